Context: an optimization exercise on an open-source flow, tuned for small area and a short achievable clock period. The choices shown serve that exercise and are no tape-out recipe. At most, simulation tests tie the RTL to the original design; equivalence was not proved. The runs stand in the order in which they began. Some may have run side by side, so a run need not build on the results above it, and the first need not be the original design. Some runs may be left out. An edit can pass the tests and still lose a function that they never use. The RTL of runs 7, 8, 15 and 17 was laid out without a check of its function. Power figures rest on the tool's default switching activity, not on a simulated workload.

$ cat flow/config.mk
export PLATFORM = sky130hd
export DESIGN_NAME = IMU_synth
export DESIGN_NICKNAME = IMU_synth
export VERILOG_FILES = /design/flow/design.v
export SDC_FILE = /design/flow/constraint.sdc
export NUM_CORES = 4
export LEC_CHECK = 0
export CAP_MARGIN = 20
export CORE_MARGIN = 2
export CORE_UTILIZATION = 40
export SLEW_MARGIN = 20
$ cat flow/constraint.sdc
create_clock -name core_clock -period 8.0 [get_ports {clk}]
set_input_delay 1.6000 -clock core_clock [delete_from_list [all_inputs] [get_ports {clk}]]
set_output_delay 1.6000 -clock core_clock [all_outputs]
set_load 0.01 [all_outputs]
$ cat flow/design.v
`timescale 1ns/10ps
module IMU_synth
                                (data,  
                                value, row, clk, rst);
    output [31:0] data;
    input [31:0] value;
    input [31:0] row;
    input clk;
    input rst;
    wire [31:0] value_w;
    wire [31:0] row_w;
    wire [31:0] data_w;
    D_FF_32 DF1(row_w, row, clk, rst);
    D_FF_32 DF2(value_w, value, clk, rst);
    IMU_FP FP1(data_w, value_w, row_w);
    D_FF_32 DF3(data, data_w, clk, rst);
endmodule
module IMU_FP   
                                (out_data,  
                                value, row_data);  
    output [31:0] out_data;  
    input [31:0] value;
    input [31:0] row_data;
    wire check_zero;
    wire [31:0]mult_out;
    assign check_zero = (row_data == 32'b0); 
    float32_multiplier fpmult(value, row_data, mult_out);
    assign out_data = mult_out & {32{~check_zero}};
endmodule
module float32_multiplier (
    a, b, out
);
    input [31:0] a;    
    input [31:0] b;    
    output [31:0] out;  
    wire sign_a = a[31];
    wire [7:0] exponent_a = a[30:23];
    wire [22:0] mantissa_a = a[22:0];
    wire sign_b = b[31];
    wire [7:0] exponent_b = b[30:23];
    wire [22:0] mantissa_b = b[22:0];
    wire out_sign = sign_a ^ sign_b;
    wire [8:0] exponent_sum = {1'b0, exponent_a} + {1'b0, exponent_b} - 8'd127;
    wire [23:0] normalized_mantissa_a = {1'b1, mantissa_a};
    wire [23:0] normalized_mantissa_b = {1'b1, mantissa_b};
    wire [47:0] mantissa_product = normalized_mantissa_a * normalized_mantissa_b;
    wire [7:0] out_exponent;
    wire [22:0] out_mantissa;
    assign out_exponent = (mantissa_product[47]) ? exponent_sum[7:0] + 1 : exponent_sum[7:0];
    assign out_mantissa = (mantissa_product[47]) ? mantissa_product[46:24] : mantissa_product[45:23];
    assign out = {out_sign, out_exponent, out_mantissa};
endmodule
module D_FF_32(q, in, clk, reset);  
  	output [31:0] q;
  	input [31:0] in;
  	input clk, reset;
  	reg [31:0] q;
    	always @ (posedge clk)
  	  begin
      	   if(!reset)
             q <= 2'b0;
            else
             q <= in;
      end
endmodule
$ cat flow/run.sh
#!/bin/bash
# synth_recipe.tcl (not shown) runs the flow's synth.tcl, then flattens the netlist and writes it again
# the make line also repeats each setting of config.mk as NAME=value (left out here)
make -C /OpenROAD-flow-scripts/flow DESIGN_CONFIG=/design/flow/config.mk WORK_HOME=/design/flow/orfs CLKGATE_MAP_FILE= SYNTH_SCRIPT=/design/flow/synth_recipe.tcl finish
==> results.json, run 1 <==
{
  "critPathSlowestCell": "sky130_fd_sc_hd__dfxtp_1",
  "final_max_slew_viol_count": 0,
  "top_level_ports": 98,
  "first_global_vias": 18000,
  "outcome": "timing/DRC/antenna clean",
  "synthToLayoutAreaGrowth_pct": 11.8,
  "post_synth_instance_area_mm2": 0.0216,
  "first_pass_iters": 7,
  "combPwrFrac": 0.768,
  "switchingPower_uw": 2540,
  "detail_route.vias_per_cell": 4.96,
  "synth.net_count": 3121,
  "placed_cells_incl_taps": 3178,
  "share_of_post_route_cells_with_drive_strength_above_1": 0.0649,
  "die_x_um": 237,
  "yosysWarningCount": 1,
  "instances_no_fill": 3196,
  "critical_path_peak_fanout": 14,
  "critPathCapture": "DF3.q[20]",
  "timing.critical_path.from": "DF2.q[3]",
  "multi_input_area_mm2": 0.0171,
  "grt_start_max_net_pins": 66,
  "finalWirelength_um": 60600,
  "synth.yosys.seq_area_share": 0.0888,
  "layout_commonest_cell": "sky130_fd_sc_hd__inv_1",
  "clkSlewWorstSetupHoldPaths_ps": 110,
  "ir_drop_mv": 0.203,
  "tritoncts_clock_tree": "done",
  "grt.total_usage": 0.229,
  "power.share.switching": 0.515,
  "pwr-share-clk": 0.105,
  "post_synth_inst_count": 2390,
  "power_density_mw_per_mm2": 204,
  "number_of_i_o_port_buffers": 97,
  "synth_enable_flop_cells": 0,
  "hold_path.class": "reg2reg",
  "finalCriticalPeriod_ps": 7570,
  "synth-seq-cells": 96,
  "postCtsHoldBufs": 0,
  "clk_path_buf_depth": 2,
  "clock-sinks": 96,
  "fin_util": 0.451,
  "cts_root_buffer_type": "sky130_fd_sc_hd__clkbuf_16",
  "fillerInstances": 5189,
  "route.detailed.wl_per_inst_um": 19.0,
  "critPathArrivalTime_ps": 7840,
  "place_congestion": 0.890,
  "critical_path.cell_chain": "buf_4 -> and2_1 -> fa_1 -> inv_1 -> fa_1 -> fa_1 -> fa_1 -> inv_1 -> fa_1 -> fa_1 -> inv_1 -> fa_1 -> inv_1 -> ha_1 -> a21oi_1 -> o21ai_0 -> a31oi_1 -> o221a_2 -> a31o_4 -> o31ai_4 -> xnor2_4 -> buf_4 -> nor2_1 -> a2111oi_1",
  "antenna_found_initial": 3,
  "die_y_um": 237,
  "synth_area_per_cell_um2": 9.06,
  "rsz0062_at_grt": "false",
  "crit_type": "reg2reg",
  "most-common-layout-cells": "604 x sky130_fd_sc_hd__inv_1, 482 x sky130_fd_sc_hd__fa_1, 301 x sky130_fd_sc_hd__and2_1",
  "cpLargestDelayFamily": "adder cells",
  "critPathRequiredTime_ps": 8270,
  "cp_num_cells": 24,
  "cts.htree.levels": 3,
  "timing.clock.skew_ps": 26.7,
  "coreArea_mm2": 0.0537,
  "power.sequential.fraction": 0.127,
  "worst_path_most_repeated_cell": "sky130_fd_sc_hd__fa_1",
  "drtIter0Drc": 888,
  "rr_endpoint": "DF3.q[20]",
  "design.die.area_mm2": 0.0560,
  "p_leak_uw": 0.0122,
  "ys.flop_type": "sky130_fd_sc_hd__dfxtp_1",
  "std_cell_rows": 85,
  "synthDistinctLibCells": 57,
  "worst_setup_path_end_kind": "flop",
  "worstReg2RegStart": "DF2.q[3]",
  "globalRoute.totalOverflow": 0,
  "internal-power_uw": 2390,
  "drcViolationCount": 0,
  "hpwlAfterDp_um": 50800,
  "element_type_at_the_critical_path_start": "flop",
  "maxCapViolCount": 0,
  "starting_density": 0.403,
  "drt.antenna.violating_nets": 0,
  "setup_violations": 0,
  "numCtsBuffers": 9,
  "clock_insertion_delay_at_the_later_pin_of_the_skew_report_ps": 410,
  "grt_pass1_wl_um": 97900,
  "fin_setup_tns_ps": 0,
  "reg2regPathDepth": 24,
  "route.vias.total": 15900,
  "finalCritPeriodShare": 0.946,
  "final-hold-violation-count": 0,
  "critical_path_buf_inv_count": 6,
  "maxClockFrequency_mhz": 132,
  "worst_pin_slew_ps": 809,
  "synthArstFlopShare": 0,
  "worst-r2r-setup-slack_ps": 430,
  "nNetsFinal": 3224,
  "post_cts.repair.setup_buffers": 0,
  "critPathMaxStageDelay_ps": 860,
  "maxSlewHeadroom": 0.460,
  "sequential_standard_cell_area_mm2": 0.00196
}
layer usage:
| metal | vias up | share of wire | global-route usage |
|---|---|---|---|
| met5 | - | 0.00021 | 0 |
| met2 | 408 | 0.50 | 0.398 |
| li1 | 7166 | - | - |
| met1 | 8194 | 0.41 | 0.286 |
| met3 | 97 | 0.048 | 0.0403 |
| met4 | 2 | 0.037 | 0.0844 |
cell families (layout without fill, tap and decap cells):
logic type,count (synthesis),after routing,share of synthesized area
simple gates,733,733,0.171
buf+inv,713,821,0.124
fa+ha+maj,665,665,0.552
compound gates,126,126,0.0390
flops,96,96,0.0888
xor+xnor,34,34,0.0141
mux,23,23,0.0109
other cells,0,2,0
state kept, by name (all words and copies together) (netlist names):
register,count
DF3.q,32
DF1.q,32
DF2.q,32
layout make-up:
type | count | area share
diodes | 2 | 0.000207
clock buffers | 9 | 0.00930
clock inverters | 7 | 0.00367
inverters | 606 | 0.0940
multi-input cells | 1581 | 0.704
flip-flops and latches | 96 | 0.0808
well taps | 696 | 0.0360
repair buffers | 199 | 0.0716
worst reg2reg max path, stage by stage, from the launching register on:
cell and delay [ps]:
sky130_fd_sc_hd__dfxtp_1 860, sky130_fd_sc_hd__buf_4 360, sky130_fd_sc_hd__and2_1 190, sky130_fd_sc_hd__fa_1 160, sky130_fd_sc_hd__inv_1 50, sky130_fd_sc_hd__fa_1 470
sky130_fd_sc_hd__fa_1 450, sky130_fd_sc_hd__fa_1 490, sky130_fd_sc_hd__inv_1 50, sky130_fd_sc_hd__fa_1 440, sky130_fd_sc_hd__fa_1 520, sky130_fd_sc_hd__inv_1 60
sky130_fd_sc_hd__fa_1 500, sky130_fd_sc_hd__inv_1 50, sky130_fd_sc_hd__ha_1 310, sky130_fd_sc_hd__a21oi_1 410, sky130_fd_sc_hd__o21ai_0 170, sky130_fd_sc_hd__a31oi_1 290
sky130_fd_sc_hd__o221a_2 300, sky130_fd_sc_hd__a31o_4 190, sky130_fd_sc_hd__o31ai_4 90, sky130_fd_sc_hd__xnor2_4 420, sky130_fd_sc_hd__buf_4 210, sky130_fd_sc_hd__nor2_1 40
sky130_fd_sc_hd__a2111oi_1 350
power groups by stage:
stage	sequential [uW]	combinational, uW	clock (uW)
floorplan	621	2510	0
global placement	641	3750	0
detailed placement	638	3790	0
CTS	629	3830	534
global route	638	4280	547
finish	629	3790	517
Yosys cell counts (all sizes together) (8+ instances only):
| cell type | n | area share |
|---|---|---|
| ha | 183 | 0.11 |
| a21oi | 40 | 0.0092 |
| or3 | 9 | 0.0026 |
| o21ai | 21 | 0.0049 |
| mux2i | 19 | 0.0088 |
| and3 | 8 | 0.0023 |
| nor4 | 12 | 0.0038 |
| buf | 10 | 0.0025 |
| xor2 | 12 | 0.0049 |
| a21o | 24 | 0.0083 |
| fa | 482 | 0.45 |
| nand4 | 12 | 0.0038 |
| xnor2 | 22 | 0.0092 |
| clkbuf | 97 | 0.017 |
| nor2 | 68 | 0.012 |
| nand3 | 9 | 0.0021 |
| dfxtp | 96 | 0.089 |
| and2 | 301 | 0.087 |
| nand2 | 286 | 0.050 |
| inv | 604 | 0.10 |
worst min-delay path by stage:
stage / startpoint / to / depth (start not counted)
4_1_cts: DF2.q[31] / DF3.q[31] / 2
5_1_grt: DF2.q[31] / DF3.q[31] / 2
2_1_floorplan: DF2.q[31] / DF3.q[31] / 2
3_5_place_dp: DF2.q[31] / DF3.q[31] / 2
6_report: DF2.q[31] / DF3.q[31] / 2
3_3_place_gp: DF2.q[31] / DF3.q[31] / 2
metrics by stage:
| stage | hold WS [ps] | setup WS, ps | area [um2] | total power [uW] |
|---|---|---|---|---|
| floorplan | 454 | 1060 | 21600 | 3130 |
| global placement | 467 | 337 | 23800 | 4390 |
| detailed placement | 488 | 251 | 23800 | 4420 |
| CTS | 509 | 181 | 24200 | 4990 |
| global route | 557 | 12.4 | 24200 | 5470 |
| finish | 500 | 428 | 24200 | 4930 |
repair_timing:
action | 4_1_cts | 5_1_grt
endpoints found under the hold margin | 0 | 0
setup endpoints to repair | 0 | 28
resized for setup | 0 | 29
==> inputs of run 2 (changes only) <==
==> flow/design.v (replaced) <==
`timescale 1ns/10ps
module IMU_synth (data, value, row, clk, rst);
  output [31:0] data;
  input [31:0] value;
  input [31:0] row;
  input clk;
  input rst;
  wire [24:0] bx = {2'b01, row[22:0]};    
  wire [11:0] neg_d, one_d, two_d;
  genvar g;
  generate for (g = 0; g < 12; g = g + 1) begin : enc
    wire b2 = bx[2*g+1];
    wire b1 = bx[2*g];
    wire b0 = (g == 0) ? 1'b0 : bx[2*g-1];
    assign neg_d[g] = b2;
    assign one_d[g] = b1 ^ b0;
    assign two_d[g] = (b2 & ~b1 & ~b0) | (~b2 & b1 & b0);
  end endgenerate
  wire [7:0] e_d = value[30:23] + row[30:23] + 8'd129;   
  wire v_d = rst & (|row);
  reg [22:0] a_r;
  reg [11:0] one_r, two_r;
  reg [10:0] neg_r;
  reg [7:0] e_r;
  reg s_r, v_r;
  always @(posedge clk) begin
    a_r <= value[22:0];
    one_r <= one_d[11:0];
    two_r <= two_d[11:0];
    neg_r <= neg_d[10:0];
    e_r <= e_d;
    s_r <= value[31] ^ row[31];
    v_r <= v_d;
  end
  wire pp1;
  assign pp1 = ((one_r[0] & a_r[0])) ^ neg_r[0];
  wire pp2;
  assign pp2 = ((one_r[0] & a_r[1]) | (two_r[0] & a_r[0])) ^ neg_r[0];
  wire pp3;
  assign pp3 = ((one_r[0] & a_r[2]) | (two_r[0] & a_r[1])) ^ neg_r[0];
  wire pp4;
  assign pp4 = ((one_r[0] & a_r[3]) | (two_r[0] & a_r[2])) ^ neg_r[0];
  wire pp5;
  assign pp5 = ((one_r[0] & a_r[4]) | (two_r[0] & a_r[3])) ^ neg_r[0];
  wire pp6;
  assign pp6 = ((one_r[0] & a_r[5]) | (two_r[0] & a_r[4])) ^ neg_r[0];
  wire pp7;
  assign pp7 = ((one_r[0] & a_r[6]) | (two_r[0] & a_r[5])) ^ neg_r[0];
  wire pp8;
  assign pp8 = ((one_r[0] & a_r[7]) | (two_r[0] & a_r[6])) ^ neg_r[0];
  wire pp9;
  assign pp9 = ((one_r[0] & a_r[8]) | (two_r[0] & a_r[7])) ^ neg_r[0];
  wire pp10;
  assign pp10 = ((one_r[0] & a_r[9]) | (two_r[0] & a_r[8])) ^ neg_r[0];
  wire pp11;
  assign pp11 = ((one_r[0] & a_r[10]) | (two_r[0] & a_r[9])) ^ neg_r[0];
  wire pp12;
  assign pp12 = ((one_r[0] & a_r[11]) | (two_r[0] & a_r[10])) ^ neg_r[0];
  wire pp13;
  assign pp13 = ((one_r[0] & a_r[12]) | (two_r[0] & a_r[11])) ^ neg_r[0];
  wire pp14;
  assign pp14 = ((one_r[0] & a_r[13]) | (two_r[0] & a_r[12])) ^ neg_r[0];
  wire pp15;
  assign pp15 = ((one_r[0] & a_r[14]) | (two_r[0] & a_r[13])) ^ neg_r[0];
  wire pp16;
  assign pp16 = ((one_r[0] & a_r[15]) | (two_r[0] & a_r[14])) ^ neg_r[0];
  wire pp17;
  assign pp17 = ((one_r[0] & a_r[16]) | (two_r[0] & a_r[15])) ^ neg_r[0];
  wire pp18;
  assign pp18 = ((one_r[0] & a_r[17]) | (two_r[0] & a_r[16])) ^ neg_r[0];
  wire pp19;
  assign pp19 = ((one_r[0] & a_r[18]) | (two_r[0] & a_r[17])) ^ neg_r[0];
  wire pp20;
  assign pp20 = ((one_r[0] & a_r[19]) | (two_r[0] & a_r[18])) ^ neg_r[0];
  wire pp21;
  assign pp21 = ((one_r[0] & a_r[20]) | (two_r[0] & a_r[19])) ^ neg_r[0];
  wire pp22;
  assign pp22 = ((one_r[0] & a_r[21]) | (two_r[0] & a_r[20])) ^ neg_r[0];
  wire pp23;
  assign pp23 = ((one_r[0] & a_r[22]) | (two_r[0] & a_r[21])) ^ neg_r[0];
  wire pp24;
  assign pp24 = (one_r[0] | (two_r[0] & a_r[22])) ^ neg_r[0];
  wire pp25;
  assign pp25 = (two_r[0]) ^ neg_r[0];
  wire ns26;
  assign ns26 = ~neg_r[0];
  wire pp27;
  assign pp27 = ((one_r[1] & a_r[0])) ^ neg_r[1];
  wire pp28;
  assign pp28 = ((one_r[1] & a_r[1]) | (two_r[1] & a_r[0])) ^ neg_r[1];
  wire pp29;
  assign pp29 = ((one_r[1] & a_r[2]) | (two_r[1] & a_r[1])) ^ neg_r[1];
  wire pp30;
  assign pp30 = ((one_r[1] & a_r[3]) | (two_r[1] & a_r[2])) ^ neg_r[1];
  wire pp31;
  assign pp31 = ((one_r[1] & a_r[4]) | (two_r[1] & a_r[3])) ^ neg_r[1];
  wire pp32;
  assign pp32 = ((one_r[1] & a_r[5]) | (two_r[1] & a_r[4])) ^ neg_r[1];
  wire pp33;
  assign pp33 = ((one_r[1] & a_r[6]) | (two_r[1] & a_r[5])) ^ neg_r[1];
  wire pp34;
  assign pp34 = ((one_r[1] & a_r[7]) | (two_r[1] & a_r[6])) ^ neg_r[1];
  wire pp35;
  assign pp35 = ((one_r[1] & a_r[8]) | (two_r[1] & a_r[7])) ^ neg_r[1];
  wire pp36;
  assign pp36 = ((one_r[1] & a_r[9]) | (two_r[1] & a_r[8])) ^ neg_r[1];
  wire pp37;
  assign pp37 = ((one_r[1] & a_r[10]) | (two_r[1] & a_r[9])) ^ neg_r[1];
  wire pp38;
  assign pp38 = ((one_r[1] & a_r[11]) | (two_r[1] & a_r[10])) ^ neg_r[1];
  wire pp39;
  assign pp39 = ((one_r[1] & a_r[12]) | (two_r[1] & a_r[11])) ^ neg_r[1];
  wire pp40;
  assign pp40 = ((one_r[1] & a_r[13]) | (two_r[1] & a_r[12])) ^ neg_r[1];
  wire pp41;
  assign pp41 = ((one_r[1] & a_r[14]) | (two_r[1] & a_r[13])) ^ neg_r[1];
  wire pp42;
  assign pp42 = ((one_r[1] & a_r[15]) | (two_r[1] & a_r[14])) ^ neg_r[1];
  wire pp43;
  assign pp43 = ((one_r[1] & a_r[16]) | (two_r[1] & a_r[15])) ^ neg_r[1];
  wire pp44;
  assign pp44 = ((one_r[1] & a_r[17]) | (two_r[1] & a_r[16])) ^ neg_r[1];
  wire pp45;
  assign pp45 = ((one_r[1] & a_r[18]) | (two_r[1] & a_r[17])) ^ neg_r[1];
  wire pp46;
  assign pp46 = ((one_r[1] & a_r[19]) | (two_r[1] & a_r[18])) ^ neg_r[1];
  wire pp47;
  assign pp47 = ((one_r[1] & a_r[20]) | (two_r[1] & a_r[19])) ^ neg_r[1];
  wire pp48;
  assign pp48 = ((one_r[1] & a_r[21]) | (two_r[1] & a_r[20])) ^ neg_r[1];
  wire pp49;
  assign pp49 = ((one_r[1] & a_r[22]) | (two_r[1] & a_r[21])) ^ neg_r[1];
  wire pp50;
  assign pp50 = (one_r[1] | (two_r[1] & a_r[22])) ^ neg_r[1];
  wire pp51;
  assign pp51 = (two_r[1]) ^ neg_r[1];
  wire ns52;
  assign ns52 = ~neg_r[1];
  wire pp53;
  assign pp53 = ((one_r[2] & a_r[0])) ^ neg_r[2];
  wire pp54;
  assign pp54 = ((one_r[2] & a_r[1]) | (two_r[2] & a_r[0])) ^ neg_r[2];
  wire pp55;
  assign pp55 = ((one_r[2] & a_r[2]) | (two_r[2] & a_r[1])) ^ neg_r[2];
  wire pp56;
  assign pp56 = ((one_r[2] & a_r[3]) | (two_r[2] & a_r[2])) ^ neg_r[2];
  wire pp57;
  assign pp57 = ((one_r[2] & a_r[4]) | (two_r[2] & a_r[3])) ^ neg_r[2];
  wire pp58;
  assign pp58 = ((one_r[2] & a_r[5]) | (two_r[2] & a_r[4])) ^ neg_r[2];
  wire pp59;
  assign pp59 = ((one_r[2] & a_r[6]) | (two_r[2] & a_r[5])) ^ neg_r[2];
  wire pp60;
  assign pp60 = ((one_r[2] & a_r[7]) | (two_r[2] & a_r[6])) ^ neg_r[2];
  wire pp61;
  assign pp61 = ((one_r[2] & a_r[8]) | (two_r[2] & a_r[7])) ^ neg_r[2];
  wire pp62;
  assign pp62 = ((one_r[2] & a_r[9]) | (two_r[2] & a_r[8])) ^ neg_r[2];
  wire pp63;
  assign pp63 = ((one_r[2] & a_r[10]) | (two_r[2] & a_r[9])) ^ neg_r[2];
  wire pp64;
  assign pp64 = ((one_r[2] & a_r[11]) | (two_r[2] & a_r[10])) ^ neg_r[2];
  wire pp65;
  assign pp65 = ((one_r[2] & a_r[12]) | (two_r[2] & a_r[11])) ^ neg_r[2];
  wire pp66;
  assign pp66 = ((one_r[2] & a_r[13]) | (two_r[2] & a_r[12])) ^ neg_r[2];
  wire pp67;
  assign pp67 = ((one_r[2] & a_r[14]) | (two_r[2] & a_r[13])) ^ neg_r[2];
  wire pp68;
  assign pp68 = ((one_r[2] & a_r[15]) | (two_r[2] & a_r[14])) ^ neg_r[2];
  wire pp69;
  assign pp69 = ((one_r[2] & a_r[16]) | (two_r[2] & a_r[15])) ^ neg_r[2];
  wire pp70;
  assign pp70 = ((one_r[2] & a_r[17]) | (two_r[2] & a_r[16])) ^ neg_r[2];
  wire pp71;
  assign pp71 = ((one_r[2] & a_r[18]) | (two_r[2] & a_r[17])) ^ neg_r[2];
  wire pp72;
  assign pp72 = ((one_r[2] & a_r[19]) | (two_r[2] & a_r[18])) ^ neg_r[2];
  wire pp73;
  assign pp73 = ((one_r[2] & a_r[20]) | (two_r[2] & a_r[19])) ^ neg_r[2];
  wire pp74;
  assign pp74 = ((one_r[2] & a_r[21]) | (two_r[2] & a_r[20])) ^ neg_r[2];
  wire pp75;
  assign pp75 = ((one_r[2] & a_r[22]) | (two_r[2] & a_r[21])) ^ neg_r[2];
  wire pp76;
  assign pp76 = (one_r[2] | (two_r[2] & a_r[22])) ^ neg_r[2];
  wire pp77;
  assign pp77 = (two_r[2]) ^ neg_r[2];
  wire ns78;
  assign ns78 = ~neg_r[2];
  wire pp79;
  assign pp79 = ((one_r[3] & a_r[0])) ^ neg_r[3];
  wire pp80;
  assign pp80 = ((one_r[3] & a_r[1]) | (two_r[3] & a_r[0])) ^ neg_r[3];
  wire pp81;
  assign pp81 = ((one_r[3] & a_r[2]) | (two_r[3] & a_r[1])) ^ neg_r[3];
  wire pp82;
  assign pp82 = ((one_r[3] & a_r[3]) | (two_r[3] & a_r[2])) ^ neg_r[3];
  wire pp83;
  assign pp83 = ((one_r[3] & a_r[4]) | (two_r[3] & a_r[3])) ^ neg_r[3];
  wire pp84;
  assign pp84 = ((one_r[3] & a_r[5]) | (two_r[3] & a_r[4])) ^ neg_r[3];
  wire pp85;
  assign pp85 = ((one_r[3] & a_r[6]) | (two_r[3] & a_r[5])) ^ neg_r[3];
  wire pp86;
  assign pp86 = ((one_r[3] & a_r[7]) | (two_r[3] & a_r[6])) ^ neg_r[3];
  wire pp87;
  assign pp87 = ((one_r[3] & a_r[8]) | (two_r[3] & a_r[7])) ^ neg_r[3];
  wire pp88;
  assign pp88 = ((one_r[3] & a_r[9]) | (two_r[3] & a_r[8])) ^ neg_r[3];
  wire pp89;
  assign pp89 = ((one_r[3] & a_r[10]) | (two_r[3] & a_r[9])) ^ neg_r[3];
  wire pp90;
  assign pp90 = ((one_r[3] & a_r[11]) | (two_r[3] & a_r[10])) ^ neg_r[3];
  wire pp91;
  assign pp91 = ((one_r[3] & a_r[12]) | (two_r[3] & a_r[11])) ^ neg_r[3];
  wire pp92;
  assign pp92 = ((one_r[3] & a_r[13]) | (two_r[3] & a_r[12])) ^ neg_r[3];
  wire pp93;
  assign pp93 = ((one_r[3] & a_r[14]) | (two_r[3] & a_r[13])) ^ neg_r[3];
  wire pp94;
  assign pp94 = ((one_r[3] & a_r[15]) | (two_r[3] & a_r[14])) ^ neg_r[3];
  wire pp95;
  assign pp95 = ((one_r[3] & a_r[16]) | (two_r[3] & a_r[15])) ^ neg_r[3];
  wire pp96;
  assign pp96 = ((one_r[3] & a_r[17]) | (two_r[3] & a_r[16])) ^ neg_r[3];
  wire pp97;
  assign pp97 = ((one_r[3] & a_r[18]) | (two_r[3] & a_r[17])) ^ neg_r[3];
  wire pp98;
  assign pp98 = ((one_r[3] & a_r[19]) | (two_r[3] & a_r[18])) ^ neg_r[3];
  wire pp99;
  assign pp99 = ((one_r[3] & a_r[20]) | (two_r[3] & a_r[19])) ^ neg_r[3];
  wire pp100;
  assign pp100 = ((one_r[3] & a_r[21]) | (two_r[3] & a_r[20])) ^ neg_r[3];
  wire pp101;
  assign pp101 = ((one_r[3] & a_r[22]) | (two_r[3] & a_r[21])) ^ neg_r[3];
  wire pp102;
  assign pp102 = (one_r[3] | (two_r[3] & a_r[22])) ^ neg_r[3];
  wire pp103;
  assign pp103 = (two_r[3]) ^ neg_r[3];
  wire ns104;
  assign ns104 = ~neg_r[3];
  wire pp105;
  assign pp105 = ((one_r[4] & a_r[0])) ^ neg_r[4];
  wire pp106;
  assign pp106 = ((one_r[4] & a_r[1]) | (two_r[4] & a_r[0])) ^ neg_r[4];
  wire pp107;
  assign pp107 = ((one_r[4] & a_r[2]) | (two_r[4] & a_r[1])) ^ neg_r[4];
  wire pp108;
  assign pp108 = ((one_r[4] & a_r[3]) | (two_r[4] & a_r[2])) ^ neg_r[4];
  wire pp109;
  assign pp109 = ((one_r[4] & a_r[4]) | (two_r[4] & a_r[3])) ^ neg_r[4];
  wire pp110;
  assign pp110 = ((one_r[4] & a_r[5]) | (two_r[4] & a_r[4])) ^ neg_r[4];
  wire pp111;
  assign pp111 = ((one_r[4] & a_r[6]) | (two_r[4] & a_r[5])) ^ neg_r[4];
  wire pp112;
  assign pp112 = ((one_r[4] & a_r[7]) | (two_r[4] & a_r[6])) ^ neg_r[4];
  wire pp113;
  assign pp113 = ((one_r[4] & a_r[8]) | (two_r[4] & a_r[7])) ^ neg_r[4];
  wire pp114;
  assign pp114 = ((one_r[4] & a_r[9]) | (two_r[4] & a_r[8])) ^ neg_r[4];
  wire pp115;
  assign pp115 = ((one_r[4] & a_r[10]) | (two_r[4] & a_r[9])) ^ neg_r[4];
  wire pp116;
  assign pp116 = ((one_r[4] & a_r[11]) | (two_r[4] & a_r[10])) ^ neg_r[4];
  wire pp117;
  assign pp117 = ((one_r[4] & a_r[12]) | (two_r[4] & a_r[11])) ^ neg_r[4];
  wire pp118;
  assign pp118 = ((one_r[4] & a_r[13]) | (two_r[4] & a_r[12])) ^ neg_r[4];
  wire pp119;
  assign pp119 = ((one_r[4] & a_r[14]) | (two_r[4] & a_r[13])) ^ neg_r[4];
  wire pp120;
  assign pp120 = ((one_r[4] & a_r[15]) | (two_r[4] & a_r[14])) ^ neg_r[4];
  wire pp121;
  assign pp121 = ((one_r[4] & a_r[16]) | (two_r[4] & a_r[15])) ^ neg_r[4];
  wire pp122;
  assign pp122 = ((one_r[4] & a_r[17]) | (two_r[4] & a_r[16])) ^ neg_r[4];
  wire pp123;
  assign pp123 = ((one_r[4] & a_r[18]) | (two_r[4] & a_r[17])) ^ neg_r[4];
  wire pp124;
  assign pp124 = ((one_r[4] & a_r[19]) | (two_r[4] & a_r[18])) ^ neg_r[4];
  wire pp125;
  assign pp125 = ((one_r[4] & a_r[20]) | (two_r[4] & a_r[19])) ^ neg_r[4];
  wire pp126;
  assign pp126 = ((one_r[4] & a_r[21]) | (two_r[4] & a_r[20])) ^ neg_r[4];
  wire pp127;
  assign pp127 = ((one_r[4] & a_r[22]) | (two_r[4] & a_r[21])) ^ neg_r[4];
  wire pp128;
  assign pp128 = (one_r[4] | (two_r[4] & a_r[22])) ^ neg_r[4];
  wire pp129;
  assign pp129 = (two_r[4]) ^ neg_r[4];
  wire ns130;
  assign ns130 = ~neg_r[4];
  wire pp131;
  assign pp131 = ((one_r[5] & a_r[0])) ^ neg_r[5];
  wire pp132;
  assign pp132 = ((one_r[5] & a_r[1]) | (two_r[5] & a_r[0])) ^ neg_r[5];
  wire pp133;
  assign pp133 = ((one_r[5] & a_r[2]) | (two_r[5] & a_r[1])) ^ neg_r[5];
  wire pp134;
  assign pp134 = ((one_r[5] & a_r[3]) | (two_r[5] & a_r[2])) ^ neg_r[5];
  wire pp135;
  assign pp135 = ((one_r[5] & a_r[4]) | (two_r[5] & a_r[3])) ^ neg_r[5];
  wire pp136;
  assign pp136 = ((one_r[5] & a_r[5]) | (two_r[5] & a_r[4])) ^ neg_r[5];
  wire pp137;
  assign pp137 = ((one_r[5] & a_r[6]) | (two_r[5] & a_r[5])) ^ neg_r[5];
  wire pp138;
  assign pp138 = ((one_r[5] & a_r[7]) | (two_r[5] & a_r[6])) ^ neg_r[5];
  wire pp139;
  assign pp139 = ((one_r[5] & a_r[8]) | (two_r[5] & a_r[7])) ^ neg_r[5];
  wire pp140;
  assign pp140 = ((one_r[5] & a_r[9]) | (two_r[5] & a_r[8])) ^ neg_r[5];
  wire pp141;
  assign pp141 = ((one_r[5] & a_r[10]) | (two_r[5] & a_r[9])) ^ neg_r[5];
  wire pp142;
  assign pp142 = ((one_r[5] & a_r[11]) | (two_r[5] & a_r[10])) ^ neg_r[5];
  wire pp143;
  assign pp143 = ((one_r[5] & a_r[12]) | (two_r[5] & a_r[11])) ^ neg_r[5];
  wire pp144;
  assign pp144 = ((one_r[5] & a_r[13]) | (two_r[5] & a_r[12])) ^ neg_r[5];
  wire pp145;
  assign pp145 = ((one_r[5] & a_r[14]) | (two_r[5] & a_r[13])) ^ neg_r[5];
  wire pp146;
  assign pp146 = ((one_r[5] & a_r[15]) | (two_r[5] & a_r[14])) ^ neg_r[5];
  wire pp147;
  assign pp147 = ((one_r[5] & a_r[16]) | (two_r[5] & a_r[15])) ^ neg_r[5];
  wire pp148;
  assign pp148 = ((one_r[5] & a_r[17]) | (two_r[5] & a_r[16])) ^ neg_r[5];
  wire pp149;
  assign pp149 = ((one_r[5] & a_r[18]) | (two_r[5] & a_r[17])) ^ neg_r[5];
  wire pp150;
  assign pp150 = ((one_r[5] & a_r[19]) | (two_r[5] & a_r[18])) ^ neg_r[5];
  wire pp151;
  assign pp151 = ((one_r[5] & a_r[20]) | (two_r[5] & a_r[19])) ^ neg_r[5];
  wire pp152;
  assign pp152 = ((one_r[5] & a_r[21]) | (two_r[5] & a_r[20])) ^ neg_r[5];
  wire pp153;
  assign pp153 = ((one_r[5] & a_r[22]) | (two_r[5] & a_r[21])) ^ neg_r[5];
  wire pp154;
  assign pp154 = (one_r[5] | (two_r[5] & a_r[22])) ^ neg_r[5];
  wire pp155;
  assign pp155 = (two_r[5]) ^ neg_r[5];
  wire ns156;
  assign ns156 = ~neg_r[5];
  wire pp157;
  assign pp157 = ((one_r[6] & a_r[0])) ^ neg_r[6];
  wire pp158;
  assign pp158 = ((one_r[6] & a_r[1]) | (two_r[6] & a_r[0])) ^ neg_r[6];
  wire pp159;
  assign pp159 = ((one_r[6] & a_r[2]) | (two_r[6] & a_r[1])) ^ neg_r[6];
  wire pp160;
  assign pp160 = ((one_r[6] & a_r[3]) | (two_r[6] & a_r[2])) ^ neg_r[6];
  wire pp161;
  assign pp161 = ((one_r[6] & a_r[4]) | (two_r[6] & a_r[3])) ^ neg_r[6];
  wire pp162;
  assign pp162 = ((one_r[6] & a_r[5]) | (two_r[6] & a_r[4])) ^ neg_r[6];
  wire pp163;
  assign pp163 = ((one_r[6] & a_r[6]) | (two_r[6] & a_r[5])) ^ neg_r[6];
  wire pp164;
  assign pp164 = ((one_r[6] & a_r[7]) | (two_r[6] & a_r[6])) ^ neg_r[6];
  wire pp165;
  assign pp165 = ((one_r[6] & a_r[8]) | (two_r[6] & a_r[7])) ^ neg_r[6];
  wire pp166;
  assign pp166 = ((one_r[6] & a_r[9]) | (two_r[6] & a_r[8])) ^ neg_r[6];
  wire pp167;
  assign pp167 = ((one_r[6] & a_r[10]) | (two_r[6] & a_r[9])) ^ neg_r[6];
  wire pp168;
  assign pp168 = ((one_r[6] & a_r[11]) | (two_r[6] & a_r[10])) ^ neg_r[6];
  wire pp169;
  assign pp169 = ((one_r[6] & a_r[12]) | (two_r[6] & a_r[11])) ^ neg_r[6];
  wire pp170;
  assign pp170 = ((one_r[6] & a_r[13]) | (two_r[6] & a_r[12])) ^ neg_r[6];
  wire pp171;
  assign pp171 = ((one_r[6] & a_r[14]) | (two_r[6] & a_r[13])) ^ neg_r[6];
  wire pp172;
  assign pp172 = ((one_r[6] & a_r[15]) | (two_r[6] & a_r[14])) ^ neg_r[6];
  wire pp173;
  assign pp173 = ((one_r[6] & a_r[16]) | (two_r[6] & a_r[15])) ^ neg_r[6];
  wire pp174;
  assign pp174 = ((one_r[6] & a_r[17]) | (two_r[6] & a_r[16])) ^ neg_r[6];
  wire pp175;
  assign pp175 = ((one_r[6] & a_r[18]) | (two_r[6] & a_r[17])) ^ neg_r[6];
  wire pp176;
  assign pp176 = ((one_r[6] & a_r[19]) | (two_r[6] & a_r[18])) ^ neg_r[6];
  wire pp177;
  assign pp177 = ((one_r[6] & a_r[20]) | (two_r[6] & a_r[19])) ^ neg_r[6];
  wire pp178;
  assign pp178 = ((one_r[6] & a_r[21]) | (two_r[6] & a_r[20])) ^ neg_r[6];
  wire pp179;
  assign pp179 = ((one_r[6] & a_r[22]) | (two_r[6] & a_r[21])) ^ neg_r[6];
  wire pp180;
  assign pp180 = (one_r[6] | (two_r[6] & a_r[22])) ^ neg_r[6];
  wire pp181;
  assign pp181 = (two_r[6]) ^ neg_r[6];
  wire ns182;
  assign ns182 = ~neg_r[6];
  wire pp183;
  assign pp183 = ((one_r[7] & a_r[0])) ^ neg_r[7];
  wire pp184;
  assign pp184 = ((one_r[7] & a_r[1]) | (two_r[7] & a_r[0])) ^ neg_r[7];
  wire pp185;
  assign pp185 = ((one_r[7] & a_r[2]) | (two_r[7] & a_r[1])) ^ neg_r[7];
  wire pp186;
  assign pp186 = ((one_r[7] & a_r[3]) | (two_r[7] & a_r[2])) ^ neg_r[7];
  wire pp187;
  assign pp187 = ((one_r[7] & a_r[4]) | (two_r[7] & a_r[3])) ^ neg_r[7];
  wire pp188;
  assign pp188 = ((one_r[7] & a_r[5]) | (two_r[7] & a_r[4])) ^ neg_r[7];
  wire pp189;
  assign pp189 = ((one_r[7] & a_r[6]) | (two_r[7] & a_r[5])) ^ neg_r[7];
  wire pp190;
  assign pp190 = ((one_r[7] & a_r[7]) | (two_r[7] & a_r[6])) ^ neg_r[7];
  wire pp191;
  assign pp191 = ((one_r[7] & a_r[8]) | (two_r[7] & a_r[7])) ^ neg_r[7];
  wire pp192;
  assign pp192 = ((one_r[7] & a_r[9]) | (two_r[7] & a_r[8])) ^ neg_r[7];
  wire pp193;
  assign pp193 = ((one_r[7] & a_r[10]) | (two_r[7] & a_r[9])) ^ neg_r[7];
  wire pp194;
  assign pp194 = ((one_r[7] & a_r[11]) | (two_r[7] & a_r[10])) ^ neg_r[7];
  wire pp195;
  assign pp195 = ((one_r[7] & a_r[12]) | (two_r[7] & a_r[11])) ^ neg_r[7];
  wire pp196;
  assign pp196 = ((one_r[7] & a_r[13]) | (two_r[7] & a_r[12])) ^ neg_r[7];
  wire pp197;
  assign pp197 = ((one_r[7] & a_r[14]) | (two_r[7] & a_r[13])) ^ neg_r[7];
  wire pp198;
  assign pp198 = ((one_r[7] & a_r[15]) | (two_r[7] & a_r[14])) ^ neg_r[7];
  wire pp199;
  assign pp199 = ((one_r[7] & a_r[16]) | (two_r[7] & a_r[15])) ^ neg_r[7];
  wire pp200;
  assign pp200 = ((one_r[7] & a_r[17]) | (two_r[7] & a_r[16])) ^ neg_r[7];
  wire pp201;
  assign pp201 = ((one_r[7] & a_r[18]) | (two_r[7] & a_r[17])) ^ neg_r[7];
  wire pp202;
  assign pp202 = ((one_r[7] & a_r[19]) | (two_r[7] & a_r[18])) ^ neg_r[7];
  wire pp203;
  assign pp203 = ((one_r[7] & a_r[20]) | (two_r[7] & a_r[19])) ^ neg_r[7];
  wire pp204;
  assign pp204 = ((one_r[7] & a_r[21]) | (two_r[7] & a_r[20])) ^ neg_r[7];
  wire pp205;
  assign pp205 = ((one_r[7] & a_r[22]) | (two_r[7] & a_r[21])) ^ neg_r[7];
  wire pp206;
  assign pp206 = (one_r[7] | (two_r[7] & a_r[22])) ^ neg_r[7];
  wire pp207;
  assign pp207 = (two_r[7]) ^ neg_r[7];
  wire ns208;
  assign ns208 = ~neg_r[7];
  wire pp209;
  assign pp209 = ((one_r[8] & a_r[0])) ^ neg_r[8];
  wire pp210;
  assign pp210 = ((one_r[8] & a_r[1]) | (two_r[8] & a_r[0])) ^ neg_r[8];
  wire pp211;
  assign pp211 = ((one_r[8] & a_r[2]) | (two_r[8] & a_r[1])) ^ neg_r[8];
  wire pp212;
  assign pp212 = ((one_r[8] & a_r[3]) | (two_r[8] & a_r[2])) ^ neg_r[8];
  wire pp213;
  assign pp213 = ((one_r[8] & a_r[4]) | (two_r[8] & a_r[3])) ^ neg_r[8];
  wire pp214;
  assign pp214 = ((one_r[8] & a_r[5]) | (two_r[8] & a_r[4])) ^ neg_r[8];
  wire pp215;
  assign pp215 = ((one_r[8] & a_r[6]) | (two_r[8] & a_r[5])) ^ neg_r[8];
  wire pp216;
  assign pp216 = ((one_r[8] & a_r[7]) | (two_r[8] & a_r[6])) ^ neg_r[8];
  wire pp217;
  assign pp217 = ((one_r[8] & a_r[8]) | (two_r[8] & a_r[7])) ^ neg_r[8];
  wire pp218;
  assign pp218 = ((one_r[8] & a_r[9]) | (two_r[8] & a_r[8])) ^ neg_r[8];
  wire pp219;
  assign pp219 = ((one_r[8] & a_r[10]) | (two_r[8] & a_r[9])) ^ neg_r[8];
  wire pp220;
  assign pp220 = ((one_r[8] & a_r[11]) | (two_r[8] & a_r[10])) ^ neg_r[8];
  wire pp221;
  assign pp221 = ((one_r[8] & a_r[12]) | (two_r[8] & a_r[11])) ^ neg_r[8];
  wire pp222;
  assign pp222 = ((one_r[8] & a_r[13]) | (two_r[8] & a_r[12])) ^ neg_r[8];
  wire pp223;
  assign pp223 = ((one_r[8] & a_r[14]) | (two_r[8] & a_r[13])) ^ neg_r[8];
  wire pp224;
  assign pp224 = ((one_r[8] & a_r[15]) | (two_r[8] & a_r[14])) ^ neg_r[8];
  wire pp225;
  assign pp225 = ((one_r[8] & a_r[16]) | (two_r[8] & a_r[15])) ^ neg_r[8];
  wire pp226;
  assign pp226 = ((one_r[8] & a_r[17]) | (two_r[8] & a_r[16])) ^ neg_r[8];
  wire pp227;
  assign pp227 = ((one_r[8] & a_r[18]) | (two_r[8] & a_r[17])) ^ neg_r[8];
  wire pp228;
  assign pp228 = ((one_r[8] & a_r[19]) | (two_r[8] & a_r[18])) ^ neg_r[8];
  wire pp229;
  assign pp229 = ((one_r[8] & a_r[20]) | (two_r[8] & a_r[19])) ^ neg_r[8];
  wire pp230;
  assign pp230 = ((one_r[8] & a_r[21]) | (two_r[8] & a_r[20])) ^ neg_r[8];
  wire pp231;
  assign pp231 = ((one_r[8] & a_r[22]) | (two_r[8] & a_r[21])) ^ neg_r[8];
  wire pp232;
  assign pp232 = (one_r[8] | (two_r[8] & a_r[22])) ^ neg_r[8];
  wire pp233;
  assign pp233 = (two_r[8]) ^ neg_r[8];
  wire ns234;
  assign ns234 = ~neg_r[8];
  wire pp235;
  assign pp235 = ((one_r[9] & a_r[0])) ^ neg_r[9];
  wire pp236;
  assign pp236 = ((one_r[9] & a_r[1]) | (two_r[9] & a_r[0])) ^ neg_r[9];
  wire pp237;
  assign pp237 = ((one_r[9] & a_r[2]) | (two_r[9] & a_r[1])) ^ neg_r[9];
  wire pp238;
  assign pp238 = ((one_r[9] & a_r[3]) | (two_r[9] & a_r[2])) ^ neg_r[9];
  wire pp239;
  assign pp239 = ((one_r[9] & a_r[4]) | (two_r[9] & a_r[3])) ^ neg_r[9];
  wire pp240;
  assign pp240 = ((one_r[9] & a_r[5]) | (two_r[9] & a_r[4])) ^ neg_r[9];
  wire pp241;
  assign pp241 = ((one_r[9] & a_r[6]) | (two_r[9] & a_r[5])) ^ neg_r[9];
  wire pp242;
  assign pp242 = ((one_r[9] & a_r[7]) | (two_r[9] & a_r[6])) ^ neg_r[9];
  wire pp243;
  assign pp243 = ((one_r[9] & a_r[8]) | (two_r[9] & a_r[7])) ^ neg_r[9];
  wire pp244;
  assign pp244 = ((one_r[9] & a_r[9]) | (two_r[9] & a_r[8])) ^ neg_r[9];
  wire pp245;
  assign pp245 = ((one_r[9] & a_r[10]) | (two_r[9] & a_r[9])) ^ neg_r[9];
  wire pp246;
  assign pp246 = ((one_r[9] & a_r[11]) | (two_r[9] & a_r[10])) ^ neg_r[9];
  wire pp247;
  assign pp247 = ((one_r[9] & a_r[12]) | (two_r[9] & a_r[11])) ^ neg_r[9];
  wire pp248;
  assign pp248 = ((one_r[9] & a_r[13]) | (two_r[9] & a_r[12])) ^ neg_r[9];
  wire pp249;
  assign pp249 = ((one_r[9] & a_r[14]) | (two_r[9] & a_r[13])) ^ neg_r[9];
  wire pp250;
  assign pp250 = ((one_r[9] & a_r[15]) | (two_r[9] & a_r[14])) ^ neg_r[9];
  wire pp251;
  assign pp251 = ((one_r[9] & a_r[16]) | (two_r[9] & a_r[15])) ^ neg_r[9];
  wire pp252;
  assign pp252 = ((one_r[9] & a_r[17]) | (two_r[9] & a_r[16])) ^ neg_r[9];
  wire pp253;
  assign pp253 = ((one_r[9] & a_r[18]) | (two_r[9] & a_r[17])) ^ neg_r[9];
  wire pp254;
  assign pp254 = ((one_r[9] & a_r[19]) | (two_r[9] & a_r[18])) ^ neg_r[9];
  wire pp255;
  assign pp255 = ((one_r[9] & a_r[20]) | (two_r[9] & a_r[19])) ^ neg_r[9];
  wire pp256;
  assign pp256 = ((one_r[9] & a_r[21]) | (two_r[9] & a_r[20])) ^ neg_r[9];
  wire pp257;
  assign pp257 = ((one_r[9] & a_r[22]) | (two_r[9] & a_r[21])) ^ neg_r[9];
  wire pp258;
  assign pp258 = (one_r[9] | (two_r[9] & a_r[22])) ^ neg_r[9];
  wire pp259;
  assign pp259 = (two_r[9]) ^ neg_r[9];
  wire ns260;
  assign ns260 = ~neg_r[9];
  wire pp261;
  assign pp261 = ((one_r[10] & a_r[0])) ^ neg_r[10];
  wire pp262;
  assign pp262 = ((one_r[10] & a_r[1]) | (two_r[10] & a_r[0])) ^ neg_r[10];
  wire pp263;
  assign pp263 = ((one_r[10] & a_r[2]) | (two_r[10] & a_r[1])) ^ neg_r[10];
  wire pp264;
  assign pp264 = ((one_r[10] & a_r[3]) | (two_r[10] & a_r[2])) ^ neg_r[10];
  wire pp265;
  assign pp265 = ((one_r[10] & a_r[4]) | (two_r[10] & a_r[3])) ^ neg_r[10];
  wire pp266;
  assign pp266 = ((one_r[10] & a_r[5]) | (two_r[10] & a_r[4])) ^ neg_r[10];
  wire pp267;
  assign pp267 = ((one_r[10] & a_r[6]) | (two_r[10] & a_r[5])) ^ neg_r[10];
  wire pp268;
  assign pp268 = ((one_r[10] & a_r[7]) | (two_r[10] & a_r[6])) ^ neg_r[10];
  wire pp269;
  assign pp269 = ((one_r[10] & a_r[8]) | (two_r[10] & a_r[7])) ^ neg_r[10];
  wire pp270;
  assign pp270 = ((one_r[10] & a_r[9]) | (two_r[10] & a_r[8])) ^ neg_r[10];
  wire pp271;
  assign pp271 = ((one_r[10] & a_r[10]) | (two_r[10] & a_r[9])) ^ neg_r[10];
  wire pp272;
  assign pp272 = ((one_r[10] & a_r[11]) | (two_r[10] & a_r[10])) ^ neg_r[10];
  wire pp273;
  assign pp273 = ((one_r[10] & a_r[12]) | (two_r[10] & a_r[11])) ^ neg_r[10];
  wire pp274;
  assign pp274 = ((one_r[10] & a_r[13]) | (two_r[10] & a_r[12])) ^ neg_r[10];
  wire pp275;
  assign pp275 = ((one_r[10] & a_r[14]) | (two_r[10] & a_r[13])) ^ neg_r[10];
  wire pp276;
  assign pp276 = ((one_r[10] & a_r[15]) | (two_r[10] & a_r[14])) ^ neg_r[10];
  wire pp277;
  assign pp277 = ((one_r[10] & a_r[16]) | (two_r[10] & a_r[15])) ^ neg_r[10];
  wire pp278;
  assign pp278 = ((one_r[10] & a_r[17]) | (two_r[10] & a_r[16])) ^ neg_r[10];
  wire pp279;
  assign pp279 = ((one_r[10] & a_r[18]) | (two_r[10] & a_r[17])) ^ neg_r[10];
  wire pp280;
  assign pp280 = ((one_r[10] & a_r[19]) | (two_r[10] & a_r[18])) ^ neg_r[10];
  wire pp281;
  assign pp281 = ((one_r[10] & a_r[20]) | (two_r[10] & a_r[19])) ^ neg_r[10];
  wire pp282;
  assign pp282 = ((one_r[10] & a_r[21]) | (two_r[10] & a_r[20])) ^ neg_r[10];
  wire pp283;
  assign pp283 = ((one_r[10] & a_r[22]) | (two_r[10] & a_r[21])) ^ neg_r[10];
  wire pp284;
  assign pp284 = (one_r[10] | (two_r[10] & a_r[22])) ^ neg_r[10];
  wire pp285;
  assign pp285 = (two_r[10]) ^ neg_r[10];
  wire ns286;
  assign ns286 = ~neg_r[10];
  wire pp287;
  assign pp287 = ~((one_r[11] & a_r[0]));
  wire pp288;
  assign pp288 = ~((one_r[11] & a_r[1]) | (two_r[11] & a_r[0]));
  wire pp289;
  assign pp289 = ~((one_r[11] & a_r[2]) | (two_r[11] & a_r[1]));
  wire pp290;
  assign pp290 = ~((one_r[11] & a_r[3]) | (two_r[11] & a_r[2]));
  wire pp291;
  assign pp291 = ~((one_r[11] & a_r[4]) | (two_r[11] & a_r[3]));
  wire pp292;
  assign pp292 = ~((one_r[11] & a_r[5]) | (two_r[11] & a_r[4]));
  wire pp293;
  assign pp293 = ~((one_r[11] & a_r[6]) | (two_r[11] & a_r[5]));
  wire pp294;
  assign pp294 = ~((one_r[11] & a_r[7]) | (two_r[11] & a_r[6]));
  wire pp295;
  assign pp295 = ~((one_r[11] & a_r[8]) | (two_r[11] & a_r[7]));
  wire pp296;
  assign pp296 = ~((one_r[11] & a_r[9]) | (two_r[11] & a_r[8]));
  wire pp297;
  assign pp297 = ~((one_r[11] & a_r[10]) | (two_r[11] & a_r[9]));
  wire pp298;
  assign pp298 = ~((one_r[11] & a_r[11]) | (two_r[11] & a_r[10]));
  wire pp299;
  assign pp299 = ~((one_r[11] & a_r[12]) | (two_r[11] & a_r[11]));
  wire pp300;
  assign pp300 = ~((one_r[11] & a_r[13]) | (two_r[11] & a_r[12]));
  wire pp301;
  assign pp301 = ~((one_r[11] & a_r[14]) | (two_r[11] & a_r[13]));
  wire pp302;
  assign pp302 = ~((one_r[11] & a_r[15]) | (two_r[11] & a_r[14]));
  wire pp303;
  assign pp303 = ~((one_r[11] & a_r[16]) | (two_r[11] & a_r[15]));
  wire pp304;
  assign pp304 = ~((one_r[11] & a_r[17]) | (two_r[11] & a_r[16]));
  wire pp305;
  assign pp305 = ~((one_r[11] & a_r[18]) | (two_r[11] & a_r[17]));
  wire pp306;
  assign pp306 = ~((one_r[11] & a_r[19]) | (two_r[11] & a_r[18]));
  wire pp307;
  assign pp307 = ~((one_r[11] & a_r[20]) | (two_r[11] & a_r[19]));
  wire pp308;
  assign pp308 = ~((one_r[11] & a_r[21]) | (two_r[11] & a_r[20]));
  wire pp309;
  assign pp309 = ~((one_r[11] & a_r[22]) | (two_r[11] & a_r[21]));
  wire pp310;
  assign pp310 = ~(one_r[11] | (two_r[11] & a_r[22]));
  wire pp311;
  assign pp311 = ~(two_r[11]);
  wire s312;
  wire c313;
  assign s312 = neg_r[1] ^ pp3 ^ pp27;
  assign c313 = (neg_r[1] & pp3) | (neg_r[1] & pp27) | (pp3 & pp27);
  wire s314;
  wire c315;
  assign s314 = pp4 ^ pp28;
  assign c315 = pp4 & pp28;
  wire s316;
  wire c317;
  assign s316 = neg_r[2] ^ pp5 ^ pp29;
  assign c317 = (neg_r[2] & pp5) | (neg_r[2] & pp29) | (pp5 & pp29);
  wire s318;
  wire c319;
  assign s318 = pp53 ^ c315;
  assign c319 = pp53 & c315;
  wire s320;
  wire c321;
  assign s320 = pp6 ^ pp30 ^ pp54;
  assign c321 = (pp6 & pp30) | (pp6 & pp54) | (pp30 & pp54);
  wire s322;
  wire c323;
  assign s322 = c317 ^ c319 ^ s320;
  assign c323 = (c317 & c319) | (c317 & s320) | (c319 & s320);
  wire s324;
  wire c325;
  assign s324 = neg_r[3] ^ pp7 ^ pp31;
  assign c325 = (neg_r[3] & pp7) | (neg_r[3] & pp31) | (pp7 & pp31);
  wire s326;
  wire c327;
  assign s326 = pp55 ^ pp79 ^ c321;
  assign c327 = (pp55 & pp79) | (pp55 & c321) | (pp79 & c321);
  wire s328;
  wire c329;
  assign s328 = s324 ^ c323 ^ s326;
  assign c329 = (s324 & c323) | (s324 & s326) | (c323 & s326);
  wire s330;
  wire c331;
  assign s330 = pp8 ^ pp32 ^ pp56;
  assign c331 = (pp8 & pp32) | (pp8 & pp56) | (pp32 & pp56);
  wire s332;
  wire c333;
  assign s332 = pp80 ^ c325 ^ s330;
  assign c333 = (pp80 & c325) | (pp80 & s330) | (c325 & s330);
  wire s334;
  wire c335;
  assign s334 = c327 ^ s332;
  assign c335 = c327 & s332;
  wire s336;
  wire c337;
  assign s336 = neg_r[4] ^ pp9 ^ pp33;
  assign c337 = (neg_r[4] & pp9) | (neg_r[4] & pp33) | (pp9 & pp33);
  wire s338;
  wire c339;
  assign s338 = pp57 ^ pp81 ^ pp105;
  assign c339 = (pp57 & pp81) | (pp57 & pp105) | (pp81 & pp105);
  wire s340;
  wire c341;
  assign s340 = c331 ^ s336 ^ s338;
  assign c341 = (c331 & s336) | (c331 & s338) | (s336 & s338);
  wire s342;
  wire c343;
  assign s342 = c333 ^ s340;
  assign c343 = c333 & s340;
  wire s344;
  wire c345;
  assign s344 = pp10 ^ pp34 ^ pp58;
  assign c345 = (pp10 & pp34) | (pp10 & pp58) | (pp34 & pp58);
  wire s346;
  wire c347;
  assign s346 = pp82 ^ pp106 ^ c337;
  assign c347 = (pp82 & pp106) | (pp82 & c337) | (pp106 & c337);
  wire s348;
  wire c349;
  assign s348 = c339 ^ s344 ^ c341;
  assign c349 = (c339 & s344) | (c339 & c341) | (s344 & c341);
  wire s350;
  wire c351;
  assign s350 = s346 ^ c343 ^ s348;
  assign c351 = (s346 & c343) | (s346 & s348) | (c343 & s348);
  wire s352;
  wire c353;
  assign s352 = neg_r[5] ^ pp11 ^ pp35;
  assign c353 = (neg_r[5] & pp11) | (neg_r[5] & pp35) | (pp11 & pp35);
  wire s354;
  wire c355;
  assign s354 = pp59 ^ pp83 ^ pp107;
  assign c355 = (pp59 & pp83) | (pp59 & pp107) | (pp83 & pp107);
  wire s356;
  wire c357;
  assign s356 = pp131 ^ c345 ^ s352;
  assign c357 = (pp131 & c345) | (pp131 & s352) | (c345 & s352);
  wire s358;
  wire c359;
  assign s358 = s354 ^ c347 ^ s356;
  assign c359 = (s354 & c347) | (s354 & s356) | (c347 & s356);
  wire s360;
  wire c361;
  assign s360 = c349 ^ s358;
  assign c361 = c349 & s358;
  wire s362;
  wire c363;
  assign s362 = pp12 ^ pp36 ^ pp60;
  assign c363 = (pp12 & pp36) | (pp12 & pp60) | (pp36 & pp60);
  wire s364;
  wire c365;
  assign s364 = pp84 ^ pp108 ^ pp132;
  assign c365 = (pp84 & pp108) | (pp84 & pp132) | (pp108 & pp132);
  wire s366;
  wire c367;
  assign s366 = c353 ^ c355 ^ s362;
  assign c367 = (c353 & c355) | (c353 & s362) | (c355 & s362);
  wire s368;
  wire c369;
  assign s368 = s364 ^ c357 ^ s366;
  assign c369 = (s364 & c357) | (s364 & s366) | (c357 & s366);
  wire s370;
  wire c371;
  assign s370 = c359 ^ s368;
  assign c371 = c359 & s368;
  wire s372;
  wire c373;
  assign s372 = neg_r[6] ^ pp13 ^ pp37;
  assign c373 = (neg_r[6] & pp13) | (neg_r[6] & pp37) | (pp13 & pp37);
  wire s374;
  wire c375;
  assign s374 = pp61 ^ pp85 ^ pp109;
  assign c375 = (pp61 & pp85) | (pp61 & pp109) | (pp85 & pp109);
  wire s376;
  wire c377;
  assign s376 = pp133 ^ pp157 ^ c363;
  assign c377 = (pp133 & pp157) | (pp133 & c363) | (pp157 & c363);
  wire s378;
  wire c379;
  assign s378 = c365 ^ s372 ^ s374;
  assign c379 = (c365 & s372) | (c365 & s374) | (s372 & s374);
  wire s380;
  wire c381;
  assign s380 = c367 ^ s376 ^ s378;
  assign c381 = (c367 & s376) | (c367 & s378) | (s376 & s378);
  wire s382;
  wire c383;
  assign s382 = c369 ^ s380;
  assign c383 = c369 & s380;
  wire s384;
  wire c385;
  assign s384 = pp14 ^ pp38 ^ pp62;
  assign c385 = (pp14 & pp38) | (pp14 & pp62) | (pp38 & pp62);
  wire s386;
  wire c387;
  assign s386 = pp86 ^ pp110 ^ pp134;
  assign c387 = (pp86 & pp110) | (pp86 & pp134) | (pp110 & pp134);
  wire s388;
  wire c389;
  assign s388 = pp158 ^ c373 ^ c375;
  assign c389 = (pp158 & c373) | (pp158 & c375) | (c373 & c375);
  wire s390;
  wire c391;
  assign s390 = s384 ^ s386 ^ c377;
  assign c391 = (s384 & s386) | (s384 & c377) | (s386 & c377);
  wire s392;
  wire c393;
  assign s392 = c379 ^ s388 ^ s390;
  assign c393 = (c379 & s388) | (c379 & s390) | (s388 & s390);
  wire s394;
  wire c395;
  assign s394 = c381 ^ c383 ^ s392;
  assign c395 = (c381 & c383) | (c381 & s392) | (c383 & s392);
  wire s396;
  wire c397;
  assign s396 = neg_r[7] ^ pp15 ^ pp39;
  assign c397 = (neg_r[7] & pp15) | (neg_r[7] & pp39) | (pp15 & pp39);
  wire s398;
  wire c399;
  assign s398 = pp63 ^ pp87 ^ pp111;
  assign c399 = (pp63 & pp87) | (pp63 & pp111) | (pp87 & pp111);
  wire s400;
  wire c401;
  assign s400 = pp135 ^ pp159 ^ pp183;
  assign c401 = (pp135 & pp159) | (pp135 & pp183) | (pp159 & pp183);
  wire s402;
  wire c403;
  assign s402 = c385 ^ c387 ^ s396;
  assign c403 = (c385 & c387) | (c385 & s396) | (c387 & s396);
  wire s404;
  wire c405;
  assign s404 = s398 ^ s400 ^ c389;
  assign c405 = (s398 & s400) | (s398 & c389) | (s400 & c389);
  wire s406;
  wire c407;
  assign s406 = s402 ^ c391 ^ s404;
  assign c407 = (s402 & c391) | (s402 & s404) | (c391 & s404);
  wire s408;
  wire c409;
  assign s408 = c393 ^ s406;
  assign c409 = c393 & s406;
  wire s410;
  wire c411;
  assign s410 = pp16 ^ pp40 ^ pp64;
  assign c411 = (pp16 & pp40) | (pp16 & pp64) | (pp40 & pp64);
  wire s412;
  wire c413;
  assign s412 = pp88 ^ pp112 ^ pp136;
  assign c413 = (pp88 & pp112) | (pp88 & pp136) | (pp112 & pp136);
  wire s414;
  wire c415;
  assign s414 = pp160 ^ pp184 ^ c397;
  assign c415 = (pp160 & pp184) | (pp160 & c397) | (pp184 & c397);
  wire s416;
  wire c417;
  assign s416 = c399 ^ c401 ^ s410;
  assign c417 = (c399 & c401) | (c399 & s410) | (c401 & s410);
  wire s418;
  wire c419;
  assign s418 = s412 ^ c403 ^ s414;
  assign c419 = (s412 & c403) | (s412 & s414) | (c403 & s414);
  wire s420;
  wire c421;
  assign s420 = s416 ^ c405 ^ s418;
  assign c421 = (s416 & c405) | (s416 & s418) | (c405 & s418);
  wire s422;
  wire c423;
  assign s422 = c407 ^ s420 ^ c409;
  assign c423 = (c407 & s420) | (c407 & c409) | (s420 & c409);
  wire s424;
  wire c425;
  assign s424 = neg_r[8] ^ pp17 ^ pp41;
  assign c425 = (neg_r[8] & pp17) | (neg_r[8] & pp41) | (pp17 & pp41);
  wire s426;
  wire c427;
  assign s426 = pp65 ^ pp89 ^ pp113;
  assign c427 = (pp65 & pp89) | (pp65 & pp113) | (pp89 & pp113);
  wire s428;
  wire c429;
  assign s428 = pp137 ^ pp161 ^ pp185;
  assign c429 = (pp137 & pp161) | (pp137 & pp185) | (pp161 & pp185);
  wire s430;
  wire c431;
  assign s430 = pp209 ^ c411 ^ c413;
  assign c431 = (pp209 & c411) | (pp209 & c413) | (c411 & c413);
  wire s432;
  wire c433;
  assign s432 = s424 ^ s426 ^ s428;
  assign c433 = (s424 & s426) | (s424 & s428) | (s426 & s428);
  wire s434;
  wire c435;
  assign s434 = c415 ^ c417 ^ s430;
  assign c435 = (c415 & c417) | (c415 & s430) | (c417 & s430);
  wire s436;
  wire c437;
  assign s436 = s432 ^ c419 ^ s434;
  assign c437 = (s432 & c419) | (s432 & s434) | (c419 & s434);
  wire s438;
  wire c439;
  assign s438 = c421 ^ s436;
  assign c439 = c421 & s436;
  wire s440;
  wire c441;
  assign s440 = pp18 ^ pp42 ^ pp66;
  assign c441 = (pp18 & pp42) | (pp18 & pp66) | (pp42 & pp66);
  wire s442;
  wire c443;
  assign s442 = pp90 ^ pp114 ^ pp138;
  assign c443 = (pp90 & pp114) | (pp90 & pp138) | (pp114 & pp138);
  wire s444;
  wire c445;
  assign s444 = pp162 ^ pp186 ^ pp210;
  assign c445 = (pp162 & pp186) | (pp162 & pp210) | (pp186 & pp210);
  wire s446;
  wire c447;
  assign s446 = c425 ^ c427 ^ c429;
  assign c447 = (c425 & c427) | (c425 & c429) | (c427 & c429);
  wire s448;
  wire c449;
  assign s448 = s440 ^ s442 ^ s444;
  assign c449 = (s440 & s442) | (s440 & s444) | (s442 & s444);
  wire s450;
  wire c451;
  assign s450 = c431 ^ c433 ^ s446;
  assign c451 = (c431 & c433) | (c431 & s446) | (c433 & s446);
  wire s452;
  wire c453;
  assign s452 = s448 ^ c435 ^ s450;
  assign c453 = (s448 & c435) | (s448 & s450) | (c435 & s450);
  wire s454;
  wire c455;
  assign s454 = c437 ^ s452;
  assign c455 = c437 & s452;
  wire s456;
  wire c457;
  assign s456 = neg_r[9] ^ pp19 ^ pp43;
  assign c457 = (neg_r[9] & pp19) | (neg_r[9] & pp43) | (pp19 & pp43);
  wire s458;
  wire c459;
  assign s458 = pp67 ^ pp91 ^ pp115;
  assign c459 = (pp67 & pp91) | (pp67 & pp115) | (pp91 & pp115);
  wire s460;
  wire c461;
  assign s460 = pp139 ^ pp163 ^ pp187;
  assign c461 = (pp139 & pp163) | (pp139 & pp187) | (pp163 & pp187);
  wire s462;
  wire c463;
  assign s462 = pp211 ^ pp235 ^ c441;
  assign c463 = (pp211 & pp235) | (pp211 & c441) | (pp235 & c441);
  wire s464;
  wire c465;
  assign s464 = c443 ^ c445 ^ s456;
  assign c465 = (c443 & c445) | (c443 & s456) | (c445 & s456);
  wire s466;
  wire c467;
  assign s466 = s458 ^ s460 ^ c447;
  assign c467 = (s458 & s460) | (s458 & c447) | (s460 & c447);
  wire s468;
  wire c469;
  assign s468 = c449 ^ s462 ^ s464;
  assign c469 = (c449 & s462) | (c449 & s464) | (s462 & s464);
  wire s470;
  wire c471;
  assign s470 = c451 ^ s466 ^ s468;
  assign c471 = (c451 & s466) | (c451 & s468) | (s466 & s468);
  wire s472;
  wire c473;
  assign s472 = c453 ^ s470 ^ c455;
  assign c473 = (c453 & s470) | (c453 & c455) | (s470 & c455);
  wire s474;
  wire c475;
  assign s474 = pp20 ^ pp44 ^ pp68;
  assign c475 = (pp20 & pp44) | (pp20 & pp68) | (pp44 & pp68);
  wire s476;
  wire c477;
  assign s476 = pp92 ^ pp116 ^ pp140;
  assign c477 = (pp92 & pp116) | (pp92 & pp140) | (pp116 & pp140);
  wire s478;
  wire c479;
  assign s478 = pp164 ^ pp188 ^ pp212;
  assign c479 = (pp164 & pp188) | (pp164 & pp212) | (pp188 & pp212);
  wire s480;
  wire c481;
  assign s480 = pp236 ^ c457 ^ c459;
  assign c481 = (pp236 & c457) | (pp236 & c459) | (c457 & c459);
  wire s482;
  wire c483;
  assign s482 = c461 ^ s474 ^ s476;
  assign c483 = (c461 & s474) | (c461 & s476) | (s474 & s476);
  wire s484;
  wire c485;
  assign s484 = s478 ^ c463 ^ c465;
  assign c485 = (s478 & c463) | (s478 & c465) | (c463 & c465);
  wire s486;
  wire c487;
  assign s486 = s480 ^ s482 ^ c467;
  assign c487 = (s480 & s482) | (s480 & c467) | (s482 & c467);
  wire s488;
  wire c489;
  assign s488 = c469 ^ s484 ^ s486;
  assign c489 = (c469 & s484) | (c469 & s486) | (s484 & s486);
  wire s490;
  wire c491;
  assign s490 = c471 ^ s488;
  assign c491 = c471 & s488;
  wire s492;
  wire c493;
  assign s492 = neg_r[10] ^ pp21 ^ pp45;
  assign c493 = (neg_r[10] & pp21) | (neg_r[10] & pp45) | (pp21 & pp45);
  wire s494;
  wire c495;
  assign s494 = pp69 ^ pp93 ^ pp117;
  assign c495 = (pp69 & pp93) | (pp69 & pp117) | (pp93 & pp117);
  wire s496;
  wire c497;
  assign s496 = pp141 ^ pp165 ^ pp189;
  assign c497 = (pp141 & pp165) | (pp141 & pp189) | (pp165 & pp189);
  wire s498;
  wire c499;
  assign s498 = pp213 ^ pp237 ^ pp261;
  assign c499 = (pp213 & pp237) | (pp213 & pp261) | (pp237 & pp261);
  wire s500;
  wire c501;
  assign s500 = c475 ^ c477 ^ c479;
  assign c501 = (c475 & c477) | (c475 & c479) | (c477 & c479);
  wire s502;
  wire c503;
  assign s502 = s492 ^ s494 ^ s496;
  assign c503 = (s492 & s494) | (s492 & s496) | (s494 & s496);
  wire s504;
  wire c505;
  assign s504 = s498 ^ c481 ^ c483;
  assign c505 = (s498 & c481) | (s498 & c483) | (c481 & c483);
  wire s506;
  wire c507;
  assign s506 = s500 ^ s502 ^ c485;
  assign c507 = (s500 & s502) | (s500 & c485) | (s502 & c485);
  wire s508;
  wire c509;
  assign s508 = s504 ^ c487 ^ s506;
  assign c509 = (s504 & c487) | (s504 & s506) | (c487 & s506);
  wire s510;
  wire c511;
  assign s510 = c489 ^ s508 ^ c491;
  assign c511 = (c489 & s508) | (c489 & c491) | (s508 & c491);
  wire s512;
  wire c513;
  assign s512 = pp22 ^ pp46 ^ pp70;
  assign c513 = (pp22 & pp46) | (pp22 & pp70) | (pp46 & pp70);
  wire s514;
  wire c515;
  assign s514 = pp94 ^ pp118 ^ pp142;
  assign c515 = (pp94 & pp118) | (pp94 & pp142) | (pp118 & pp142);
  wire s516;
  wire c517;
  assign s516 = pp166 ^ pp190 ^ pp214;
  assign c517 = (pp166 & pp190) | (pp166 & pp214) | (pp190 & pp214);
  wire s518;
  wire c519;
  assign s518 = pp238 ^ pp262 ^ c493;
  assign c519 = (pp238 & pp262) | (pp238 & c493) | (pp262 & c493);
  wire s520;
  wire c521;
  assign s520 = c495 ^ c497 ^ c499;
  assign c521 = (c495 & c497) | (c495 & c499) | (c497 & c499);
  wire s522;
  wire c523;
  assign s522 = s512 ^ s514 ^ s516;
  assign c523 = (s512 & s514) | (s512 & s516) | (s514 & s516);
  wire s524;
  wire c525;
  assign s524 = c501 ^ c503 ^ s518;
  assign c525 = (c501 & c503) | (c501 & s518) | (c503 & s518);
  wire s526;
  wire c527;
  assign s526 = s520 ^ s522 ^ c505;
  assign c527 = (s520 & s522) | (s520 & c505) | (s522 & c505);
  wire s528;
  wire c529;
  assign s528 = s524 ^ c507 ^ s526;
  assign c529 = (s524 & c507) | (s524 & s526) | (c507 & s526);
  wire s530;
  wire c531;
  assign s530 = c509 ^ s528;
  assign c531 = c509 & s528;
  wire s532;
  wire c533;
  assign s532 = ~(pp23 ^ pp47);
  assign c533 = pp23 | pp47;
  wire s534;
  wire c535;
  assign s534 = pp71 ^ pp95 ^ pp119;
  assign c535 = (pp71 & pp95) | (pp71 & pp119) | (pp95 & pp119);
  wire s536;
  wire c537;
  assign s536 = pp143 ^ pp167 ^ pp191;
  assign c537 = (pp143 & pp167) | (pp143 & pp191) | (pp167 & pp191);
  wire s538;
  wire c539;
  assign s538 = pp215 ^ pp239 ^ pp263;
  assign c539 = (pp215 & pp239) | (pp215 & pp263) | (pp239 & pp263);
  wire s540;
  wire c541;
  assign s540 = pp287 ^ s532 ^ c513;
  assign c541 = (pp287 & s532) | (pp287 & c513) | (s532 & c513);
  wire s542;
  wire c543;
  assign s542 = c515 ^ c517 ^ s534;
  assign c543 = (c515 & c517) | (c515 & s534) | (c517 & s534);
  wire s544;
  wire c545;
  assign s544 = s536 ^ s538 ^ c519;
  assign c545 = (s536 & s538) | (s536 & c519) | (s538 & c519);
  wire s546;
  wire c547;
  assign s546 = c521 ^ c523 ^ s540;
  assign c547 = (c521 & c523) | (c521 & s540) | (c523 & s540);
  wire s548;
  wire c549;
  assign s548 = s542 ^ c525 ^ s544;
  assign c549 = (s542 & c525) | (s542 & s544) | (c525 & s544);
  wire s550;
  wire c551;
  assign s550 = s546 ^ c527 ^ s548;
  assign c551 = (s546 & c527) | (s546 & s548) | (c527 & s548);
  wire s552;
  wire c553;
  assign s552 = c529 ^ s550;
  assign c553 = c529 & s550;
  wire s554;
  wire c555;
  assign s554 = pp24 ^ pp48 ^ pp72;
  assign c555 = (pp24 & pp48) | (pp24 & pp72) | (pp48 & pp72);
  wire s556;
  wire c557;
  assign s556 = pp96 ^ pp120 ^ pp144;
  assign c557 = (pp96 & pp120) | (pp96 & pp144) | (pp120 & pp144);
  wire s558;
  wire c559;
  assign s558 = pp168 ^ pp192 ^ pp216;
  assign c559 = (pp168 & pp192) | (pp168 & pp216) | (pp192 & pp216);
  wire s560;
  wire c561;
  assign s560 = pp240 ^ pp264 ^ pp288;
  assign c561 = (pp240 & pp264) | (pp240 & pp288) | (pp264 & pp288);
  wire s562;
  wire c563;
  assign s562 = c533 ^ c535 ^ c537;
  assign c563 = (c533 & c535) | (c533 & c537) | (c535 & c537);
  wire s564;
  wire c565;
  assign s564 = c539 ^ s554 ^ s556;
  assign c565 = (c539 & s554) | (c539 & s556) | (s554 & s556);
  wire s566;
  wire c567;
  assign s566 = s558 ^ s560 ^ c541;
  assign c567 = (s558 & s560) | (s558 & c541) | (s560 & c541);
  wire s568;
  wire c569;
  assign s568 = c543 ^ s562 ^ s564;
  assign c569 = (c543 & s562) | (c543 & s564) | (s562 & s564);
  wire s570;
  wire c571;
  assign s570 = c545 ^ c547 ^ s566;
  assign c571 = (c545 & c547) | (c545 & s566) | (c547 & s566);
  wire s572;
  wire c573;
  assign s572 = s568 ^ c549 ^ s570;
  assign c573 = (s568 & c549) | (s568 & s570) | (c549 & s570);
  wire s574;
  wire c575;
  assign s574 = c551 ^ s572;
  assign c575 = c551 & s572;
  wire s576;
  wire c577;
  assign s576 = a_r[0] ^ pp25 ^ pp49;
  assign c577 = (a_r[0] & pp25) | (a_r[0] & pp49) | (pp25 & pp49);
  wire s578;
  wire c579;
  assign s578 = pp73 ^ pp97 ^ pp121;
  assign c579 = (pp73 & pp97) | (pp73 & pp121) | (pp97 & pp121);
  wire s580;
  wire c581;
  assign s580 = pp145 ^ pp169 ^ pp193;
  assign c581 = (pp145 & pp169) | (pp145 & pp193) | (pp169 & pp193);
  wire s582;
  wire c583;
  assign s582 = pp217 ^ pp241 ^ pp265;
  assign c583 = (pp217 & pp241) | (pp217 & pp265) | (pp241 & pp265);
  wire s584;
  wire c585;
  assign s584 = pp289 ^ c555 ^ c557;
  assign c585 = (pp289 & c555) | (pp289 & c557) | (c555 & c557);
  wire s586;
  wire c587;
  assign s586 = c559 ^ c561 ^ s576;
  assign c587 = (c559 & c561) | (c559 & s576) | (c561 & s576);
  wire s588;
  wire c589;
  assign s588 = s578 ^ s580 ^ s582;
  assign c589 = (s578 & s580) | (s578 & s582) | (s580 & s582);
  wire s590;
  wire c591;
  assign s590 = c563 ^ c565 ^ s584;
  assign c591 = (c563 & c565) | (c563 & s584) | (c565 & s584);
  wire s592;
  wire c593;
  assign s592 = s586 ^ s588 ^ c567;
  assign c593 = (s586 & s588) | (s586 & c567) | (s588 & c567);
  wire s594;
  wire c595;
  assign s594 = c569 ^ s590 ^ c571;
  assign c595 = (c569 & s590) | (c569 & c571) | (s590 & c571);
  wire s596;
  wire c597;
  assign s596 = s592 ^ c573 ^ s594;
  assign c597 = (s592 & c573) | (s592 & s594) | (c573 & s594);
  wire s598;
  wire c599;
  assign s598 = ~(ns26 ^ a_r[1]);
  assign c599 = ns26 | a_r[1];
  wire s600;
  wire c601;
  assign s600 = pp50 ^ pp74 ^ pp98;
  assign c601 = (pp50 & pp74) | (pp50 & pp98) | (pp74 & pp98);
  wire s602;
  wire c603;
  assign s602 = pp122 ^ pp146 ^ pp170;
  assign c603 = (pp122 & pp146) | (pp122 & pp170) | (pp146 & pp170);
  wire s604;
  wire c605;
  assign s604 = pp194 ^ pp218 ^ pp242;
  assign c605 = (pp194 & pp218) | (pp194 & pp242) | (pp218 & pp242);
  wire s606;
  wire c607;
  assign s606 = pp266 ^ pp290 ^ s598;
  assign c607 = (pp266 & pp290) | (pp266 & s598) | (pp290 & s598);
  wire s608;
  wire c609;
  assign s608 = c577 ^ c579 ^ c581;
  assign c609 = (c577 & c579) | (c577 & c581) | (c579 & c581);
  wire s610;
  wire c611;
  assign s610 = c583 ^ s600 ^ s602;
  assign c611 = (c583 & s600) | (c583 & s602) | (s600 & s602);
  wire s612;
  wire c613;
  assign s612 = s604 ^ s606 ^ c585;
  assign c613 = (s604 & s606) | (s604 & c585) | (s606 & c585);
  wire s614;
  wire c615;
  assign s614 = c587 ^ c589 ^ s608;
  assign c615 = (c587 & c589) | (c587 & s608) | (c589 & s608);
  wire s616;
  wire c617;
  assign s616 = s610 ^ c591 ^ s612;
  assign c617 = (s610 & c591) | (s610 & s612) | (c591 & s612);
  wire s618;
  wire c619;
  assign s618 = s614 ^ c593 ^ s616;
  assign c619 = (s614 & c593) | (s614 & s616) | (c593 & s616);
  wire s620;
  wire c621;
  assign s620 = c595 ^ s618;
  assign c621 = c595 & s618;
  wire s622;
  wire c623;
  assign s622 = ~(a_r[2] ^ c599);
  assign c623 = a_r[2] | c599;
  wire s624;
  wire c625;
  assign s624 = pp51 ^ pp75 ^ pp99;
  assign c625 = (pp51 & pp75) | (pp51 & pp99) | (pp75 & pp99);
  wire s626;
  wire c627;
  assign s626 = pp123 ^ pp147 ^ pp171;
  assign c627 = (pp123 & pp147) | (pp123 & pp171) | (pp147 & pp171);
  wire s628;
  wire c629;
  assign s628 = pp195 ^ pp219 ^ pp243;
  assign c629 = (pp195 & pp219) | (pp195 & pp243) | (pp219 & pp243);
  wire s630;
  wire c631;
  assign s630 = pp267 ^ pp291 ^ s622;
  assign c631 = (pp267 & pp291) | (pp267 & s622) | (pp291 & s622);
  wire s632;
  wire c633;
  assign s632 = c601 ^ c603 ^ c605;
  assign c633 = (c601 & c603) | (c601 & c605) | (c603 & c605);
  wire s634;
  wire c635;
  assign s634 = c607 ^ s624 ^ s626;
  assign c635 = (c607 & s624) | (c607 & s626) | (s624 & s626);
  wire s636;
  wire c637;
  assign s636 = s628 ^ s630 ^ c609;
  assign c637 = (s628 & s630) | (s628 & c609) | (s630 & c609);
  wire s638;
  wire c639;
  assign s638 = c611 ^ s632 ^ s634;
  assign c639 = (c611 & s632) | (c611 & s634) | (s632 & s634);
  wire s640;
  wire c641;
  assign s640 = c613 ^ c615 ^ s636;
  assign c641 = (c613 & c615) | (c613 & s636) | (c615 & s636);
  wire s642;
  wire c643;
  assign s642 = s638 ^ c617 ^ s640;
  assign c643 = (s638 & c617) | (s638 & s640) | (c617 & s640);
  wire s644;
  wire c645;
  assign s644 = c619 ^ s642;
  assign c645 = c619 & s642;
  wire s646;
  wire c647;
  assign s646 = ns52 ^ a_r[3] ^ pp76;
  assign c647 = (ns52 & a_r[3]) | (ns52 & pp76) | (a_r[3] & pp76);
  wire s648;
  wire c649;
  assign s648 = pp100 ^ pp124 ^ pp148;
  assign c649 = (pp100 & pp124) | (pp100 & pp148) | (pp124 & pp148);
  wire s650;
  wire c651;
  assign s650 = pp172 ^ pp196 ^ pp220;
  assign c651 = (pp172 & pp196) | (pp172 & pp220) | (pp196 & pp220);
  wire s652;
  wire c653;
  assign s652 = pp244 ^ pp268 ^ pp292;
  assign c653 = (pp244 & pp268) | (pp244 & pp292) | (pp268 & pp292);
  wire s654;
  wire c655;
  assign s654 = c623 ^ c625 ^ c627;
  assign c655 = (c623 & c625) | (c623 & c627) | (c625 & c627);
  wire s656;
  wire c657;
  assign s656 = c629 ^ s646 ^ s648;
  assign c657 = (c629 & s646) | (c629 & s648) | (s646 & s648);
  wire s658;
  wire c659;
  assign s658 = s650 ^ s652 ^ c631;
  assign c659 = (s650 & s652) | (s650 & c631) | (s652 & c631);
  wire s660;
  wire c661;
  assign s660 = c633 ^ c635 ^ s654;
  assign c661 = (c633 & c635) | (c633 & s654) | (c635 & s654);
  wire s662;
  wire c663;
  assign s662 = s656 ^ s658 ^ c637;
  assign c663 = (s656 & s658) | (s656 & c637) | (s658 & c637);
  wire s664;
  wire c665;
  assign s664 = c639 ^ s660 ^ c641;
  assign c665 = (c639 & s660) | (c639 & c641) | (s660 & c641);
  wire s666;
  wire c667;
  assign s666 = s662 ^ c643 ^ s664;
  assign c667 = (s662 & c643) | (s662 & s664) | (c643 & s664);
  wire s668;
  wire c669;
  assign s668 = ~(a_r[4] ^ pp77);
  assign c669 = a_r[4] | pp77;
  wire s670;
  wire c671;
  assign s670 = pp101 ^ pp125 ^ pp149;
  assign c671 = (pp101 & pp125) | (pp101 & pp149) | (pp125 & pp149);
  wire s672;
  wire c673;
  assign s672 = pp173 ^ pp197 ^ pp221;
  assign c673 = (pp173 & pp197) | (pp173 & pp221) | (pp197 & pp221);
  wire s674;
  wire c675;
  assign s674 = pp245 ^ pp269 ^ pp293;
  assign c675 = (pp245 & pp269) | (pp245 & pp293) | (pp269 & pp293);
  wire s676;
  wire c677;
  assign s676 = s668 ^ c647 ^ c649;
  assign c677 = (s668 & c647) | (s668 & c649) | (c647 & c649);
  wire s678;
  wire c679;
  assign s678 = c651 ^ c653 ^ s670;
  assign c679 = (c651 & c653) | (c651 & s670) | (c653 & s670);
  wire s680;
  wire c681;
  assign s680 = s672 ^ s674 ^ c655;
  assign c681 = (s672 & s674) | (s672 & c655) | (s674 & c655);
  wire s682;
  wire c683;
  assign s682 = c657 ^ s676 ^ s678;
  assign c683 = (c657 & s676) | (c657 & s678) | (s676 & s678);
  wire s684;
  wire c685;
  assign s684 = c659 ^ c661 ^ s680;
  assign c685 = (c659 & c661) | (c659 & s680) | (c661 & s680);
  wire s686;
  wire c687;
  assign s686 = s682 ^ c663 ^ s684;
  assign c687 = (s682 & c663) | (s682 & s684) | (c663 & s684);
  wire s688;
  wire c689;
  assign s688 = c665 ^ s686;
  assign c689 = c665 & s686;
  wire s690;
  wire c691;
  assign s690 = ns78 ^ a_r[5] ^ pp102;
  assign c691 = (ns78 & a_r[5]) | (ns78 & pp102) | (a_r[5] & pp102);
  wire s692;
  wire c693;
  assign s692 = pp126 ^ pp150 ^ pp174;
  assign c693 = (pp126 & pp150) | (pp126 & pp174) | (pp150 & pp174);
  wire s694;
  wire c695;
  assign s694 = pp198 ^ pp222 ^ pp246;
  assign c695 = (pp198 & pp222) | (pp198 & pp246) | (pp222 & pp246);
  wire s696;
  wire c697;
  assign s696 = pp270 ^ pp294 ^ c669;
  assign c697 = (pp270 & pp294) | (pp270 & c669) | (pp294 & c669);
  wire s698;
  wire c699;
  assign s698 = c671 ^ c673 ^ c675;
  assign c699 = (c671 & c673) | (c671 & c675) | (c673 & c675);
  wire s700;
  wire c701;
  assign s700 = s690 ^ s692 ^ s694;
  assign c701 = (s690 & s692) | (s690 & s694) | (s692 & s694);
  wire s702;
  wire c703;
  assign s702 = s696 ^ c677 ^ c679;
  assign c703 = (s696 & c677) | (s696 & c679) | (c677 & c679);
  wire s704;
  wire c705;
  assign s704 = s698 ^ s700 ^ c681;
  assign c705 = (s698 & s700) | (s698 & c681) | (s700 & c681);
  wire s706;
  wire c707;
  assign s706 = c683 ^ s702 ^ c685;
  assign c707 = (c683 & s702) | (c683 & c685) | (s702 & c685);
  wire s708;
  wire c709;
  assign s708 = s704 ^ c687 ^ s706;
  assign c709 = (s704 & c687) | (s704 & s706) | (c687 & s706);
  wire s710;
  wire c711;
  assign s710 = ~(a_r[6] ^ pp103);
  assign c711 = a_r[6] | pp103;
  wire s712;
  wire c713;
  assign s712 = pp127 ^ pp151 ^ pp175;
  assign c713 = (pp127 & pp151) | (pp127 & pp175) | (pp151 & pp175);
  wire s714;
  wire c715;
  assign s714 = pp199 ^ pp223 ^ pp247;
  assign c715 = (pp199 & pp223) | (pp199 & pp247) | (pp223 & pp247);
  wire s716;
  wire c717;
  assign s716 = pp271 ^ pp295 ^ s710;
  assign c717 = (pp271 & pp295) | (pp271 & s710) | (pp295 & s710);
  wire s718;
  wire c719;
  assign s718 = c691 ^ c693 ^ c695;
  assign c719 = (c691 & c693) | (c691 & c695) | (c693 & c695);
  wire s720;
  wire c721;
  assign s720 = s712 ^ s714 ^ c697;
  assign c721 = (s712 & s714) | (s712 & c697) | (s714 & c697);
  wire s722;
  wire c723;
  assign s722 = c699 ^ s716 ^ c701;
  assign c723 = (c699 & s716) | (c699 & c701) | (s716 & c701);
  wire s724;
  wire c725;
  assign s724 = s718 ^ s720 ^ c703;
  assign c725 = (s718 & s720) | (s718 & c703) | (s720 & c703);
  wire s726;
  wire c727;
  assign s726 = s722 ^ c705 ^ s724;
  assign c727 = (s722 & c705) | (s722 & s724) | (c705 & s724);
  wire s728;
  wire c729;
  assign s728 = c707 ^ s726;
  assign c729 = c707 & s726;
  wire s730;
  wire c731;
  assign s730 = ns104 ^ a_r[7] ^ pp128;
  assign c731 = (ns104 & a_r[7]) | (ns104 & pp128) | (a_r[7] & pp128);
  wire s732;
  wire c733;
  assign s732 = pp152 ^ pp176 ^ pp200;
  assign c733 = (pp152 & pp176) | (pp152 & pp200) | (pp176 & pp200);
  wire s734;
  wire c735;
  assign s734 = pp224 ^ pp248 ^ pp272;
  assign c735 = (pp224 & pp248) | (pp224 & pp272) | (pp248 & pp272);
  wire s736;
  wire c737;
  assign s736 = pp296 ^ c711 ^ c713;
  assign c737 = (pp296 & c711) | (pp296 & c713) | (c711 & c713);
  wire s738;
  wire c739;
  assign s738 = c715 ^ s730 ^ s732;
  assign c739 = (c715 & s730) | (c715 & s732) | (s730 & s732);
  wire s740;
  wire c741;
  assign s740 = s734 ^ c717 ^ c719;
  assign c741 = (s734 & c717) | (s734 & c719) | (c717 & c719);
  wire s742;
  wire c743;
  assign s742 = s736 ^ s738 ^ c721;
  assign c743 = (s736 & s738) | (s736 & c721) | (s738 & c721);
  wire s744;
  wire c745;
  assign s744 = c723 ^ s740 ^ s742;
  assign c745 = (c723 & s740) | (c723 & s742) | (s740 & s742);
  wire s746;
  wire c747;
  assign s746 = c725 ^ s744 ^ c727;
  assign c747 = (c725 & s744) | (c725 & c727) | (s744 & c727);
  wire s748;
  wire c749;
  assign s748 = ~(a_r[8] ^ pp129);
  assign c749 = a_r[8] | pp129;
  wire s750;
  wire c751;
  assign s750 = pp153 ^ pp177 ^ pp201;
  assign c751 = (pp153 & pp177) | (pp153 & pp201) | (pp177 & pp201);
  wire s752;
  wire c753;
  assign s752 = pp225 ^ pp249 ^ pp273;
  assign c753 = (pp225 & pp249) | (pp225 & pp273) | (pp249 & pp273);
  wire s754;
  wire c755;
  assign s754 = pp297 ^ s748 ^ c731;
  assign c755 = (pp297 & s748) | (pp297 & c731) | (s748 & c731);
  wire s756;
  wire c757;
  assign s756 = c733 ^ c735 ^ s750;
  assign c757 = (c733 & c735) | (c733 & s750) | (c735 & s750);
  wire s758;
  wire c759;
  assign s758 = s752 ^ c737 ^ c739;
  assign c759 = (s752 & c737) | (s752 & c739) | (c737 & c739);
  wire s760;
  wire c761;
  assign s760 = s754 ^ s756 ^ c741;
  assign c761 = (s754 & s756) | (s754 & c741) | (s756 & c741);
  wire s762;
  wire c763;
  assign s762 = s758 ^ c743 ^ s760;
  assign c763 = (s758 & c743) | (s758 & s760) | (c743 & s760);
  wire s764;
  wire c765;
  assign s764 = c745 ^ s762;
  assign c765 = c745 & s762;
  wire s766;
  wire c767;
  assign s766 = ns130 ^ a_r[9] ^ pp154;
  assign c767 = (ns130 & a_r[9]) | (ns130 & pp154) | (a_r[9] & pp154);
  wire s768;
  wire c769;
  assign s768 = pp178 ^ pp202 ^ pp226;
  assign c769 = (pp178 & pp202) | (pp178 & pp226) | (pp202 & pp226);
  wire s770;
  wire c771;
  assign s770 = pp250 ^ pp274 ^ pp298;
  assign c771 = (pp250 & pp274) | (pp250 & pp298) | (pp274 & pp298);
  wire s772;
  wire c773;
  assign s772 = c749 ^ c751 ^ c753;
  assign c773 = (c749 & c751) | (c749 & c753) | (c751 & c753);
  wire s774;
  wire c775;
  assign s774 = s766 ^ s768 ^ s770;
  assign c775 = (s766 & s768) | (s766 & s770) | (s768 & s770);
  wire s776;
  wire c777;
  assign s776 = c755 ^ c757 ^ s772;
  assign c777 = (c755 & c757) | (c755 & s772) | (c757 & s772);
  wire s778;
  wire c779;
  assign s778 = s774 ^ c759 ^ s776;
  assign c779 = (s774 & c759) | (s774 & s776) | (c759 & s776);
  wire s780;
  wire c781;
  assign s780 = c761 ^ s778 ^ c763;
  assign c781 = (c761 & s778) | (c761 & c763) | (s778 & c763);
  wire s782;
  wire c783;
  assign s782 = ~(a_r[10] ^ pp155);
  assign c783 = a_r[10] | pp155;
  wire s784;
  wire c785;
  assign s784 = pp179 ^ pp203 ^ pp227;
  assign c785 = (pp179 & pp203) | (pp179 & pp227) | (pp203 & pp227);
  wire s786;
  wire c787;
  assign s786 = pp251 ^ pp275 ^ pp299;
  assign c787 = (pp251 & pp275) | (pp251 & pp299) | (pp275 & pp299);
  wire s788;
  wire c789;
  assign s788 = s782 ^ c767 ^ c769;
  assign c789 = (s782 & c767) | (s782 & c769) | (c767 & c769);
  wire s790;
  wire c791;
  assign s790 = c771 ^ s784 ^ s786;
  assign c791 = (c771 & s784) | (c771 & s786) | (s784 & s786);
  wire s792;
  wire c793;
  assign s792 = c773 ^ c775 ^ s788;
  assign c793 = (c773 & c775) | (c773 & s788) | (c775 & s788);
  wire s794;
  wire c795;
  assign s794 = s790 ^ c777 ^ s792;
  assign c795 = (s790 & c777) | (s790 & s792) | (c777 & s792);
  wire s796;
  wire c797;
  assign s796 = c779 ^ s794;
  assign c797 = c779 & s794;
  wire s798;
  wire c799;
  assign s798 = ns156 ^ a_r[11] ^ pp180;
  assign c799 = (ns156 & a_r[11]) | (ns156 & pp180) | (a_r[11] & pp180);
  wire s800;
  wire c801;
  assign s800 = pp204 ^ pp228 ^ pp252;
  assign c801 = (pp204 & pp228) | (pp204 & pp252) | (pp228 & pp252);
  wire s802;
  wire c803;
  assign s802 = pp276 ^ pp300 ^ c783;
  assign c803 = (pp276 & pp300) | (pp276 & c783) | (pp300 & c783);
  wire s804;
  wire c805;
  assign s804 = c785 ^ c787 ^ s798;
  assign c805 = (c785 & c787) | (c785 & s798) | (c787 & s798);
  wire s806;
  wire c807;
  assign s806 = s800 ^ s802 ^ c789;
  assign c807 = (s800 & s802) | (s800 & c789) | (s802 & c789);
  wire s808;
  wire c809;
  assign s808 = c791 ^ s804 ^ c793;
  assign c809 = (c791 & s804) | (c791 & c793) | (s804 & c793);
  wire s810;
  wire c811;
  assign s810 = s806 ^ c795 ^ s808;
  assign c811 = (s806 & c795) | (s806 & s808) | (c795 & s808);
  wire s812;
  wire c813;
  assign s812 = ~(a_r[12] ^ pp181);
  assign c813 = a_r[12] | pp181;
  wire s814;
  wire c815;
  assign s814 = pp205 ^ pp229 ^ pp253;
  assign c815 = (pp205 & pp229) | (pp205 & pp253) | (pp229 & pp253);
  wire s816;
  wire c817;
  assign s816 = pp277 ^ pp301 ^ s812;
  assign c817 = (pp277 & pp301) | (pp277 & s812) | (pp301 & s812);
  wire s818;
  wire c819;
  assign s818 = c799 ^ c801 ^ s814;
  assign c819 = (c799 & c801) | (c799 & s814) | (c801 & s814);
  wire s820;
  wire c821;
  assign s820 = c803 ^ s816 ^ c805;
  assign c821 = (c803 & s816) | (c803 & c805) | (s816 & c805);
  wire s822;
  wire c823;
  assign s822 = s818 ^ c807 ^ s820;
  assign c823 = (s818 & c807) | (s818 & s820) | (c807 & s820);
  wire s824;
  wire c825;
  assign s824 = c809 ^ s822;
  assign c825 = c809 & s822;
  wire s826;
  wire c827;
  assign s826 = ns182 ^ a_r[13] ^ pp206;
  assign c827 = (ns182 & a_r[13]) | (ns182 & pp206) | (a_r[13] & pp206);
  wire s828;
  wire c829;
  assign s828 = pp230 ^ pp254 ^ pp278;
  assign c829 = (pp230 & pp254) | (pp230 & pp278) | (pp254 & pp278);
  wire s830;
  wire c831;
  assign s830 = pp302 ^ c813 ^ c815;
  assign c831 = (pp302 & c813) | (pp302 & c815) | (c813 & c815);
  wire s832;
  wire c833;
  assign s832 = s826 ^ s828 ^ c817;
  assign c833 = (s826 & s828) | (s826 & c817) | (s828 & c817);
  wire s834;
  wire c835;
  assign s834 = c819 ^ s830 ^ s832;
  assign c835 = (c819 & s830) | (c819 & s832) | (s830 & s832);
  wire s836;
  wire c837;
  assign s836 = c821 ^ s834 ^ c823;
  assign c837 = (c821 & s834) | (c821 & c823) | (s834 & c823);
  wire s838;
  wire c839;
  assign s838 = ~(a_r[14] ^ pp207);
  assign c839 = a_r[14] | pp207;
  wire s840;
  wire c841;
  assign s840 = pp231 ^ pp255 ^ pp279;
  assign c841 = (pp231 & pp255) | (pp231 & pp279) | (pp255 & pp279);
  wire s842;
  wire c843;
  assign s842 = pp303 ^ s838 ^ c827;
  assign c843 = (pp303 & s838) | (pp303 & c827) | (s838 & c827);
  wire s844;
  wire c845;
  assign s844 = c829 ^ s840 ^ c831;
  assign c845 = (c829 & s840) | (c829 & c831) | (s840 & c831);
  wire s846;
  wire c847;
  assign s846 = s842 ^ c833 ^ s844;
  assign c847 = (s842 & c833) | (s842 & s844) | (c833 & s844);
  wire s848;
  wire c849;
  assign s848 = c835 ^ s846;
  assign c849 = c835 & s846;
  wire s850;
  wire c851;
  assign s850 = ns208 ^ a_r[15] ^ pp232;
  assign c851 = (ns208 & a_r[15]) | (ns208 & pp232) | (a_r[15] & pp232);
  wire s852;
  wire c853;
  assign s852 = pp256 ^ pp280 ^ pp304;
  assign c853 = (pp256 & pp280) | (pp256 & pp304) | (pp280 & pp304);
  wire s854;
  wire c855;
  assign s854 = c839 ^ c841 ^ s850;
  assign c855 = (c839 & c841) | (c839 & s850) | (c841 & s850);
  wire s856;
  wire c857;
  assign s856 = s852 ^ c843 ^ s854;
  assign c857 = (s852 & c843) | (s852 & s854) | (c843 & s854);
  wire s858;
  wire c859;
  assign s858 = c845 ^ s856 ^ c847;
  assign c859 = (c845 & s856) | (c845 & c847) | (s856 & c847);
  wire s860;
  wire c861;
  assign s860 = ~(a_r[16] ^ pp233);
  assign c861 = a_r[16] | pp233;
  wire s862;
  wire c863;
  assign s862 = pp257 ^ pp281 ^ pp305;
  assign c863 = (pp257 & pp281) | (pp257 & pp305) | (pp281 & pp305);
  wire s864;
  wire c865;
  assign s864 = s860 ^ c851 ^ c853;
  assign c865 = (s860 & c851) | (s860 & c853) | (c851 & c853);
  wire s866;
  wire c867;
  assign s866 = s862 ^ c855 ^ s864;
  assign c867 = (s862 & c855) | (s862 & s864) | (c855 & s864);
  wire s868;
  wire c869;
  assign s868 = c857 ^ s866;
  assign c869 = c857 & s866;
  wire s870;
  wire c871;
  assign s870 = ns234 ^ a_r[17] ^ pp258;
  assign c871 = (ns234 & a_r[17]) | (ns234 & pp258) | (a_r[17] & pp258);
  wire s872;
  wire c873;
  assign s872 = pp282 ^ pp306 ^ c861;
  assign c873 = (pp282 & pp306) | (pp282 & c861) | (pp306 & c861);
  wire s874;
  wire c875;
  assign s874 = c863 ^ s870 ^ s872;
  assign c875 = (c863 & s870) | (c863 & s872) | (s870 & s872);
  wire s876;
  wire c877;
  assign s876 = c865 ^ s874 ^ c867;
  assign c877 = (c865 & s874) | (c865 & c867) | (s874 & c867);
  wire s878;
  wire c879;
  assign s878 = ~(a_r[18] ^ pp259);
  assign c879 = a_r[18] | pp259;
  wire s880;
  wire c881;
  assign s880 = pp283 ^ pp307 ^ s878;
  assign c881 = (pp283 & pp307) | (pp283 & s878) | (pp307 & s878);
  wire s882;
  wire c883;
  assign s882 = c871 ^ c873 ^ s880;
  assign c883 = (c871 & c873) | (c871 & s880) | (c873 & s880);
  wire s884;
  wire c885;
  assign s884 = c875 ^ s882;
  assign c885 = c875 & s882;
  wire s886;
  wire c887;
  assign s886 = ns260 ^ a_r[19] ^ pp284;
  assign c887 = (ns260 & a_r[19]) | (ns260 & pp284) | (a_r[19] & pp284);
  wire s888;
  wire c889;
  assign s888 = pp308 ^ c879 ^ s886;
  assign c889 = (pp308 & c879) | (pp308 & s886) | (c879 & s886);
  wire s890;
  wire c891;
  assign s890 = c881 ^ s888 ^ c883;
  assign c891 = (c881 & s888) | (c881 & c883) | (s888 & c883);
  wire s892;
  wire c893;
  assign s892 = ~(a_r[20] ^ pp285);
  assign c893 = a_r[20] | pp285;
  wire s894;
  wire c895;
  assign s894 = pp309 ^ s892 ^ c887;
  assign c895 = (pp309 & s892) | (pp309 & c887) | (s892 & c887);
  wire s896;
  wire c897;
  assign s896 = c889 ^ s894;
  assign c897 = c889 & s894;
  wire s898;
  wire c899;
  assign s898 = ns286 ^ a_r[21] ^ pp310;
  assign c899 = (ns286 & a_r[21]) | (ns286 & pp310) | (a_r[21] & pp310);
  wire s900;
  wire c901;
  assign s900 = c893 ^ s898 ^ c895;
  assign c901 = (c893 & s898) | (c893 & c895) | (s898 & c895);
  wire s902;
  wire c903;
  assign s902 = ~(a_r[22] ^ pp311);
  assign c903 = a_r[22] | pp311;
  wire s904;
  wire c905;
  assign s904 = s902 ^ c899;
  assign c905 = s902 & c899;
  wire s906;
  wire c907;
  assign s906 = ~(c903 ^ c905);
  assign c907 = c903 | c905;
  wire [47:0] rs = {s906, c901, c897, c891, c885, c877, c869, c859, c849, c837, c825, c811, c797, c781, c765, c747, c729, c709, c689, c667, c645, c621, c597, c575, c553, c531, c511, s510, c473, s472, c439, c423, s422, c395, s394, c371, c361, c351, s350, c335, c329, s328, s322, s316, c313, s312, pp2, pp1};
  wire [47:0] rc = {1'b0, s904, s900, s896, s890, s884, s876, s868, s858, s848, s836, s824, s810, s796, s780, s764, s746, s728, s708, s688, s666, s644, s620, s596, s574, s552, s530, 1'b0, s490, 1'b0, s454, s438, 1'b0, s408, 1'b0, s382, s370, s360, 1'b0, s342, s334, 1'b0, 1'b0, s318, s314, 1'b0, 1'b0, neg_r[0]};
  wire [17:0] lo = {1'b0, rs[16:0]} + {1'b0, rc[16:0]};
  wire [30:0] hg = rs[47:17] & rc[47:17];
  wire [30:0] hp = rs[47:17] ^ rc[47:17];
  reg [30:0] hg_q, hp_q;
  reg ci_q, s_q, v_q;
  reg [7:0] e_q;
  always @(posedge clk) begin
    hg_q <= hg;
    hp_q <= hp;
    ci_q <= lo[17];
    e_q <= e_r;
    s_q <= s_r;
    v_q <= rst & v_r;
  end
  wire gg_0_1 = hg_q[0] | (hp_q[0] & ci_q);
  wire gg_2_3 = hg_q[2] | (hp_q[2] & hg_q[1]);
  wire gp_2_3 = hp_q[2] & hp_q[1];
  wire gg_4_5 = hg_q[4] | (hp_q[4] & hg_q[3]);
  wire gp_4_5 = hp_q[4] & hp_q[3];
  wire gg_6_7 = hg_q[6] | (hp_q[6] & hg_q[5]);
  wire gp_6_7 = hp_q[6] & hp_q[5];
  wire gg_8_9 = hg_q[8] | (hp_q[8] & hg_q[7]);
  wire gp_8_9 = hp_q[8] & hp_q[7];
  wire gg_10_11 = hg_q[10] | (hp_q[10] & hg_q[9]);
  wire gp_10_11 = hp_q[10] & hp_q[9];
  wire gg_12_13 = hg_q[12] | (hp_q[12] & hg_q[11]);
  wire gp_12_13 = hp_q[12] & hp_q[11];
  wire gg_14_15 = hg_q[14] | (hp_q[14] & hg_q[13]);
  wire gp_14_15 = hp_q[14] & hp_q[13];
  wire gg_16_17 = hg_q[16] | (hp_q[16] & hg_q[15]);
  wire gp_16_17 = hp_q[16] & hp_q[15];
  wire gg_18_19 = hg_q[18] | (hp_q[18] & hg_q[17]);
  wire gp_18_19 = hp_q[18] & hp_q[17];
  wire gg_20_21 = hg_q[20] | (hp_q[20] & hg_q[19]);
  wire gp_20_21 = hp_q[20] & hp_q[19];
  wire gg_22_23 = hg_q[22] | (hp_q[22] & hg_q[21]);
  wire gp_22_23 = hp_q[22] & hp_q[21];
  wire gg_24_25 = hg_q[24] | (hp_q[24] & hg_q[23]);
  wire gp_24_25 = hp_q[24] & hp_q[23];
  wire gg_26_27 = hg_q[26] | (hp_q[26] & hg_q[25]);
  wire gp_26_27 = hp_q[26] & hp_q[25];
  wire gg_28_29 = hg_q[28] | (hp_q[28] & hg_q[27]);
  wire gp_28_29 = hp_q[28] & hp_q[27];
  wire gg_30_31 = hg_q[30] | (hp_q[30] & hg_q[29]);
  wire gp_30_31 = hp_q[30] & hp_q[29];
  wire gg_0_2 = hg_q[1] | (hp_q[1] & gg_0_1);
  wire gg_0_3 = gg_2_3 | (gp_2_3 & gg_0_1);
  wire gg_4_6 = hg_q[5] | (hp_q[5] & gg_4_5);
  wire gp_4_6 = hp_q[5] & gp_4_5;
  wire gg_4_7 = gg_6_7 | (gp_6_7 & gg_4_5);
  wire gp_4_7 = gp_6_7 & gp_4_5;
  wire gg_8_10 = hg_q[9] | (hp_q[9] & gg_8_9);
  wire gp_8_10 = hp_q[9] & gp_8_9;
  wire gg_8_11 = gg_10_11 | (gp_10_11 & gg_8_9);
  wire gp_8_11 = gp_10_11 & gp_8_9;
  wire gg_12_14 = hg_q[13] | (hp_q[13] & gg_12_13);
  wire gp_12_14 = hp_q[13] & gp_12_13;
  wire gg_12_15 = gg_14_15 | (gp_14_15 & gg_12_13);
  wire gp_12_15 = gp_14_15 & gp_12_13;
  wire gg_16_18 = hg_q[17] | (hp_q[17] & gg_16_17);
  wire gp_16_18 = hp_q[17] & gp_16_17;
  wire gg_16_19 = gg_18_19 | (gp_18_19 & gg_16_17);
  wire gp_16_19 = gp_18_19 & gp_16_17;
  wire gg_20_22 = hg_q[21] | (hp_q[21] & gg_20_21);
  wire gp_20_22 = hp_q[21] & gp_20_21;
  wire gg_20_23 = gg_22_23 | (gp_22_23 & gg_20_21);
  wire gp_20_23 = gp_22_23 & gp_20_21;
  wire gg_24_26 = hg_q[25] | (hp_q[25] & gg_24_25);
  wire gp_24_26 = hp_q[25] & gp_24_25;
  wire gg_24_27 = gg_26_27 | (gp_26_27 & gg_24_25);
  wire gp_24_27 = gp_26_27 & gp_24_25;
  wire gg_28_30 = hg_q[29] | (hp_q[29] & gg_28_29);
  wire gp_28_30 = hp_q[29] & gp_28_29;
  wire gg_28_31 = gg_30_31 | (gp_30_31 & gg_28_29);
  wire gp_28_31 = gp_30_31 & gp_28_29;
  wire gg_0_4 = hg_q[3] | (hp_q[3] & gg_0_3);
  wire gg_0_5 = gg_4_5 | (gp_4_5 & gg_0_3);
  wire gg_0_6 = gg_4_6 | (gp_4_6 & gg_0_3);
  wire gg_0_7 = gg_4_7 | (gp_4_7 & gg_0_3);
  wire gg_8_12 = hg_q[11] | (hp_q[11] & gg_8_11);
  wire gp_8_12 = hp_q[11] & gp_8_11;
  wire gg_8_13 = gg_12_13 | (gp_12_13 & gg_8_11);
  wire gp_8_13 = gp_12_13 & gp_8_11;
  wire gg_8_14 = gg_12_14 | (gp_12_14 & gg_8_11);
  wire gp_8_14 = gp_12_14 & gp_8_11;
  wire gg_8_15 = gg_12_15 | (gp_12_15 & gg_8_11);
  wire gp_8_15 = gp_12_15 & gp_8_11;
  wire gg_16_20 = hg_q[19] | (hp_q[19] & gg_16_19);
  wire gp_16_20 = hp_q[19] & gp_16_19;
  wire gg_16_21 = gg_20_21 | (gp_20_21 & gg_16_19);
  wire gp_16_21 = gp_20_21 & gp_16_19;
  wire gg_16_22 = gg_20_22 | (gp_20_22 & gg_16_19);
  wire gp_16_22 = gp_20_22 & gp_16_19;
  wire gg_16_23 = gg_20_23 | (gp_20_23 & gg_16_19);
  wire gp_16_23 = gp_20_23 & gp_16_19;
  wire gg_24_28 = hg_q[27] | (hp_q[27] & gg_24_27);
  wire gp_24_28 = hp_q[27] & gp_24_27;
  wire gg_24_29 = gg_28_29 | (gp_28_29 & gg_24_27);
  wire gp_24_29 = gp_28_29 & gp_24_27;
  wire gg_24_30 = gg_28_30 | (gp_28_30 & gg_24_27);
  wire gp_24_30 = gp_28_30 & gp_24_27;
  wire gg_24_31 = gg_28_31 | (gp_28_31 & gg_24_27);
  wire gp_24_31 = gp_28_31 & gp_24_27;
  wire gg_0_8 = hg_q[7] | (hp_q[7] & gg_0_7);
  wire gg_0_9 = gg_8_9 | (gp_8_9 & gg_0_7);
  wire gg_0_10 = gg_8_10 | (gp_8_10 & gg_0_7);
  wire gg_0_11 = gg_8_11 | (gp_8_11 & gg_0_7);
  wire gg_0_12 = gg_8_12 | (gp_8_12 & gg_0_7);
  wire gg_0_13 = gg_8_13 | (gp_8_13 & gg_0_7);
  wire gg_0_14 = gg_8_14 | (gp_8_14 & gg_0_7);
  wire gg_0_15 = gg_8_15 | (gp_8_15 & gg_0_7);
  wire gg_16_24 = hg_q[23] | (hp_q[23] & gg_16_23);
  wire gp_16_24 = hp_q[23] & gp_16_23;
  wire gg_16_25 = gg_24_25 | (gp_24_25 & gg_16_23);
  wire gp_16_25 = gp_24_25 & gp_16_23;
  wire gg_16_26 = gg_24_26 | (gp_24_26 & gg_16_23);
  wire gp_16_26 = gp_24_26 & gp_16_23;
  wire gg_16_27 = gg_24_27 | (gp_24_27 & gg_16_23);
  wire gp_16_27 = gp_24_27 & gp_16_23;
  wire gg_16_28 = gg_24_28 | (gp_24_28 & gg_16_23);
  wire gp_16_28 = gp_24_28 & gp_16_23;
  wire gg_16_29 = gg_24_29 | (gp_24_29 & gg_16_23);
  wire gp_16_29 = gp_24_29 & gp_16_23;
  wire gg_16_30 = gg_24_30 | (gp_24_30 & gg_16_23);
  wire gp_16_30 = gp_24_30 & gp_16_23;
  wire gg_16_31 = gg_24_31 | (gp_24_31 & gg_16_23);
  wire gp_16_31 = gp_24_31 & gp_16_23;
  wire gg_0_16 = hg_q[15] | (hp_q[15] & gg_0_15);
  wire gg_0_17 = gg_16_17 | (gp_16_17 & gg_0_15);
  wire gg_0_18 = gg_16_18 | (gp_16_18 & gg_0_15);
  wire gg_0_19 = gg_16_19 | (gp_16_19 & gg_0_15);
  wire gg_0_20 = gg_16_20 | (gp_16_20 & gg_0_15);
  wire gg_0_21 = gg_16_21 | (gp_16_21 & gg_0_15);
  wire gg_0_22 = gg_16_22 | (gp_16_22 & gg_0_15);
  wire gg_0_23 = gg_16_23 | (gp_16_23 & gg_0_15);
  wire gg_0_24 = gg_16_24 | (gp_16_24 & gg_0_15);
  wire gg_0_25 = gg_16_25 | (gp_16_25 & gg_0_15);
  wire gg_0_26 = gg_16_26 | (gp_16_26 & gg_0_15);
  wire gg_0_27 = gg_16_27 | (gp_16_27 & gg_0_15);
  wire gg_0_28 = gg_16_28 | (gp_16_28 & gg_0_15);
  wire gg_0_29 = gg_16_29 | (gp_16_29 & gg_0_15);
  wire gg_0_30 = gg_16_30 | (gp_16_30 & gg_0_15);
  wire gg_0_31 = gg_16_31 | (gp_16_31 & gg_0_15);
  wire [24:0] p;    
  assign p[0] = hp_q[6] ^ gg_0_6;
  assign p[1] = hp_q[7] ^ gg_0_7;
  assign p[2] = hp_q[8] ^ gg_0_8;
  assign p[3] = hp_q[9] ^ gg_0_9;
  assign p[4] = hp_q[10] ^ gg_0_10;
  assign p[5] = hp_q[11] ^ gg_0_11;
  assign p[6] = hp_q[12] ^ gg_0_12;
  assign p[7] = hp_q[13] ^ gg_0_13;
  assign p[8] = hp_q[14] ^ gg_0_14;
  assign p[9] = hp_q[15] ^ gg_0_15;
  assign p[10] = hp_q[16] ^ gg_0_16;
  assign p[11] = hp_q[17] ^ gg_0_17;
  assign p[12] = hp_q[18] ^ gg_0_18;
  assign p[13] = hp_q[19] ^ gg_0_19;
  assign p[14] = hp_q[20] ^ gg_0_20;
  assign p[15] = hp_q[21] ^ gg_0_21;
  assign p[16] = hp_q[22] ^ gg_0_22;
  assign p[17] = hp_q[23] ^ gg_0_23;
  assign p[18] = hp_q[24] ^ gg_0_24;
  assign p[19] = hp_q[25] ^ gg_0_25;
  assign p[20] = hp_q[26] ^ gg_0_26;
  assign p[21] = hp_q[27] ^ gg_0_27;
  assign p[22] = hp_q[28] ^ gg_0_28;
  assign p[23] = hp_q[29] ^ gg_0_29;
  assign p[24] = hp_q[30] ^ gg_0_30;
  wire sel1 = v_q & p[24];
  wire sel0 = v_q & ~p[24];
  wire [7:0] e1_q = e_q + 8'd1;
  assign data[31] = v_q & s_q;
  assign data[30:23] = ({8{sel1}} & e1_q) | ({8{sel0}} & e_q);
  assign data[22:0] = ({23{sel1}} & p[23:1]) | ({23{sel0}} & p[22:0]);
endmodule
==> flow/flow/run.sh (new file) <==
#!/bin/bash
# Layout flow: the standard ORFS flow (standard.sh) with two make settings added:
#  - SYNTH_ARGS=-noabc: Yosys's synth skips its early generic "abc -fast" pass, so extract_fa
#    maps the RTL's explicit full adders directly, without polarity inverters between them.
#    Registers, their names and their cell types are the same as the standard synthesis.
#  - BUFFER_PORTS_ARGS: the port buffers are buf_2 cells (repair may resize them later).
# Each tool's full output is in orfs/logs/; make's own output goes to standard.log.
set -euo pipefail
bash standard.sh SYNTH_ARGS=-noabc "BUFFER_PORTS_ARGS=-buffer_cell sky130_fd_sc_hd__buf_2" finish > standard.log 2>&1
==> flow/standard.sh (new file) <==
#!/bin/bash
# synth_recipe.tcl (not shown) runs the flow's synth.tcl, then flattens the netlist and writes it again
# the make line also repeats each setting of config.mk as NAME=value (left out here)
make -C /OpenROAD-flow-scripts/flow DESIGN_CONFIG=/design/flow/config.mk WORK_HOME=/design/flow/orfs CLKGATE_MAP_FILE= SYNTH_SCRIPT=/design/flow/synth_recipe.tcl "${@:-finish}"
--- a/flow/config.mk
+++ b/flow/config.mk
@@ -5,7 +5,10 @@
 export SDC_FILE = /design/flow/constraint.sdc
 export NUM_CORES = 4
 export LEC_CHECK = 0
+export ABC_CLOCK_PERIOD_IN_PS = 4000
 export CAP_MARGIN = 20
 export CORE_MARGIN = 2
-export CORE_UTILIZATION = 40
+export CORE_UTILIZATION = 45
+export CTS_BUF_LIST = sky130_fd_sc_hd__clkbuf_4 sky130_fd_sc_hd__clkbuf_8
+export SETUP_SLACK_MARGIN = 2.8
 export SLEW_MARGIN = 20
removed: flow/run.sh
==> run 2 against run 1 <==
Against the previous run: still clean on timing, DRC and antenna; core utilization is 4.3 points higher; sequential share of layout area is 7.2 points higher; design area is 25% lower; synthesized cell count is 31% lower; clock power is 18% higher; flip-flop and latch count is 42 higher; worst setup slack better by 2600 ps; critical endpoint is now data[19]; largest power group unchanged.
==> results.json, run 2 <==
{
  "outcome": "timing/DRC/antenna clean",
  "tritoncts_clock_tree": "done",
  "layout_commonest_cell": "sky130_fd_sc_hd__xnor2_1",
  "sequential_standard_cell_area_mm2": 0.00277,
  "p_leak_uw": 0.00731,
  "synth-seq-cells": 138,
  "hold_path.class": "reg2reg",
  "grt.total_usage": 0.257,
  "antenna_found_initial": 0,
  "post_synth_instance_area_mm2": 0.0168,
  "synth.yosys.seq_area_share": 0.165,
  "timing.clock.skew_ps": 31.8,
  "die_x_um": 197,
  "synth_area_per_cell_um2": 10.2,
  "cts.htree.levels": 4,
  "finalWirelength_um": 49000,
  "final-hold-violation-count": 0,
  "postLayoutSetupSlackWorst_ps": 3050,
  "worst_pin_slew_ps": 1140,
  "hpwlAfterDp_um": 34000,
  "rr_endpoint": "hp_q[4]",
  "first_pass_iters": 5,
  "hold_path_startpoint": "e_r[7]",
  "clock-sinks": 138,
  "fin_setup_tns_ps": 0,
  "most-common-layout-cells": "262 x sky130_fd_sc_hd__xnor2_1, 259 x sky130_fd_sc_hd__fa_1, 249 x sky130_fd_sc_hd__a22oi_1",
  "largest_area_contributor_in_the_synthesized_netlist": "sky130_fd_sc_hd__fa_1",
  "std_cell_rows": 70,
  "top_level_ports": 98,
  "timing.hold.worst_endpoint": "e_q[7]",
  "pre_cts_slack_ps": 2990,
  "n_antenna_cell": 0,
  "design.die.area_mm2": 0.0389,
  "multi_input_area_mm2": 0.0131,
  "largest_reg_flops": 31,
  "postCtsHoldBufs": 0,
  "power_density_mw_per_mm2": 424,
  "worstReg2RegStart": "a_r[15]",
  "worstHoldPathCells": 0,
  "synth.net_count": 2074,
  "ir_drop_mv": 0.252,
  "reg2regPathDepth": 10,
  "fillerInstances": 3351,
  "maxClockFrequency_mhz": 202,
  "setup_violations": 0,
  "starting_density": 0.457,
  "ys.flop_type": "sky130_fd_sc_hd__dfxtp_1",
  "number_of_i_o_port_buffers": 97,
  "crit_type": "reg2out",
  "synth.area.top_cells": "sky130_fd_sc_hd__fa_1 31%, sky130_fd_sc_hd__dfxtp_1 16%, sky130_fd_sc_hd__xnor2_1 14%",
  "route.detailed.wl_per_inst_um": 22.9,
  "synth_top_area_share": 0.309,
  "critPathArrivalTime_ps": 3350,
  "yosys-top-cells-count": "262 x sky130_fd_sc_hd__xnor2_1, 259 x sky130_fd_sc_hd__fa_1, 249 x sky130_fd_sc_hd__a22oi_1",
  "globalRoute.totalOverflow": 0,
  "element_type_at_the_critical_path_start": "flop",
  "place_congestion": 0.882,
  "register_with_the_highest_flop_count": "hp_q",
  "critPathSlowestCell": "sky130_fd_sc_hd__o31a_2",
  "clkSlewWorstSetupHoldPaths_ps": 100,
  "share_of_post_route_cells_with_drive_strength_above_1": 0.125,
  "synthDistinctLibCells": 66,
  "clock_insertion_delay_at_the_later_pin_of_the_skew_report_ps": 490,
  "drtIter0Drc": 1182,
  "drt.antenna.violating_nets": 0,
  "worst_setup_path_end_kind": "primary output",
  "synthToLayoutAreaGrowth_pct": 8.02,
  "first_global_vias": 13300,
  "rsz0062_at_grt": "false",
  "post_synth_inst_count": 1653,
  "cts_root_buffer_type": "sky130_fd_sc_hd__clkbuf_8",
  "grt_start_max_net_pins": 28,
  "yosysWarningCount": 1,
  "route.vias.total": 12900,
  "worst-r2r-setup-slack_ps": 3070,
  "critPathRequiredTime_ps": 6400,
  "grt_pass1_wl_um": 76500,
  "numCtsBuffers": 17,
  "nNetsFinal": 2083,
  "coreArea_mm2": 0.0367,
  "yosysMostFrequentCell": "sky130_fd_sc_hd__xnor2_1",
  "finalCriticalPeriod_ps": 4950,
  "critical_path_peak_fanout": 16,
  "drcViolationCount": 0,
  "reg.largest.list": "hp_q (31), hg_q (28), a_r (23)",
  "critPathMaxStageDelay_ps": 440,
  "power.total_uw": 7690,
  "synthArstFlopShare": 0,
  "finalCritPeriodShare": 0.619,
  "detail_route.vias_per_cell": 6.02,
  "synth_enable_flop_cells": 0,
  "maxCapViolCount": 0,
  "clk_path_buf_depth": 2,
  "die_y_um": 197,
  "final_max_slew_viol_count": 0,
  "maxSlewHeadroom": 0.239,
  "critical_path.cell_chain": "a211oi_2 -> nor3_4 -> and4_4 -> o21ai_4 -> o31a_2 -> o211ai_4 -> o21ai_1 -> o22ai_1 -> buf_2"
}
-- run 2: cell count changes in the layout (fill, tap and decap cells not counted), sizes merged, moves of 29 or more --
cell and change:
nor2 -45, nand2 -243, ha -87, clkdlybuf4s50 -96
fa -223, xor2 +29, a22oi +249, inv -500
and2 -297, xnor2 +240, dfxtp +42, buf +48
-- run 2: worst max path at each step --
stage / start / end / slack (ps) / depth (start not counted)
2_1_floorplan: neg_r[2] / hp_q[4] / 3380 / 11
3_3_place_gp: ci_q / data[19] / 2950 / 9
3_5_place_dp: a_r[16] / hp_q[4] / 2990 / 10
4_1_cts: hg_q[23] / data[6] / 2810 / 9
5_1_grt: hp_q[17] / data[13] / 2860 / 12
6_report: ci_q / data[19] / 3050 / 9
-- run 2: kinds of logic (layout without fill, tap and decap cells) --
| family | after synthesis | count (layout) | synth area share |
|---|---|---|---|
| xor+xnor | 303 | 303 | 0.158 |
| compound gates | 416 | 418 | 0.178 |
| mux | 6 | 6 | 0.00358 |
| simple gates | 170 | 170 | 0.0547 |
| buf+inv | 265 | 285 | 0.0599 |
| fa+ha+maj | 355 | 355 | 0.381 |
| flops | 138 | 138 | 0.165 |
-- run 2: layout make-up --
cell class / instances / share of cell area
timing repair buffer: 151 / 0.0505
sequential: 138 / 0.153
multi-input combinational: 1252 / 0.722
clock buffer: 20 / 0.0148
tap: 468 / 0.0323
clock inverter: 12 / 0.00711
inverter: 102 / 0.0211
-- run 2: where the power goes --
part	internal [uW]	total (uW)	switching, uW
combinational	2700	5840	3140
clock	276	609	333
sequential	1030	1240	210
total	4010	7690	3690
-- run 2: worst max-delay path: cells and delay by family, from the launching register on --
kind,cells,cell delay (ps)
AOI/OAI and AO/OA,6,1600
and+or+nand+nor,2,630
DFF,1,420
buffers and inverters,1,200
-- run 2: through the flow --
| step | hold slack [ps] | area (um2) | std cells | utilization |
|---|---|---|---|---|
| finish | 333 | 18100 | 2143 | 0.494 |
| global route | 341 | 18100 | 2143 | 0.494 |
| CTS | 336 | 18000 | 2134 | 0.491 |
| detailed placement | 314 | 17600 | 2100 | 0.479 |
| global placement | 311 | 17600 | 2100 | 0.479 |
| floorplan | 310 | 16800 | 1653 | - |
-- run 2: metal layers --
metal	track usage	routed length [um]
met3	0.0570	4730
met2	0.388	21700
met5	0	0
met4	0.0780	912
met1	0.369	21600
-- run 2: repair_timing --
action,CTS,global route
resized for setup,2,4
cloned,2,0
setup buffers,0,9
endpoints found under the setup margin,29,26
pin swaps,3,3
==> inputs of run 3 (changes only) <==
--- a/flow/config.mk
+++ b/flow/config.mk
@@ -10,5 +10,5 @@
 export CORE_MARGIN = 2
 export CORE_UTILIZATION = 45
 export CTS_BUF_LIST = sky130_fd_sc_hd__clkbuf_4 sky130_fd_sc_hd__clkbuf_8
-export SETUP_SLACK_MARGIN = 2.8
+export SETUP_SLACK_MARGIN = 3.3
 export SLEW_MARGIN = 20
==> run 3 against run 2 <==
Against the previous run: still clean on timing, DRC and antenna; critical path depth is 3 higher; fmax is 6.3% higher; cell count is 1.4% higher; synthesized cell count stayed put; clock power hardly changed; combinational power is 4.5% higher; sequential power hardly changed; non-clock buffer count is 29 higher; die area stayed put; flip-flop and latch count stayed put; critical endpoint unchanged.
==> results.json, run 3 <==
{
  "power_density_mw_per_mm2": 428,
  "first_global_vias": 13400,
  "finalCritPeriodShare": 0.582,
  "final-hold-violation-count": 0,
  "cts.htree.levels": 4,
  "coreArea_mm2": 0.0367,
  "die_x_um": 197,
  "hpwlAfterDp_um": 34000,
  "drt.antenna.violating_nets": 0,
  "synthXorXnorAreaFrac": 0.158,
  "placed_area_mm2": 0.0176,
  "finalCriticalPeriod_ps": 4660,
  "post_synth_instance_area_mm2": 0.0168,
  "p_leak_uw": 0.00753,
  "place_congestion": 0.882,
  "std_cell_rows": 70,
  "globalRoute.totalOverflow": 0,
  "setup_violations": 0,
  "drtIter0Drc": 1168,
  "synth_top_family_by_area": "adder cells",
  "n_antenna_cell": 0,
  "synth_area_per_cell_um2": 10.2,
  "reg2regPathDepth": 10,
  "power.sequential.fraction": 0.158,
  "grt_start_max_net_pins": 28,
  "grt_pass1_wl_um": 77000,
  "synth_enable_flop_cells": 0,
  "routedLengthMet1_um": 21800,
  "postCtsHoldBufs": 0,
  "fin_setup_tns_ps": 0,
  "worstReg2RegStart": "a_r[15]",
  "outcome": "timing/DRC/antenna clean",
  "maxCapViolCount": 0,
  "share_of_post_route_cells_with_drive_strength_above_1": 0.169,
  "hold_path_startpoint": "e_r[7]",
  "first_pass_iters": 8,
  "rsz0062_at_grt": "true",
  "met3_wirelength_um": 4830,
  "synth.net_count": 2074,
  "hold_path.class": "reg2reg",
  "crit_type": "reg2out",
  "critPathArrivalTime_ps": 3060,
  "final_max_slew_viol_count": 0,
  "antenna_found_initial": 0,
  "route.vias.total": 13100,
  "ir_drop_mv": 0.256,
  "switchingPower_uw": 3800,
  "synthArstFlopShare": 0,
  "number_of_i_o_port_buffers": 97,
  "worst_pin_slew_ps": 707,
  "clock-sinks": 138,
  "drcViolationCount": 0,
  "detail_route.vias_per_cell": 6.04,
  "synthToLayoutAreaGrowth_pct": 11.0,
  "power.share.switching": 0.477,
  "synthDistinctLibCells": 66,
  "maxSlewHeadroom": 0.528,
  "combPwrFrac": 0.766,
  "worstHoldPathCells": 0,
  "cts_root_buffer_type": "sky130_fd_sc_hd__clkbuf_8",
  "pwr-share-clk": 0.076,
  "critical_path_peak_fanout": 4,
  "critPathRequiredTime_ps": 6400,
  "route.detailed.wl_per_inst_um": 23.0,
  "element_type_at_the_critical_path_start": "flop",
  "synth.yosys.seq_area_share": 0.165,
  "rr_endpoint": "hp_q[4]",
  "fillerInstances": 3340,
  "wl_met2_um": 22400,
  "design.die.area_mm2": 0.0389,
  "top_level_ports": 98,
  "reg.largest.list": "hp_q (31), hg_q (28), a_r (23)",
  "most-common-layout-cells": "262 x sky130_fd_sc_hd__xnor2_1, 259 x sky130_fd_sc_hd__fa_1, 249 x sky130_fd_sc_hd__a22oi_1",
  "maxClockFrequency_mhz": 215,
  "clkSlewWorstSetupHoldPaths_ps": 90,
  "worst-r2r-setup-slack_ps": 3470,
  "die_y_um": 197,
  "synth.area.top_cells": "sky130_fd_sc_hd__fa_1 31%, sky130_fd_sc_hd__dfxtp_1 16%, sky130_fd_sc_hd__xnor2_1 14%",
  "multi_input_area_mm2": 0.0133,
  "synth-seq-cells": 138,
  "sequential_standard_cell_area_mm2": 0.00282,
  "synth-adder-area-share": 0.381,
  "post_synth_inst_count": 1653,
  "tritoncts_clock_tree": "done",
  "finalWirelength_um": 50000,
  "clock_insertion_delay_at_the_later_pin_of_the_skew_report_ps": 490,
  "numCtsBuffers": 17,
  "yosysWarningCount": 1,
  "post_synth_simple_gate_area": 0.0547,
  "timing.hold.worst_endpoint": "e_q[7]",
  "synth_compound_gate_area_share": 0.178,
  "nNetsFinal": 2113,
  "max_used_layer": "met4",
  "yosysMostFrequentCell": "sky130_fd_sc_hd__xnor2_1",
  "timing.clock.skew_ps": 29.2,
  "internal-power_uw": 4170,
  "yosys-top-cells-count": "262 x sky130_fd_sc_hd__xnor2_1, 259 x sky130_fd_sc_hd__fa_1, 249 x sky130_fd_sc_hd__a22oi_1",
  "largest_area_contributor_in_the_synthesized_netlist": "sky130_fd_sc_hd__fa_1",
  "synth_top_area_share": 0.309,
  "grt.total_usage": 0.258,
  "ys.flop_type": "sky130_fd_sc_hd__dfxtp_1",
  "starting_density": 0.457,
  "layout_commonest_cell": "sky130_fd_sc_hd__xnor2_1",
  "worst_setup_path_end_kind": "primary output",
  "muxShareOfSynthArea": 0.00358,
  "design_area_mm2": 0.0186,
  "largest_reg_flops": 31,
  "clk_path_buf_depth": 2,
  "register_with_the_highest_flop_count": "hp_q"
}
==> run 3: cell types whose count changed in the layout (fill, tap and decap cells not counted), sizes merged <==
cell and delta:
buf +28, clkbuf +1, o211a +1
==> run 3: worst max path at each step <==
stage / startpoint / end / slack, ps / cells past startpoint
after detailed placement: a_r[16] / hp_q[4] / 2990 / 10
after floorplan: neg_r[2] / hp_q[4] / 3380 / 11
after global placement: ci_q / data[19] / 2950 / 9
after global routing: hp_q[12] / data[1] / 3220 / 13
final: hp_q[12] / data[19] / 3340 / 12
after CTS: hp_q[17] / data[6] / 3270 / 10
==> run 3: cell families after synthesis <==
| family | Yosys count |
|---|---|
| and+or+nand+nor | 170 |
| muxes | 6 |
| AOI/OAI and AO/OA | 416 |
| adders and majority gates | 355 |
| xor gates and xnor gates | 303 |
| DFF | 138 |
| buffers and inverters | 265 |
==> run 3: repair_timing <==
| item | in CTS | in global routing |
|---|---|---|
| gates cloned | 2 | 3 |
| endpoints found under the setup margin | 43 | 40 |
| setup buffers | 18 | 18 |
| pin swaps | 13 | 33 |
| resized for setup | 31 | 58 |
==> run 3: routing by layer <==
layer  vias to the layer above  GRT usage
li1                       5759          -
met1                      6668      0.371
met2                       638      0.391
met3                        61     0.0563
met4                         0     0.0771
met5                         -          0
==> run 3: final cells by class <==
type                       count  area share
multi-input combinational   1253       0.711
sequential                   138       0.151
timing repair buffer         180      0.0641
tap                          468      0.0314
inverter                     102      0.0206
clock buffer                  20      0.0144
clock inverter                12     0.00692
==> run 3: power groups by stage <==
stage,clock (uW),combinational (uW),sequential (uW)
5_1_grt,650,7020,1280
3_3_place_gp,0,5510,1250
4_1_cts,623,5940,1240
3_5_place_dp,0,5730,1250
2_1_floorplan,0,4050,1170
6_report,608,6100,1260
==> run 3: worst max-delay path, stage by stage (launching register included) <==
cell	delay (ps)
sky130_fd_sc_hd__dfxtp_4	360
sky130_fd_sc_hd__a21oi_4	150
sky130_fd_sc_hd__o21ai_2	100
sky130_fd_sc_hd__a221oi_4	350
sky130_fd_sc_hd__a2bb2oi_4	200
sky130_fd_sc_hd__o311ai_4	120
sky130_fd_sc_hd__buf_12	160
sky130_fd_sc_hd__buf_12	120
sky130_fd_sc_hd__a211oi_4	320
sky130_fd_sc_hd__buf_4	160
sky130_fd_sc_hd__o21ai_1	90
sky130_fd_sc_hd__o22ai_2	260
sky130_fd_sc_hd__buf_2	180
==> run 3: metrics by stage <==
stage	hold WS [ps]	setup slack, ps	instances	utilization	power [uW]
final	333	3340	2173	0.508	7970
after global routing	341	3220	2173	0.508	8960
after detailed placement	314	2990	2100	0.479	6980
after CTS	336	3270	2152	0.498	7800
after floorplan	310	3380	1653	-	5210
after global placement	311	2950	2100	0.479	6760
==> inputs of run 4 (changes only) <==
--- a/flow/design.v
+++ b/flow/design.v
@@ -732,8 +732,8 @@
   assign c349 = (c339 & s344) | (c339 & c341) | (s344 & c341);
   wire s350;
   wire c351;
-  assign s350 = s346 ^ c343 ^ s348;
-  assign c351 = (s346 & c343) | (s346 & s348) | (c343 & s348);
+  assign s350 = s346 ^ c343;
+  assign c351 = s346 & c343;
   wire s352;
   wire c353;
   assign s352 = neg_r[5] ^ pp11 ^ pp35;
@@ -752,8 +752,8 @@
   assign c359 = (s354 & c347) | (s354 & s356) | (c347 & s356);
   wire s360;
   wire c361;
-  assign s360 = c349 ^ s358;
-  assign c361 = c349 & s358;
+  assign s360 = c349 ^ c351 ^ s358;
+  assign c361 = (c349 & c351) | (c349 & s358) | (c351 & s358);
   wire s362;
   wire c363;
   assign s362 = pp12 ^ pp36 ^ pp60;
@@ -820,8 +820,8 @@
   assign c393 = (c379 & s388) | (c379 & s390) | (s388 & s390);
   wire s394;
   wire c395;
-  assign s394 = c381 ^ c383 ^ s392;
-  assign c395 = (c381 & c383) | (c381 & s392) | (c383 & s392);
+  assign s394 = c381 ^ c383;
+  assign c395 = c381 & c383;
   wire s396;
   wire c397;
   assign s396 = neg_r[7] ^ pp15 ^ pp39;
@@ -876,8 +876,8 @@
   assign c421 = (s416 & c405) | (s416 & s418) | (c405 & s418);
   wire s422;
   wire c423;
-  assign s422 = c407 ^ s420 ^ c409;
-  assign c423 = (c407 & s420) | (c407 & c409) | (s420 & c409);
+  assign s422 = c407 ^ s420;
+  assign c423 = c407 & s420;
   wire s424;
   wire c425;
   assign s424 = neg_r[8] ^ pp17 ^ pp41;
@@ -976,8 +976,8 @@
   assign c471 = (c451 & s466) | (c451 & s468) | (s466 & s468);
   wire s472;
   wire c473;
-  assign s472 = c453 ^ s470 ^ c455;
-  assign c473 = (c453 & s470) | (c453 & c455) | (s470 & c455);
+  assign s472 = c453 ^ s470;
+  assign c473 = c453 & s470;
   wire s474;
   wire c475;
   assign s474 = pp20 ^ pp44 ^ pp68;
@@ -1052,8 +1052,8 @@
   assign c509 = (s504 & c487) | (s504 & s506) | (c487 & s506);
   wire s510;
   wire c511;
-  assign s510 = c489 ^ s508 ^ c491;
-  assign c511 = (c489 & s508) | (c489 & c491) | (s508 & c491);
+  assign s510 = c489 ^ s508;
+  assign c511 = c489 & s508;
   wire s512;
   wire c513;
   assign s512 = pp22 ^ pp46 ^ pp70;
@@ -1846,19 +1846,21 @@
   wire c907;
   assign s906 = ~(c903 ^ c905);
   assign c907 = c903 | c905;
-  wire [47:0] rs = {s906, c901, c897, c891, c885, c877, c869, c859, c849, c837, c825, c811, c797, c781, c765, c747, c729, c709, c689, c667, c645, c621, c597, c575, c553, c531, c511, s510, c473, s472, c439, c423, s422, c395, s394, c371, c361, c351, s350, c335, c329, s328, s322, s316, c313, s312, pp2, pp1};
-  wire [47:0] rc = {1'b0, s904, s900, s896, s890, s884, s876, s868, s858, s848, s836, s824, s810, s796, s780, s764, s746, s728, s708, s688, s666, s644, s620, s596, s574, s552, s530, 1'b0, s490, 1'b0, s454, s438, 1'b0, s408, 1'b0, s382, s370, s360, 1'b0, s342, s334, 1'b0, 1'b0, s318, s314, 1'b0, 1'b0, neg_r[0]};
+  wire [47:0] rs = {s906, c901, c897, c891, c885, c877, c869, c859, c849, c837, c825, c811, c797, c781, c765, c747, c729, c709, c689, c667, c645, c621, c597, c575, c553, c531, c511, c491, c473, c455, c439, c423, c409, c395, s392, c371, c361, s360, s348, c335, c329, s328, s322, s316, c313, s312, pp2, pp1};
+  wire [47:0] rc = {1'b0, s904, s900, s896, s890, s884, s876, s868, s858, s848, s836, s824, s810, s796, s780, s764, s746, s728, s708, s688, s666, s644, s620, s596, s574, s552, s530, s510, s490, s472, s454, s438, s422, s408, s394, s382, s370, 1'b0, s350, s342, s334, 1'b0, 1'b0, s318, s314, 1'b0, 1'b0, neg_r[0]};
   wire [17:0] lo = {1'b0, rs[16:0]} + {1'b0, rc[16:0]};
   wire [30:0] hg = rs[47:17] & rc[47:17];
   wire [30:0] hp = rs[47:17] ^ rc[47:17];
   reg [30:0] hg_q, hp_q;
   reg ci_q, s_q, v_q;
   reg [7:0] e_q;
+  reg [7:0] e1_q;
   always @(posedge clk) begin
     hg_q <= hg;
     hp_q <= hp;
     ci_q <= lo[17];
     e_q <= e_r;
+    e1_q <= e_r + 8'd1;
     s_q <= s_r;
     v_q <= rst & v_r;
   end
@@ -2019,7 +2021,6 @@
   assign p[24] = hp_q[30] ^ gg_0_30;
   wire sel1 = v_q & p[24];
   wire sel0 = v_q & ~p[24];
-  wire [7:0] e1_q = e_q + 8'd1;
   assign data[31] = v_q & s_q;
   assign data[30:23] = ({8{sel1}} & e1_q) | ({8{sel0}} & e_q);
   assign data[22:0] = ({23{sel1}} & p[23:1]) | ({23{sel0}} & p[22:0]);
--- a/flow/config.mk
+++ b/flow/config.mk
@@ -10,5 +10,5 @@
 export CORE_MARGIN = 2
 export CORE_UTILIZATION = 45
 export CTS_BUF_LIST = sky130_fd_sc_hd__clkbuf_4 sky130_fd_sc_hd__clkbuf_8
-export SETUP_SLACK_MARGIN = 3.3
+export SETUP_SLACK_MARGIN = 3.8
 export SLEW_MARGIN = 20
==> run 4 against run 3 <==
Against the previous run: die area down 0.22%; largest cell class unchanged; register-to-register slack better by 430 ps; clock skew down 11 ps; highest routed layer is now met5.
==> results.json, run 4 <==
{
  "post_synth_inst_count": 1611,
  "grt.total_usage": 0.258,
  "fin_setup_tns_ps": 0,
  "route.vias.total": 13000,
  "finalWirelength_um": 51200,
  "drcViolationCount": 0,
  "place_congestion": 0.848,
  "cts.htree.levels": 4,
  "n_antenna_cell": 0,
  "placed_area_mm2": 0.0176,
  "tritoncts_clock_tree": "done",
  "critical_path_peak_fanout": 8,
  "worst-r2r-setup-slack_ps": 3900,
  "yosysMostFrequentCell": "sky130_fd_sc_hd__xnor2_1",
  "first_global_vias": 13100,
  "globalRoute.totalOverflow": 0,
  "finalCritPeriodShare": 0.603,
  "maxSlewHeadroom": 0.706,
  "drt.antenna.violating_nets": 0,
  "register_with_the_highest_flop_count": "hp_q",
  "synth_top_area_share": 0.305,
  "top_level_ports": 98,
  "grt_start_max_net_pins": 41,
  "final-hold-violation-count": 0,
  "post_synth_instance_area_mm2": 0.0167,
  "instances_no_fill": 2137,
  "design.die.area_mm2": 0.0388,
  "hold_path.class": "reg2reg",
  "die_x_um": 197,
  "largest_reg_flops": 31,
  "critPathRequiredTime_ps": 6400,
  "power_density_mw_per_mm2": 392,
  "antenna_found_initial": 0,
  "synthArstFlopShare": 0,
  "clkSlewWorstSetupHoldPaths_ps": 90,
  "synthToLayoutAreaGrowth_pct": 14.5,
  "largest_area_contributor_in_the_synthesized_netlist": "sky130_fd_sc_hd__fa_1",
  "yosys-top-cells-count": "266 x sky130_fd_sc_hd__xnor2_1, 255 x sky130_fd_sc_hd__fa_1, 249 x sky130_fd_sc_hd__a22oi_1",
  "final_max_slew_viol_count": 0,
  "yosysWarningCount": 1,
  "placed_cells_incl_taps": 2075,
  "numCtsBuffers": 17,
  "critPathArrivalTime_ps": 3220,
  "element_type_at_the_critical_path_start": "flop",
  "synth_area_per_cell_um2": 10.4,
  "route.detailed.wl_per_inst_um": 24.0,
  "std_cell_rows": 70,
  "hpwlAfterDp_um": 31500,
  "timing.clock.skew_ps": 18.0,
  "die_y_um": 197,
  "synth.net_count": 2036,
  "maxClockFrequency_mhz": 207,
  "rsz0062_at_grt": "true",
  "synth.yosys.seq_area_share": 0.177,
  "maxCapViolCount": 0,
  "setup_violations": 0,
  "first_pass_iters": 6,
  "clock-sinks": 148,
  "nNetsFinal": 2082,
  "synth_enable_flop_cells": 0,
  "grt_pass1_wl_um": 75800,
  "worst_pin_slew_ps": 438,
  "postLayoutSetupSlackWorst_ps": 3180,
  "p_leak_uw": 0.00776,
  "outcome": "timing/DRC/antenna clean",
  "clk_path_buf_depth": 2,
  "starting_density": 0.457,
  "ir_drop_mv": 0.204,
  "detail_route.vias_per_cell": 6.07,
  "layout_commonest_cell": "sky130_fd_sc_hd__xnor2_1",
  "reg.largest.list": "hp_q (31), hg_q (30), a_r (23)",
  "most-common-layout-cells": "263 x sky130_fd_sc_hd__xnor2_1, 246 x sky130_fd_sc_hd__fa_1, 239 x sky130_fd_sc_hd__a22oi_1",
  "finalCriticalPeriod_ps": 4820,
  "crit_type": "reg2out",
  "number_of_i_o_port_buffers": 97,
  "synth.area.top_cells": "sky130_fd_sc_hd__fa_1 30%, sky130_fd_sc_hd__dfxtp_1 18%, sky130_fd_sc_hd__xnor2_1 14%",
  "design_area_mm2": 0.0192,
  "ys.flop_type": "sky130_fd_sc_hd__dfxtp_1",
  "cts_root_buffer_type": "sky130_fd_sc_hd__clkbuf_8",
  "coreArea_mm2": 0.0366,
  "worst_setup_path_end_kind": "primary output",
  "synth-seq-cells": 148,
  "clock_insertion_delay_at_the_later_pin_of_the_skew_report_ps": 490,
  "drtIter0Drc": 1320,
  "synthDistinctLibCells": 59,
  "pre_cts_slack_ps": 3130,
  "share_of_post_route_cells_with_drive_strength_above_1": 0.172,
  "fillerInstances": 3350
}
==> run 4: metrics by stage <==
step,hold WS [ps],total power [uW],utilization
after floorplan,310,5130,-
after global placement,313,6480,0.481
after detailed placement,315,6630,0.481
after CTS,337,7420,0.503
after global routing,351,8530,0.523
final,334,7510,0.523
==> run 4: cells by family after synthesis <==
kind of cell	after synthesis	share of synthesized area
adder cells (fa/ha/maj)	359	0.383
multiplexers	30	0.0179
XOR/XNOR	310	0.162
AND/OR/NAND/NOR	141	0.0418
flip-flops	148	0.177
buffers and inverters	259	0.0594
AO/OA/AOI/OAI	364	0.159
==> run 4: repair_timing <==
item / 4_1_cts / 5_1_grt
hold endpoints to repair: 0 / 0
setup buffers: 8 / 12
gates cloned: 2 / 9
hold buffers: 0 / 0
pin swaps: 9 / 13
resized for setup: 91 / 107
endpoints found under the setup margin: 66 / 48
==> run 4: final cells by class <==
type                            instances  area, um2  share of cell area
Multi-Input combinational cell       1204      13000               0.680
Sequential cell                       148       3020               0.157
Timing Repair Buffer                  182       1790              0.0935
Tap cell                              468        586              0.0306
Inverter                              104        390              0.0204
Clock buffer                           19        249              0.0130
Clock inverter                         12       95.1             0.00496
==> run 4: final timing paths <==
kind	cells after the start	endpoint	start
max	13	data[27]	ci_q
min	0	s_q	s_r
max reg2reg	10	hp_q[12]	a_r[22]
min reg2reg	0	s_q	s_r
==> run 4: where the power goes <==
group | switching [uW] | internal [uW]
clock | 319 | 224
combinational | 2970 | 2720
sequential | 171 | 1100
total | 3460 | 4050
==> run 4: critical path, stage by stage, from the launching register on <==
cell,delay (ps)
sky130_fd_sc_hd__dfxtp_4,390
sky130_fd_sc_hd__a21oi_4,160
sky130_fd_sc_hd__o22ai_4,100
sky130_fd_sc_hd__a41oi_4,210
sky130_fd_sc_hd__a211oi_4,90
sky130_fd_sc_hd__buf_6,140
sky130_fd_sc_hd__o211ai_4,240
sky130_fd_sc_hd__a21oi_4,100
sky130_fd_sc_hd__o31a_2,320
sky130_fd_sc_hd__o211ai_4,190
sky130_fd_sc_hd__buf_12,170
sky130_fd_sc_hd__buf_16,170
sky130_fd_sc_hd__mux2i_2,250
sky130_fd_sc_hd__buf_2,170
==> run 4: metal layers <==
metal / track usage / vias up / routed length [um]
li1: - / 5564 / -
met1: 0.365 / 6493 / 21300
met2: 0.394 / 812 / 23000
met3: 0.0546 / 98 / 5680
met4: 0.0883 / 2 / 1150
met5: 0 / - / 86
==> inputs of run 5 (changes only) <==
--- a/flow/config.mk
+++ b/flow/config.mk
@@ -8,7 +8,7 @@
 export ABC_CLOCK_PERIOD_IN_PS = 4000
 export CAP_MARGIN = 20
 export CORE_MARGIN = 2
-export CORE_UTILIZATION = 45
+export CORE_UTILIZATION = 55
 export CTS_BUF_LIST = sky130_fd_sc_hd__clkbuf_4 sky130_fd_sc_hd__clkbuf_8
-export SETUP_SLACK_MARGIN = 3.8
+export SETUP_SLACK_MARGIN = 3.5
 export SLEW_MARGIN = 20
==> run 5 against run 4 <==
Against the previous run: design area fell by 4.8%; clock skew rose by 2.8 ps; worst setup slack got worse by 19 ps; non-clock buffer count fell by 24; global-route usage rose by 6.4 points; area after synthesis did not move; sequential share of layout area rose by 0.82 points; critical endpoint is now data[22].
==> results.json, run 5 <==
{
  "first_pass_iters": 6,
  "tritoncts_clock_tree": "done",
  "most-common-layout-cells": "266 x sky130_fd_sc_hd__xnor2_1, 255 x sky130_fd_sc_hd__fa_1, 249 x sky130_fd_sc_hd__a22oi_1",
  "worst-r2r-setup-slack_ps": 3600,
  "maxSlewHeadroom": 0.594,
  "design.die.area_mm2": 0.0319,
  "largest_reg_flops": 31,
  "std_cell_rows": 63,
  "setup_violations": 0,
  "place_congestion": 0.881,
  "finalWirelength_um": 48900,
  "synth.area.top_cells": "sky130_fd_sc_hd__fa_1 30%, sky130_fd_sc_hd__dfxtp_1 18%, sky130_fd_sc_hd__xnor2_1 14%",
  "grt.total_usage": 0.322,
  "clkSlewWorstSetupHoldPaths_ps": 90,
  "maxClockFrequency_mhz": 207,
  "synth_top_area_share": 0.305,
  "register_with_the_highest_flop_count": "hp_q",
  "rsz0062_at_grt": "true",
  "maxCapViolCount": 0,
  "layout_commonest_cell": "sky130_fd_sc_hd__xnor2_1",
  "sequential_standard_cell_area_mm2": 0.00302,
  "reg2regPathDepth": 10,
  "cp_num_cells": 12,
  "timing.clock.skew_ps": 20.8,
  "yosysMostFrequentCell": "sky130_fd_sc_hd__xnor2_1",
  "hpwlAfterDp_um": 32000,
  "clk_path_buf_depth": 2,
  "cts_root_buffer_type": "sky130_fd_sc_hd__clkbuf_8",
  "synth.net_count": 2036,
  "critical_path.cell_chain": "nand4_1 -> o22ai_4 -> a41oi_4 -> a211oi_4 -> o211ai_2 -> a21oi_2 -> o31a_2 -> o211ai_4 -> buf_6 -> buf_16 -> o2111a_1 -> buf_2",
  "synth-seq-cells": 148,
  "route.detailed.wl_per_inst_um": 24.0,
  "number_of_i_o_port_buffers": 97,
  "synth_enable_flop_cells": 0,
  "die_x_um": 178,
  "critPathMaxStageDelay_ps": 420,
  "top_level_ports": 98,
  "cpLargestDelayFamily": "compound AO/OA/AOI/OAI gates",
  "numCtsBuffers": 17,
  "ir_drop_mv": 0.280,
  "outcome": "timing/DRC/antenna clean",
  "reg.largest.list": "hp_q (31), hg_q (30), a_r (23)",
  "synthToLayoutAreaGrowth_pct": 8.98,
  "rr_endpoint": "hp_q[10]",
  "synthArstFlopShare": 0,
  "worstReg2RegStart": "a_r[11]",
  "fin_hold_ws_ps": 340,
  "fin_util": 0.612,
  "p_leak_uw": 0.00748,
  "critical_path_peak_fanout": 15,
  "placed_area_mm2": 0.0175,
  "hold_path_startpoint": "s_r",
  "share_of_post_route_cells_with_drive_strength_above_1": 0.144,
  "die_y_um": 178,
  "crit_type": "reg2out",
  "final-hold-violation-count": 0,
  "yosys-top-cells-count": "266 x sky130_fd_sc_hd__xnor2_1, 255 x sky130_fd_sc_hd__fa_1, 249 x sky130_fd_sc_hd__a22oi_1",
  "design_area_mm2": 0.0182,
  "grt_pass1_wl_um": 76500,
  "synthDistinctLibCells": 59,
  "worst_setup_path_end_kind": "primary output",
  "antenna_found_initial": 3,
  "synth.yosys.seq_area_share": 0.177,
  "clock-sinks": 148,
  "timing.hold.worst_endpoint": "s_q",
  "drtIter0Drc": 1325,
  "element_type_at_the_critical_path_start": "flop",
  "worstHoldPathCells": 0,
  "worst_pin_slew_ps": 610,
  "grt_start_max_net_pins": 41,
  "clock_insertion_delay_at_the_later_pin_of_the_skew_report_ps": 490,
  "drt.antenna.violating_nets": 0,
  "power.total_uw": 7580,
  "critPathRequiredTime_ps": 6400,
  "fin_setup_tns_ps": 0,
  "final_max_slew_viol_count": 0,
  "fillerInstances": 2606,
  "multi_input_area_mm2": 0.0129,
  "ys.flop_type": "sky130_fd_sc_hd__dfxtp_1",
  "starting_density": 0.562,
  "critPathArrivalTime_ps": 3240,
  "route.vias.total": 12700,
  "finalCritPeriodShare": 0.605,
  "finalCriticalPeriod_ps": 4840,
  "power_density_mw_per_mm2": 416,
  "yosysWarningCount": 1,
  "nNetsFinal": 2058,
  "hold_path.class": "reg2reg",
  "post_synth_instance_area_mm2": 0.0167,
  "globalRoute.totalOverflow": 0,
  "drcViolationCount": 0,
  "post_synth_inst_count": 1611,
  "synth_area_per_cell_um2": 10.4,
  "first_global_vias": 13300,
  "postCtsHoldBufs": 0,
  "detail_route.vias_per_cell": 6.24,
  "critical_path_buf_inv_count": 3,
  "cts.htree.levels": 4,
  "largest_area_contributor_in_the_synthesized_netlist": "sky130_fd_sc_hd__fa_1",
  "coreArea_mm2": 0.0298,
  "critPathSlowestCell": "sky130_fd_sc_hd__a211oi_4"
}
==> run 5: worst max path at each step <==
stage                     startpoint       end  slack [ps]
after detailed placement    two_r[3]  hp_q[10]        3150
after global placement          ci_q   data[1]        3180
after CTS                       ci_q  data[28]        3150
final                        hp_q[4]  data[22]        3160
after floorplan             neg_r[2]   hp_q[7]        3530
after global routing         hp_q[4]  data[22]        3010
==> run 5: worst reg2reg max path, delay by kind of cell, from the launching register on <==
| family | cells | cell delay [ps] |
|---|---|---|
| AO/OA/AOI/OAI | 1 | 190 |
| XOR/XNOR | 1 | 180 |
| adder cells (fa/ha/maj) | 7 | 3230 |
| buffers and inverters | 1 | 340 |
| flip-flops | 1 | 330 |
==> run 5: cells by family (layout without fill, tap and decap cells) <==
family | after synthesis | after routing | share of synthesized area
compound gates | 364 | 364 | 0.159
xor+xnor | 310 | 310 | 0.162
fa+ha+maj | 359 | 359 | 0.383
buf+inv | 259 | 294 | 0.0594
flops | 148 | 148 | 0.177
mux | 30 | 30 | 0.0179
other cells | 0 | 2 | 0
simple gates | 141 | 141 | 0.0418
==> run 5: through the flow <==
step	setup WS (ps)	std cells
after floorplan	3530	1611
after global placement	3180	1994
after detailed placement	3150	1994
after CTS	3150	2034
after global routing	3010	2036
final	3160	2038
==> run 5: report_power, final <==
part / internal, uW / switching (uW) / total [uW]
logic: 2670 / 2990 / 5660
clock network: 292 / 338 / 631
registers: 1100 / 193 / 1290
total: 4060 / 3520 / 7580
==> run 5: repair_timing <==
item | in CTS | in global routing
cloned | 2 | 0
buffers inserted | 6 | 2
pin swaps | 9 | 5
setup endpoints to repair | 62 | 41
resized for setup | 38 | 32
==> run 5: area by class of cell <==
class / count / share of cell area
antenna: 2 / 0.000274
clock buffer: 17 / 0.0128
clock inverter: 15 / 0.0106
inverter: 104 / 0.0214
multi-input combinational: 1204 / 0.706
sequential: 148 / 0.166
tap: 390 / 0.0267
timing repair buffer: 158 / 0.0570
==> run 5: metal layers <==
metal / GRT usage / vias up / share of wire
li1: - / 5517 / -
met1: 0.434 / 6339 / 0.42
met2: 0.493 / 743 / 0.44
met3: 0.0963 / 123 / 0.11
met4: 0.112 / 2 / 0.031
met5: 0 / - / 0.00016
==> inputs of run 6 (changes only) <==
--- a/flow/config.mk
+++ b/flow/config.mk
@@ -8,7 +8,8 @@
 export ABC_CLOCK_PERIOD_IN_PS = 4000
 export CAP_MARGIN = 20
 export CORE_MARGIN = 2
-export CORE_UTILIZATION = 55
+export CORE_UTILIZATION = 45
 export CTS_BUF_LIST = sky130_fd_sc_hd__clkbuf_4 sky130_fd_sc_hd__clkbuf_8
 export SETUP_SLACK_MARGIN = 3.5
 export SLEW_MARGIN = 20
+export TNS_END_PERCENT = 10
==> run 6 against run 5 <==
Against the previous run: still clean on timing, DRC and antenna; area after synthesis is the same; power shrank 1.1%; combinational power shrank 0.9%; non-clock buffer count grew 5; fmax grew 1.0%; sequential share of layout area shrank 0.32 points; core utilization shrank 11 points; worst setup slack gained 50 ps.
==> results.json, run 6 <==
{
  "design.die.area_mm2": 0.0388,
  "fin_setup_tns_ps": 0,
  "final-hold-violation-count": 0,
  "synthDistinctLibCells": 59,
  "reg.largest.list": "hp_q (31), hg_q (30), a_r (23)",
  "hold_path.class": "reg2reg",
  "power_density_mw_per_mm2": 409,
  "first_pass_iters": 6,
  "yosysWarningCount": 1,
  "synth_top_area_share": 0.305,
  "yosysMostFrequentCell": "sky130_fd_sc_hd__xnor2_1",
  "hold_path_startpoint": "s_r",
  "p_leak_uw": 0.00748,
  "top_level_ports": 98,
  "nNetsFinal": 2063,
  "fillerInstances": 3374,
  "tritoncts_clock_tree": "done",
  "timing.clock.skew_ps": 25.0,
  "reg2regPathDepth": 10,
  "clk_path_buf_depth": 2,
  "power.total_uw": 7500,
  "cts_root_buffer_type": "sky130_fd_sc_hd__clkbuf_8",
  "layout_commonest_cell": "sky130_fd_sc_hd__xnor2_1",
  "finalWirelength_um": 50200,
  "placed_cells_incl_taps": 2076,
  "worstReg2RegStart": "two_r[4]",
  "ir_drop_mv": 0.242,
  "most-common-layout-cells": "266 x sky130_fd_sc_hd__xnor2_1, 255 x sky130_fd_sc_hd__fa_1, 249 x sky130_fd_sc_hd__a22oi_1",
  "maxClockFrequency_mhz": 209,
  "synthToLayoutAreaGrowth_pct": 9.49,
  "synth_enable_flop_cells": 0,
  "fin_hold_ws_ps": 336,
  "timing.hold.worst_endpoint": "s_q",
  "ys.flop_type": "sky130_fd_sc_hd__dfxtp_1",
  "placed_area_mm2": 0.0176,
  "synth.net_count": 2036,
  "critPathRequiredTime_ps": 8360,
  "die_x_um": 197,
  "antenna_found_initial": 1,
  "synth_area_per_cell_um2": 10.4,
  "share_of_post_route_cells_with_drive_strength_above_1": 0.141,
  "std_cell_rows": 70,
  "grt_start_max_net_pins": 41,
  "rr_endpoint": "hp_q[7]",
  "final_max_slew_viol_count": 0,
  "hpwlAfterDp_um": 31700,
  "grt_pass1_wl_um": 77300,
  "cts.htree.levels": 4,
  "maxCapViolCount": 0,
  "post_synth_instance_area_mm2": 0.0167,
  "maxSlewHeadroom": 0.369,
  "place_congestion": 0.875,
  "critical_path_peak_fanout": 13,
  "rsz0062_at_grt": "true",
  "finalCritPeriodShare": 0.599,
  "finalCriticalPeriod_ps": 4790,
  "synth-seq-cells": 148,
  "number_of_i_o_port_buffers": 97,
  "design_area_mm2": 0.0183,
  "worst_pin_slew_ps": 945,
  "numCtsBuffers": 17,
  "detail_route.vias_per_cell": 6.08,
  "largest_reg_flops": 31,
  "register_with_the_highest_flop_count": "hp_q",
  "synthArstFlopShare": 0,
  "critPathArrivalTime_ps": 5150,
  "n_antenna_cell": 0,
  "clkSlewWorstSetupHoldPaths_ps": 110,
  "globalRoute.totalOverflow": 0,
  "drcViolationCount": 0,
  "drtIter0Drc": 1346,
  "yosys-top-cells-count": "266 x sky130_fd_sc_hd__xnor2_1, 255 x sky130_fd_sc_hd__fa_1, 249 x sky130_fd_sc_hd__a22oi_1",
  "post_synth_inst_count": 1611,
  "clock-sinks": 148,
  "first_global_vias": 13400,
  "synth.area.top_cells": "sky130_fd_sc_hd__fa_1 30%, sky130_fd_sc_hd__dfxtp_1 18%, sky130_fd_sc_hd__xnor2_1 14%",
  "setup_violations": 0,
  "route.vias.total": 12900,
  "worst-r2r-setup-slack_ps": 3210,
  "clock_insertion_delay_at_the_later_pin_of_the_skew_report_ps": 480,
  "largest_area_contributor_in_the_synthesized_netlist": "sky130_fd_sc_hd__fa_1",
  "drt.antenna.violating_nets": 0,
  "synth.yosys.seq_area_share": 0.177,
  "worst_setup_path_end_kind": "flop",
  "route.detailed.wl_per_inst_um": 23.7,
  "element_type_at_the_critical_path_start": "flop",
  "worstHoldPathCells": 0,
  "starting_density": 0.457,
  "instances_no_fill": 2119,
  "coreArea_mm2": 0.0366,
  "die_y_um": 197,
  "grt.total_usage": 0.264,
  "outcome": "timing/DRC/antenna clean",
  "postCtsHoldBufs": 0,
  "crit_type": "reg2reg"
}
==> run 6: cell counts after synthesis <==
Identical to the previous run, type by type.
==> run 6: metrics by stage <==
stage	util	setup slack (ps)
2_1_floorplan	-	3530
3_3_place_gp	0.481	3260
3_5_place_dp	0.481	3210
4_1_cts	0.499	3220
5_1_grt	0.501	3140
6_report	0.501	3210
==> run 6: worst max-delay path: stages (launching register included) <==
cell and delay, ps:
sky130_fd_sc_hd__dfxtp_1 870, sky130_fd_sc_hd__buf_4 370, sky130_fd_sc_hd__a22oi_1 130, sky130_fd_sc_hd__xnor2_1 220
sky130_fd_sc_hd__fa_1 480, sky130_fd_sc_hd__fa_1 430, sky130_fd_sc_hd__fa_1 440, sky130_fd_sc_hd__fa_1 480
sky130_fd_sc_hd__fa_1 490, sky130_fd_sc_hd__fa_1 550, sky130_fd_sc_hd__ha_1 220
==> run 6: how the worst max path moves through the flow <==
stage / startpoint / to / slack [ps] / depth (start not counted)
6_report: two_r[4] / hp_q[7] / 3210 / 10
3_5_place_dp: a_r[18] / hp_q[10] / 3210 / 9
4_1_cts: ci_q / data[22] / 3220 / 11
2_1_floorplan: neg_r[2] / hp_q[7] / 3530 / 10
5_1_grt: hp_q[4] / data[7] / 3140 / 12
3_3_place_gp: ci_q / data[29] / 3260 / 11
==> run 6: cells by family after synthesis <==
family / after synthesis / share of synthesized area
buffers and inverters: 259 / 0.0594
and+or+nand+nor: 141 / 0.0418
DFF: 148 / 0.177
AOI/OAI and AO/OA: 364 / 0.159
xor gates and xnor gates: 310 / 0.162
adders and majority gates: 359 / 0.383
muxes: 30 / 0.0179
==> run 6: routing by layer <==
metal / GRT usage / part of all wire
met4: 0.102 / 0.027
met3: 0.0657 / 0.11
met2: 0.396 / 0.44
met1: 0.369 / 0.42
met5: 0 / 0.00022
==> run 6: area by class of cell <==
| cell class | count | area, um2 | area share |
|---|---|---|---|
| multi-input cells | 1204 | 12900 | 0.704 |
| flip-flops and latches | 148 | 2980 | 0.162 |
| repair buffers | 163 | 1070 | 0.0584 |
| well taps | 468 | 586 | 0.0319 |
| inverters | 104 | 390 | 0.0213 |
| clock buffers | 18 | 241 | 0.0132 |
| clock inverters | 14 | 159 | 0.00867 |
==> run 6: power by group <==
group | total (uW) | internal (uW) | switching [uW]
clock | 616 | 240 | 376
sequential | 1270 | 1100 | 173
combinational | 5610 | 2650 | 2960
==> run 6: timing repair <==
| action | 4_1_cts | 5_1_grt |
|---|---|---|
| pin swaps | 12 | 4 |
| gates resized for setup | 26 | 14 |
| endpoints found under the setup margin | 56 | 64 |
| buffers inserted | 6 | 2 |
| gates cloned | 3 | 0 |
==> inputs of run 7 (changes only) <==
--- a/flow/design.v
+++ b/flow/design.v
@@ -1865,133 +1865,231 @@
     v_q <= rst & v_r;
   end
   wire gg_0_1 = hg_q[0] | (hp_q[0] & ci_q);
+  wire gg_1_2 = hg_q[1] | (hp_q[1] & hg_q[0]);
+  wire gp_1_2 = hp_q[1] & hp_q[0];
   wire gg_2_3 = hg_q[2] | (hp_q[2] & hg_q[1]);
   wire gp_2_3 = hp_q[2] & hp_q[1];
+  wire gg_3_4 = hg_q[3] | (hp_q[3] & hg_q[2]);
+  wire gp_3_4 = hp_q[3] & hp_q[2];
   wire gg_4_5 = hg_q[4] | (hp_q[4] & hg_q[3]);
   wire gp_4_5 = hp_q[4] & hp_q[3];
+  wire gg_5_6 = hg_q[5] | (hp_q[5] & hg_q[4]);
+  wire gp_5_6 = hp_q[5] & hp_q[4];
   wire gg_6_7 = hg_q[6] | (hp_q[6] & hg_q[5]);
   wire gp_6_7 = hp_q[6] & hp_q[5];
+  wire gg_7_8 = hg_q[7] | (hp_q[7] & hg_q[6]);
+  wire gp_7_8 = hp_q[7] & hp_q[6];
   wire gg_8_9 = hg_q[8] | (hp_q[8] & hg_q[7]);
   wire gp_8_9 = hp_q[8] & hp_q[7];
+  wire gg_9_10 = hg_q[9] | (hp_q[9] & hg_q[8]);
+  wire gp_9_10 = hp_q[9] & hp_q[8];
   wire gg_10_11 = hg_q[10] | (hp_q[10] & hg_q[9]);
   wire gp_10_11 = hp_q[10] & hp_q[9];
+  wire gg_11_12 = hg_q[11] | (hp_q[11] & hg_q[10]);
+  wire gp_11_12 = hp_q[11] & hp_q[10];
   wire gg_12_13 = hg_q[12] | (hp_q[12] & hg_q[11]);
   wire gp_12_13 = hp_q[12] & hp_q[11];
+  wire gg_13_14 = hg_q[13] | (hp_q[13] & hg_q[12]);
+  wire gp_13_14 = hp_q[13] & hp_q[12];
   wire gg_14_15 = hg_q[14] | (hp_q[14] & hg_q[13]);
   wire gp_14_15 = hp_q[14] & hp_q[13];
+  wire gg_15_16 = hg_q[15] | (hp_q[15] & hg_q[14]);
+  wire gp_15_16 = hp_q[15] & hp_q[14];
   wire gg_16_17 = hg_q[16] | (hp_q[16] & hg_q[15]);
   wire gp_16_17 = hp_q[16] & hp_q[15];
+  wire gg_17_18 = hg_q[17] | (hp_q[17] & hg_q[16]);
+  wire gp_17_18 = hp_q[17] & hp_q[16];
   wire gg_18_19 = hg_q[18] | (hp_q[18] & hg_q[17]);
   wire gp_18_19 = hp_q[18] & hp_q[17];
+  wire gg_19_20 = hg_q[19] | (hp_q[19] & hg_q[18]);
+  wire gp_19_20 = hp_q[19] & hp_q[18];
   wire gg_20_21 = hg_q[20] | (hp_q[20] & hg_q[19]);
   wire gp_20_21 = hp_q[20] & hp_q[19];
+  wire gg_21_22 = hg_q[21] | (hp_q[21] & hg_q[20]);
+  wire gp_21_22 = hp_q[21] & hp_q[20];
   wire gg_22_23 = hg_q[22] | (hp_q[22] & hg_q[21]);
   wire gp_22_23 = hp_q[22] & hp_q[21];
+  wire gg_23_24 = hg_q[23] | (hp_q[23] & hg_q[22]);
+  wire gp_23_24 = hp_q[23] & hp_q[22];
   wire gg_24_25 = hg_q[24] | (hp_q[24] & hg_q[23]);
   wire gp_24_25 = hp_q[24] & hp_q[23];
+  wire gg_25_26 = hg_q[25] | (hp_q[25] & hg_q[24]);
+  wire gp_25_26 = hp_q[25] & hp_q[24];
   wire gg_26_27 = hg_q[26] | (hp_q[26] & hg_q[25]);
   wire gp_26_27 = hp_q[26] & hp_q[25];
+  wire gg_27_28 = hg_q[27] | (hp_q[27] & hg_q[26]);
+  wire gp_27_28 = hp_q[27] & hp_q[26];
   wire gg_28_29 = hg_q[28] | (hp_q[28] & hg_q[27]);
   wire gp_28_29 = hp_q[28] & hp_q[27];
+  wire gg_29_30 = hg_q[29] | (hp_q[29] & hg_q[28]);
+  wire gp_29_30 = hp_q[29] & hp_q[28];
   wire gg_30_31 = hg_q[30] | (hp_q[30] & hg_q[29]);
   wire gp_30_31 = hp_q[30] & hp_q[29];
-  wire gg_0_2 = hg_q[1] | (hp_q[1] & gg_0_1);
+  wire gg_0_2 = gg_1_2 | (gp_1_2 & ci_q);
   wire gg_0_3 = gg_2_3 | (gp_2_3 & gg_0_1);
-  wire gg_4_6 = hg_q[5] | (hp_q[5] & gg_4_5);
-  wire gp_4_6 = hp_q[5] & gp_4_5;
+  wire gg_1_4 = gg_3_4 | (gp_3_4 & gg_1_2);
+  wire gp_1_4 = gp_3_4 & gp_1_2;
+  wire gg_2_5 = gg_4_5 | (gp_4_5 & gg_2_3);
+  wire gp_2_5 = gp_4_5 & gp_2_3;
+  wire gg_3_6 = gg_5_6 | (gp_5_6 & gg_3_4);
+  wire gp_3_6 = gp_5_6 & gp_3_4;
   wire gg_4_7 = gg_6_7 | (gp_6_7 & gg_4_5);
   wire gp_4_7 = gp_6_7 & gp_4_5;
-  wire gg_8_10 = hg_q[9] | (hp_q[9] & gg_8_9);
-  wire gp_8_10 = hp_q[9] & gp_8_9;
+  wire gg_5_8 = gg_7_8 | (gp_7_8 & gg_5_6);
+  wire gp_5_8 = gp_7_8 & gp_5_6;
+  wire gg_6_9 = gg_8_9 | (gp_8_9 & gg_6_7);
+  wire gp_6_9 = gp_8_9 & gp_6_7;
+  wire gg_7_10 = gg_9_10 | (gp_9_10 & gg_7_8);
+  wire gp_7_10 = gp_9_10 & gp_7_8;
   wire gg_8_11 = gg_10_11 | (gp_10_11 & gg_8_9);
   wire gp_8_11 = gp_10_11 & gp_8_9;
-  wire gg_12_14 = hg_q[13] | (hp_q[13] & gg_12_13);
-  wire gp_12_14 = hp_q[13] & gp_12_13;
+  wire gg_9_12 = gg_11_12 | (gp_11_12 & gg_9_10);
+  wire gp_9_12 = gp_11_12 & gp_9_10;
+  wire gg_10_13 = gg_12_13 | (gp_12_13 & gg_10_11);
+  wire gp_10_13 = gp_12_13 & gp_10_11;
+  wire gg_11_14 = gg_13_14 | (gp_13_14 & gg_11_12);
+  wire gp_11_14 = gp_13_14 & gp_11_12;
   wire gg_12_15 = gg_14_15 | (gp_14_15 & gg_12_13);
   wire gp_12_15 = gp_14_15 & gp_12_13;
-  wire gg_16_18 = hg_q[17] | (hp_q[17] & gg_16_17);
-  wire gp_16_18 = hp_q[17] & gp_16_17;
+  wire gg_13_16 = gg_15_16 | (gp_15_16 & gg_13_14);
+  wire gp_13_16 = gp_15_16 & gp_13_14;
+  wire gg_14_17 = gg_16_17 | (gp_16_17 & gg_14_15);
+  wire gp_14_17 = gp_16_17 & gp_14_15;
+  wire gg_15_18 = gg_17_18 | (gp_17_18 & gg_15_16);
+  wire gp_15_18 = gp_17_18 & gp_15_16;
   wire gg_16_19 = gg_18_19 | (gp_18_19 & gg_16_17);
   wire gp_16_19 = gp_18_19 & gp_16_17;
-  wire gg_20_22 = hg_q[21] | (hp_q[21] & gg_20_21);
-  wire gp_20_22 = hp_q[21] & gp_20_21;
+  wire gg_17_20 = gg_19_20 | (gp_19_20 & gg_17_18);
+  wire gp_17_20 = gp_19_20 & gp_17_18;
+  wire gg_18_21 = gg_20_21 | (gp_20_21 & gg_18_19);
+  wire gp_18_21 = gp_20_21 & gp_18_19;
+  wire gg_19_22 = gg_21_22 | (gp_21_22 & gg_19_20);
+  wire gp_19_22 = gp_21_22 & gp_19_20;
   wire gg_20_23 = gg_22_23 | (gp_22_23 & gg_20_21);
   wire gp_20_23 = gp_22_23 & gp_20_21;
-  wire gg_24_26 = hg_q[25] | (hp_q[25] & gg_24_25);
-  wire gp_24_26 = hp_q[25] & gp_24_25;
+  wire gg_21_24 = gg_23_24 | (gp_23_24 & gg_21_22);
+  wire gp_21_24 = gp_23_24 & gp_21_22;
+  wire gg_22_25 = gg_24_25 | (gp_24_25 & gg_22_23);
+  wire gp_22_25 = gp_24_25 & gp_22_23;
+  wire gg_23_26 = gg_25_26 | (gp_25_26 & gg_23_24);
+  wire gp_23_26 = gp_25_26 & gp_23_24;
   wire gg_24_27 = gg_26_27 | (gp_26_27 & gg_24_25);
   wire gp_24_27 = gp_26_27 & gp_24_25;
-  wire gg_28_30 = hg_q[29] | (hp_q[29] & gg_28_29);
-  wire gp_28_30 = hp_q[29] & gp_28_29;
+  wire gg_25_28 = gg_27_28 | (gp_27_28 & gg_25_26);
+  wire gp_25_28 = gp_27_28 & gp_25_26;
+  wire gg_26_29 = gg_28_29 | (gp_28_29 & gg_26_27);
+  wire gp_26_29 = gp_28_29 & gp_26_27;
+  wire gg_27_30 = gg_29_30 | (gp_29_30 & gg_27_28);
+  wire gp_27_30 = gp_29_30 & gp_27_28;
   wire gg_28_31 = gg_30_31 | (gp_30_31 & gg_28_29);
   wire gp_28_31 = gp_30_31 & gp_28_29;
-  wire gg_0_4 = hg_q[3] | (hp_q[3] & gg_0_3);
-  wire gg_0_5 = gg_4_5 | (gp_4_5 & gg_0_3);
-  wire gg_0_6 = gg_4_6 | (gp_4_6 & gg_0_3);
+  wire gg_0_4 = gg_1_4 | (gp_1_4 & ci_q);
+  wire gg_0_5 = gg_2_5 | (gp_2_5 & gg_0_1);
+  wire gg_0_6 = gg_3_6 | (gp_3_6 & gg_0_2);
   wire gg_0_7 = gg_4_7 | (gp_4_7 & gg_0_3);
-  wire gg_8_12 = hg_q[11] | (hp_q[11] & gg_8_11);
-  wire gp_8_12 = hp_q[11] & gp_8_11;
-  wire gg_8_13 = gg_12_13 | (gp_12_13 & gg_8_11);
-  wire gp_8_13 = gp_12_13 & gp_8_11;
-  wire gg_8_14 = gg_12_14 | (gp_12_14 & gg_8_11);
-  wire gp_8_14 = gp_12_14 & gp_8_11;
+  wire gg_1_8 = gg_5_8 | (gp_5_8 & gg_1_4);
+  wire gp_1_8 = gp_5_8 & gp_1_4;
+  wire gg_2_9 = gg_6_9 | (gp_6_9 & gg_2_5);
+  wire gp_2_9 = gp_6_9 & gp_2_5;
+  wire gg_3_10 = gg_7_10 | (gp_7_10 & gg_3_6);
+  wire gp_3_10 = gp_7_10 & gp_3_6;
+  wire gg_4_11 = gg_8_11 | (gp_8_11 & gg_4_7);
+  wire gp_4_11 = gp_8_11 & gp_4_7;
+  wire gg_5_12 = gg_9_12 | (gp_9_12 & gg_5_8);
+  wire gp_5_12 = gp_9_12 & gp_5_8;
+  wire gg_6_13 = gg_10_13 | (gp_10_13 & gg_6_9);
+  wire gp_6_13 = gp_10_13 & gp_6_9;
+  wire gg_7_14 = gg_11_14 | (gp_11_14 & gg_7_10);
+  wire gp_7_14 = gp_11_14 & gp_7_10;
   wire gg_8_15 = gg_12_15 | (gp_12_15 & gg_8_11);
   wire gp_8_15 = gp_12_15 & gp_8_11;
-  wire gg_16_20 = hg_q[19] | (hp_q[19] & gg_16_19);
-  wire gp_16_20 = hp_q[19] & gp_16_19;
-  wire gg_16_21 = gg_20_21 | (gp_20_21 & gg_16_19);
-  wire gp_16_21 = gp_20_21 & gp_16_19;
-  wire gg_16_22 = gg_20_22 | (gp_20_22 & gg_16_19);
-  wire gp_16_22 = gp_20_22 & gp_16_19;
+  wire gg_9_16 = gg_13_16 | (gp_13_16 & gg_9_12);
+  wire gp_9_16 = gp_13_16 & gp_9_12;
+  wire gg_10_17 = gg_14_17 | (gp_14_17 & gg_10_13);
+  wire gp_10_17 = gp_14_17 & gp_10_13;
+  wire gg_11_18 = gg_15_18 | (gp_15_18 & gg_11_14);
+  wire gp_11_18 = gp_15_18 & gp_11_14;
+  wire gg_12_19 = gg_16_19 | (gp_16_19 & gg_12_15);
+  wire gp_12_19 = gp_16_19 & gp_12_15;
+  wire gg_13_20 = gg_17_20 | (gp_17_20 & gg_13_16);
+  wire gp_13_20 = gp_17_20 & gp_13_16;
+  wire gg_14_21 = gg_18_21 | (gp_18_21 & gg_14_17);
+  wire gp_14_21 = gp_18_21 & gp_14_17;
+  wire gg_15_22 = gg_19_22 | (gp_19_22 & gg_15_18);
+  wire gp_15_22 = gp_19_22 & gp_15_18;
   wire gg_16_23 = gg_20_23 | (gp_20_23 & gg_16_19);
   wire gp_16_23 = gp_20_23 & gp_16_19;
-  wire gg_24_28 = hg_q[27] | (hp_q[27] & gg_24_27);
-  wire gp_24_28 = hp_q[27] & gp_24_27;
-  wire gg_24_29 = gg_28_29 | (gp_28_29 & gg_24_27);
-  wire gp_24_29 = gp_28_29 & gp_24_27;
-  wire gg_24_30 = gg_28_30 | (gp_28_30 & gg_24_27);
-  wire gp_24_30 = gp_28_30 & gp_24_27;
+  wire gg_17_24 = gg_21_24 | (gp_21_24 & gg_17_20);
+  wire gp_17_24 = gp_21_24 & gp_17_20;
+  wire gg_18_25 = gg_22_25 | (gp_22_25 & gg_18_21);
+  wire gp_18_25 = gp_22_25 & gp_18_21;
+  wire gg_19_26 = gg_23_26 | (gp_23_26 & gg_19_22);
+  wire gp_19_26 = gp_23_26 & gp_19_22;
+  wire gg_20_27 = gg_24_27 | (gp_24_27 & gg_20_23);
+  wire gp_20_27 = gp_24_27 & gp_20_23;
+  wire gg_21_28 = gg_25_28 | (gp_25_28 & gg_21_24);
+  wire gp_21_28 = gp_25_28 & gp_21_24;
+  wire gg_22_29 = gg_26_29 | (gp_26_29 & gg_22_25);
+  wire gp_22_29 = gp_26_29 & gp_22_25;
+  wire gg_23_30 = gg_27_30 | (gp_27_30 & gg_23_26);
+  wire gp_23_30 = gp_27_30 & gp_23_26;
   wire gg_24_31 = gg_28_31 | (gp_28_31 & gg_24_27);
   wire gp_24_31 = gp_28_31 & gp_24_27;
-  wire gg_0_8 = hg_q[7] | (hp_q[7] & gg_0_7);
-  wire gg_0_9 = gg_8_9 | (gp_8_9 & gg_0_7);
-  wire gg_0_10 = gg_8_10 | (gp_8_10 & gg_0_7);
-  wire gg_0_11 = gg_8_11 | (gp_8_11 & gg_0_7);
-  wire gg_0_12 = gg_8_12 | (gp_8_12 & gg_0_7);
-  wire gg_0_13 = gg_8_13 | (gp_8_13 & gg_0_7);
-  wire gg_0_14 = gg_8_14 | (gp_8_14 & gg_0_7);
+  wire gg_0_8 = gg_1_8 | (gp_1_8 & ci_q);
+  wire gg_0_9 = gg_2_9 | (gp_2_9 & gg_0_1);
+  wire gg_0_10 = gg_3_10 | (gp_3_10 & gg_0_2);
+  wire gg_0_11 = gg_4_11 | (gp_4_11 & gg_0_3);
+  wire gg_0_12 = gg_5_12 | (gp_5_12 & gg_0_4);
+  wire gg_0_13 = gg_6_13 | (gp_6_13 & gg_0_5);
+  wire gg_0_14 = gg_7_14 | (gp_7_14 & gg_0_6);
   wire gg_0_15 = gg_8_15 | (gp_8_15 & gg_0_7);
-  wire gg_16_24 = hg_q[23] | (hp_q[23] & gg_16_23);
-  wire gp_16_24 = hp_q[23] & gp_16_23;
-  wire gg_16_25 = gg_24_25 | (gp_24_25 & gg_16_23);
-  wire gp_16_25 = gp_24_25 & gp_16_23;
-  wire gg_16_26 = gg_24_26 | (gp_24_26 & gg_16_23);
-  wire gp_16_26 = gp_24_26 & gp_16_23;
-  wire gg_16_27 = gg_24_27 | (gp_24_27 & gg_16_23);
-  wire gp_16_27 = gp_24_27 & gp_16_23;
-  wire gg_16_28 = gg_24_28 | (gp_24_28 & gg_16_23);
-  wire gp_16_28 = gp_24_28 & gp_16_23;
-  wire gg_16_29 = gg_24_29 | (gp_24_29 & gg_16_23);
-  wire gp_16_29 = gp_24_29 & gp_16_23;
-  wire gg_16_30 = gg_24_30 | (gp_24_30 & gg_16_23);
-  wire gp_16_30 = gp_24_30 & gp_16_23;
+  wire gg_1_16 = gg_9_16 | (gp_9_16 & gg_1_8);
+  wire gp_1_16 = gp_9_16 & gp_1_8;
+  wire gg_2_17 = gg_10_17 | (gp_10_17 & gg_2_9);
+  wire gp_2_17 = gp_10_17 & gp_2_9;
+  wire gg_3_18 = gg_11_18 | (gp_11_18 & gg_3_10);
+  wire gp_3_18 = gp_11_18 & gp_3_10;
+  wire gg_4_19 = gg_12_19 | (gp_12_19 & gg_4_11);
+  wire gp_4_19 = gp_12_19 & gp_4_11;
+  wire gg_5_20 = gg_13_20 | (gp_13_20 & gg_5_12);
+  wire gp_5_20 = gp_13_20 & gp_5_12;
+  wire gg_6_21 = gg_14_21 | (gp_14_21 & gg_6_13);
+  wire gp_6_21 = gp_14_21 & gp_6_13;
+  wire gg_7_22 = gg_15_22 | (gp_15_22 & gg_7_14);
+  wire gp_7_22 = gp_15_22 & gp_7_14;
+  wire gg_8_23 = gg_16_23 | (gp_16_23 & gg_8_15);
+  wire gp_8_23 = gp_16_23 & gp_8_15;
+  wire gg_9_24 = gg_17_24 | (gp_17_24 & gg_9_16);
+  wire gp_9_24 = gp_17_24 & gp_9_16;
+  wire gg_10_25 = gg_18_25 | (gp_18_25 & gg_10_17);
+  wire gp_10_25 = gp_18_25 & gp_10_17;
+  wire gg_11_26 = gg_19_26 | (gp_19_26 & gg_11_18);
+  wire gp_11_26 = gp_19_26 & gp_11_18;
+  wire gg_12_27 = gg_20_27 | (gp_20_27 & gg_12_19);
+  wire gp_12_27 = gp_20_27 & gp_12_19;
+  wire gg_13_28 = gg_21_28 | (gp_21_28 & gg_13_20);
+  wire gp_13_28 = gp_21_28 & gp_13_20;
+  wire gg_14_29 = gg_22_29 | (gp_22_29 & gg_14_21);
+  wire gp_14_29 = gp_22_29 & gp_14_21;
+  wire gg_15_30 = gg_23_30 | (gp_23_30 & gg_15_22);
+  wire gp_15_30 = gp_23_30 & gp_15_22;
   wire gg_16_31 = gg_24_31 | (gp_24_31 & gg_16_23);
   wire gp_16_31 = gp_24_31 & gp_16_23;
-  wire gg_0_16 = hg_q[15] | (hp_q[15] & gg_0_15);
-  wire gg_0_17 = gg_16_17 | (gp_16_17 & gg_0_15);
-  wire gg_0_18 = gg_16_18 | (gp_16_18 & gg_0_15);
-  wire gg_0_19 = gg_16_19 | (gp_16_19 & gg_0_15);
-  wire gg_0_20 = gg_16_20 | (gp_16_20 & gg_0_15);
-  wire gg_0_21 = gg_16_21 | (gp_16_21 & gg_0_15);
-  wire gg_0_22 = gg_16_22 | (gp_16_22 & gg_0_15);
-  wire gg_0_23 = gg_16_23 | (gp_16_23 & gg_0_15);
-  wire gg_0_24 = gg_16_24 | (gp_16_24 & gg_0_15);
-  wire gg_0_25 = gg_16_25 | (gp_16_25 & gg_0_15);
-  wire gg_0_26 = gg_16_26 | (gp_16_26 & gg_0_15);
-  wire gg_0_27 = gg_16_27 | (gp_16_27 & gg_0_15);
-  wire gg_0_28 = gg_16_28 | (gp_16_28 & gg_0_15);
-  wire gg_0_29 = gg_16_29 | (gp_16_29 & gg_0_15);
-  wire gg_0_30 = gg_16_30 | (gp_16_30 & gg_0_15);
+  wire gg_0_16 = gg_1_16 | (gp_1_16 & ci_q);
+  wire gg_0_17 = gg_2_17 | (gp_2_17 & gg_0_1);
+  wire gg_0_18 = gg_3_18 | (gp_3_18 & gg_0_2);
+  wire gg_0_19 = gg_4_19 | (gp_4_19 & gg_0_3);
+  wire gg_0_20 = gg_5_20 | (gp_5_20 & gg_0_4);
+  wire gg_0_21 = gg_6_21 | (gp_6_21 & gg_0_5);
+  wire gg_0_22 = gg_7_22 | (gp_7_22 & gg_0_6);
+  wire gg_0_23 = gg_8_23 | (gp_8_23 & gg_0_7);
+  wire gg_0_24 = gg_9_24 | (gp_9_24 & gg_0_8);
+  wire gg_0_25 = gg_10_25 | (gp_10_25 & gg_0_9);
+  wire gg_0_26 = gg_11_26 | (gp_11_26 & gg_0_10);
+  wire gg_0_27 = gg_12_27 | (gp_12_27 & gg_0_11);
+  wire gg_0_28 = gg_13_28 | (gp_13_28 & gg_0_12);
+  wire gg_0_29 = gg_14_29 | (gp_14_29 & gg_0_13);
+  wire gg_0_30 = gg_15_30 | (gp_15_30 & gg_0_14);
   wire gg_0_31 = gg_16_31 | (gp_16_31 & gg_0_15);
   wire [24:0] p;    
   assign p[0] = hp_q[6] ^ gg_0_6;
--- a/flow/config.mk
+++ b/flow/config.mk
@@ -12,4 +12,3 @@
 export CTS_BUF_LIST = sky130_fd_sc_hd__clkbuf_4 sky130_fd_sc_hd__clkbuf_8
 export SETUP_SLACK_MARGIN = 3.5
 export SLEW_MARGIN = 20
-export TNS_END_PERCENT = 10
==> run 7 against run 6 <==
Against the previous run: still clean on timing, DRC and antenna; global-route usage increased by 0.49 points; cell count grew 2.9%; sequential power about the same; sequential share of layout area fell by 0.47 points; combinational power is 15% higher; highest routed layer is now met4.
==> results.json, run 7 <==
{
  "outcome": "timing/DRC/antenna clean",
  "maxCapViolCount": 0,
  "synth.net_count": 2072,
  "largest_area_contributor_in_the_synthesized_netlist": "sky130_fd_sc_hd__fa_1",
  "die_x_um": 197,
  "layout_commonest_cell": "sky130_fd_sc_hd__xnor2_1",
  "synth_area_per_cell_um2": 10.2,
  "finalCritPeriodShare": 0.598,
  "cts.htree.levels": 4,
  "clock_insertion_delay_at_the_later_pin_of_the_skew_report_ps": 490,
  "setup_violations": 0,
  "die_y_um": 197,
  "synthArstFlopShare": 0,
  "clock-sinks": 148,
  "post_synth_inst_count": 1649,
  "routedLengthMet1_um": 21700,
  "globalRoute.totalOverflow": 0,
  "critical_path_peak_fanout": 7,
  "critPathArrivalTime_ps": 3180,
  "grt_start_max_net_pins": 28,
  "worst_path_most_repeated_cell": "sky130_fd_sc_hd__buf_12",
  "top_level_ports": 98,
  "place_congestion": 0.859,
  "critPathMaxStageDelay_ps": 360,
  "met3_wirelength_um": 5800,
  "numCtsBuffers": 17,
  "synthDistinctLibCells": 61,
  "final-hold-violation-count": 0,
  "synth_enable_flop_cells": 0,
  "element_type_at_the_critical_path_start": "flop",
  "detail_route.vias_per_cell": 6.00,
  "power_density_mw_per_mm2": 441,
  "register_with_the_highest_flop_count": "hp_q",
  "drtIter0Drc": 1295,
  "ys.flop_type": "sky130_fd_sc_hd__dfxtp_1",
  "critical_path.cell_chain": "a21oi_2 -> o21bai_1 -> a221oi_2 -> a21oi_2 -> o211ai_2 -> a21o_2 -> a31oi_4 -> buf_12 -> xor2_4 -> buf_12 -> buf_12 -> nor2_4 -> a2111oi_4 -> buf_2",
  "synth-seq-cells": 148,
  "placed_cells_incl_taps": 2112,
  "largest_reg_flops": 31,
  "drt.antenna.violating_nets": 0,
  "route.detailed.wl_per_inst_um": 23.8,
  "reg.largest.list": "hp_q (31), hg_q (30), a_r (23)",
  "synth.yosys.seq_area_share": 0.176,
  "yosysWarningCount": 1,
  "finalWirelength_um": 51800,
  "nNetsFinal": 2122,
  "post_synth_instance_area_mm2": 0.0168,
  "crit_type": "reg2out",
  "instances_no_fill": 2180,
  "yosysMostFrequentCell": "sky130_fd_sc_hd__xnor2_1",
  "grt.total_usage": 0.269,
  "ir_drop_mv": 0.244,
  "maxSlewHeadroom": 0.562,
  "rsz0062_at_grt": "true",
  "std_cell_rows": 70,
  "most-common-layout-cells": "267 x sky130_fd_sc_hd__xnor2_1, 255 x sky130_fd_sc_hd__fa_1, 249 x sky130_fd_sc_hd__a22oi_1",
  "cts_root_buffer_type": "sky130_fd_sc_hd__clkbuf_8",
  "drcViolationCount": 0,
  "pre_cts_slack_ps": 3010,
  "worst_setup_path_end_kind": "primary output",
  "timing.clock.skew_ps": 21.0,
  "wl_met2_um": 23000,
  "synthToLayoutAreaGrowth_pct": 12.7,
  "clk_path_buf_depth": 2,
  "worst_pin_slew_ps": 656,
  "synth_top_area_share": 0.303,
  "hold_path.class": "reg2reg",
  "grt_pass1_wl_um": 79400,
  "final_max_slew_viol_count": 0,
  "first_pass_iters": 6,
  "number_of_i_o_port_buffers": 97,
  "p_leak_uw": 0.00770,
  "critPathSlowestCell": "sky130_fd_sc_hd__dfxtp_4",
  "share_of_post_route_cells_with_drive_strength_above_1": 0.184,
  "tritoncts_clock_tree": "done",
  "postLayoutSetupSlackWorst_ps": 3220,
  "design.die.area_mm2": 0.0390,
  "route.vias.total": 13100,
  "yosys-top-cells-count": "267 x sky130_fd_sc_hd__xnor2_1, 255 x sky130_fd_sc_hd__fa_1, 249 x sky130_fd_sc_hd__a22oi_1",
  "maxClockFrequency_mhz": 209,
  "hpwlAfterDp_um": 32100,
  "coreArea_mm2": 0.0367,
  "max_used_layer": "met4",
  "critPathRequiredTime_ps": 6400,
  "clkSlewWorstSetupHoldPaths_ps": 90,
  "synth.area.top_cells": "sky130_fd_sc_hd__fa_1 30%, sky130_fd_sc_hd__dfxtp_1 18%, sky130_fd_sc_hd__xnor2_1 14%",
  "finalCriticalPeriod_ps": 4780,
  "fin_setup_tns_ps": 0,
  "antenna_found_initial": 0,
  "first_global_vias": 13800,
  "starting_density": 0.458,
  "n_antenna_cell": 0
}
-- run 7: cell types whose count changed in the layout (fill, tap and decap cells not counted), sizes merged, moves of 5 or more --
| cell | before | now |
|---|---|---|
| a21oi | 36 | 65 |
| nor2 | 11 | 30 |
| buf | 163 | 186 |
| nand3b | 9 | 4 |
| o311ai | 1 | 6 |
| nand2 | 65 | 73 |
| mux2i | 30 | 3 |
-- run 7: cell families (layout without fill, tap and decap cells) --
family / after synthesis / after routing / share of synthesized area
simple gates: 161 / 161 / 0.0450
mux: 4 / 4 / 0.00245
buf+inv: 259 / 321 / 0.0591
xor+xnor: 313 / 314 / 0.164
flops: 148 / 148 / 0.176
compound gates: 407 / 407 / 0.174
fa+ha+maj: 357 / 357 / 0.379
-- run 7: timing repair --
item	4_1_cts	5_1_grt
pin swaps	35	33
hold buffers	0	0
gates resized for setup	39	79
setup buffers	21	11
setup endpoints to repair	47	33
cloned	1	2
-- run 7: worst max-delay path: cells and delay by family, from the launching register on --
kind / cells / cell delay (ps)
flip-flops: 1 / 360
XOR/XNOR: 1 / 220
AO/OA/AOI/OAI: 8 / 1470
AND/OR/NAND/NOR: 1 / 40
buffers and inverters: 4 / 610
-- run 7: layout make-up --
type	count	area (um2)
repair buffers	188	1350
clock inverters	14	185
fillers	3327	17700
clock buffers	18	248
inverters	101	379
flip-flops and latches	148	2990
multi-input cells	1243	13200
well taps	468	586
-- run 7: per-layer routing --
metal,vias up,GRT usage
li1,5683,-
met1,6550,0.366
met2,741,0.407
met3,109,0.0792
met4,0,0.0983
met5,-,0
-- run 7: stage by stage --
stage	hold WS (ps)	power, uW	cell area [um2]	util
2_1_floorplan	310	5310	16800	-
3_3_place_gp	311	6960	17700	0.482
3_5_place_dp	321	7020	17700	0.482
4_1_cts	343	8080	18500	0.504
5_1_grt	352	9450	19000	0.517
6_report	339	8370	19000	0.517
-- run 7: worst paths after layout --
path	endpoint	start	slack [ps]	cells past startpoint
worst max-delay path	data[8]	hp_q[11]	3220	14
worst min-delay path	s_q	s_r	340	0
worst max register to register	hp_q[10]	one_r[1]	3630	9
worst min register to register	s_q	s_r	340	0
-- run 7: power breakdown --
part	total (uW)	internal, uW	switching (uW)
Sequential	1290	1110	185
Clock	647	303	344
Combinational	6430	3020	3410
Total	8370	4430	3940
==> inputs of run 8 (changes only) <==
--- a/flow/config.mk
+++ b/flow/config.mk
@@ -10,5 +10,5 @@
 export CORE_MARGIN = 2
 export CORE_UTILIZATION = 45
 export CTS_BUF_LIST = sky130_fd_sc_hd__clkbuf_4 sky130_fd_sc_hd__clkbuf_8
-export SETUP_SLACK_MARGIN = 3.5
+export SETUP_SLACK_MARGIN = 3.7
 export SLEW_MARGIN = 20
==> run 8 against run 7 <==
Against the previous run: die area did not move; flip-flop and latch count did not move; non-clock buffer count fell by 5; first-iteration DRC count fell by 2.0%; core utilization rose by 0.68 points; clock skew fell by 2.6 ps; design area rose by 1.3%; worst hold slack got worse by 4.3 ps; worst setup slack improved by 39 ps; critical path depth did not move.
==> results.json, run 8 <==
{
  "share_of_post_route_cells_with_drive_strength_above_1": 0.175,
  "synthDistinctLibCells": 61,
  "p_leak_uw": 0.00777,
  "first_global_vias": 13600,
  "yosys-top-cells-count": "267 x sky130_fd_sc_hd__xnor2_1, 255 x sky130_fd_sc_hd__fa_1, 249 x sky130_fd_sc_hd__a22oi_1",
  "worstReg2RegStart": "two_r[1]",
  "register_with_the_highest_flop_count": "hp_q",
  "clock-sinks": 148,
  "yosysMostFrequentCell": "sky130_fd_sc_hd__xnor2_1",
  "placed_cells_incl_taps": 2111,
  "clk_path_buf_depth": 2,
  "drcViolationCount": 0,
  "finalCriticalPeriod_ps": 4740,
  "ys.flop_type": "sky130_fd_sc_hd__dfxtp_1",
  "first_pass_iters": 6,
  "die_x_um": 197,
  "clkSlewWorstSetupHoldPaths_ps": 80,
  "grt_start_max_net_pins": 28,
  "grt.total_usage": 0.268,
  "most-common-layout-cells": "267 x sky130_fd_sc_hd__xnor2_1, 251 x sky130_fd_sc_hd__fa_1, 248 x sky130_fd_sc_hd__a22oi_1",
  "maxCapViolCount": 0,
  "synth.area.top_cells": "sky130_fd_sc_hd__fa_1 30%, sky130_fd_sc_hd__dfxtp_1 18%, sky130_fd_sc_hd__xnor2_1 14%",
  "power.sequential.fraction": 0.159,
  "std_cell_rows": 70,
  "power_density_mw_per_mm2": 424,
  "route.detailed.wl_per_inst_um": 24.0,
  "ir_drop_mv": 0.258,
  "worst_setup_path_end_kind": "primary output",
  "top_level_ports": 98,
  "die_y_um": 197,
  "outcome": "timing/DRC/antenna clean",
  "rsz0062_at_grt": "true",
  "fin_hold_ws_ps": 334,
  "critPathSlowestCell": "sky130_fd_sc_hd__dfxtp_2",
  "maxSlewHeadroom": 0.509,
  "hpwlAfterDp_um": 32500,
  "synth.net_count": 2072,
  "globalRoute.totalOverflow": 0,
  "hold_path_startpoint": "s_r",
  "rr_endpoint": "hp_q[4]",
  "synthArstFlopShare": 0,
  "critPathArrivalTime_ps": 3140,
  "timing.clock.skew_ps": 18.5,
  "element_type_at_the_critical_path_start": "flop",
  "worst-r2r-setup-slack_ps": 3780,
  "worst_pin_slew_ps": 737,
  "detail_route.vias_per_cell": 6.01,
  "synth_enable_flop_cells": 0,
  "internal-power_uw": 4310,
  "finalCritPeriodShare": 0.593,
  "critical_path_buf_inv_count": 4,
  "postLayoutSetupSlackWorst_ps": 3260,
  "fin_util": 0.523,
  "largest_reg_flops": 31,
  "cts.htree.levels": 4,
  "reg.largest.list": "hp_q (31), hg_q (30), a_r (23)",
  "critical_path.cell_chain": "a21oi_2 -> o21bai_1 -> a221oi_2 -> a21oi_2 -> o211ai_2 -> a21o_2 -> a31oi_4 -> buf_12 -> xor2_4 -> buf_12 -> buf_6 -> mux2i_1 -> a211oi_2 -> buf_2",
  "number_of_i_o_port_buffers": 97,
  "finalWirelength_um": 52200,
  "antenna_found_initial": 1,
  "switchingPower_uw": 3840,
  "power.share.switching": 0.472,
  "synth_top_area_share": 0.303,
  "maxClockFrequency_mhz": 211,
  "starting_density": 0.458,
  "numCtsBuffers": 17,
  "drt.antenna.violating_nets": 0,
  "largest_area_contributor_in_the_synthesized_netlist": "sky130_fd_sc_hd__fa_1",
  "yosysWarningCount": 1,
  "design.die.area_mm2": 0.0390,
  "critPathRequiredTime_ps": 6400,
  "coreArea_mm2": 0.0367,
  "critPathMaxStageDelay_ps": 360,
  "postCtsHoldBufs": 0,
  "tritoncts_clock_tree": "done",
  "pwr-share-clk": 0.065,
  "synth_area_per_cell_um2": 10.2,
  "worstHoldPathCells": 0,
  "fin_setup_tns_ps": 0,
  "cts_root_buffer_type": "sky130_fd_sc_hd__clkbuf_8",
  "clock_insertion_delay_at_the_later_pin_of_the_skew_report_ps": 480,
  "nNetsFinal": 2117,
  "drtIter0Drc": 1269,
  "pre_cts_slack_ps": 3030,
  "synth-seq-cells": 148,
  "final-hold-violation-count": 0,
  "synthToLayoutAreaGrowth_pct": 14.2,
  "critical_path_peak_fanout": 6,
  "crit_type": "reg2out",
  "post_synth_instance_area_mm2": 0.0168,
  "grt_pass1_wl_um": 78800,
  "reg2regPathDepth": 10,
  "layout_commonest_cell": "sky130_fd_sc_hd__xnor2_1",
  "n_antenna_cell": 0,
  "post_synth_inst_count": 1649,
  "setup_violations": 0,
  "cpLargestDelayFamily": "compound AO/OA/AOI/OAI gates",
  "hold_path.class": "reg2reg",
  "combPwrFrac": 0.776,
  "timing.hold.worst_endpoint": "s_q",
  "instances_no_fill": 2174,
  "place_congestion": 0.853,
  "synth.yosys.seq_area_share": 0.176,
  "route.vias.total": 13100,
  "final_max_slew_viol_count": 0
}
-- run 8: cell counts after synthesis --
Identical to the previous run, type by type.
-- run 8: cells by family (layout without fill, tap and decap cells) --
group,Yosys count,after routing,share of synthesized area
AO/OA/AOI/OAI,407,407,0.174
AND/OR/NAND/NOR,161,161,0.0450
XOR/XNOR,313,314,0.164
flip-flops,148,148,0.176
adder cells (fa/ha/maj),357,357,0.379
multiplexers,4,4,0.00245
buffers and inverters,259,315,0.0591
-- run 8: cell type report --
cell class / count / area [um2]
clock buffer: 19 / 255
fill: 3268 / 17500
clock inverter: 12 / 96.3
inverter: 101 / 383
timing repair buffer: 183 / 1760
multi-input combinational: 1243 / 13100
sequential: 148 / 3010
tap: 468 / 586
-- run 8: layer usage --
layer  up-vias  part of all wire  GRT usage  routed length (um)
met5         -           0.00021          0                  11
met4         2             0.022     0.0902                1170
met3       101              0.12     0.0785                6020
met2       746              0.45      0.412               23300
met1      6535              0.41      0.362               21600
li1       5677                 -          -                   -
-- run 8: worst max-delay path by stage --
stage | depth (start not counted) | startpoint | end
after global routing | 11 | ci_q | data[7]
after floorplan | 10 | neg_r[5] | hp_q[4]
after detailed placement | 11 | hp_q[9] | data[18]
final | 14 | hp_q[11] | data[5]
after CTS | 13 | ci_q | data[8]
after global placement | 11 | hp_q[5] | data[18]
-- run 8: per-stage QoR --
| stage | instance area, um2 | total power [uW] |
|---|---|---|
| after global routing | 19200 | 9210 |
| final | 19200 | 8150 |
| after detailed placement | 17700 | 7010 |
| after floorplan | 16800 | 5310 |
| after CTS | 18400 | 7930 |
| after global placement | 17700 | 6930 |
-- run 8: worst reg2reg max path, cell delays in order, from the launching register on --
cell and delay, ps:
sky130_fd_sc_hd__dfxtp_4 500, sky130_fd_sc_hd__buf_6 220, sky130_fd_sc_hd__a22oi_1 120, sky130_fd_sc_hd__xnor2_1 300, sky130_fd_sc_hd__fa_1 510, sky130_fd_sc_hd__fa_1 430
sky130_fd_sc_hd__fa_1 450, sky130_fd_sc_hd__fa_1 480, sky130_fd_sc_hd__fa_1 500, sky130_fd_sc_hd__ha_1 300, sky130_fd_sc_hd__ha_1 290
-- run 8: power by group through the flow --
stage / registers [uW] / logic [uW] / clock network [uW]
floorplan: 1230 / 4080 / 0
global placement: 1270 / 5660 / 0
detailed placement: 1280 / 5740 / 0
CTS: 1270 / 6110 / 544
global route: 1320 / 7310 / 574
finish: 1300 / 6330 / 528
-- run 8: timing repair --
item                                    CTS  global route
endpoints found under the setup margin   60            52
setup buffers                            17             9
gates cloned                              1             5
resized for setup                        47           162
pin swaps                                26            34
==> inputs of run 9 (changes only) <==
==> flow/design.v: back to that of run 4 <==
--- a/flow/config.mk
+++ b/flow/config.mk
@@ -10,5 +10,5 @@
 export CORE_MARGIN = 2
 export CORE_UTILIZATION = 45
 export CTS_BUF_LIST = sky130_fd_sc_hd__clkbuf_4 sky130_fd_sc_hd__clkbuf_8
-export SETUP_SLACK_MARGIN = 3.7
+export SETUP_SLACK_MARGIN = 3.5
 export SLEW_MARGIN = 20
==> run 9 against run 8 <==
Against the previous run: worst hold slack gained 2.1 ps; routed wire length decreased by 3.8%; sequential power hardly changed; cell count down 2.5%; area after synthesis is 0.48% lower; critical path depth fell by 2; global-route usage decreased by 0.37 points; highest routed layer unchanged; clock power grew 17%; core utilization shrank 2.2 points; still clean; non-clock buffer count down 20.
==> results.json, run 9 <==
{
  "number_of_i_o_port_buffers": 97,
  "pre_cts_slack_ps": 3210,
  "detail_route.vias_per_cell": 6.09,
  "post_synth_inst_count": 1611,
  "drt.antenna.violating_nets": 0,
  "fillerInstances": 3372,
  "design.die.area_mm2": 0.0388,
  "yosysMostFrequentCell": "sky130_fd_sc_hd__xnor2_1",
  "synthDistinctLibCells": 59,
  "tritoncts_clock_tree": "done",
  "route.vias.total": 12900,
  "ir_drop_mv": 0.249,
  "final_max_slew_viol_count": 0,
  "post_synth_instance_area_mm2": 0.0167,
  "critPathRequiredTime_ps": 6400,
  "post_synth_simple_gate_area": 0.0418,
  "numCtsBuffers": 17,
  "rsz0062_at_grt": "true",
  "clock-sinks": 148,
  "synth.area.top_cells": "sky130_fd_sc_hd__fa_1 30%, sky130_fd_sc_hd__dfxtp_1 18%, sky130_fd_sc_hd__xnor2_1 14%",
  "synthXorXnorAreaFrac": 0.162,
  "synth_enable_flop_cells": 0,
  "finalCritPeriodShare": 0.589,
  "die_y_um": 197,
  "first_global_vias": 13400,
  "synth_top_family_by_area": "adder cells",
  "p_leak_uw": 0.00748,
  "postLayoutSetupSlackWorst_ps": 3290,
  "cts_root_buffer_type": "sky130_fd_sc_hd__clkbuf_8",
  "synth-adder-area-share": 0.383,
  "clk_path_buf_depth": 2,
  "outcome": "timing/DRC/antenna clean",
  "register_with_the_highest_flop_count": "hp_q",
  "power_density_mw_per_mm2": 409,
  "fin_hold_ws_ps": 337,
  "critical_path.cell_chain": "a21o_1 -> a21o_1 -> a221oi_4 -> o21ai_1 -> clkinv_1 -> a21oi_4 -> o31a_2 -> o211ai_4 -> buf_12 -> buf_12 -> mux2i_1 -> buf_2",
  "critPathSlowestCell": "sky130_fd_sc_hd__dfxtp_1",
  "ys.flop_type": "sky130_fd_sc_hd__dfxtp_1",
  "starting_density": 0.457,
  "placed_area_mm2": 0.0176,
  "largest_reg_flops": 31,
  "power.sequential.fraction": 0.170,
  "synthArstFlopShare": 0,
  "reg.largest.list": "hp_q (31), hg_q (30), a_r (23)",
  "synth_top_area_share": 0.305,
  "yosysWarningCount": 1,
  "drcViolationCount": 0,
  "synthToLayoutAreaGrowth_pct": 9.61,
  "grt_pass1_wl_um": 77300,
  "hold_path.class": "reg2reg",
  "share_of_post_route_cells_with_drive_strength_above_1": 0.141,
  "element_type_at_the_critical_path_start": "flop",
  "critical_path_peak_fanout": 8,
  "final-hold-violation-count": 0,
  "postCtsHoldBufs": 0,
  "setup_violations": 0,
  "critPathMaxStageDelay_ps": 360,
  "cpLargestDelayFamily": "compound AO/OA/AOI/OAI gates",
  "grt.total_usage": 0.264,
  "route.detailed.wl_per_inst_um": 23.7,
  "clkSlewWorstSetupHoldPaths_ps": 110,
  "power.share.switching": 0.468,
  "largest_area_contributor_in_the_synthesized_netlist": "sky130_fd_sc_hd__fa_1",
  "critPathArrivalTime_ps": 3110,
  "crit_type": "reg2out",
  "top_level_ports": 98,
  "synth_area_per_cell_um2": 10.4,
  "fin_setup_tns_ps": 0,
  "synth_compound_gate_area_share": 0.159,
  "finalCriticalPeriod_ps": 4710,
  "layout_commonest_cell": "sky130_fd_sc_hd__xnor2_1",
  "first_pass_iters": 6,
  "maxClockFrequency_mhz": 212,
  "worst_pin_slew_ps": 950,
  "combPwrFrac": 0.748,
  "hpwlAfterDp_um": 31700,
  "yosys-top-cells-count": "266 x sky130_fd_sc_hd__xnor2_1, 255 x sky130_fd_sc_hd__fa_1, 249 x sky130_fd_sc_hd__a22oi_1",
  "n_antenna_cell": 0,
  "cts.htree.levels": 4,
  "timing.clock.skew_ps": 24.0,
  "most-common-layout-cells": "266 x sky130_fd_sc_hd__xnor2_1, 255 x sky130_fd_sc_hd__fa_1, 249 x sky130_fd_sc_hd__a22oi_1",
  "place_congestion": 0.875,
  "globalRoute.totalOverflow": 0,
  "fin_util": 0.501,
  "antenna_found_initial": 1,
  "pwr-share-clk": 0.083,
  "worst_setup_path_end_kind": "primary output",
  "maxSlewHeadroom": 0.366,
  "critical_path_buf_inv_count": 4,
  "drtIter0Drc": 1397,
  "nNetsFinal": 2063,
  "coreArea_mm2": 0.0366,
  "die_x_um": 197,
  "design_area_mm2": 0.0184,
  "finalWirelength_um": 50200,
  "clock_insertion_delay_at_the_later_pin_of_the_skew_report_ps": 490,
  "muxShareOfSynthArea": 0.0179,
  "switchingPower_uw": 3510,
  "maxCapViolCount": 0,
  "synth.net_count": 2036,
  "synth.yosys.seq_area_share": 0.177,
  "grt_start_max_net_pins": 41,
  "synth-seq-cells": 148,
  "internal-power_uw": 3990,
  "std_cell_rows": 70
}
-- run 9: path summary, 6_finish.rpt --
kind,start,end,slack [ps],depth (start not counted)
worst max-delay path,hp_q[20],data[29],3290,12
worst min-delay path,s_r,s_q,340,0
worst max register to register,one_r[10],hp_q[10],3560,9
worst min register to register,s_r,s_q,340,0
-- run 9: kinds of logic after synthesis --
kind of cell,count (synthesis)
DFF,148
AOI/OAI and AO/OA,364
muxes,30
xor gates and xnor gates,310
buffers and inverters,259
and+or+nand+nor,141
adders and majority gates,359
-- run 9: worst reg2reg max path, stage by stage, from the launching register on --
cell and delay [ps]:
sky130_fd_sc_hd__dfxtp_1 780, sky130_fd_sc_hd__a22oi_1 220, sky130_fd_sc_hd__xnor2_1 180, sky130_fd_sc_hd__fa_1 430, sky130_fd_sc_hd__fa_1 450, sky130_fd_sc_hd__fa_1 460, sky130_fd_sc_hd__fa_1 540, sky130_fd_sc_hd__fa_1 500
sky130_fd_sc_hd__fa_1 560, sky130_fd_sc_hd__ha_1 220
-- run 9: what timing repair did --
item	4_1_cts	5_1_grt
buffers inserted	6	2
gates cloned	3	0
gates resized for setup	32	16
setup endpoints to repair	56	41
pin swaps	12	4
-- run 9: power by group through the flow --
stage / Combinational, uW / Sequential [uW] / Clock [uW]
final: 5610 / 1270 / 619
after global routing: 6600 / 1300 / 668
after CTS: 5650 / 1260 / 634
after detailed placement: 5410 / 1270 / 0
after global placement: 5250 / 1270 / 0
after floorplan: 3900 / 1220 / 0
-- run 9: stage by stage --
step                power (uW)  cells
floorplan                 5120   1611
global placement          6510   2076
detailed placement        6680   2076
CTS                       7550   2117
global route              8560   2119
finish                    7500   2119
-- run 9: layer usage --
| layer | GRT usage | wire length, um |
|---|---|---|
| met5 | 0 | 11 |
| met4 | 0.102 | 1590 |
| met3 | 0.0657 | 5150 |
| met2 | 0.396 | 22100 |
| met1 | 0.369 | 21400 |
-- run 9: final cells by class --
type,instances,area (um2),share of cell area
tap,468,586,0.0319
clock inverter,14,159,0.00866
inverter,104,390,0.0213
clock buffer,18,241,0.0132
multi-input combinational,1204,12900,0.703
timing repair buffer,163,1070,0.0585
sequential,148,2990,0.163
==> inputs of run 10 (changes only) <==
--- a/flow/config.mk
+++ b/flow/config.mk
@@ -6,9 +6,9 @@
 export NUM_CORES = 4
 export LEC_CHECK = 0
 export ABC_CLOCK_PERIOD_IN_PS = 4000
-export CAP_MARGIN = 20
+export CAP_MARGIN = 0
 export CORE_MARGIN = 2
 export CORE_UTILIZATION = 45
 export CTS_BUF_LIST = sky130_fd_sc_hd__clkbuf_4 sky130_fd_sc_hd__clkbuf_8
 export SETUP_SLACK_MARGIN = 3.5
-export SLEW_MARGIN = 20
+export SLEW_MARGIN = 0
==> run 10 against run 9 <==
Against the previous run: register-to-register slack about the same; non-clock buffer count unchanged; clock skew unchanged; largest cell class unchanged; clock-buffer cell count unchanged; fmax unchanged; flip-flop and latch count unchanged; routed wire length unchanged; area after synthesis unchanged; highest routed layer unchanged.
==> results.json, run 10 <==
{
  "design.die.area_mm2": 0.0388,
  "wl_met2_um": 22100,
  "globalRoute.totalOverflow": 0,
  "finalCriticalPeriod_ps": 4710,
  "cts.htree.levels": 4,
  "largest_area_contributor_in_the_synthesized_netlist": "sky130_fd_sc_hd__fa_1",
  "most-common-layout-cells": "266 x sky130_fd_sc_hd__xnor2_1, 255 x sky130_fd_sc_hd__fa_1, 249 x sky130_fd_sc_hd__a22oi_1",
  "place_congestion": 0.875,
  "grt.total_usage": 0.264,
  "synth.area.top_cells": "sky130_fd_sc_hd__fa_1 30%, sky130_fd_sc_hd__dfxtp_1 18%, sky130_fd_sc_hd__xnor2_1 14%",
  "ys.flop_type": "sky130_fd_sc_hd__dfxtp_1",
  "setup_violations": 0,
  "yosysMostFrequentCell": "sky130_fd_sc_hd__xnor2_1",
  "cts_root_buffer_type": "sky130_fd_sc_hd__clkbuf_8",
  "layout_commonest_cell": "sky130_fd_sc_hd__xnor2_1",
  "placed_area_mm2": 0.0176,
  "synth.yosys.seq_area_share": 0.177,
  "route.vias.total": 12900,
  "design_area_mm2": 0.0184,
  "yosys-top-cells-count": "266 x sky130_fd_sc_hd__xnor2_1, 255 x sky130_fd_sc_hd__fa_1, 249 x sky130_fd_sc_hd__a22oi_1",
  "synth-seq-cells": 148,
  "top_level_ports": 98,
  "critPathRequiredTime_ps": 6400,
  "ir_drop_mv": 0.249,
  "maxClockFrequency_mhz": 212,
  "critPathArrivalTime_ps": 3110,
  "p_leak_uw": 0.00748,
  "number_of_i_o_port_buffers": 97,
  "maxCapViolCount": 0,
  "yosysWarningCount": 1,
  "first_pass_iters": 6,
  "post_synth_inst_count": 1611,
  "synth_area_per_cell_um2": 10.4,
  "final-hold-violation-count": 0,
  "largest_reg_flops": 31,
  "grt_pass1_wl_um": 77300,
  "element_type_at_the_critical_path_start": "flop",
  "met3_wirelength_um": 5150,
  "critPathSlowestCell": "sky130_fd_sc_hd__dfxtp_1",
  "max_used_layer": "met5",
  "clock-sinks": 148,
  "fin_setup_tns_ps": 0,
  "timing.clock.skew_ps": 24.0,
  "outcome": "timing/DRC/antenna clean",
  "register_with_the_highest_flop_count": "hp_q",
  "grt_start_max_net_pins": 41,
  "starting_density": 0.457,
  "reg.largest.list": "hp_q (31), hg_q (30), a_r (23)",
  "die_x_um": 197,
  "worst_setup_path_end_kind": "primary output",
  "numCtsBuffers": 17,
  "synthToLayoutAreaGrowth_pct": 9.61,
  "power.total_uw": 7500,
  "nNetsFinal": 2063,
  "finalWirelength_um": 50200,
  "std_cell_rows": 70,
  "antenna_found_initial": 1,
  "synth_enable_flop_cells": 0,
  "critical_path.cell_chain": "a21o_1 -> a21o_1 -> a221oi_4 -> o21ai_1 -> clkinv_1 -> a21oi_4 -> o31a_2 -> o211ai_4 -> buf_12 -> buf_12 -> mux2i_1 -> buf_2",
  "final_max_slew_viol_count": 0,
  "finalCritPeriodShare": 0.589,
  "coreArea_mm2": 0.0366,
  "synthDistinctLibCells": 59,
  "share_of_post_route_cells_with_drive_strength_above_1": 0.141,
  "n_antenna_cell": 0,
  "worst_pin_slew_ps": 950,
  "drcViolationCount": 0,
  "route.detailed.wl_per_inst_um": 23.7,
  "routedLengthMet1_um": 21400,
  "pre_cts_slack_ps": 3210,
  "tritoncts_clock_tree": "done",
  "die_y_um": 197,
  "critical_path_peak_fanout": 8,
  "hold_path.class": "reg2reg",
  "drt.antenna.violating_nets": 0,
  "maxSlewHeadroom": 0.366,
  "first_global_vias": 13400,
  "postLayoutSetupSlackWorst_ps": 3290,
  "rsz0062_at_grt": "true",
  "drtIter0Drc": 1397,
  "clk_path_buf_depth": 2,
  "synthArstFlopShare": 0,
  "post_synth_instance_area_mm2": 0.0167,
  "power_density_mw_per_mm2": 409,
  "hpwlAfterDp_um": 31700,
  "critPathMaxStageDelay_ps": 360,
  "clkSlewWorstSetupHoldPaths_ps": 110,
  "crit_type": "reg2out",
  "detail_route.vias_per_cell": 6.09,
  "postCtsHoldBufs": 0,
  "synth.net_count": 2036,
  "synth_top_area_share": 0.305,
  "clock_insertion_delay_at_the_later_pin_of_the_skew_report_ps": 490
}
run 10: report_power, final:
group          total (uW)  internal (uW)  switching [uW]  leakage, uW
clock network         619            240             379     0.000199
registers            1270           1100             173      0.00125
logic                5610           2650            2960      0.00603
total                7500           3990            3510      0.00748
run 10: kinds of logic (layout without fill, tap and decap cells):
logic type / Yosys count / after routing / synth area share
buffers and inverters: 259 / 299 / 0.0594
DFF: 148 / 148 / 0.177
and+or+nand+nor: 141 / 141 / 0.0418
adders and majority gates: 359 / 359 / 0.383
xor gates and xnor gates: 310 / 310 / 0.162
muxes: 30 / 30 / 0.0179
AOI/OAI and AO/OA: 364 / 364 / 0.159
run 10: metrics by stage:
step           std cells  utilization  hold WS [ps]
2_1_floorplan       1611            -           310
3_3_place_gp        2076        0.481           313
3_5_place_dp        2076        0.481           312
4_1_cts             2117        0.499           338
5_1_grt             2119        0.501           351
6_report            2119        0.501           337
run 10: routing by layer:
metal  up-vias  track usage
met2       717        0.396
met4         2        0.102
met1      6507        0.369
met5         -            0
met3       135       0.0657
li1       5537            -
run 10: what timing repair did:
action | 4_1_cts | 5_1_grt
setup endpoints to repair | 56 | 41
gates cloned | 3 | 0
gates resized for setup | 32 | 16
hold endpoints to repair | 0 | 0
pin swaps | 12 | 4
buffers inserted | 6 | 2
run 10: cell type report:
| class | count | area, um2 |
|---|---|---|
| Clock buffer | 18 | 241 |
| Clock inverter | 14 | 159 |
| Fill cell | 3372 | 18300 |
| Inverter | 104 | 390 |
| Multi-Input combinational cell | 1204 | 12900 |
| Sequential cell | 148 | 2990 |
| Tap cell | 468 | 586 |
| Timing Repair Buffer | 163 | 1070 |
run 10: critical path, delay by kind of cell, from the launching register on:
kind,cells,cell delay [ps]
buffers and inverters,4,590
flip-flops,1,360
multiplexers,1,200
AO/OA/AOI/OAI,7,1470
run 10: final timing paths:
path | startpoint | to | slack (ps) | cells past startpoint
setup reg to reg | one_r[10] | hp_q[10] | 3560 | 9
hold reg to reg | s_r | s_q | 340 | 0
setup / recovery | hp_q[20] | data[29] | 3290 | 12
hold / removal | s_r | s_q | 340 | 0
==> inputs of run 11 (changes only) <==
--- a/flow/config.mk
+++ b/flow/config.mk
@@ -6,9 +6,9 @@
 export NUM_CORES = 4
 export LEC_CHECK = 0
 export ABC_CLOCK_PERIOD_IN_PS = 4000
-export CAP_MARGIN = 0
+export CAP_MARGIN = 20
 export CORE_MARGIN = 2
 export CORE_UTILIZATION = 45
 export CTS_BUF_LIST = sky130_fd_sc_hd__clkbuf_4 sky130_fd_sc_hd__clkbuf_8
-export SETUP_SLACK_MARGIN = 3.5
-export SLEW_MARGIN = 0
+export SETUP_SLACK_MARGIN = 3.3
+export SLEW_MARGIN = 20
==> run 11 against run 10 <==
Against the previous run: first-iteration DRC count grew 6.1%; via count is 0.29% lower; routed wire length up 0.22%; die area unchanged; synthesized cell count stayed put; clock power about the same; register-to-register slack got worse by 80 ps; critical endpoint unchanged.
==> results.json, run 11 <==
{
  "layout_commonest_cell": "sky130_fd_sc_hd__xnor2_1",
  "globalRoute.totalOverflow": 0,
  "ir_drop_mv": 0.249,
  "setup_violations": 0,
  "postCtsHoldBufs": 0,
  "outcome": "timing/DRC/antenna clean",
  "yosysMostFrequentCell": "sky130_fd_sc_hd__xnor2_1",
  "crit_type": "reg2out",
  "most-common-layout-cells": "266 x sky130_fd_sc_hd__xnor2_1, 255 x sky130_fd_sc_hd__fa_1, 249 x sky130_fd_sc_hd__a22oi_1",
  "fillerInstances": 3373,
  "clock-sinks": 148,
  "nNetsFinal": 2063,
  "synth_enable_flop_cells": 0,
  "ys.flop_type": "sky130_fd_sc_hd__dfxtp_1",
  "element_type_at_the_critical_path_start": "flop",
  "synth.net_count": 2036,
  "largest_area_contributor_in_the_synthesized_netlist": "sky130_fd_sc_hd__fa_1",
  "design.die.area_mm2": 0.0388,
  "maxSlewHeadroom": 0.360,
  "rsz0062_at_grt": "true",
  "clkSlewWorstSetupHoldPaths_ps": 100,
  "cts_root_buffer_type": "sky130_fd_sc_hd__clkbuf_8",
  "drtIter0Drc": 1482,
  "finalCritPeriodShare": 0.591,
  "first_global_vias": 13400,
  "reg.largest.list": "hp_q (31), hg_q (30), a_r (23)",
  "grt.met3_usage": 0.0657,
  "fin_util": 0.501,
  "antenna_found_initial": 1,
  "number_of_i_o_port_buffers": 97,
  "maxClockFrequency_mhz": 212,
  "busiest_layer": "met2",
  "hold_path.class": "reg2reg",
  "final_max_slew_viol_count": 0,
  "yosysWarningCount": 1,
  "share_of_post_route_cells_with_drive_strength_above_1": 0.141,
  "worst_pin_slew_ps": 959,
  "post_synth_inst_count": 1611,
  "drcViolationCount": 0,
  "register_with_the_highest_flop_count": "hp_q",
  "coreArea_mm2": 0.0366,
  "globalRouteMet2Util": 0.396,
  "critPathArrivalTime_ps": 3130,
  "die_y_um": 197,
  "detail_route.vias_per_cell": 6.07,
  "fin_setup_tns_ps": 0,
  "synthDistinctLibCells": 59,
  "std_cell_rows": 70,
  "place_congestion": 0.875,
  "worstHoldPathCells": 0,
  "grt_start_max_net_pins": 41,
  "finalWirelength_um": 50300,
  "drt.antenna.violating_nets": 0,
  "synthToLayoutAreaGrowth_pct": 9.50,
  "worst_setup_path_end_kind": "primary output",
  "synth-seq-cells": 148,
  "timing.clock.skew_ps": 24.7,
  "synth_top_area_share": 0.305,
  "tritoncts_clock_tree": "done",
  "starting_density": 0.457,
  "postLayoutSetupSlackWorst_ps": 3270,
  "hpwlAfterDp_um": 31700,
  "maxCapViolCount": 0,
  "grt_pass1_wl_um": 77300,
  "cts.htree.levels": 4,
  "first_pass_iters": 6,
  "post_synth_instance_area_mm2": 0.0167,
  "grt.total_usage": 0.264,
  "synthArstFlopShare": 0,
  "synth.area.top_cells": "sky130_fd_sc_hd__fa_1 30%, sky130_fd_sc_hd__dfxtp_1 18%, sky130_fd_sc_hd__xnor2_1 14%",
  "n_antenna_cell": 0,
  "route.vias.total": 12900,
  "die_x_um": 197,
  "finalCriticalPeriod_ps": 4730,
  "critical_path_peak_fanout": 8,
  "power_density_mw_per_mm2": 410,
  "critPathRequiredTime_ps": 6400,
  "largest_reg_flops": 31,
  "route.detailed.wl_per_inst_um": 23.7,
  "synth.yosys.seq_area_share": 0.177,
  "top_level_ports": 98,
  "pre_cts_slack_ps": 3210,
  "fin_hold_ws_ps": 336,
  "p_leak_uw": 0.00748,
  "final-hold-violation-count": 0,
  "reg2regPathDepth": 10,
  "synth_area_per_cell_um2": 10.4,
  "clock_insertion_delay_at_the_later_pin_of_the_skew_report_ps": 500,
  "met1_usage": 0.368,
  "clk_path_buf_depth": 2,
  "numCtsBuffers": 17,
  "yosys-top-cells-count": "266 x sky130_fd_sc_hd__xnor2_1, 255 x sky130_fd_sc_hd__fa_1, 249 x sky130_fd_sc_hd__a22oi_1"
}
[run 11: cell counts after synthesis]
No cell type changed its count.
[run 11: critical path, cell delays in order (launching register included)]
cell and delay (ps):
sky130_fd_sc_hd__dfxtp_2 350, sky130_fd_sc_hd__a21oi_2 180, sky130_fd_sc_hd__o21ai_2 90, sky130_fd_sc_hd__a41oi_4 260, sky130_fd_sc_hd__a211oi_4 140, sky130_fd_sc_hd__o211ai_4 280
sky130_fd_sc_hd__a21oi_4 120, sky130_fd_sc_hd__o31a_2 330, sky130_fd_sc_hd__o211ai_4 210, sky130_fd_sc_hd__buf_12 160, sky130_fd_sc_hd__buf_12 160, sky130_fd_sc_hd__mux2i_1 210
sky130_fd_sc_hd__buf_2 160
[run 11: final cells by class]
| cell class | count | area (um2) | area share |
|---|---|---|---|
| multi-input cells | 1204 | 12900 | 0.704 |
| clock buffers | 18 | 241 | 0.0132 |
| repair buffers | 163 | 1070 | 0.0584 |
| inverters | 104 | 390 | 0.0213 |
| well taps | 468 | 586 | 0.0319 |
| flip-flops and latches | 148 | 2980 | 0.162 |
| clock inverters | 14 | 159 | 0.00867 |
[run 11: power by group]
part           switching (uW)  internal, uW  total [uW]
clock network             379           239         618
registers                 173          1100        1270
logic                    2970          2650        5620
[run 11: metrics by stage]
step / instance area, um2 / std cells / total power, uW
3_3_place_gp: 17600 / 2076 / 6510
2_1_floorplan: 16700 / 1611 / 5120
6_report: 18300 / 2119 / 7510
4_1_cts: 18300 / 2117 / 7550
5_1_grt: 18300 / 2119 / 8560
3_5_place_dp: 17600 / 2076 / 6680
[run 11: cell families (layout without fill, tap and decap cells)]
logic type               count (synthesis)  in the layout  synth area share
AND/OR/NAND/NOR                        141            141            0.0418
adder cells (fa/ha/maj)                359            359             0.383
AO/OA/AOI/OAI                          364            364             0.159
XOR/XNOR                               310            310             0.162
multiplexers                            30             30            0.0179
flip-flops                             148            148             0.177
buffers and inverters                  259            299            0.0594
[run 11: worst paths after layout]
path	start	to	slack [ps]
worst min register to register	s_r	s_q	340
worst min-delay path	s_r	s_q	340
worst max register to register	one_r[4]	hp_q[10]	3480
worst max-delay path	hp_q[8]	data[29]	3270
[run 11: repair_timing]
| item | CTS | global route |
|---|---|---|
| pin swaps | 12 | 4 |
| setup buffers | 6 | 2 |
| hold endpoints to repair | 0 | 0 |
| gates cloned | 3 | 0 |
| resized for setup | 27 | 14 |
| setup endpoints to repair | 36 | 53 |
[run 11: per-layer routing]
| layer | vias to the layer above | part of all wire |
|---|---|---|
| met5 | - | 0.00022 |
| met4 | 2 | 0.030 |
| met3 | 127 | 0.11 |
| met2 | 742 | 0.44 |
| met1 | 6451 | 0.42 |
| li1 | 5538 | - |
==> inputs of run 12 (changes only) <==
--- a/flow/config.mk
+++ b/flow/config.mk
@@ -10,5 +10,6 @@
 export CORE_MARGIN = 2
 export CORE_UTILIZATION = 45
 export CTS_BUF_LIST = sky130_fd_sc_hd__clkbuf_4 sky130_fd_sc_hd__clkbuf_8
-export SETUP_SLACK_MARGIN = 3.3
+export PLACE_DENSITY = 0.75
+export SETUP_SLACK_MARGIN = 3.5
 export SLEW_MARGIN = 20
==> run 12 against run 11 <==
Against the previous run: combinational power decreased by 2%; fmax decreased by 1.9%; area after synthesis did not move; non-clock buffer count shrank 11; sequential share of layout area rose by 0.30 points; clock skew fell by 3.7 ps; power shrank 1.5%.
==> results.json, run 12 <==
{
  "synth_top_area_share": 0.305,
  "cts_root_buffer_type": "sky130_fd_sc_hd__clkbuf_8",
  "critPathRequiredTime_ps": 6400,
  "std_cell_rows": 70,
  "die_y_um": 197,
  "top_level_ports": 98,
  "maxClockFrequency_mhz": 208,
  "nNetsFinal": 2052,
  "share_of_post_route_cells_with_drive_strength_above_1": 0.141,
  "ys.flop_type": "sky130_fd_sc_hd__dfxtp_1",
  "critPathArrivalTime_ps": 3220,
  "rsz0062_at_grt": "true",
  "yosysWarningCount": 1,
  "layout_commonest_cell": "sky130_fd_sc_hd__xnor2_1",
  "setup_violations": 0,
  "drcViolationCount": 0,
  "detail_route.vias_per_cell": 6.21,
  "reg.largest.list": "hp_q (31), hg_q (30), a_r (23)",
  "outcome": "timing/DRC/antenna clean",
  "most-common-layout-cells": "266 x sky130_fd_sc_hd__xnor2_1, 255 x sky130_fd_sc_hd__fa_1, 249 x sky130_fd_sc_hd__a22oi_1",
  "synth_enable_flop_cells": 0,
  "synthDistinctLibCells": 59,
  "synth.yosys.seq_area_share": 0.177,
  "ir_drop_mv": 0.173,
  "hold_path.class": "reg2reg",
  "place_congestion": 0.927,
  "finalCritPeriodShare": 0.602,
  "coreArea_mm2": 0.0366,
  "hpwlAfterDp_um": 31600,
  "numCtsBuffers": 17,
  "starting_density": 0.457,
  "post_synth_inst_count": 1611,
  "synth.net_count": 2036,
  "largest_reg_flops": 31,
  "synthToLayoutAreaGrowth_pct": 9.12,
  "clkSlewWorstSetupHoldPaths_ps": 100,
  "final_max_slew_viol_count": 0,
  "grt_start_max_net_pins": 41,
  "number_of_i_o_port_buffers": 97,
  "antenna_found_initial": 0,
  "element_type_at_the_critical_path_start": "flop",
  "yosysMostFrequentCell": "sky130_fd_sc_hd__xnor2_1",
  "crit_type": "reg2out",
  "finalCriticalPeriod_ps": 4820,
  "tritoncts_clock_tree": "done",
  "maxSlewHeadroom": 0.592,
  "synth.area.top_cells": "sky130_fd_sc_hd__fa_1 30%, sky130_fd_sc_hd__dfxtp_1 18%, sky130_fd_sc_hd__xnor2_1 14%",
  "design.die.area_mm2": 0.0388,
  "postCtsHoldBufs": 0,
  "critical_path_peak_fanout": 7,
  "p_leak_uw": 0.00742,
  "maxCapViolCount": 0,
  "clk_path_buf_depth": 2,
  "route.vias.total": 13100,
  "clock-sinks": 148,
  "die_x_um": 197,
  "clock_insertion_delay_at_the_later_pin_of_the_skew_report_ps": 500,
  "cts.htree.levels": 4,
  "post_synth_instance_area_mm2": 0.0167,
  "power.total_uw": 7390,
  "first_pass_iters": 7,
  "fin_setup_tns_ps": 0,
  "timing.clock.skew_ps": 20.9,
  "synth-seq-cells": 148,
  "worst_setup_path_end_kind": "primary output",
  "drt.antenna.violating_nets": 0,
  "globalRoute.totalOverflow": 0,
  "postLayoutSetupSlackWorst_ps": 3180,
  "route.detailed.wl_per_inst_um": 22.7,
  "first_global_vias": 13600,
  "power_density_mw_per_mm2": 405,
  "synthArstFlopShare": 0,
  "register_with_the_highest_flop_count": "hp_q",
  "finalWirelength_um": 47900,
  "grt_pass1_wl_um": 74800,
  "final-hold-violation-count": 0,
  "largest_area_contributor_in_the_synthesized_netlist": "sky130_fd_sc_hd__fa_1",
  "synth_area_per_cell_um2": 10.4,
  "worst_pin_slew_ps": 612,
  "yosys-top-cells-count": "266 x sky130_fd_sc_hd__xnor2_1, 255 x sky130_fd_sc_hd__fa_1, 249 x sky130_fd_sc_hd__a22oi_1",
  "pre_cts_slack_ps": 3140,
  "drtIter0Drc": 2086,
  "grt.total_usage": 0.250
}
run 12: cell count changes in the layout (fill, tap and decap cells not counted), moves of 3 or more:
cell	before	now
sky130_fd_sc_hd__a21oi_1	30	33
sky130_fd_sc_hd__buf_4	60	49
sky130_fd_sc_hd__dfxtp_1	137	126
sky130_fd_sc_hd__dfxtp_4	1	13
sky130_fd_sc_hd__inv_6	5	0
sky130_fd_sc_hd__inv_8	3	6
sky130_fd_sc_hd__mux2i_1	30	27
sky130_fd_sc_hd__mux2i_2	0	3
sky130_fd_sc_hd__o21ai_1	3	6
sky130_fd_sc_hd__o21ai_2	3	0
run 12: critical path: stages (launching register included):
cell                        delay (ps)
sky130_fd_sc_hd__dfxtp_1           350
sky130_fd_sc_hd__nand4_1           110
sky130_fd_sc_hd__o22ai_2           260
sky130_fd_sc_hd__a41oi_4           180
sky130_fd_sc_hd__a211oi_4          390
sky130_fd_sc_hd__o211ai_2          190
sky130_fd_sc_hd__a21oi_4           240
sky130_fd_sc_hd__o31a_2            190
sky130_fd_sc_hd__o211ai_4          110
sky130_fd_sc_hd__buf_12            160
sky130_fd_sc_hd__clkbuf_16         160
sky130_fd_sc_hd__o2111a_1          250
sky130_fd_sc_hd__buf_2             140
run 12: path summary, 6_finish.rpt:
| check | cells after the start | endpoint | start | slack, ps |
|---|---|---|---|---|
| min reg2reg | 0 | s_q | s_r | 340 |
| max | 12 | data[22] | hp_q[2] | 3180 |
| max reg2reg | 9 | hp_q[10] | neg_r[5] | 3600 |
| min | 0 | s_q | s_r | 340 |
run 12: timing repair:
| item | CTS | global route |
|---|---|---|
| buffers inserted | 4 | 3 |
| gates resized for setup | 35 | 25 |
| pin swaps | 7 | 6 |
| setup endpoints to repair | 64 | 37 |
| gates cloned | 1 | 1 |
run 12: layer usage:
metal	GRT usage	vias to the layer above	wire length (um)
met5	0	-	0
met4	0.114	0	2010
met3	0.0549	210	5770
met2	0.395	989	21500
met1	0.329	6391	18700
li1	-	5501	-
run 12: where the power goes:
group	switching (uW)	leakage, uW	internal [uW]	total (uW)
Combinational	2880	0.00597	2600	5480
Clock	376	0.000205	240	616
Sequential	195	0.00125	1100	1300
run 12: cells by family after synthesis:
family / share of synthesized area
buffers and inverters: 0.0594
AO/OA/AOI/OAI: 0.159
AND/OR/NAND/NOR: 0.0418
adder cells (fa/ha/maj): 0.383
XOR/XNOR: 0.162
flip-flops: 0.177
multiplexers: 0.0179
run 12: stage by stage:
| step | instances | area [um2] | utilization | hold slack, ps |
|---|---|---|---|---|
| 3_5_place_dp | 2067 | 17600 | 0.480 | 313 |
| 6_report | 2109 | 18300 | 0.499 | 341 |
| 5_1_grt | 2108 | 18300 | 0.499 | 342 |
| 2_1_floorplan | 1611 | 16700 | - | 310 |
| 4_1_cts | 2104 | 18100 | 0.495 | 339 |
| 3_3_place_gp | 2067 | 17600 | 0.480 | 313 |
run 12: layout make-up:
class / instances / area (um2)
multi-input combinational: 1204 / 12900
timing repair buffer: 152 / 968
antenna: 1 / 2.50
clock inverter: 15 / 183
sequential: 148 / 3020
tap: 468 / 586
inverter: 104 / 390
clock buffer: 17 / 234
fill: 3234 / 18300
==> inputs of run 13 (changes only) <==
--- a/flow/config.mk
+++ b/flow/config.mk
@@ -8,8 +8,7 @@
 export ABC_CLOCK_PERIOD_IN_PS = 4000
 export CAP_MARGIN = 20
 export CORE_MARGIN = 2
-export CORE_UTILIZATION = 45
+export CORE_UTILIZATION = 35
 export CTS_BUF_LIST = sky130_fd_sc_hd__clkbuf_4 sky130_fd_sc_hd__clkbuf_8
-export PLACE_DENSITY = 0.75
 export SETUP_SLACK_MARGIN = 3.5
 export SLEW_MARGIN = 20
==> run 13 against run 12 <==
Against the previous run: still clean on timing, DRC and antenna; die area rose by 28%; routed wire length rose by 6.6%; area after synthesis did not move; sequential power barely moved; synthesized cell count did not move; core utilization fell by 11 points; clock power fell by 7.3%; cell count rose by 7.5%; largest cell class unchanged.
==> results.json, run 13 <==
{
  "fin_util": 0.391,
  "cts.htree.levels": 4,
  "std_cell_rows": 80,
  "critical_path_peak_fanout": 8,
  "place_congestion": 0.861,
  "worst_pin_slew_ps": 802,
  "yosysWarningCount": 1,
  "antenna_found_initial": 0,
  "power_density_mw_per_mm2": 406,
  "hold_path.class": "reg2reg",
  "rsz0062_at_grt": "true",
  "cts_root_buffer_type": "sky130_fd_sc_hd__clkbuf_8",
  "grt_pass1_wl_um": 78300,
  "synthToLayoutAreaGrowth_pct": 10.8,
  "finalCriticalPeriod_ps": 4760,
  "worst_setup_path_end_kind": "primary output",
  "yosysMostFrequentCell": "sky130_fd_sc_hd__xnor2_1",
  "fin_setup_tns_ps": 0,
  "share_of_post_route_cells_with_drive_strength_above_1": 0.142,
  "globalRoute.totalOverflow": 0,
  "clk_path_buf_depth": 2,
  "largest_area_contributor_in_the_synthesized_netlist": "sky130_fd_sc_hd__fa_1",
  "final-hold-violation-count": 0,
  "critPathRequiredTime_ps": 6400,
  "layout_commonest_cell": "sky130_fd_sc_hd__xnor2_1",
  "clkSlewWorstSetupHoldPaths_ps": 90,
  "number_of_i_o_port_buffers": 97,
  "clock_insertion_delay_at_the_later_pin_of_the_skew_report_ps": 510,
  "fillerInstances": 4671,
  "synthDistinctLibCells": 59,
  "yosys-top-cells-count": "266 x sky130_fd_sc_hd__xnor2_1, 255 x sky130_fd_sc_hd__fa_1, 249 x sky130_fd_sc_hd__a22oi_1",
  "most-common-layout-cells": "266 x sky130_fd_sc_hd__xnor2_1, 255 x sky130_fd_sc_hd__fa_1, 249 x sky130_fd_sc_hd__a22oi_1",
  "n_antenna_cell": 0,
  "ys.flop_type": "sky130_fd_sc_hd__dfxtp_1",
  "detail_route.vias_per_cell": 5.65,
  "synth-seq-cells": 148,
  "grt.total_usage": 0.206,
  "element_type_at_the_critical_path_start": "flop",
  "globalRouteMet2Util": 0.330,
  "die_x_um": 223,
  "met1_usage": 0.269,
  "nNetsFinal": 2065,
  "synthArstFlopShare": 0,
  "tritoncts_clock_tree": "done",
  "starting_density": 0.353,
  "post_synth_inst_count": 1611,
  "synth_top_area_share": 0.305,
  "ir_drop_mv": 0.213,
  "clock-sinks": 148,
  "synth.yosys.seq_area_share": 0.177,
  "route.detailed.wl_per_inst_um": 22.5,
  "outcome": "timing/DRC/antenna clean",
  "reg.largest.list": "hp_q (31), hg_q (30), a_r (23)",
  "maxClockFrequency_mhz": 210,
  "numCtsBuffers": 17,
  "busiest_layer": "met2",
  "crit_type": "reg2out",
  "first_global_vias": 13700,
  "drtIter0Drc": 1047,
  "setup_violations": 0,
  "maxSlewHeadroom": 0.465,
  "synth_area_per_cell_um2": 10.4,
  "grt_start_max_net_pins": 41,
  "synth.area.top_cells": "sky130_fd_sc_hd__fa_1 30%, sky130_fd_sc_hd__dfxtp_1 18%, sky130_fd_sc_hd__xnor2_1 14%",
  "finalCritPeriodShare": 0.595,
  "post_synth_instance_area_mm2": 0.0167,
  "design.die.area_mm2": 0.0496,
  "die_y_um": 223,
  "postCtsHoldBufs": 0,
  "top_level_ports": 98,
  "largest_reg_flops": 31,
  "coreArea_mm2": 0.0474,
  "synth_enable_flop_cells": 0,
  "timing.clock.skew_ps": 30.6,
  "final_max_slew_viol_count": 0,
  "finalWirelength_um": 51100,
  "first_pass_iters": 5,
  "hpwlAfterDp_um": 33200,
  "critPathArrivalTime_ps": 3160,
  "grt.met3_usage": 0.0454,
  "register_with_the_highest_flop_count": "hp_q",
  "drt.antenna.violating_nets": 0,
  "maxCapViolCount": 0,
  "drcViolationCount": 0,
  "p_leak_uw": 0.00749,
  "route.vias.total": 12800,
  "synth.net_count": 2036
}
-- run 13: metal layers --
metal / share of wire / vias up / routed length, um
li1: - / 5528 / -
met1: 0.42 / 6471 / 21300
met2: 0.46 / 678 / 23500
met3: 0.090 / 131 / 4570
met4: 0.034 / 0 / 1740
met5: 0 / - / 0
-- run 13: power by group --
group | switching (uW) | internal, uW | total (uW)
Clock | 334 | 236 | 571
Combinational | 3020 | 2680 | 5700
Sequential | 170 | 1100 | 1270
-- run 13: worst max-delay path, stage by stage (launching register included) --
cell and delay [ps]:
sky130_fd_sc_hd__dfxtp_1 350, sky130_fd_sc_hd__a21o_1 180, sky130_fd_sc_hd__a21o_1 210, sky130_fd_sc_hd__a221oi_4 320, sky130_fd_sc_hd__o21ai_1 140, sky130_fd_sc_hd__clkinv_1 110, sky130_fd_sc_hd__a21oi_4 80, sky130_fd_sc_hd__o31a_4 310
sky130_fd_sc_hd__o211ai_4 240, sky130_fd_sc_hd__buf_12 170, sky130_fd_sc_hd__buf_12 160, sky130_fd_sc_hd__mux2i_2 230, sky130_fd_sc_hd__buf_2 170
-- run 13: final cells by class --
| class | instances | area, um2 | share of cell area |
|---|---|---|---|
| Multi-Input combinational cell | 1204 | 12900 | 0.696 |
| Sequential cell | 148 | 3000 | 0.161 |
| Timing Repair Buffer | 165 | 1100 | 0.0594 |
| Tap cell | 615 | 769 | 0.0415 |
| Inverter | 104 | 390 | 0.0210 |
| Clock buffer | 18 | 248 | 0.0134 |
| Clock inverter | 14 | 141 | 0.00762 |
-- run 13: through the flow --
| stage | std cells | total power [uW] | setup slack [ps] | area (um2) | hold slack [ps] |
|---|---|---|---|---|---|
| 2_1_floorplan | 1611 | 5120 | 3530 | 16700 | 310 |
| 3_3_place_gp | 2225 | 6550 | 3250 | 17800 | 312 |
| 3_5_place_dp | 2225 | 6760 | 3230 | 17800 | 320 |
| 4_1_cts | 2265 | 7580 | 3150 | 18400 | 341 |
| 5_1_grt | 2268 | 8520 | 3080 | 18600 | 343 |
| 6_report | 2268 | 7540 | 3240 | 18600 | 337 |
-- run 13: cells by family after synthesis --
logic type / share of synthesized area
AOI/OAI and AO/OA: 0.159
adders and majority gates: 0.383
xor gates and xnor gates: 0.162
buffers and inverters: 0.0594
DFF: 0.177
and+or+nand+nor: 0.0418
muxes: 0.0179
-- run 13: path summary, 6_finish.rpt --
| check | start | to | slack [ps] | cells past startpoint |
|---|---|---|---|---|
| worst min-delay path | s_r | s_q | 340 | 0 |
| worst max register to register | one_r[10] | hp_q[10] | 3520 | 9 |
| worst max-delay path | hp_q[20] | data[29] | 3240 | 12 |
| worst min register to register | s_r | s_q | 340 | 0 |
-- run 13: timing repair --
| item | in CTS | in global routing |
|---|---|---|
| endpoints found under the setup margin | 56 | 41 |
| setup buffers | 6 | 2 |
| pin swaps | 11 | 5 |
| cloned | 2 | 1 |
| resized for setup | 23 | 26 |
==> inputs of run 14 (changes only) <==
--- a/flow/config.mk
+++ b/flow/config.mk
@@ -5,10 +5,11 @@
 export SDC_FILE = /design/flow/constraint.sdc
 export NUM_CORES = 4
 export LEC_CHECK = 0
+export ABC_AREA = 1
 export ABC_CLOCK_PERIOD_IN_PS = 4000
 export CAP_MARGIN = 20
 export CORE_MARGIN = 2
-export CORE_UTILIZATION = 35
+export CORE_UTILIZATION = 45
 export CTS_BUF_LIST = sky130_fd_sc_hd__clkbuf_4 sky130_fd_sc_hd__clkbuf_8
 export SETUP_SLACK_MARGIN = 3.5
 export SLEW_MARGIN = 20
==> run 14 against run 13 <==
Against the previous run: still clean; worst hold slack gained 7.3 ps; design area grew 0.51%; area after synthesis grew 0.72%; non-clock buffer count shrank 9; clock skew grew 3.3 ps; combinational power shrank 0.9%; clock-buffer cell count shrank 1; power grew 0.25%; first-iteration DRC count grew 54%; cell count grew 3.6%; fmax grew 6.0%.
==> results.json, run 14 <==
{
  "critPathArrivalTime_ps": 4880,
  "clkSlewWorstSetupHoldPaths_ps": 100,
  "timing.hold.worst_endpoint": "s_q",
  "routedLengthMet1_um": 21500,
  "hold_path.class": "reg2reg",
  "first_global_vias": 14100,
  "std_cell_rows": 70,
  "synth-seq-cells": 148,
  "worst_path_most_repeated_cell": "sky130_fd_sc_hd__fa_1",
  "yosysMostFrequentCell": "sky130_fd_sc_hd__xor2_1",
  "synthArstFlopShare": 0,
  "pre_cts_slack_ps": 3220,
  "wl_met2_um": 22800,
  "numCtsBuffers": 17,
  "first_pass_iters": 6,
  "clock_insertion_delay_at_the_later_pin_of_the_skew_report_ps": 520,
  "ys.flop_type": "sky130_fd_sc_hd__dfxtp_1",
  "n_antenna_cell": 0,
  "cp_num_cells": 10,
  "hold_path_startpoint": "s_r",
  "postCtsHoldBufs": 0,
  "reg2regPathDepth": 10,
  "hpwlAfterDp_um": 33800,
  "die_y_um": 198,
  "drt.antenna.violating_nets": 0,
  "power_density_mw_per_mm2": 405,
  "share_of_post_route_cells_with_drive_strength_above_1": 0.162,
  "critical_path_buf_inv_count": 2,
  "maxClockFrequency_mhz": 223,
  "yosys-top-cells-count": "272 x sky130_fd_sc_hd__xor2_1, 264 x sky130_fd_sc_hd__o22ai_1, 255 x sky130_fd_sc_hd__fa_1",
  "element_type_at_the_critical_path_start": "flop",
  "finalWirelength_um": 53300,
  "layout_commonest_cell": "sky130_fd_sc_hd__xor2_1",
  "synthDistinctLibCells": 35,
  "grt_start_max_net_pins": 64,
  "synth_top_area_share": 0.303,
  "tritoncts_clock_tree": "done",
  "route.detailed.wl_per_inst_um": 22.7,
  "synth.yosys.seq_area_share": 0.176,
  "critical_path.cell_chain": "buf_4 -> inv_1 -> xor2_1 -> fa_1 -> fa_1 -> fa_1 -> fa_1 -> fa_1 -> fa_1 -> ha_1",
  "cts_root_buffer_type": "sky130_fd_sc_hd__clkbuf_8",
  "globalRoute.totalOverflow": 0,
  "synth_enable_flop_cells": 0,
  "worstHoldPathCells": 0,
  "grt_pass1_wl_um": 79400,
  "nNetsFinal": 2294,
  "finalCritPeriodShare": 0.561,
  "starting_density": 0.458,
  "cpLargestDelayFamily": "adder cells",
  "worstReg2RegStart": "neg_r[0]",
  "fin_setup_tns_ps": 0,
  "post_synth_instance_area_mm2": 0.0169,
  "detail_route.vias_per_cell": 5.95,
  "grt.total_usage": 0.268,
  "setup_violations": 0,
  "number_of_i_o_port_buffers": 97,
  "critPathMaxStageDelay_ps": 540,
  "synthToLayoutAreaGrowth_pct": 10.6,
  "drcViolationCount": 0,
  "outcome": "timing/DRC/antenna clean",
  "rsz0062_at_grt": "false",
  "synth.area.top_cells": "sky130_fd_sc_hd__fa_1 30%, sky130_fd_sc_hd__dfxtp_1 18%, sky130_fd_sc_hd__xor2_1 14%",
  "drtIter0Drc": 1610,
  "largest_area_contributor_in_the_synthesized_netlist": "sky130_fd_sc_hd__fa_1",
  "postLayoutSetupSlackWorst_ps": 3510,
  "post_synth_inst_count": 1813,
  "met3_wirelength_um": 6350,
  "ir_drop_mv": 0.194,
  "critPathRequiredTime_ps": 8390,
  "top_level_ports": 98,
  "register_with_the_highest_flop_count": "hp_q",
  "coreArea_mm2": 0.0368,
  "final-hold-violation-count": 0,
  "crit_type": "reg2reg",
  "critical_path_peak_fanout": 26,
  "final_max_slew_viol_count": 0,
  "largest_reg_flops": 31,
  "finalCriticalPeriod_ps": 4490,
  "timing.clock.skew_ps": 33.9,
  "reg.largest.list": "hp_q (31), hg_q (30), a_r (23)",
  "most-common-layout-cells": "272 x sky130_fd_sc_hd__xor2_1, 264 x sky130_fd_sc_hd__o22ai_1, 255 x sky130_fd_sc_hd__fa_1",
  "maxSlewHeadroom": 0.291,
  "clk_path_buf_depth": 2,
  "worst-r2r-setup-slack_ps": 3510,
  "p_leak_uw": 0.00841,
  "clock-sinks": 148,
  "rr_endpoint": "hp_q[10]",
  "maxCapViolCount": 0,
  "worst_setup_path_end_kind": "flop",
  "cts.htree.levels": 4,
  "synth.net_count": 2238,
  "worst_pin_slew_ps": 1050,
  "max_used_layer": "met4",
  "synth_area_per_cell_um2": 9.30,
  "place_congestion": 0.901,
  "yosysWarningCount": 1,
  "design.die.area_mm2": 0.0390,
  "antenna_found_initial": 0,
  "route.vias.total": 14000,
  "die_x_um": 198,
  "critPathSlowestCell": "sky130_fd_sc_hd__fa_1"
}
==> run 14: worst max-delay path by stage <==
stage               slack, ps       end  startpoint
floorplan                3570   hp_q[7]    neg_r[1]
global placement         3260  hp_q[10]      a_r[0]
detailed placement       3220  hp_q[10]      a_r[0]
CTS                      3370   hp_q[7]    one_r[3]
global route             3480  hp_q[10]    two_r[9]
finish                   3510  hp_q[10]    neg_r[0]
==> run 14: worst reg2reg max path, stage by stage, from the launching register on <==
cell and delay, ps:
sky130_fd_sc_hd__dfxtp_1 320, sky130_fd_sc_hd__buf_4 390, sky130_fd_sc_hd__inv_1 220, sky130_fd_sc_hd__xor2_1 220, sky130_fd_sc_hd__fa_1 540, sky130_fd_sc_hd__fa_1 490, sky130_fd_sc_hd__fa_1 480, sky130_fd_sc_hd__fa_1 490
sky130_fd_sc_hd__fa_1 460, sky130_fd_sc_hd__fa_1 550, sky130_fd_sc_hd__ha_1 210
==> run 14: layer usage <==
layer | track usage | vias to the layer above
li1 | - | 6090
met1 | 0.356 | 6672
met4 | 0.124 | 0
met5 | 0 | -
met3 | 0.0683 | 201
met2 | 0.409 | 1003
==> run 14: kinds of logic (layout without fill, tap and decap cells) <==
family                   count (synthesis)  count (layout)  share of synthesized area
XOR/XNOR                               301             301                      0.156
multiplexers                             4               4                    0.00267
buffers and inverters                  333             397                     0.0786
adder cells (fa/ha/maj)                359             359                      0.380
AO/OA/AOI/OAI                          323             323                      0.117
flip-flops                             148             148                      0.176
AND/OR/NAND/NOR                        345             349                     0.0902
==> run 14: layout make-up <==
cell class                 count  area [um2]
clock buffer                  17         234
clock inverter                14         190
fill                        3451       18100
inverter                     193         833
multi-input combinational   1336       12700
sequential                   148        3000
tap                          468         586
timing repair buffer         156        1020
timing repair inverter        17         120
==> run 14: stage by stage <==
step | util | hold WS (ps) | instances | instance area [um2] | power, uW
floorplan | - | 310 | 1813 | 16900 | 5200
global placement | 0.475 | 310 | 2258 | 17500 | 6570
detailed placement | 0.475 | 327 | 2258 | 17500 | 6750
CTS | 0.492 | 348 | 2307 | 18100 | 7520
global route | 0.507 | 351 | 2349 | 18600 | 8590
finish | 0.507 | 344 | 2349 | 18600 | 7560
==> run 14: timing repair <==
action,in CTS,in global routing
endpoints found under the setup margin,60,67
pin swaps,0,5
setup buffers,10,29
resized for setup,22,76
gates cloned,8,13
hold endpoints to repair,0,0
==> run 14: where the power goes <==
group	switching (uW)	internal [uW]	total [uW]	leakage, uW
Combinational	3150	2510	5650	0.00695
Sequential	146	1100	1240	0.00125
Clock	345	318	662	0.000211
Total	3640	3920	7560	0.00841
==> inputs of run 15 (changes only) <==
--- a/flow/design.v
+++ b/flow/design.v
@@ -1851,19 +1851,21 @@
   wire [17:0] lo = {1'b0, rs[16:0]} + {1'b0, rc[16:0]};
   wire [30:0] hg = rs[47:17] & rc[47:17];
   wire [30:0] hp = rs[47:17] ^ rc[47:17];
-  reg [30:0] hg_q, hp_q;
+  reg [30:0] hs_q, hc_q;
   reg ci_q, s_q, v_q;
   reg [7:0] e_q;
   reg [7:0] e1_q;
   always @(posedge clk) begin
-    hg_q <= hg;
-    hp_q <= hp;
+    hs_q <= rs[47:17];
+    hc_q <= rc[47:17];
     ci_q <= lo[17];
     e_q <= e_r;
     e1_q <= e_r + 8'd1;
     s_q <= s_r;
     v_q <= rst & v_r;
   end
+  wire [30:0] hg_q = hs_q & hc_q;
+  wire [30:0] hp_q = hs_q ^ hc_q;
   wire gg_0_1 = hg_q[0] | (hp_q[0] & ci_q);
   wire gg_2_3 = hg_q[2] | (hp_q[2] & hg_q[1]);
   wire gp_2_3 = hp_q[2] & hp_q[1];
==> run 15 against run 14 <==
Against the previous run: fmax is 0.33% higher; clock-buffer cell count is 4 higher; power is 5.2% lower; routed wire length is 1.5% lower; still clean; cell count stayed put; first-iteration DRC count is 18% lower; critical path type unchanged; combinational power is 4.2% lower; worst hold slack worse by 9.3 ps; via count hardly changed; largest power group unchanged; highest routed layer unchanged; synthesized cell count is 0.11% higher; sequential power is 6% lower; non-clock buffer count is 4 lower.
==> results.json, run 15 <==
{
  "largest_area_contributor_in_the_synthesized_netlist": "sky130_fd_sc_hd__fa_1",
  "globalRouteMet2Util": 0.398,
  "grt.met3_usage": 0.0511,
  "number_of_i_o_port_buffers": 97,
  "first_global_vias": 13800,
  "synth_top_area_share": 0.305,
  "starting_density": 0.459,
  "postCtsHoldBufs": 0,
  "grt.total_usage": 0.257,
  "critical_path.cell_chain": "clkinvlp_4 -> o22ai_1 -> xor2_1 -> fa_1 -> fa_1 -> fa_1 -> fa_1 -> fa_1 -> fa_1",
  "synth_area_per_cell_um2": 9.30,
  "synth.net_count": 2240,
  "finalWirelength_um": 52500,
  "yosysMostFrequentCell": "sky130_fd_sc_hd__xor2_1",
  "design_area_mm2": 0.0186,
  "synth_top_family_by_area": "adder cells",
  "design.die.area_mm2": 0.0391,
  "synth-seq-cells": 148,
  "drcViolationCount": 0,
  "fin_setup_tns_ps": 0,
  "worst_pin_slew_ps": 1150,
  "reg.largest.list": "hs_q (31), hc_q (30), a_r (23)",
  "grt_start_max_net_pins": 64,
  "timing.clock.skew_ps": 16.9,
  "synthXorXnorAreaFrac": 0.156,
  "critPathSlowestCell": "sky130_fd_sc_hd__clkinvlp_4",
  "hold_path.class": "reg2reg",
  "synthArstFlopShare": 0,
  "die_x_um": 198,
  "clock-sinks": 148,
  "first_pass_iters": 7,
  "n_antenna_cell": 0,
  "die_y_um": 198,
  "antenna_found_initial": 0,
  "final_max_slew_viol_count": 0,
  "met1_usage": 0.355,
  "critPathRequiredTime_ps": 8390,
  "std_cell_rows": 70,
  "synth_compound_gate_area_share": 0.117,
  "crit_type": "reg2reg",
  "post_synth_inst_count": 1815,
  "cts.htree.levels": 4,
  "synthDistinctLibCells": 36,
  "numCtsBuffers": 17,
  "power_density_mw_per_mm2": 385,
  "finalCriticalPeriod_ps": 4470,
  "layout_commonest_cell": "sky130_fd_sc_hd__xor2_1",
  "maxSlewHeadroom": 0.224,
  "detail_route.vias_per_cell": 5.94,
  "synth_enable_flop_cells": 0,
  "synthToLayoutAreaGrowth_pct": 10.2,
  "maxClockFrequency_mhz": 224,
  "share_of_post_route_cells_with_drive_strength_above_1": 0.159,
  "final-hold-violation-count": 0,
  "coreArea_mm2": 0.0368,
  "register_with_the_highest_flop_count": "hs_q",
  "worst_setup_path_end_kind": "flop",
  "clock_insertion_delay_at_the_later_pin_of_the_skew_report_ps": 510,
  "route.detailed.wl_per_inst_um": 22.3,
  "route.vias.total": 14000,
  "critPathArrivalTime_ps": 4870,
  "drtIter0Drc": 1327,
  "post_synth_simple_gate_area": 0.0909,
  "placed_cells_incl_taps": 2259,
  "critPathMaxStageDelay_ps": 550,
  "hpwlAfterDp_um": 34100,
  "fillerInstances": 3408,
  "muxShareOfSynthArea": 0.00267,
  "clkSlewWorstSetupHoldPaths_ps": 90,
  "setup_violations": 0,
  "element_type_at_the_critical_path_start": "flop",
  "critical_path_peak_fanout": 22,
  "yosys-top-cells-count": "273 x sky130_fd_sc_hd__xor2_1, 264 x sky130_fd_sc_hd__o22ai_1, 257 x sky130_fd_sc_hd__fa_1",
  "placed_area_mm2": 0.0175,
  "synth.yosys.seq_area_share": 0.175,
  "busiest_layer": "met2",
  "post_synth_instance_area_mm2": 0.0169,
  "maxCapViolCount": 0,
  "instances_no_fill": 2349,
  "tritoncts_clock_tree": "done",
  "worst_path_most_repeated_cell": "sky130_fd_sc_hd__fa_1",
  "top_level_ports": 98,
  "grt_pass1_wl_um": 77100,
  "ir_drop_mv": 0.187,
  "fin_util": 0.506,
  "cts_root_buffer_type": "sky130_fd_sc_hd__clkbuf_8",
  "rsz0062_at_grt": "true",
  "p_leak_uw": 0.00840,
  "place_congestion": 0.867,
  "yosysWarningCount": 1,
  "finalCritPeriodShare": 0.559,
  "clk_path_buf_depth": 2,
  "synth.area.top_cells": "sky130_fd_sc_hd__fa_1 30%, sky130_fd_sc_hd__dfxtp_1 18%, sky130_fd_sc_hd__xor2_1 14%",
  "nNetsFinal": 2294,
  "synth-adder-area-share": 0.380,
  "drt.antenna.violating_nets": 0,
  "outcome": "timing/DRC/antenna clean",
  "largest_reg_flops": 31,
  "most-common-layout-cells": "272 x sky130_fd_sc_hd__xor2_1, 264 x sky130_fd_sc_hd__o22ai_1, 256 x sky130_fd_sc_hd__fa_1",
  "power.total_uw": 7160,
  "ys.flop_type": "sky130_fd_sc_hd__dfxtp_1",
  "globalRoute.totalOverflow": 0
}
run 15: cell types whose count changed after synthesis, moves of 2 or more:
cell	delta
sky130_fd_sc_hd__nand2_4	+2
sky130_fd_sc_hd__nand2_2	-4
sky130_fd_sc_hd__nand2_1	+6
sky130_fd_sc_hd__nor2_1	+4
sky130_fd_sc_hd__a21oi_1	-2
sky130_fd_sc_hd__ha_1	-2
sky130_fd_sc_hd__xnor2_1	-2
sky130_fd_sc_hd__a21oi_2	+2
sky130_fd_sc_hd__fa_1	+2
run 15: worst paths after layout:
check | slack [ps] | from | cells past startpoint | endpoint
min | 330 | s_r | 0 | s_q
min reg2reg | 330 | s_r | 0 | s_q
max | 3530 | two_r[7] | 9 | hc_q[10]
max reg2reg | 3530 | two_r[7] | 9 | hc_q[10]
run 15: logic make-up (layout without fill, tap and decap cells):
group	after synthesis	after routing
adder cells (fa/ha/maj)	359	359
AND/OR/NAND/NOR	350	356
multiplexers	4	4
AO/OA/AOI/OAI	323	323
XOR/XNOR	300	300
flip-flops	148	148
buffers and inverters	331	391
run 15: power by group:
group	switching (uW)	leakage (uW)	internal [uW]
clock	319	0.000186	269
combinational	3130	0.00697	2280
sequential	105	0.00125	1060
run 15: worst max-delay path: cells and delay by family (launching register included):
family          cells  cell delay (ps)
fa+ha+maj           6             2750
buf+inv             1              550
flops               1              420
compound gates      1              410
xor+xnor            1              220
run 15: what timing repair did:
action | CTS | global route
hold endpoints to repair | 0 | 0
gates cloned | 0 | 23
endpoints found under the setup margin | 39 | 37
buffers inserted | 2 | 34
pin swaps | 2 | 9
resized for setup | 14 | 76
run 15: area by class of cell:
| type | count | area, um2 | share of cell area |
|---|---|---|---|
| well taps | 468 | 586 | 0.0315 |
| clock buffers | 21 | 277 | 0.0149 |
| inverters | 191 | 800 | 0.0430 |
| flip-flops and latches | 148 | 2980 | 0.160 |
| repair buffers | 152 | 898 | 0.0483 |
| repair inverters | 17 | 113 | 0.00605 |
| clock inverters | 10 | 97.6 | 0.00525 |
| multi-input cells | 1342 | 12900 | 0.691 |
run 15: layer usage:
layer / share of wire / wire length (um)
met1: 0.42 / 22200
met4: 0.041 / 2140
met5: 0 / 0
met3: 0.098 / 5170
met2: 0.44 / 23000
run 15: per-stage QoR:
stage                     hold WS, ps  setup WS [ps]
after floorplan                   310           3710
after global placement            310           3330
after detailed placement          316           3280
after CTS                         337           3480
after global routing              344           3420
final                             335           3530
==> inputs of run 16 (changes only) <==
--- a/flow/design.v
+++ b/flow/design.v
@@ -1851,21 +1851,19 @@
   wire [17:0] lo = {1'b0, rs[16:0]} + {1'b0, rc[16:0]};
   wire [30:0] hg = rs[47:17] & rc[47:17];
   wire [30:0] hp = rs[47:17] ^ rc[47:17];
-  reg [30:0] hs_q, hc_q;
+  reg [30:0] hg_q, hp_q;
   reg ci_q, s_q, v_q;
   reg [7:0] e_q;
   reg [7:0] e1_q;
   always @(posedge clk) begin
-    hs_q <= rs[47:17];
-    hc_q <= rc[47:17];
+    hg_q <= hg;
+    hp_q <= hp;
     ci_q <= lo[17];
     e_q <= e_r;
     e1_q <= e_r + 8'd1;
     s_q <= s_r;
     v_q <= rst & v_r;
   end
-  wire [30:0] hg_q = hs_q & hc_q;
-  wire [30:0] hp_q = hs_q ^ hc_q;
   wire gg_0_1 = hg_q[0] | (hp_q[0] & ci_q);
   wire gg_2_3 = hg_q[2] | (hp_q[2] & hg_q[1]);
   wire gp_2_3 = hp_q[2] & hp_q[1];
--- a/flow/config.mk
+++ b/flow/config.mk
@@ -11,5 +11,5 @@
 export CORE_MARGIN = 2
 export CORE_UTILIZATION = 45
 export CTS_BUF_LIST = sky130_fd_sc_hd__clkbuf_4 sky130_fd_sc_hd__clkbuf_8
-export SETUP_SLACK_MARGIN = 3.5
+export SETUP_SLACK_MARGIN = 4.1
 export SLEW_MARGIN = 20
==> run 16 against run 15 <==
Against the previous run: global-route usage increased by 4.5 points; still clean on timing, DRC and antenna; core utilization increased by 7.0 points; critical path type unchanged; clock-buffer cell count decreased by 4; non-clock buffer count grew 88; critical endpoint is now ci_q; first-iteration DRC count up 32%.
==> results.json, run 16 <==
{
  "register_with_the_highest_flop_count": "hp_q",
  "reg2regPathDepth": 17,
  "synth_enable_flop_cells": 0,
  "clock-sinks": 148,
  "power.share.switching": 0.478,
  "switchingPower_uw": 4020,
  "place_congestion": 0.906,
  "synth.yosys.seq_area_share": 0.176,
  "power.sequential.fraction": 0.150,
  "nNetsFinal": 2385,
  "critical_path_peak_fanout": 6,
  "coreArea_mm2": 0.0368,
  "hpwlAfterDp_um": 33800,
  "largest_area_contributor_in_the_synthesized_netlist": "sky130_fd_sc_hd__fa_1",
  "route.vias.total": 14600,
  "placed_cells_incl_taps": 2254,
  "share_of_post_route_cells_with_drive_strength_above_1": 0.342,
  "most-common-layout-cells": "254 x sky130_fd_sc_hd__xor2_1, 207 x sky130_fd_sc_hd__o22ai_1, 166 x sky130_fd_sc_hd__fa_1",
  "power_density_mw_per_mm2": 398,
  "tritoncts_clock_tree": "done",
  "finalCritPeriodShare": 0.524,
  "critPathArrivalTime_ps": 4590,
  "critPathRequiredTime_ps": 8400,
  "globalRouteMet2Util": 0.466,
  "worst-r2r-setup-slack_ps": 3800,
  "worst_pin_slew_ps": 1040,
  "synthDistinctLibCells": 35,
  "setup_violations": 0,
  "p_leak_uw": 0.00916,
  "first_pass_iters": 5,
  "worst_setup_path_end_kind": "flop",
  "design.die.area_mm2": 0.0390,
  "cts.htree.levels": 4,
  "std_cell_rows": 70,
  "timing.clock.skew_ps": 19.0,
  "ir_drop_mv": 0.238,
  "route.detailed.wl_per_inst_um": 23.6,
  "die_x_um": 198,
  "critPathMaxStageDelay_ps": 500,
  "ys.flop_type": "sky130_fd_sc_hd__dfxtp_1",
  "outcome": "timing/DRC/antenna clean",
  "synthToLayoutAreaGrowth_pct": 25.5,
  "worstHoldPathCells": 0,
  "clock_insertion_delay_at_the_later_pin_of_the_skew_report_ps": 500,
  "grt.total_usage": 0.302,
  "yosys-top-cells-count": "272 x sky130_fd_sc_hd__xor2_1, 264 x sky130_fd_sc_hd__o22ai_1, 255 x sky130_fd_sc_hd__fa_1",
  "maxSlewHeadroom": 0.302,
  "drt.antenna.violating_nets": 0,
  "globalRoute.totalOverflow": 0,
  "clk_path_buf_depth": 2,
  "reg.largest.list": "hp_q (31), hg_q (30), a_r (23)",
  "yosysWarningCount": 1,
  "final_max_slew_viol_count": 0,
  "top_level_ports": 98,
  "post_synth_instance_area_mm2": 0.0169,
  "finalCriticalPeriod_ps": 4200,
  "rsz0062_at_grt": "true",
  "grt_pass1_wl_um": 88500,
  "post_synth_inst_count": 1813,
  "n_antenna_cell": 0,
  "layout_commonest_cell": "sky130_fd_sc_hd__xor2_1",
  "synth.net_count": 2238,
  "fin_setup_tns_ps": 0,
  "critical_path.cell_chain": "buf_4 -> clkinvlp_4 -> buf_4 -> o22ai_1 -> xor2_1 -> fa_1 -> fa_1 -> fa_1 -> ha_1 -> ha_1 -> ha_1 -> nand2_1 -> inv_1 -> o21ai_0 -> nand2_1 -> a211oi_2 -> nand2_1",
  "maxClockFrequency_mhz": 238,
  "crit_type": "reg2reg",
  "largest_reg_flops": 31,
  "synth_area_per_cell_um2": 9.30,
  "busiest_layer": "met2",
  "postCtsHoldBufs": 0,
  "maxCapViolCount": 0,
  "yosysMostFrequentCell": "sky130_fd_sc_hd__xor2_1",
  "finalWirelength_um": 57500,
  "hold_path.class": "reg2reg",
  "synthArstFlopShare": 0,
  "synth_top_area_share": 0.303,
  "internal-power_uw": 4400,
  "die_y_um": 198,
  "synth.area.top_cells": "sky130_fd_sc_hd__fa_1 30%, sky130_fd_sc_hd__dfxtp_1 18%, sky130_fd_sc_hd__xor2_1 14%",
  "detail_route.vias_per_cell": 5.99,
  "met1_usage": 0.383,
  "cts_root_buffer_type": "sky130_fd_sc_hd__clkbuf_8",
  "antenna_found_initial": 0,
  "combPwrFrac": 0.772,
  "first_global_vias": 15200,
  "grt.met3_usage": 0.0843,
  "numCtsBuffers": 17,
  "element_type_at_the_critical_path_start": "flop",
  "critPathSlowestCell": "sky130_fd_sc_hd__fa_1",
  "power.total_uw": 8420,
  "drtIter0Drc": 1750,
  "pwr-share-clk": 0.078,
  "drcViolationCount": 0,
  "final-hold-violation-count": 0,
  "instances_no_fill": 2440,
  "clkSlewWorstSetupHoldPaths_ps": 100,
  "number_of_i_o_port_buffers": 97,
  "synth-seq-cells": 148,
  "grt_start_max_net_pins": 64,
  "starting_density": 0.458
}
==> run 16: cell types whose count changed after synthesis, sizes merged <==
cell / delta
nand2: -4
nor2: -3
fa: -2
ha: +2
inv: +2
nor3: +2
xnor2: +2
xor2: -1
==> run 16: area by class of cell <==
type                    count  area [um2]
repair inverters           22         158
clock inverters            14         189
multi-input cells        1338       14100
inverters                 193         947
clock buffers              17         234
well taps                 468         586
flip-flops and latches    148        3070
fillers                  3096       15600
repair buffers            240        1920
==> run 16: critical path: cells and delay by family (launching register included) <==
family / cells / cell delay, ps
adders and majority gates: 6 / 2050
AOI/OAI and AO/OA: 3 / 590
and+or+nand+nor: 3 / 230
buffers and inverters: 4 / 530
xor gates and xnor gates: 1 / 300
DFF: 1 / 390
==> run 16: path summary, 6_finish.rpt <==
kind / from / to
hold reg to reg: s_r / s_q
setup reg to reg: two_r[1] / ci_q
hold / removal: s_r / s_q
setup / recovery: two_r[1] / ci_q
==> run 16: power by group through the flow <==
stage	Clock (uW)	Sequential, uW	Combinational [uW]
2_1_floorplan	0	1210	4060
3_3_place_gp	0	1240	5410
3_5_place_dp	0	1250	5600
4_1_cts	671	1260	6270
5_1_grt	702	1290	7520
6_report	653	1260	6500
==> run 16: stage by stage <==
stage | setup WS (ps) | area (um2) | hold WS, ps | utilization
after global placement | 3270 | 17500 | 312 | 0.477
final | 3800 | 21200 | 337 | 0.575
after CTS | 3910 | 20500 | 340 | 0.558
after detailed placement | 3230 | 17500 | 316 | 0.477
after floorplan | 4090 | 17200 | 310 | -
after global routing | 3720 | 21200 | 346 | 0.575
==> run 16: per-layer routing <==
layer	up-vias	part of all wire
met2	1100	0.44
met1	7009	0.38
met3	249	0.12
met4	0	0.055
li1	6261	-
met5	-	0
==> run 16: what timing repair did <==
action,in CTS,in global routing
buffers inserted,105,19
hold endpoints to repair,0,0
endpoints found under the setup margin,83,72
pin swaps,105,52
cloned,30,0
resized for setup,376,100
==> run 16: cell families after synthesis <==
group / Yosys count / share of synthesized area
DFF: 148 / 0.176
xor gates and xnor gates: 301 / 0.156
adders and majority gates: 359 / 0.380
and+or+nand+nor: 345 / 0.0902
AOI/OAI and AO/OA: 323 / 0.117
muxes: 4 / 0.00267
buffers and inverters: 333 / 0.0786
==> inputs of run 17 (changes only) <==
--- a/flow/design.v
+++ b/flow/design.v
@@ -1851,19 +1851,21 @@
   wire [17:0] lo = {1'b0, rs[16:0]} + {1'b0, rc[16:0]};
   wire [30:0] hg = rs[47:17] & rc[47:17];
   wire [30:0] hp = rs[47:17] ^ rc[47:17];
-  reg [30:0] hg_q, hp_q;
+  reg [30:0] hs_q, hc_q;
   reg ci_q, s_q, v_q;
   reg [7:0] e_q;
   reg [7:0] e1_q;
   always @(posedge clk) begin
-    hg_q <= hg;
-    hp_q <= hp;
+    hs_q <= rs[47:17];
+    hc_q <= rc[47:17];
     ci_q <= lo[17];
     e_q <= e_r;
     e1_q <= e_r + 8'd1;
     s_q <= s_r;
     v_q <= rst & v_r;
   end
+  wire [30:0] hg_q = hs_q & hc_q;
+  wire [30:0] hp_q = hs_q ^ hc_q;
   wire gg_0_1 = hg_q[0] | (hp_q[0] & ci_q);
   wire gg_2_3 = hg_q[2] | (hp_q[2] & hg_q[1]);
   wire gp_2_3 = hp_q[2] & hp_q[1];
--- a/flow/config.mk
+++ b/flow/config.mk
@@ -11,5 +11,5 @@
 export CORE_MARGIN = 2
 export CORE_UTILIZATION = 45
 export CTS_BUF_LIST = sky130_fd_sc_hd__clkbuf_4 sky130_fd_sc_hd__clkbuf_8
-export SETUP_SLACK_MARGIN = 4.1
+export SETUP_SLACK_MARGIN = 3.8
 export SLEW_MARGIN = 20
==> run 17 against run 16 <==
Against the previous run: sequential share of layout area rose by 0.96 points; flip-flop and latch count did not move; worst setup slack got worse by 7.6 ps; worst hold slack improved by 5.9 ps; critical endpoint is now data[9]; non-clock buffer count fell by 64; clock power fell by about 10%; register-to-register slack barely moved; critical path depth fell by 4; critical path type is now reg2out; combinational power fell by 8.5%; clock skew rose by 0.75 ps; design area fell by 7.1%; synthesized cell count rose by 0.11%; highest routed layer unchanged.
==> results.json, run 17 <==
{
  "synthDistinctLibCells": 36,
  "synthToLayoutAreaGrowth_pct": 16.5,
  "die_y_um": 198,
  "antenna_found_initial": 0,
  "design.die.area_mm2": 0.0391,
  "synth.yosys.seq_area_share": 0.175,
  "register_with_the_highest_flop_count": "hs_q",
  "first_global_vias": 14400,
  "share_of_post_route_cells_with_drive_strength_above_1": 0.234,
  "finalCriticalPeriod_ps": 4200,
  "pre_cts_slack_ps": 3250,
  "nNetsFinal": 2318,
  "layout_commonest_cell": "sky130_fd_sc_hd__xor2_1",
  "largest_area_contributor_in_the_synthesized_netlist": "sky130_fd_sc_hd__fa_1",
  "final_max_slew_viol_count": 0,
  "finalWirelength_um": 54200,
  "synth_area_per_cell_um2": 9.30,
  "finalCritPeriodShare": 0.525,
  "clk_path_buf_depth": 2,
  "timing.clock.skew_ps": 19.8,
  "yosysWarningCount": 1,
  "synth_enable_flop_cells": 0,
  "drtIter0Drc": 1539,
  "clkSlewWorstSetupHoldPaths_ps": 100,
  "globalRouteMet2Util": 0.418,
  "switchingPower_uw": 3830,
  "first_pass_iters": 6,
  "yosys-top-cells-count": "273 x sky130_fd_sc_hd__xor2_1, 264 x sky130_fd_sc_hd__o22ai_1, 257 x sky130_fd_sc_hd__fa_1",
  "synth.net_count": 2240,
  "synth_top_area_share": 0.305,
  "numCtsBuffers": 17,
  "synth-seq-cells": 148,
  "postCtsHoldBufs": 0,
  "coreArea_mm2": 0.0368,
  "grt_start_max_net_pins": 64,
  "grt.total_usage": 0.279,
  "instances_no_fill": 2375,
  "starting_density": 0.459,
  "internal-power_uw": 3950,
  "top_level_ports": 98,
  "grt_pass1_wl_um": 82800,
  "combPwrFrac": 0.765,
  "postLayoutSetupSlackWorst_ps": 3800,
  "hold_path.class": "reg2reg",
  "reg.largest.list": "hs_q (31), hc_q (30), a_r (23)",
  "power.share.switching": 0.492,
  "timing.hold.worst_endpoint": "s_q",
  "element_type_at_the_critical_path_start": "flop",
  "cts.htree.levels": 4,
  "busiest_layer": "met2",
  "worst_setup_path_end_kind": "primary output",
  "rsz0062_at_grt": "true",
  "die_x_um": 198,
  "globalRoute.totalOverflow": 0,
  "maxClockFrequency_mhz": 238,
  "p_leak_uw": 0.00863,
  "worst_pin_slew_ps": 1160,
  "reg2regPathDepth": 11,
  "critPathRequiredTime_ps": 6400,
  "detail_route.vias_per_cell": 5.93,
  "std_cell_rows": 70,
  "hpwlAfterDp_um": 34200,
  "cts_root_buffer_type": "sky130_fd_sc_hd__clkbuf_8",
  "critical_path_peak_fanout": 8,
  "post_synth_inst_count": 1815,
  "final-hold-violation-count": 0,
  "number_of_i_o_port_buffers": 97,
  "rr_endpoint": "hc_q[7]",
  "drt.antenna.violating_nets": 0,
  "place_congestion": 0.846,
  "setup_violations": 0,
  "most-common-layout-cells": "271 x sky130_fd_sc_hd__xor2_1, 253 x sky130_fd_sc_hd__o22ai_1, 235 x sky130_fd_sc_hd__fa_1",
  "clock-sinks": 148,
  "ir_drop_mv": 0.220,
  "critPathArrivalTime_ps": 2600,
  "tritoncts_clock_tree": "done",
  "placed_cells_incl_taps": 2261,
  "route.detailed.wl_per_inst_um": 22.8,
  "worst-r2r-setup-slack_ps": 3800,
  "power.sequential.fraction": 0.159,
  "drcViolationCount": 0,
  "power_density_mw_per_mm2": 395,
  "clock_insertion_delay_at_the_later_pin_of_the_skew_report_ps": 510,
  "met1_usage": 0.371,
  "maxSlewHeadroom": 0.223,
  "worstReg2RegStart": "one_r[0]",
  "grt.met3_usage": 0.0824,
  "largest_reg_flops": 31,
  "synthArstFlopShare": 0,
  "fin_setup_tns_ps": 0,
  "synth.area.top_cells": "sky130_fd_sc_hd__fa_1 30%, sky130_fd_sc_hd__dfxtp_1 18%, sky130_fd_sc_hd__xor2_1 14%",
  "yosysMostFrequentCell": "sky130_fd_sc_hd__xor2_1",
  "worstHoldPathCells": 0,
  "ys.flop_type": "sky130_fd_sc_hd__dfxtp_1",
  "route.vias.total": 14100,
  "hold_path_startpoint": "s_r",
  "crit_type": "reg2out",
  "pwr-share-clk": 0.075,
  "post_synth_instance_area_mm2": 0.0169,
  "outcome": "timing/DRC/antenna clean",
  "maxCapViolCount": 0
}
## run 17: cell types whose count changed after synthesis, moves of 2 or more
cell / previous run / this run
sky130_fd_sc_hd__a21oi_1: 46 / 44
sky130_fd_sc_hd__a21oi_2: 1 / 3
sky130_fd_sc_hd__fa_1: 255 / 257
sky130_fd_sc_hd__ha_1: 104 / 102
sky130_fd_sc_hd__nand2_1: 171 / 177
sky130_fd_sc_hd__nand2_2: 14 / 10
sky130_fd_sc_hd__nand2_4: 0 / 2
sky130_fd_sc_hd__nor2_1: 41 / 45
sky130_fd_sc_hd__xnor2_1: 29 / 27
## run 17: metrics by stage
step	power, uW	hold slack, ps	utilization	instance area (um2)
2_1_floorplan	4940	310	-	16900
3_3_place_gp	6250	310	0.476	17500
3_5_place_dp	6400	325	0.476	17500
4_1_cts	7340	346	0.509	18700
5_1_grt	8670	350	0.535	19700
6_report	7770	343	0.535	19700
## run 17: routing by layer
metal  vias to the layer above  wire length, um  part of all wire
li1                       6144                -                 -
met1                      6805            22000              0.41
met2                       947            23800              0.44
met3                       186             5980              0.11
met4                         0             2390             0.044
met5                         -                0                 0
## run 17: worst max-delay path, cell delays in order (launching register included)
cell	delay [ps]
sky130_fd_sc_hd__dfxtp_2	340
sky130_fd_sc_hd__ha_4	260
sky130_fd_sc_hd__nand2_2	70
sky130_fd_sc_hd__nand2_2	60
sky130_fd_sc_hd__nand3_2	80
sky130_fd_sc_hd__nand2_4	70
sky130_fd_sc_hd__nand2_2	70
sky130_fd_sc_hd__nand2_2	60
sky130_fd_sc_hd__nor2_4	250
sky130_fd_sc_hd__nand3_4	280
sky130_fd_sc_hd__nand2_8	190
sky130_fd_sc_hd__nand3_1	80
sky130_fd_sc_hd__nand2_1	120
sky130_fd_sc_hd__buf_2	130
## run 17: power groups by stage
stage	logic, uW	clock network [uW]	registers, uW
3_3_place_gp	5080	0	1170
4_1_cts	5550	602	1190
5_1_grt	6780	633	1260
3_5_place_dp	5230	0	1170
6_report	5950	585	1240
2_1_floorplan	3800	0	1140
## run 17: repair_timing
action | in CTS | in global routing
cloned | 21 | 2
resized for setup | 107 | 160
setup buffers | 27 | 31
endpoints found under the setup margin | 61 | 51
endpoints found under the hold margin | 0 | 0
pin swaps | 22 | 63
## run 17: area by class of cell
cell class	instances	area, um2
well taps	468	586
clock buffers	19	262
inverters	191	841
fillers	3276	17100
flip-flops and latches	148	3040
repair buffers	176	1200
clock inverters	13	119
diodes	1	2.50
repair inverters	17	115
multi-input cells	1342	13500
## run 17: how the worst max path moves through the flow
| stage | from | to | slack [ps] | cells past startpoint |
|---|---|---|---|---|
| detailed placement | a_r[5] | ci_q | 3250 | 15 |
| floorplan | neg_r[0] | ci_q | 3840 | 15 |
| global placement | a_r[5] | ci_q | 3370 | 15 |
| finish | hs_q[24] | data[9] | 3800 | 13 |
| CTS | hs_q[0] | data[8] | 3740 | 13 |
| global route | hs_q[24] | data[9] | 3650 | 13 |
## run 17: cells by family after synthesis
| group | Yosys count | share of synthesized area |
|---|---|---|
| buffers and inverters | 331 | 0.0781 |
| adder cells (fa/ha/maj) | 359 | 0.380 |
| AND/OR/NAND/NOR | 350 | 0.0909 |
| AO/OA/AOI/OAI | 323 | 0.117 |
| flip-flops | 148 | 0.175 |
| XOR/XNOR | 300 | 0.156 |
| multiplexers | 4 | 0.00267 |
==> inputs of run 18 (changes only) <==
--- a/flow/design.v
+++ b/flow/design.v
@@ -1851,21 +1851,19 @@
   wire [17:0] lo = {1'b0, rs[16:0]} + {1'b0, rc[16:0]};
   wire [30:0] hg = rs[47:17] & rc[47:17];
   wire [30:0] hp = rs[47:17] ^ rc[47:17];
-  reg [30:0] hs_q, hc_q;
+  reg [30:0] hg_q, hp_q;
   reg ci_q, s_q, v_q;
   reg [7:0] e_q;
   reg [7:0] e1_q;
   always @(posedge clk) begin
-    hs_q <= rs[47:17];
-    hc_q <= rc[47:17];
+    hg_q <= hg;
+    hp_q <= hp;
     ci_q <= lo[17];
     e_q <= e_r;
     e1_q <= e_r + 8'd1;
     s_q <= s_r;
     v_q <= rst & v_r;
   end
-  wire [30:0] hg_q = hs_q & hc_q;
-  wire [30:0] hp_q = hs_q ^ hc_q;
   wire gg_0_1 = hg_q[0] | (hp_q[0] & ci_q);
   wire gg_2_3 = hg_q[2] | (hp_q[2] & hg_q[1]);
   wire gp_2_3 = hp_q[2] & hp_q[1];
==> run 18 against run 17 <==
Against the previous run: flip-flop and latch count unchanged; global-route usage increased by 0.50 points; area after synthesis decreased by 0.12%; sequential share of layout area increased by 0.058 points; largest power group unchanged; fmax decreased by 0.36%; power increased by 1.7%; cell count increased by 0.42%.
==> results.json, run 18 <==
{
  "grt.total_usage": 0.284,
  "busiest_layer": "met2",
  "met1_usage": 0.368,
  "synth.net_count": 2238,
  "antenna_found_initial": 0,
  "coreArea_mm2": 0.0368,
  "p_leak_uw": 0.00868,
  "reg.largest.list": "hp_q (31), hg_q (30), a_r (23)",
  "hold_path.class": "reg2reg",
  "yosys-top-cells-count": "272 x sky130_fd_sc_hd__xor2_1, 264 x sky130_fd_sc_hd__o22ai_1, 255 x sky130_fd_sc_hd__fa_1",
  "timing.clock.skew_ps": 24.4,
  "route.detailed.wl_per_inst_um": 22.9,
  "drcViolationCount": 0,
  "route.vias.total": 14200,
  "grt_pass1_wl_um": 83800,
  "synth.yosys.seq_area_share": 0.176,
  "final_max_slew_viol_count": 0,
  "post_synth_instance_area_mm2": 0.0169,
  "critPathMaxStageDelay_ps": 530,
  "clock-sinks": 148,
  "clk_path_buf_depth": 2,
  "maxSlewHeadroom": 0.285,
  "clkSlewWorstSetupHoldPaths_ps": 110,
  "clock_insertion_delay_at_the_later_pin_of_the_skew_report_ps": 500,
  "worst_path_most_repeated_cell": "sky130_fd_sc_hd__fa_1",
  "top_level_ports": 98,
  "largest_area_contributor_in_the_synthesized_netlist": "sky130_fd_sc_hd__fa_1",
  "drt.antenna.violating_nets": 0,
  "critPathSlowestCell": "sky130_fd_sc_hd__fa_1",
  "crit_type": "reg2reg",
  "finalCritPeriodShare": 0.527,
  "die_y_um": 198,
  "critical_path_peak_fanout": 5,
  "place_congestion": 0.888,
  "most-common-layout-cells": "268 x sky130_fd_sc_hd__xor2_1, 248 x sky130_fd_sc_hd__o22ai_1, 211 x sky130_fd_sc_hd__fa_1",
  "critPathRequiredTime_ps": 8380,
  "numCtsBuffers": 17,
  "die_x_um": 198,
  "finalWirelength_um": 54600,
  "critical_path.cell_chain": "clkinvlp_4 -> o22ai_2 -> xor2_1 -> fa_1 -> fa_2 -> fa_1 -> fa_1 -> fa_1 -> fa_1 -> ha_1",
  "switchingPower_uw": 3840,
  "post_synth_inst_count": 1813,
  "worst_setup_path_end_kind": "flop",
  "synth_area_per_cell_um2": 9.30,
  "grt_start_max_net_pins": 64,
  "cts_root_buffer_type": "sky130_fd_sc_hd__clkbuf_8",
  "yosysMostFrequentCell": "sky130_fd_sc_hd__xor2_1",
  "synthToLayoutAreaGrowth_pct": 16.0,
  "finalCriticalPeriod_ps": 4220,
  "detail_route.vias_per_cell": 5.94,
  "synthArstFlopShare": 0,
  "maxClockFrequency_mhz": 237,
  "maxCapViolCount": 0,
  "n_antenna_cell": 0,
  "synth_top_area_share": 0.303,
  "grt.met3_usage": 0.0883,
  "final-hold-violation-count": 0,
  "yosysWarningCount": 1,
  "setup_violations": 0,
  "power.sequential.fraction": 0.158,
  "synth-seq-cells": 148,
  "largest_reg_flops": 31,
  "register_with_the_highest_flop_count": "hp_q",
  "drtIter0Drc": 1566,
  "synth_enable_flop_cells": 0,
  "std_cell_rows": 70,
  "first_pass_iters": 6,
  "critPathArrivalTime_ps": 4600,
  "internal-power_uw": 4070,
  "cts.htree.levels": 4,
  "globalRoute.totalOverflow": 0,
  "rsz0062_at_grt": "true",
  "tritoncts_clock_tree": "done",
  "design.die.area_mm2": 0.0390,
  "fin_setup_tns_ps": 0,
  "worst_pin_slew_ps": 1060,
  "pwr-share-clk": 0.077,
  "nNetsFinal": 2329,
  "synthDistinctLibCells": 35,
  "globalRouteMet2Util": 0.423,
  "cpLargestDelayFamily": "adder cells",
  "ys.flop_type": "sky130_fd_sc_hd__dfxtp_1",
  "fin_hold_ws_ps": 333,
  "starting_density": 0.458,
  "power.share.switching": 0.486,
  "first_global_vias": 14500,
  "postCtsHoldBufs": 0,
  "outcome": "timing/DRC/antenna clean",
  "number_of_i_o_port_buffers": 97,
  "share_of_post_route_cells_with_drive_strength_above_1": 0.224,
  "layout_commonest_cell": "sky130_fd_sc_hd__xor2_1",
  "synth.area.top_cells": "sky130_fd_sc_hd__fa_1 30%, sky130_fd_sc_hd__dfxtp_1 18%, sky130_fd_sc_hd__xor2_1 14%",
  "combPwrFrac": 0.765,
  "power_density_mw_per_mm2": 404,
  "hpwlAfterDp_um": 34000,
  "element_type_at_the_critical_path_start": "flop",
  "ir_drop_mv": 0.320,
  "critical_path_buf_inv_count": 1
}
==> run 18: cell count changes in the layout (fill, tap and decap cells not counted), sizes merged, moves of 3 or more <==
cell / change
buf: +12
clkinvlp: +3
nand2: -5
nor2: -3
==> run 18: logic make-up after synthesis <==
kind of cell / synth area share
AOI/OAI and AO/OA: 0.117
and+or+nand+nor: 0.0902
DFF: 0.176
adders and majority gates: 0.380
buffers and inverters: 0.0786
xor gates and xnor gates: 0.156
muxes: 0.00267
==> run 18: power groups by stage <==
stage	logic [uW]	clock network (uW)	registers, uW
finish	6050	611	1250
global route	7090	666	1270
CTS	5850	630	1240
detailed placement	5600	0	1240
global placement	5360	0	1240
floorplan	4000	0	1210
==> run 18: through the flow <==
stage	util	power, uW	setup WS [ps]	cell area [um2]	cells
3_5_place_dp	0.475	6850	3110	17500	2256
5_1_grt	0.532	9030	3730	19600	2385
3_3_place_gp	0.475	6610	3180	17500	2256
2_1_floorplan	-	5200	3800	16900	1813
6_report	0.532	7910	3780	19600	2385
4_1_cts	0.514	7720	3770	18900	2358
==> run 18: what timing repair did <==
item,CTS,global route
cloned,22,2
buffers inserted,48,25
pin swaps,14,26
resized for setup,137,96
setup endpoints to repair,75,60
==> run 18: worst paths after layout <==
check / endpoint / start / slack [ps] / cells past startpoint
worst min register to register: s_q / s_r / 330 / 0
worst max-delay path: hp_q[7] / one_r[0] / 3780 / 10
worst max register to register: hp_q[7] / one_r[0] / 3780 / 10
worst min-delay path: s_q / s_r / 330 / 0
==> run 18: area by class of cell <==
cell class / count / area [um2]
Sequential cell: 148 / 3040
Multi-Input combinational cell: 1337 / 13100
Fill cell: 3350 / 17200
Inverter: 193 / 867
Clock inverter: 13 / 135
Clock buffer: 19 / 255
Timing Repair Buffer: 188 / 1470
Timing Repair inverter: 19 / 140
Tap cell: 468 / 586
==> run 18: routing by layer <==
metal  share of wire  vias up
li1                -     6158
met1            0.39     6810
met2            0.43      989
met3            0.12      211
met4           0.052        0
met5               0        -
==> inputs of run 19 (changes only) <==
--- a/flow/config.mk
+++ b/flow/config.mk
@@ -11,5 +11,5 @@
 export CORE_MARGIN = 2
 export CORE_UTILIZATION = 45
 export CTS_BUF_LIST = sky130_fd_sc_hd__clkbuf_4 sky130_fd_sc_hd__clkbuf_8
-export SETUP_SLACK_MARGIN = 3.8
+export SETUP_SLACK_MARGIN = 3.7
 export SLEW_MARGIN = 20
==> run 19 against run 18 <==
Against the previous run: combinational power is 4.3% lower; clock-buffer cell count stayed put; still clean on timing, DRC and antenna; cell count is 0.46% lower; clock power is 4.9% higher.
==> results.json, run 19 <==
{
  "outcome": "timing/DRC/antenna clean",
  "synth.net_count": 2238,
  "most-common-layout-cells": "268 x sky130_fd_sc_hd__xor2_1, 255 x sky130_fd_sc_hd__o22ai_1, 227 x sky130_fd_sc_hd__fa_1",
  "critPathRequiredTime_ps": 8380,
  "register_with_the_highest_flop_count": "hp_q",
  "nNetsFinal": 2318,
  "crit_type": "reg2reg",
  "placed_area_mm2": 0.0175,
  "timing.clock.skew_ps": 22.0,
  "design_area_mm2": 0.0192,
  "synth-adder-area-share": 0.380,
  "final_max_slew_viol_count": 0,
  "synth_top_area_share": 0.303,
  "number_of_i_o_port_buffers": 97,
  "critPathArrivalTime_ps": 4660,
  "fin_util": 0.521,
  "largest_reg_flops": 31,
  "final-hold-violation-count": 0,
  "yosysWarningCount": 1,
  "synth_compound_gate_area_share": 0.117,
  "drt.antenna.violating_nets": 0,
  "numCtsBuffers": 17,
  "worst_setup_path_end_kind": "flop",
  "clock-sinks": 148,
  "place_congestion": 0.920,
  "route.detailed.wl_per_inst_um": 22.5,
  "synth_enable_flop_cells": 0,
  "placed_cells_incl_taps": 2259,
  "synth_top_family_by_area": "adder cells",
  "worst_path_most_repeated_cell": "sky130_fd_sc_hd__fa_1",
  "globalRoute.totalOverflow": 0,
  "fin_setup_tns_ps": 0,
  "post_synth_simple_gate_area": 0.0902,
  "route.vias.total": 14100,
  "maxSlewHeadroom": 0.312,
  "finalCriticalPeriod_ps": 4280,
  "maxClockFrequency_mhz": 234,
  "setup_violations": 0,
  "share_of_post_route_cells_with_drive_strength_above_1": 0.197,
  "yosysMostFrequentCell": "sky130_fd_sc_hd__xor2_1",
  "starting_density": 0.458,
  "antenna_found_initial": 0,
  "p_leak_uw": 0.00860,
  "critical_path.cell_chain": "inv_1 -> buf_8 -> o22ai_2 -> xor2_1 -> fa_2 -> fa_1 -> fa_2 -> fa_1 -> fa_1 -> fa_1 -> ha_1",
  "std_cell_rows": 70,
  "post_synth_inst_count": 1813,
  "synth-seq-cells": 148,
  "first_global_vias": 14300,
  "synth_area_per_cell_um2": 9.30,
  "design.die.area_mm2": 0.0390,
  "ys.flop_type": "sky130_fd_sc_hd__dfxtp_1",
  "post_synth_instance_area_mm2": 0.0169,
  "power_density_mw_per_mm2": 400,
  "n_antenna_cell": 0,
  "critPathMaxStageDelay_ps": 540,
  "power.total_uw": 7670,
  "synthXorXnorAreaFrac": 0.156,
  "fillerInstances": 3326,
  "cts_root_buffer_type": "sky130_fd_sc_hd__clkbuf_8",
  "cts.htree.levels": 4,
  "synth.yosys.seq_area_share": 0.176,
  "grt_start_max_net_pins": 64,
  "yosys-top-cells-count": "272 x sky130_fd_sc_hd__xor2_1, 264 x sky130_fd_sc_hd__o22ai_1, 255 x sky130_fd_sc_hd__fa_1",
  "first_pass_iters": 8,
  "synthToLayoutAreaGrowth_pct": 13.7,
  "worstHoldPathCells": 0,
  "hold_path.class": "reg2reg",
  "drcViolationCount": 0,
  "critical_path_peak_fanout": 22,
  "top_level_ports": 98,
  "clock_insertion_delay_at_the_later_pin_of_the_skew_report_ps": 500,
  "die_y_um": 198,
  "reg2regPathDepth": 11,
  "finalWirelength_um": 53500,
  "clk_path_buf_depth": 2,
  "rsz0062_at_grt": "true",
  "tritoncts_clock_tree": "done",
  "largest_area_contributor_in_the_synthesized_netlist": "sky130_fd_sc_hd__fa_1",
  "muxShareOfSynthArea": 0.00267,
  "reg.largest.list": "hp_q (31), hg_q (30), a_r (23)",
  "synth.area.top_cells": "sky130_fd_sc_hd__fa_1 30%, sky130_fd_sc_hd__dfxtp_1 18%, sky130_fd_sc_hd__xor2_1 14%",
  "synthDistinctLibCells": 35,
  "grt_pass1_wl_um": 82800,
  "element_type_at_the_critical_path_start": "flop",
  "layout_commonest_cell": "sky130_fd_sc_hd__xor2_1",
  "hpwlAfterDp_um": 34000,
  "drtIter0Drc": 1666,
  "clkSlewWorstSetupHoldPaths_ps": 100,
  "coreArea_mm2": 0.0368,
  "worst_pin_slew_ps": 1020,
  "critPathSlowestCell": "sky130_fd_sc_hd__fa_2",
  "instances_no_fill": 2374,
  "finalCritPeriodShare": 0.535,
  "maxCapViolCount": 0,
  "grt.total_usage": 0.280,
  "detail_route.vias_per_cell": 5.95,
  "ir_drop_mv": 0.214,
  "synthArstFlopShare": 0,
  "die_x_um": 198
}
-- run 19: cell counts after synthesis --
Identical to the previous run, type by type.
-- run 19: path summary, 6_finish.rpt --
| check | startpoint | end | slack, ps |
|---|---|---|---|
| worst max-delay path | two_r[6] | hp_q[12] | 3720 |
| worst min-delay path | s_r | s_q | 350 |
| worst max register to register | two_r[6] | hp_q[12] | 3720 |
| worst min register to register | s_r | s_q | 350 |
-- run 19: power breakdown --
part           internal, uW  total, uW  switching (uW)
combinational          2580       5790            3210
clock                   304        641             336
sequential             1100       1240             143
total                  3980       7670            3690
-- run 19: layout make-up --
| type | count | area, um2 | area share |
|---|---|---|---|
| sequential | 148 | 3030 | 0.158 |
| timing repair inverter | 16 | 113 | 0.00587 |
| multi-input combinational | 1336 | 12900 | 0.673 |
| clock inverter | 13 | 158 | 0.00822 |
| clock buffer | 19 | 262 | 0.0136 |
| inverter | 193 | 846 | 0.0441 |
| timing repair buffer | 181 | 1290 | 0.0671 |
| tap | 468 | 586 | 0.0305 |
-- run 19: stage by stage --
step	hold slack, ps	setup slack (ps)
2_1_floorplan	310	3730
3_3_place_gp	310	3250
3_5_place_dp	328	3210
4_1_cts	350	3690
5_1_grt	358	3620
6_report	345	3720
-- run 19: repair_timing --
item                       4_1_cts  5_1_grt
pin swaps                        5       22
setup buffers                   37       26
resized for setup               93       80
cloned                          18        2
setup endpoints to repair       69       62
hold buffers                     0        0
-- run 19: worst max-delay path: cells and delay by family, from the launching register on --
kind / cells / cell delay [ps]
adders and majority gates: 7 / 2990
DFF: 1 / 390
xor gates and xnor gates: 1 / 280
buffers and inverters: 2 / 270
AOI/OAI and AO/OA: 1 / 180
-- run 19: kinds of logic (layout without fill, tap and decap cells) --
group	count (synthesis)	count (layout)
xor gates and xnor gates	301	301
AOI/OAI and AO/OA	323	323
DFF	148	148
buffers and inverters	333	422
adders and majority gates	359	359
and+or+nand+nor	345	349
muxes	4	4
-- run 19: layer usage --
layer  up-vias  routed length [um]  GRT usage
li1       6134                   -          -
met1      6712               21200      0.366
met2      1011               22600      0.418
met3       269                6610     0.0881
met4         0                3110      0.138
met5         -                   0          0
==> inputs of run 20 (changes only) <==
--- a/flow/config.mk
+++ b/flow/config.mk
@@ -11,5 +11,5 @@
 export CORE_MARGIN = 2
 export CORE_UTILIZATION = 45
 export CTS_BUF_LIST = sky130_fd_sc_hd__clkbuf_4 sky130_fd_sc_hd__clkbuf_8
-export SETUP_SLACK_MARGIN = 3.7
+export SETUP_SLACK_MARGIN = 3.9
 export SLEW_MARGIN = 20
==> run 20 against run 19 <==
Against the previous run: still clean; non-clock buffer count up 53; first-iteration DRC count increased by 10%; sequential power about the same; clock-buffer cell count down 2.
==> results.json, run 20 <==
{
  "cts_root_buffer_type": "sky130_fd_sc_hd__clkbuf_8",
  "layout_commonest_cell": "sky130_fd_sc_hd__xor2_1",
  "antenna_found_initial": 0,
  "synth_enable_flop_cells": 0,
  "hold_path.class": "reg2reg",
  "die_y_um": 198,
  "maxSlewHeadroom": 0.166,
  "tritoncts_clock_tree": "done",
  "fin_setup_tns_ps": 0,
  "nNetsFinal": 2375,
  "critPathMaxStageDelay_ps": 530,
  "met1_usage": 0.372,
  "die_x_um": 198,
  "critPathArrivalTime_ps": 4520,
  "synth_area_per_cell_um2": 9.30,
  "yosysWarningCount": 1,
  "share_of_post_route_cells_with_drive_strength_above_1": 0.308,
  "setup_violations": 0,
  "finalCriticalPeriod_ps": 4130,
  "crit_type": "reg2reg",
  "ir_drop_mv": 0.287,
  "post_synth_instance_area_mm2": 0.0169,
  "starting_density": 0.458,
  "numCtsBuffers": 17,
  "synth.yosys.seq_area_share": 0.176,
  "route.vias.total": 14500,
  "grt_start_max_net_pins": 64,
  "postLayoutSetupSlackWorst_ps": 3870,
  "final-hold-violation-count": 0,
  "timing.clock.skew_ps": 27.1,
  "std_cell_rows": 70,
  "yosys-top-cells-count": "272 x sky130_fd_sc_hd__xor2_1, 264 x sky130_fd_sc_hd__o22ai_1, 255 x sky130_fd_sc_hd__fa_1",
  "element_type_at_the_critical_path_start": "flop",
  "critPathSlowestCell": "sky130_fd_sc_hd__fa_2",
  "top_level_ports": 98,
  "cpLargestDelayFamily": "adder cells",
  "worst_setup_path_end_kind": "flop",
  "register_with_the_highest_flop_count": "hp_q",
  "grt_pass1_wl_um": 83900,
  "detail_route.vias_per_cell": 5.95,
  "drt.antenna.violating_nets": 0,
  "drcViolationCount": 0,
  "grt.total_usage": 0.286,
  "critical_path.cell_chain": "clkinvlp_4 -> buf_6 -> o22ai_4 -> xor2_2 -> fa_1 -> fa_2 -> fa_2 -> fa_2 -> fa_2 -> fa_2 -> ha_1",
  "first_pass_iters": 8,
  "critical_path_buf_inv_count": 2,
  "busiest_layer": "met2",
  "power_density_mw_per_mm2": 408,
  "hpwlAfterDp_um": 34200,
  "clock_insertion_delay_at_the_later_pin_of_the_skew_report_ps": 520,
  "p_leak_uw": 0.00910,
  "route.detailed.wl_per_inst_um": 22.9,
  "drtIter0Drc": 1839,
  "synth_top_area_share": 0.303,
  "cts.htree.levels": 4,
  "finalWirelength_um": 55700,
  "number_of_i_o_port_buffers": 97,
  "synth.area.top_cells": "sky130_fd_sc_hd__fa_1 30%, sky130_fd_sc_hd__dfxtp_1 18%, sky130_fd_sc_hd__xor2_1 14%",
  "clock-sinks": 148,
  "critical_path_peak_fanout": 4,
  "most-common-layout-cells": "258 x sky130_fd_sc_hd__xor2_1, 218 x sky130_fd_sc_hd__o22ai_1, 181 x sky130_fd_sc_hd__fa_1",
  "maxCapViolCount": 0,
  "pre_cts_slack_ps": 3280,
  "globalRouteMet2Util": 0.424,
  "finalCritPeriodShare": 0.516,
  "worst_pin_slew_ps": 1250,
  "fillerInstances": 3143,
  "ys.flop_type": "sky130_fd_sc_hd__dfxtp_1",
  "first_global_vias": 14500,
  "largest_area_contributor_in_the_synthesized_netlist": "sky130_fd_sc_hd__fa_1",
  "n_antenna_cell": 0,
  "grt.met3_usage": 0.0862,
  "coreArea_mm2": 0.0368,
  "clkSlewWorstSetupHoldPaths_ps": 100,
  "yosysMostFrequentCell": "sky130_fd_sc_hd__xor2_1",
  "multi_input_area_mm2": 0.0138,
  "synth.net_count": 2238,
  "globalRoute.totalOverflow": 0,
  "place_congestion": 0.918,
  "reg.largest.list": "hp_q (31), hg_q (30), a_r (23)",
  "rsz0062_at_grt": "true",
  "final_max_slew_viol_count": 0,
  "worst_path_most_repeated_cell": "sky130_fd_sc_hd__fa_2",
  "critPathRequiredTime_ps": 8390,
  "outcome": "timing/DRC/antenna clean",
  "maxClockFrequency_mhz": 242,
  "synthToLayoutAreaGrowth_pct": 23.7,
  "sequential_standard_cell_area_mm2": 0.00307,
  "clk_path_buf_depth": 2,
  "post_synth_inst_count": 1813,
  "synthArstFlopShare": 0,
  "synthDistinctLibCells": 35,
  "synth-seq-cells": 148,
  "design.die.area_mm2": 0.0390,
  "largest_reg_flops": 31
}
run 20: cell count changes in the layout (fill, tap and decap cells not counted), moves of 22 or more:
cell	before	now
sky130_fd_sc_hd__fa_1	227	181
sky130_fd_sc_hd__fa_2	28	74
sky130_fd_sc_hd__o22ai_1	255	218
sky130_fd_sc_hd__o22ai_2	8	38
sky130_fd_sc_hd__buf_4	57	86
sky130_fd_sc_hd__dfxtp_1	127	105
run 20: final cells by class:
| cell class | instances | area share |
|---|---|---|
| Multi-Input combinational cell | 1338 | 0.661 |
| Timing Repair Buffer | 234 | 0.0947 |
| Inverter | 193 | 0.0426 |
| Timing Repair inverter | 18 | 0.00624 |
| Clock buffer | 17 | 0.0112 |
| Clock inverter | 15 | 0.00858 |
| Tap cell | 468 | 0.0281 |
| Sequential cell | 148 | 0.147 |
run 20: stage by stage:
| stage | instances | total power [uW] | hold WS (ps) | cell area (um2) | util |
|---|---|---|---|---|---|
| 2_1_floorplan | 1813 | 5210 | 310 | 16900 | - |
| 3_3_place_gp | 2259 | 6620 | 311 | 17500 | 0.476 |
| 3_5_place_dp | 2259 | 6840 | 316 | 17500 | 0.476 |
| 4_1_cts | 2387 | 7840 | 338 | 19300 | 0.525 |
| 5_1_grt | 2431 | 9580 | 340 | 20900 | 0.567 |
| 6_report | 2431 | 8500 | 334 | 20900 | 0.567 |
run 20: path summary, 6_finish.rpt:
kind	start	end	cells past startpoint	slack (ps)
worst max-delay path	one_r[8]	hp_q[7]	11	3870
worst min register to register	s_r	s_q	0	330
worst min-delay path	s_r	s_q	0	330
worst max register to register	one_r[8]	hp_q[7]	11	3870
run 20: per-layer routing:
layer	up-vias	share of wire	wire [um]
met5	-	0	0
met4	0	0.056	3100
met3	240	0.12	6550
met2	1034	0.44	24400
met1	6928	0.39	21600
li1	6256	-	-
run 20: power by group:
group	total [uW]	internal [uW]	leakage (uW)	switching (uW)
clock network	629	266	0.000208	363
registers	1250	1110	0.00125	146
logic	6620	3020	0.00764	3600
total	8500	4390	0.00910	4110
run 20: logic make-up after synthesis:
kind of cell,after synthesis,synth area share
adder cells (fa/ha/maj),359,0.380
AND/OR/NAND/NOR,345,0.0902
buffers and inverters,333,0.0786
AO/OA/AOI/OAI,323,0.117
XOR/XNOR,301,0.156
flip-flops,148,0.176
multiplexers,4,0.00267
run 20: repair_timing:
| item | CTS | global route |
|---|---|---|
| hold buffers | 0 | 0 |
| pin swaps | 31 | 111 |
| gates cloned | 21 | 3 |
| setup endpoints to repair | 72 | 64 |
| gates resized for setup | 189 | 246 |
| buffers inserted | 75 | 41 |

## separate check: timing with driven ports
How much do the figures lean on ideal ports? The routed layouts below were timed once more, with nothing changed but the port constraints.
Step 1 (the two cells are an assumption about what drives the block):
set clk [get_ports {clk}]
set_driving_cell -lib_cell sky130_fd_sc_hd__clkbuf_16 $clk
set_driving_cell -lib_cell sky130_fd_sc_hd__buf_2 [delete_from_list [all_inputs] $clk]
Step 2 times the ports against the registers' clock, not the clock port: input delays grow and output delays shrink by t, the midpoint of the rising clock arrivals with the driver on.
a / b / c = ideal ports / drivers / drivers and shift; a / b = the first two.
| run | t (ns) | slack for setup (ns) | latest minus earliest clock arrival (ns) |
|---|---|---|---|
| run 1 | 0.454 | 0.428 / 0.428 / 0.428 | 0.028 / 0.028 |
| run 2 | 0.522 | 3.048 / 3.002 / 3.069 | 0.032 / 0.032 |
| run 3 | 0.518 | 3.340 / 3.294 / 3.466 | 0.029 / 0.029 |
| run 4 | 0.531 | 3.178 / 3.127 / 3.658 | 0.018 / 0.018 |
| run 5 | 0.535 | 3.160 / 3.108 / 3.595 | 0.022 / 0.022 |
| run 6 | 0.524 | 3.210 / 3.210 / 3.210 | 0.025 / 0.025 |
| run 7 | 0.528 | 3.219 / 3.171 / 3.625 | 0.021 / 0.021 |
| run 8 | 0.514 | 3.258 / 3.214 / 3.728 | 0.018 / 0.018 |
| run 9 | 0.526 | 3.287 / 3.236 / 3.555 | 0.026 / 0.025 |
| run 10 | 0.526 | 3.287 / 3.236 / 3.555 | 0.026 / 0.025 |
| run 11 | 0.537 | 3.275 / 3.223 / 3.479 | 0.026 / 0.026 |
| run 12 | 0.550 | 3.184 / 3.126 / 3.596 | 0.021 / 0.021 |
| run 13 | 0.542 | 3.240 / 3.190 / 3.519 | 0.030 / 0.031 |
| run 14 | 0.551 | 3.511 / 3.511 / 3.511 | 0.033 / 0.034 |
| run 15 | 0.548 | 3.526 / 3.526 / 3.526 | 0.017 / 0.017 |
| run 16 | 0.543 | 3.804 / 3.804 / 3.804 | 0.024 / 0.024 |
| run 17 | 0.541 | 3.797 / 3.751 / 3.798 | 0.020 / 0.020 |
| run 18 | 0.546 | 3.782 / 3.782 / 3.782 | 0.025 / 0.024 |
| run 19 | 0.542 | 3.720 / 3.720 / 3.720 | 0.025 / 0.025 |
| run 20 | 0.553 | 3.874 / 3.874 / 3.874 | 0.027 / 0.027 |
After both steps every run listed still meets setup and hold.
